This design comes from an exercise in tuning for small area and a short achievable clock period on the open sky130 flow, not from production work.
Where RTL was checked, it was by simulation tests only, not by an equivalence proof against the original.
The runs stand in the order in which they began. Some may have run side by side, so a run need not build on the results above it, and the first need not be the original design.
The series may have gaps, and a smaller design here may also do less where the tests do not look.
The RTL of runs 1 to 6, 8, 10 to 12, 16 to 18, 20, 21 and 33 was laid out without a check of its function.
Power figures rest on the tool's default switching activity, not on a simulated workload.

## design/flow/design.v

```verilog
`timescale 1ns/1ns
module CAM #(parameter SIZE=32)(
	input 							clock, reset,
	input 							enable,
	input 							command,
	input[31:0]						data,
	input[$clog2(SIZE)-1:0]			write_idx,
	output logic[$clog2(SIZE)-1:0]	read_idx,
	output logic					hit
);
	localparam logic READ = 1'b0, WRITE = 1'b1;
	logic[SIZE-1:0][31:0]			mem;	
	logic[SIZE-1:0]					mem_valid, next_mem_valid;
	logic[$clog2(SIZE)-1:0]			next_read_idx;
	logic							next_hit;
	always@* begin
		next_mem_valid	= mem_valid;
		next_hit 		= 0;
		next_read_idx	= 0;
		if(enable && command == WRITE & write_idx <= SIZE-1)begin
			next_mem_valid[write_idx] = 1;
		end
		else if(enable && command == READ)begin
			for(int i = SIZE - 1; i >= 0; i--)begin
				if(mem[i] == data && mem_valid[i])begin
					next_hit		= 1;
					next_read_idx	= i;
				end
			end
		end
	end
	always@(posedge clock)begin
		if(reset)begin
			read_idx	<= 0;
			hit			<= 0;
			mem_valid	<= 0;
		end
		else begin
			read_idx	<= next_read_idx;
			hit			<= next_hit;
			mem_valid	<= next_mem_valid;
			if(enable && command == WRITE & write_idx <= SIZE-1)begin
				mem[write_idx] <= data;
			end
		end
	end
endmodule
```

## design/flow/run.sh

```bash
#!/bin/bash
# synth_recipe.tcl (not shown) runs the flow's synth.tcl, then flattens the netlist and writes it again
# the make line also repeats each setting of config.mk as NAME=value (left out here)
make -C /OpenROAD-flow-scripts/flow DESIGN_CONFIG=/design/flow/config.mk WORK_HOME=/design/flow/orfs CLKGATE_MAP_FILE= SYNTH_SCRIPT=/design/flow/synth_recipe.tcl finish
```

## design/flow/config.mk

```make
export PLATFORM = sky130hd
export DESIGN_NAME = CAM
export DESIGN_NICKNAME = CAM
export VERILOG_FILES = /design/flow/design.v
export SDC_FILE = /design/flow/constraint.sdc
export NUM_CORES = 4
export LEC_CHECK = 0
export CAP_MARGIN = 20
export CORE_MARGIN = 2
export CORE_UTILIZATION = 40
export SLEW_MARGIN = 20
```

## design/flow/constraint.sdc

```tcl
create_clock -name core_clock -period 4.5 [get_ports {clock}]
set_input_delay 0.9000 -clock core_clock [delete_from_list [all_inputs] [get_ports {clock}]]
set_output_delay 0.9000 -clock core_clock [all_outputs]
set_load 0.01 [all_outputs]
```

==> results of run 1 <==
==> worst paths after layout <==
check | from | to | slack [ns] | cells past startpoint
worst max-delay path | write_idx[0] | mem[291] | 0.99 | 11
worst min-delay path | mem_valid[19] | mem_valid[19] | 0.47 | 2
worst max register to register | mem[497] | read_idx[2] | 1.41 | 9
worst min register to register | mem_valid[19] | mem_valid[19] | 0.47 | 2
==> report_power, final <==
group | total, mW | internal (mW) | switching [mW]
sequential | 11.3 | 11.1 | 0.150
clock | 9.17 | 5.09 | 4.08
combinational | 2.27 | 0.965 | 1.30
total | 22.7 | 17.2 | 5.53
==> logic make-up (layout without fill, tap and decap cells) <==
logic type               Yosys count  in the layout  synth area share
AO/OA/AOI/OAI                    114            114            0.0110
XOR/XNOR                        1023           1023             0.157
adder cells (fa/ha/maj)            3              3          0.000655
buffers and inverters            346            561            0.0336
flip-flops                      1062           1062             0.550
multiplexers                     974            974             0.192
other                              0              1                 0
AND/OR/NAND/NOR                  568            568            0.0561
==> synthesized netlist by cell type (2+ instances only) <==
library cell,instances,area (um^2)
a21oi_1,37,185
a31o_1,2,17.5
a31oi_1,4,25.0
a41oi_1,2,17.5
and2_1,6,37.5
and3_1,10,62.6
buf_1,10,37.5
buf_2,104,521
buf_4,14,105
buf_6,57,642
clkbuf_1,148,556
dfxtp_1,38,761
edfxtp_1,1024,30700
ha_1,3,37.5
inv_1,12,45.0
mux2_1,5,56.3
mux2_2,969,10900
nand2_1,88,330
nand2b_1,3,18.8
nand3_1,55,275
nand4_1,199,1240
nand4_2,2,25.0
nor2_1,55,206
nor2b_1,6,37.5
nor3_1,24,120
nor3_2,3,30.0
nor4_1,84,526
nor4_2,2,25.0
o21ai_0,54,270
o21ai_1,2,10.0
o22ai_1,2,12.5
or2_2,2,12.5
or4_1,13,97.6
or4_4,9,101
xnor2_1,793,6950
xnor2_2,3,48.8
xor2_1,227,1990
==> layer usage <==
metal | vias to the layer above | routed length (um)
met5 | - | 126
met4 | 8 | 4130
met3 | 195 | 9800
met2 | 912 | 68500
met1 | 17300 | 71500
li1 | 15300 | -
==> area by class of cell <==
class	instances	share of cell area
diodes	1	0.0000387
clock buffers	169	0.0506
clock inverters	48	0.00468
inverters	12	0.000696
multi-input cells	2682	0.369
flip-flops and latches	1062	0.487
well taps	1890	0.0365
repair buffers	332	0.0511
==> registers in the layout (all words and copies together), names as in the netlist <==
name,flops
mem,1024
mem_valid,32
read_idx,5
hit,1
==> critical path, stage by stage <==
cell,delay [ns]
clkdlybuf4s50_1,0.59
inv_1,0.12
ha_1,0.29
nor3b_1,0.18
ha_1,0.30
buf_4,0.15
nand2_1,0.11
or2_2,0.35
nor3_2,0.36
buf_12,0.27
mux2_2,0.36
==> stage by stage <==
step                      worst slack, ns  power, mW  cell area [um^2]   util  hold slack, ns
after floorplan                    -12.44       13.1             57300      -           0.429
after global placement              0.287       13.7             61100  0.431           0.450
after detailed placement            0.279       13.7             61100  0.431           0.464
after CTS                            1.07       22.9             64700  0.457           0.479
after global routing                0.943       23.4             64700  0.457           0.505
final                               0.985       22.7             64700  0.457           0.475
==> placed cells by master (no fill, tap or decap), types with 3 or more instances in the layout <==
cell type	instances
dfxtp_1	38
nor2_1	54
buf_12	63
and2_1	6
a31oi_1	4
xnor2_1	793
nor2b_1	6
and3_1	10
clkbuf_8	9
clkdlybuf4s50_1	13
o21ai_0	54
or4_4	9
clkinv_2	19
nand2_1	86
clkbuf_1	40
nor3_2	7
xor2_1	227
nand3_1	55
edfxtp_1	1024
buf_4	255
mux2_2	969
a21oi_1	37
nor3_1	20
xnor2_2	3
clkinv_1	22
or4_1	13
nand4_1	199
nor4_1	84
mux2_1	5
clkbuf_16	120
inv_1	12
==> out/metrics.csv, run 1 <==
stage,metric,value,unit
status,status,timing/DRC/antenna clean,
yosys,synth_edf_count,1024,
routing,viasPerCell,5.44,
grt,grtUsageTotal,0.207,
floorplan,die_w,382,um
routing,final_antenna_net_count,0,
clock_network,clk_latency,0.74,ns
grt,grt_max_degree,126,
clock_network,cts_tree,done,
critical_path,critPathRequiredTime,4.99,ns
layout,final_cells,6196,
layout,multi_input_area,23900,um^2
critical_path,path_class,in2reg,
placement,place_inst,5978,
clock_network,cts_resized,0,
grt,grt_overflow,0,
grt,antenna_found_initial,11,
yosys,synth_nets,4134,
routing,drt-initial-drc-count,3008,
yosys,yosysSeqAreaShare,0.550,
yosys,ys_types,56,
critical_path,endpoint_kind,flop,
clock_network,post_cts_buffers,0,
layout,layout.nets,4252,
yosys,synth_top_flop_cell,edfxtp_1,
clock_network,ctsHtreeMaxLevel,3,
grt,gr-max-usage-layer,met2,
clock_network,cts.clk_slew.worst_paths,0.06,ns
routing,vias,33700,
routing,drt_pass1_iterations,5,
critical_path,worst_setup_path_start_kind,input port,
yosys,ys_ff_latch,1062,
floorplan,coreArea,142000,um^2
timing,slew_headroom,0.410,
routing,drc,0,
layout,syn2layout_area_growth,13.0,%
routing,wire_per_inst,24.9,um
critical_path,path_max_fanout,32,
placement,dp.final_hpwl,98.6,mm
yosys,syn_area,57300,um^2
grt,met3_usage,0.0370,
grt,grtUsageMet1,0.300,
pwr,power.density,351,nW/um^2
pwr,vdd_drop_max,0.319,mV
timing,rsz0062_at_grt,no,
placement,place_congestion,0.838,
yosys,syn_avg_cell_area,14.0,um^2
floorplan,initial_utilization,0.404,
job,maxCapViolCount,0,
timing,final.setup.tns,0,ns
floorplan,dieArea,146000,um^2
grt,grt_pass1_wl,223,mm
timing,max_freq,285,MHz
floorplan,rows,138,
grt,met2_usage,0.314,
layout,final.fill_count,12700,
yosys,yosys_warnings,1,
yosys,syn_inst,4090,
pwr,p_leak,21.0,nW
floorplan,ios,47,
placement,io_buffer_count,46,
floorplan,fp.dieH,382,um
timing,hold_viol,0,
clock_network,cts_hold_buf,0,
clock_network,ctsLongestPathBuffers,3,
grt,grt_pass1_vias,32300,
critical_path,arrival,4.00,ns
routing,wl,154,mm
hold_path,hp-class,reg2reg,
clock_network,numCtsBuffers,118,
yosys,async_reset_ff_frac,0,
timing,clock_skew,0.0239,ns
clock_network,clock-sinks,1062,
timing,tightest_slew,0.885,ns
timing,slew_violations,0,
layout,seqCellArea,31500,um^2
layout,drive_gt1_frac,0.344,
timing,setup_viol,0,
timing,fin_crit,3.51,ns
timing,fin_crit_sh,0.781,
clock_network,root_buffer,clkbuf_16,
==> inputs of run 2 (changes only) <==
==> design/flow/design.v (replaced) <==
`timescale 1ns/1ns
module CAM #(parameter SIZE=32)(
	input 							clock, reset,
	input 							enable,
	input 							command,
	input[31:0]						data,
	input[$clog2(SIZE)-1:0]			write_idx,
	output reg[$clog2(SIZE)-1:0]	read_idx,
	output reg						hit
);
	localparam IW = $clog2(SIZE);
	wire wr = enable & command;
	wire rd = enable & ~command;
	reg [SIZE-1:0] valid;
	wire [SIZE-1:0] match;
	genvar i;
	generate for (i = 0; i < SIZE; i = i + 1) begin : e
		reg [31:0] word;
		always @(posedge clock)
			if (!reset && wr && write_idx == i)
				word <= data;
		assign match[i] = valid[i] && (word == data);
	end endgenerate
	always @(posedge clock)
		if (reset)
			valid <= 0;
		else if (wr)
			valid[write_idx] <= 1'b1;
	reg [IW-1:0] idx;
	integer k;
	always @* begin
		idx = 0;
		for (k = SIZE - 1; k >= 0; k = k - 1)
			if (match[k]) idx = k;
	end
	always @(posedge clock)
		if (reset || !rd) begin
			hit <= 1'b0;
			read_idx <= 0;
		end else begin
			hit <= |match;
			read_idx <= idx;
		end
endmodule
==> out/metrics.csv, run 2 <==
stage,metric,value,unit,change
status,status,timing/DRC/antenna clean,,unchanged
grt,antenna_found_initial,4,,was 11
yosys,synth_top_cell_by_area,edfxtp_1,,unchanged
timing,tightest_slew,1.06,ns,was 0.885 ns
pwr,p_sw,4.67,mW,was 5.53 mW
pwr,power.density,410,nW/um^2,was 351 nW/um^2
grt,grt_overflow,0,,unchanged
yosys,ys_types,40,,was 56
yosys,yosys_warnings,1,,unchanged
timing,hold_viol,0,,unchanged
layout,drive_gt1_frac,0.139,,was 0.344
clock_network,cts.clk_slew.worst_paths,0.06,ns,about the same
clock_network,post_cts_buffers,0,,unchanged
critical_path,slowest_delay,0.70,ns,was 0.59 ns
clock_network,ctsLongestPathBuffers,3,,unchanged
timing,clock_skew,0.0372,ns,was 0.0239 ns
layout,fin_area,51800,um^2,was 64700 um^2
routing,final_antenna_net_count,0,,unchanged
yosys,synth_top_area_frac,0.685,,was 0.537
clock_network,clock-sinks,1062,,unchanged
routing,drt_pass1_iterations,5,,unchanged
yosys,syn_area,44900,um^2,was 57300 um^2
routing,topRoutingLayerUsed,met5,,unchanged
floorplan,dieArea,115000,um^2,was 146000 um^2
floorplan,initial_utilization,0.405,,was 0.404
pwr,p_clk_frac,0.424,,was 0.404
routing,viasPerCell,5.33,,was 5.44
grt,grt_max_degree,43,,was 126
yosys,syn_inst,2801,,was 4090
clock_network,cts_tree,done,,unchanged
clock_network,numCtsBuffers,108,,was 118
yosys,synth_nets,2849,,was 4134
yosys,ys_ff_latch,1062,,unchanged
critical_path,critPathRequiredTime,5.09,ns,was 4.99 ns
yosys,ys_top_cells_by_count,"edfxtp_1 (1024), xnor2_1 (765), xor2_1 (258), nand4_1 (198), nor4_1 (92)",,"was edfxtp_1 (1024), mux2_2 (969), xnor2_1 (793), xor2_1 (227), nand4_1 (199)"
critical_path,crit_family,simple AND/OR/NAND/NOR gates,,was buffers and inverters
floorplan,rows,122,,was 138
grt,grt_pass1_wl,175,mm,was 223 mm
grt,grtUsageTotal,0.208,,was 0.207
grt,grt_pass1_vias,24300,,was 32300
yosys,yosysSeqAreaShare,0.702,,was 0.550
pwr,swShare,0.220,,was 0.243
timing,slew_headroom,0.290,,was 0.410
critical_path,endpoint_kind,flop,,unchanged
yosys,synth_edf_count,1024,,unchanged
yosys,syn_avg_cell_area,16.0,um^2,was 14.0 um^2
critical_path,path_max_fanout,14,,was 32
clock_network,clk_latency,0.70,ns,was 0.74 ns
floorplan,ios,47,,unchanged
routing,dr_wl_met3,8.45,mm,was 9.80 mm
layout,layout_commonest_cell,edfxtp_1,,unchanged
pwr,p_comb_frac,0.063,,was 0.100
pwr,vdd_drop_max,0.300,mV,was 0.319 mV
routing,drt-initial-drc-count,2587,,was 3008
floorplan,fp.dieH,339,um,was 382 um
yosys,yosysMostFrequentCell,edfxtp_1,,unchanged
critical_path,crit_chain,buf_4 > buf_4 > xnor2_1 > nand4_1 > nor4_1 > nand4_1 > or4_1 > nand2_2 > nor2_1 > a21oi_1 > o21ai_1 > a21oi_1 > nor3_2,,was clkdlybuf4s50_1 > inv_1 > ha_1 > nor3b_1 > ha_1 > buf_4 > nand2_1 > or2_2 > nor3_2 > buf_12 > mux2_2
layout,layout.nets,3079,,was 4252
clock_network,root_buffer,clkbuf_16,,unchanged
layout,top_regs,"e.word (1024), valid (32), read_idx (5)",,"was mem (1024), mem_valid (32), read_idx (5)"
pwr,sequentialPowerShare,0.512,,was 0.496
layout,final_cell_mix,"edfxtp_1 (1024), xnor2_1 (765), xor2_1 (257), buf_4 (205), nand4_1 (198)",,"was edfxtp_1 (1024), mux2_2 (969), xnor2_1 (793), buf_4 (255), xor2_1 (227)"
placement,io_buffer_count,46,,unchanged
routing,drc,0,,unchanged
job,maxCapViolCount,0,,unchanged
routing,wire_per_inst,26.2,um,was 24.9 um
layout,syn2layout_area_growth,15.4,%,was 13.0%
clock_network,cts_hold_buf,0,,unchanged
routing,wl,121,mm,was 154 mm
floorplan,die_w,339,um,was 382 um
placement,dp.final_hpwl,77.4,mm,was 98.6 mm
timing,fin_crit,3.43,ns,was 3.51 ns
placement,place_congestion,0.918,,was 0.838
layout,largest_reg_flops,1024,,unchanged
timing,setup_viol,0,,unchanged
pwr,p_leak,16.1,nW,was 21.0 nW
timing,rsz0062_at_grt,no,,unchanged
routing,vias,24600,,was 33700
placement,dpl_cell_area,48200,um^2,was 61100 um^2
layout,regMostFlops,e.word,,was mem
yosys,synth_top_flop_cell,edfxtp_1,,unchanged
clock_network,cts_resized,0,,unchanged
critical_path,arrival,4.02,ns,was 4.00 ns
timing,slew_violations,0,,unchanged
routing,met1_length,54.0,mm,was 71.5 mm
layout,final.fill_count,9575,,was 12700
routing,wl_met2,55.0,mm,was 68.5 mm
critical_path,cpMaxStageDelayCell,or4_1,,was clkdlybuf4s50_1
yosys,async_reset_ff_frac,0,,unchanged
timing,final.setup.tns,0,ns,unchanged
critical_path,worst_setup_path_start_kind,input port,,unchanged
yosys,synth_top_cells_by_area,"edfxtp_1 (69%), xnor2_1 (15%), xor2_1 (5.0%)",,"was edfxtp_1 (54%), mux2_2 (19%), xnor2_1 (12%)"
critical_path,path_class,in2reg,,unchanged
timing,fin_crit_sh,0.762,,was 0.781
hold_path,hp-class,reg2reg,,unchanged
clock_network,ctsHtreeMaxLevel,3,,unchanged
timing,max_freq,292,MHz,was 285 MHz
critical_path,path_buf_inv,2,,was 4
pwr,internal_power,16.6,mW,was 17.2 mW
floorplan,coreArea,111000,um^2,was 142000 um^2
-- run 2: worst min-delay path, stage by stage (launching register included) --
cell     delay [ns]
dfxtp_1        0.34
a31oi_1        0.05
nor2_1         0.07
-- run 2: worst paths after layout --
| path | start | to | slack (ns) | depth (start not counted) |
|---|---|---|---|---|
| setup / recovery | data[14] | read_idx[2] | 1.07 | 13 |
| setup reg to reg | e[24].word[25] | read_idx[2] | 1.41 | 11 |
| hold / removal | valid[12] | valid[12] | 0.49 | 2 |
| hold reg to reg | valid[12] | valid[12] | 0.49 | 2 |
-- run 2: power by group through the flow --
| stage | registers [mW] | logic (mW) | clock network (mW) |
|---|---|---|---|
| after global routing | 10.9 | 1.43 | 9.56 |
| after detailed placement | 11.1 | 1.35 | 0 |
| after CTS | 10.9 | 1.35 | 9.18 |
| final | 10.9 | 1.35 | 9.01 |
| after global placement | 11.1 | 1.33 | 0 |
| after floorplan | 11.1 | 0.714 | 0 |
-- run 2: layer usage --
| layer | global-route usage | vias to the layer above |
|---|---|---|
| met3 | 0.0388 | 179 |
| met2 | 0.325 | 902 |
| met1 | 0.298 | 12800 |
| met4 | 0.0575 | 10 |
| li1 | - | 10700 |
| met5 | 0 | - |
-- run 2: area by class of cell --
| cell class | instances | area (um^2) | share of cell area |
|---|---|---|---|
| Timing Repair Buffer | 258 | 2450 | 0.0474 |
| Sequential cell | 1062 | 31500 | 0.608 |
| Multi-Input combinational cell | 1590 | 12400 | 0.239 |
| Clock buffer | 148 | 3020 | 0.0583 |
| Antenna cell | 1 | 2.50 | 0.0000483 |
| Tap cell | 1488 | 1860 | 0.0359 |
| Inverter | 11 | 41.3 | 0.000797 |
| Clock inverter | 50 | 551 | 0.0106 |
-- run 2: logic make-up after synthesis --
kind of cell / after synthesis / share of synthesized area
buffers and inverters: 149 / 0.0239
AND/OR/NAND/NOR: 498 / 0.0640
AO/OA/AOI/OAI: 60 / 0.00783
adder cells (fa/ha/maj): 7 / 0.00195
XOR/XNOR: 1025 / 0.200
flip-flops: 1062 / 0.702
-- run 2: stage by stage --
step | utilization | setup WS, ns | instances | total power, mW | hold WS, ns
after floorplan | - | 0.316 | 2801 | 11.8 | 0.429
after global placement | 0.435 | 0.456 | 4409 | 12.4 | 0.472
after detailed placement | 0.435 | 0.409 | 4409 | 12.4 | 0.475
after CTS | 0.467 | 1.13 | 4607 | 21.4 | 0.491
after global routing | 0.467 | 1.01 | 4607 | 21.9 | 0.518
final | 0.467 | 1.07 | 4608 | 21.2 | 0.493
==> inputs of run 3 (changes only) <==
==> design/flow/design.v (replaced) <==
`timescale 1ns/1ns
module CAM #(parameter SIZE=32)(
	input 							clock, reset,
	input 							enable,
	input 							command,
	input[31:0]						data,
	input[$clog2(SIZE)-1:0]			write_idx,
	output reg[$clog2(SIZE)-1:0]	read_idx,
	output reg						hit
);
	localparam IW = $clog2(SIZE);
	wire wr = enable & command;
	wire rd = enable & ~command;
	reg [SIZE-1:0] valid;
	reg [SIZE-1:0] found;
	genvar i;
	generate for (i = 0; i < SIZE; i = i + 1) begin : e
		reg [31:0] word;
		always @(posedge clock)
			if (!reset && wr && write_idx == i)
				word <= data;
		always @(posedge clock)
			found[i] <= !reset && rd && valid[i] && (word == data);
	end endgenerate
	always @(posedge clock)
		if (reset)
			valid <= 0;
		else if (wr)
			valid[write_idx] <= 1'b1;
	integer k;
	always @* begin
		hit = |found;
		read_idx = 0;
		for (k = SIZE - 1; k >= 0; k = k - 1)
			if (found[k]) read_idx = k;
	end
endmodule
==> out/metrics.csv, run 3 <==
stage,metric,value,unit,change
pwr,vdd_drop_max,0.349,mV,was 0.300 mV
critical_path,critPathRequiredTime,3.60,ns,was 5.09 ns
critical_path,ff2ff_setup_slack,2.40,ns,was 1.41 ns
grt,grt_pass1_vias,24500,,was 24300
timing,final.setup.tns,0,ns,unchanged
floorplan,die_w,340,um,was 339 um
critical_path,path_class,reg2out,,was in2reg
grt,grt_pass1_wl,173,mm,was 175 mm
yosys,ys_types,42,,was 40
clock_network,root_buffer,clkbuf_16,,unchanged
timing,fin_crit_sh,0.910,,was 0.762
yosys,ys_top_cells_by_count,"edfxtp_1 (1024), xor2_1 (546), xnor2_1 (468), nor4_1 (166), nand4_1 (157)",,"was edfxtp_1 (1024), xnor2_1 (765), xor2_1 (258), nand4_1 (198), nor4_1 (92)"
floorplan,rows,123,,was 122
timing,setup_viol,0,,unchanged
yosys,synth_top_flop_cell,edfxtp_1,,unchanged
layout,syn2layout_area_growth,15.2,%,was 15.4%
routing,drt_pass1_iterations,5,,unchanged
clock_network,cts_hold_buf,0,,unchanged
yosys,yosysMostFrequentCell,edfxtp_1,,unchanged
layout,final.fill_count,9529,,was 9575
layout,layout_commonest_cell,edfxtp_1,,unchanged
yosys,synth_top_cell_by_area,edfxtp_1,,unchanged
grt,grt_overflow,0,,unchanged
clock_network,clock-sinks,1088,,was 1062
yosys,yosys_warnings,1,,unchanged
clock_network,ctsLongestPathBuffers,3,,unchanged
layout,largest_reg_flops,1024,,unchanged
floorplan,coreArea,112000,um^2,was 111000 um^2
clock_network,numCtsBuffers,109,,was 108
layout,layout.nets,3083,,was 3079
pwr,internal_power,17.1,mW,was 16.6 mW
critical_path,path_max_fanout,5,,was 14
timing,fin_ws,0.403,ns,was 1.07 ns
yosys,yosysSeqAreaShare,0.710,,was 0.702
critical_path,crit_family,compound AO/OA/AOI/OAI gates,,was simple AND/OR/NAND/NOR gates
critical_path,arrival,3.20,ns,was 4.02 ns
hold_path,hp-class,reg2reg,,unchanged
pwr,p_clk_frac,0.434,,was 0.424
timing,fin_crit,4.10,ns,was 3.43 ns
pwr,p_sw,4.69,mW,was 4.67 mW
grt,antenna_found_initial,10,,was 4
routing,drc,0,,unchanged
routing,final_antenna_net_count,0,,unchanged
routing,drt-initial-drc-count,2239,,was 2587
clock_network,ctsHtreeMaxLevel,3,,unchanged
pwr,p_comb_frac,0.057,,was 0.063
critical_path,endpoint_kind,primary output,,was flop
status,status,timing/DRC/antenna clean,,unchanged
clock_network,post_cts_buffers,0,,unchanged
pwr,sequentialPowerShare,0.509,,was 0.512
routing,wire_per_inst,25.9,um,was 26.2 um
clock_network,cts_resized,0,,unchanged
floorplan,initial_utilization,0.402,,was 0.405
critical_path,path_buf_inv,1,,was 2
timing,rsz0062_at_grt,no,,unchanged
pwr,power.density,420,nW/um^2,was 410 nW/um^2
yosys,synth_edf_count,1024,,unchanged
clock_network,clk_latency,0.68,ns,was 0.70 ns
timing,clock_skew,0.0195,ns,was 0.0372 ns
critical_path,worst_setup_path_start_kind,flop,,was input port
job,maxCapViolCount,0,,unchanged
timing,slew_violations,0,,unchanged
critical_path,slowest_delay,0.68,ns,was 0.70 ns
timing,tightest_slew,1.05,ns,was 1.06 ns
layout,regMostFlops,e.word,,unchanged
yosys,syn_inst,2856,,was 2801
layout,top_regs,"e.word (1024), found (32), valid (32)",,"was e.word (1024), valid (32), read_idx (5)"
routing,vias,24700,,was 24600
layout,final_cell_mix,"edfxtp_1 (1024), xor2_1 (546), xnor2_1 (468), buf_4 (179), nor4_1 (165)",,"was edfxtp_1 (1024), xnor2_1 (765), xor2_1 (257), buf_4 (205), nand4_1 (198)"
timing,slew_headroom,0.295,,was 0.290
placement,place_congestion,0.841,,was 0.918
clock_network,cts_tree,done,,unchanged
routing,wl,120,mm,was 121 mm
pwr,p_leak,16.6,nW,was 16.1 nW
yosys,syn_avg_cell_area,15.8,um^2,was 16.0 um^2
floorplan,fp.dieH,340,um,was 339 um
pwr,swShare,0.215,,was 0.220
clock_network,cts.clk_slew.worst_paths,0.07,ns,was 0.06 ns
floorplan,dieArea,115000,um^2,about the same
timing,hold_viol,0,,unchanged
critical_path,cpMaxStageDelayCell,clkdlybuf4s50_1,,was or4_1
grt,grt_max_degree,36,,was 43
grt,grtUsageTotal,0.206,,was 0.208
yosys,syn_area,45100,um^2,was 44900 um^2
yosys,async_reset_ff_frac,0,,unchanged
layout,final_core_util,0.463,,was 0.467
yosys,ys_ff_latch,1088,,was 1062
placement,pre_cts_slack,0.637,ns,was 0.409 ns
yosys,synth_top_cells_by_area,"edfxtp_1 (68%), xor2_1 (11%), xnor2_1 (9.1%)",,"was edfxtp_1 (69%), xnor2_1 (15%), xor2_1 (5.0%)"
critical_path,crit_chain,nor3b_1 > nor3_1 > o31ai_1 > o2111ai_1 > a221oi_1 > clkdlybuf4s50_1,,was buf_4 > buf_4 > xnor2_1 > nand4_1 > nor4_1 > nand4_1 > or4_1 > nand2_2 > nor2_1 > a21oi_1 > o21ai_1 > a21oi_1 > nor3_2
floorplan,ios,47,,unchanged
timing,max_freq,244,MHz,was 292 MHz
routing,viasPerCell,5.33,,about the same
yosys,synth_top_area_frac,0.682,,was 0.685
placement,io_buffer_count,46,,unchanged
placement,dp.final_hpwl,72.0,mm,was 77.4 mm
layout,drive_gt1_frac,0.123,,was 0.139
yosys,synth_nets,2903,,was 2849
run 3: cell types whose count changed after synthesis, moves of 21 or more:
cell / delta
nor3_1: +21
buf_2: +33
nand3_1: -37
nand4_1: -41
nor4_1: +74
xor2_1: +288
buf_6: -38
xnor2_1: -297
nand2_1: +23
dfxtp_1: +26
clkbuf_1: +31
run 3: final timing paths:
check                                  start          end  cells after the start
worst min-delay path               valid[23]    valid[23]                      2
worst min register to register     valid[23]    valid[23]                      2
worst max-delay path               found[28]  read_idx[0]                      6
worst max register to register  e[4].word[1]     found[4]                      5
run 3: logic make-up after synthesis:
| logic type | synth area share |
|---|---|
| flops | 0.710 |
| xor+xnor | 0.197 |
| simple gates | 0.0648 |
| buf+inv | 0.0164 |
| compound gates | 0.00996 |
| fa+ha+maj | 0.00166 |
run 3: power by group through the flow:
stage | combinational, mW | clock [mW] | sequential [mW]
after detailed placement | 1.25 | 0 | 11.3
final | 1.25 | 9.48 | 11.1
after global routing | 1.33 | 10.0 | 11.1
after CTS | 1.26 | 9.61 | 11.1
after global placement | 1.23 | 0 | 11.3
after floorplan | 0.638 | 0 | 11.3
run 3: layout make-up:
cell class / instances / area [um^2] / area share
Timing Repair Buffer: 208 / 1780 / 0.0342
Clock buffer: 161 / 3270 / 0.0629
Multi-Input combinational cell: 1605 / 12400 / 0.238
Sequential cell: 1088 / 32000 / 0.616
Tap cell: 1500 / 1880 / 0.0361
Clock inverter: 44 / 528 / 0.0102
Antenna cell: 2 / 5.00 / 0.0000963
Inverter: 24 / 90.1 / 0.00173
run 3: layer usage:
layer,up-vias,track usage,part of all wire
li1,10800,-,-
met1,12900,0.298,0.46
met2,826,0.326,0.46
met3,164,0.0296,0.057
met4,6,0.0523,0.024
met5,-,0,0.00028
run 3: metrics by stage:
stage / cells / power [mW] / instance area, um^2 / hold slack, ns
after global placement: 4425 / 12.6 / 48200 / 0.485
after floorplan: 2856 / 12.0 / 45100 / 0.430
after CTS: 4630 / 22.0 / 52000 / 0.489
after detailed placement: 4425 / 12.6 / 48200 / 0.473
after global routing: 4631 / 22.4 / 52000 / 0.508
final: 4632 / 21.8 / 52000 / 0.484
run 3: tightest hold or removal path, stage by stage (launching register included):
cell and delay [ns]:
dfxtp_1 0.34, a31oi_1 0.04, nor2_1 0.07
==> inputs of run 4 (changes only) <==
--- a/design/flow/design.v
+++ b/design/flow/design.v
@@ -13,5 +13,5 @@
 	wire rd = enable & ~command;
 	reg [SIZE-1:0] valid;
-	reg [SIZE-1:0] found;
+	wire [SIZE-1:0] match;
 	genvar i;
 	generate for (i = 0; i < SIZE; i = i + 1) begin : e
@@ -20,6 +20,5 @@
 			if (!reset && wr && write_idx == i)
 				word <= data;
-		always @(posedge clock)
-			found[i] <= !reset && rd && valid[i] && (word == data);
+		assign match[i] = valid[i] && (word == data);
 	end endgenerate
 	always @(posedge clock)
@@ -28,10 +27,18 @@
 		else if (wr)
 			valid[write_idx] <= 1'b1;
+	reg [IW-1:0] idx;
 	integer k;
 	always @* begin
-		hit = |found;
-		read_idx = 0;
+		idx = 0;
 		for (k = SIZE - 1; k >= 0; k = k - 1)
-			if (found[k]) read_idx = k;
+			if (match[k]) idx = k;
 	end
+	always @(posedge clock)
+		if (reset || !rd) begin
+			hit <= 1'b0;
+			read_idx <= 0;
+		end else begin
+			hit <= |match;
+			read_idx <= idx;
+		end
 endmodule
--- a/design/flow/config.mk
+++ b/design/flow/config.mk
@@ -9,3 +9,4 @@
 export CORE_MARGIN = 2
 export CORE_UTILIZATION = 40
+export SETUP_SLACK_MARGIN = 1.5
 export SLEW_MARGIN = 20
==> out/metrics.csv, run 4 <==
stage,metric,value,unit,change
critical_path,worst_setup_path_start_kind,input port,,was flop
placement,dp.final_hpwl,78.7,mm,was 72.0 mm
layout,regMostFlops,e.word,,unchanged
clock_network,numCtsBuffers,108,,was 109
timing,setup_viol,0,,unchanged
floorplan,rows,122,,was 123
routing,wl,126,mm,was 120 mm
clock_network,clock-sinks,1062,,was 1088
routing,topRoutingLayerUsed,met5,,unchanged
timing,max_freq,336,MHz,was 244 MHz
grt,grtUsageTotal,0.212,,was 0.206
layout,final.fill_count,9469,,was 9529
routing,met1_length,56.6,mm,was 54.8 mm
yosys,ys_ff_latch,1062,,was 1088
layout,final_cell_mix,"edfxtp_1 (1024), xnor2_1 (759), xor2_1 (257), nand4_1 (198), buf_4 (190)",,"was edfxtp_1 (1024), xor2_1 (546), xnor2_1 (468), buf_4 (179), nor4_1 (165)"
layout,layout_commonest_cell,edfxtp_1,,unchanged
placement,place_inst,4429,,was 4425
yosys,syn_area,44900,um^2,was 45100 um^2
grt,grt_pass1_wl,178,mm,was 173 mm
yosys,async_reset_ff_frac,0,,unchanged
routing,drt_pass1_iterations,6,,was 5
clock_network,clk_latency,0.69,ns,was 0.68 ns
yosys,synth_edf_count,1024,,unchanged
layout,syn2layout_area_growth,17.7,%,was 15.2%
pwr,p_leak,16.6,nW,about the same
timing,rsz0062_at_grt,yes,,was no
critical_path,cp-startpoint,data[13],,was found[28]
floorplan,die_w,339,um,was 340 um
routing,vias,24900,,was 24700
clock_network,ctsHtreeMaxLevel,3,,unchanged
yosys,synth_top_cell_by_area,edfxtp_1,,unchanged
critical_path,crit_family,simple AND/OR/NAND/NOR gates,,was compound AO/OA/AOI/OAI gates
floorplan,initial_utilization,0.405,,was 0.402
critical_path,critPathRequiredTime,5.07,ns,was 3.60 ns
routing,drt-initial-drc-count,2760,,was 2239
timing,tightest_slew,0.765,ns,was 1.05 ns
pwr,power.density,403,nW/um^2,was 420 nW/um^2
yosys,yosysSeqAreaShare,0.702,,was 0.710
floorplan,dieArea,115000,um^2,about the same
placement,io_buffer_count,46,,unchanged
layout,final_cells,4646,,was 4632
critical_path,path_max_fanout,17,,was 5
routing,viasPerCell,5.36,,was 5.33
floorplan,ios,47,,unchanged
clock_network,root_buffer,clkbuf_16,,unchanged
yosys,synth_nets,2849,,was 2903
clock_network,ctsLongestPathBuffers,3,,unchanged
critical_path,crit_chain,buf_4 > buf_4 > xor2_1 > nor4_1 > nand4_1 > or4_4 > nand4_1 > o21ai_2 > a21oi_1 > nor3_2,,was nor3b_1 > nor3_1 > o31ai_1 > o2111ai_1 > a221oi_1 > clkdlybuf4s50_1
yosys,synth_top_area_frac,0.685,,was 0.682
pwr,vdd_drop_max,0.372,mV,was 0.349 mV
floorplan,fp.dieH,339,um,was 340 um
yosys,synth_top_flop_cell,edfxtp_1,,unchanged
layout,layout.nets,3114,,was 3083
yosys,ys_top_cells_by_count,"edfxtp_1 (1024), xnor2_1 (765), xor2_1 (258), nand4_1 (198), nor4_1 (92)",,"was edfxtp_1 (1024), xor2_1 (546), xnor2_1 (468), nor4_1 (166), nand4_1 (157)"
timing,slew_headroom,0.490,,was 0.295
yosys,yosys_warnings,1,,unchanged
timing,fin_crit,2.98,ns,was 4.10 ns
status,status,timing/DRC/antenna clean,,unchanged
grt,grt_pass1_vias,24500,,about the same
critical_path,path_class,in2reg,,was reg2out
timing,slew_violations,0,,unchanged
yosys,syn_inst,2801,,was 2856
timing,clock_skew,0.0260,ns,was 0.0195 ns
critical_path,cpMaxStageDelayCell,or4_4,,was clkdlybuf4s50_1
critical_path,worstReg2RegStart,e[21].word[11],,was e[4].word[1]
grt,grt_overflow,0,,unchanged
yosys,synth_top_cells_by_area,"edfxtp_1 (69%), xnor2_1 (15%), xor2_1 (5.0%)",,"was edfxtp_1 (68%), xor2_1 (11%), xnor2_1 (9.1%)"
yosys,yosysMostFrequentCell,edfxtp_1,,unchanged
critical_path,arrival,3.55,ns,was 3.20 ns
critical_path,slowest_delay,0.62,ns,was 0.68 ns
timing,fin_crit_sh,0.661,,was 0.910
routing,drc,0,,unchanged
routing,dr_wl_met3,8.60,mm,was 6.84 mm
clock_network,cts_tree,done,,unchanged
critical_path,endpoint_kind,flop,,was primary output
grt,antenna_found_initial,6,,was 10
floorplan,coreArea,111000,um^2,was 112000 um^2
timing,final.setup.tns,0,ns,unchanged
layout,largest_reg_flops,1024,,unchanged
yosys,ys_types,40,,was 42
critical_path,path_buf_inv,2,,was 1
hold_path,hp-class,reg2reg,,unchanged
yosys,syn_avg_cell_area,16.0,um^2,was 15.8 um^2
grt,grt_max_degree,34,,was 36
timing,hold_viol,0,,unchanged
job,maxCapViolCount,0,,unchanged
routing,wl_met2,58.1,mm,was 55.3 mm
layout,drive_gt1_frac,0.161,,was 0.123
hold_path,hold_start,valid[11],,was valid[23]
routing,final_antenna_net_count,0,,unchanged
clock_network,cts.clk_slew.worst_paths,0.06,ns,was 0.07 ns
routing,wire_per_inst,27.1,um,was 25.9 um
placement,place_congestion,0.898,,was 0.841
layout,top_regs,"e.word (1024), valid (32), read_idx (5)",,"was e.word (1024), found (32), valid (32)"
## run 4: cells by family (layout without fill, tap and decap cells)
logic type,count (synthesis),after routing,synth area share
compound gates,60,60,0.00783
xor+xnor,1025,1025,0.200
fa+ha+maj,7,7,0.00195
buf+inv,149,503,0.0239
flops,1062,1062,0.702
other cells,0,3,0
simple gates,498,498,0.0640
## run 4: where the power goes
group / internal (mW) / switching, mW
clock network: 5.21 / 3.75
logic: 0.546 / 0.911
registers: 10.9 / 0.0168
## run 4: metal layers
layer | track usage | vias to the layer above
met3 | 0.0275 | 149
met5 | 0 | -
li1 | - | 10800
met2 | 0.333 | 912
met1 | 0.311 | 13100
met4 | 0.0501 | 2
## run 4: final cells by class
class	count	area, um^2	area share
inverter	11	41.3	0.000782
multi-input combinational	1590	12800	0.242
clock buffer	152	2970	0.0562
tap	1488	1860	0.0353
antenna	3	7.51	0.000142
timing repair buffer	293	3120	0.0590
clock inverter	47	526	0.00995
sequential	1062	31500	0.597
## run 4: worst paths after layout
check | end | slack, ns | depth (start not counted)
min | valid[11] | 0.48 | 2
min reg2reg | valid[11] | 0.48 | 2
max | read_idx[2] | 1.52 | 10
max reg2reg | read_idx[0] | 1.71 | 10
## run 4: what timing repair did
item,CTS,global route
endpoints found under the setup margin,18,59
gates resized for setup,58,93
pin swaps,0,15
buffers inserted,0,9
hold buffers,0,0
gates cloned,0,6
## run 4: through the flow
stage	power (mW)	hold slack [ns]	setup slack (ns)	util	instance area, um^2
finish	21.3	0.480	1.52	0.476	52800
detailed placement	12.5	0.455	0.282	0.436	48300
global route	21.9	0.491	1.46	0.476	52800
global placement	12.4	0.443	0.236	0.436	48300
CTS	21.4	0.472	1.45	0.470	52100
floorplan	11.8	0.429	1.18	-	44900
## run 4: tightest hold or removal path, delay by kind of cell, from the launching register on
| kind | cells | cell delay, ns |
|---|---|---|
| DFF | 1 | 0.33 |
| AOI/OAI and AO/OA | 1 | 0.05 |
| and+or+nand+nor | 1 | 0.07 |
==> inputs of run 5 (changes only) <==
--- a/design/flow/config.mk
+++ b/design/flow/config.mk
@@ -9,4 +9,4 @@
 export CORE_MARGIN = 2
 export CORE_UTILIZATION = 40
-export SETUP_SLACK_MARGIN = 1.5
+export SETUP_SLACK_MARGIN = 2.2
 export SLEW_MARGIN = 20
==> out/metrics.csv, run 5 <==
stage,metric,value,unit,change
critical_path,ff2ff_setup_slack,1.70,ns,was 1.71 ns
placement,dp.final_hpwl,77.3,mm,was 78.7 mm
critical_path,worst_path_most_repeated_cell,nand4_1,,
yosys,synth_top_flop_cell,edfxtp_1,,unchanged
grt,antenna_found_initial,18,,was 6
routing,dr_wl_met3,14.0,mm,was 8.60 mm
placement,place_congestion,0.873,,was 0.898
clock_network,clock-sinks,1062,,unchanged
critical_path,cpMaxStageDelayCell,or4_4,,unchanged
critical_path,crit_chain,buf_16 > buf_12 > xnor2_2 > nand4_1 > nor4_4 > nand4_1 > or4_4 > nand4_1 > nor3b_4 > a41oi_2,,was buf_4 > buf_4 > xor2_1 > nor4_1 > nand4_1 > or4_4 > nand4_1 > o21ai_2 > a21oi_1 > nor3_2
layout,final.fill_count,9071,,was 9469
critical_path,crit_family,simple AND/OR/NAND/NOR gates,,unchanged
hold_path,hp-class,in2reg,,was reg2reg
yosys,synth_top_area_frac,0.685,,unchanged
yosys,synth_nets,2849,,unchanged
pwr,sequentialPowerShare,0.500,,was 0.511
yosys,syn_avg_cell_area,16.0,um^2,unchanged
timing,setup_viol,0,,unchanged
clock_network,numCtsBuffers,111,,was 108
critical_path,reg2reg_depth,8,,was 10
grt,grtUsageTotal,0.243,,was 0.212
clock_network,clk_latency,0.70,ns,was 0.69 ns
routing,wl,144,mm,was 126 mm
yosys,syn_area,44900,um^2,unchanged
pwr,internal_power,16.9,mW,was 16.6 mW
floorplan,initial_utilization,0.405,,unchanged
clock_network,cts.clk_slew.worst_paths,0.06,ns,about the same
timing,rsz0062_at_grt,yes,,unchanged
critical_path,slowest_delay,0.56,ns,was 0.62 ns
grt,grt_overflow,0,,unchanged
pwr,total_power,21.8,mW,was 21.3 mW
clock_network,root_buffer,clkbuf_16,,unchanged
pwr,swShare,0.225,,was 0.219
routing,drt_pass1_iterations,7,,was 6
timing,final.setup.tns,0,ns,unchanged
layout,drive_gt1_frac,0.236,,was 0.161
routing,met1_length,59.8,mm,was 56.6 mm
yosys,yosysMostFrequentCell,edfxtp_1,,unchanged
critical_path,critical_path_cell_count,10,,unchanged
yosys,yosys_warnings,1,,unchanged
grt,grt_pass1_vias,25600,,was 24500
critical_path,path_class,in2reg,,unchanged
yosys,ys_ff_latch,1062,,unchanged
layout,regMostFlops,e.word,,unchanged
floorplan,rows,122,,unchanged
floorplan,ios,47,,unchanged
timing,fin_crit,2.87,ns,was 2.98 ns
critical_path,path_max_fanout,26,,was 17
yosys,synth_top_cells_by_area,"edfxtp_1 (69%), xnor2_1 (15%), xor2_1 (5.0%)",,unchanged
yosys,yosysSeqAreaShare,0.702,,unchanged
routing,final_antenna_net_count,0,,unchanged
placement,io_buffer_count,46,,unchanged
critical_path,arrival,3.44,ns,was 3.55 ns
pwr,power.density,388,nW/um^2,was 403 nW/um^2
critical_path,worst_setup_path_start_kind,input port,,unchanged
pwr,vdd_drop_max,0.281,mV,was 0.372 mV
layout,multi_input_area,13800,um^2,was 12800 um^2
timing,hold_viol,0,,unchanged
routing,vias,26400,,was 24900
yosys,synth_edf_count,1024,,unchanged
floorplan,fp.dieH,339,um,unchanged
yosys,async_reset_ff_frac,0,,unchanged
routing,drc,0,,unchanged
critical_path,critPathRequiredTime,5.07,ns,about the same
timing,clock_skew,0.0218,ns,was 0.0260 ns
grt,grt_max_degree,35,,was 34
pwr,p_comb_frac,0.084,,was 0.068
critical_path,path_buf_inv,2,,unchanged
layout,final_cell_mix,"edfxtp_1 (1024), xnor2_1 (723), xor2_1 (257), buf_4 (218), nand4_1 (198)",,"was edfxtp_1 (1024), xnor2_1 (759), xor2_1 (257), nand4_1 (198), buf_4 (190)"
layout,top_regs,"e.word (1024), valid (32), read_idx (5)",,unchanged
hold_path,whs_path_depth,1,,was 2
clock_network,ctsHtreeMaxLevel,3,,unchanged
pwr,p_sw,4.91,mW,was 4.67 mW
layout,largest_reg_flops,1024,,unchanged
layout,syn2layout_area_growth,24.9,%,was 17.7%
yosys,syn_inst,2801,,unchanged
placement,pre_cts_slack,0.241,ns,was 0.282 ns
status,status,timing/DRC/antenna clean,,unchanged
routing,wl_met2,65.5,mm,was 58.1 mm
floorplan,coreArea,111000,um^2,unchanged
timing,max_freq,349,MHz,was 336 MHz
critical_path,endpoint_kind,flop,,unchanged
routing,topRoutingLayerUsed,met5,,unchanged
job,maxCapViolCount,0,,unchanged
grt,grt_pass1_wl,197,mm,was 178 mm
yosys,ys_types,40,,unchanged
routing,wire_per_inst,30.2,um,was 27.1 um
clock_network,ctsLongestPathBuffers,3,,unchanged
timing,fin_crit_sh,0.637,,was 0.661
routing,drt-initial-drc-count,3616,,was 2760
yosys,ys_top_cells_by_count,"edfxtp_1 (1024), xnor2_1 (765), xor2_1 (258), nand4_1 (198), nor4_1 (92)",,unchanged
timing,tightest_slew,0.872,ns,was 0.765 ns
clock_network,cts_tree,done,,unchanged
pwr,p_clk_frac,0.417,,was 0.421
layout,layout_commonest_cell,edfxtp_1,,unchanged
timing,slew_violations,0,,unchanged
layout,seqCellArea,31500,um^2,about the same
timing,slew_headroom,0.419,,was 0.490
clock_network,cts_hold_buf,0,,unchanged
floorplan,die_w,339,um,unchanged
floorplan,dieArea,115000,um^2,unchanged
pwr,p_leak,18.2,nW,was 16.6 nW
routing,viasPerCell,5.53,,was 5.36
yosys,synth_top_cell_by_area,edfxtp_1,,unchanged
timing,fin_ws,1.63,ns,was 1.52 ns
layout,layout.nets,3234,,was 3114
==> run 5: cell counts after synthesis <==
No cell type changed its count.
==> run 5: power groups by stage <==
| stage | combinational [mW] | clock, mW | sequential, mW |
|---|---|---|---|
| floorplan | 0.796 | 0 | 11.1 |
| global placement | 1.37 | 0 | 11.1 |
| detailed placement | 1.39 | 0 | 11.1 |
| CTS | 1.75 | 9.16 | 10.9 |
| global route | 1.89 | 9.52 | 10.9 |
| finish | 1.82 | 9.07 | 10.9 |
==> run 5: worst paths after layout <==
path | from | endpoint
min reg2reg | valid[29] | valid[29]
min | data[1] | e[30].word[1]
max | data[12] | hit
max reg2reg | e[17].word[8] | hit
==> run 5: kinds of logic (layout without fill, tap and decap cells) <==
family / count (synthesis) / count (layout) / share of synthesized area
buffers and inverters: 149 / 615 / 0.0239
other: 0 / 1 / 0
DFF: 1062 / 1062 / 0.702
adders and majority gates: 7 / 7 / 0.00195
AOI/OAI and AO/OA: 60 / 60 / 0.00783
xor gates and xnor gates: 1025 / 1025 / 0.200
and+or+nand+nor: 498 / 509 / 0.0640
==> run 5: repair_timing <==
item,in CTS,in global routing
gates cloned,33,6
endpoints found under the setup margin,1063,584
buffers inserted,91,34
pin swaps,61,33
hold endpoints to repair,0,0
resized for setup,292,68
==> run 5: area by class of cell <==
| type | instances | share of cell area |
|---|---|---|
| Tap cell | 1488 | 0.0332 |
| Clock inverter | 56 | 0.00915 |
| Multi-Input combinational cell | 1601 | 0.246 |
| Inverter | 11 | 0.000736 |
| Antenna cell | 1 | 0.0000446 |
| Sequential cell | 1062 | 0.562 |
| Clock buffer | 149 | 0.0543 |
| Timing Repair Buffer | 399 | 0.0949 |
==> run 5: per-stage QoR <==
step	util	instances	hold WS (ns)	cell area, um^2
final	0.505	4767	0.441	56100
after global routing	0.505	4766	0.417	56100
after CTS	0.499	4726	0.404	55400
after detailed placement	0.439	4397	0.461	48700
after global placement	0.439	4397	0.445	48700
after floorplan	-	2801	0.429	45900
==> run 5: worst reg2reg max path, cell delays in order (launching register included) <==
cell and delay, ns:
edfxtp_1 0.39, xnor2_1 0.31, nand4_1 0.26, nor4_4 0.36, nand4_1 0.13, or4_4 0.56, nand4_1 0.26, nor3b_4 0.11
a41oi_2 0.32
==> run 5: layer usage <==
layer	GRT usage	vias to the layer above
met2	0.376	1368
met5	0	-
met1	0.347	13700
met3	0.0483	235
li1	-	11100
met4	0.0706	14
==> inputs of run 6 (changes only) <==
--- a/design/flow/config.mk
+++ b/design/flow/config.mk
@@ -8,5 +8,6 @@
 export CAP_MARGIN = 20
 export CORE_MARGIN = 2
-export CORE_UTILIZATION = 40
+export CORE_UTILIZATION = 65
+export PLACE_DENSITY = 0.75
 export SETUP_SLACK_MARGIN = 2.2
 export SLEW_MARGIN = 20
==> out/metrics.csv, run 6 <==
stage,metric,value,unit,change
yosys,synth_compound_area_frac,0.00783,,unchanged
grt,grt_overflow,0,,unchanged
clock_network,numCtsBuffers,103,,was 111
yosys,synthMuxAreaShare,0,,unchanged
yosys,synth_top_cells_by_area,"edfxtp_1 (69%), xnor2_1 (15%), xor2_1 (5.0%)",,unchanged
layout,final.fill_count,3225,,was 9071
grt,grt_pass1_wl,199,mm,was 197 mm
floorplan,ios,47,,unchanged
yosys,synth_nets,2849,,unchanged
pwr,vdd_drop_max,0.352,mV,was 0.281 mV
routing,drt-initial-drc-count,3848,,was 3616
yosys,ys_ff_latch,1062,,unchanged
routing,drc,0,,unchanged
layout,final_core_util,0.819,,was 0.505
placement,place_inst,3775,,was 4397
yosys,synth_adder_area_share,0.00195,,unchanged
critical_path,reg2reg_depth,12,,was 8
critical_path,path_class,in2reg,,unchanged
routing,wl_met2,63.6,mm,was 65.5 mm
floorplan,dieArea,71200,um^2,was 115000 um^2
placement,place_congestion,0.973,,was 0.873
layout,largest_reg_flops,1024,,unchanged
yosys,syn_area,44900,um^2,unchanged
grt,grt_pass1_vias,27400,,was 25600
timing,rsz0062_at_grt,yes,,unchanged
timing,setup_viol,0,,unchanged
layout,syn2layout_area_growth,24.9,%,about the same
timing,hold_viol,0,,unchanged
yosys,synth_xor_area_frac,0.200,,unchanged
layout,drive_gt1_frac,0.250,,was 0.236
yosys,synth_edf_count,1024,,unchanged
yosys,yosysSeqAreaShare,0.702,,unchanged
yosys,synth_top_area_frac,0.685,,unchanged
yosys,async_reset_ff_frac,0,,unchanged
timing,slew_headroom,0.368,,was 0.419
layout,seqCellArea,31500,um^2,about the same
timing,max_freq,347,MHz,was 349 MHz
timing,tightest_slew,0.948,ns,was 0.872 ns
clock_network,cts_tree,done,,unchanged
hold_path,whs_path_depth,2,,was 1
yosys,yosysMostFrequentCell,edfxtp_1,,unchanged
timing,final.setup.tns,0,ns,unchanged
layout,final_cells,4195,,was 4767
routing,drt_pass1_iterations,6,,was 7
grt,grtUsageTotal,0.404,,was 0.243
yosys,yosys.area_share.simple,0.0640,,unchanged
floorplan,die_w,267,um,was 339 um
floorplan,rows,96,,was 122
yosys,ys_types,40,,unchanged
floorplan,coreArea,68500,um^2,was 111000 um^2
clock_network,ctsLongestPathBuffers,3,,unchanged
hold_path,hp-class,reg2reg,,was in2reg
yosys,syn_inst,2801,,unchanged
placement,io_buffer_count,46,,unchanged
timing,clock_skew,0.0180,ns,was 0.0218 ns
placement,pre_cts_slack,0.533,ns,was 0.241 ns
floorplan,fp.dieH,267,um,was 339 um
routing,topRoutingLayerUsed,met5,,unchanged
critical_path,worst_setup_path_start_kind,input port,,unchanged
grt,antenna_found_initial,5,,was 18
timing,fin_crit_sh,0.640,,was 0.637
routing,vias,27800,,was 26400
yosys,syn_avg_cell_area,16.0,um^2,unchanged
timing,fin_ws,1.62,ns,was 1.63 ns
clock_network,clk_latency,0.67,ns,was 0.70 ns
layout,final_cell_mix,"edfxtp_1 (1024), xnor2_1 (707), xor2_1 (254), buf_4 (252), nand4_1 (198)",,"was edfxtp_1 (1024), xnor2_1 (723), xor2_1 (257), buf_4 (218), nand4_1 (198)"
yosys,ys_top_cells_by_count,"edfxtp_1 (1024), xnor2_1 (765), xor2_1 (258), nand4_1 (198), nor4_1 (92)",,unchanged
critical_path,endpoint_kind,flop,,unchanged
timing,fin_crit,2.88,ns,was 2.87 ns
layout,layout.nets,3276,,was 3234
yosys,yosys_warnings,1,,unchanged
critical_path,path_max_fanout,14,,was 26
job,maxCapViolCount,0,,unchanged
yosys,synth_top_flop_cell,edfxtp_1,,unchanged
routing,wl,142,mm,was 144 mm
clock_network,ctsHtreeMaxLevel,3,,unchanged
pwr,power.density,383,nW/um^2,was 388 nW/um^2
routing,wire_per_inst,33.7,um,was 30.2 um
clock_network,clock-sinks,1062,,unchanged
clock_network,root_buffer,clkbuf_16,,unchanged
placement,dp.final_hpwl,70.8,mm,was 77.3 mm
routing,dr_wl_met3,19.0,mm,was 14.0 mm
layout,multi_input_area,14000,um^2,was 13800 um^2
critical_path,arrival,3.48,ns,was 3.44 ns
status,status,timing/DRC/antenna clean,,unchanged
grt,grt_max_degree,35,,unchanged
layout,layout_commonest_cell,edfxtp_1,,unchanged
routing,viasPerCell,6.62,,was 5.53
routing,met1_length,48.9,mm,was 59.8 mm
routing,final_antenna_net_count,0,,unchanged
clock_network,cts.clk_slew.worst_paths,0.06,ns,about the same
timing,slew_violations,0,,unchanged
layout,top_regs,"e.word (1024), valid (32), read_idx (5)",,unchanged
yosys,synth_top_family_by_area,XOR/XNOR gates,,unchanged
yosys,synth_top_cell_by_area,edfxtp_1,,unchanged
layout,regMostFlops,e.word,,unchanged
floorplan,initial_utilization,0.656,,was 0.405
critical_path,critPathRequiredTime,5.10,ns,was 5.07 ns
pwr,p_leak,18.6,nW,was 18.2 nW
run 6: cell counts after synthesis:
Identical to the previous run, type by type.
run 6: power breakdown:
group / internal, mW / switching (mW)
sequential: 10.9 / 0.0180
clock: 4.90 / 3.72
combinational: 0.848 / 1.09
run 6: final cells by class:
type,instances,share of cell area
Antenna cell,4,0.000179
Timing Repair Buffer,448,0.109
Clock buffer,138,0.0504
Tap cell,882,0.0197
Clock inverter,48,0.00848
Sequential cell,1062,0.562
Inverter,11,0.000781
Multi-Input combinational cell,1602,0.249
run 6: worst paths after layout:
check / start / endpoint / slack [ns]
hold / removal: valid[24] / valid[24] / 0.47
hold reg to reg: valid[24] / valid[24] / 0.47
setup / recovery: data[26] / read_idx[1] / 1.62
setup reg to reg: e[24].word[13] / read_idx[2] / 1.77
run 6: through the flow:
step           power, mW  hold WS (ns)  area, um^2
2_1_floorplan       11.9         0.429       45900
3_3_place_gp        12.4         0.448       47700
3_5_place_dp        12.4         0.456       47700
4_1_cts             21.3         0.462       55400
5_1_grt             21.8         0.463       56000
6_report            21.5         0.475       56100
run 6: timing repair:
item / 4_1_cts / 5_1_grt
endpoints found under the hold margin: 0 / 0
pin swaps: 65 / 56
gates resized for setup: 363 / 59
cloned: 49 / 0
buffers inserted: 141 / 40
endpoints found under the setup margin: 1068 / 953
hold buffers: 0 / 0
run 6: per-layer routing:
metal | track usage | vias to the layer above
li1 | - | 11100
met1 | 0.547 | 14000
met2 | 0.599 | 2166
met3 | 0.0978 | 524
met4 | 0.243 | 6
met5 | 0 | -
run 6: kinds of logic (layout without fill, tap and decap cells):
kind of cell | Yosys count | count (layout)
adders and majority gates | 7 | 7
and+or+nand+nor | 498 | 510
xor gates and xnor gates | 1025 | 1025
buffers and inverters | 149 | 645
AOI/OAI and AO/OA | 60 | 60
DFF | 1062 | 1062
other | 0 | 4
run 6: critical path: stages:
cell	delay (ns)
buf_16	0.14
buf_16	0.16
buf_12	0.13
buf_12	0.14
xor2_1	0.19
nor4_2	0.38
and3_1	0.24
nand3_1	0.18
nand2_2	0.20
a21oi_2	0.06
nor2_4	0.12
o21bai_4	0.08
a31oi_4	0.22
o21ai_2	0.09
a31oi_1	0.18
==> inputs of run 7 (changes only) <==
==> design/flow/design.v (replaced) <==
`timescale 1ns/1ns
module CAM #(parameter SIZE=32)(
	input 							clock, reset,
	input 							enable,
	input 							command,
	input[31:0]						data,
	input[$clog2(SIZE)-1:0]			write_idx,
	output reg[$clog2(SIZE)-1:0]	read_idx,
	output reg						hit
);
	localparam IW = $clog2(SIZE);
	wire wr = enable & command;
	wire rd = enable & ~command;
	reg [SIZE-1:0] valid;
	wire [SIZE-1:0] h0;
	genvar i, l;
	generate for (i = 0; i < SIZE; i = i + 1) begin : e
		reg [31:0] word;
		always @(posedge clock)
			if (!reset && wr && write_idx == i)
				word <= data;
		assign h0[i] = valid[i] && (word == data);
	end endgenerate
	generate for (l = 1; l <= IW; l = l + 1) begin : t
		localparam N = SIZE >> l;
		wire [N-1:0] h;
		wire [N*l-1:0] x;
		for (i = 0; i < N; i = i + 1) begin : n
			wire hl, hh;
			if (l == 1) begin : b
				assign hl = h0[2*i];
				assign hh = h0[2*i+1];
				assign x[i] = !hl && hh;
			end else begin : b
				assign hl = t[l-1].h[2*i];
				assign hh = t[l-1].h[2*i+1];
				assign x[i*l +: l] = hl ? {1'b0, t[l-1].x[(2*i)*(l-1) +: l-1]}
				                        : {hh,   t[l-1].x[(2*i+1)*(l-1) +: l-1]};
			end
			assign h[i] = hl || hh;
		end
	end endgenerate
	always @(posedge clock)
		if (reset || !rd) begin
			hit <= 1'b0;
			read_idx <= 0;
		end else begin
			hit <= t[IW].h[0];
			read_idx <= t[IW].x[IW-1:0];
		end
	always @(posedge clock)
		if (reset)
			valid <= 0;
		else if (wr)
			valid[write_idx] <= 1'b1;
endmodule
--- a/design/flow/config.mk
+++ b/design/flow/config.mk
@@ -8,6 +8,5 @@
 export CAP_MARGIN = 20
 export CORE_MARGIN = 2
-export CORE_UTILIZATION = 65
-export PLACE_DENSITY = 0.75
+export CORE_UTILIZATION = 40
 export SETUP_SLACK_MARGIN = 2.2
 export SLEW_MARGIN = 20
==> out/metrics.csv, run 7 <==
stage,metric,value,unit,change
layout,drive_gt1_frac,0.212,,was 0.250
grt,grtUsageTotal,0.242,,was 0.404
yosys,synth_top_flop_cell,edfxtp_1,,unchanged
layout,layout.nets,3219,,was 3276
yosys,synth_top_cell_by_area,edfxtp_1,,unchanged
critical_path,crit_family,simple AND/OR/NAND/NOR gates,,unchanged
pwr,p_leak,18.0,nW,was 18.6 nW
critical_path,worstReg2RegStart,e[14].word[27],,was e[24].word[13]
timing,setup_viol,0,,unchanged
hold_path,whs_path_depth,1,,was 2
routing,wl,140,mm,was 142 mm
timing,fin_crit_sh,0.632,,was 0.640
grt,grt_pass1_vias,25700,,was 27400
critical_path,path_class,in2reg,,unchanged
pwr,vdd_drop_max,0.354,mV,was 0.352 mV
clock_network,ctsHtreeMaxLevel,3,,unchanged
floorplan,initial_utilization,0.404,,was 0.656
critical_path,reg2reg_depth,11,,was 12
timing,clock_skew,0.0221,ns,was 0.0180 ns
grt,grt_pass1_wl,196,mm,was 199 mm
grt,antenna_found_initial,16,,was 5
layout,final_cell_mix,"edfxtp_1 (1024), xnor2_1 (599), xor2_1 (400), buf_4 (204), nand4_1 (153)",,"was edfxtp_1 (1024), xnor2_1 (707), xor2_1 (254), buf_4 (252), nand4_1 (198)"
floorplan,dieArea,115000,um^2,was 71200 um^2
timing,hold_slack,0.459,ns,was 0.475 ns
routing,vias,26000,,was 27800
yosys,async_reset_ff_frac,0,,unchanged
layout,layout_commonest_cell,edfxtp_1,,unchanged
yosys,yosys_warnings,1,,unchanged
timing,rsz0062_at_grt,yes,,unchanged
critical_path,slowest_delay,0.57,ns,was 0.38 ns
routing,final_antenna_net_count,0,,unchanged
placement,dp.final_hpwl,76.1,mm,was 70.8 mm
floorplan,fp.dieH,338,um,was 267 um
critical_path,worst_path_most_repeated_cell,nand4_1,,
placement,place_congestion,0.878,,was 0.973
yosys,yosysMostFrequentCell,edfxtp_1,,unchanged
critical_path,cpMaxStageDelayCell,or4_4,,was nor4_2
critical_path,critPathRequiredTime,5.10,ns,about the same
timing,hold_viol,0,,unchanged
yosys,ys_top_cells_by_count,"edfxtp_1 (1024), xnor2_1 (613), xor2_1 (402), nand4_1 (153), nor4_1 (116)",,"was edfxtp_1 (1024), xnor2_1 (765), xor2_1 (258), nand4_1 (198), nor4_1 (92)"
clock_network,clock-sinks,1062,,unchanged
yosys,yosysSeqAreaShare,0.704,,was 0.702
clock_network,cts_tree,done,,unchanged
clock_network,cts.clk_slew.worst_paths,0.06,ns,about the same
yosys,synth_top_cells_by_area,"edfxtp_1 (69%), xnor2_1 (12%), xor2_1 (7.9%)",,"was edfxtp_1 (69%), xnor2_1 (15%), xor2_1 (5.0%)"
yosys,syn_inst,2819,,was 2801
grt,grt_overflow,0,,unchanged
yosys,ys_ff_latch,1062,,unchanged
clock_network,cts_hold_buf,0,,unchanged
floorplan,ios,47,,unchanged
hold_path,hold_start,data[23],,was valid[24]
floorplan,rows,122,,was 96
pwr,power.density,388,nW/um^2,was 383 nW/um^2
yosys,synth_edf_count,1024,,unchanged
yosys,ys_types,49,,was 40
layout,top_regs,"e.word (1024), valid (32), read_idx (5)",,unchanged
status,status,timing/DRC/antenna clean,,unchanged
yosys,syn_area,44800,um^2,was 44900 um^2
hold_path,hp-class,in2reg,,was reg2reg
critical_path,worst_setup_path_start_kind,input port,,unchanged
clock_network,numCtsBuffers,108,,was 103
critical_path,path_buf_inv,5,,was 4
yosys,syn_avg_cell_area,15.9,um^2,was 16.0 um^2
layout,syn2layout_area_growth,23.3,%,was 24.9%
critical_path,crit_chain,buf_8 > buf_12 > buf_16 > xnor2_2 > nand4_1 > nor4_2 > nand4_1 > or4_4 > nand4_1 > nand3b_1 > buf_4 > a21oi_1 > buf_4,,was buf_16 > buf_16 > buf_12 > buf_12 > xor2_1 > nor4_2 > and3_1 > nand3_1 > nand2_2 > a21oi_2 > nor2_4 > o21bai_4 > a31oi_4 > o21ai_2 > a31oi_1
critical_path,endpoint_kind,flop,,unchanged
critical_path,ff2ff_setup_slack,1.80,ns,was 1.77 ns
yosys,synth_top_area_frac,0.687,,was 0.685
critical_path,path_max_fanout,8,,was 14
job,maxCapViolCount,0,,unchanged
routing,wire_per_inst,29.5,um,was 33.7 um
clock_network,clk_latency,0.70,ns,was 0.67 ns
clock_network,ctsLongestPathBuffers,3,,unchanged
timing,tightest_slew,0.865,ns,was 0.948 ns
timing,slew_headroom,0.423,,was 0.368
placement,io_buffer_count,46,,unchanged
routing,drc,0,,unchanged
critical_path,reg2reg_to,read_idx[0],,was read_idx[2]
timing,slew_violations,0,,unchanged
floorplan,die_w,338,um,was 267 um
routing,drt_pass1_iterations,7,,was 6
timing,final.setup.tns,0,ns,unchanged
timing,fin_crit,2.84,ns,was 2.88 ns
grt,grt_max_degree,37,,was 35
layout,regMostFlops,e.word,,unchanged
routing,viasPerCell,5.46,,was 6.62
routing,drt-initial-drc-count,2895,,was 3848
floorplan,coreArea,111000,um^2,was 68500 um^2
clock_network,root_buffer,clkbuf_16,,unchanged
timing,max_freq,352,MHz,was 347 MHz
hold_path,whs_endpoint,e[14].word[23],,was valid[24]
yosys,synth_nets,2867,,was 2849
critical_path,arrival,3.44,ns,was 3.48 ns
layout,largest_reg_flops,1024,,unchanged
layout,final.fill_count,9269,,was 3225
[run 7: power breakdown]
group | switching [mW] | total (mW) | internal [mW] | leakage [nW]
Combinational | 1.04 | 1.74 | 0.697 | 6.78
Sequential | 0.0165 | 10.9 | 10.9 | 9.52
Clock | 3.81 | 8.76 | 4.95 | 1.66
Total | 4.87 | 21.4 | 16.5 | 18.0
[run 7: cell families after synthesis]
logic type | share of synthesized area
flops | 0.704
compound gates | 0.0105
xor+xnor | 0.200
buf+inv | 0.0206
fa+ha+maj | 0.00196
simple gates | 0.0631
[run 7: cell type report]
type	count	area, um^2	area share
Inverter	18	71.3	0.00129
Clock inverter	54	474	0.00859
Multi-Input combinational cell	1605	13500	0.244
Sequential cell	1062	31500	0.571
Tap cell	1488	1860	0.0337
Timing Repair Buffer	376	4860	0.0881
Antenna cell	2	5.00	0.0000907
Clock buffer	144	2920	0.0530
[run 7: routing by layer]
layer	share of wire	track usage	vias to the layer above	wire, um
met3	0.098	0.0615	280	13700
met5	0.00037	0	-	52
met4	0.041	0.0971	10	5730
met2	0.45	0.369	1249	62900
met1	0.41	0.332	13400	57600
li1	-	-	11000	-
[run 7: through the flow]
stage | cells | utilization | cell area (um^2) | power (mW) | worst slack (ns)
final | 4749 | 0.498 | 55200 | 21.4 | 1.66
after global routing | 4747 | 0.498 | 55200 | 21.9 | 1.64
after CTS | 4736 | 0.495 | 54900 | 21.5 | 1.81
after detailed placement | 4408 | 0.439 | 48600 | 12.4 | 0.481
after global placement | 4408 | 0.439 | 48600 | 12.4 | 0.441
after floorplan | 2819 | - | 45700 | 11.9 | 1.53
[run 7: worst max-delay path by stage]
stage,from,end,slack (ns),depth (start not counted)
4_1_cts,e[14].word[27],read_idx[0],1.81,11
3_5_place_dp,data[25],read_idx[0],0.48,12
6_report,data[3],read_idx[3],1.66,13
5_1_grt,data[5],read_idx[1],1.64,12
3_3_place_gp,data[25],read_idx[0],0.44,12
2_1_floorplan,data[6],read_idx[2],1.53,12
[run 7: repair_timing]
action / 4_1_cts / 5_1_grt
setup buffers: 106 / 9
cloned: 24 / 2
pin swaps: 44 / 15
setup endpoints to repair: 1064 / 469
resized for setup: 269 / 37
==> inputs of run 8 (changes only) <==
==> design/flow/design.v (replaced) <==
`timescale 1ns/1ns
module CAM #(parameter SIZE=32)(
	input 							clock, reset,
	input 							enable,
	input 							command,
	input[31:0]						data,
	input[$clog2(SIZE)-1:0]			write_idx,
	output reg[$clog2(SIZE)-1:0]	read_idx,
	output reg						hit
);
	localparam IW = $clog2(SIZE);
	wire wr = enable & command;
	wire rd = enable & ~command;
	reg [SIZE-1:0] valid;
	wire [SIZE-1:0] match;
	genvar i;
	generate for (i = 0; i < SIZE; i = i + 1) begin : e
		reg [31:0] word;
		always @(posedge clock)
			if (!reset && wr && write_idx == i)
				word <= data;
		assign match[i] = valid[i] && (word == data);
	end endgenerate
	always @(posedge clock)
		if (reset)
			valid <= 0;
		else if (wr)
			valid[write_idx] <= 1'b1;
	reg [IW-1:0] idx;
	integer k;
	always @* begin
		idx = 0;
		for (k = SIZE - 1; k >= 0; k = k - 1)
			if (match[k]) idx = k;
	end
	always @(posedge clock)
		if (reset || !rd) begin
			hit <= 1'b0;
			read_idx <= 0;
		end else begin
			hit <= |match;
			read_idx <= idx;
		end
endmodule
--- a/design/flow/config.mk
+++ b/design/flow/config.mk
@@ -6,7 +6,8 @@
 export NUM_CORES = 4
 export LEC_CHECK = 0
+export ABC_AREA = 1
 export CAP_MARGIN = 20
 export CORE_MARGIN = 2
 export CORE_UTILIZATION = 40
-export SETUP_SLACK_MARGIN = 2.2
+export SETUP_SLACK_MARGIN = 2.3
 export SLEW_MARGIN = 20
==> out/metrics.csv, run 8 <==
stage,metric,value,unit,change
status,status,timing/DRC/antenna clean,,unchanged
critical_path,reg2reg_to,read_idx[0],,unchanged
critical_path,cpMaxStageDelayCell,or4_4,,unchanged
timing,clock_skew,0.0311,ns,was 0.0221 ns
yosys,async_reset_ff_frac,0,,unchanged
critical_path,slowest_delay,0.44,ns,was 0.57 ns
layout,final_core_util,0.490,,was 0.498
grt,grt_overflow,0,,unchanged
layout,layout.nets,4032,,was 3219
timing,slew_headroom,0.408,,was 0.423
yosys,synth_top_cell_by_area,edfxtp_1,,unchanged
critical_path,worst_setup_path_start_kind,input port,,unchanged
job,maxCapViolCount,0,,unchanged
floorplan,fp.dieH,342,um,was 338 um
yosys,synth_adder_area_share,0.00192,,was 0.00196
timing,final.setup.tns,0,ns,unchanged
layout,layout_commonest_cell,edfxtp_1,,unchanged
critical_path,arrival,4.10,ns,was 3.44 ns
critical_path,cp-endpoint,read_idx[0],,was read_idx[3]
routing,wl,170,mm,was 140 mm
clock_network,root_buffer,clkbuf_16,,unchanged
floorplan,initial_utilization,0.404,,about the same
routing,wire_per_inst,30.5,um,was 29.5 um
yosys,ys_types,46,,was 49
yosys,yosysSeqAreaShare,0.691,,was 0.704
layout,largest_reg_flops,1024,,unchanged
layout,syn2layout_area_growth,21.4,%,was 23.3%
yosys,syn_avg_cell_area,12.5,um^2,was 15.9 um^2
clock_network,cts_tree,done,,unchanged
critical_path,path_class,in2reg,,unchanged
yosys,synth_edf_count,1024,,unchanged
clock_network,cts.clk_slew.worst_paths,0.06,ns,about the same
routing,met1_length,67.1,mm,was 57.6 mm
routing,drc,0,,unchanged
floorplan,die_w,342,um,was 338 um
pwr,p_leak,18.7,nW,was 18.0 nW
grt,grt_pass1_wl,235,mm,was 196 mm
timing,max_freq,290,MHz,was 352 MHz
critical_path,path_max_fanout,11,,was 8
timing,setup_viol,0,,unchanged
critical_path,cp-startpoint,data[1],,was data[3]
placement,io_buffer_count,46,,unchanged
grt,grt_pass1_vias,31100,,was 25700
layout,top_regs,"e.word (1024), valid (32), read_idx (5)",,unchanged
pwr,vdd_drop_max,0.274,mV,was 0.354 mV
yosys,yosysMostFrequentCell,edfxtp_1,,unchanged
yosys,synth_xor_area_frac,0.0559,,was 0.200
critical_path,reg2reg_depth,31,,was 11
clock_network,ctsLongestPathBuffers,3,,unchanged
yosys,yosys.area_share.simple,0.121,,was 0.0631
layout,regMostFlops,e.word,,unchanged
floorplan,coreArea,113000,um^2,was 111000 um^2
timing,hold_viol,0,,unchanged
grt,antenna_found_initial,20,,was 16
floorplan,ios,47,,unchanged
timing,hold_slack,0.464,ns,was 0.459 ns
routing,drt-initial-drc-count,5446,,was 2895
layout,final_cell_mix,"edfxtp_1 (1024), nand2_1 (646), buf_4 (285), o21ai_0 (246), xnor2_1 (186)",,"was edfxtp_1 (1024), xnor2_1 (599), xor2_1 (400), buf_4 (204), nand4_1 (153)"
routing,final_antenna_net_count,0,,unchanged
routing,drt_pass1_iterations,6,,was 7
grt,grt_max_degree,39,,was 37
floorplan,dieArea,117000,um^2,was 115000 um^2
yosys,synth_compound_area_frac,0.0956,,was 0.0105
grt,grtUsageTotal,0.287,,was 0.242
routing,wl_met2,74.6,mm,was 62.9 mm
clock_network,clock-sinks,1062,,unchanged
clock_network,numCtsBuffers,110,,was 108
clock_network,clk_latency,0.71,ns,was 0.70 ns
timing,fin_crit,3.45,ns,was 2.84 ns
critical_path,ff2ff_setup_slack,1.16,ns,was 1.80 ns
yosys,synthMuxAreaShare,0,,unchanged
yosys,synth_top_cells_by_area,"edfxtp_1 (67%), nand2_1 (5.5%), xnor2_1 (3.6%)",,"was edfxtp_1 (69%), xnor2_1 (12%), xor2_1 (7.9%)"
placement,pre_cts_slack,-0.0312,ns,was 0.481 ns
hold_path,hp-class,in2reg,,unchanged
critical_path,critPathRequiredTime,5.15,ns,was 5.10 ns
critical_path,worstReg2RegStart,e[23].word[10],,was e[14].word[27]
floorplan,rows,123,,was 122
timing,tightest_slew,0.889,ns,was 0.865 ns
placement,place_congestion,0.970,,was 0.878
pwr,power.density,400,nW/um^2,was 388 nW/um^2
routing,viasPerCell,5.99,,was 5.46
yosys,syn_inst,3633,,was 2819
clock_network,cts_hold_buf,0,,unchanged
yosys,synth_top_flop_cell,edfxtp_1,,unchanged
yosys,syn_area,45600,um^2,was 44800 um^2
clock_network,ctsHtreeMaxLevel,3,,unchanged
yosys,ys_top_cells_by_count,"edfxtp_1 (1024), nand2_1 (663), o21ai_0 (248), nor2_1 (199), xnor2_1 (187)",,"was edfxtp_1 (1024), xnor2_1 (613), xor2_1 (402), nand4_1 (153), nor4_1 (116)"
timing,fin_ws,1.05,ns,was 1.66 ns
pwr,total_power,22.1,mW,was 21.4 mW
layout,drive_gt1_frac,0.195,,was 0.212
timing,fin_crit_sh,0.767,,was 0.632
yosys,synth_top_family_by_area,simple AND/OR/NAND/NOR gates,,was XOR/XNOR gates
placement,dp.final_hpwl,113,mm,was 76.1 mm
critical_path,endpoint_kind,flop,,unchanged
routing,topRoutingLayerUsed,met5,,unchanged
yosys,synth_nets,3681,,was 2867
timing,rsz0062_at_grt,yes,,unchanged
critical_path,worst_path_most_repeated_cell,nand2_1,,was nand4_1
yosys,ys_ff_latch,1062,,unchanged
timing,slew_violations,0,,unchanged
yosys,synth_top_area_frac,0.675,,was 0.687
yosys,yosys_warnings,1,,unchanged
routing,dr_wl_met3,21.4,mm,was 13.7 mm
routing,vias,33400,,was 26000
## run 8: cell count changes after synthesis, sizes merged, moves of 86 or more
cell   previous run  this run
inv              18       175
xor2            402       104
nand2            26       663
o22ai             2       147
nor2             67       199
nand4           153        67
o21ai            10       248
xnor2           616       187
## run 8: how the worst min path moves through the flow
stage | from | end | slack, ns | cells past startpoint
2_1_floorplan | valid[0] | valid[0] | 0.42 | 2
6_report | data[24] | e[12].word[24] | 0.46 | 1
3_5_place_dp | valid[25] | valid[25] | 0.45 | 2
3_3_place_gp | valid[17] | valid[17] | 0.45 | 2
4_1_cts | data[24] | e[23].word[24] | 0.44 | 1
5_1_grt | data[24] | e[12].word[24] | 0.45 | 1
## run 8: layer usage
metal | track usage | up-vias
met5 | 0 | -
met4 | 0.107 | 12
met3 | 0.0671 | 379
met2 | 0.431 | 2303
met1 | 0.406 | 16600
li1 | - | 14100
## run 8: final cells by class
type / instances / area (um^2)
sequential: 1062 / 31500
clock inverter: 59 / 647
timing repair inverter: 1 / 7.51
tap: 1500 / 1880
clock buffer: 148 / 3130
antenna: 5 / 12.5
fill: 9728 / 57500
timing repair buffer: 417 / 4100
inverter: 177 / 800
multi-input combinational: 2215 / 13200
## run 8: report_power, final
part           switching [mW]  total, mW  internal [mW]
clock network            3.95       9.57           5.62
registers              0.0177       10.9           10.9
logic                    1.19       1.69          0.504
total                    5.15       22.1           17.0
## run 8: stage by stage
step                      cell area (um^2)  std cells
after floorplan                      46500       3633
final                                55300       5584
after global placement               50300       5340
after CTS                            54900       5568
after global routing                 55300       5580
after detailed placement             50300       5340
## run 8: worst max-delay path: cells and delay by family
kind / cells / cell delay (ns)
buffers and inverters: 6 / 0.93
AO/OA/AOI/OAI: 2 / 0.22
AND/OR/NAND/NOR: 22 / 2.04
## run 8: timing repair
action / in CTS / in global routing
pin swaps: 25 / 31
gates cloned: 3 / 4
resized for setup: 178 / 64
endpoints found under the setup margin: 1068 / 1029
buffers inserted: 18 / 7
## run 8: logic make-up (layout without fill, tap and decap cells)
| kind of cell | Yosys count | in the layout |
|---|---|---|
| simple gates | 1236 | 1238 |
| flops | 1062 | 1062 |
| compound gates | 679 | 679 |
| buf+inv | 358 | 802 |
| xor+xnor | 291 | 291 |
| fa+ha+maj | 7 | 7 |
| other cells | 0 | 5 |
==> inputs of run 9 (changes only) <==
==> design/flow/design.v (replaced) <==
`timescale 1ns/1ns
module CAM #(parameter SIZE=32)(
	input 							clock, reset,
	input 							enable,
	input 							command,
	input[31:0]						data,
	input[$clog2(SIZE)-1:0]			write_idx,
	output reg[$clog2(SIZE)-1:0]	read_idx,
	output reg						hit
);
	localparam IW = $clog2(SIZE);
	wire wr = enable & command;
	wire rd = enable & ~command;
	reg [SIZE-1:0] valid;
	wire [SIZE-1:0] h0;
	genvar i, l;
	generate for (i = 0; i < SIZE; i = i + 1) begin : e
		reg [31:0] word;
		always @(posedge clock)
			if (!reset && wr && write_idx == i)
				word <= data;
		assign h0[i] = valid[i] && (word == data);
	end endgenerate
	generate for (l = 1; l <= IW; l = l + 1) begin : t
		localparam N = SIZE >> l;
		wire [N-1:0] h;
		wire [N*l-1:0] x;
		for (i = 0; i < N; i = i + 1) begin : n
			wire hl, hh;
			if (l == 1) begin : b
				assign hl = h0[2*i];
				assign hh = h0[2*i+1];
				assign x[i] = !hl && hh;
			end else begin : b
				assign hl = t[l-1].h[2*i];
				assign hh = t[l-1].h[2*i+1];
				assign x[i*l +: l] = hl ? {1'b0, t[l-1].x[(2*i)*(l-1) +: l-1]}
				                        : {hh,   t[l-1].x[(2*i+1)*(l-1) +: l-1]};
			end
			assign h[i] = hl || hh;
		end
	end endgenerate
	always @(posedge clock)
		if (reset || !rd) begin
			hit <= 1'b0;
			read_idx <= 0;
		end else begin
			hit <= t[IW].h[0];
			read_idx <= t[IW].x[IW-1:0];
		end
	always @(posedge clock)
		if (reset)
			valid <= 0;
		else if (wr)
			valid[write_idx] <= 1'b1;
endmodule
==> out/metrics.csv, run 9 <==
stage,metric,value,unit,change
status,status,timing/DRC/antenna clean,,unchanged
yosys,synth_top_family_by_area,simple AND/OR/NAND/NOR gates,,unchanged
yosys,synth_xor_area_frac,0.0575,,was 0.0559
critical_path,reg2reg_depth,13,,was 31
clock_network,cts.clk_slew.worst_paths,0.06,ns,about the same
floorplan,fp.dieH,355,um,was 342 um
critical_path,critPathRequiredTime,5.08,ns,was 5.15 ns
timing,slew_violations,0,,unchanged
hold_path,hp-class,reg2reg,,was in2reg
yosys,synth_top_cells_by_area,"edfxtp_1 (63%), nand2_1 (10%), xnor2_1 (4.9%)",,"was edfxtp_1 (67%), nand2_1 (5.5%), xnor2_1 (3.6%)"
routing,viasPerCell,5.62,,was 5.99
yosys,synth_edf_count,1024,,unchanged
timing,tightest_slew,0.947,ns,was 0.889 ns
yosys,syn_area,49200,um^2,was 45600 um^2
layout,seqCellArea,31500,um^2,about the same
grt,grt_pass1_vias,34400,,was 31100
grt,grt_overflow,0,,unchanged
critical_path,worst_setup_path_start_kind,input port,,unchanged
layout,final_core_util,0.491,,was 0.490
timing,hold_slack,0.454,ns,was 0.464 ns
yosys,async_reset_ff_frac,0,,unchanged
pwr,power.density,376,nW/um^2,was 400 nW/um^2
pwr,p_leak,22.4,nW,was 18.7 nW
pwr,vdd_drop_max,0.334,mV,was 0.274 mV
layout,drive_gt1_frac,0.136,,was 0.195
floorplan,coreArea,122000,um^2,was 113000 um^2
routing,wire_per_inst,28.6,um,was 30.5 um
yosys,ys_ff_latch,1062,,unchanged
layout,regMostFlops,e.word,,unchanged
yosys,synthMuxAreaShare,0,,unchanged
yosys,synth_compound_area_frac,0.0546,,was 0.0956
yosys,synth_top_area_frac,0.625,,was 0.675
yosys,syn_inst,4809,,was 3633
clock_network,ctsHtreeMaxLevel,3,,unchanged
clock_network,ctsLongestPathBuffers,3,,unchanged
timing,slew_headroom,0.364,,was 0.408
hold_path,whs_path_depth,2,,was 1
yosys,synth_top_flop_cell,edfxtp_1,,unchanged
floorplan,rows,128,,was 123
layout,final_cell_mix,"nand2_1 (1356), edfxtp_1 (1024), inv_1 (491), nor2_1 (444), o21ai_0 (301)",,"was edfxtp_1 (1024), nand2_1 (646), buf_4 (285), o21ai_0 (246), xnor2_1 (186)"
critical_path,path_class,in2reg,,unchanged
critical_path,cp-startpoint,data[16],,was data[1]
timing,final.setup.tns,0,ns,unchanged
grt,antenna_found_initial,22,,was 20
placement,place_congestion,0.930,,was 0.970
job,maxCapViolCount,0,,unchanged
grt,grt_max_degree,50,,was 39
routing,vias,38200,,was 33400
yosys,yosys_warnings,1,,unchanged
layout,layout.nets,5109,,was 4032
layout,final.fill_count,10800,,was 9728
yosys,synth_adder_area_share,0.00178,,was 0.00192
yosys,yosys.area_share.simple,0.179,,was 0.121
yosys,ys_top_cells_by_count,"nand2_1 (1372), edfxtp_1 (1024), nor2_1 (535), inv_1 (497), o21ai_0 (314)",,"was edfxtp_1 (1024), nand2_1 (663), o21ai_0 (248), nor2_1 (199), xnor2_1 (187)"
yosys,ys_types,38,,was 46
routing,final_antenna_net_count,0,,unchanged
critical_path,path_max_fanout,21,,was 11
floorplan,ios,47,,unchanged
layout,layout_commonest_cell,nand2_1,,was edfxtp_1
critical_path,reg2reg_to,read_idx[0],,unchanged
clock_network,clock-sinks,1062,,unchanged
routing,drt-initial-drc-count,5807,,was 5446
routing,drc,0,,unchanged
clock_network,clk_latency,0.70,ns,was 0.71 ns
timing,clock_skew,0.0264,ns,was 0.0311 ns
yosys,synth_nets,4857,,was 3681
layout,syn2layout_area_growth,21.7,%,was 21.4%
hold_path,whs_endpoint,valid[25],,was e[12].word[24]
hold_path,hold_start,valid[25],,was data[24]
timing,setup_viol,0,,unchanged
yosys,yosysMostFrequentCell,nand2_1,,was edfxtp_1
timing,max_freq,432,MHz,was 290 MHz
floorplan,initial_utilization,0.404,,about the same
timing,rsz0062_at_grt,yes,,unchanged
yosys,synth_top_cell_by_area,edfxtp_1,,unchanged
grt,grtUsageTotal,0.287,,about the same
layout,largest_reg_flops,1024,,unchanged
critical_path,endpoint_kind,flop,,unchanged
clock_network,cts_hold_buf,0,,unchanged
timing,hold_viol,0,,unchanged
routing,drt_pass1_iterations,6,,unchanged
critical_path,ff2ff_setup_slack,2.38,ns,was 1.16 ns
clock_network,numCtsBuffers,113,,was 110
grt,grt_pass1_wl,255,mm,was 235 mm
floorplan,dieArea,126000,um^2,was 117000 um^2
timing,fin_crit_sh,0.514,,was 0.767
clock_network,root_buffer,clkbuf_16,,unchanged
timing,fin_crit,2.31,ns,was 3.45 ns
layout,multi_input_area,15300,um^2,was 13200 um^2
floorplan,die_w,355,um,was 342 um
routing,wl,195,mm,was 170 mm
layout,top_regs,"e.word (1024), valid (32), read_idx (5)",,unchanged
yosys,syn_avg_cell_area,10.2,um^2,was 12.5 um^2
critical_path,arrival,2.89,ns,was 4.10 ns
critical_path,worstReg2RegStart,e[4].word[29],,was e[23].word[10]
clock_network,cts_tree,done,,unchanged
placement,dp.final_hpwl,102,mm,was 113 mm
placement,io_buffer_count,46,,unchanged
yosys,yosysSeqAreaShare,0.641,,was 0.691
run 9: cells by family (layout without fill, tap and decap cells):
| kind of cell | after synthesis | after routing |
|---|---|---|
| and+or+nand+nor | 2197 | 2200 |
| buffers and inverters | 713 | 1060 |
| AOI/OAI and AO/OA | 507 | 507 |
| other | 0 | 15 |
| adders and majority gates | 7 | 7 |
| xor gates and xnor gates | 323 | 323 |
| DFF | 1062 | 1062 |
run 9: stage by stage:
| step | worst slack [ns] | instances | cell area (um^2) | total power [mW] |
|---|---|---|---|---|
| after floorplan | 2.06 | 4809 | 49800 | 11.9 |
| after global placement | 0.831 | 6445 | 52100 | 12.6 |
| after detailed placement | 0.866 | 6445 | 52100 | 12.6 |
| after CTS | 2.26 | 6728 | 58300 | 22.3 |
| after global routing | 2.16 | 6792 | 59800 | 22.9 |
| final | 2.19 | 6799 | 59800 | 22.5 |
run 9: worst max-delay path by stage:
stage / slack (ns) / end / cells after the start
2_1_floorplan: 2.06 / e[10].word[0] / 5
3_3_place_gp: 0.83 / read_idx[1] / 16
3_5_place_dp: 0.87 / read_idx[0] / 16
4_1_cts: 2.26 / read_idx[1] / 17
5_1_grt: 2.16 / read_idx[0] / 18
6_report: 2.19 / read_idx[0] / 14
run 9: power by group:
part | internal (mW) | switching, mW | leakage, nW
clock network | 5.57 | 3.98 | 1.83
registers | 10.9 | 0.0162 | 9.52
logic | 0.657 | 1.44 | 11.1
run 9: worst max-delay path, stage by stage:
cell,delay [ns]
buf_12,0.20
inv_6,0.18
nand2_1,0.15
nand3_1,0.16
nor2_4,0.17
nand2_1,0.06
nor2_1,0.16
nand3_2,0.20
inv_1,0.10
o21ai_1,0.07
nand2_2,0.16
nand2_1,0.09
a21oi_1,0.13
a21oi_1,0.09
run 9: timing repair:
item / 4_1_cts / 5_1_grt
buffers inserted: 44 / 34
endpoints found under the setup margin: 1068 / 722
pin swaps: 20 / 36
cloned: 26 / 22
resized for setup: 398 / 197
run 9: per-layer routing:
layer  wire [um]  global-route usage  share of wire  vias to the layer above
met5          32                   0        0.00016                        -
met4       11900               0.136          0.061                        4
met1       72500               0.398           0.37                    18500
met2       83400               0.435           0.43                     2766
met3       26800              0.0571           0.14                      564
li1            -                   -              -                    16400
run 9: layout make-up:
cell class | count | area share
Timing Repair Buffer | 307 | 0.0803
Antenna cell | 15 | 0.000627
Sequential cell | 1062 | 0.527
Clock buffer | 150 | 0.0513
Tap cell | 1625 | 0.0340
Multi-Input combinational cell | 3037 | 0.255
Clock inverter | 63 | 0.0109
Timing Repair inverter | 7 | 0.00115
Inverter | 533 | 0.0399
==> inputs of run 10 (changes only) <==
==> design/flow/design.v (replaced) <==
`timescale 1ns/1ns
module CAM #(parameter SIZE=32)(
	input 							clock, reset,
	input 							enable,
	input 							command,
	input[31:0]						data,
	input[$clog2(SIZE)-1:0]			write_idx,
	output reg[$clog2(SIZE)-1:0]	read_idx,
	output reg						hit
);
	localparam IW = $clog2(SIZE);
	wire wr = enable & command;
	wire rd = enable & ~command;
	reg [SIZE-1:0] valid;
	wire [SIZE-1:0] match;
	genvar i;
	generate for (i = 0; i < SIZE; i = i + 1) begin : e
		reg [31:0] word;
		always @(posedge clock)
			if (!reset && wr && write_idx == i)
				word <= data;
		CAM_match u_match (.word(word), .key(data), .valid(valid[i]), .match(match[i]));
	end endgenerate
	wire			any;
	wire [IW-1:0]	first;
	CAM_first u_first (.m(match), .hit(any), .idx(first));
	always @(posedge clock)
		if (reset || !rd) begin
			hit <= 1'b0;
			read_idx <= 0;
		end else begin
			hit <= any;
			read_idx <= first;
		end
	always @(posedge clock)
		if (reset)
			valid <= 0;
		else if (wr)
			valid[write_idx] <= 1'b1;
endmodule
module CAM_match(
	input [31:0]	word,
	input [31:0]	key,
	input			valid,
	output			match
);
	assign match = valid && (word == key);
endmodule
module CAM_first(
	input [31:0]	m,
	output			hit,
	output [4:0]	idx
);
	genvar i, l;
	generate for (l = 1; l <= 5; l = l + 1) begin : t
		localparam N = 32 >> l;
		wire [N-1:0] h;
		wire [N*l-1:0] x;
		for (i = 0; i < N; i = i + 1) begin : n
			wire hl, hh;
			if (l == 1) begin : b
				assign hl = m[2*i];
				assign hh = m[2*i+1];
				assign x[i] = !hl && hh;
			end else begin : b
				assign hl = t[l-1].h[2*i];
				assign hh = t[l-1].h[2*i+1];
				assign x[i*l +: l] = hl ? {1'b0, t[l-1].x[(2*i)*(l-1) +: l-1]}
				                        : {hh,   t[l-1].x[(2*i+1)*(l-1) +: l-1]};
			end
			assign h[i] = hl || hh;
		end
	end endgenerate
	assign hit = t[5].h[0];
	assign idx = t[5].x[4:0];
endmodule
--- a/design/flow/config.mk
+++ b/design/flow/config.mk
@@ -6,5 +6,4 @@
 export NUM_CORES = 4
 export LEC_CHECK = 0
-export ABC_AREA = 1
 export CAP_MARGIN = 20
 export CORE_MARGIN = 2
@@ -12,2 +11,4 @@
 export SETUP_SLACK_MARGIN = 2.3
 export SLEW_MARGIN = 20
+export SYNTH_HIERARCHICAL = 1
+export SYNTH_MINIMUM_KEEP_SIZE = 0
==> out/metrics.csv, run 10 <==
stage,metric,value,unit,change
status,status,timing/DRC/antenna clean,,unchanged
clock_network,ctsHtreeMaxLevel,3,,unchanged
yosys,synth_nets,2743,,was 4857
layout,final.fill_count,8948,,was 10800
critical_path,reg2reg_to,read_idx[0],,unchanged
clock_network,cts_tree,done,,unchanged
layout,top_regs,"e.word (1024), valid (32), read_idx (5)",,unchanged
grt,grt_pass1_wl,175,mm,was 255 mm
yosys,ys_top_cells_by_count,"edfxtp_1 (1024), xor2_1 (993), nor4_1 (227), nand3_1 (65), nor3_1 (42)",,"was nand2_1 (1372), edfxtp_1 (1024), nor2_1 (535), inv_1 (497), o21ai_0 (314)"
clock_network,clock-sinks,1062,,unchanged
floorplan,fp.dieH,337,um,was 355 um
routing,final_antenna_net_count,0,,unchanged
pwr,sequentialPowerShare,0.504,,was 0.483
placement,place_congestion,0.821,,was 0.930
critical_path,endpoint_kind,flop,,unchanged
layout,layout_commonest_cell,edfxtp_1,,was nand2_1
layout,drive_gt1_frac,0.240,,was 0.136
pwr,p_sw,4.75,mW,was 5.44 mW
hold_path,hold_start,data[6],,was valid[25]
pwr,power.density,384,nW/um^2,was 376 nW/um^2
yosys,ys_types,49,,was 38
layout,fin_area,56300,um^2,was 59800 um^2
floorplan,rows,122,,was 128
grt,grt_overflow,0,,unchanged
hold_path,hp-class,in2reg,,was reg2reg
floorplan,dieArea,113000,um^2,was 126000 um^2
pwr,internal_power,16.9,mW,was 17.1 mW
yosys,syn_avg_cell_area,16.4,um^2,was 10.2 um^2
critical_path,path_class,in2reg,,unchanged
timing,rsz0062_at_grt,yes,,unchanged
clock_network,cts.clk_slew.worst_paths,0.06,ns,about the same
clock_network,ctsLongestPathBuffers,3,,unchanged
timing,max_freq,356,MHz,was 432 MHz
hold_path,whs_endpoint,e[11].word[6],,was valid[25]
routing,drt-initial-drc-count,3025,,was 5807
routing,vias,25500,,was 38200
grt,grtUsageTotal,0.215,,was 0.287
yosys,syn_inst,2696,,was 4809
layout,final_cell_mix,"edfxtp_1 (1024), xor2_1 (981), buf_4 (238), nor4_1 (143), clkbuf_16 (122)",,"was nand2_1 (1356), edfxtp_1 (1024), inv_1 (491), nor2_1 (444), o21ai_0 (301)"
yosys,yosysSeqAreaShare,0.712,,was 0.641
layout,layout.nets,3255,,was 5109
hold_path,whs_path_depth,1,,was 2
placement,dp.final_hpwl,71.2,mm,was 102 mm
critical_path,worstReg2RegStart,e[26].word[25],,was e[4].word[29]
pwr,total_power,21.6,mW,was 22.5 mW
timing,hold_viol,0,,unchanged
pwr,p_clk_frac,0.426,,was 0.424
timing,slew_violations,0,,unchanged
critical_path,critPathRequiredTime,5.08,ns,about the same
yosys,ys_ff_latch,1062,,unchanged
yosys,synth_top_cell_by_area,edfxtp_1,,unchanged
timing,clock_skew,0.0290,ns,was 0.0264 ns
critical_path,arrival,3.39,ns,was 2.89 ns
timing,fin_crit,2.81,ns,was 2.31 ns
timing,setup_viol,0,,unchanged
layout,largest_reg_flops,1024,,unchanged
yosys,yosysMostFrequentCell,edfxtp_1,,was nand2_1
yosys,synth_top_flop_cell,edfxtp_1,,unchanged
job,maxCapViolCount,0,,unchanged
grt,grt_max_degree,45,,was 50
clock_network,numCtsBuffers,109,,was 113
critical_path,path_max_fanout,10,,was 21
layout,seqCellArea,31500,um^2,about the same
layout,regMostFlops,e.word,,unchanged
floorplan,initial_utilization,0.402,,was 0.404
yosys,async_reset_ff_frac,0,,unchanged
routing,viasPerCell,5.32,,was 5.62
critical_path,reg2reg_depth,10,,was 13
routing,drc,0,,unchanged
pwr,p_leak,19.7,nW,was 22.4 nW
critical_path,ff2ff_setup_slack,1.82,ns,was 2.38 ns
floorplan,ios,47,,unchanged
yosys,syn_area,44300,um^2,was 49200 um^2
yosys,synth_top_cells_by_area,"edfxtp_1 (69%), xor2_1 (20%), nor4_1 (3.2%)",,"was edfxtp_1 (63%), nand2_1 (10%), xnor2_1 (4.9%)"
grt,antenna_found_initial,3,,was 22
yosys,synth_edf_count,1024,,unchanged
clock_network,cts_hold_buf,0,,unchanged
timing,fin_crit_sh,0.624,,was 0.514
layout,multi_input_area,14100,um^2,was 15300 um^2
pwr,swShare,0.220,,was 0.241
layout,final_core_util,0.511,,was 0.491
yosys,synth_top_area_frac,0.695,,was 0.625
critical_path,worst_setup_path_start_kind,input port,,unchanged
routing,wire_per_inst,26.8,um,was 28.6 um
placement,place_inst,4410,,was 6445
clock_network,root_buffer,clkbuf_16,,unchanged
routing,wl,128,mm,was 195 mm
layout,syn2layout_area_growth,27.2,%,was 21.7%
clock_network,clk_latency,0.69,ns,was 0.70 ns
floorplan,die_w,337,um,was 355 um
grt,grt_pass1_vias,24500,,was 34400
timing,final.setup.tns,0,ns,unchanged
timing,tightest_slew,0.656,ns,was 0.947 ns
floorplan,coreArea,110000,um^2,was 122000 um^2
yosys,yosys_warnings,7,,was 1
routing,drt_pass1_iterations,7,,was 6
pwr,vdd_drop_max,0.367,mV,was 0.334 mV
placement,dpl_cell_area,48500,um^2,was 52100 um^2
placement,io_buffer_count,46,,unchanged
pwr,p_comb_frac,0.070,,was 0.093
layout,final_cells,4791,,was 6799
timing,slew_headroom,0.562,,was 0.364
==> run 10: changes by cell type after synthesis, moves of 70 or more <==
cell | before | now
buf_2 | 74 | 4
nand3_1 | 140 | 65
o21ai_0 | 314 | 4
inv_1 | 497 | 38
xor2_1 | 49 | 993
nor2_1 | 535 | 28
nor4_1 | 0 | 227
xnor2_1 | 274 | 33
nand2_1 | 1372 | 12
==> run 10: what timing repair did <==
item | 4_1_cts | 5_1_grt
buffers inserted | 64 | 73
resized for setup | 298 | 111
gates cloned | 24 | 14
pin swaps | 69 | 42
setup endpoints to repair | 1060 | 278
endpoints found under the hold margin | 0 | 0
==> run 10: modules after synthesis, one instance, submodules excluded <==
module | cells | area [um^2] | flops+latches | times used
CAM_match | 44 | 355 | 0 | 32
CAM | 1227 | 32500 | 1062 | 1
CAM_first | 61 | 375 | 0 | 1
==> run 10: worst max path at each step <==
stage,from,end,slack (ns),cells past startpoint
detailed placement,data[19],read_idx[0],0.29,13
CTS,data[3],read_idx[0],1.77,13
finish,data[19],read_idx[0],1.69,13
floorplan,reset,e[3].word[0],1.73,4
global placement,data[19],read_idx[0],0.38,13
global route,data[21],read_idx[0],1.66,12
==> run 10: worst max-delay path, stage by stage <==
cell and delay, ns:
buf_16 0.14, buf_16 0.16, buf_12 0.13, xor2_1 0.16
nor4_1 0.28, nand4_1 0.43, nor3_4 0.39, inv_2 0.07
a21oi_2 0.16, o221ai_2 0.13, o211ai_1 0.10, o221ai_1 0.14
and2_1 0.16
==> run 10: per-layer routing <==
metal  vias to the layer above  routed length, um  part of all wire  GRT usage
li1                      11100                  -                 -          -
met1                     13200              57300              0.45      0.324
met2                      1049              58300              0.45      0.325
met3                       156              10200             0.080     0.0400
met4                         0               2500             0.019     0.0426
met5                         -                  0                 0          0
==> run 10: power by group through the flow <==
stage	combinational, mW	clock [mW]	sequential [mW]
after global placement	1.09	0	11.1
after CTS	1.38	9.33	10.9
final	1.52	9.21	10.9
after floorplan	0.425	0	11.1
after global routing	1.60	9.70	10.9
after detailed placement	1.11	0	11.1
==> run 10: kinds of logic after synthesis <==
family	Yosys count	share of synthesized area
compound gates	56	0.00890
fa+ha+maj	6	0.00170
simple gates	496	0.0696
buf+inv	46	0.00410
mux	4	0.000905
flops	1062	0.712
xor+xnor	1026	0.203
==> run 10: stage by stage <==
stage / hold WS (ns) / worst slack [ns]
2_1_floorplan: 0.427 / 1.73
3_3_place_gp: 0.460 / 0.376
3_5_place_dp: 0.468 / 0.293
4_1_cts: 0.449 / 1.77
5_1_grt: 0.406 / 1.66
6_report: 0.431 / 1.69
==> run 10: layout make-up <==
class,count,area share
multi-input combinational,1595,0.250
antenna,1,0.0000444
tap,1488,0.0331
inverter,38,0.00258
sequential,1062,0.560
clock buffer,148,0.0534
timing repair buffer,402,0.0897
clock inverter,57,0.0117
==> inputs of run 11 (changes only) <==
==> design/flow/design.v (replaced) <==
`timescale 1ns/1ns
module CAM #(parameter SIZE=32)(
	input 							clock, reset,
	input 							enable,
	input 							command,
	input[31:0]						data,
	input[$clog2(SIZE)-1:0]			write_idx,
	output reg[$clog2(SIZE)-1:0]	read_idx,
	output reg						hit
);
	localparam IW = $clog2(SIZE);	 
	wire wr = enable & command;
	wire rd = enable & ~command;
	reg [SIZE-1:0] vacant;			 
	wire [SIZE-1:0] z;				 
	genvar i;
	generate for (i = 0; i < SIZE; i = i + 1) begin : e
		reg [31:0] word;
		always @(posedge clock)
			if (!reset && wr && write_idx == i)
				word <= data;
		CAM_miss u_miss (.word(word), .key(data), .vacant(vacant[i]), .z(z[i]));
	end endgenerate
	wire			any;
	wire [IW-1:0]	first;
	CAM_first u_first (.z(z), .hit(any), .idx(first));
	always @(posedge clock)
		if (reset || !rd) begin
			hit <= 1'b0;
			read_idx <= 0;
		end else begin
			hit <= any;
			read_idx <= first;
		end
	always @(posedge clock)
		if (reset)
			vacant <= {SIZE{1'b1}};
		else if (wr)
			vacant[write_idx] <= 1'b0;
endmodule
module CAM_miss(
	input [31:0]	word,
	input [31:0]	key,
	input			vacant,
	output			z
);
	wire [31:0]	eq;		 
	wire [7:0]	ne4;	 
	wire [3:0]	eq8;	 
	genvar j;
	generate for (j = 0; j < 32; j = j + 1) begin : b
		CAM_xnor2 u (.a(word[j]), .b(key[j]), .y(eq[j]));
	end
	for (j = 0; j < 8; j = j + 1) begin : n
		CAM_nand4 u (.a(eq[4*j]), .b(eq[4*j+1]), .c(eq[4*j+2]), .d(eq[4*j+3]), .y(ne4[j]));
	end
	for (j = 1; j < 4; j = j + 1) begin : y
		CAM_nor2 u (.a(ne4[2*j]), .b(ne4[2*j+1]), .y(eq8[j]));
	end endgenerate
	CAM_nor3 u_y0 (.a(ne4[0]), .b(ne4[1]), .c(vacant), .y(eq8[0]));
	CAM_nand4 u_w (.a(eq8[0]), .b(eq8[1]), .c(eq8[2]), .d(eq8[3]), .y(z));
endmodule
module CAM_first(
	input [31:0]	z,
	output			hit,
	output [4:0]	idx
);
	genvar i, l, b;
	generate for (l = 1; l <= 5; l = l + 1) begin : t
		localparam N = 32 >> l;
		wire [N-1:0] h;
		wire [N*l-1:0] x;
		for (i = 0; i < N; i = i + 1) begin : n
			wire hl, hh;
			wire [l-1:0] xo;
			if (l == 1) begin : c
				assign hl = z[2*i];
				assign hh = z[2*i+1];
			end else begin : c
				assign hl = t[l-1].h[2*i];
				assign hh = t[l-1].h[2*i+1];
			end
			if (l % 2 == 1) begin : o
				CAM_nand2 u_h (.a(hl), .b(hh), .y(h[i]));
				CAM_andn  u_t (.a(hl), .b(hh), .y(xo[l-1]));
				for (b = 0; b < l - 1; b = b + 1) begin : m
					CAM_muxi u (.s(hl), .a(t[l-1].x[(2*i)*(l-1) + b]), .b(t[l-1].x[(2*i+1)*(l-1) + b]), .y(xo[b]));
				end
			end else begin : o
				CAM_nor2 u_h (.a(hl), .b(hh), .y(h[i]));
				CAM_andn  u_t (.a(hh), .b(hl), .y(xo[l-1]));
				for (b = 0; b < l - 1; b = b + 1) begin : m
					CAM_muxi u (.s(hl), .a(t[l-1].x[(2*i+1)*(l-1) + b]), .b(t[l-1].x[(2*i)*(l-1) + b]), .y(xo[b]));
				end
			end
			assign x[i*l +: l] = xo;
		end
	end endgenerate
	assign hit = t[5].h[0];
	assign idx = t[5].x[4:0] ^ 5'b01010;
endmodule
module CAM_xnor2(input a, input b, output y);
	assign y = ~(a ^ b);
endmodule
module CAM_nand4(input a, input b, input c, input d, output y);
	assign y = ~(a & b & c & d);
endmodule
module CAM_nor3(input a, input b, input c, output y);
	assign y = ~(a | b | c);
endmodule
module CAM_nor2(input a, input b, output y);
	assign y = ~(a | b);
endmodule
module CAM_nand2(input a, input b, output y);
	assign y = ~(a & b);
endmodule
module CAM_andn(input a, input b, output y);
	assign y = a & ~b;
endmodule
module CAM_muxi(input s, input a, input b, output y);
	assign y = ~(s ? b : a);
endmodule
==> out/metrics.csv, run 11 <==
stage,metric,value,unit,change
status,status,timing/DRC/antenna clean,,unchanged
timing,fin_crit_sh,0.567,,was 0.624
grt,grtUsageTotal,0.240,,was 0.215
grt,antenna_found_initial,5,,was 3
timing,rsz0062_at_grt,yes,,unchanged
grt,grt_pass1_wl,197,mm,was 175 mm
hold_path,hp-class,in2reg,,unchanged
layout,multi_input_area,14600,um^2,was 14100 um^2
clock_network,cts.clk_slew.worst_paths,0.06,ns,about the same
clock_network,ctsLongestPathBuffers,3,,unchanged
critical_path,slowest_delay,0.28,ns,was 0.43 ns
layout,regMostFlops,e.word,,unchanged
timing,setup_viol,0,,unchanged
pwr,power.density,373,nW/um^2,was 384 nW/um^2
layout,top_regs,"e.word (1024), vacant (32), read_idx (5)",,"was e.word (1024), valid (32), read_idx (5)"
critical_path,reg2reg_to,read_idx[0],,unchanged
routing,drt-initial-drc-count,2933,,was 3025
layout,largest_reg_flops,1024,,unchanged
critical_path,cp-endpoint,read_idx[0],,unchanged
critical_path,path_max_fanout,10,,unchanged
grt,grt_overflow,0,,unchanged
pwr,total_power,21.7,mW,was 21.6 mW
critical_path,ff2ff_setup_slack,2.05,ns,was 1.82 ns
yosys,synth_edf_count,1024,,unchanged
critical_path,worst_setup_path_start_kind,input port,,unchanged
critical_path,arrival,3.13,ns,was 3.39 ns
critical_path,reg2reg_depth,10,,unchanged
yosys,synth_nets,2785,,was 2743
critical_path,worstReg2RegStart,e[25].word[0],,was e[26].word[25]
yosys,synthMuxAreaShare,0.00607,,was 0.000904
job,maxCapViolCount,0,,unchanged
clock_network,clock-sinks,1062,,unchanged
yosys,synth_top_flop_cell,edfxtp_1,,unchanged
placement,dp.final_hpwl,69.1,mm,was 71.2 mm
yosys,synth_top_cell_by_area,edfxtp_1,,unchanged
critical_path,crit_chain,buf_16 > buf_16 > xnor2_2 > nand4_1 > nor3_2 > nand4_1 > nand2_2 > mux2i_1 > mux2i_1 > mux2i_1 > mux2i_1 > and2_1,,was buf_16 > buf_16 > buf_12 > xor2_1 > nor4_1 > nand4_1 > nor3_4 > inv_2 > a21oi_2 > o221ai_2 > o211ai_1 > o221ai_1 > and2_1
yosys,syn_avg_cell_area,16.3,um^2,was 16.4 um^2
yosys,ys_types,32,,was 49
critical_path,cpMaxStageDelayCell,nand4_1,,unchanged
floorplan,initial_utilization,0.404,,was 0.402
yosys,yosysMostFrequentCell,xnor2_1,,was edfxtp_1
floorplan,dieArea,114000,um^2,was 113000 um^2
yosys,yosys.area_share.simple,0.0787,,was 0.0696
layout,layout.nets,3359,,was 3255
yosys,ys_ff_latch,1062,,unchanged
yosys,syn_area,44700,um^2,was 44300 um^2
routing,vias,26400,,was 25500
critical_path,cp-startpoint,data[0],,was data[19]
clock_network,numCtsBuffers,114,,was 109
yosys,synth_top_area_frac,0.688,,was 0.695
layout,final.fill_count,8846,,was 8948
placement,io_buffer_count,46,,unchanged
clock_network,root_buffer,clkbuf_16,,unchanged
yosys,synth_compound_area_frac,0.00557,,was 0.00890
layout,final_cell_mix,"edfxtp_1 (1024), xnor2_1 (954), nand4_1 (288), buf_4 (208), clkbuf_16 (121)",,"was edfxtp_1 (1024), xor2_1 (981), buf_4 (238), nor4_1 (143), clkbuf_16 (122)"
routing,viasPerCell,5.39,,was 5.32
floorplan,ios,47,,unchanged
routing,final_antenna_net_count,0,,unchanged
yosys,yosys_warnings,7,,unchanged
critical_path,endpoint_kind,flop,,unchanged
timing,slew_headroom,0.377,,was 0.562
timing,slew_violations,0,,unchanged
critical_path,worst_path_most_repeated_cell,mux2i_1,,was buf_16
yosys,yosysSeqAreaShare,0.705,,was 0.712
critical_path,crit_family,simple AND/OR/NAND/NOR gates,,unchanged
layout,drive_gt1_frac,0.268,,was 0.240
routing,wire_per_inst,28.6,um,was 26.8 um
yosys,synth_top_family_by_area,XOR/XNOR gates,,unchanged
critical_path,critPathRequiredTime,5.08,ns,about the same
timing,fin_ws,1.95,ns,was 1.69 ns
critical_path,critical_path_cell_count,12,,was 13
routing,drc,0,,unchanged
timing,tightest_slew,0.932,ns,was 0.656 ns
routing,drt_pass1_iterations,5,,was 7
pwr,p_leak,18.7,nW,was 19.7 nW
grt,grt_max_degree,36,,was 45
grt,grt_pass1_vias,26000,,was 24500
layout,layout_commonest_cell,edfxtp_1,,unchanged
critical_path,path_class,in2reg,,unchanged
floorplan,fp.dieH,338,um,was 337 um
yosys,syn_inst,2738,,was 2696
routing,wl,140,mm,was 128 mm
yosys,ys_top_cells_by_count,"xnor2_1 (1026), edfxtp_1 (1024), nand4_1 (288), nor2_1 (123), dfxtp_1 (38)",,"was edfxtp_1 (1024), xor2_1 (993), nor4_1 (227), nand3_1 (65), nor3_1 (42)"
clock_network,cts_hold_buf,0,,unchanged
layout,seqCellArea,31500,um^2,about the same
pwr,vdd_drop_max,0.294,mV,was 0.367 mV
yosys,synth_top_cells_by_area,"edfxtp_1 (69%), xnor2_1 (20%), nand4_1 (4.0%)",,"was edfxtp_1 (69%), xor2_1 (20%), nor4_1 (3.2%)"
layout,final_core_util,0.526,,was 0.511
floorplan,coreArea,111000,um^2,was 110000 um^2
timing,max_freq,392,MHz,was 356 MHz
timing,fin_crit,2.55,ns,was 2.81 ns
clock_network,ctsHtreeMaxLevel,3,,unchanged
placement,place_congestion,0.852,,was 0.821
yosys,async_reset_ff_frac,0,,unchanged
timing,hold_viol,0,,unchanged
floorplan,die_w,338,um,was 337 um
critical_path,path_buf_inv,2,,was 4
yosys,synth_xor_area_frac,0.202,,was 0.203
timing,final.setup.tns,0,ns,unchanged
yosys,synth_adder_area_share,0.00168,,was 0.00170
timing,hold_slack,0.472,ns,was 0.431 ns
timing,clock_skew,0.0210,ns,was 0.0290 ns
clock_network,cts_tree,done,,unchanged
placement,pre_cts_slack,0.673,ns,was 0.293 ns
layout,syn2layout_area_growth,30.4,%,was 27.2%
floorplan,rows,122,,unchanged
clock_network,clk_latency,0.69,ns,about the same
-- run 11: how the worst min path moves through the flow --
stage,start,to,depth (start not counted)
floorplan,vacant[0],vacant[0],1
CTS,vacant[0],vacant[0],1
detailed placement,vacant[0],vacant[0],1
finish,data[23],e[30].word[23],1
global route,data[23],e[30].word[23],1
global placement,vacant[0],vacant[0],1
-- run 11: cell families after synthesis --
logic type | count (synthesis)
adders and majority gates | 6
AOI/OAI and AO/OA | 32
DFF | 1062
buffers and inverters | 16
xor gates and xnor gates | 1028
and+or+nand+nor | 567
muxes | 27
-- run 11: area by class of cell --
type | count | area share
Multi-Input combinational cell | 1689 | 0.250
Antenna cell | 3 | 0.000129
Clock buffer | 155 | 0.0539
Tap cell | 1488 | 0.0319
Inverter | 5 | 0.000322
Timing Repair Buffer | 440 | 0.116
Sequential cell | 1062 | 0.541
Clock inverter | 52 | 0.00727
-- run 11: stage by stage --
stage / cell area (um^2) / instances
CTS: 57700 / 4851
finish: 58300 / 4894
detailed placement: 48400 / 4373
global placement: 48400 / 4373
global route: 58300 / 4891
floorplan: 45100 / 2738
-- run 11: metal layers --
metal,up-vias,wire (um),GRT usage
met2,1043,65600,0.385
met5,-,13,0
met1,13800,61200,0.350
met3,162,10300,0.0356
met4,2,2740,0.0472
li1,11400,-,-
-- run 11: per-module statistics from Yosys, one instance, submodules excluded, excerpt --
module	cell area [um^2]	flip-flops and latches
CAM_nor2	3.75	0
CAM_first	30.0	0
CAM_nand2	3.75	0
CAM	32400	1062
CAM_andn	13.8	0
CAM_nand4	6.26	0
CAM_nor3	10.0	0
CAM_muxi	10.0	0
CAM_xnor2	8.76	0
-- run 11: where the power goes --
group / internal (mW) / leakage [nW] / switching (mW) / total (mW)
sequential: 10.9 / 9.52 / 0.0179 / 10.9
combinational: 0.906 / 7.48 / 0.933 / 1.84
clock: 5.25 / 1.74 / 3.78 / 9.02
total: 17.0 / 18.7 / 4.73 / 21.7
-- run 11: repair_timing --
item | CTS | global route
pin swaps | 136 | 50
setup endpoints to repair | 1068 | 711
setup buffers | 187 | 34
gates resized for setup | 458 | 41
gates cloned | 84 | 6
==> inputs of run 12 (changes only) <==
--- a/design/flow/config.mk
+++ b/design/flow/config.mk
@@ -9,5 +9,5 @@
 export CORE_MARGIN = 2
 export CORE_UTILIZATION = 40
-export SETUP_SLACK_MARGIN = 2.3
+export SETUP_SLACK_MARGIN = 1.9
 export SLEW_MARGIN = 20
 export SYNTH_HIERARCHICAL = 1
==> out/metrics.csv, run 12 <==
stage,metric,value,unit,change
status,status,timing/DRC/antenna clean,,unchanged
yosys,synth_top_flop_cell,edfxtp_1,,unchanged
timing,tightest_slew,0.795,ns,was 0.932 ns
placement,dpl_cell_area,48200,um^2,was 48400 um^2
pwr,swShare,0.214,,was 0.217
timing,fin_crit,2.67,ns,was 2.55 ns
critical_path,path_class,in2reg,,unchanged
layout,regMostFlops,e.word,,unchanged
routing,drt-initial-drc-count,2535,,was 2933
yosys,synthMuxAreaShare,0.00607,,unchanged
critical_path,worst_setup_path_start_kind,input port,,unchanged
clock_network,cts.clk_slew.worst_paths,0.06,ns,about the same
yosys,ys_types,32,,unchanged
layout,final_cell_mix,"edfxtp_1 (1024), xnor2_1 (991), nand4_1 (288), buf_4 (187), clkbuf_16 (140)",,"was edfxtp_1 (1024), xnor2_1 (954), nand4_1 (288), buf_4 (208), clkbuf_16 (121)"
routing,final_antenna_net_count,0,,unchanged
hold_path,hp-class,reg2reg,,was in2reg
layout,drive_gt1_frac,0.211,,was 0.268
grt,grtUsageTotal,0.198,,was 0.240
hold_path,hold_start,vacant[0],,was data[23]
yosys,yosysMostFrequentCell,xnor2_1,,unchanged
layout,syn2layout_area_growth,24.0,%,was 30.4%
critical_path,endpoint_kind,flop,,unchanged
floorplan,dieArea,114000,um^2,unchanged
critical_path,reg2reg_to,read_idx[0],,unchanged
clock_network,root_buffer,clkbuf_16,,unchanged
timing,final.setup.tns,0,ns,unchanged
job,maxCapViolCount,0,,unchanged
yosys,synth_xor_area_frac,0.202,,unchanged
placement,dp.final_hpwl,69.3,mm,was 69.1 mm
critical_path,worstReg2RegStart,e[8].word[6],,was e[25].word[0]
yosys,yosys_warnings,7,,unchanged
clock_network,cts_hold_buf,0,,unchanged
grt,antenna_found_initial,5,,unchanged
timing,clock_skew,0.0164,ns,was 0.0210 ns
grt,met3_usage,0.0353,,was 0.0356
routing,wire_per_inst,26.3,um,was 28.6 um
clock_network,clk_latency,0.68,ns,was 0.69 ns
floorplan,fp.dieH,338,um,unchanged
yosys,synth_compound_area_frac,0.00557,,unchanged
placement,place_congestion,0.886,,was 0.852
routing,vias,25100,,was 26400
grt,met2_usage,0.304,,was 0.385
yosys,yosys.area_share.simple,0.0787,,unchanged
timing,slew_headroom,0.470,,was 0.377
timing,max_freq,374,MHz,was 392 MHz
floorplan,ios,47,,unchanged
pwr,p_comb_frac,0.072,,was 0.085
placement,io_buffer_count,46,,unchanged
critical_path,reg2reg_depth,10,,unchanged
pwr,p_leak,17.3,nW,was 18.7 nW
yosys,async_reset_ff_frac,0,,unchanged
timing,rsz0062_at_grt,yes,,unchanged
floorplan,initial_utilization,0.404,,unchanged
pwr,p_sw,4.56,mW,was 4.73 mW
clock_network,ctsHtreeMaxLevel,3,,unchanged
grt,grtUsageMet1,0.294,,was 0.350
critical_path,path_max_fanout,8,,was 10
layout,top_regs,"e.word (1024), vacant (32), read_idx (5)",,unchanged
pwr,sequentialPowerShare,0.511,,was 0.500
yosys,ys_ff_latch,1062,,unchanged
grt,grt_overflow,0,,unchanged
yosys,synth_top_family_by_area,XOR/XNOR gates,,unchanged
yosys,synth_edf_count,1024,,unchanged
pwr,power.density,384,nW/um^2,was 373 nW/um^2
pwr,p_clk_frac,0.417,,was 0.415
clock_network,ctsLongestPathBuffers,3,,unchanged
routing,drt_pass1_iterations,5,,unchanged
grt,grt_max_degree,51,,was 36
clock_network,numCtsBuffers,110,,was 114
critical_path,critPathRequiredTime,5.07,ns,was 5.08 ns
clock_network,clock-sinks,1062,,unchanged
yosys,yosysSeqAreaShare,0.705,,unchanged
layout,layout_commonest_cell,edfxtp_1,,unchanged
yosys,ys_top_cells_by_count,"xnor2_1 (1026), edfxtp_1 (1024), nand4_1 (288), nor2_1 (123), dfxtp_1 (38)",,unchanged
yosys,syn_avg_cell_area,16.3,um^2,unchanged
layout,largest_reg_flops,1024,,unchanged
yosys,syn_inst,2738,,unchanged
critical_path,arrival,3.25,ns,was 3.13 ns
grt,grt_pass1_vias,23600,,was 26000
timing,hold_slack,0.478,ns,was 0.472 ns
floorplan,die_w,338,um,unchanged
routing,viasPerCell,5.28,,was 5.39
timing,hold_viol,0,,unchanged
layout,layout.nets,3223,,was 3359
clock_network,cts_tree,done,,unchanged
pwr,vdd_drop_max,0.276,mV,was 0.294 mV
pwr,internal_power,16.7,mW,was 17.0 mW
timing,fin_crit_sh,0.594,,was 0.567
hold_path,whs_endpoint,vacant[0],,was e[30].word[23]
grt,grt_pass1_wl,167,mm,was 197 mm
hold_path,whs_path_depth,1,,unchanged
yosys,synth_nets,2785,,unchanged
critical_path,ff2ff_setup_slack,2.00,ns,was 2.05 ns
routing,drc,0,,unchanged
timing,slew_violations,0,,unchanged
yosys,synth_top_area_frac,0.688,,unchanged
floorplan,coreArea,111000,um^2,unchanged
yosys,synth_top_cell_by_area,edfxtp_1,,unchanged
floorplan,rows,122,,unchanged
yosys,synth_top_cells_by_area,"edfxtp_1 (69%), xnor2_1 (20%), nand4_1 (4.0%)",,unchanged
yosys,synth_adder_area_share,0.00168,,unchanged
grt,gr-max-usage-layer,met2,,unchanged
timing,setup_viol,0,,unchanged
layout,fin_area,55400,um^2,was 58300 um^2
routing,wl,125,mm,was 140 mm
yosys,syn_area,44700,um^2,unchanged
-- run 12: cell counts after synthesis --
Identical to the previous run, type by type.
-- run 12: what timing repair did --
action / in CTS / in global routing
pin swaps: 13 / 71
setup buffers: 16 / 119
resized for setup: 168 / 172
endpoints found under the setup margin: 656 / 420
gates cloned: 15 / 29
-- run 12: Yosys stat by module (local to each module, per instance), a selection --
module | cell area [um^2] | flops+latches | times used | cells
CAM | 32400 | 1062 | 1 | 1205
CAM_andn | 13.8 | 0 | 31 | 1
CAM_nor3 | 10.0 | 0 | 32 | 1
CAM_muxi | 10.0 | 0 | 26 | 1
CAM_nand2 | 3.75 | 0 | 21 | 1
CAM_nor2 | 3.75 | 0 | 106 | 1
-- run 12: through the flow --
stage	setup WS [ns]	util	power (mW)	instances
6_report	1.83	0.500	21.3	4754
5_1_grt	1.77	0.500	21.9	4751
4_1_cts	1.77	0.478	21.2	4603
3_5_place_dp	0.594	0.435	12.2	4373
3_3_place_gp	0.492	0.435	12.2	4373
2_1_floorplan	1.72	-	11.6	2738
-- run 12: kinds of logic after synthesis --
| logic type | count (synthesis) |
|---|---|
| flops | 1062 |
| xor+xnor | 1028 |
| simple gates | 567 |
| compound gates | 32 |
| mux | 27 |
| buf+inv | 16 |
| fa+ha+maj | 6 |
-- run 12: worst max path at each step --
stage                       startpoint            to  slack, ns  depth (start not counted)
after global placement         data[7]   read_idx[1]       0.49                         13
after floorplan                  reset  e[8].word[0]       1.72                          5
after detailed placement       data[7]   read_idx[1]       0.59                         13
after global routing      write_idx[0]     vacant[0]       1.77                          8
final                     write_idx[0]     vacant[0]       1.83                          8
after CTS                 write_idx[0]     vacant[0]       1.77                          8
-- run 12: final cells by class --
| cell class | count | area [um^2] |
|---|---|---|
| clock inverter | 43 | 427 |
| timing repair buffer | 337 | 4700 |
| antenna | 3 | 7.51 |
| multi-input combinational | 1660 | 13800 |
| tap | 1488 | 1860 |
| inverter | 5 | 18.8 |
| fill | 9130 | 55400 |
| sequential | 1062 | 31500 |
| clock buffer | 156 | 3060 |
-- run 12: power groups by stage --
| stage | sequential (mW) | clock (mW) | combinational [mW] |
|---|---|---|---|
| 5_1_grt | 10.9 | 9.41 | 1.63 |
| 4_1_cts | 10.9 | 9.00 | 1.29 |
| 3_5_place_dp | 11.1 | 0 | 1.14 |
| 3_3_place_gp | 11.1 | 0 | 1.11 |
| 6_report | 10.9 | 8.88 | 1.54 |
| 2_1_floorplan | 11.1 | 0 | 0.508 |
-- run 12: critical path: stages --
cell             delay (ns)
clkdlybuf4s50_1        0.60
inv_1                  0.13
ha_4                   0.22
nor3b_2                0.17
ha_1                   0.40
nor4b_1                0.35
nand3_1                0.24
a21o_1                 0.23
-- run 12: metal layers --
metal / vias to the layer above / routed length (um)
li1: 11000 / -
met1: 13100 / 56500
met2: 870 / 56500
met3: 174 / 9080
met4: 2 / 3010
met5: - / 18
==> inputs of run 13 (changes only) <==
==> design/flow/design.v (replaced) <==
`timescale 1ns/1ns
module CAM #(parameter SIZE=32)(
	input 							clock, reset,
	input 							enable,
	input 							command,
	input[31:0]						data,
	input[$clog2(SIZE)-1:0]			write_idx,
	output reg[$clog2(SIZE)-1:0]	read_idx,
	output reg						hit
);
	localparam IW = $clog2(SIZE);
	wire wr = enable & command;
	wire rd = enable & ~command;
	reg [SIZE-1:0] valid;
	wire [SIZE-1:0] h0;
	genvar i, l;
	generate for (i = 0; i < SIZE; i = i + 1) begin : e
		reg [31:0] word;
		always @(posedge clock)
			if (!reset && wr && write_idx == i)
				word <= data;
		assign h0[i] = valid[i] && (word == data);
	end endgenerate
	generate for (l = 1; l <= IW; l = l + 1) begin : t
		localparam N = SIZE >> l;
		wire [N-1:0] h;
		wire [N*l-1:0] x;
		for (i = 0; i < N; i = i + 1) begin : n
			wire hl, hh;
			if (l == 1) begin : b
				assign hl = h0[2*i];
				assign hh = h0[2*i+1];
				assign x[i] = !hl && hh;
			end else begin : b
				assign hl = t[l-1].h[2*i];
				assign hh = t[l-1].h[2*i+1];
				assign x[i*l +: l] = hl ? {1'b0, t[l-1].x[(2*i)*(l-1) +: l-1]}
				                        : {hh,   t[l-1].x[(2*i+1)*(l-1) +: l-1]};
			end
			assign h[i] = hl || hh;
		end
	end endgenerate
	always @(posedge clock)
		if (reset || !rd) begin
			hit <= 1'b0;
			read_idx <= 0;
		end else begin
			hit <= t[IW].h[0];
			read_idx <= t[IW].x[IW-1:0];
		end
	always @(posedge clock)
		if (reset)
			valid <= 0;
		else if (wr)
			valid[write_idx] <= 1'b1;
endmodule
==> design/flow/config.mk (replaced) <==
export PLATFORM = sky130hd
export DESIGN_NAME = CAM
export DESIGN_NICKNAME = CAM
export VERILOG_FILES = /design/flow/design.v
export SDC_FILE = /design/flow/constraint.sdc
export NUM_CORES = 4
export LEC_CHECK = 0
export ABC_AREA = 1
export CAP_MARGIN = 20
export CORE_MARGIN = 2
export CORE_UTILIZATION = 40
export SETUP_SLACK_MARGIN = 2.3
export SLEW_MARGIN = 20
export TNS_END_PERCENT = 5
==> out/metrics.csv, run 13 <==
stage,metric,value,unit,change
status,status,timing/DRC/antenna clean,,unchanged
pwr,vdd_drop_max,0.311,mV,was 0.276 mV
yosys,async_reset_ff_frac,0,,unchanged
yosys,yosysMostFrequentCell,nand2_1,,was xnor2_1
floorplan,coreArea,122000,um^2,was 111000 um^2
placement,dp.final_hpwl,99.3,mm,was 69.3 mm
layout,fin_area,59300,um^2,was 55400 um^2
hold_path,hp-class,in2reg,,was reg2reg
pwr,p_leak,22.3,nW,was 17.3 nW
layout,layout_commonest_cell,nand2_1,,was edfxtp_1
yosys,yosysSeqAreaShare,0.641,,was 0.705
floorplan,fp.dieH,355,um,was 338 um
layout,drive_gt1_frac,0.131,,was 0.211
floorplan,rows,128,,was 122
yosys,synth_top_area_frac,0.625,,was 0.688
floorplan,initial_utilization,0.404,,about the same
floorplan,dieArea,126000,um^2,was 114000 um^2
layout,syn2layout_area_growth,20.7,%,was 24.0%
routing,vias,38400,,was 25100
yosys,ys_top_cells_by_count,"nand2_1 (1372), edfxtp_1 (1024), nor2_1 (535), inv_1 (497), o21ai_0 (314)",,"was xnor2_1 (1026), edfxtp_1 (1024), nand4_1 (288), nor2_1 (123), dfxtp_1 (38)"
routing,drt_pass1_iterations,6,,was 5
timing,final.setup.tns,0,ns,unchanged
timing,fin_ws,2.15,ns,was 1.83 ns
layout,top_regs,"e.word (1024), valid (32), read_idx (5)",,"was e.word (1024), vacant (32), read_idx (5)"
floorplan,die_w,355,um,was 338 um
layout,regMostFlops,e.word,,unchanged
critical_path,path_class,in2reg,,unchanged
placement,pre_cts_slack,0.820,ns,was 0.594 ns
clock_network,numCtsBuffers,113,,was 110
yosys,synth_top_cell_by_area,edfxtp_1,,unchanged
grt,grt_pass1_vias,34000,,was 23600
layout,largest_reg_flops,1024,,unchanged
layout,final_cells,6799,,was 4754
yosys,synth_nets,4857,,was 2785
clock_network,clock-sinks,1062,,unchanged
timing,fin_crit,2.35,ns,was 2.67 ns
clock_network,cts.clk_slew.worst_paths,0.06,ns,about the same
timing,slew_violations,0,,unchanged
placement,place_inst,6459,,was 4373
critical_path,path_max_fanout,5,,was 8
placement,dpl_cell_area,52200,um^2,was 48200 um^2
routing,drt-initial-drc-count,6839,,was 2535
yosys,syn_avg_cell_area,10.2,um^2,was 16.3 um^2
layout,final_cell_mix,"nand2_1 (1362), edfxtp_1 (1024), inv_1 (488), nor2_1 (463), o21ai_0 (309)",,"was edfxtp_1 (1024), xnor2_1 (991), nand4_1 (288), buf_4 (187), clkbuf_16 (140)"
yosys,ys_types,38,,was 32
clock_network,clk_latency,0.71,ns,was 0.68 ns
routing,wl,199,mm,was 125 mm
pwr,power.density,370,nW/um^2,was 384 nW/um^2
timing,tightest_slew,0.523,ns,was 0.795 ns
clock_network,cts_tree,done,,unchanged
critical_path,critPathRequiredTime,5.09,ns,was 5.07 ns
yosys,synth_top_cells_by_area,"edfxtp_1 (63%), nand2_1 (10%), xnor2_1 (4.9%)",,"was edfxtp_1 (69%), xnor2_1 (20%), nand4_1 (4.0%)"
timing,slew_headroom,0.648,,was 0.470
timing,hold_viol,0,,unchanged
yosys,syn_inst,4809,,was 2738
grt,grt_pass1_wl,263,mm,was 167 mm
timing,setup_viol,0,,unchanged
timing,clock_skew,0.0236,ns,was 0.0164 ns
routing,drc,0,,unchanged
layout,layout.nets,5116,,was 3223
yosys,syn_area,49200,um^2,was 44700 um^2
clock_network,root_buffer,clkbuf_16,,unchanged
placement,io_buffer_count,46,,unchanged
timing,rsz0062_at_grt,yes,,unchanged
critical_path,endpoint_kind,flop,,unchanged
yosys,yosys_warnings,1,,was 7
job,maxCapViolCount,0,,unchanged
critical_path,arrival,2.94,ns,was 3.25 ns
grt,antenna_found_initial,23,,was 5
grt,grt_overflow,0,,unchanged
timing,hold_slack,0.459,ns,was 0.478 ns
yosys,synth_top_flop_cell,edfxtp_1,,unchanged
placement,place_congestion,0.931,,was 0.886
clock_network,ctsHtreeMaxLevel,3,,unchanged
timing,max_freq,426,MHz,was 374 MHz
critical_path,worst_setup_path_start_kind,input port,,unchanged
routing,wire_per_inst,29.3,um,was 26.3 um
timing,fin_crit_sh,0.521,,was 0.594
clock_network,ctsLongestPathBuffers,3,,unchanged
routing,viasPerCell,5.64,,was 5.28
grt,grt_max_degree,56,,was 51
routing,final_antenna_net_count,0,,unchanged
floorplan,ios,47,,unchanged
grt,grtUsageTotal,0.301,,was 0.198
yosys,synth_edf_count,1024,,unchanged
yosys,ys_ff_latch,1062,,unchanged
==> run 13: repair_timing <==
item / 4_1_cts / 5_1_grt
hold buffers: 0 / 0
buffers inserted: 33 / 39
gates cloned: 34 / 13
endpoints found under the setup margin: 1063 / 968
pin swaps: 11 / 29
hold endpoints to repair: 0 / 0
resized for setup: 341 / 128
==> run 13: logic make-up after synthesis <==
| family | share of synthesized area |
|---|---|
| simple gates | 0.179 |
| compound gates | 0.0546 |
| flops | 0.641 |
| xor+xnor | 0.0575 |
| buf+inv | 0.0668 |
| fa+ha+maj | 0.00178 |
==> run 13: metrics by stage <==
step           total power, mW   util
2_1_floorplan             11.9      -
3_3_place_gp              12.6  0.428
3_5_place_dp              12.6  0.428
4_1_cts                   21.7  0.477
5_1_grt                   22.3  0.487
6_report                  21.9  0.487
==> run 13: critical path: stages <==
cell and delay, ns:
buf_4 0.15, clkinv_8 0.09, buf_12 0.11, nor2_1 0.05
nor2_2 0.20, nand2_1 0.11, nor2_2 0.17, nand2_1 0.12
nor2_4 0.22, nand3_4 0.16, nand2_2 0.14, nor2_2 0.07
nand3_1 0.07, nand2_1 0.06, a21oi_1 0.21, a21oi_2 0.08
==> run 13: report_power, final <==
part	internal (mW)	switching, mW	leakage, nW
combinational	0.664	1.48	11.1
sequential	10.9	0.0161	9.52
clock	4.96	3.96	1.70
==> run 13: final cells by class <==
| type | count | area (um^2) |
|---|---|---|
| repair buffers | 317 | 4750 |
| fillers | 10800 | 62500 |
| repair inverters | 6 | 60.1 |
| well taps | 1625 | 2030 |
| flip-flops and latches | 1062 | 31500 |
| clock inverters | 56 | 362 |
| inverters | 533 | 2410 |
| diodes | 12 | 30.0 |
| multi-input cells | 3035 | 15100 |
| clock buffers | 153 | 3090 |
==> run 13: path summary, 6_finish.rpt <==
kind	slack [ns]	cells after the start	endpoint	from
worst max-delay path	2.15	16	read_idx[0]	data[9]
worst min-delay path	0.46	1	e[30].word[24]	data[24]
worst max register to register	2.19	13	read_idx[0]	e[8].word[9]
worst min register to register	0.46	2	valid[2]	valid[2]
==> run 13: layer usage <==
| layer | vias to the layer above | wire [um] | GRT usage |
|---|---|---|---|
| met4 | 10 | 11500 | 0.140 |
| met1 | 18500 | 74300 | 0.420 |
| met3 | 537 | 29500 | 0.0705 |
| li1 | 16400 | - | - |
| met5 | - | 78 | 0 |
| met2 | 2985 | 83600 | 0.443 |
==> inputs of run 14 (changes only) <==
==> design/flow/design.v (replaced) <==
`timescale 1ns/1ns
module CAM #(parameter SIZE=32)(
	input 							clock, reset,
	input 							enable,
	input 							command,
	input[31:0]						data,
	input[$clog2(SIZE)-1:0]			write_idx,
	output reg[$clog2(SIZE)-1:0]	read_idx,
	output reg						hit
);
	localparam IW = $clog2(SIZE);	 
	wire wr = enable & command;
	wire rd = enable & ~command;
	reg [SIZE-1:0] vacant;			 
	wire [SIZE-1:0] z;				 
	genvar i;
	generate for (i = 0; i < SIZE; i = i + 1) begin : e
		reg [31:0] word;
		always @(posedge clock)
			if (!reset && wr && write_idx == i)
				word <= data;
		CAM_miss u_miss (.word(word), .key(data), .vacant(vacant[i]), .z(z[i]));
	end endgenerate
	wire			any;
	wire [IW-1:0]	first_n;
	CAM_first u_first (.z(z), .hit(any), .idx_n(first_n));
	always @(posedge clock)
		if (reset || !rd) begin
			hit <= 1'b0;
			read_idx <= 0;
		end else begin
			hit <= any;
			read_idx <= ~first_n;
		end
	always @(posedge clock)
		if (reset)
			vacant <= {SIZE{1'b1}};
		else if (wr)
			vacant[write_idx] <= 1'b0;
endmodule
module CAM_miss(
	input [31:0]	word,
	input [31:0]	key,
	input			vacant,
	output			z
);
	wire [31:0]	eq1;	 
	wire [15:0]	ne2;	 
	wire [7:0]	eq4;	 
	wire [3:0]	ne8;	 
	wire [1:0]	eq16;	 
	genvar j;
	generate for (j = 0; j < 32; j = j + 1) begin : b
		CAM_xnor2 u (.a(word[j]), .b(key[j]), .y(eq1[j]));
	end
	for (j = 0; j < 16; j = j + 1) begin : p
		CAM_nand2 u (.a(eq1[2*j]), .b(eq1[2*j+1]), .y(ne2[j]));
	end
	for (j = 0; j < 8; j = j + 1) begin : n
		CAM_nor2 u (.a(ne2[2*j]), .b(ne2[2*j+1]), .y(eq4[j]));
	end
	for (j = 0; j < 4; j = j + 1) begin : y
		CAM_nand2 u (.a(eq4[2*j]), .b(eq4[2*j+1]), .y(ne8[j]));
	end endgenerate
	CAM_nor3 u_h0 (.a(ne8[0]), .b(ne8[1]), .c(vacant), .y(eq16[0]));
	CAM_nor2 u_h1 (.a(ne8[2]), .b(ne8[3]), .y(eq16[1]));
	CAM_nand2 u_w (.a(eq16[0]), .b(eq16[1]), .y(z));
endmodule
module CAM_first(
	input [31:0]	z,
	output			hit,	 
	output [4:0]	idx_n	 
);
	genvar i, l, b;
	generate for (l = 1; l <= 5; l = l + 1) begin : t
		localparam N = 32 >> l;
		wire [N-1:0] h;
		wire [N*l-1:0] x;
		for (i = 0; i < N; i = i + 1) begin : n
			wire cl, ch;	 
			wire [l-1:0] xo;
			if (l == 1) begin : c
				assign cl = z[2*i];
				assign ch = z[2*i+1];
			end else begin : c
				assign cl = t[l-1].h[2*i];
				assign ch = t[l-1].h[2*i+1];
			end
			if (l % 2 == 1) begin : o
				CAM_nand2  u_h (.a(cl), .b(ch), .y(h[i]));
				CAM_nand2b u_t (.a_n(ch), .b(cl), .y(xo[l-1]));
				for (b = 0; b < l - 1; b = b + 1) begin : m
					CAM_a21oi u (.a1(cl), .a2(t[l-1].x[(2*i+1)*(l-1) + b]), .b1(t[l-1].x[(2*i)*(l-1) + b]), .y(xo[b]));
				end
			end else begin : o
				CAM_nor2  u_h (.a(cl), .b(ch), .y(h[i]));
				CAM_nor2b u_t (.a(cl), .b_n(ch), .y(xo[l-1]));
				for (b = 0; b < l - 1; b = b + 1) begin : m
					CAM_o21ai u (.a1(cl), .a2(t[l-1].x[(2*i+1)*(l-1) + b]), .b1(t[l-1].x[(2*i)*(l-1) + b]), .y(xo[b]));
				end
			end
			assign x[i*l +: l] = xo;
		end
	end endgenerate
	assign hit = t[5].h[0];
	assign idx_n = t[5].x[4:0];
endmodule
module CAM_xnor2(input a, input b, output y);
	assign y = ~(a ^ b);
endmodule
module CAM_nor3(input a, input b, input c, output y);
	assign y = ~(a | b | c);
endmodule
module CAM_nor2(input a, input b, output y);
	assign y = ~(a | b);
endmodule
module CAM_nand2(input a, input b, output y);
	assign y = ~(a & b);
endmodule
module CAM_nand2b(input a_n, input b, output y);
	assign y = ~(~a_n & b);
endmodule
module CAM_nor2b(input a, input b_n, output y);
	assign y = ~a & b_n;
endmodule
module CAM_a21oi(input a1, input a2, input b1, output y);
	assign y = ~((a1 & a2) | b1);
endmodule
module CAM_o21ai(input a1, input a2, input b1, output y);
	assign y = ~((a1 | a2) & b1);
endmodule
--- a/design/flow/config.mk
+++ b/design/flow/config.mk
@@ -6,9 +6,12 @@
 export NUM_CORES = 4
 export LEC_CHECK = 0
-export ABC_AREA = 1
 export CAP_MARGIN = 20
 export CORE_MARGIN = 2
 export CORE_UTILIZATION = 40
+export CTS_BUF_LIST = sky130_fd_sc_hd__clkbuf_8 sky130_fd_sc_hd__clkbuf_16
+export CTS_CLUSTER_DIAMETER = 80
+export CTS_CLUSTER_SIZE = 20
 export SETUP_SLACK_MARGIN = 2.3
 export SLEW_MARGIN = 20
-export TNS_END_PERCENT = 5
+export SYNTH_HIERARCHICAL = 1
+export SYNTH_MINIMUM_KEEP_SIZE = 0
==> out/metrics.csv, run 14 <==
stage,metric,value,unit,change
status,status,timing/DRC/antenna clean,,unchanged
layout,syn2layout_area_growth,20.8,%,was 20.7%
placement,place_congestion,0.777,,was 0.931
layout,drive_gt1_frac,0.171,,was 0.131
timing,fin_ws,2.18,ns,was 2.15 ns
yosys,synth_edf_count,1024,,unchanged
critical_path,path_max_fanout,21,,was 5
layout,layout.nets,3717,,was 5116
grt,grt_max_degree,45,,was 56
clock_network,cts_tree,done,,unchanged
pwr,vdd_drop_max,0.311,mV,about the same
timing,slew_headroom,0.414,,was 0.648
layout,largest_reg_flops,1024,,unchanged
yosys,syn_area,45900,um^2,was 49200 um^2
timing,fin_crit,2.32,ns,was 2.35 ns
clock_network,ctsLongestPathBuffers,3,,unchanged
placement,dp.final_hpwl,59.3,mm,was 99.3 mm
clock_network,clock-sinks,1062,,unchanged
grt,grt_pass1_vias,24100,,was 34000
grt,grtUsageTotal,0.188,,was 0.301
routing,wire_per_inst,22.6,um,was 29.3 um
layout,regMostFlops,e.word,,unchanged
timing,final.setup.tns,0,ns,unchanged
critical_path,endpoint_kind,flop,,unchanged
routing,final_antenna_net_count,0,,unchanged
routing,vias,25700,,was 38400
critical_path,path_class,in2reg,,unchanged
timing,max_freq,431,MHz,was 426 MHz
timing,fin_crit_sh,0.515,,was 0.521
routing,drc,0,,unchanged
timing,hold_slack,0.474,ns,was 0.459 ns
routing,drt_pass1_iterations,5,,was 6
layout,final_cells,5227,,was 6799
yosys,async_reset_ff_frac,0,,unchanged
yosys,ys_top_cells_by_count,"xnor2_1 (1026), edfxtp_1 (1024), nand2_1 (705), nor2_1 (321), dfxtp_1 (38)",,"was nand2_1 (1372), edfxtp_1 (1024), nor2_1 (535), inv_1 (497), o21ai_0 (314)"
timing,setup_viol,0,,unchanged
critical_path,ff2ff_setup_slack,2.45,ns,was 2.19 ns
critical_path,worstReg2RegStart,e[17].word[12],,was e[8].word[9]
yosys,synth_top_cells_by_area,"edfxtp_1 (67%), xnor2_1 (20%), nand2_1 (5.8%)",,"was edfxtp_1 (63%), nand2_1 (10%), xnor2_1 (4.9%)"
clock_network,cts_hold_buf,0,,unchanged
clock_network,cts.clk_slew.worst_paths,0.08,ns,was 0.06 ns
placement,io_buffer_count,46,,unchanged
layout,fin_area,55400,um^2,was 59300 um^2
yosys,syn_inst,3311,,was 4809
clock_network,numCtsBuffers,60,,was 113
layout,top_regs,"e.word (1024), vacant (32), read_idx (5)",,"was e.word (1024), valid (32), read_idx (5)"
floorplan,die_w,343,um,was 355 um
timing,hold_viol,0,,unchanged
routing,wl,118,mm,was 199 mm
floorplan,initial_utilization,0.402,,was 0.404
grt,antenna_found_initial,9,,was 23
hold_path,hold_start,data[12],,was data[24]
yosys,yosysSeqAreaShare,0.687,,was 0.641
floorplan,coreArea,114000,um^2,was 122000 um^2
critical_path,critPathRequiredTime,4.84,ns,was 5.09 ns
hold_path,hp-class,in2reg,,unchanged
grt,grt_pass1_wl,162,mm,was 263 mm
yosys,synth_top_area_frac,0.670,,was 0.625
yosys,ys_types,32,,was 38
critical_path,arrival,2.65,ns,was 2.94 ns
critical_path,reg2reg_depth,12,,was 13
timing,slew_violations,0,,unchanged
placement,pre_cts_slack,0.738,ns,was 0.820 ns
floorplan,rows,124,,was 128
floorplan,fp.dieH,343,um,was 355 um
yosys,synth_top_cell_by_area,edfxtp_1,,unchanged
pwr,p_leak,17.9,nW,was 22.3 nW
job,maxCapViolCount,0,,unchanged
yosys,syn_avg_cell_area,13.9,um^2,was 10.2 um^2
hold_path,whs_endpoint,e[1].word[12],,was e[30].word[24]
hold_path,whs_path_depth,1,,unchanged
yosys,yosys_warnings,7,,was 1
yosys,ys_ff_latch,1062,,unchanged
clock_network,clk_latency,0.68,ns,was 0.71 ns
yosys,synth_top_flop_cell,edfxtp_1,,unchanged
timing,clock_skew,0.0291,ns,was 0.0236 ns
critical_path,reg2reg_to,read_idx[0],,unchanged
floorplan,dieArea,117000,um^2,was 126000 um^2
placement,place_inst,4938,,was 6459
grt,grt_overflow,0,,unchanged
placement,dpl_cell_area,49000,um^2,was 52200 um^2
yosys,synth_nets,3358,,was 4857
timing,rsz0062_at_grt,yes,,unchanged
layout,layout_commonest_cell,edfxtp_1,,was nand2_1
routing,viasPerCell,4.92,,was 5.64
layout,final_cell_mix,"edfxtp_1 (1024), xnor2_1 (1001), nand2_1 (649), nor2_1 (266), clkbuf_16 (85)",,"was nand2_1 (1362), edfxtp_1 (1024), inv_1 (488), nor2_1 (463), o21ai_0 (309)"
clock_network,ctsHtreeMaxLevel,2,,was 3
clock_network,root_buffer,clkbuf_16,,unchanged
routing,drt-initial-drc-count,2144,,was 6839
floorplan,ios,47,,unchanged
yosys,yosysMostFrequentCell,xnor2_1,,was nand2_1
critical_path,worst_setup_path_start_kind,input port,,unchanged
timing,tightest_slew,0.879,ns,was 0.523 ns
pwr,power.density,328,nW/um^2,was 370 nW/um^2
run 14: per-module statistics from Yosys, one instance, submodules excluded, excerpt:
module / cells / flip-flops and latches / area [um^2]
CAM: 1207 / 1062 / 32400
CAM_nand2: 1 / 0 / 3.75
CAM_nor3: 1 / 0 / 10.0
CAM_xnor2: 1 / 0 / 8.76
CAM_nand2b: 1 / 0 / 6.26
CAM_o21ai: 1 / 0 / 5.00
CAM_nor2: 1 / 0 / 3.75
CAM_nor2b: 1 / 0 / 13.8
CAM_a21oi: 1 / 0 / 8.76
run 14: worst max-delay path by stage:
stage                 startpoint        endpoint  cells after the start
floorplan                  reset    e[8].word[0]                      5
global placement    write_idx[1]   e[0].word[24]                      6
detailed placement  write_idx[1]   e[0].word[24]                      6
CTS                 write_idx[0]   e[22].word[5]                      4
global route        write_idx[0]   e[23].word[4]                      3
finish              write_idx[0]  e[23].word[12]                      3
run 14: critical path, cell delays in order:
cell and delay, ns:
dlygate4sd2_1 0.34, ha_2 0.82, and2_2 0.58
run 14: stage by stage:
step | total power, mW | util
2_1_floorplan | 11.7 | -
3_3_place_gp | 12.3 | 0.430
3_5_place_dp | 12.3 | 0.430
4_1_cts | 18.2 | 0.470
5_1_grt | 18.8 | 0.486
6_report | 18.2 | 0.486
run 14: final cells by class:
class / instances / area (um^2)
Antenna cell: 4 / 10.0
Inverter: 4 / 15.0
Clock buffer: 64 / 1590
Fill cell: 9812 / 58600
Clock inverter: 39 / 176
Multi-Input combinational cell: 2274 / 15700
Sequential cell: 1062 / 31500
Timing Repair Buffer: 268 / 4490
Tap cell: 1512 / 1890
run 14: timing repair:
item	4_1_cts	5_1_grt
gates resized for setup	336	195
endpoints found under the setup margin	1068	612
gates cloned	53	29
buffers inserted	49	51
pin swaps	40	91
run 14: power by group:
group	switching [mW]	leakage, nW	total [mW]	internal (mW)
clock network	3.17	0.990	5.72	2.55
registers	0.0174	9.52	10.9	10.8
logic	0.867	7.42	1.61	0.747
run 14: cells by family after synthesis:
logic type / count (synthesis) / share of synthesized area
DFF: 1062 / 0.687
buffers and inverters: 13 / 0.00134
muxes: 1 / 0.000245
adders and majority gates: 6 / 0.00164
xor gates and xnor gates: 1028 / 0.196
and+or+nand+nor: 1143 / 0.104
AOI/OAI and AO/OA: 58 / 0.00924
run 14: metal layers:
layer | vias up | global-route usage | wire [um]
li1 | 12000 | - | -
met1 | 13000 | 0.276 | 54300
met2 | 628 | 0.298 | 55100
met3 | 135 | 0.0230 | 6160
met4 | 6 | 0.0424 | 2570
met5 | - | 0 | 28
==> inputs of run 15 (changes only) <==
--- a/design/flow/config.mk
+++ b/design/flow/config.mk
@@ -9,7 +9,4 @@
 export CORE_MARGIN = 2
 export CORE_UTILIZATION = 40
-export CTS_BUF_LIST = sky130_fd_sc_hd__clkbuf_8 sky130_fd_sc_hd__clkbuf_16
-export CTS_CLUSTER_DIAMETER = 80
-export CTS_CLUSTER_SIZE = 20
 export SETUP_SLACK_MARGIN = 2.3
 export SLEW_MARGIN = 20
==> out/metrics.csv, run 15 <==
stage,metric,value,unit,change
status,status,timing/DRC/antenna clean,,unchanged
timing,max_freq,448,MHz,was 431 MHz
layout,syn2layout_area_growth,23.5,%,was 20.8%
yosys,yosys_warnings,7,,unchanged
timing,slew_violations,0,,unchanged
critical_path,cp-startpoint,data[15],,was write_idx[0]
pwr,sequentialPowerShare,0.515,,was 0.597
clock_network,cts.clk_slew.worst_paths,0.06,ns,was 0.08 ns
timing,hold_viol,0,,unchanged
grt,grt_overflow,0,,unchanged
grt,met2_usage,0.306,,was 0.298
yosys,synth_top_area_frac,0.670,,unchanged
routing,drt-initial-drc-count,2084,,was 2144
pwr,p_sw,4.63,mW,was 4.05 mW
routing,drt_pass1_iterations,5,,unchanged
timing,clock_skew,0.0316,ns,was 0.0291 ns
critical_path,endpoint_kind,flop,,unchanged
critical_path,worstReg2RegStart,e[17].word[12],,unchanged
yosys,synth_top_cell_by_area,edfxtp_1,,unchanged
routing,final_antenna_net_count,0,,unchanged
layout,diodes,0,,was 4
layout,largest_reg_flops,1024,,unchanged
pwr,vdd_drop_max,0.302,mV,was 0.311 mV
routing,viasPerCell,4.87,,was 4.92
yosys,syn_inst,3311,,unchanged
layout,layout_commonest_cell,edfxtp_1,,unchanged
critical_path,path_class,in2reg,,unchanged
pwr,swShare,0.219,,was 0.223
pwr,p_clk_frac,0.410,,was 0.314
grt,grtUsageTotal,0.195,,was 0.188
critical_path,path_buf_inv,2,,was 1
routing,vias,25900,,was 25700
critical_path,crit_family,simple AND/OR/NAND/NOR gates,,was adder cells
timing,fin_crit,2.23,ns,was 2.32 ns
placement,dp.final_hpwl,59.3,mm,unchanged
floorplan,die_w,343,um,unchanged
timing,rsz0062_at_grt,yes,,unchanged
floorplan,rows,124,,unchanged
grt,grt_max_degree,45,,unchanged
critical_path,arrival,2.86,ns,was 2.65 ns
yosys,syn_area,45900,um^2,unchanged
yosys,yosysMostFrequentCell,xnor2_1,,unchanged
clock_network,cts_hold_buf,0,,unchanged
grt,grt_pass1_vias,24800,,was 24100
grt,antenna_found_initial,3,,was 9
yosys,async_reset_ff_frac,0,,unchanged
pwr,internal_power,16.5,mW,was 14.1 mW
floorplan,coreArea,114000,um^2,unchanged
critical_path,critPathRequiredTime,5.13,ns,was 4.84 ns
placement,place_congestion,0.777,,unchanged
yosys,ys_top_cells_by_count,"xnor2_1 (1026), edfxtp_1 (1024), nand2_1 (705), nor2_1 (321), dfxtp_1 (38)",,unchanged
floorplan,initial_utilization,0.402,,unchanged
critical_path,crit_chain,buf_16 > buf_12 > xnor2_1 > nand2_1 > nor2_1 > nand2_1 > nor3_2 > nand2_2 > nand2b_1 > o21ai_1 > a21oi_2 > o21ai_2 > a21oi_2 > nor2_1,,was dlygate4sd2_1 > ha_2 > and2_2
hold_path,hold_start,data[7],,was data[12]
clock_network,ctsLongestPathBuffers,3,,unchanged
grt,gr-max-usage-layer,met2,,unchanged
yosys,synth_top_cells_by_area,"edfxtp_1 (67%), xnor2_1 (20%), nand2_1 (5.8%)",,unchanged
routing,wire_per_inst,22.1,um,was 22.6 um
critical_path,worst_setup_path_start_kind,input port,,unchanged
clock_network,clk_latency,0.70,ns,was 0.68 ns
layout,regMostFlops,e.word,,unchanged
pwr,power.density,373,nW/um^2,was 328 nW/um^2
placement,dpl_cell_area,49000,um^2,unchanged
grt,met3_usage,0.0285,,was 0.0230
timing,setup_viol,0,,unchanged
clock_network,ctsHtreeMaxLevel,3,,was 2
timing,slew_headroom,0.474,,was 0.414
pwr,p_comb_frac,0.074,,was 0.089
yosys,synth_top_flop_cell,edfxtp_1,,unchanged
yosys,synth_nets,3358,,unchanged
critical_path,slowest_delay,0.29,ns,was 0.82 ns
critical_path,path_max_fanout,13,,was 21
critical_path,cpMaxStageDelayCell,nor3_2,,was ha_2
pwr,p_leak,18.4,nW,was 17.9 nW
yosys,synth_edf_count,1024,,unchanged
timing,fin_crit_sh,0.496,,was 0.515
yosys,yosysSeqAreaShare,0.687,,unchanged
timing,tightest_slew,0.790,ns,was 0.879 ns
layout,layout.nets,3761,,was 3717
routing,wl,117,mm,was 118 mm
floorplan,dieArea,117000,um^2,unchanged
layout,fin_area,56700,um^2,was 55400 um^2
clock_network,clock-sinks,1062,,unchanged
layout,top_regs,"e.word (1024), vacant (32), read_idx (5)",,unchanged
job,maxCapViolCount,0,,unchanged
placement,io_buffer_count,46,,unchanged
grt,grtUsageMet1,0.284,,was 0.276
layout,final_cell_mix,"edfxtp_1 (1024), xnor2_1 (1006), nand2_1 (655), nor2_1 (269), clkbuf_16 (124)",,"was edfxtp_1 (1024), xnor2_1 (1001), nand2_1 (649), nor2_1 (266), clkbuf_16 (85)"
grt,grt_pass1_wl,167,mm,was 162 mm
floorplan,fp.dieH,343,um,unchanged
clock_network,cts_tree,done,,unchanged
yosys,ys_ff_latch,1062,,unchanged
clock_network,root_buffer,clkbuf_16,,unchanged
floorplan,ios,47,,unchanged
layout,drive_gt1_frac,0.180,,was 0.171
clock_network,numCtsBuffers,111,,was 60
yosys,ys_types,32,,unchanged
timing,final.setup.tns,0,ns,unchanged
hold_path,hp-class,in2reg,,unchanged
yosys,syn_avg_cell_area,13.9,um^2,unchanged
routing,drc,0,,unchanged
## run 15: cell count changes in the layout (fill, tap and decap cells not counted), sizes merged, moves of 2 or more
cell	change
bufinv	+3
clkinv	+45
diode	-4
dlygate4sd2	-2
inv	-35
and2	-3
buf	+4
clkbuf	+83
## run 15: metal layers
| layer | routed length (um) | part of all wire |
|---|---|---|
| met4 | 2510 | 0.021 |
| met2 | 54000 | 0.46 |
| met1 | 54300 | 0.46 |
| met5 | 21 | 0.00018 |
| met3 | 6570 | 0.056 |
## run 15: path summary, 6_finish.rpt
path | end | slack (ns) | cells after the start
hold / removal | e[17].word[7] | 0.48 | 1
setup reg to reg | read_idx[0] | 2.41 | 12
hold reg to reg | vacant[14] | 0.52 | 1
setup / recovery | read_idx[0] | 2.27 | 14
## run 15: cells by family (layout without fill, tap and decap cells)
logic type               after synthesis  after routing  synth area share
AO/OA/AOI/OAI                         58             58           0.00924
XOR/XNOR                            1028           1028             0.196
adder cells (fa/ha/maj)                6              6           0.00164
buffers and inverters                 13            476           0.00134
flip-flops                          1062           1062             0.687
multiplexers                           1              1          0.000245
AND/OR/NAND/NOR                     1143           1178             0.104
## run 15: timing repair
action / in CTS / in global routing
resized for setup: 336 / 159
endpoints found under the setup margin: 1068 / 719
pin swaps: 38 / 64
hold endpoints to repair: 0 / 0
setup buffers: 54 / 51
cloned: 57 / 13
## run 15: final cells by class
class	instances	area (um^2)
Inverter	4	15.0
Timing Repair Buffer	264	4240
Sequential cell	1062	31500
Multi-Input combinational cell	2271	15600
Clock inverter	53	372
Tap cell	1512	1890
Clock buffer	155	3060
Fill cell	9737	57400
## run 15: per-stage QoR
step | setup slack [ns] | power, mW | std cells | hold WS, ns | utilization
CTS | 2.23 | 21.2 | 5257 | 0.466 | 0.485
global route | 2.18 | 21.8 | 5321 | 0.464 | 0.497
global placement | 0.772 | 12.3 | 4938 | 0.470 | 0.430
detailed placement | 0.738 | 12.3 | 4938 | 0.475 | 0.430
finish | 2.27 | 21.1 | 5321 | 0.479 | 0.497
floorplan | 1.80 | 11.7 | 3311 | 0.448 | -
## run 15: power groups by stage
stage          combinational (mW)  clock [mW]  sequential [mW]
2_1_floorplan               0.597           0             11.1
3_3_place_gp                 1.19           0             11.1
3_5_place_dp                 1.21           0             11.1
4_1_cts                      1.47        8.84             10.9
5_1_grt                      1.69        9.22             10.9
6_report                     1.57        8.67             10.9
## run 15: Yosys stat by module (local to each module, per instance), a selection
module | flops+latches | cells inside | area (um^2) | times used
CAM | 1062 | 1207 | 32400 | 1
CAM_nor2b | 0 | 1 | 13.8 | 10
CAM_nor3 | 0 | 1 | 10.0 | 32
CAM_a21oi | 0 | 1 | 8.76 | 12
CAM_xnor2 | 0 | 1 | 8.76 | 1024
CAM_nand2b | 0 | 1 | 6.26 | 21
CAM_o21ai | 0 | 1 | 5.00 | 14
CAM_nand2 | 0 | 1 | 3.75 | 693
CAM_nor2 | 0 | 1 | 3.75 | 298
==> inputs of run 16 (changes only) <==
--- a/design/flow/design.v
+++ b/design/flow/design.v
@@ -12,13 +12,23 @@
 	wire wr = enable & command;
 	wire rd = enable & ~command;
-	reg [SIZE-1:0] vacant;			 
+	reg [SIZE-1:0] valid;
 	wire [SIZE-1:0] z;				 
+	wire [3:0] we_lo;
+	wire [7:0] we_hi;
+	wire [SIZE-1:0] we;
 	genvar i;
-	generate for (i = 0; i < SIZE; i = i + 1) begin : e
+	generate for (i = 0; i < 4; i = i + 1) begin : pl
+		assign we_lo[i] = write_idx[1:0] == i;
+	end
+	for (i = 0; i < 8; i = i + 1) begin : ph
+		assign we_hi[i] = !reset && wr && write_idx[4:2] == i;
+	end
+	for (i = 0; i < SIZE; i = i + 1) begin : e
 		reg [31:0] word;
+		CAM_and2 u_we (.a(we_lo[i % 4]), .b(we_hi[i / 4]), .y(we[i]));
 		always @(posedge clock)
-			if (!reset && wr && write_idx == i)
+			if (we[i])
 				word <= data;
-		CAM_miss u_miss (.word(word), .key(data), .vacant(vacant[i]), .z(z[i]));
+		CAM_miss u_miss (.word(word), .key(data), .valid(valid[i]), .z(z[i]));
 	end endgenerate
 	wire			any;
@@ -35,12 +45,12 @@
 	always @(posedge clock)
 		if (reset)
-			vacant <= {SIZE{1'b1}};
+			valid <= 0;
 		else if (wr)
-			vacant[write_idx] <= 1'b0;
+			valid[write_idx] <= 1'b1;
 endmodule
 module CAM_miss(
 	input [31:0]	word,
 	input [31:0]	key,
-	input			vacant,
+	input			valid,
 	output			z
 );
@@ -63,7 +73,7 @@
 		CAM_nand2 u (.a(eq4[2*j]), .b(eq4[2*j+1]), .y(ne8[j]));
 	end endgenerate
-	CAM_nor3 u_h0 (.a(ne8[0]), .b(ne8[1]), .c(vacant), .y(eq16[0]));
+	CAM_nor2 u_h0 (.a(ne8[0]), .b(ne8[1]), .y(eq16[0]));
 	CAM_nor2 u_h1 (.a(ne8[2]), .b(ne8[3]), .y(eq16[1]));
-	CAM_nand2 u_w (.a(eq16[0]), .b(eq16[1]), .y(z));
+	CAM_nand3 u_w (.a(eq16[0]), .b(eq16[1]), .c(valid), .y(z));
 endmodule
 module CAM_first(
@@ -109,6 +119,9 @@
 	assign y = ~(a ^ b);
 endmodule
-module CAM_nor3(input a, input b, input c, output y);
-	assign y = ~(a | b | c);
+module CAM_nand3(input a, input b, input c, output y);
+	assign y = ~(a & b & c);
+endmodule
+module CAM_and2(input a, input b, output y);
+	assign y = a & b;
 endmodule
 module CAM_nor2(input a, input b, output y);
==> out/metrics.csv, run 16 <==
stage,metric,value,unit,change
critical_path,crit_chain,buf_16 > xnor2_1 > nand2_1 > nor2_1 > nand2_1 > nor2_2 > nand3_1 > nand2b_1 > o21ai_1 > a21oi_2 > o21ai_2 > a21oi_2 > nor2_1,,was buf_16 > buf_12 > xnor2_1 > nand2_1 > nor2_1 > nand2_1 > nor3_2 > nand2_2 > nand2b_1 > o21ai_1 > a21oi_2 > o21ai_2 > a21oi_2 > nor2_1
routing,final_antenna_net_count,0,,unchanged
floorplan,dieArea,117000,um^2,about the same
layout,top_regs,"e.word (1024), valid (32), read_idx (5)",,"was e.word (1024), vacant (32), read_idx (5)"
layout,final.fill_count,9586,,was 9737
hold_path,hp-class,reg2reg,,was in2reg
layout,layout.nets,3757,,was 3761
yosys,syn_avg_cell_area,13.7,um^2,was 13.9 um^2
placement,place_congestion,0.831,,was 0.777
layout,layout_commonest_cell,edfxtp_1,,unchanged
yosys,synth_top_cells_by_area,"edfxtp_1 (67%), xnor2_1 (20%), nand2_1 (5.5%)",,"was edfxtp_1 (67%), xnor2_1 (20%), nand2_1 (5.8%)"
clock_network,ctsLongestPathBuffers,3,,unchanged
layout,seqCellArea,31500,um^2,about the same
placement,dp.final_hpwl,58.9,mm,was 59.3 mm
floorplan,coreArea,114000,um^2,about the same
clock_network,numCtsBuffers,108,,was 111
yosys,synth_top_flop_cell,edfxtp_1,,unchanged
yosys,async_reset_ff_frac,0,,unchanged
critical_path,path_class,in2reg,,unchanged
timing,hold_slack,0.467,ns,was 0.479 ns
job,maxCapViolCount,0,,unchanged
clock_network,clk_latency,0.68,ns,was 0.70 ns
yosys,ys_types,30,,was 32
critical_path,critPathRequiredTime,5.12,ns,was 5.13 ns
yosys,synth_nets,3378,,was 3358
critical_path,worst_setup_path_start_kind,input port,,unchanged
critical_path,cpMaxStageDelayCell,nor2_2,,was nor3_2
layout,drive_gt1_frac,0.165,,was 0.180
timing,hold_viol,0,,unchanged
routing,drt_pass1_iterations,5,,unchanged
layout,syn2layout_area_growth,24.2,%,was 23.5%
timing,max_freq,448,MHz,about the same
layout,multi_input_area,15300,um^2,was 15600 um^2
floorplan,ios,47,,unchanged
yosys,ys_top_cells_by_count,"edfxtp_1 (1024), xnor2_1 (1024), nand2_1 (667), nor2_1 (380), dfxtp_1 (38)",,"was xnor2_1 (1026), edfxtp_1 (1024), nand2_1 (705), nor2_1 (321), dfxtp_1 (38)"
pwr,vdd_drop_max,0.282,mV,was 0.302 mV
status,status,timing/DRC/antenna clean,,unchanged
layout,final_cell_mix,"edfxtp_1 (1024), xnor2_1 (1017), nand2_1 (646), nor2_1 (308), clkbuf_16 (133)",,"was edfxtp_1 (1024), xnor2_1 (1006), nand2_1 (655), nor2_1 (269), clkbuf_16 (124)"
grt,antenna_found_initial,11,,was 3
placement,io_buffer_count,46,,unchanged
timing,rsz0062_at_grt,yes,,unchanged
yosys,syn_area,45700,um^2,was 45900 um^2
pwr,power.density,380,nW/um^2,was 373 nW/um^2
grt,grt_pass1_wl,168,mm,was 167 mm
yosys,synth_top_cell_by_area,edfxtp_1,,unchanged
timing,slew_headroom,0.665,,was 0.474
timing,final.setup.tns,0,ns,unchanged
yosys,yosysSeqAreaShare,0.689,,was 0.687
routing,vias,26500,,was 25900
timing,setup_viol,0,,unchanged
critical_path,path_max_fanout,24,,was 13
clock_network,cts_hold_buf,0,,unchanged
grt,grtUsageTotal,0.196,,was 0.195
timing,slew_violations,0,,unchanged
clock_network,cts.clk_slew.worst_paths,0.06,ns,about the same
floorplan,rows,124,,unchanged
layout,largest_reg_flops,1024,,unchanged
yosys,synth_top_area_frac,0.673,,was 0.670
critical_path,endpoint_kind,flop,,unchanged
routing,viasPerCell,4.98,,was 4.87
grt,grt_pass1_vias,24700,,was 24800
yosys,ys_ff_latch,1062,,unchanged
timing,clock_skew,0.0288,ns,was 0.0316 ns
clock_network,ctsHtreeMaxLevel,3,,unchanged
routing,drt-initial-drc-count,2808,,was 2084
yosys,yosys_warnings,7,,unchanged
critical_path,slowest_delay,0.21,ns,was 0.29 ns
pwr,p_leak,18.1,nW,was 18.4 nW
clock_network,cts_tree,done,,unchanged
routing,wl,125,mm,was 117 mm
routing,wire_per_inst,23.4,um,was 22.1 um
yosys,syn_inst,3331,,was 3311
clock_network,root_buffer,clkbuf_16,,unchanged
grt,grt_max_degree,55,,was 45
floorplan,initial_utilization,0.402,,about the same
floorplan,die_w,342,um,was 343 um
grt,grt_overflow,0,,unchanged
timing,fin_crit_sh,0.497,,was 0.496
timing,fin_crit,2.23,ns,about the same
critical_path,arrival,2.86,ns,about the same
clock_network,clock-sinks,1062,,unchanged
routing,drc,0,,unchanged
floorplan,fp.dieH,342,um,was 343 um
timing,tightest_slew,0.493,ns,was 0.790 ns
yosys,synth_edf_count,1024,,unchanged
layout,regMostFlops,e.word,,unchanged
-- run 16: timing repair --
action / 4_1_cts / 5_1_grt
gates cloned: 53 / 24
pin swaps: 27 / 20
setup buffers: 77 / 13
endpoints found under the setup margin: 1067 / 522
resized for setup: 322 / 122
-- run 16: logic make-up after synthesis --
group,after synthesis,share of synthesized area
adder cells (fa/ha/maj),6,0.00164
AND/OR/NAND/NOR,1165,0.104
multiplexers,2,0.000438
AO/OA/AOI/OAI,62,0.00802
buffers and inverters,9,0.000739
flip-flops,1062,0.689
XOR/XNOR,1025,0.197
-- run 16: area by class of cell --
class | instances | area share
multi-input cells | 2296 | 0.269
well taps | 1512 | 0.0333
clock inverters | 60 | 0.0116
inverters | 3 | 0.000198
repair buffers | 239 | 0.0791
clock buffers | 143 | 0.0515
flip-flops and latches | 1062 | 0.555
diodes | 5 | 0.000220
-- run 16: power by group --
part           total (mW)  switching (mW)  internal, mW
clock                9.14            3.77          5.36
sequential           10.9          0.0151          10.9
combinational        1.56           0.868         0.694
total                21.6            4.66          16.9
-- run 16: Yosys stat by module (local to each module, per instance), excerpt --
module      cells  copies in the design  area, um^2
CAM_nand2       1                   661        3.75
CAM_nor2        1                   330        3.75
CAM          1195                     1       32200
CAM_xnor2       1                  1024        8.76
CAM_nor2b       1                    10        13.8
CAM_nand2b      1                    21        6.26
CAM_nand3       1                    32        5.00
CAM_a21oi       1                    12        8.76
CAM_and2        1                    32        6.26
-- run 16: final timing paths --
kind	startpoint	endpoint	slack, ns	depth (start not counted)
setup / recovery	data[15]	read_idx[0]	2.27	13
hold / removal	valid[16]	valid[16]	0.47	2
setup reg to reg	e[31].word[14]	read_idx[0]	2.34	12
hold reg to reg	valid[16]	valid[16]	0.47	2
-- run 16: metal layers --
metal | routed length (um) | part of all wire | track usage
met1 | 56000 | 0.45 | 0.294
met2 | 55600 | 0.45 | 0.291
met3 | 10700 | 0.086 | 0.0400
met4 | 2250 | 0.018 | 0.0480
met5 | 94 | 0.00075 | 0
-- run 16: critical path: cells and delay by family --
kind	cells	cell delay (ns)
simple gates	7	1.00
compound gates	4	0.55
xor+xnor	1	0.19
buf+inv	1	0.15
-- run 16: per-stage QoR --
step           instances  cell area [um^2]  setup WS, ns  power [mW]  utilization
2_1_floorplan       3331             45900          2.14        11.7            -
3_3_place_gp        4945             48800         0.997        12.3        0.429
3_5_place_dp        4945             48800         0.945        12.3        0.429
4_1_cts             5278             55600          2.25        21.6        0.488
5_1_grt             5315             56800          2.20        22.2        0.499
6_report            5320             56800          2.27        21.6        0.499
==> inputs of run 17 (changes only) <==
--- a/design/flow/config.mk
+++ b/design/flow/config.mk
@@ -9,4 +9,7 @@
 export CORE_MARGIN = 2
 export CORE_UTILIZATION = 40
+export CTS_BUF_LIST = sky130_fd_sc_hd__clkbuf_8 sky130_fd_sc_hd__clkbuf_16
+export CTS_CLUSTER_DIAMETER = 80
+export CTS_CLUSTER_SIZE = 20
 export SETUP_SLACK_MARGIN = 2.3
 export SLEW_MARGIN = 20
==> out/metrics.csv, run 17 <==
stage,metric,value,unit,change
yosys,async_reset_ff_frac,0,,unchanged
pwr,total_power,18.1,mW,was 21.6 mW
placement,dp.final_hpwl,58.9,mm,unchanged
yosys,ys_top_cells_by_count,"edfxtp_1 (1024), xnor2_1 (1024), nand2_1 (667), nor2_1 (380), dfxtp_1 (38)",,unchanged
floorplan,initial_utilization,0.402,,unchanged
floorplan,rows,124,,unchanged
routing,dr_wl_met3,10.2,mm,was 10.7 mm
yosys,yosysSeqAreaShare,0.689,,unchanged
timing,slew_headroom,0.611,,was 0.665
yosys,syn_area,45700,um^2,unchanged
timing,slew_violations,0,,unchanged
layout,final_cells,5230,,was 5320
timing,rsz0062_at_grt,yes,,unchanged
timing,tightest_slew,0.583,ns,was 0.493 ns
layout,drive_gt1_frac,0.146,,was 0.165
yosys,ys_ff_latch,1062,,unchanged
grt,antenna_found_initial,10,,was 11
critical_path,path_max_fanout,24,,unchanged
critical_path,path_class,in2reg,,unchanged
grt,grt_max_degree,55,,unchanged
routing,vias,26000,,was 26500
floorplan,fp.dieH,342,um,unchanged
timing,fin_crit_sh,0.508,,was 0.497
layout,top_regs,"e.word (1024), valid (32), read_idx (5)",,unchanged
grt,grt_overflow,0,,unchanged
routing,wl_met2,54.6,mm,was 55.6 mm
yosys,yosys_warnings,7,,unchanged
timing,setup_viol,0,,unchanged
grt,grt_pass1_wl,168,mm,about the same
critical_path,endpoint_kind,flop,,unchanged
routing,final_antenna_net_count,0,,unchanged
layout,final_cell_mix,"edfxtp_1 (1024), xnor2_1 (1016), nand2_1 (646), nor2_1 (305), clkbuf_16 (78)",,"was edfxtp_1 (1024), xnor2_1 (1017), nand2_1 (646), nor2_1 (308), clkbuf_16 (133)"
placement,place_inst,4945,,unchanged
status,status,timing/DRC/antenna clean,,unchanged
critical_path,path_buf_inv,2,,was 1
routing,topRoutingLayerUsed,met5,,unchanged
floorplan,die_w,342,um,unchanged
clock_network,numCtsBuffers,60,,was 108
critical_path,crit_chain,buf_16 > buf_12 > xnor2_1 > nand2_1 > nor2_2 > nand2_1 > nor2_1 > nand3_1 > nand2b_1 > o21ai_1 > a21oi_2 > o21ai_2 > a21oi_2 > nor2_1,,was buf_16 > xnor2_1 > nand2_1 > nor2_1 > nand2_1 > nor2_2 > nand3_1 > nand2b_1 > o21ai_1 > a21oi_2 > o21ai_2 > a21oi_2 > nor2_1
yosys,syn_avg_cell_area,13.7,um^2,unchanged
routing,drt-initial-drc-count,2676,,was 2808
pwr,power.density,328,nW/um^2,was 380 nW/um^2
clock_network,cts.clk_slew.worst_paths,0.08,ns,was 0.06 ns
critical_path,arrival,2.89,ns,was 2.86 ns
routing,drt_pass1_iterations,5,,unchanged
yosys,synth_top_area_frac,0.673,,unchanged
floorplan,coreArea,114000,um^2,unchanged
clock_network,cts_hold_buf,0,,unchanged
grt,grt_pass1_vias,24200,,was 24700
critical_path,slowest_delay,0.24,ns,was 0.21 ns
placement,dpl_cell_area,48800,um^2,unchanged
yosys,syn_inst,3331,,unchanged
floorplan,dieArea,117000,um^2,unchanged
yosys,synth_top_cell_by_area,edfxtp_1,,unchanged
critical_path,critPathRequiredTime,5.10,ns,was 5.12 ns
pwr,p_leak,17.4,nW,was 18.1 nW
clock_network,root_buffer,clkbuf_16,,unchanged
floorplan,ios,47,,unchanged
timing,fin_crit,2.28,ns,was 2.23 ns
yosys,synth_edf_count,1024,,unchanged
layout,fin_area,55200,um^2,was 56800 um^2
routing,met1_length,55.6,mm,was 56.0 mm
layout,layout.nets,3712,,was 3757
layout,regMostFlops,e.word,,unchanged
clock_network,ctsLongestPathBuffers,3,,unchanged
placement,place_congestion,0.831,,unchanged
routing,drc,0,,unchanged
yosys,synth_top_cells_by_area,"edfxtp_1 (67%), xnor2_1 (20%), nand2_1 (5.5%)",,unchanged
yosys,synth_nets,3378,,unchanged
yosys,ys_types,30,,unchanged
critical_path,worst_setup_path_start_kind,input port,,unchanged
layout,largest_reg_flops,1024,,unchanged
timing,hold_viol,0,,unchanged
clock_network,ctsHtreeMaxLevel,2,,was 3
clock_network,clk_latency,0.68,ns,about the same
layout,layout_commonest_cell,edfxtp_1,,unchanged
clock_network,clock-sinks,1062,,unchanged
grt,grtUsageTotal,0.198,,was 0.196
hold_path,hp-class,reg2reg,,unchanged
routing,viasPerCell,4.98,,about the same
timing,clock_skew,0.0175,ns,was 0.0288 ns
clock_network,cts_tree,done,,unchanged
critical_path,crit_family,simple AND/OR/NAND/NOR gates,,unchanged
timing,final.setup.tns,0,ns,unchanged
layout,syn2layout_area_growth,20.6,%,was 24.2%
placement,io_buffer_count,46,,unchanged
yosys,synth_top_flop_cell,edfxtp_1,,unchanged
critical_path,cpMaxStageDelayCell,nor2_2,,unchanged
routing,wl,122,mm,was 125 mm
timing,max_freq,438,MHz,was 448 MHz
pwr,vdd_drop_max,0.318,mV,was 0.282 mV
routing,wire_per_inst,23.4,um,about the same
job,maxCapViolCount,0,,unchanged
-- run 17: cell counts after synthesis --
No cell type changed its count.
-- run 17: layer usage --
layer  GRT usage  vias up
met5           0        -
met2       0.298      829
met1       0.295    13100
li1            -    12000
met4      0.0393        4
met3      0.0404      102
-- run 17: logic make-up (layout without fill, tap and decap cells) --
kind of cell             Yosys count  after routing  share of synthesized area
AND/OR/NAND/NOR                 1165           1199                      0.104
flip-flops                      1062           1062                      0.689
XOR/XNOR                        1025           1025                      0.197
AO/OA/AOI/OAI                     62             62                    0.00802
buffers and inverters              9            359                   0.000739
adder cells (fa/ha/maj)            6              6                    0.00164
multiplexers                       2              2                   0.000438
other                              0              3                          0
-- run 17: what timing repair did --
| item | in CTS | in global routing |
|---|---|---|
| pin swaps | 25 | 26 |
| gates cloned | 56 | 18 |
| setup buffers | 79 | 17 |
| gates resized for setup | 331 | 126 |
| endpoints found under the setup margin | 1068 | 767 |
-- run 17: path summary, 6_finish.rpt --
kind                  startpoint          end  slack (ns)  depth (start not counted)
hold / removal         valid[19]    valid[19]        0.47                          2
setup / recovery        data[15]  read_idx[0]        2.22                         14
hold reg to reg        valid[19]    valid[19]        0.47                          2
setup reg to reg  e[31].word[14]  read_idx[0]        2.39                         12
-- run 17: area by class of cell --
cell class / instances / area, um^2
fill: 9799 / 58700
sequential: 1062 / 31500
inverter: 3 / 11.3
multi-input combinational: 2294 / 15300
timing repair buffer: 244 / 4660
clock inverter: 51 / 221
clock buffer: 61 / 1530
antenna: 3 / 7.51
tap: 1512 / 1890
-- run 17: through the flow --
step	util	worst slack (ns)	hold WS (ns)
6_report	0.484	2.22	0.474
2_1_floorplan	-	2.14	0.437
5_1_grt	0.484	2.17	0.456
4_1_cts	0.474	2.22	0.470
3_5_place_dp	0.429	0.945	0.459
3_3_place_gp	0.429	0.997	0.448
-- run 17: per-module statistics from Yosys (local to each module, per instance), a selection --
| module | area (um^2) | cells inside | copies in the design | flip-flops and latches |
|---|---|---|---|---|
| CAM | 32200 | 1195 | 1 | 1062 |
| CAM_nor2b | 13.8 | 1 | 10 | 0 |
| CAM_xnor2 | 8.76 | 1 | 1024 | 0 |
| CAM_a21oi | 8.76 | 1 | 12 | 0 |
| CAM_nand3 | 5.00 | 1 | 32 | 0 |
| CAM_o21ai | 5.00 | 1 | 14 | 0 |
| CAM_nor2 | 3.75 | 1 | 330 | 0 |
| CAM_nand2 | 3.75 | 1 | 661 | 0 |
-- run 17: report_power, final --
| group | total [mW] | switching [mW] | leakage (nW) | internal, mW |
|---|---|---|---|---|
| sequential | 10.9 | 0.0151 | 9.51 | 10.8 |
| clock | 5.67 | 3.20 | 1.02 | 2.47 |
| combinational | 1.57 | 0.866 | 6.87 | 0.705 |
| total | 18.1 | 4.08 | 17.4 | 14.0 |
-- run 17: worst register-to-register path, delay by kind of cell (launching register included) --
family	cells	cell delay, ns
AO/OA/AOI/OAI	4	0.54
flip-flops	1	0.39
AND/OR/NAND/NOR	7	0.96
XOR/XNOR	1	0.15
==> inputs of run 18 (changes only) <==
--- a/design/flow/config.mk
+++ b/design/flow/config.mk
@@ -12,5 +12,5 @@
 export CTS_CLUSTER_DIAMETER = 80
 export CTS_CLUSTER_SIZE = 20
-export SETUP_SLACK_MARGIN = 2.3
+export SETUP_SLACK_MARGIN = 2.5
 export SLEW_MARGIN = 20
 export SYNTH_HIERARCHICAL = 1
==> out/metrics.csv, run 18 <==
stage,metric,value,unit,change
yosys,syn_area,45700,um^2,unchanged
critical_path,endpoint_kind,flop,,unchanged
critical_path,critPathRequiredTime,5.13,ns,was 5.10 ns
clock_network,clock-sinks,1062,,unchanged
placement,place_congestion,0.797,,was 0.831
hold_path,hold_start,data[2],,was valid[19]
floorplan,die_w,342,um,unchanged
layout,final_cells,5384,,was 5230
grt,met3_usage,0.0302,,was 0.0404
critical_path,worstReg2RegStart,e[31].word[2],,was e[31].word[14]
critical_path,ff2ff_setup_slack,2.48,ns,was 2.39 ns
yosys,yosys_warnings,7,,unchanged
critical_path,slowest_delay,0.20,ns,was 0.24 ns
critical_path,worst_setup_path_start_kind,input port,,unchanged
routing,drt_pass1_iterations,5,,unchanged
pwr,swShare,0.230,,was 0.225
clock_network,ctsHtreeMaxLevel,2,,unchanged
floorplan,dieArea,117000,um^2,unchanged
critical_path,path_max_fanout,8,,was 24
yosys,synth_nets,3378,,unchanged
clock_network,clk_latency,0.71,ns,was 0.68 ns
layout,layout_commonest_cell,edfxtp_1,,unchanged
grt,grt_pass1_wl,188,mm,was 168 mm
placement,pre_cts_slack,0.990,ns,was 0.945 ns
yosys,syn_avg_cell_area,13.7,um^2,unchanged
critical_path,reg2reg_depth,12,,unchanged
floorplan,rows,124,,unchanged
pwr,p_clk_frac,0.313,,about the same
hold_path,whs_path_depth,1,,was 2
yosys,async_reset_ff_frac,0,,unchanged
layout,layout.nets,3866,,was 3712
grt,grt_max_degree,40,,was 55
layout,top_regs,"e.word (1024), valid (32), read_idx (5)",,unchanged
clock_network,ctsLongestPathBuffers,3,,unchanged
yosys,yosysSeqAreaShare,0.689,,unchanged
routing,drt-initial-drc-count,2489,,was 2676
clock_network,cts_hold_buf,0,,unchanged
yosys,ys_types,30,,unchanged
timing,setup_viol,0,,unchanged
layout,final_cell_mix,"edfxtp_1 (1024), xnor2_1 (965), nand2_1 (631), nor2_1 (261), buf_4 (141)",,"was edfxtp_1 (1024), xnor2_1 (1016), nand2_1 (646), nor2_1 (305), clkbuf_16 (78)"
grt,gr-max-usage-layer,met2,,unchanged
grt,grt_pass1_vias,26000,,was 24200
placement,io_buffer_count,46,,unchanged
critical_path,path_class,in2reg,,unchanged
layout,drive_gt1_frac,0.220,,was 0.146
clock_network,cts_tree,done,,unchanged
hold_path,whs_endpoint,e[31].word[2],,was valid[19]
pwr,total_power,18.7,mW,was 18.1 mW
layout,diodes,0,,was 3
yosys,synth_edf_count,1024,,unchanged
hold_path,hp-class,in2reg,,was reg2reg
timing,fin_crit_sh,0.488,,was 0.508
critical_path,cpMaxStageDelayCell,nor2_4,,was nor2_2
timing,tightest_slew,0.388,ns,was 0.583 ns
pwr,vdd_drop_max,0.306,mV,was 0.318 mV
timing,hold_slack,0.451,ns,was 0.474 ns
grt,antenna_found_initial,5,,was 10
layout,fin_area,58500,um^2,was 55200 um^2
yosys,synth_top_area_frac,0.673,,unchanged
pwr,p_comb_frac,0.104,,was 0.087
timing,fin_crit,2.20,ns,was 2.28 ns
layout,regMostFlops,e.word,,unchanged
grt,grtUsageMet1,0.312,,was 0.295
status,status,timing/DRC/antenna clean,,unchanged
grt,met2_usage,0.365,,was 0.298
job,maxCapViolCount,0,,unchanged
timing,rsz0062_at_grt,yes,,unchanged
timing,clock_skew,0.0246,ns,was 0.0175 ns
yosys,synth_top_cells_by_area,"edfxtp_1 (67%), xnor2_1 (20%), nand2_1 (5.5%)",,unchanged
clock_network,numCtsBuffers,61,,was 60
layout,final_core_util,0.514,,was 0.484
pwr,p_leak,19.1,nW,was 17.4 nW
critical_path,arrival,2.83,ns,was 2.89 ns
placement,place_inst,4953,,was 4945
pwr,power.density,319,nW/um^2,was 328 nW/um^2
layout,final.fill_count,9424,,was 9799
grt,grt_overflow,0,,unchanged
routing,drc,0,,unchanged
floorplan,coreArea,114000,um^2,unchanged
yosys,ys_ff_latch,1062,,unchanged
timing,slew_headroom,0.736,,was 0.611
pwr,sequentialPowerShare,0.582,,was 0.600
timing,max_freq,455,MHz,was 438 MHz
floorplan,initial_utilization,0.402,,unchanged
grt,grtUsageTotal,0.224,,was 0.198
placement,dpl_cell_area,49300,um^2,was 48800 um^2
floorplan,fp.dieH,342,um,unchanged
yosys,synth_top_flop_cell,edfxtp_1,,unchanged
clock_network,root_buffer,clkbuf_16,,unchanged
layout,multi_input_area,16200,um^2,was 15300 um^2
routing,vias,27200,,was 26000
critical_path,crit_chain,buf_16 > buf_16 > buf_4 > xnor2_1 > nand2_1 > nor2_1 > nand2_1 > nor2_4 > nand3_2 > nand2b_1 > o21ai_2 > a21oi_2 > o21ai_2 > a21oi_2 > nor2_1,,was buf_16 > buf_12 > xnor2_1 > nand2_1 > nor2_2 > nand2_1 > nor2_1 > nand3_1 > nand2b_1 > o21ai_1 > a21oi_2 > o21ai_2 > a21oi_2 > nor2_1
routing,viasPerCell,5.05,,was 4.98
routing,wl,135,mm,was 122 mm
critical_path,reg2reg_to,read_idx[0],,unchanged
clock_network,cts.clk_slew.worst_paths,0.09,ns,was 0.08 ns
yosys,synth_top_cell_by_area,edfxtp_1,,unchanged
layout,largest_reg_flops,1024,,unchanged
timing,hold_viol,0,,unchanged
yosys,syn_inst,3331,,unchanged
placement,dp.final_hpwl,59.1,mm,was 58.9 mm
pwr,p_sw,4.30,mW,was 4.08 mW
pwr,internal_power,14.4,mW,was 14.0 mW
layout,syn2layout_area_growth,28.0,%,was 20.6%
timing,slew_violations,0,,unchanged
floorplan,ios,47,,unchanged
timing,fin_ws,2.30,ns,was 2.22 ns
timing,final.setup.tns,0,ns,unchanged
layout,seqCellArea,31500,um^2,about the same
routing,final_antenna_net_count,0,,unchanged
routing,wire_per_inst,25.0,um,was 23.4 um
yosys,ys_top_cells_by_count,"edfxtp_1 (1024), xnor2_1 (1024), nand2_1 (667), nor2_1 (380), dfxtp_1 (38)",,unchanged
[run 18: power by group through the flow]
stage / logic, mW / registers, mW / clock network (mW)
floorplan: 0.606 / 11.1 / 0
global placement: 1.24 / 11.1 / 0
detailed placement: 1.25 / 11.1 / 0
CTS: 1.82 / 10.9 / 5.97
global route: 2.06 / 10.9 / 6.29
finish: 1.94 / 10.9 / 5.85
[run 18: worst max-delay path by stage]
stage	startpoint	end	depth (start not counted)
2_1_floorplan	reset	e[0].word[0]	4
3_3_place_gp	data[11]	read_idx[0]	14
3_5_place_dp	data[11]	read_idx[0]	14
4_1_cts	read_idx[3]	read_idx[3]	1
5_1_grt	data[30]	read_idx[0]	14
6_report	data[9]	read_idx[0]	15
[run 18: kinds of logic after synthesis]
family,count (synthesis),share of synthesized area
mux,2,0.000438
compound gates,62,0.00802
buf+inv,9,0.000739
simple gates,1165,0.104
fa+ha+maj,6,0.00164
flops,1062,0.689
xor+xnor,1025,0.197
[run 18: worst max-delay path: cells and delay by family]
| kind | cells | cell delay (ns) |
|---|---|---|
| buf+inv | 3 | 0.43 |
| simple gates | 7 | 0.88 |
| xor+xnor | 1 | 0.14 |
| compound gates | 4 | 0.44 |
[run 18: timing repair]
| item | CTS | global route |
|---|---|---|
| setup endpoints to repair | 1068 | 921 |
| setup buffers | 144 | 62 |
| pin swaps | 110 | 89 |
| gates resized for setup | 525 | 131 |
| cloned | 95 | 14 |
[run 18: cell type report]
cell class / instances / share of cell area
clock buffer: 63 / 0.0269
clock inverter: 53 / 0.00425
inverter: 3 / 0.000256
multi-input combinational: 2293 / 0.278
sequential: 1062 / 0.539
tap: 1512 / 0.0323
timing repair buffer: 398 / 0.120
[run 18: modules after synthesis, one instance, submodules excluded, a selection]
module / copies in the design / flip-flops and latches / cells inside
CAM_nand2b: 21 / 0 / 1
CAM_xnor2: 1024 / 0 / 1
CAM_nand3: 32 / 0 / 1
CAM: 1 / 1062 / 1195
CAM_nand2: 661 / 0 / 1
CAM_and2: 32 / 0 / 1
CAM_o21ai: 14 / 0 / 1
CAM_a21oi: 12 / 0 / 1
CAM_nor2b: 10 / 0 / 1
CAM_nor2: 330 / 0 / 1
[run 18: metal layers]
metal,up-vias,wire length [um],share of wire
met1,13800,57300,0.42
li1,12300,-,-
met4,10,3780,0.028
met5,-,60,0.00045
met3,182,9130,0.068
met2,854,64600,0.48
==> inputs of run 19 (changes only) <==
--- a/design/flow/design.v
+++ b/design/flow/design.v
@@ -13,4 +13,5 @@
 	wire rd = enable & ~command;
 	reg [SIZE-1:0] valid;
+	wire search = rd && !reset;		 
 	wire [SIZE-1:0] z;				 
 	wire [3:0] we_lo;
@@ -30,17 +31,15 @@
 			if (we[i])
 				word <= data;
-		CAM_miss u_miss (.word(word), .key(data), .valid(valid[i]), .z(z[i]));
+		wire live;
+		CAM_and2 u_live (.a(valid[i]), .b(search), .y(live));
+		CAM_miss u_miss (.word(word), .key(data), .valid(live), .z(z[i]));
 	end endgenerate
 	wire			any;
-	wire [IW-1:0]	first_n;
-	CAM_first u_first (.z(z), .hit(any), .idx_n(first_n));
-	always @(posedge clock)
-		if (reset || !rd) begin
-			hit <= 1'b0;
-			read_idx <= 0;
-		end else begin
-			hit <= any;
-			read_idx <= ~first_n;
-		end
+	wire [IW-1:0]	first;
+	CAM_first u_first (.z(z), .hit(any), .idx(first));
+	always @(posedge clock) begin
+		hit <= any;
+		read_idx <= first;
+	end
 	always @(posedge clock)
 		if (reset)
@@ -80,5 +79,5 @@
 	input [31:0]	z,
 	output			hit,	 
-	output [4:0]	idx_n	 
+	output [4:0]	idx		 
 );
 	genvar i, l, b;
@@ -97,5 +96,11 @@
 				assign ch = t[l-1].h[2*i+1];
 			end
-			if (l % 2 == 1) begin : o
+			if (l == 5) begin : o
+				CAM_nand2 u_h (.a(cl), .b(ch), .y(h[i]));
+				CAM_nor2b u_t (.a(ch), .b_n(cl), .y(xo[l-1]));
+				for (b = 0; b < l - 1; b = b + 1) begin : m
+					CAM_a21o u (.a1(cl), .a2(t[l-1].x[(2*i+1)*(l-1) + b]), .b1(t[l-1].x[(2*i)*(l-1) + b]), .y(xo[b]));
+				end
+			end else if (l % 2 == 1) begin : o
 				CAM_nand2  u_h (.a(cl), .b(ch), .y(h[i]));
 				CAM_nand2b u_t (.a_n(ch), .b(cl), .y(xo[l-1]));
@@ -114,5 +119,5 @@
 	end endgenerate
 	assign hit = t[5].h[0];
-	assign idx_n = t[5].x[4:0];
+	assign idx = t[5].x[4:0];
 endmodule
 module CAM_xnor2(input a, input b, output y);
@@ -143,2 +148,5 @@
 	assign y = ~((a1 | a2) & b1);
 endmodule
+module CAM_a21o(input a1, input a2, input b1, output y);
+	assign y = (a1 & a2) | b1;
+endmodule
--- a/design/flow/config.mk
+++ b/design/flow/config.mk
@@ -12,5 +12,5 @@
 export CTS_CLUSTER_DIAMETER = 80
 export CTS_CLUSTER_SIZE = 20
-export SETUP_SLACK_MARGIN = 2.5
+export SETUP_SLACK_MARGIN = 2.3
 export SLEW_MARGIN = 20
 export SYNTH_HIERARCHICAL = 1
==> out/metrics.csv, run 19 <==
stage,metric,value,unit,change
grt,grt_pass1_wl,157,mm,was 188 mm
layout,final_cell_mix,"edfxtp_1 (1024), xnor2_1 (1023), nand2_1 (652), nor2_1 (275), clkbuf_16 (79)",,"was edfxtp_1 (1024), xnor2_1 (965), nand2_1 (631), nor2_1 (261), buf_4 (141)"
critical_path,path_max_fanout,21,,was 8
yosys,synth_top_cells_by_area,"edfxtp_1 (67%), xnor2_1 (20%), nand2_1 (5.5%)",,unchanged
floorplan,rows,124,,unchanged
timing,fin_crit,2.18,ns,was 2.20 ns
layout,layout.nets,3677,,was 3866
hold_path,hold_start,valid[17],,was data[2]
layout,largest_reg_flops,1024,,unchanged
routing,wire_per_inst,21.8,um,was 25.0 um
clock_network,ctsHtreeMaxLevel,2,,unchanged
routing,final_antenna_net_count,0,,unchanged
critical_path,cp-startpoint,data[26],,was data[9]
yosys,synth_top_flop_cell,edfxtp_1,,unchanged
yosys,syn_area,45900,um^2,was 45700 um^2
floorplan,dieArea,118000,um^2,was 117000 um^2
routing,vias,25300,,was 27200
timing,max_freq,458,MHz,was 455 MHz
layout,layout_commonest_cell,edfxtp_1,,unchanged
clock_network,ctsLongestPathBuffers,3,,unchanged
critical_path,endpoint_kind,flop,,unchanged
clock_network,cts.clk_slew.worst_paths,0.09,ns,about the same
status,status,timing/DRC/antenna clean,,unchanged
yosys,synth_top_cell_by_area,edfxtp_1,,unchanged
yosys,ys_ff_latch,1062,,unchanged
routing,viasPerCell,4.86,,was 5.05
timing,setup_viol,0,,unchanged
clock_network,root_buffer,clkbuf_16,,unchanged
layout,drive_gt1_frac,0.126,,was 0.220
placement,place_congestion,0.824,,was 0.797
timing,clock_skew,0.0301,ns,was 0.0246 ns
pwr,power.density,335,nW/um^2,was 319 nW/um^2
routing,drt-initial-drc-count,2182,,was 2489
critical_path,path_class,in2reg,,unchanged
yosys,ys_top_cells_by_count,"xnor2_1 (1025), edfxtp_1 (1024), nand2_1 (669), nor2_1 (338), and2_1 (65)",,"was edfxtp_1 (1024), xnor2_1 (1024), nand2_1 (667), nor2_1 (380), dfxtp_1 (38)"
floorplan,coreArea,114000,um^2,about the same
grt,grt_max_degree,49,,was 40
critical_path,ff2ff_setup_slack,2.42,ns,was 2.48 ns
timing,slew_headroom,0.660,,was 0.736
timing,hold_viol,0,,unchanged
pwr,p_leak,16.7,nW,was 19.1 nW
timing,fin_crit_sh,0.485,,was 0.488
yosys,yosys_warnings,7,,unchanged
floorplan,ios,47,,unchanged
yosys,synth_edf_count,1024,,unchanged
pwr,vdd_drop_max,0.271,mV,was 0.306 mV
layout,final_core_util,0.471,,was 0.514
yosys,syn_avg_cell_area,13.7,um^2,about the same
routing,wl,114,mm,was 135 mm
yosys,ys_types,36,,was 30
critical_path,critPathRequiredTime,5.10,ns,was 5.13 ns
clock_network,numCtsBuffers,60,,was 61
clock_network,cts_hold_buf,0,,unchanged
clock_network,clk_latency,0.70,ns,was 0.71 ns
critical_path,arrival,2.78,ns,was 2.83 ns
yosys,async_reset_ff_frac,0,,unchanged
timing,rsz0062_at_grt,yes,,unchanged
grt,grt_pass1_vias,23800,,was 26000
grt,grt_overflow,0,,unchanged
hold_path,hp-class,reg2reg,,was in2reg
placement,dp.final_hpwl,58.5,mm,was 59.1 mm
layout,regMostFlops,e.word,,unchanged
timing,fin_ws,2.32,ns,was 2.30 ns
critical_path,worst_setup_path_start_kind,input port,,unchanged
critical_path,worstReg2RegStart,e[15].word[9],,was e[31].word[2]
timing,tightest_slew,0.510,ns,was 0.388 ns
placement,io_buffer_count,46,,unchanged
clock_network,cts_tree,done,,unchanged
floorplan,fp.dieH,343,um,was 342 um
layout,syn2layout_area_growth,17.2,%,was 28.0%
job,maxCapViolCount,0,,unchanged
yosys,synth_top_area_frac,0.669,,was 0.673
routing,drt_pass1_iterations,5,,unchanged
yosys,yosysSeqAreaShare,0.686,,was 0.689
layout,top_regs,"e.word (1024), valid (32), read_idx (5)",,unchanged
floorplan,initial_utilization,0.402,,about the same
clock_network,clock-sinks,1062,,unchanged
placement,pre_cts_slack,0.984,ns,was 0.990 ns
grt,antenna_found_initial,8,,was 5
timing,final.setup.tns,0,ns,unchanged
yosys,yosysMostFrequentCell,xnor2_1,,
routing,drc,0,,unchanged
yosys,syn_inst,3358,,was 3331
timing,slew_violations,0,,unchanged
grt,grtUsageTotal,0.180,,was 0.224
floorplan,die_w,343,um,was 342 um
yosys,synth_nets,3405,,was 3378
run 19: power by group:
group,total [mW],switching [mW],leakage (nW),internal (mW)
Clock,5.75,3.19,1.04,2.56
Sequential,10.9,0.0142,9.52,10.8
Combinational,1.44,0.812,6.16,0.626
Total,18.0,4.01,16.7,14.0
run 19: path summary, 6_finish.rpt:
check | depth (start not counted) | end
setup / recovery | 13 | read_idx[1]
hold reg to reg | 2 | valid[17]
hold / removal | 2 | valid[17]
setup reg to reg | 11 | read_idx[0]
run 19: cells by family after synthesis:
family | after synthesis | synth area share
adder cells (fa/ha/maj) | 6 | 0.00163
XOR/XNOR | 1025 | 0.195
flip-flops | 1062 | 0.686
buffers and inverters | 42 | 0.00392
AND/OR/NAND/NOR | 1158 | 0.104
AO/OA/AOI/OAI | 65 | 0.00901
run 19: critical path, cell delays in order:
cell     delay [ns]
buf_8          0.20
buf_8          0.21
xnor2_1        0.14
nand2_1        0.10
nor2_1         0.11
nand2_1        0.09
nor2_2         0.21
nand3_2        0.13
nand2_4        0.11
nor2_4         0.06
a21oi_2        0.18
o21ai_1        0.13
a21o_1         0.17
run 19: layout make-up:
cell class	instances	area [um^2]
Antenna cell	5	12.5
Clock inverter	49	233
Inverter	35	131
Fill cell	10100	60400
Clock buffer	63	1550
Sequential cell	1062	31500
Timing Repair Buffer	170	3080
Tap cell	1512	1890
Multi-Input combinational cell	2301	15400
run 19: routing by layer:
metal  GRT usage  share of wire  vias up
met4      0.0330          0.018        6
met5     0.00881        0.00038        -
met3      0.0383          0.068      117
met2       0.276           0.45      580
li1            -              -    11900
met1       0.266           0.47    12600
run 19: through the flow:
stage               hold slack [ns]  total power [mW]  area (um^2)  cells
finish                        0.469              18.0        53800   5197
global route                  0.479              18.7        53800   5196
global placement              0.453              12.3        49200   4980
CTS                           0.471              18.1        52800   5170
detailed placement            0.458              12.3        49200   4980
floorplan                     0.421              11.7        46300   3358
run 19: what timing repair did:
action | CTS | global route
endpoints found under the setup margin | 1068 | 489
buffers inserted | 26 | 4
resized for setup | 277 | 134
cloned | 52 | 18
pin swaps | 21 | 3
run 19: modules after synthesis, one instance, submodules excluded, a selection:
module / cells inside / copies in the design / flops+latches
CAM_nor2: 1 / 330 / 0
CAM_nand2b: 1 / 20 / 0
CAM_a21o: 1 / 4 / 0
CAM_xnor2: 1 / 1024 / 0
CAM_o21ai: 1 / 14 / 0
CAM_nand2: 1 / 661 / 0
CAM_nand3: 1 / 32 / 0
CAM_nor2b: 1 / 11 / 0
==> inputs of run 20 (changes only) <==
--- a/design/flow/design.v
+++ b/design/flow/design.v
@@ -55,24 +55,23 @@
 );
 	wire [31:0]	eq1;	 
-	wire [15:0]	ne2;	 
-	wire [7:0]	eq4;	 
-	wire [3:0]	ne8;	 
-	wire [1:0]	eq16;	 
+	wire [7:0]	ne4;	 
+	wire [3:0]	eq8;	 
+	wire [1:0]	ne16;	 
+	wire		eq32;	 
 	genvar j;
 	generate for (j = 0; j < 32; j = j + 1) begin : b
 		CAM_xnor2 u (.a(word[j]), .b(key[j]), .y(eq1[j]));
 	end
-	for (j = 0; j < 16; j = j + 1) begin : p
-		CAM_nand2 u (.a(eq1[2*j]), .b(eq1[2*j+1]), .y(ne2[j]));
-	end
 	for (j = 0; j < 8; j = j + 1) begin : n
-		CAM_nor2 u (.a(ne2[2*j]), .b(ne2[2*j+1]), .y(eq4[j]));
+		CAM_nand4 u (.a(eq1[4*j]), .b(eq1[4*j+1]), .c(eq1[4*j+2]), .d(eq1[4*j+3]), .y(ne4[j]));
 	end
 	for (j = 0; j < 4; j = j + 1) begin : y
-		CAM_nand2 u (.a(eq4[2*j]), .b(eq4[2*j+1]), .y(ne8[j]));
+		CAM_nor2 u (.a(ne4[2*j]), .b(ne4[2*j+1]), .y(eq8[j]));
+	end
+	for (j = 0; j < 2; j = j + 1) begin : h
+		CAM_nand2 u (.a(eq8[2*j]), .b(eq8[2*j+1]), .y(ne16[j]));
 	end endgenerate
-	CAM_nor2 u_h0 (.a(ne8[0]), .b(ne8[1]), .y(eq16[0]));
-	CAM_nor2 u_h1 (.a(ne8[2]), .b(ne8[3]), .y(eq16[1]));
-	CAM_nand3 u_w (.a(eq16[0]), .b(eq16[1]), .c(valid), .y(z));
+	CAM_nor2 u_w (.a(ne16[0]), .b(ne16[1]), .y(eq32));
+	CAM_nand2 u_z (.a(eq32), .b(valid), .y(z));
 endmodule
 module CAM_first(
@@ -151,2 +150,5 @@
 	assign y = (a1 & a2) | b1;
 endmodule
+module CAM_nand4(input a, input b, input c, input d, output y);
+	assign y = ~(a & b & c & d);
+endmodule
==> out/metrics.csv, run 20 <==
stage,metric,value,unit,change
yosys,ys_top_cells_by_count,"xnor2_1 (1025), edfxtp_1 (1024), nand4_1 (256), nor2_1 (178), nand2_1 (125)",,"was xnor2_1 (1025), edfxtp_1 (1024), nand2_1 (669), nor2_1 (338), and2_1 (65)"
grt,grt_overflow,0,,unchanged
clock_network,clock-sinks,1062,,unchanged
yosys,syn_avg_cell_area,15.5,um^2,was 13.7 um^2
placement,place_congestion,0.844,,was 0.824
layout,top_regs,"e.word (1024), valid (32), read_idx (5)",,unchanged
clock_network,clk_latency,0.70,ns,about the same
clock_network,root_buffer,clkbuf_16,,unchanged
pwr,vdd_drop_max,0.332,mV,was 0.271 mV
layout,drive_gt1_frac,0.211,,was 0.126
grt,antenna_found_initial,12,,was 8
routing,wl,144,mm,was 114 mm
timing,slew_violations,0,,unchanged
critical_path,path_class,in2reg,,unchanged
job,maxCapViolCount,0,,unchanged
clock_network,cts.clk_slew.worst_paths,0.08,ns,was 0.09 ns
timing,final.setup.tns,0,ns,unchanged
routing,drt_pass1_iterations,5,,unchanged
grt,grt_pass1_vias,25200,,was 23800
routing,viasPerCell,5.49,,was 4.86
placement,io_buffer_count,46,,unchanged
pwr,power.density,335,nW/um^2,about the same
timing,slew_headroom,0.628,,was 0.660
critical_path,worst_setup_path_start_kind,input port,,unchanged
routing,final_antenna_net_count,0,,unchanged
clock_network,ctsLongestPathBuffers,3,,unchanged
routing,vias,26800,,was 25300
critical_path,critPathRequiredTime,4.90,ns,was 5.10 ns
yosys,ys_types,37,,was 36
timing,fin_crit_sh,0.505,,was 0.485
layout,layout_commonest_cell,edfxtp_1,,unchanged
yosys,synth_top_cells_by_area,"edfxtp_1 (69%), xnor2_1 (20%), nand4_1 (3.6%)",,"was edfxtp_1 (67%), xnor2_1 (20%), nand2_1 (5.5%)"
clock_network,cts_hold_buf,0,,unchanged
clock_network,numCtsBuffers,61,,was 60
yosys,synth_top_flop_cell,edfxtp_1,,unchanged
routing,drc,0,,unchanged
routing,wire_per_inst,29.5,um,was 21.8 um
timing,setup_viol,0,,unchanged
clock_network,cts_tree,done,,unchanged
yosys,syn_inst,2878,,was 3358
timing,fin_crit,2.27,ns,was 2.18 ns
routing,drt-initial-drc-count,3139,,was 2182
floorplan,fp.dieH,338,um,was 343 um
grt,grt_max_degree,38,,was 49
grt,grt_pass1_wl,185,mm,was 157 mm
floorplan,ios,47,,unchanged
yosys,synth_top_cell_by_area,edfxtp_1,,unchanged
layout,final_core_util,0.502,,was 0.471
hold_path,hp-class,in2reg,,was reg2reg
critical_path,endpoint_kind,flop,,unchanged
layout,syn2layout_area_growth,24.2,%,was 17.2%
timing,clock_skew,0.0322,ns,was 0.0301 ns
layout,final_cells,4889,,was 5197
layout,layout.nets,3400,,was 3677
floorplan,dieArea,115000,um^2,was 118000 um^2
layout,regMostFlops,e.word,,unchanged
layout,largest_reg_flops,1024,,unchanged
floorplan,rows,122,,was 124
timing,rsz0062_at_grt,yes,,unchanged
floorplan,die_w,338,um,was 343 um
yosys,synth_nets,2925,,was 3405
yosys,syn_area,44700,um^2,was 45900 um^2
yosys,yosysSeqAreaShare,0.704,,was 0.686
yosys,yosys_warnings,7,,unchanged
clock_network,ctsHtreeMaxLevel,2,,unchanged
grt,grtUsageTotal,0.224,,was 0.180
placement,dp.final_hpwl,63.5,mm,was 58.5 mm
layout,final_cell_mix,"edfxtp_1 (1024), xnor2_1 (988), nand4_1 (256), buf_4 (164), nor2_1 (116)",,"was edfxtp_1 (1024), xnor2_1 (1023), nand2_1 (652), nor2_1 (275), clkbuf_16 (79)"
critical_path,arrival,2.67,ns,was 2.78 ns
yosys,async_reset_ff_frac,0,,unchanged
pwr,p_leak,17.1,nW,was 16.7 nW
critical_path,path_max_fanout,15,,was 21
floorplan,initial_utilization,0.404,,was 0.402
placement,place_inst,4516,,was 4980
yosys,synth_top_area_frac,0.687,,was 0.669
timing,hold_viol,0,,unchanged
yosys,yosysMostFrequentCell,xnor2_1,,unchanged
timing,tightest_slew,0.558,ns,was 0.510 ns
yosys,ys_ff_latch,1062,,unchanged
status,status,timing/DRC/antenna clean,,unchanged
timing,max_freq,440,MHz,was 458 MHz
floorplan,coreArea,111000,um^2,was 114000 um^2
yosys,synth_edf_count,1024,,unchanged
run 20: layout make-up:
type / count / area, um^2
tap: 1488 / 1860
multi-input combinational: 1827 / 14500
clock inverter: 43 / 259
clock buffer: 64 / 1580
fill: 9174 / 55200
sequential: 1062 / 31500
inverter: 35 / 131
timing repair buffer: 366 / 5670
antenna: 4 / 10.0
run 20: cells by family (layout without fill, tap and decap cells):
| kind of cell | Yosys count | count (layout) | share of synthesized area |
|---|---|---|---|
| adder cells (fa/ha/maj) | 6 | 6 | 0.00168 |
| XOR/XNOR | 1025 | 1025 | 0.201 |
| flip-flops | 1062 | 1062 | 0.704 |
| other | 0 | 4 | 0 |
| buffers and inverters | 42 | 508 | 0.00403 |
| AO/OA/AOI/OAI | 65 | 65 | 0.00926 |
| AND/OR/NAND/NOR | 678 | 731 | 0.0802 |
run 20: per-layer routing:
| metal | vias to the layer above | routed length [um] | track usage |
|---|---|---|---|
| met5 | - | 60 | 0 |
| met4 | 10 | 3640 | 0.0569 |
| met3 | 195 | 12800 | 0.0339 |
| met2 | 1266 | 68000 | 0.362 |
| met1 | 13900 | 59900 | 0.317 |
| li1 | 11400 | - | - |
run 20: final timing paths:
| kind | startpoint | endpoint | slack [ns] | cells after the start |
|---|---|---|---|---|
| max reg2reg | e[20].word[28] | read_idx[2] | 2.43 | 11 |
| min | data[7] | e[9].word[7] | 0.46 | 1 |
| max | command | e[4].word[14] | 2.23 | 8 |
| min reg2reg | valid[18] | valid[18] | 0.47 | 2 |
run 20: through the flow:
stage / total power [mW] / hold slack [ns] / setup WS (ns) / cell area (um^2)
floorplan: 11.6 / 0.421 / 2.12 / 45000
global placement: 12.3 / 0.449 / 0.897 / 48500
detailed placement: 12.4 / 0.459 / 0.867 / 48500
CTS: 18.5 / 0.456 / 2.28 / 53300
global route: 19.1 / 0.429 / 2.19 / 55600
finish: 18.6 / 0.463 / 2.23 / 55600
run 20: critical path: stages:
cell and delay [ns]:
dlygate4sd2_1 0.30, nand2_2 0.15, buf_4 0.17, nor2_2 0.20, nand2_4 0.17, nor3_4 0.26
buf_12 0.20, and2_2 0.31
run 20: timing repair:
action	4_1_cts	5_1_grt
setup buffers	58	91
pin swaps	17	106
hold endpoints to repair	0	0
cloned	72	41
gates resized for setup	310	181
setup endpoints to repair	1068	606
run 20: modules after synthesis, one instance, submodules excluded, excerpt:
module	copies in the design	area [um^2]	flops+latches	cells
CAM_nor2b	11	13.8	0	1
CAM_nand2	117	3.75	0	1
CAM_nand2b	20	6.26	0	1
CAM_nor2	170	3.75	0	1
CAM_nand4	256	6.26	0	1
CAM_o21ai	14	5.00	0	1
CAM	1	32300	1062	1190
CAM_xnor2	1024	8.76	0	1
CAM_and2	64	6.26	0	1
CAM_a21oi	8	8.76	0	1
CAM_a21o	4	7.51	0	1
run 20: report_power, final:
group	total (mW)	internal [mW]	switching (mW)
clock	5.87	2.61	3.26
sequential	10.9	10.8	0.0156
combinational	1.89	0.833	1.06
total	18.6	14.3	4.33
==> inputs of run 21 (changes only) <==
--- a/design/flow/design.v
+++ b/design/flow/design.v
@@ -56,7 +56,5 @@
 	wire [31:0]	eq1;	 
 	wire [7:0]	ne4;	 
-	wire [3:0]	eq8;	 
-	wire [1:0]	ne16;	 
-	wire		eq32;	 
+	wire [1:0]	eq16;	 
 	genvar j;
 	generate for (j = 0; j < 32; j = j + 1) begin : b
@@ -66,12 +64,8 @@
 		CAM_nand4 u (.a(eq1[4*j]), .b(eq1[4*j+1]), .c(eq1[4*j+2]), .d(eq1[4*j+3]), .y(ne4[j]));
 	end
-	for (j = 0; j < 4; j = j + 1) begin : y
-		CAM_nor2 u (.a(ne4[2*j]), .b(ne4[2*j+1]), .y(eq8[j]));
-	end
 	for (j = 0; j < 2; j = j + 1) begin : h
-		CAM_nand2 u (.a(eq8[2*j]), .b(eq8[2*j+1]), .y(ne16[j]));
+		CAM_nor4 u (.a(ne4[4*j]), .b(ne4[4*j+1]), .c(ne4[4*j+2]), .d(ne4[4*j+3]), .y(eq16[j]));
 	end endgenerate
-	CAM_nor2 u_w (.a(ne16[0]), .b(ne16[1]), .y(eq32));
-	CAM_nand2 u_z (.a(eq32), .b(valid), .y(z));
+	CAM_nand3 u_z (.a(eq16[0]), .b(eq16[1]), .c(valid), .y(z));
 endmodule
 module CAM_first(
@@ -153,2 +147,5 @@
 	assign y = ~(a & b & c & d);
 endmodule
+module CAM_nor4(input a, input b, input c, input d, output y);
+	assign y = ~(a | b | c | d);
+endmodule
==> out/metrics.csv, run 21 <==
stage,metric,value,unit,change
yosys,synth_adder_area_share,0.00168,,unchanged
routing,viasPerCell,5.66,,was 5.49
grt,grtUsageTotal,0.247,,was 0.224
yosys,synth_nets,2765,,was 2925
layout,fin_area,56000,um^2,was 55600 um^2
yosys,synthMuxAreaShare,0,,unchanged
critical_path,reg2reg_depth,9,,was 11
yosys,synth_top_flop_cell,edfxtp_1,,unchanged
pwr,vdd_drop_max,0.280,mV,was 0.332 mV
pwr,internal_power,14.6,mW,was 14.3 mW
clock_network,ctsLongestPathBuffers,3,,unchanged
clock_network,cts_hold_buf,0,,unchanged
layout,final_core_util,0.505,,was 0.502
yosys,synth_top_cells_by_area,"edfxtp_1 (69%), xnor2_1 (20%), nand4_1 (3.6%)",,unchanged
floorplan,initial_utilization,0.404,,unchanged
pwr,power.density,338,nW/um^2,was 335 nW/um^2
critical_path,critPathRequiredTime,5.04,ns,was 4.90 ns
floorplan,fp.dieH,338,um,unchanged
routing,wl,148,mm,was 144 mm
clock_network,root_buffer,clkbuf_16,,unchanged
pwr,swShare,0.230,,was 0.232
yosys,ys_types,38,,was 37
layout,syn2layout_area_growth,25.1,%,was 24.2%
hold_path,hp-class,reg2reg,,was in2reg
job,maxCapViolCount,0,,unchanged
grt,antenna_found_initial,16,,was 12
grt,grt_pass1_vias,25200,,about the same
floorplan,ios,47,,unchanged
placement,place_congestion,0.865,,was 0.844
layout,top_regs,"e.word (1024), valid (32), read_idx (5)",,unchanged
yosys,async_reset_ff_frac,0,,unchanged
placement,pre_cts_slack,0.771,ns,was 0.867 ns
pwr,total_power,18.9,mW,was 18.6 mW
layout,regMostFlops,e.word,,unchanged
critical_path,arrival,2.99,ns,was 2.67 ns
yosys,yosysMostFrequentCell,xnor2_1,,unchanged
timing,rsz0062_at_grt,yes,,unchanged
pwr,p_leak,17.7,nW,was 17.1 nW
pwr,p_comb_frac,0.099,,was 0.101
critical_path,cp-endpoint,read_idx[1],,was e[4].word[14]
routing,vias,26400,,was 26800
pwr,p_sw,4.35,mW,was 4.33 mW
layout,final_cells,4660,,was 4889
placement,dp.final_hpwl,66.3,mm,was 63.5 mm
timing,setup_viol,0,,unchanged
clock_network,clock-sinks,1062,,unchanged
pwr,sequentialPowerShare,0.574,,was 0.583
layout,drive_gt1_frac,0.218,,was 0.211
routing,wire_per_inst,31.8,um,was 29.5 um
yosys,synth_compound_area_frac,0.00926,,unchanged
placement,place_inst,4340,,was 4516
timing,slew_violations,0,,unchanged
placement,io_buffer_count,46,,unchanged
yosys,ys_top_cells_by_count,"xnor2_1 (1025), edfxtp_1 (1024), nand4_1 (256), and2_1 (65), nor4_2 (64)",,"was xnor2_1 (1025), edfxtp_1 (1024), nand4_1 (256), nor2_1 (178), nand2_1 (125)"
layout,layout.nets,3186,,was 3400
clock_network,ctsHtreeMaxLevel,3,,was 2
clock_network,numCtsBuffers,66,,was 61
clock_network,clk_latency,0.65,ns,was 0.70 ns
timing,fin_crit,2.45,ns,was 2.27 ns
critical_path,endpoint_kind,flop,,unchanged
routing,final_antenna_net_count,0,,unchanged
timing,clock_skew,0.0394,ns,was 0.0322 ns
floorplan,dieArea,115000,um^2,unchanged
yosys,yosysSeqAreaShare,0.704,,unchanged
timing,hold_slack,0.469,ns,was 0.463 ns
critical_path,worstReg2RegStart,e[4].word[19],,was e[20].word[28]
yosys,synth_xor_area_frac,0.201,,unchanged
critical_path,reg2reg_to,read_idx[0],,was read_idx[2]
layout,layout_commonest_cell,edfxtp_1,,unchanged
layout,final_cell_mix,"edfxtp_1 (1024), xnor2_1 (983), nand4_1 (256), buf_4 (109), clkbuf_16 (84)",,"was edfxtp_1 (1024), xnor2_1 (988), nand4_1 (256), buf_4 (164), nor2_1 (116)"
routing,drt-initial-drc-count,3505,,was 3139
timing,slew_headroom,0.538,,was 0.628
critical_path,path_max_fanout,13,,was 15
grt,grt_max_degree,41,,was 38
grt,grt_overflow,0,,unchanged
routing,drc,0,,unchanged
placement,dpl_cell_area,48200,um^2,was 48500 um^2
timing,hold_viol,0,,unchanged
yosys,yosys_warnings,7,,unchanged
clock_network,cts.clk_slew.worst_paths,0.09,ns,was 0.08 ns
routing,drt_pass1_iterations,6,,was 5
layout,largest_reg_flops,1024,,unchanged
yosys,syn_avg_cell_area,16.5,um^2,was 15.5 um^2
yosys,synth_top_area_frac,0.687,,unchanged
pwr,p_clk_frac,0.327,,was 0.315
timing,max_freq,408,MHz,was 440 MHz
floorplan,rows,122,,unchanged
yosys,synth_top_cell_by_area,edfxtp_1,,unchanged
critical_path,worst_setup_path_start_kind,input port,,unchanged
yosys,synth_top_family_by_area,XOR/XNOR gates,,unchanged
critical_path,path_class,in2reg,,unchanged
floorplan,die_w,338,um,unchanged
timing,fin_ws,2.05,ns,was 2.23 ns
grt,grt_pass1_wl,199,mm,was 185 mm
critical_path,ff2ff_setup_slack,2.24,ns,was 2.43 ns
clock_network,cts_tree,done,,unchanged
yosys,syn_area,44700,um^2,unchanged
status,status,timing/DRC/antenna clean,,unchanged
yosys,synth_edf_count,1024,,unchanged
yosys,ys_ff_latch,1062,,unchanged
timing,tightest_slew,0.692,ns,was 0.558 ns
timing,final.setup.tns,0,ns,unchanged
floorplan,coreArea,111000,um^2,unchanged
yosys,syn_inst,2718,,was 2878
critical_path,cp-startpoint,data[24],,was command
timing,fin_crit_sh,0.545,,was 0.505
yosys,yosys.area_share.simple,0.0802,,unchanged
run 21: area by class of cell:
class | instances | area [um^2]
antenna | 2 | 5.00
clock buffer | 70 | 1750
clock inverter | 29 | 205
fill | 9054 | 54900
inverter | 35 | 131
multi-input combinational | 1655 | 14800
sequential | 1062 | 31500
tap | 1488 | 1860
timing repair buffer | 319 | 5630
run 21: worst min path at each step:
stage	startpoint	to	slack (ns)	depth (start not counted)
2_1_floorplan	valid[0]	valid[0]	0.42	2
3_3_place_gp	valid[0]	valid[0]	0.44	2
3_5_place_dp	valid[0]	valid[0]	0.45	2
4_1_cts	valid[0]	valid[0]	0.47	2
5_1_grt	valid[0]	valid[0]	0.49	2
6_report	valid[0]	valid[0]	0.47	2
run 21: routing by layer:
metal  wire (um)  vias up  track usage
met5          40        -            0
met4        4630        6       0.0723
met3       14900      230       0.0476
met2       66600     1303        0.383
met1       61700    13800        0.353
li1            -    11000            -
run 21: repair_timing:
action | in CTS | in global routing
resized for setup | 420 | 87
buffers inserted | 63 | 48
setup endpoints to repair | 1068 | 651
gates cloned | 88 | 20
pin swaps | 119 | 73
run 21: Yosys stat by module, one instance, submodules excluded, excerpt:
module      copies in the design  flops+latches  area [um^2]
CAM                            1           1062        32300
CAM_nor2b                     11              0         13.8
CAM_a21oi                      8              0         8.76
CAM_xnor2                   1024              0         8.76
CAM_a21o                       4              0         7.51
CAM_nand2b                    20              0         6.26
CAM_o21ai                     14              0         5.00
CAM_nand3                     32              0         5.00
CAM_nor2                      10              0         3.75
run 21: worst max-delay path, stage by stage:
cell and delay [ns]:
buf_16 0.13, buf_16 0.13, buf_12 0.15, xnor2_1 0.18
nand4_1 0.22, nor4_4 0.43, nand3_2 0.15, nand2_2 0.12
nor2_4 0.06, a21oi_2 0.19, o21ai_1 0.11, a21o_1 0.17
run 21: kinds of logic after synthesis:
family                     Yosys count
DFF                               1062
xor gates and xnor gates          1025
and+or+nand+nor                    518
AOI/OAI and AO/OA                   65
buffers and inverters               42
adders and majority gates            6
run 21: power groups by stage:
stage | Sequential, mW | Clock, mW | Combinational [mW]
6_report | 10.9 | 6.20 | 1.88
5_1_grt | 10.9 | 6.59 | 1.94
4_1_cts | 10.9 | 6.29 | 1.74
3_5_place_dp | 11.1 | 0 | 1.21
3_3_place_gp | 11.1 | 0 | 1.17
2_1_floorplan | 11.1 | 0 | 0.519
==> inputs of run 22 (changes only) <==
--- a/design/flow/design.v
+++ b/design/flow/design.v
@@ -55,5 +55,7 @@
 );
 	wire [31:0]	eq1;	 
-	wire [7:0]	ne4;	 
+	wire [15:0]	ne2;	 
+	wire [7:0]	eq4;	 
+	wire [3:0]	ne8;	 
 	wire [1:0]	eq16;	 
 	genvar j;
@@ -61,11 +63,16 @@
 		CAM_xnor2 u (.a(word[j]), .b(key[j]), .y(eq1[j]));
 	end
+	for (j = 0; j < 16; j = j + 1) begin : p
+		CAM_nand2 u (.a(eq1[2*j]), .b(eq1[2*j+1]), .y(ne2[j]));
+	end
 	for (j = 0; j < 8; j = j + 1) begin : n
-		CAM_nand4 u (.a(eq1[4*j]), .b(eq1[4*j+1]), .c(eq1[4*j+2]), .d(eq1[4*j+3]), .y(ne4[j]));
+		CAM_nor2 u (.a(ne2[2*j]), .b(ne2[2*j+1]), .y(eq4[j]));
 	end
-	for (j = 0; j < 2; j = j + 1) begin : h
-		CAM_nor4 u (.a(ne4[4*j]), .b(ne4[4*j+1]), .c(ne4[4*j+2]), .d(ne4[4*j+3]), .y(eq16[j]));
+	for (j = 0; j < 4; j = j + 1) begin : y
+		CAM_nand2 u (.a(eq4[2*j]), .b(eq4[2*j+1]), .y(ne8[j]));
 	end endgenerate
-	CAM_nand3 u_z (.a(eq16[0]), .b(eq16[1]), .c(valid), .y(z));
+	CAM_nor2 u_h0 (.a(ne8[0]), .b(ne8[1]), .y(eq16[0]));
+	CAM_nor2 u_h1 (.a(ne8[2]), .b(ne8[3]), .y(eq16[1]));
+	CAM_nand3 u_w (.a(eq16[0]), .b(eq16[1]), .c(valid), .y(z));
 endmodule
 module CAM_first(
@@ -144,8 +151,2 @@
 	assign y = (a1 & a2) | b1;
 endmodule
-module CAM_nand4(input a, input b, input c, input d, output y);
-	assign y = ~(a & b & c & d);
-endmodule
-module CAM_nor4(input a, input b, input c, input d, output y);
-	assign y = ~(a | b | c | d);
-endmodule
--- a/design/flow/config.mk
+++ b/design/flow/config.mk
@@ -11,5 +11,5 @@
 export CTS_BUF_LIST = sky130_fd_sc_hd__clkbuf_8 sky130_fd_sc_hd__clkbuf_16
 export CTS_CLUSTER_DIAMETER = 80
-export CTS_CLUSTER_SIZE = 20
+export CTS_CLUSTER_SIZE = 25
 export SETUP_SLACK_MARGIN = 2.3
 export SLEW_MARGIN = 20
==> out/metrics.csv, run 22 <==
stage,metric,value,unit,change
yosys,yosys.area_share.simple,0.104,,was 0.0802
routing,viasPerCell,4.89,,was 5.66
yosys,synthMuxAreaShare,0,,unchanged
job,maxCapViolCount,0,,unchanged
clock_network,clk_latency,0.68,ns,was 0.65 ns
grt,grt_pass1_wl,160,mm,was 199 mm
pwr,internal_power,14.0,mW,was 14.6 mW
yosys,synth_top_cells_by_area,"edfxtp_1 (67%), xnor2_1 (20%), nand2_1 (5.5%)",,"was edfxtp_1 (69%), xnor2_1 (20%), nand4_1 (3.6%)"
timing,max_freq,456,MHz,was 408 MHz
layout,regMostFlops,e.word,,unchanged
critical_path,critPathRequiredTime,5.12,ns,was 5.04 ns
grt,grt_overflow,0,,unchanged
yosys,synth_top_area_frac,0.669,,was 0.687
routing,drc,0,,unchanged
yosys,synth_xor_area_frac,0.195,,was 0.201
floorplan,ios,47,,unchanged
critical_path,path_class,in2reg,,unchanged
placement,io_buffer_count,46,,unchanged
floorplan,dieArea,118000,um^2,was 115000 um^2
grt,antenna_found_initial,12,,was 16
layout,syn2layout_area_growth,17.2,%,was 25.1%
timing,rsz0062_at_grt,yes,,unchanged
pwr,p_clk_frac,0.314,,was 0.327
timing,slew_violations,0,,unchanged
floorplan,die_w,343,um,was 338 um
timing,slew_headroom,0.651,,was 0.538
clock_network,cts_hold_buf,0,,unchanged
yosys,async_reset_ff_frac,0,,unchanged
placement,dp.final_hpwl,58.5,mm,was 66.3 mm
routing,final_antenna_net_count,0,,unchanged
yosys,syn_inst,3358,,was 2718
critical_path,reg2reg_depth,11,,was 9
layout,largest_reg_flops,1024,,unchanged
critical_path,path_max_fanout,26,,was 13
timing,fin_crit,2.19,ns,was 2.45 ns
layout,final_cell_mix,"edfxtp_1 (1024), xnor2_1 (1023), nand2_1 (652), nor2_1 (274), and2_4 (68)",,"was edfxtp_1 (1024), xnor2_1 (983), nand4_1 (256), buf_4 (109), clkbuf_16 (84)"
yosys,syn_avg_cell_area,13.7,um^2,was 16.5 um^2
floorplan,rows,124,,was 122
yosys,ys_ff_latch,1062,,unchanged
grt,grtUsageTotal,0.185,,was 0.247
pwr,vdd_drop_max,0.242,mV,was 0.280 mV
pwr,total_power,17.9,mW,was 18.9 mW
pwr,swShare,0.221,,was 0.230
yosys,ys_top_cells_by_count,"xnor2_1 (1025), edfxtp_1 (1024), nand2_1 (669), nor2_1 (338), and2_1 (65)",,"was xnor2_1 (1025), edfxtp_1 (1024), nand4_1 (256), and2_1 (65), nor4_2 (64)"
yosys,yosysMostFrequentCell,xnor2_1,,unchanged
routing,drt-initial-drc-count,2302,,was 3505
yosys,ys_types,36,,was 38
routing,drt_pass1_iterations,5,,was 6
hold_path,whs_path_depth,2,,unchanged
timing,fin_crit_sh,0.487,,was 0.545
yosys,synth_top_family_by_area,XOR/XNOR gates,,unchanged
yosys,yosys_warnings,7,,unchanged
clock_network,numCtsBuffers,52,,was 66
yosys,synth_top_flop_cell,edfxtp_1,,unchanged
placement,place_inst,4980,,was 4340
timing,final.setup.tns,0,ns,unchanged
floorplan,fp.dieH,343,um,was 338 um
routing,wl,114,mm,was 148 mm
clock_network,cts_tree,done,,unchanged
grt,grt_max_degree,49,,was 41
clock_network,root_buffer,clkbuf_16,,unchanged
grt,grt_pass1_vias,24000,,was 25200
yosys,syn_area,45900,um^2,was 44700 um^2
timing,clock_skew,0.0326,ns,was 0.0394 ns
layout,layout_commonest_cell,edfxtp_1,,unchanged
layout,layout.nets,3677,,was 3186
yosys,synth_nets,3405,,was 2765
clock_network,cts.clk_slew.worst_paths,0.10,ns,was 0.09 ns
clock_network,clock-sinks,1062,,unchanged
status,status,timing/DRC/antenna clean,,unchanged
placement,place_congestion,0.824,,was 0.865
layout,top_regs,"e.word (1024), valid (32), read_idx (5)",,unchanged
pwr,sequentialPowerShare,0.606,,was 0.574
routing,wire_per_inst,22.0,um,was 31.8 um
layout,drive_gt1_frac,0.129,,was 0.218
clock_network,ctsLongestPathBuffers,3,,unchanged
layout,final_cells,5172,,was 4660
yosys,yosysSeqAreaShare,0.686,,was 0.704
critical_path,worst_setup_path_start_kind,input port,,unchanged
timing,tightest_slew,0.523,ns,was 0.692 ns
floorplan,initial_utilization,0.402,,was 0.404
yosys,synth_edf_count,1024,,unchanged
hold_path,hp-class,reg2reg,,unchanged
floorplan,coreArea,114000,um^2,was 111000 um^2
clock_network,ctsHtreeMaxLevel,2,,was 3
timing,hold_viol,0,,unchanged
pwr,p_comb_frac,0.080,,was 0.099
yosys,synth_compound_area_frac,0.00901,,was 0.00926
critical_path,endpoint_kind,flop,,unchanged
yosys,synth_top_cell_by_area,edfxtp_1,,unchanged
pwr,p_leak,16.6,nW,was 17.7 nW
pwr,p_sw,3.97,mW,was 4.35 mW
timing,setup_viol,0,,unchanged
critical_path,arrival,2.81,ns,was 2.99 ns
yosys,synth_adder_area_share,0.00163,,was 0.00168
pwr,power.density,333,nW/um^2,was 338 nW/um^2
routing,vias,25300,,was 26400
[run 22: cell count changes after synthesis, sizes merged]
cell / previous run / this run
nand4: 256 / 0
nand2: 29 / 669
nor2: 18 / 338
nor4: 68 / 4
[run 22: final timing paths]
path	from	endpoint	slack, ns
max reg2reg	e[15].word[9]	read_idx[0]	2.43
min reg2reg	valid[17]	valid[17]	0.47
min	valid[17]	valid[17]	0.47
max	data[23]	read_idx[0]	2.31
[run 22: through the flow]
stage               utilization  hold WS [ns]  worst slack (ns)  instance area [um^2]
floorplan                     -         0.421              2.10                 46300
global placement          0.431         0.453             0.991                 49200
detailed placement        0.431         0.458             0.984                 49200
CTS                       0.464         0.473              2.19                 53000
global route              0.472         0.487              2.21                 53800
finish                    0.472         0.474              2.31                 53800
[run 22: final cells by class]
cell class	count	area (um^2)
Timing Repair Buffer	182	3300
Clock buffer	54	1340
Multi-Input combinational cell	2297	15400
Sequential cell	1062	31500
Inverter	35	131
Tap cell	1512	1890
Clock inverter	27	297
Antenna cell	3	7.51
Fill cell	10100	60300
[run 22: per-layer routing]
layer	vias up	global-route usage	wire length [um]	part of all wire
met1	12700	0.280	53000	0.47
met3	101	0.0270	7250	0.064
met5	-	0	27	0.00024
li1	11900	-	-	-
met2	554	0.283	51600	0.45
met4	4	0.0349	1720	0.015
[run 22: power by group through the flow]
stage	Combinational, mW	Clock [mW]	Sequential, mW
after floorplan	0.599	0	11.1
after global routing	1.56	6.10	10.9
after detailed placement	1.20	0	11.1
final	1.43	5.63	10.9
after CTS	1.36	5.79	10.9
after global placement	1.19	0	11.1
[run 22: per-module statistics from Yosys, one instance, submodules excluded, a selection]
module | area [um^2] | cells
CAM_nor2 | 3.75 | 1
CAM_o21ai | 5.00 | 1
CAM_xnor2 | 8.76 | 1
CAM | 32300 | 1190
CAM_nor2b | 13.8 | 1
CAM_a21o | 7.51 | 1
CAM_a21oi | 8.76 | 1
CAM_nand3 | 5.00 | 1
CAM_and2 | 6.26 | 1
CAM_nand2b | 6.26 | 1
CAM_nand2 | 3.75 | 1
[run 22: timing repair]
item / CTS / global route
resized for setup: 290 / 110
endpoints found under the setup margin: 1068 / 554
cloned: 51 / 14
setup buffers: 43 / 0
pin swaps: 22 / 2
[run 22: kinds of logic after synthesis]
kind of cell / count (synthesis)
AND/OR/NAND/NOR: 1158
flip-flops: 1062
XOR/XNOR: 1025
AO/OA/AOI/OAI: 65
buffers and inverters: 42
adder cells (fa/ha/maj): 6
[run 22: critical path, stage by stage]
cell and delay, ns:
buf_12 0.20, buf_16 0.20, xnor2_1 0.14, nand2_1 0.08, nor2_1 0.10, nand2_1 0.13
nor2_4 0.21, nand3_1 0.15, nand2b_1 0.18, o21ai_2 0.15, a21oi_2 0.06, o21ai_1 0.14
a21o_1 0.16
==> inputs of run 23 (changes only) <==
--- a/design/flow/config.mk
+++ b/design/flow/config.mk
@@ -11,6 +11,6 @@
 export CTS_BUF_LIST = sky130_fd_sc_hd__clkbuf_8 sky130_fd_sc_hd__clkbuf_16
 export CTS_CLUSTER_DIAMETER = 80
-export CTS_CLUSTER_SIZE = 25
-export SETUP_SLACK_MARGIN = 2.3
+export CTS_CLUSTER_SIZE = 20
+export SETUP_SLACK_MARGIN = 2.2
 export SLEW_MARGIN = 20
 export SYNTH_HIERARCHICAL = 1
==> out/metrics.csv, run 23 <==
stage,metric,value,unit,change
status,status,timing/DRC/antenna clean,,unchanged
grt,antenna_found_initial,5,,was 12
yosys,ys_ff_latch,1062,,unchanged
yosys,synth_top_cell_by_area,edfxtp_1,,unchanged
yosys,ys_top_cells_by_count,"xnor2_1 (1025), edfxtp_1 (1024), nand2_1 (669), nor2_1 (338), and2_1 (65)",,unchanged
timing,max_freq,426,MHz,was 456 MHz
yosys,synth_edf_count,1024,,unchanged
clock_network,ctsHtreeMaxLevel,2,,unchanged
routing,viasPerCell,4.80,,was 4.89
layout,diodes,0,,was 3
critical_path,slowest_delay,0.47,ns,was 0.21 ns
layout,final_cell_mix,"xnor2_1 (1025), edfxtp_1 (1024), nand2_1 (650), nor2_1 (292), clkbuf_16 (69)",,"was edfxtp_1 (1024), xnor2_1 (1023), nand2_1 (652), nor2_1 (274), and2_4 (68)"
critical_path,worst_setup_path_start_kind,input port,,unchanged
floorplan,initial_utilization,0.402,,unchanged
critical_path,crit_chain,clkdlybuf4s15_2 > buf_8 > or3_4 > nor3_4 > buf_12 > and2_4 > buf_12,,was buf_12 > buf_16 > xnor2_1 > nand2_1 > nor2_1 > nand2_1 > nor2_4 > nand3_1 > nand2b_1 > o21ai_2 > a21oi_2 > o21ai_1 > a21o_1
layout,top_regs,"e.word (1024), valid (32), read_idx (5)",,unchanged
routing,wl,105,mm,was 114 mm
timing,fin_crit_sh,0.521,,was 0.487
layout,multi_input_area,15100,um^2,was 15400 um^2
placement,dp.final_hpwl,56.8,mm,was 58.5 mm
grt,grt_pass1_wl,154,mm,was 160 mm
yosys,synth_top_family_by_area,XOR/XNOR gates,,unchanged
critical_path,path_max_fanout,37,,was 26
floorplan,die_w,343,um,unchanged
critical_path,cp-startpoint,reset,,was data[23]
routing,wire_per_inst,20.5,um,was 22.0 um
timing,setup_viol,0,,unchanged
critical_path,arrival,2.74,ns,was 2.81 ns
timing,rsz0062_at_grt,yes,,unchanged
pwr,vdd_drop_max,0.323,mV,was 0.242 mV
yosys,synth_xor_area_frac,0.195,,unchanged
routing,drt-initial-drc-count,1707,,was 2302
clock_network,cts_hold_buf,0,,unchanged
grt,grtUsageTotal,0.175,,was 0.185
timing,tightest_slew,0.699,ns,was 0.523 ns
yosys,yosys_warnings,7,,unchanged
timing,slew_violations,0,,unchanged
placement,place_inst,4979,,was 4980
floorplan,ios,47,,unchanged
clock_network,cts_tree,done,,unchanged
hold_path,hold_start,valid[13],,was valid[17]
yosys,synth_top_flop_cell,edfxtp_1,,unchanged
placement,io_buffer_count,46,,unchanged
yosys,yosysSeqAreaShare,0.686,,unchanged
grt,grt_pass1_vias,24000,,about the same
yosys,async_reset_ff_frac,0,,unchanged
clock_network,root_buffer,clkbuf_16,,unchanged
timing,clock_skew,0.0472,ns,was 0.0326 ns
yosys,synth_top_cells_by_area,"edfxtp_1 (67%), xnor2_1 (20%), nand2_1 (5.5%)",,unchanged
floorplan,fp.dieH,343,um,unchanged
floorplan,rows,124,,unchanged
yosys,syn_area,45900,um^2,unchanged
timing,slew_headroom,0.534,,was 0.651
critical_path,worstReg2RegStart,e[25].word[26],,was e[15].word[9]
yosys,synth_nets,3405,,unchanged
floorplan,coreArea,114000,um^2,unchanged
job,maxCapViolCount,0,,unchanged
critical_path,endpoint_kind,flop,,unchanged
routing,vias,24700,,was 25300
critical_path,critPathRequiredTime,4.89,ns,was 5.12 ns
floorplan,dieArea,118000,um^2,unchanged
routing,drc,0,,unchanged
grt,grt_overflow,0,,unchanged
layout,drive_gt1_frac,0.112,,was 0.129
timing,final.setup.tns,0,ns,unchanged
clock_network,ctsLongestPathBuffers,3,,unchanged
yosys,yosysMostFrequentCell,xnor2_1,,unchanged
layout,seqCellArea,31500,um^2,about the same
layout,final_cells,5144,,was 5172
clock_network,cts.clk_slew.worst_paths,0.08,ns,was 0.10 ns
layout,layout_commonest_cell,xnor2_1,,was edfxtp_1
hold_path,hp-class,reg2reg,,unchanged
yosys,yosys.area_share.simple,0.104,,unchanged
critical_path,cpMaxStageDelayCell,or3_4,,was nor2_4
yosys,ys_types,36,,unchanged
layout,largest_reg_flops,1024,,unchanged
yosys,synthMuxAreaShare,0,,unchanged
clock_network,numCtsBuffers,61,,was 52
timing,fin_crit,2.35,ns,was 2.19 ns
placement,place_congestion,0.768,,was 0.824
yosys,syn_avg_cell_area,13.7,um^2,unchanged
routing,drt_pass1_iterations,5,,unchanged
pwr,p_leak,16.2,nW,was 16.6 nW
layout,final.fill_count,10200,,was 10100
pwr,power.density,339,nW/um^2,was 333 nW/um^2
critical_path,path_class,in2reg,,unchanged
yosys,synth_compound_area_frac,0.00901,,unchanged
yosys,synth_top_area_frac,0.669,,unchanged
critical_path,worst_path_most_repeated_cell,buf_12,,was nand2_1
layout,syn2layout_area_growth,14.9,%,was 17.2%
yosys,syn_inst,3358,,unchanged
clock_network,clock-sinks,1062,,unchanged
yosys,synth_adder_area_share,0.00163,,unchanged
routing,final_antenna_net_count,0,,unchanged
layout,layout.nets,3645,,was 3677
clock_network,clk_latency,0.71,ns,was 0.68 ns
timing,hold_viol,0,,unchanged
layout,regMostFlops,e.word,,unchanged
grt,grt_max_degree,46,,was 49
## run 23: cell counts after synthesis
No cell type changed its count.
## run 23: area by class of cell
| type | count | area share |
|---|---|---|
| tap | 1512 | 0.0358 |
| inverter | 35 | 0.00249 |
| clock buffer | 63 | 0.0296 |
| clock inverter | 34 | 0.00372 |
| timing repair buffer | 150 | 0.0450 |
| sequential | 1062 | 0.597 |
| multi-input combinational | 2288 | 0.286 |
## run 23: where the power goes
| part | internal (mW) | switching, mW | leakage, nW |
|---|---|---|---|
| registers | 10.8 | 0.0144 | 9.52 |
| clock network | 2.53 | 3.17 | 0.954 |
| logic | 0.560 | 0.776 | 5.74 |
## run 23: timing repair
| action | in CTS | in global routing |
|---|---|---|
| endpoints found under the setup margin | 1068 | 277 |
| pin swaps | 16 | 1 |
| cloned | 31 | 11 |
| resized for setup | 205 | 78 |
| buffers inserted | 24 | 2 |
## run 23: final timing paths
check,end,slack (ns),depth (start not counted)
worst max-delay path,e[3].word[14],2.15,7
worst min-delay path,valid[13],0.47,2
worst max register to register,read_idx[0],2.48,11
worst min register to register,valid[13],0.47,2
## run 23: per-layer routing
| metal | vias to the layer above | part of all wire | wire [um] | global-route usage |
|---|---|---|---|---|
| li1 | 11800 | - | - | - |
| met1 | 12300 | 0.49 | 51300 | 0.263 |
| met2 | 453 | 0.45 | 47400 | 0.273 |
| met3 | 114 | 0.049 | 5120 | 0.0262 |
| met4 | 4 | 0.016 | 1680 | 0.0341 |
| met5 | - | 0.00026 | 27 | 0 |
## run 23: cells by family (layout without fill, tap and decap cells)
kind of cell / after synthesis / in the layout
buffers and inverters: 42 / 282
AO/OA/AOI/OAI: 65 / 65
flip-flops: 1062 / 1062
adder cells (fa/ha/maj): 6 / 6
AND/OR/NAND/NOR: 1158 / 1191
XOR/XNOR: 1025 / 1026
## run 23: modules after synthesis, one instance, submodules excluded, a selection
module / area (um^2) / flip-flops and latches
CAM_nand3: 5.00 / 0
CAM_o21ai: 5.00 / 0
CAM_a21o: 7.51 / 0
CAM_nor2b: 13.8 / 0
CAM_a21oi: 8.76 / 0
CAM_xnor2: 8.76 / 0
CAM: 32300 / 1062
CAM_and2: 6.26 / 0
CAM_nand2: 3.75 / 0
CAM_nor2: 3.75 / 0
CAM_nand2b: 6.26 / 0
## run 23: through the flow
stage | setup WS (ns) | power, mW | instance area (um^2) | util | hold slack, ns
3_3_place_gp | 0.744 | 12.3 | 49200 | 0.431 | 0.454
6_report | 2.15 | 17.9 | 52800 | 0.462 | 0.473
3_5_place_dp | 0.750 | 12.3 | 49200 | 0.431 | 0.459
2_1_floorplan | 2.10 | 11.7 | 46300 | - | 0.421
4_1_cts | 2.20 | 18.1 | 52300 | 0.458 | 0.471
5_1_grt | 2.18 | 18.6 | 52800 | 0.462 | 0.490
## run 23: critical path, delay by kind of cell
family / cells / cell delay [ns]
buf+inv: 4 / 0.92
simple gates: 3 / 0.87
==> inputs of run 24 (changes only) <==
--- a/design/flow/config.mk
+++ b/design/flow/config.mk
@@ -6,5 +6,5 @@
 export NUM_CORES = 4
 export LEC_CHECK = 0
-export CAP_MARGIN = 20
+export CAP_MARGIN = 10
 export CORE_MARGIN = 2
 export CORE_UTILIZATION = 40
@@ -12,6 +12,6 @@
 export CTS_CLUSTER_DIAMETER = 80
 export CTS_CLUSTER_SIZE = 20
-export SETUP_SLACK_MARGIN = 2.2
-export SLEW_MARGIN = 20
+export SETUP_SLACK_MARGIN = 2.3
+export SLEW_MARGIN = 10
 export SYNTH_HIERARCHICAL = 1
 export SYNTH_MINIMUM_KEEP_SIZE = 0
==> out/metrics.csv, run 24 <==
stage,metric,value,unit,change
yosys,synth_top_area_frac,0.669,,unchanged
timing,fin_crit_sh,0.485,,was 0.521
routing,final_antenna_net_count,0,,unchanged
yosys,synth_top_flop_cell,edfxtp_1,,unchanged
critical_path,endpoint_kind,flop,,unchanged
clock_network,clk_latency,0.70,ns,was 0.71 ns
clock_network,clock-sinks,1062,,unchanged
critical_path,arrival,2.78,ns,was 2.74 ns
placement,io_buffer_count,46,,unchanged
critical_path,path_class,in2reg,,unchanged
grt,grt_pass1_vias,23800,,was 24000
yosys,syn_area,45900,um^2,unchanged
clock_network,numCtsBuffers,60,,was 61
grt,met3_usage,0.0383,,was 0.0262
yosys,yosysMostFrequentCell,xnor2_1,,unchanged
critical_path,reg2reg_depth,11,,unchanged
floorplan,dieArea,118000,um^2,unchanged
hold_path,whs_path_depth,2,,unchanged
placement,place_congestion,0.824,,was 0.768
floorplan,initial_utilization,0.402,,unchanged
clock_network,cts_hold_buf,0,,unchanged
routing,wire_per_inst,21.8,um,was 20.5 um
hold_path,hp-class,reg2reg,,unchanged
clock_network,root_buffer,clkbuf_16,,unchanged
layout,largest_reg_flops,1024,,unchanged
timing,slew_headroom,0.660,,was 0.534
critical_path,cpMaxStageDelayCell,buf_8,,was or3_4
timing,fin_ws,2.32,ns,was 2.15 ns
layout,syn2layout_area_growth,17.2,%,was 14.9%
layout,top_regs,"e.word (1024), valid (32), read_idx (5)",,unchanged
yosys,synth_top_cells_by_area,"edfxtp_1 (67%), xnor2_1 (20%), nand2_1 (5.5%)",,unchanged
floorplan,ios,47,,unchanged
layout,final_core_util,0.471,,was 0.462
floorplan,coreArea,114000,um^2,unchanged
layout,layout.nets,3677,,was 3645
routing,drt-initial-drc-count,2182,,was 1707
routing,viasPerCell,4.86,,was 4.80
yosys,ys_top_cells_by_count,"xnor2_1 (1025), edfxtp_1 (1024), nand2_1 (669), nor2_1 (338), and2_1 (65)",,unchanged
grt,grt_max_degree,49,,was 46
grt,grt_pass1_wl,157,mm,was 154 mm
timing,tightest_slew,0.510,ns,was 0.699 ns
placement,pre_cts_slack,0.984,ns,was 0.750 ns
yosys,syn_avg_cell_area,13.7,um^2,unchanged
yosys,synth_edf_count,1024,,unchanged
yosys,ys_types,36,,unchanged
grt,grtUsageMet1,0.266,,was 0.263
grt,antenna_found_initial,8,,was 5
timing,clock_skew,0.0301,ns,was 0.0472 ns
layout,regMostFlops,e.word,,unchanged
critical_path,critPathRequiredTime,5.10,ns,was 4.89 ns
critical_path,crit_chain,buf_8 > buf_8 > xnor2_1 > nand2_1 > nor2_1 > nand2_1 > nor2_2 > nand3_2 > nand2_4 > nor2_4 > a21oi_2 > o21ai_1 > a21o_1,,was clkdlybuf4s15_2 > buf_8 > or3_4 > nor3_4 > buf_12 > and2_4 > buf_12
yosys,async_reset_ff_frac,0,,unchanged
timing,hold_viol,0,,unchanged
placement,dp.final_hpwl,58.5,mm,was 56.8 mm
clock_network,cts_tree,done,,unchanged
critical_path,ff2ff_setup_slack,2.42,ns,was 2.48 ns
timing,final.setup.tns,0,ns,unchanged
pwr,p_leak,16.7,nW,was 16.2 nW
timing,fin_crit,2.18,ns,was 2.35 ns
pwr,vdd_drop_max,0.271,mV,was 0.323 mV
grt,grt_overflow,0,,unchanged
yosys,yosys_warnings,7,,unchanged
yosys,synth_nets,3405,,unchanged
timing,slew_violations,0,,unchanged
critical_path,worst_setup_path_start_kind,input port,,unchanged
routing,vias,25300,,was 24700
layout,final_cells,5197,,was 5144
yosys,syn_inst,3358,,unchanged
timing,max_freq,458,MHz,was 426 MHz
grt,grtUsageTotal,0.180,,was 0.175
pwr,power.density,335,nW/um^2,was 339 nW/um^2
clock_network,ctsHtreeMaxLevel,2,,unchanged
yosys,ys_ff_latch,1062,,unchanged
clock_network,cts.clk_slew.worst_paths,0.09,ns,was 0.08 ns
routing,drc,0,,unchanged
placement,place_inst,4980,,was 4979
floorplan,rows,124,,unchanged
status,status,timing/DRC/antenna clean,,unchanged
critical_path,slowest_delay,0.21,ns,was 0.47 ns
yosys,synth_top_cell_by_area,edfxtp_1,,unchanged
layout,drive_gt1_frac,0.126,,was 0.112
floorplan,die_w,343,um,unchanged
job,maxCapViolCount,0,,unchanged
routing,wl,114,mm,was 105 mm
timing,setup_viol,0,,unchanged
floorplan,fp.dieH,343,um,unchanged
critical_path,path_max_fanout,21,,was 37
grt,gr-max-usage-layer,met2,,unchanged
layout,final_cell_mix,"edfxtp_1 (1024), xnor2_1 (1023), nand2_1 (652), nor2_1 (275), clkbuf_16 (79)",,"was xnor2_1 (1025), edfxtp_1 (1024), nand2_1 (650), nor2_1 (292), clkbuf_16 (69)"
timing,rsz0062_at_grt,yes,,unchanged
routing,drt_pass1_iterations,5,,unchanged
grt,met2_usage,0.276,,was 0.273
yosys,yosysSeqAreaShare,0.686,,unchanged
clock_network,ctsLongestPathBuffers,3,,unchanged
layout,layout_commonest_cell,edfxtp_1,,was xnor2_1
==> run 24: cells by family after synthesis <==
| kind of cell | synth area share |
|---|---|
| flip-flops | 0.686 |
| buffers and inverters | 0.00392 |
| XOR/XNOR | 0.195 |
| adder cells (fa/ha/maj) | 0.00163 |
| AO/OA/AOI/OAI | 0.00901 |
| AND/OR/NAND/NOR | 0.104 |
==> run 24: through the flow <==
stage	cell area, um^2	total power [mW]	hold WS [ns]
3_5_place_dp	49200	12.3	0.458
5_1_grt	53800	18.7	0.479
4_1_cts	52800	18.1	0.471
2_1_floorplan	46300	11.7	0.421
3_3_place_gp	49200	12.3	0.453
6_report	53800	18.0	0.469
==> run 24: final cells by class <==
type / instances / area (um^2)
antenna: 5 / 12.5
multi-input combinational: 2301 / 15400
sequential: 1062 / 31500
tap: 1512 / 1890
clock inverter: 49 / 233
timing repair buffer: 170 / 3080
inverter: 35 / 131
fill: 10100 / 60400
clock buffer: 63 / 1550
==> run 24: final timing paths <==
path / start / end
setup / recovery: data[26] / read_idx[1]
hold reg to reg: valid[17] / valid[17]
setup reg to reg: e[15].word[9] / read_idx[0]
hold / removal: valid[17] / valid[17]
==> run 24: report_power, final <==
part,switching [mW],internal [mW],total (mW)
Clock,3.19,2.56,5.75
Sequential,0.0142,10.8,10.9
Combinational,0.812,0.626,1.44
Total,4.01,14.0,18.0
==> run 24: modules after synthesis, one instance, submodules excluded, excerpt <==
module / flip-flops and latches / copies in the design / area, um^2 / cells
CAM_nor2: 0 / 330 / 3.75 / 1
CAM_a21o: 0 / 4 / 7.51 / 1
CAM_and2: 0 / 64 / 6.26 / 1
CAM_nand2b: 0 / 20 / 6.26 / 1
CAM_nand2: 0 / 661 / 3.75 / 1
CAM: 1062 / 1 / 32300 / 1190
CAM_xnor2: 0 / 1024 / 8.76 / 1
CAM_a21oi: 0 / 8 / 8.76 / 1
CAM_nand3: 0 / 32 / 5.00 / 1
CAM_nor2b: 0 / 11 / 13.8 / 1
CAM_o21ai: 0 / 14 / 5.00 / 1
==> run 24: worst max-delay path: cells and delay by family <==
kind                   cells  cell delay, ns
XOR/XNOR                   1            0.14
AND/OR/NAND/NOR            7            0.81
AO/OA/AOI/OAI              3            0.48
buffers and inverters      2            0.41
==> run 24: repair_timing <==
action	CTS	global route
setup endpoints to repair	1068	489
pin swaps	21	3
cloned	52	18
gates resized for setup	277	134
setup buffers	26	4
==> run 24: metal layers <==
| layer | up-vias | share of wire |
|---|---|---|
| met1 | 12600 | 0.47 |
| li1 | 11900 | - |
| met2 | 580 | 0.45 |
| met4 | 6 | 0.018 |
| met3 | 117 | 0.068 |
| met5 | - | 0.00038 |
==> inputs of run 25 (changes only) <==
--- a/design/flow/config.mk
+++ b/design/flow/config.mk
@@ -6,5 +6,5 @@
 export NUM_CORES = 4
 export LEC_CHECK = 0
-export CAP_MARGIN = 10
+export CAP_MARGIN = 20
 export CORE_MARGIN = 2
 export CORE_UTILIZATION = 40
@@ -12,6 +12,6 @@
 export CTS_CLUSTER_DIAMETER = 80
 export CTS_CLUSTER_SIZE = 20
-export SETUP_SLACK_MARGIN = 2.3
-export SLEW_MARGIN = 10
+export SETUP_SLACK_MARGIN = 2.4
+export SLEW_MARGIN = 20
 export SYNTH_HIERARCHICAL = 1
 export SYNTH_MINIMUM_KEEP_SIZE = 0
==> out/metrics.csv, run 25 <==
stage,metric,value,unit,change
critical_path,reg2reg_to,read_idx[0],,unchanged
yosys,synth_top_flop_cell,edfxtp_1,,unchanged
yosys,yosysSeqAreaShare,0.686,,unchanged
yosys,syn_area,45900,um^2,unchanged
grt,grt_overflow,0,,unchanged
timing,final.setup.tns,0,ns,unchanged
layout,final_core_util,0.497,,was 0.471
critical_path,path_max_fanout,10,,was 21
critical_path,critPathRequiredTime,5.12,ns,was 5.10 ns
yosys,synth_nets,3405,,unchanged
yosys,async_reset_ff_frac,0,,unchanged
timing,tightest_slew,0.495,ns,was 0.510 ns
placement,io_buffer_count,46,,unchanged
yosys,yosys_warnings,7,,unchanged
timing,max_freq,473,MHz,was 458 MHz
critical_path,arrival,2.74,ns,was 2.78 ns
clock_network,ctsLongestPathBuffers,3,,unchanged
yosys,ys_types,36,,unchanged
floorplan,dieArea,118000,um^2,unchanged
routing,vias,26800,,was 25300
clock_network,clk_latency,0.72,ns,was 0.70 ns
timing,slew_violations,0,,unchanged
placement,dp.final_hpwl,60.0,mm,was 58.5 mm
clock_network,numCtsBuffers,60,,unchanged
pwr,power.density,323,nW/um^2,was 335 nW/um^2
critical_path,worst_path_most_repeated_cell,nand2_1,,
yosys,syn_inst,3358,,unchanged
status,status,timing/DRC/antenna clean,,unchanged
timing,fin_crit,2.11,ns,was 2.18 ns
routing,final_antenna_net_count,0,,unchanged
grt,antenna_found_initial,8,,unchanged
timing,rsz0062_at_grt,yes,,unchanged
grt,grt_pass1_wl,171,mm,was 157 mm
timing,hold_viol,0,,unchanged
floorplan,die_w,343,um,unchanged
critical_path,reg2reg_depth,11,,unchanged
critical_path,worstReg2RegStart,e[11].word[30],,was e[15].word[9]
routing,wl,132,mm,was 114 mm
layout,regMostFlops,e.word,,unchanged
hold_path,hold_start,valid[18],,was valid[17]
timing,slew_headroom,0.666,,was 0.660
grt,grt_max_degree,40,,was 49
routing,drt-initial-drc-count,2801,,was 2182
grt,grtUsageTotal,0.199,,was 0.180
clock_network,cts.clk_slew.worst_paths,0.09,ns,about the same
layout,layout.nets,3795,,was 3677
yosys,yosysMostFrequentCell,xnor2_1,,unchanged
clock_network,ctsHtreeMaxLevel,2,,unchanged
layout,top_regs,"e.word (1024), valid (32), read_idx (5)",,unchanged
timing,fin_crit_sh,0.470,,was 0.485
clock_network,root_buffer,clkbuf_16,,unchanged
layout,final_cell_mix,"edfxtp_1 (1024), xnor2_1 (989), nand2_1 (631), nor2_1 (236), clkbuf_16 (104)",,"was edfxtp_1 (1024), xnor2_1 (1023), nand2_1 (652), nor2_1 (275), clkbuf_16 (79)"
floorplan,fp.dieH,343,um,unchanged
layout,final.fill_count,9681,,was 10100
timing,setup_viol,0,,unchanged
routing,viasPerCell,5.06,,was 4.86
yosys,synth_top_cell_by_area,edfxtp_1,,unchanged
layout,largest_reg_flops,1024,,unchanged
clock_network,cts_tree,done,,unchanged
hold_path,whs_path_depth,2,,unchanged
critical_path,cpMaxStageDelayCell,nor2_4,,was buf_8
pwr,vdd_drop_max,0.317,mV,was 0.271 mV
routing,drc,0,,unchanged
yosys,synth_top_cells_by_area,"edfxtp_1 (67%), xnor2_1 (20%), nand2_1 (5.5%)",,unchanged
critical_path,endpoint_kind,flop,,unchanged
yosys,ys_ff_latch,1062,,unchanged
yosys,syn_avg_cell_area,13.7,um^2,unchanged
timing,clock_skew,0.0308,ns,was 0.0301 ns
placement,place_congestion,0.816,,was 0.824
routing,wire_per_inst,24.9,um,was 21.8 um
critical_path,crit_chain,buf_16 > buf_4 > xnor2_1 > nand2_1 > nor2_1 > nand2_1 > nor2_4 > nand3_1 > nand2b_1 > o21ai_1 > a21oi_2 > o21ai_2 > a21o_1,,was buf_8 > buf_8 > xnor2_1 > nand2_1 > nor2_1 > nand2_1 > nor2_2 > nand3_2 > nand2_4 > nor2_4 > a21oi_2 > o21ai_1 > a21o_1
yosys,synth_top_area_frac,0.669,,unchanged
routing,drt_pass1_iterations,6,,was 5
critical_path,slowest_delay,0.21,ns,about the same
hold_path,whs_endpoint,valid[18],,was valid[17]
yosys,synth_edf_count,1024,,unchanged
floorplan,ios,47,,unchanged
job,maxCapViolCount,0,,unchanged
critical_path,worst_setup_path_start_kind,input port,,unchanged
hold_path,hp-class,reg2reg,,unchanged
critical_path,ff2ff_setup_slack,2.48,ns,was 2.42 ns
clock_network,clock-sinks,1062,,unchanged
layout,drive_gt1_frac,0.181,,was 0.126
critical_path,path_class,in2reg,,unchanged
layout,syn2layout_area_growth,23.6,%,was 17.2%
grt,grt_pass1_vias,24500,,was 23800
pwr,p_leak,18.1,nW,was 16.7 nW
yosys,ys_top_cells_by_count,"xnor2_1 (1025), edfxtp_1 (1024), nand2_1 (669), nor2_1 (338), and2_1 (65)",,unchanged
layout,layout_commonest_cell,edfxtp_1,,unchanged
floorplan,rows,124,,unchanged
floorplan,initial_utilization,0.402,,unchanged
floorplan,coreArea,114000,um^2,unchanged
[run 25: report_power, final]
group,total [mW],switching [mW],internal (mW)
combinational,1.74,0.930,0.812
sequential,10.9,0.0149,10.8
clock,5.71,3.24,2.47
total,18.3,4.19,14.1
[run 25: layout make-up]
| type | count | area, um^2 | area share |
|---|---|---|---|
| Timing Repair Buffer | 298 | 5600 | 0.0986 |
| Tap cell | 1512 | 1890 | 0.0333 |
| Clock buffer | 61 | 1530 | 0.0269 |
| Inverter | 35 | 131 | 0.00231 |
| Sequential cell | 1062 | 31500 | 0.555 |
| Clock inverter | 42 | 198 | 0.00348 |
| Antenna cell | 2 | 5.00 | 0.0000881 |
| Multi-Input combinational cell | 2291 | 15900 | 0.280 |
[run 25: how the worst max path moves through the flow]
stage,from,end,slack (ns),depth (start not counted)
after floorplan,reset,read_idx[0],2.10,9
after global placement,data[22],read_idx[2],0.91,14
after detailed placement,data[22],read_idx[2],0.95,14
after CTS,read_idx[1],read_idx[1],2.35,1
after global routing,read_idx[3],read_idx[3],2.33,1
final,data[22],read_idx[0],2.39,13
[run 25: layer usage]
| metal | wire [um] | part of all wire | track usage |
|---|---|---|---|
| met3 | 8510 | 0.065 | 0.0281 |
| met1 | 59900 | 0.45 | 0.304 |
| met2 | 61000 | 0.46 | 0.305 |
| met4 | 2540 | 0.019 | 0.0347 |
| met5 | 51 | 0.00039 | 0 |
[run 25: cell families (layout without fill, tap and decap cells)]
| logic type | count (synthesis) | in the layout | share of synthesized area |
|---|---|---|---|
| simple gates | 1158 | 1195 | 0.104 |
| flops | 1062 | 1062 | 0.686 |
| xor+xnor | 1025 | 1025 | 0.195 |
| compound gates | 65 | 65 | 0.00901 |
| buf+inv | 42 | 436 | 0.00392 |
| fa+ha+maj | 6 | 6 | 0.00163 |
| other cells | 0 | 2 | 0 |
[run 25: timing repair]
action | 4_1_cts | 5_1_grt
cloned | 60 | 43
pin swaps | 27 | 74
setup buffers | 56 | 58
gates resized for setup | 380 | 228
hold buffers | 0 | 0
setup endpoints to repair | 1068 | 676
[run 25: through the flow]
stage                     cells  total power [mW]  setup slack [ns]  hold WS [ns]  cell area, um^2
after detailed placement   4981              12.3             0.954         0.458            49200
after global placement     4981              12.3             0.906         0.455            49200
after global routing       5303              18.9              2.33         0.445            56800
final                      5303              18.3              2.39         0.471            56800
after CTS                  5200              18.2              2.35         0.472            54100
after floorplan            3358              11.7              2.10         0.421            46300
[run 25: modules after synthesis, one instance, submodules excluded, a selection]
module / copies in the design / area [um^2] / cells
CAM_nor2: 330 / 3.75 / 1
CAM: 1 / 32300 / 1190
CAM_nor2b: 11 / 13.8 / 1
CAM_o21ai: 14 / 5.00 / 1
CAM_nand2: 661 / 3.75 / 1
CAM_a21o: 4 / 7.51 / 1
CAM_a21oi: 8 / 8.76 / 1
CAM_nand3: 32 / 5.00 / 1
CAM_xnor2: 1024 / 8.76 / 1
CAM_nand2b: 20 / 6.26 / 1
CAM_and2: 64 / 6.26 / 1
[run 25: critical path, delay by kind of cell]
family | cells | cell delay, ns
AND/OR/NAND/NOR | 6 | 0.83
AO/OA/AOI/OAI | 4 | 0.49
buffers and inverters | 2 | 0.33
XOR/XNOR | 1 | 0.17
==> inputs of run 26 (changes only) <==
--- a/design/flow/config.mk
+++ b/design/flow/config.mk
@@ -12,5 +12,6 @@
 export CTS_CLUSTER_DIAMETER = 80
 export CTS_CLUSTER_SIZE = 20
-export SETUP_SLACK_MARGIN = 2.4
+export PLACE_DENSITY = 0.7
+export SETUP_SLACK_MARGIN = 2.3
 export SLEW_MARGIN = 20
 export SYNTH_HIERARCHICAL = 1
==> out/metrics.csv, run 26 <==
stage,metric,value,unit,change
clock_network,numCtsBuffers,59,,was 60
timing,clock_skew,0.0258,ns,was 0.0308 ns
timing,tightest_slew,0.535,ns,was 0.495 ns
routing,drt_pass1_iterations,8,,was 6
floorplan,ios,47,,unchanged
floorplan,rows,124,,unchanged
pwr,p_comb_frac,0.083,,was 0.095
placement,pre_cts_slack,0.948,ns,was 0.954 ns
yosys,yosys_warnings,7,,unchanged
yosys,ys_types,36,,unchanged
yosys,yosysMostFrequentCell,xnor2_1,,unchanged
layout,multi_input_area,15300,um^2,was 15900 um^2
placement,dp.final_hpwl,56.2,mm,was 60.0 mm
critical_path,ff2ff_setup_slack,2.50,ns,was 2.48 ns
layout,largest_reg_flops,1024,,unchanged
yosys,synth_top_cell_by_area,edfxtp_1,,unchanged
layout,layout.nets,3673,,was 3795
yosys,synth_nets,3405,,unchanged
clock_network,cts_tree,done,,unchanged
routing,wl,117,mm,was 132 mm
floorplan,initial_utilization,0.402,,unchanged
clock_network,root_buffer,clkbuf_16,,unchanged
timing,hold_viol,0,,unchanged
layout,final_cell_mix,"xnor2_1 (1024), edfxtp_1 (1024), nand2_1 (652), nor2_1 (262), clkbuf_16 (87)",,"was edfxtp_1 (1024), xnor2_1 (989), nand2_1 (631), nor2_1 (236), clkbuf_16 (104)"
layout,regMostFlops,e.word,,unchanged
yosys,ys_top_cells_by_count,"xnor2_1 (1025), edfxtp_1 (1024), nand2_1 (669), nor2_1 (338), and2_1 (65)",,unchanged
clock_network,clk_latency,0.69,ns,was 0.72 ns
grt,grtUsageMet1,0.252,,was 0.304
yosys,syn_avg_cell_area,13.7,um^2,unchanged
critical_path,worstReg2RegStart,e[7].word[10],,was e[11].word[30]
yosys,synth_top_area_frac,0.669,,unchanged
clock_network,cts.clk_slew.worst_paths,0.09,ns,about the same
timing,rsz0062_at_grt,yes,,unchanged
routing,wire_per_inst,22.5,um,was 24.9 um
floorplan,die_w,343,um,unchanged
layout,top_regs,"e.word (1024), valid (32), read_idx (5)",,unchanged
hold_path,hp-class,reg2reg,,unchanged
clock_network,ctsLongestPathBuffers,3,,unchanged
pwr,swShare,0.223,,was 0.229
grt,grtUsageTotal,0.171,,was 0.199
grt,grt_pass1_wl,152,mm,was 171 mm
yosys,syn_area,45900,um^2,unchanged
grt,gr-max-usage-layer,met2,,unchanged
timing,slew_violations,0,,unchanged
timing,fin_crit,2.22,ns,was 2.11 ns
timing,final.setup.tns,0,ns,unchanged
floorplan,coreArea,114000,um^2,unchanged
pwr,sequentialPowerShare,0.608,,was 0.593
routing,vias,26300,,was 26800
floorplan,fp.dieH,343,um,unchanged
layout,syn2layout_area_growth,17.1,%,was 23.6%
yosys,yosysSeqAreaShare,0.686,,unchanged
placement,io_buffer_count,46,,unchanged
pwr,power.density,332,nW/um^2,was 323 nW/um^2
floorplan,dieArea,118000,um^2,unchanged
critical_path,cp-startpoint,write_idx[2],,was data[22]
critical_path,endpoint_kind,flop,,unchanged
grt,antenna_found_initial,9,,was 8
timing,slew_headroom,0.643,,was 0.666
grt,grt_overflow,0,,unchanged
clock_network,cts_hold_buf,0,,unchanged
critical_path,arrival,2.63,ns,was 2.74 ns
routing,viasPerCell,5.07,,was 5.06
layout,final.fill_count,9904,,was 9681
placement,place_congestion,0.865,,was 0.816
routing,drt-initial-drc-count,3011,,was 2801
timing,fin_crit_sh,0.493,,was 0.470
critical_path,critPathRequiredTime,4.91,ns,was 5.12 ns
critical_path,reg2reg_depth,11,,unchanged
yosys,synth_top_flop_cell,edfxtp_1,,unchanged
critical_path,path_max_fanout,8,,was 10
layout,seqCellArea,31500,um^2,about the same
clock_network,ctsHtreeMaxLevel,2,,unchanged
critical_path,slowest_delay,0.50,ns,was 0.21 ns
routing,final_antenna_net_count,0,,unchanged
grt,met2_usage,0.269,,was 0.305
pwr,p_clk_frac,0.309,,was 0.312
yosys,async_reset_ff_frac,0,,unchanged
critical_path,path_class,in2reg,,unchanged
yosys,syn_inst,3358,,unchanged
yosys,synth_edf_count,1024,,unchanged
critical_path,reg2reg_to,read_idx[0],,unchanged
critical_path,crit_chain,dlygate4sd2_1 > or3_4 > nor3_4 > buf_4 > and2_4 > buf_12,,was buf_16 > buf_4 > xnor2_1 > nand2_1 > nor2_1 > nand2_1 > nor2_4 > nand3_1 > nand2b_1 > o21ai_1 > a21oi_2 > o21ai_2 > a21o_1
timing,setup_viol,0,,unchanged
yosys,synth_top_cells_by_area,"edfxtp_1 (67%), xnor2_1 (20%), nand2_1 (5.5%)",,unchanged
critical_path,cp-endpoint,e[2].word[12],,was read_idx[0]
timing,max_freq,451,MHz,was 473 MHz
grt,grt_max_degree,59,,was 40
job,maxCapViolCount,0,,unchanged
routing,drc,0,,unchanged
timing,fin_ws,2.28,ns,was 2.39 ns
critical_path,cpMaxStageDelayCell,or3_4,,was nor2_4
pwr,vdd_drop_max,0.319,mV,was 0.317 mV
pwr,internal_power,13.9,mW,was 14.1 mW
status,status,timing/DRC/antenna clean,,unchanged
grt,grt_pass1_vias,24400,,was 24500
pwr,p_leak,16.7,nW,was 18.1 nW
layout,drive_gt1_frac,0.127,,was 0.181
pwr,p_sw,3.99,mW,was 4.19 mW
grt,met3_usage,0.0263,,was 0.0281
clock_network,clock-sinks,1062,,unchanged
yosys,ys_ff_latch,1062,,unchanged
critical_path,worst_setup_path_start_kind,input port,,unchanged
## run 26: cells by family (layout without fill, tap and decap cells)
family / Yosys count / count (layout) / share of synthesized area
DFF: 1062 / 1062 / 0.686
xor gates and xnor gates: 1025 / 1025 / 0.195
adders and majority gates: 6 / 6 / 0.00163
and+or+nand+nor: 1158 / 1191 / 0.104
AOI/OAI and AO/OA: 65 / 65 / 0.00901
buffers and inverters: 42 / 327 / 0.00392
other: 0 / 2 / 0
## run 26: modules after synthesis, one instance, submodules excluded, excerpt
module      flops+latches  cells inside  cell area, um^2  times used
CAM                  1062          1190            32300           1
CAM_nor2b               0             1             13.8          11
CAM_a21oi               0             1             8.76           8
CAM_xnor2               0             1             8.76        1024
CAM_a21o                0             1             7.51           4
CAM_and2                0             1             6.26          64
CAM_nand2b              0             1             6.26          20
CAM_nand3               0             1             5.00          32
CAM_o21ai               0             1             5.00          14
CAM_nand2               0             1             3.75         661
CAM_nor2                0             1             3.75         330
## run 26: worst min-delay path by stage
stage                          from        end  slack, ns  cells past startpoint
final                      valid[0]   valid[0]       0.47                      2
after global routing      valid[21]  valid[21]       0.49                      2
after CTS                  valid[0]   valid[0]       0.47                      2
after detailed placement   valid[0]   valid[0]       0.45                      2
after global placement     valid[0]   valid[0]       0.45                      2
after floorplan            valid[0]   valid[0]       0.42                      2
## run 26: routing by layer
layer  up-vias  part of all wire
li1      11900                 -
met1     13200              0.43
met2      1034              0.46
met3       111             0.091
met4         6             0.017
met5         -           0.00029
## run 26: final cells by class
class	count	share of cell area
Tap cell	1512	0.0352
Antenna cell	2	0.0000930
Inverter	35	0.00244
Timing Repair Buffer	181	0.0596
Clock inverter	52	0.00409
Multi-Input combinational cell	2287	0.285
Sequential cell	1062	0.586
Clock buffer	59	0.0274
## run 26: metrics by stage
step                instances  power (mW)  area [um^2]  utilization  hold slack (ns)
detailed placement       4971        12.3        49200        0.431            0.453
global placement         4971        12.3        49200        0.431            0.450
CTS                      5145        17.8        52500        0.459            0.467
floorplan                3358        11.7        46300            -            0.421
finish                   5190        17.9        53800        0.471            0.466
global route             5189        18.4        53800        0.471            0.486
## run 26: what timing repair did
action | in CTS | in global routing
setup buffers | 29 | 11
pin swaps | 21 | 5
endpoints found under the setup margin | 1068 | 810
gates cloned | 34 | 32
gates resized for setup | 267 | 109
## run 26: power groups by stage
stage	clock, mW	sequential [mW]	combinational, mW
floorplan	0	11.1	0.599
global placement	0	11.1	1.16
detailed placement	0	11.1	1.19
CTS	5.63	10.9	1.31
global route	5.94	10.9	1.59
finish	5.51	10.9	1.49
## run 26: critical path, delay by kind of cell
family | cells | cell delay (ns)
AND/OR/NAND/NOR | 3 | 0.99
buffers and inverters | 3 | 0.73
==> inputs of run 27 (changes only) <==
--- a/design/flow/config.mk
+++ b/design/flow/config.mk
@@ -12,5 +12,5 @@
 export CTS_CLUSTER_DIAMETER = 80
 export CTS_CLUSTER_SIZE = 20
-export PLACE_DENSITY = 0.7
+export GPL_ROUTABILITY_DRIVEN = 0
 export SETUP_SLACK_MARGIN = 2.3
 export SLEW_MARGIN = 20
==> out/metrics.csv, run 27 <==
stage,metric,value,unit,change
status,status,timing/DRC/antenna clean,,unchanged
critical_path,critPathRequiredTime,5.10,ns,was 4.91 ns
layout,layout_commonest_cell,edfxtp_1,,
floorplan,ios,47,,unchanged
routing,vias,25300,,was 26300
timing,final.setup.tns,0,ns,unchanged
yosys,yosysSeqAreaShare,0.686,,unchanged
yosys,syn_area,45900,um^2,unchanged
timing,hold_slack,0.469,ns,was 0.466 ns
hold_path,hp-class,reg2reg,,unchanged
critical_path,reg2reg_depth,11,,unchanged
yosys,async_reset_ff_frac,0,,unchanged
routing,wire_per_inst,21.8,um,was 22.5 um
pwr,power.density,335,nW/um^2,was 332 nW/um^2
yosys,yosys_warnings,7,,unchanged
routing,drt-initial-drc-count,2182,,was 3011
critical_path,ff2ff_setup_slack,2.42,ns,was 2.50 ns
routing,drt_pass1_iterations,5,,was 8
timing,fin_crit,2.18,ns,was 2.22 ns
placement,io_buffer_count,46,,unchanged
grt,grt_overflow,0,,unchanged
layout,largest_reg_flops,1024,,unchanged
yosys,synth_top_cells_by_area,"edfxtp_1 (67%), xnor2_1 (20%), nand2_1 (5.5%)",,unchanged
layout,drive_gt1_frac,0.126,,was 0.127
layout,final_cell_mix,"edfxtp_1 (1024), xnor2_1 (1023), nand2_1 (652), nor2_1 (275), clkbuf_16 (79)",,"was xnor2_1 (1024), edfxtp_1 (1024), nand2_1 (652), nor2_1 (262), clkbuf_16 (87)"
timing,setup_viol,0,,unchanged
floorplan,dieArea,118000,um^2,unchanged
critical_path,endpoint_kind,flop,,unchanged
clock_network,numCtsBuffers,60,,was 59
yosys,synth_nets,3405,,unchanged
routing,final_antenna_net_count,0,,unchanged
yosys,synth_top_cell_by_area,edfxtp_1,,unchanged
clock_network,cts.clk_slew.worst_paths,0.09,ns,about the same
grt,grtUsageTotal,0.180,,was 0.171
timing,hold_viol,0,,unchanged
critical_path,path_max_fanout,21,,was 8
floorplan,rows,124,,unchanged
yosys,synth_top_flop_cell,edfxtp_1,,unchanged
critical_path,arrival,2.78,ns,was 2.63 ns
placement,place_inst,4980,,was 4971
floorplan,die_w,343,um,unchanged
pwr,p_leak,16.7,nW,about the same
timing,rsz0062_at_grt,yes,,unchanged
critical_path,cpMaxStageDelayCell,buf_8,,was or3_4
yosys,ys_ff_latch,1062,,unchanged
routing,wl,114,mm,was 117 mm
critical_path,path_class,in2reg,,unchanged
yosys,synth_edf_count,1024,,unchanged
timing,fin_crit_sh,0.485,,was 0.493
timing,tightest_slew,0.510,ns,was 0.535 ns
clock_network,ctsHtreeMaxLevel,2,,unchanged
layout,regMostFlops,e.word,,unchanged
layout,final_core_util,0.471,,about the same
critical_path,worst_setup_path_start_kind,input port,,unchanged
yosys,ys_types,36,,unchanged
yosys,ys_top_cells_by_count,"xnor2_1 (1025), edfxtp_1 (1024), nand2_1 (669), nor2_1 (338), and2_1 (65)",,unchanged
timing,fin_ws,2.32,ns,was 2.28 ns
clock_network,cts_tree,done,,unchanged
floorplan,coreArea,114000,um^2,unchanged
yosys,syn_inst,3358,,unchanged
layout,final.fill_count,10100,,was 9904
critical_path,slowest_delay,0.21,ns,was 0.50 ns
floorplan,fp.dieH,343,um,unchanged
routing,viasPerCell,4.86,,was 5.07
pwr,vdd_drop_max,0.271,mV,was 0.319 mV
hold_path,whs_path_depth,2,,unchanged
grt,grt_max_degree,49,,was 59
yosys,synth_top_area_frac,0.669,,unchanged
placement,dp.final_hpwl,58.5,mm,was 56.2 mm
floorplan,initial_utilization,0.402,,unchanged
grt,antenna_found_initial,8,,was 9
grt,grt_pass1_vias,23800,,was 24400
clock_network,clk_latency,0.70,ns,was 0.69 ns
placement,dpl_cell_area,49200,um^2,about the same
pwr,total_power,18.0,mW,was 17.9 mW
clock_network,ctsLongestPathBuffers,3,,unchanged
layout,layout.nets,3677,,was 3673
yosys,yosysMostFrequentCell,xnor2_1,,unchanged
clock_network,clock-sinks,1062,,unchanged
timing,clock_skew,0.0301,ns,was 0.0258 ns
grt,grt_pass1_wl,157,mm,was 152 mm
timing,slew_headroom,0.660,,was 0.643
timing,slew_violations,0,,unchanged
clock_network,cts_hold_buf,0,,unchanged
layout,fin_area,53800,um^2,about the same
timing,max_freq,458,MHz,was 451 MHz
layout,top_regs,"e.word (1024), valid (32), read_idx (5)",,unchanged
routing,drc,0,,unchanged
placement,pre_cts_slack,0.984,ns,was 0.948 ns
job,maxCapViolCount,0,,unchanged
layout,final_cells,5197,,was 5190
yosys,syn_avg_cell_area,13.7,um^2,unchanged
critical_path,crit_chain,buf_8 > buf_8 > xnor2_1 > nand2_1 > nor2_1 > nand2_1 > nor2_2 > nand3_2 > nand2_4 > nor2_4 > a21oi_2 > o21ai_1 > a21o_1,,was dlygate4sd2_1 > or3_4 > nor3_4 > buf_4 > and2_4 > buf_12
layout,syn2layout_area_growth,17.2,%,was 17.1%
clock_network,root_buffer,clkbuf_16,,unchanged
run 27: cell types whose count changed in the layout (fill, tap and decap cells not counted), moves of 6 or more:
cell and change:
clkbuf_16 -8, nor2_1 +13, nor2_2 -7, buf_8 +14, nor2_4 -6, buf_4 -15, buf_6 -6, buf_12 +10
and2_4 +15
run 27: final timing paths:
| path | endpoint | startpoint |
|---|---|---|
| max reg2reg | read_idx[0] | e[15].word[9] |
| min | valid[17] | valid[17] |
| min reg2reg | valid[17] | valid[17] |
| max | read_idx[1] | data[26] |
run 27: layer usage:
| metal | track usage | vias to the layer above | wire, um |
|---|---|---|---|
| met5 | 0.00881 | - | 43 |
| met4 | 0.0330 | 6 | 2000 |
| met3 | 0.0383 | 117 | 7750 |
| met2 | 0.276 | 580 | 50900 |
| met1 | 0.266 | 12600 | 52800 |
| li1 | - | 11900 | - |
run 27: timing repair:
action / 4_1_cts / 5_1_grt
setup buffers: 26 / 4
gates cloned: 52 / 18
pin swaps: 21 / 3
endpoints found under the setup margin: 1068 / 489
gates resized for setup: 277 / 134
run 27: final cells by class:
type | count | area, um^2 | area share
Sequential cell | 1062 | 31500 | 0.586
Multi-Input combinational cell | 2301 | 15400 | 0.286
Timing Repair Buffer | 170 | 3080 | 0.0571
Tap cell | 1512 | 1890 | 0.0351
Clock buffer | 63 | 1550 | 0.0289
Clock inverter | 49 | 233 | 0.00432
Inverter | 35 | 131 | 0.00244
Antenna cell | 5 | 12.5 | 0.000232
run 27: cells by family after synthesis:
group           after synthesis  synth area share
fa+ha+maj                     6           0.00163
xor+xnor                   1025             0.195
compound gates               65           0.00901
buf+inv                      42           0.00392
flops                      1062             0.686
simple gates               1158             0.104
run 27: power by group:
group          internal, mW  switching, mW  leakage (nW)
Sequential             10.8         0.0142          9.52
Combinational         0.626          0.812          6.16
Clock                  2.56           3.19          1.04
run 27: Yosys stat by module (local to each module, per instance), excerpt:
module	times used	cells
CAM_nor2b	11	1
CAM_a21o	4	1
CAM_nor2	330	1
CAM_o21ai	14	1
CAM	1	1190
CAM_a21oi	8	1
CAM_nand2b	20	1
CAM_xnor2	1024	1
CAM_nand3	32	1
run 27: critical path, delay by kind of cell:
kind / cells / cell delay [ns]
buf+inv: 2 / 0.41
xor+xnor: 1 / 0.14
compound gates: 3 / 0.48
simple gates: 7 / 0.81
==> inputs of run 28 (changes only) <==
--- a/design/flow/config.mk
+++ b/design/flow/config.mk
@@ -9,8 +9,7 @@
 export CORE_MARGIN = 2
 export CORE_UTILIZATION = 40
-export CTS_BUF_LIST = sky130_fd_sc_hd__clkbuf_8 sky130_fd_sc_hd__clkbuf_16
+export CTS_BUF_LIST = sky130_fd_sc_hd__clkbuf_4 sky130_fd_sc_hd__clkbuf_8
 export CTS_CLUSTER_DIAMETER = 80
-export CTS_CLUSTER_SIZE = 20
-export GPL_ROUTABILITY_DRIVEN = 0
+export CTS_CLUSTER_SIZE = 16
 export SETUP_SLACK_MARGIN = 2.3
 export SLEW_MARGIN = 20
==> out/metrics.csv, run 28 <==
stage,metric,value,unit,change
timing,slew_headroom,0.504,,was 0.660
job,maxCapViolCount,0,,unchanged
grt,grt_max_degree,49,,unchanged
timing,rsz0062_at_grt,yes,,unchanged
layout,syn2layout_area_growth,16.3,%,was 17.2%
routing,viasPerCell,4.80,,was 4.86
yosys,synth_top_cells_by_area,"edfxtp_1 (67%), xnor2_1 (20%), nand2_1 (5.5%)",,unchanged
clock_network,cts.clk_slew.worst_paths,0.11,ns,was 0.09 ns
floorplan,fp.dieH,343,um,unchanged
placement,place_inst,4980,,unchanged
routing,wire_per_inst,20.8,um,was 21.8 um
floorplan,coreArea,114000,um^2,unchanged
placement,io_buffer_count,46,,unchanged
critical_path,arrival,2.65,ns,was 2.78 ns
critical_path,cpMaxStageDelayCell,dlygate4sd2_1,,was buf_8
floorplan,die_w,343,um,unchanged
timing,clock_skew,0.0511,ns,was 0.0301 ns
hold_path,hp-class,in2reg,,was reg2reg
critical_path,crit_chain,dlygate4sd2_1 > nand2_1 > nor2_4 > and2_4,,was buf_8 > buf_8 > xnor2_1 > nand2_1 > nor2_1 > nand2_1 > nor2_2 > nand3_2 > nand2_4 > nor2_4 > a21oi_2 > o21ai_1 > a21o_1
routing,drt-initial-drc-count,1860,,was 2182
critical_path,endpoint_kind,flop,,unchanged
clock_network,ctsLongestPathBuffers,3,,unchanged
status,status,timing/DRC/antenna clean,,unchanged
grt,grt_pass1_vias,24100,,was 23800
timing,max_freq,449,MHz,was 458 MHz
timing,fin_crit_sh,0.495,,was 0.485
yosys,ys_top_cells_by_count,"xnor2_1 (1025), edfxtp_1 (1024), nand2_1 (669), nor2_1 (338), and2_1 (65)",,unchanged
layout,layout.nets,3716,,was 3677
yosys,yosysSeqAreaShare,0.686,,unchanged
critical_path,slowest_delay,0.68,ns,was 0.21 ns
layout,drive_gt1_frac,0.141,,was 0.126
yosys,ys_types,36,,unchanged
timing,final.setup.tns,0,ns,unchanged
placement,place_congestion,0.824,,
timing,tightest_slew,0.744,ns,was 0.510 ns
layout,final_cells,5233,,was 5197
routing,wl,109,mm,was 114 mm
yosys,synth_top_cell_by_area,edfxtp_1,,unchanged
layout,layout_commonest_cell,xnor2_1,,was edfxtp_1
floorplan,rows,124,,unchanged
layout,final.fill_count,10100,,about the same
routing,drc,0,,unchanged
pwr,p_leak,16.4,nW,was 16.7 nW
yosys,synth_top_flop_cell,edfxtp_1,,unchanged
layout,top_regs,"e.word (1024), valid (32), read_idx (5)",,unchanged
critical_path,worst_setup_path_start_kind,input port,,unchanged
timing,setup_viol,0,,unchanged
floorplan,ios,47,,unchanged
clock_network,clk_latency,0.76,ns,was 0.70 ns
critical_path,critPathRequiredTime,4.93,ns,was 5.10 ns
yosys,yosys_warnings,7,,unchanged
pwr,power.density,324,nW/um^2,was 335 nW/um^2
routing,drt_pass1_iterations,5,,unchanged
yosys,yosysMostFrequentCell,xnor2_1,,unchanged
layout,regMostFlops,e.word,,unchanged
timing,slew_violations,0,,unchanged
yosys,ys_ff_latch,1062,,unchanged
grt,antenna_found_initial,8,,unchanged
critical_path,path_class,in2reg,,unchanged
floorplan,dieArea,118000,um^2,unchanged
layout,largest_reg_flops,1024,,unchanged
clock_network,ctsHtreeMaxLevel,3,,was 2
yosys,synth_top_area_frac,0.669,,unchanged
clock_network,root_buffer,clkbuf_8,,was clkbuf_16
timing,fin_crit,2.23,ns,was 2.18 ns
grt,grt_pass1_wl,160,mm,was 157 mm
layout,final_cell_mix,"xnor2_1 (1025), edfxtp_1 (1024), nand2_1 (652), nor2_1 (285), buf_12 (84)",,"was edfxtp_1 (1024), xnor2_1 (1023), nand2_1 (652), nor2_1 (275), clkbuf_16 (79)"
clock_network,cts_hold_buf,0,,unchanged
routing,vias,25100,,was 25300
timing,hold_viol,0,,unchanged
yosys,async_reset_ff_frac,0,,unchanged
clock_network,clock-sinks,1062,,unchanged
routing,final_antenna_net_count,0,,unchanged
placement,dp.final_hpwl,58.5,mm,unchanged
grt,grt_overflow,0,,unchanged
yosys,syn_avg_cell_area,13.7,um^2,unchanged
yosys,syn_area,45900,um^2,unchanged
pwr,vdd_drop_max,0.193,mV,was 0.271 mV
yosys,synth_nets,3405,,unchanged
grt,grtUsageTotal,0.183,,was 0.180
critical_path,path_max_fanout,16,,was 21
yosys,synth_edf_count,1024,,unchanged
clock_network,numCtsBuffers,78,,was 60
floorplan,initial_utilization,0.402,,unchanged
clock_network,cts_tree,done,,unchanged
yosys,syn_inst,3358,,unchanged
-- run 28: changes by cell type in the layout (fill, tap and decap cells not counted), moves of 5 or more --
cell        change
buf_6          +16
clkbuf_4       +36
clkinvlp_4      +5
buf_4          +14
clkbuf_8       +80
buf_12         +37
nor2_1         +10
clkbuf_16      -74
buf_8           -5
nor2_4         -13
buf_16         -18
inv_1          -42
-- run 28: metrics by stage --
step	worst slack, ns	area (um^2)	power [mW]	hold slack (ns)	utilization
floorplan	2.10	46300	11.7	0.421	-
global placement	0.991	49200	12.3	0.453	0.431
detailed placement	0.984	49200	12.3	0.458	0.431
CTS	2.18	52900	17.5	0.434	0.463
global route	2.24	53500	18.0	0.406	0.468
finish	2.27	53500	17.3	0.465	0.468
-- run 28: path summary, 6_finish.rpt --
check / end / from / slack (ns) / depth (start not counted)
hold / removal: e[17].word[30] / data[30] / 0.47 / 1
hold reg to reg: valid[21] / valid[21] / 0.47 / 2
setup / recovery: e[25].word[23] / write_idx[3] / 2.27 / 4
setup reg to reg: read_idx[0] / e[15].word[9] / 2.46 / 11
-- run 28: Yosys stat by module, one instance, submodules excluded, excerpt --
module      area (um^2)  cells  copies in the design  flops+latches
CAM               32300   1190                     1           1062
CAM_nor2b          13.8      1                    11              0
CAM_nand3          5.00      1                    32              0
CAM_nand2          3.75      1                   661              0
CAM_xnor2          8.76      1                  1024              0
CAM_a21oi          8.76      1                     8              0
CAM_o21ai          5.00      1                    14              0
CAM_nand2b         6.26      1                    20              0
CAM_nor2           3.75      1                   330              0
CAM_and2           6.26      1                    64              0
CAM_a21o           7.51      1                     4              0
-- run 28: critical path, delay by kind of cell --
family / cells / cell delay, ns
AND/OR/NAND/NOR: 3 / 1.05
buffers and inverters: 1 / 0.68
-- run 28: final cells by class --
| cell class | count | area, um^2 | share of cell area |
|---|---|---|---|
| clock inverter | 9 | 82.6 | 0.00154 |
| inverter | 35 | 131 | 0.00246 |
| antenna | 5 | 12.5 | 0.000234 |
| clock buffer | 118 | 1400 | 0.0262 |
| timing repair buffer | 195 | 3150 | 0.0590 |
| sequential | 1062 | 31500 | 0.590 |
| multi-input combinational | 2297 | 15300 | 0.285 |
| tap | 1512 | 1890 | 0.0354 |
-- run 28: what timing repair did --
item / CTS / global route
pin swaps: 25 / 0
cloned: 47 / 5
endpoints found under the setup margin: 1068 / 100
gates resized for setup: 219 / 110
setup buffers: 66 / 3
-- run 28: logic make-up after synthesis --
| family | share of synthesized area |
|---|---|
| adders and majority gates | 0.00163 |
| xor gates and xnor gates | 0.195 |
| and+or+nand+nor | 0.104 |
| buffers and inverters | 0.00392 |
| AOI/OAI and AO/OA | 0.00901 |
| DFF | 0.686 |
-- run 28: routing by layer --
layer,share of wire,GRT usage,vias up
met5,0.00050,0,-
met3,0.051,0.0288,106
li1,-,-,12000
met4,0.014,0.0330,8
met1,0.49,0.275,12500
met2,0.45,0.282,479
-- run 28: power breakdown --
part | total (mW) | internal [mW] | switching, mW | leakage (nW)
clock network | 5.13 | 2.01 | 3.12 | 0.776
registers | 10.9 | 10.8 | 0.0142 | 9.52
logic | 1.34 | 0.568 | 0.774 | 6.14
total | 17.3 | 13.4 | 3.91 | 16.4
==> inputs of run 29 (changes only) <==
--- a/design/flow/config.mk
+++ b/design/flow/config.mk
@@ -9,7 +9,7 @@
 export CORE_MARGIN = 2
 export CORE_UTILIZATION = 40
-export CTS_BUF_LIST = sky130_fd_sc_hd__clkbuf_4 sky130_fd_sc_hd__clkbuf_8
+export CTS_BUF_LIST = sky130_fd_sc_hd__clkbuf_8
 export CTS_CLUSTER_DIAMETER = 80
-export CTS_CLUSTER_SIZE = 16
+export CTS_CLUSTER_SIZE = 15
 export SETUP_SLACK_MARGIN = 2.3
 export SLEW_MARGIN = 20
==> out/metrics.csv, run 29 <==
stage,metric,value,unit,change
pwr,power.density,321,nW/um^2,was 324 nW/um^2
grt,antenna_found_initial,9,,was 8
pwr,sequentialPowerShare,0.633,,was 0.627
timing,rsz0062_at_grt,yes,,unchanged
routing,vias,25400,,was 25100
grt,grt_pass1_wl,161,mm,was 160 mm
grt,grt_overflow,0,,unchanged
yosys,synth_nets,3405,,unchanged
floorplan,die_w,343,um,unchanged
routing,wire_per_inst,21.2,um,was 20.8 um
routing,wl,111,mm,was 109 mm
timing,max_freq,455,MHz,was 449 MHz
routing,viasPerCell,4.86,,was 4.80
yosys,yosysMostFrequentCell,xnor2_1,,unchanged
layout,regMostFlops,e.word,,unchanged
layout,drive_gt1_frac,0.132,,was 0.141
clock_network,ctsLongestPathBuffers,3,,unchanged
yosys,async_reset_ff_frac,0,,unchanged
grt,grt_pass1_vias,24300,,was 24100
clock_network,root_buffer,clkbuf_8,,unchanged
placement,dp.final_hpwl,58.5,mm,unchanged
yosys,ys_top_cells_by_count,"xnor2_1 (1025), edfxtp_1 (1024), nand2_1 (669), nor2_1 (338), and2_1 (65)",,unchanged
placement,io_buffer_count,46,,unchanged
job,maxCapViolCount,0,,unchanged
clock_network,clk_latency,0.76,ns,about the same
status,status,timing/DRC/antenna clean,,unchanged
timing,slew_headroom,0.631,,was 0.504
grt,grt_max_degree,49,,unchanged
placement,place_congestion,0.824,,unchanged
layout,largest_reg_flops,1024,,unchanged
placement,dpl_cell_area,49200,um^2,unchanged
timing,final.setup.tns,0,ns,unchanged
critical_path,crit_family,flip-flops,,was simple AND/OR/NAND/NOR gates
critical_path,worst_setup_path_start_kind,flop,,was input port
layout,layout_commonest_cell,xnor2_1,,unchanged
yosys,syn_area,45900,um^2,unchanged
yosys,yosysSeqAreaShare,0.686,,unchanged
critical_path,path_class,reg2out,,was in2reg
yosys,synth_top_cells_by_area,"edfxtp_1 (67%), xnor2_1 (20%), nand2_1 (5.5%)",,unchanged
routing,drt-initial-drc-count,2284,,was 1860
floorplan,dieArea,118000,um^2,unchanged
pwr,total_power,17.1,mW,was 17.3 mW
yosys,ys_types,36,,unchanged
floorplan,coreArea,114000,um^2,unchanged
timing,fin_crit_sh,0.488,,was 0.495
floorplan,rows,124,,unchanged
timing,hold_slack,0.462,ns,was 0.465 ns
layout,syn2layout_area_growth,16.4,%,was 16.3%
clock_network,cts_tree,done,,unchanged
timing,fin_crit,2.20,ns,was 2.23 ns
yosys,yosys_warnings,7,,unchanged
critical_path,endpoint_kind,primary output,,was flop
floorplan,initial_utilization,0.402,,unchanged
critical_path,path_buf_inv,1,,unchanged
layout,top_regs,"e.word (1024), valid (32), read_idx (5)",,unchanged
yosys,synth_top_cell_by_area,edfxtp_1,,unchanged
timing,hold_viol,0,,unchanged
clock_network,cts.clk_slew.worst_paths,0.11,ns,about the same
clock_network,clock-sinks,1062,,unchanged
routing,drc,0,,unchanged
timing,slew_violations,0,,unchanged
pwr,p_clk_frac,0.287,,was 0.296
critical_path,cpMaxStageDelayCell,dfxtp_4,,was dlygate4sd2_1
critical_path,crit_chain,buf_6,,was dlygate4sd2_1 > nand2_1 > nor2_4 > and2_4
layout,final_core_util,0.468,,about the same
layout,final_cell_mix,"xnor2_1 (1025), edfxtp_1 (1024), nand2_1 (652), nor2_1 (282), clkbuf_8 (84)",,"was xnor2_1 (1025), edfxtp_1 (1024), nand2_1 (652), nor2_1 (285), buf_12 (84)"
clock_network,numCtsBuffers,82,,was 78
yosys,syn_avg_cell_area,13.7,um^2,unchanged
timing,tightest_slew,0.553,ns,was 0.744 ns
hold_path,hp-class,in2reg,,unchanged
floorplan,fp.dieH,343,um,unchanged
pwr,p_leak,16.5,nW,was 16.4 nW
layout,fin_area,53500,um^2,about the same
pwr,p_comb_frac,0.080,,was 0.077
grt,grtUsageTotal,0.185,,was 0.183
critical_path,arrival,1.30,ns,was 2.65 ns
timing,clock_skew,0.0621,ns,was 0.0511 ns
routing,final_antenna_net_count,0,,unchanged
clock_network,ctsHtreeMaxLevel,3,,unchanged
yosys,synth_top_area_frac,0.669,,unchanged
layout,layout.nets,3716,,unchanged
critical_path,slowest_delay,0.42,ns,was 0.68 ns
yosys,syn_inst,3358,,unchanged
floorplan,ios,47,,unchanged
critical_path,path_max_fanout,1,,was 16
pwr,swShare,0.229,,was 0.225
yosys,ys_ff_latch,1062,,unchanged
pwr,internal_power,13.2,mW,was 13.4 mW
timing,setup_viol,0,,unchanged
routing,drt_pass1_iterations,5,,unchanged
yosys,synth_top_flop_cell,edfxtp_1,,unchanged
pwr,vdd_drop_max,0.202,mV,was 0.193 mV
pwr,p_sw,3.92,mW,was 3.91 mW
critical_path,critPathRequiredTime,3.60,ns,was 4.93 ns
yosys,synth_edf_count,1024,,unchanged
## run 29: cell counts after synthesis
No cell type changed its count.
## run 29: area by class of cell
cell class | instances | area (um^2)
Multi-Input combinational cell | 2299 | 15300
Tap cell | 1512 | 1890
Fill cell | 10200 | 60700
Antenna cell | 3 | 7.51
Sequential cell | 1062 | 31500
Timing Repair Buffer | 189 | 3230
Clock buffer | 84 | 1160
Clock inverter | 42 | 214
Inverter | 35 | 131
## run 29: layer usage
metal  wire length (um)  vias to the layer above  GRT usage
li1                   -                    12000          -
met1              52300                    12700      0.279
met2              49400                      595      0.282
met3               7430                      112     0.0312
met4               1430                        6     0.0349
met5                 40                        -          0
## run 29: what timing repair did
item                                     CTS  global route
endpoints found under the setup margin  1068           151
pin swaps                                 24             1
gates cloned                              49             7
gates resized for setup                  247           114
setup buffers                             61             0
hold buffers                               0             0
hold endpoints to repair                   0             0
## run 29: kinds of logic (layout without fill, tap and decap cells)
| logic type | after synthesis | after routing | share of synthesized area |
|---|---|---|---|
| adders and majority gates | 6 | 6 | 0.00163 |
| other | 0 | 3 | 0 |
| AOI/OAI and AO/OA | 65 | 65 | 0.00901 |
| DFF | 1062 | 1062 | 0.686 |
| buffers and inverters | 42 | 350 | 0.00392 |
| xor gates and xnor gates | 1025 | 1026 | 0.195 |
| and+or+nand+nor | 1158 | 1202 | 0.104 |
## run 29: through the flow
step                      std cells  worst slack, ns
after floorplan                3358             2.10
after global routing           5224             2.26
after global placement         4980            0.991
after detailed placement       4980            0.984
after CTS                      5216             2.23
final                          5226             2.30
## run 29: power groups by stage
stage | clock, mW | sequential (mW) | combinational (mW)
floorplan | 0 | 11.1 | 0.599
global placement | 0 | 11.1 | 1.19
detailed placement | 0 | 11.1 | 1.20
CTS | 5.11 | 10.9 | 1.33
global route | 5.45 | 10.9 | 1.50
finish | 4.93 | 10.9 | 1.36
## run 29: final timing paths
kind | startpoint | cells past startpoint | endpoint | slack [ns]
hold reg to reg | valid[20] | 2 | valid[20] | 0.47
hold / removal | data[21] | 1 | e[26].word[21] | 0.46
setup reg to reg | e[15].word[9] | 11 | read_idx[0] | 2.45
setup / recovery | read_idx[3] | 1 | read_idx[3] | 2.30
## run 29: modules after synthesis (local to each module, per instance), a selection
module / flip-flops and latches / cell area, um^2
CAM_and2: 0 / 6.26
CAM_nand2b: 0 / 6.26
CAM_xnor2: 0 / 8.76
CAM_a21o: 0 / 7.51
CAM_a21oi: 0 / 8.76
CAM_nor2: 0 / 3.75
CAM_nor2b: 0 / 13.8
CAM_nand2: 0 / 3.75
CAM: 1062 / 32300
CAM_o21ai: 0 / 5.00
CAM_nand3: 0 / 5.00
==> inputs of run 30 (changes only) <==
--- a/design/flow/config.mk
+++ b/design/flow/config.mk
@@ -11,5 +11,5 @@
 export CTS_BUF_LIST = sky130_fd_sc_hd__clkbuf_8
 export CTS_CLUSTER_DIAMETER = 80
-export CTS_CLUSTER_SIZE = 15
+export CTS_CLUSTER_SIZE = 12
 export SETUP_SLACK_MARGIN = 2.3
 export SLEW_MARGIN = 20
==> out/metrics.csv, run 30 <==
stage,metric,value,unit,change
placement,dpl_cell_area,49200,um^2,unchanged
timing,fin_crit,2.20,ns,about the same
yosys,yosysSeqAreaShare,0.686,,unchanged
critical_path,critPathRequiredTime,4.96,ns,was 3.60 ns
timing,hold_viol,0,,unchanged
yosys,yosysMostFrequentCell,xnor2_1,,unchanged
pwr,vdd_drop_max,0.245,mV,was 0.202 mV
layout,final_cells,5262,,was 5226
timing,fin_crit_sh,0.488,,about the same
timing,rsz0062_at_grt,yes,,unchanged
routing,viasPerCell,4.80,,was 4.86
grt,grt_overflow,0,,unchanged
floorplan,fp.dieH,343,um,unchanged
floorplan,rows,124,,unchanged
critical_path,path_class,in2reg,,was reg2out
routing,drt-initial-drc-count,1990,,was 2284
placement,place_inst,4980,,unchanged
layout,drive_gt1_frac,0.135,,was 0.132
yosys,syn_inst,3358,,unchanged
yosys,synth_edf_count,1024,,unchanged
critical_path,path_max_fanout,14,,was 1
placement,dp.final_hpwl,58.5,mm,unchanged
floorplan,dieArea,118000,um^2,unchanged
hold_path,hp-class,reg2reg,,was in2reg
clock_network,clk_latency,0.76,ns,about the same
timing,final.setup.tns,0,ns,unchanged
grt,grtUsageTotal,0.184,,was 0.185
grt,grtUsageMet1,0.271,,was 0.279
clock_network,root_buffer,clkbuf_8,,unchanged
routing,drt_pass1_iterations,5,,unchanged
clock_network,numCtsBuffers,100,,was 82
critical_path,arrival,2.65,ns,was 1.30 ns
critical_path,worst_setup_path_start_kind,input port,,was flop
floorplan,coreArea,114000,um^2,unchanged
layout,regMostFlops,e.word,,unchanged
clock_network,ctsLongestPathBuffers,3,,unchanged
layout,syn2layout_area_growth,16.7,%,was 16.4%
yosys,ys_types,36,,unchanged
critical_path,ff2ff_setup_slack,2.48,ns,was 2.45 ns
timing,slew_headroom,0.652,,was 0.631
floorplan,initial_utilization,0.402,,unchanged
layout,layout.nets,3739,,was 3716
grt,gr-max-usage-layer,met2,,unchanged
placement,io_buffer_count,46,,unchanged
timing,max_freq,455,MHz,about the same
yosys,ys_top_cells_by_count,"xnor2_1 (1025), edfxtp_1 (1024), nand2_1 (669), nor2_1 (338), and2_1 (65)",,unchanged
yosys,synth_top_flop_cell,edfxtp_1,,unchanged
yosys,synth_top_cell_by_area,edfxtp_1,,unchanged
pwr,p_leak,16.7,nW,was 16.5 nW
yosys,synth_top_cells_by_area,"edfxtp_1 (67%), xnor2_1 (20%), nand2_1 (5.5%)",,unchanged
grt,met3_usage,0.0408,,was 0.0312
grt,grt_pass1_wl,160,mm,was 161 mm
clock_network,cts.clk_slew.worst_paths,0.08,ns,was 0.11 ns
grt,met2_usage,0.279,,was 0.282
yosys,async_reset_ff_frac,0,,unchanged
critical_path,endpoint_kind,flop,,was primary output
layout,top_regs,"e.word (1024), valid (32), read_idx (5)",,unchanged
job,maxCapViolCount,0,,unchanged
placement,place_congestion,0.824,,unchanged
clock_network,cts_tree,done,,unchanged
hold_path,whs_path_depth,2,,was 1
clock_network,clock-sinks,1062,,unchanged
timing,setup_viol,0,,unchanged
grt,antenna_found_initial,13,,was 9
routing,final_antenna_net_count,0,,unchanged
critical_path,reg2reg_depth,11,,unchanged
routing,wire_per_inst,20.8,um,was 21.2 um
pwr,power.density,327,nW/um^2,was 321 nW/um^2
floorplan,ios,47,,unchanged
timing,clock_skew,0.0377,ns,was 0.0621 ns
routing,drc,0,,unchanged
layout,final_cell_mix,"xnor2_1 (1024), edfxtp_1 (1024), nand2_1 (652), nor2_1 (286), clkbuf_8 (103)",,"was xnor2_1 (1025), edfxtp_1 (1024), nand2_1 (652), nor2_1 (282), clkbuf_8 (84)"
status,status,timing/DRC/antenna clean,,unchanged
yosys,syn_area,45900,um^2,unchanged
timing,tightest_slew,0.521,ns,was 0.553 ns
yosys,ys_ff_latch,1062,,unchanged
yosys,synth_nets,3405,,unchanged
timing,slew_violations,0,,unchanged
pwr,total_power,17.5,mW,was 17.1 mW
layout,largest_reg_flops,1024,,unchanged
yosys,syn_avg_cell_area,13.7,um^2,unchanged
yosys,yosys_warnings,7,,unchanged
grt,grt_pass1_vias,24400,,was 24300
routing,wl,110,mm,was 111 mm
grt,grt_max_degree,49,,unchanged
clock_network,ctsHtreeMaxLevel,3,,unchanged
routing,vias,25300,,was 25400
layout,fin_area,53600,um^2,was 53500 um^2
floorplan,die_w,343,um,unchanged
yosys,synth_top_area_frac,0.669,,unchanged
[run 30: cell types whose count changed in the layout (fill, tap and decap cells not counted), moves of 2 or more]
| cell | previous run | this run |
|---|---|---|
| and2_4 | 70 | 66 |
| buf_12 | 78 | 83 |
| buf_16 | 19 | 12 |
| buf_4 | 24 | 39 |
| buf_6 | 27 | 30 |
| buf_8 | 22 | 19 |
| clkbuf_16 | 7 | 5 |
| clkbuf_8 | 84 | 103 |
| inv_1 | 70 | 84 |
| nor2_1 | 282 | 286 |
| nor2_4 | 24 | 20 |
[run 30: metrics by stage]
stage	worst slack, ns	hold WS [ns]	utilization
finish	2.30	0.471	0.470
global route	2.24	0.425	0.470
global placement	0.991	0.453	0.431
detailed placement	0.984	0.458	0.431
floorplan	2.10	0.421	-
CTS	2.21	0.437	0.465
[run 30: path summary, 6_finish.rpt]
| path | endpoint | from |
|---|---|---|
| max | e[2].word[9] | command |
| min | valid[20] | valid[20] |
| max reg2reg | read_idx[0] | e[13].word[14] |
| min reg2reg | valid[20] | valid[20] |
[run 30: worst max-delay path, stage by stage]
cell and delay, ns:
clkdlybuf4s15_1 0.35, nand2_2 0.17, or3_4 0.44, nor3_4 0.25, buf_12 0.18, and2_4 0.18
buf_12 0.15
[run 30: cell families (layout without fill, tap and decap cells)]
group,Yosys count,after routing,share of synthesized area
other,0,3,0
XOR/XNOR,1025,1025,0.195
AO/OA/AOI/OAI,65,65,0.00901
adder cells (fa/ha/maj),6,6,0.00163
flip-flops,1062,1062,0.686
AND/OR/NAND/NOR,1158,1197,0.104
buffers and inverters,42,392,0.00392
[run 30: area by class of cell]
class	count	area (um^2)
multi-input cells	2293	15200
clock inverters	54	228
well taps	1512	1890
clock buffers	103	1420
diodes	3	7.51
repair buffers	200	3200
inverters	35	131
flip-flops and latches	1062	31500
fillers	10100	60600
[run 30: modules after synthesis (local to each module, per instance), a selection]
module      copies in the design  flip-flops and latches  area, um^2  cells
CAM_nand2                    661                       0        3.75      1
CAM_nand2b                    20                       0        6.26      1
CAM_nor2                     330                       0        3.75      1
CAM_a21o                       4                       0        7.51      1
CAM_and2                      64                       0        6.26      1
CAM                            1                    1062       32300   1190
CAM_nand3                     32                       0        5.00      1
CAM_xnor2                   1024                       0        8.76      1
CAM_a21oi                      8                       0        8.76      1
CAM_o21ai                     14                       0        5.00      1
CAM_nor2b                     11                       0        13.8      1
[run 30: power by group]
| part | switching [mW] | internal, mW | total [mW] |
|---|---|---|---|
| Combinational | 0.770 | 0.566 | 1.34 |
| Sequential | 0.0142 | 10.8 | 10.9 |
| Clock | 3.22 | 2.11 | 5.33 |
| Total | 4.00 | 13.5 | 17.5 |
[run 30: layer usage]
metal / vias to the layer above / share of wire
li1: 12000 / -
met1: 12500 / 0.47
met2: 596 / 0.44
met3: 135 / 0.068
met4: 10 / 0.019
met5: - / 0.00058
[run 30: what timing repair did]
| item | in CTS | in global routing |
|---|---|---|
| hold buffers | 0 | 0 |
| setup endpoints to repair | 1068 | 537 |
| cloned | 43 | 5 |
| gates resized for setup | 224 | 97 |
| pin swaps | 20 | 0 |
| setup buffers | 74 | 0 |
==> inputs of run 31 (changes only) <==
--- a/design/flow/config.mk
+++ b/design/flow/config.mk
@@ -10,6 +10,6 @@
 export CORE_UTILIZATION = 40
 export CTS_BUF_LIST = sky130_fd_sc_hd__clkbuf_8
-export CTS_CLUSTER_DIAMETER = 80
-export CTS_CLUSTER_SIZE = 12
+export CTS_CLUSTER_DIAMETER = 50
+export CTS_CLUSTER_SIZE = 20
 export SETUP_SLACK_MARGIN = 2.3
 export SLEW_MARGIN = 20
==> out/metrics.csv, run 31 <==
stage,metric,value,unit,change
timing,rsz0062_at_grt,yes,,unchanged
layout,layout.nets,3739,,unchanged
yosys,ys_top_cells_by_count,"xnor2_1 (1025), edfxtp_1 (1024), nand2_1 (669), nor2_1 (338), and2_1 (65)",,unchanged
layout,drive_gt1_frac,0.156,,was 0.135
grt,grt_pass1_vias,24500,,was 24400
critical_path,arrival,2.71,ns,was 2.65 ns
grt,gr-max-usage-layer,met1,,was met2
critical_path,crit_chain,dlygate4sd2_1 > nand2b_1 > nor2_4 > and2_4,,was clkdlybuf4s15_1 > nand2_2 > or3_4 > nor3_4 > buf_12 > and2_4 > buf_12
critical_path,worstReg2RegStart,e[4].word[10],,was e[13].word[14]
timing,slew_headroom,0.506,,was 0.652
timing,clock_skew,0.0464,ns,was 0.0377 ns
layout,top_regs,"e.word (1024), valid (32), read_idx (5)",,unchanged
yosys,yosysSeqAreaShare,0.686,,unchanged
floorplan,initial_utilization,0.402,,unchanged
layout,regMostFlops,e.word,,unchanged
hold_path,hp-class,in2reg,,was reg2reg
yosys,synth_nets,3405,,unchanged
clock_network,cts.clk_slew.worst_paths,0.10,ns,was 0.08 ns
clock_network,cts_hold_buf,0,,unchanged
critical_path,slowest_delay,0.68,ns,was 0.44 ns
critical_path,cp-startpoint,write_idx[3],,was command
yosys,async_reset_ff_frac,0,,unchanged
hold_path,hold_start,data[14],,was valid[20]
critical_path,crit_family,simple AND/OR/NAND/NOR gates,,unchanged
routing,drc,0,,unchanged
clock_network,cts_tree,done,,unchanged
grt,antenna_found_initial,7,,was 13
yosys,syn_inst,3358,,unchanged
pwr,p_leak,16.9,nW,was 16.7 nW
routing,wire_per_inst,20.6,um,was 20.8 um
critical_path,endpoint_kind,flop,,unchanged
clock_network,numCtsBuffers,113,,was 100
yosys,synth_edf_count,1024,,unchanged
timing,setup_viol,0,,unchanged
grt,grt_overflow,0,,unchanged
yosys,synth_top_flop_cell,edfxtp_1,,unchanged
layout,final_cell_mix,"xnor2_1 (1024), edfxtp_1 (1024), nand2_1 (651), nor2_1 (284), clkbuf_8 (122)",,"was xnor2_1 (1024), edfxtp_1 (1024), nand2_1 (652), nor2_1 (286), clkbuf_8 (103)"
timing,hold_viol,0,,unchanged
routing,wl,109,mm,was 110 mm
timing,fin_ws,2.24,ns,was 2.30 ns
critical_path,path_class,in2reg,,unchanged
timing,fin_crit_sh,0.501,,was 0.488
yosys,ys_ff_latch,1062,,unchanged
placement,place_congestion,0.824,,unchanged
grt,met3_usage,0.0294,,was 0.0408
pwr,power.density,356,nW/um^2,was 327 nW/um^2
critical_path,path_buf_inv,1,,was 3
routing,drt_pass1_iterations,5,,unchanged
floorplan,dieArea,118000,um^2,unchanged
placement,pre_cts_slack,0.984,ns,unchanged
floorplan,die_w,343,um,unchanged
placement,dp.final_hpwl,58.5,mm,unchanged
grt,met2_usage,0.282,,was 0.279
yosys,synth_top_cells_by_area,"edfxtp_1 (67%), xnor2_1 (20%), nand2_1 (5.5%)",,unchanged
placement,io_buffer_count,46,,unchanged
yosys,synth_top_area_frac,0.669,,unchanged
floorplan,coreArea,114000,um^2,unchanged
grt,grtUsageMet1,0.283,,was 0.271
timing,final.setup.tns,0,ns,unchanged
yosys,yosys_warnings,7,,unchanged
yosys,syn_area,45900,um^2,unchanged
clock_network,ctsHtreeMaxLevel,3,,unchanged
yosys,syn_avg_cell_area,13.7,um^2,unchanged
yosys,synth_top_cell_by_area,edfxtp_1,,unchanged
status,status,timing/DRC/antenna clean,,unchanged
timing,tightest_slew,0.742,ns,was 0.521 ns
yosys,ys_types,36,,unchanged
grt,grtUsageTotal,0.186,,was 0.184
layout,largest_reg_flops,1024,,unchanged
pwr,vdd_drop_max,0.225,mV,was 0.245 mV
timing,max_freq,443,MHz,was 455 MHz
critical_path,critPathRequiredTime,4.95,ns,was 4.96 ns
yosys,yosysMostFrequentCell,xnor2_1,,unchanged
clock_network,clk_latency,0.81,ns,was 0.76 ns
critical_path,worst_setup_path_start_kind,input port,,unchanged
routing,final_antenna_net_count,0,,unchanged
clock_network,ctsLongestPathBuffers,3,,unchanged
grt,grt_max_degree,49,,unchanged
routing,drt-initial-drc-count,1989,,was 1990
grt,grt_pass1_wl,162,mm,was 160 mm
floorplan,fp.dieH,343,um,unchanged
clock_network,root_buffer,clkbuf_8,,unchanged
floorplan,rows,124,,unchanged
timing,slew_violations,0,,unchanged
job,maxCapViolCount,0,,unchanged
timing,fin_crit,2.26,ns,was 2.20 ns
critical_path,path_max_fanout,16,,was 14
layout,syn2layout_area_growth,18.2,%,was 16.7%
critical_path,cpMaxStageDelayCell,dlygate4sd2_1,,was or3_4
routing,viasPerCell,4.78,,was 4.80
clock_network,clock-sinks,1062,,unchanged
routing,vias,25400,,was 25300
floorplan,ios,47,,unchanged
==> run 31: cell counts after synthesis <==
Identical to the previous run, type by type.
==> run 31: Yosys stat by module, one instance, submodules excluded, a selection <==
module | times used | cells inside | area [um^2]
CAM_nor2b | 11 | 1 | 13.8
CAM_o21ai | 14 | 1 | 5.00
CAM_nand2b | 20 | 1 | 6.26
CAM_nor2 | 330 | 1 | 3.75
CAM_nand3 | 32 | 1 | 5.00
CAM_a21oi | 8 | 1 | 8.76
CAM_a21o | 4 | 1 | 7.51
CAM_nand2 | 661 | 1 | 3.75
==> run 31: path summary, 6_finish.rpt <==
| path | cells past startpoint | to | slack (ns) |
|---|---|---|---|
| min | 1 | e[11].word[14] | 0.45 |
| max reg2reg | 11 | read_idx[4] | 2.43 |
| max | 4 | e[14].word[2] | 2.24 |
| min reg2reg | 2 | valid[20] | 0.47 |
==> run 31: what timing repair did <==
action | in CTS | in global routing
gates resized for setup | 201 | 103
setup endpoints to repair | 1068 | 376
cloned | 40 | 2
setup buffers | 63 | 4
pin swaps | 15 | 2
==> run 31: cell type report <==
class | count | area, um^2
antenna | 3 | 7.51
sequential | 1062 | 31500
inverter | 35 | 131
multi-input combinational | 2291 | 15200
tap | 1512 | 1890
fill | 10100 | 59900
timing repair buffer | 189 | 2890
clock inverter | 92 | 983
clock buffer | 122 | 1680
==> run 31: metal layers <==
layer	routed length [um]	share of wire
met1	53100	0.49
met2	48200	0.44
met3	5980	0.055
met4	1880	0.017
met5	51	0.00047
==> run 31: stage by stage <==
| step | cell area (um^2) | cells | util | power, mW | hold WS [ns] |
|---|---|---|---|---|---|
| 2_1_floorplan | 46300 | 3358 | - | 11.7 | 0.421 |
| 3_3_place_gp | 49200 | 4980 | 0.431 | 12.3 | 0.453 |
| 3_5_place_dp | 49200 | 4980 | 0.431 | 12.3 | 0.458 |
| 4_1_cts | 53800 | 5297 | 0.471 | 19.5 | 0.391 |
| 5_1_grt | 54300 | 5306 | 0.476 | 20.0 | 0.391 |
| 6_report | 54300 | 5306 | 0.476 | 19.3 | 0.451 |
==> run 31: cells by family (layout without fill, tap and decap cells) <==
family | count (synthesis) | in the layout | share of synthesized area
other | 0 | 3 | 0
adders and majority gates | 6 | 6 | 0.00163
AOI/OAI and AO/OA | 65 | 65 | 0.00901
buffers and inverters | 42 | 438 | 0.00392
and+or+nand+nor | 1158 | 1195 | 0.104
xor gates and xnor gates | 1025 | 1025 | 0.195
DFF | 1062 | 1062 | 0.686
==> run 31: power by group <==
group	internal [mW]	switching (mW)
Sequential	10.8	0.0142
Combinational	0.551	0.763
Clock	3.29	3.86
==> inputs of run 32 (changes only) <==
--- a/design/flow/config.mk
+++ b/design/flow/config.mk
@@ -10,6 +10,6 @@
 export CORE_UTILIZATION = 40
 export CTS_BUF_LIST = sky130_fd_sc_hd__clkbuf_8
-export CTS_CLUSTER_DIAMETER = 50
-export CTS_CLUSTER_SIZE = 20
+export CTS_CLUSTER_DIAMETER = 80
+export CTS_CLUSTER_SIZE = 17
 export SETUP_SLACK_MARGIN = 2.3
 export SLEW_MARGIN = 20
==> out/metrics.csv, run 32 <==
stage,metric,value,unit,change
critical_path,worst_setup_path_start_kind,input port,,unchanged
floorplan,rows,124,,unchanged
layout,regMostFlops,e.word,,unchanged
yosys,yosys_warnings,7,,unchanged
yosys,ys_ff_latch,1062,,unchanged
pwr,power.density,320,nW/um^2,was 356 nW/um^2
floorplan,dieArea,118000,um^2,unchanged
timing,fin_crit,2.21,ns,was 2.26 ns
yosys,syn_inst,3358,,unchanged
hold_path,hp-class,in2reg,,unchanged
job,maxCapViolCount,0,,unchanged
layout,syn2layout_area_growth,16.1,%,was 18.2%
timing,hold_slack,0.472,ns,was 0.451 ns
yosys,yosys.area_share.simple,0.104,,unchanged
clock_network,ctsLongestPathBuffers,3,,unchanged
critical_path,critPathRequiredTime,4.91,ns,was 4.95 ns
grt,grt_pass1_wl,161,mm,was 162 mm
layout,fin_area,53300,um^2,was 54300 um^2
placement,dpl_cell_area,49200,um^2,unchanged
status,status,timing/DRC/antenna clean,,unchanged
grt,grt_pass1_vias,24200,,was 24500
yosys,synth_compound_area_frac,0.00901,,unchanged
critical_path,ff2ff_setup_slack,2.46,ns,was 2.43 ns
clock_network,root_buffer,clkbuf_8,,unchanged
clock_network,cts_tree,done,,unchanged
timing,tightest_slew,0.541,ns,was 0.742 ns
critical_path,arrival,2.62,ns,was 2.71 ns
yosys,synth_edf_count,1024,,unchanged
yosys,synth_top_family_by_area,XOR/XNOR gates,,unchanged
grt,antenna_found_initial,8,,was 7
layout,top_regs,"e.word (1024), valid (32), read_idx (5)",,unchanged
routing,viasPerCell,4.82,,was 4.78
timing,slew_headroom,0.639,,was 0.506
critical_path,endpoint_kind,flop,,unchanged
placement,io_buffer_count,46,,unchanged
yosys,synth_adder_area_share,0.00163,,unchanged
clock_network,clk_latency,0.75,ns,was 0.81 ns
clock_network,clock-sinks,1062,,unchanged
layout,final_cell_mix,"xnor2_1 (1024), edfxtp_1 (1024), nand2_1 (652), nor2_1 (285), buf_12 (80)",,"was xnor2_1 (1024), edfxtp_1 (1024), nand2_1 (651), nor2_1 (284), clkbuf_8 (122)"
grt,grt_overflow,0,,unchanged
yosys,synth_top_flop_cell,edfxtp_1,,unchanged
placement,pre_cts_slack,0.984,ns,unchanged
clock_network,cts.clk_slew.worst_paths,0.12,ns,was 0.10 ns
placement,dp.final_hpwl,58.5,mm,unchanged
layout,drive_gt1_frac,0.131,,was 0.156
layout,final_core_util,0.467,,was 0.476
yosys,async_reset_ff_frac,0,,unchanged
yosys,synth_top_cell_by_area,edfxtp_1,,unchanged
timing,hold_viol,0,,unchanged
grt,grtUsageTotal,0.185,,was 0.186
timing,final.setup.tns,0,ns,unchanged
yosys,ys_top_cells_by_count,"xnor2_1 (1025), edfxtp_1 (1024), nand2_1 (669), nor2_1 (338), and2_1 (65)",,unchanged
layout,largest_reg_flops,1024,,unchanged
timing,max_freq,453,MHz,was 443 MHz
floorplan,fp.dieH,343,um,unchanged
timing,fin_crit_sh,0.491,,was 0.501
timing,fin_ws,2.29,ns,was 2.24 ns
pwr,vdd_drop_max,0.207,mV,was 0.225 mV
yosys,synthMuxAreaShare,0,,unchanged
floorplan,ios,47,,unchanged
routing,drt-initial-drc-count,2060,,was 1989
yosys,ys_types,36,,unchanged
placement,place_congestion,0.824,,unchanged
yosys,synth_top_area_frac,0.669,,unchanged
pwr,p_leak,16.5,nW,was 16.9 nW
timing,clock_skew,0.0353,ns,was 0.0464 ns
yosys,yosysMostFrequentCell,xnor2_1,,unchanged
yosys,synth_xor_area_frac,0.195,,unchanged
pwr,p_sw,3.88,mW,was 4.64 mW
layout,layout.nets,3713,,was 3739
routing,drt_pass1_iterations,6,,was 5
timing,setup_viol,0,,unchanged
yosys,syn_area,45900,um^2,unchanged
yosys,syn_avg_cell_area,13.7,um^2,unchanged
pwr,p_comb_frac,0.079,,was 0.068
timing,slew_violations,0,,unchanged
yosys,synth_top_cells_by_area,"edfxtp_1 (67%), xnor2_1 (20%), nand2_1 (5.5%)",,unchanged
timing,rsz0062_at_grt,yes,,unchanged
floorplan,initial_utilization,0.402,,unchanged
clock_network,numCtsBuffers,74,,was 113
routing,drc,0,,unchanged
clock_network,ctsHtreeMaxLevel,3,,unchanged
critical_path,path_class,in2reg,,unchanged
yosys,synth_nets,3405,,unchanged
floorplan,die_w,343,um,unchanged
routing,wire_per_inst,21.0,um,was 20.6 um
pwr,p_clk_frac,0.284,,was 0.370
yosys,yosysSeqAreaShare,0.686,,unchanged
floorplan,coreArea,114000,um^2,unchanged
critical_path,path_max_fanout,16,,unchanged
routing,vias,25200,,was 25400
pwr,swShare,0.228,,was 0.240
pwr,sequentialPowerShare,0.637,,was 0.562
routing,final_antenna_net_count,0,,unchanged
pwr,internal_power,13.2,mW,was 14.7 mW
grt,grt_max_degree,49,,unchanged
routing,wl,110,mm,was 109 mm
==> run 32: cell counts after synthesis <==
Identical to the previous run, type by type.
==> run 32: per-module statistics from Yosys (local to each module, per instance), a selection <==
module | flip-flops and latches | cells inside | copies in the design | cell area [um^2]
CAM_nand2b | 0 | 1 | 20 | 6.26
CAM_nand2 | 0 | 1 | 661 | 3.75
CAM_and2 | 0 | 1 | 64 | 6.26
CAM | 1062 | 1190 | 1 | 32300
CAM_a21oi | 0 | 1 | 8 | 8.76
CAM_nand3 | 0 | 1 | 32 | 5.00
CAM_xnor2 | 0 | 1 | 1024 | 8.76
CAM_nor2 | 0 | 1 | 330 | 3.75
CAM_a21o | 0 | 1 | 4 | 7.51
CAM_nor2b | 0 | 1 | 11 | 13.8
CAM_o21ai | 0 | 1 | 14 | 5.00
==> run 32: critical path, cell delays in order <==
cell	delay (ns)
dlygate4sd2_1	0.38
nand2_2	0.17
or3_4	0.44
nor2_4	0.27
and2_4	0.44
==> run 32: worst paths after layout <==
kind / start / cells after the start / endpoint
hold reg to reg: valid[20] / 2 / valid[20]
setup reg to reg: e[15].word[9] / 11 / read_idx[0]
setup / recovery: command / 5 / e[27].word[27]
hold / removal: data[31] / 1 / e[17].word[31]
==> run 32: cell families after synthesis <==
kind of cell,after synthesis
simple gates,1158
flops,1062
compound gates,65
fa+ha+maj,6
xor+xnor,1025
buf+inv,42
==> run 32: power by group through the flow <==
stage	logic, mW	registers (mW)	clock network, mW
after CTS	1.32	10.9	5.02
after floorplan	0.599	11.1	0
after global routing	1.48	10.9	5.35
final	1.35	10.9	4.85
after detailed placement	1.20	11.1	0
after global placement	1.19	11.1	0
==> run 32: what timing repair did <==
item                       in CTS  in global routing
gates cloned                   46                  5
resized for setup             229                110
setup buffers                  71                  0
hold buffers                    0                  0
pin swaps                      26                  0
setup endpoints to repair    1068                341
==> run 32: final cells by class <==
class                      instances  area [um^2]
antenna                            5         12.5
sequential                      1062        31500
clock buffer                      79         1090
multi-input combinational       2296        15300
fill                           10200        60900
tap                             1512         1890
inverter                          35          131
timing repair buffer             197         3190
clock inverter                    40          229
==> run 32: metrics by stage <==
step	std cells	power (mW)
floorplan	3358	11.7
global route	5225	17.7
finish	5226	17.1
global placement	4980	12.3
CTS	5216	17.2
detailed placement	4980	12.3
==> run 32: per-layer routing <==
metal / GRT usage / share of wire / wire, um / up-vias
met5: 0 / 0.00057 / 63 / -
met4: 0.0356 / 0.015 / 1620 / 10
met1: 0.278 / 0.48 / 52400 / 12500
met2: 0.284 / 0.45 / 49300 / 548
li1: - / - / - / 12000
met3: 0.0300 / 0.059 / 6490 / 114
==> inputs of run 33 (changes only) <==
--- a/design/flow/design.v
+++ b/design/flow/design.v
@@ -31,7 +31,5 @@
 			if (we[i])
 				word <= data;
-		wire live;
-		CAM_and2 u_live (.a(valid[i]), .b(search), .y(live));
-		CAM_miss u_miss (.word(word), .key(data), .valid(live), .z(z[i]));
+		CAM_miss u_miss (.word(word), .key(data), .valid(valid[i]), .search(search), .z(z[i]));
 	end endgenerate
 	wire			any;
@@ -52,4 +50,5 @@
 	input [31:0]	key,
 	input			valid,
+	input			search,
 	output			z
 );
@@ -74,5 +73,5 @@
 	CAM_nor2 u_h0 (.a(ne8[0]), .b(ne8[1]), .y(eq16[0]));
 	CAM_nor2 u_h1 (.a(ne8[2]), .b(ne8[3]), .y(eq16[1]));
-	CAM_nand3 u_w (.a(eq16[0]), .b(eq16[1]), .c(valid), .y(z));
+	CAM_nand4 u_w (.a(eq16[0]), .b(eq16[1]), .c(valid), .d(search), .y(z));
 endmodule
 module CAM_first(
@@ -124,6 +123,6 @@
 	assign y = ~(a ^ b);
 endmodule
-module CAM_nand3(input a, input b, input c, output y);
-	assign y = ~(a & b & c);
+module CAM_nand4(input a, input b, input c, input d, output y);
+	assign y = ~(a & b & c & d);
 endmodule
 module CAM_and2(input a, input b, output y);
--- a/design/flow/config.mk
+++ b/design/flow/config.mk
@@ -11,5 +11,5 @@
 export CTS_BUF_LIST = sky130_fd_sc_hd__clkbuf_8
 export CTS_CLUSTER_DIAMETER = 80
-export CTS_CLUSTER_SIZE = 17
+export CTS_CLUSTER_SIZE = 12
 export SETUP_SLACK_MARGIN = 2.3
 export SLEW_MARGIN = 20
==> out/metrics.csv, run 33 <==
stage,metric,value,unit,change
yosys,synth_top_family_by_area,XOR/XNOR gates,,unchanged
layout,largest_reg_flops,1024,,unchanged
yosys,yosys.area_share.simple,0.101,,was 0.104
layout,drive_gt1_frac,0.135,,was 0.131
critical_path,reg2reg_depth,11,,unchanged
yosys,syn_avg_cell_area,13.8,um^2,was 13.7 um^2
clock_network,cts_tree,done,,unchanged
floorplan,die_w,342,um,was 343 um
critical_path,ff2ff_setup_slack,2.52,ns,was 2.46 ns
clock_network,cts_hold_buf,0,,unchanged
yosys,synth_compound_area_frac,0.00905,,was 0.00901
placement,dp.final_hpwl,58.6,mm,was 58.5 mm
critical_path,worst_setup_path_start_kind,input port,,unchanged
clock_network,numCtsBuffers,99,,was 74
yosys,ys_types,37,,was 36
critical_path,path_max_fanout,16,,unchanged
job,maxCapViolCount,0,,unchanged
routing,drt_pass1_iterations,5,,was 6
timing,setup_viol,0,,unchanged
timing,hold_slack,0.446,ns,was 0.472 ns
floorplan,ios,47,,unchanged
timing,fin_crit,2.22,ns,was 2.21 ns
yosys,synth_adder_area_share,0.00164,,was 0.00163
critical_path,worstReg2RegStart,e[11].word[14],,was e[15].word[9]
yosys,async_reset_ff_frac,0,,unchanged
timing,fin_crit_sh,0.493,,was 0.491
clock_network,root_buffer,clkbuf_8,,unchanged
floorplan,rows,124,,unchanged
clock_network,ctsHtreeMaxLevel,3,,unchanged
critical_path,reg2reg_to,read_idx[0],,unchanged
status,status,timing/DRC/antenna clean,,unchanged
grt,grt_pass1_vias,24100,,was 24200
clock_network,clk_latency,0.76,ns,was 0.75 ns
yosys,synth_top_cell_by_area,edfxtp_1,,unchanged
routing,final_antenna_net_count,0,,unchanged
hold_path,hp-class,in2reg,,unchanged
critical_path,endpoint_kind,flop,,unchanged
layout,top_regs,"e.word (1024), valid (32), read_idx (5)",,unchanged
layout,final_cell_mix,"xnor2_1 (1024), edfxtp_1 (1024), nand2_1 (657), nor2_1 (275), clkbuf_8 (101)",,"was xnor2_1 (1024), edfxtp_1 (1024), nand2_1 (652), nor2_1 (285), buf_12 (80)"
routing,wl,120,mm,was 110 mm
placement,place_congestion,0.781,,was 0.824
grt,grt_pass1_wl,156,mm,was 161 mm
routing,wire_per_inst,23.0,um,was 21.0 um
pwr,power.density,327,nW/um^2,was 320 nW/um^2
layout,regMostFlops,e.word,,unchanged
clock_network,ctsLongestPathBuffers,3,,unchanged
yosys,yosysSeqAreaShare,0.688,,was 0.686
hold_path,whs_path_depth,1,,unchanged
critical_path,arrival,2.66,ns,was 2.62 ns
yosys,synth_top_cells_by_area,"edfxtp_1 (67%), xnor2_1 (20%), nand2_1 (5.5%)",,unchanged
pwr,vdd_drop_max,0.184,mV,was 0.207 mV
critical_path,path_class,in2reg,,unchanged
floorplan,dieArea,117000,um^2,was 118000 um^2
pwr,p_leak,16.9,nW,was 16.5 nW
yosys,syn_inst,3326,,was 3358
yosys,ys_top_cells_by_count,"xnor2_1 (1025), edfxtp_1 (1024), nand2_1 (669), nor2_1 (338), dfxtp_1 (38)",,"was xnor2_1 (1025), edfxtp_1 (1024), nand2_1 (669), nor2_1 (338), and2_1 (65)"
timing,slew_headroom,0.541,,was 0.639
layout,final.fill_count,9887,,was 10200
placement,io_buffer_count,46,,unchanged
floorplan,fp.dieH,342,um,was 343 um
grt,grt_max_degree,53,,was 49
yosys,syn_area,45800,um^2,was 45900 um^2
timing,slew_violations,0,,unchanged
clock_network,cts.clk_slew.worst_paths,0.08,ns,was 0.12 ns
routing,drc,0,,unchanged
floorplan,initial_utilization,0.402,,about the same
timing,tightest_slew,0.688,ns,was 0.541 ns
timing,clock_skew,0.0464,ns,was 0.0353 ns
timing,final.setup.tns,0,ns,unchanged
yosys,synth_nets,3373,,was 3405
critical_path,critPathRequiredTime,4.94,ns,was 4.91 ns
grt,grtUsageTotal,0.180,,was 0.185
timing,hold_viol,0,,unchanged
yosys,synth_top_flop_cell,edfxtp_1,,unchanged
clock_network,clock-sinks,1062,,unchanged
routing,viasPerCell,4.92,,was 4.82
routing,drt-initial-drc-count,2371,,was 2060
routing,vias,25700,,was 25200
hold_path,whs_endpoint,e[8].word[9],,was e[17].word[31]
grt,antenna_found_initial,7,,was 8
timing,max_freq,450,MHz,was 453 MHz
layout,layout.nets,3716,,was 3713
grt,grt_overflow,0,,unchanged
yosys,synth_top_area_frac,0.672,,was 0.669
timing,rsz0062_at_grt,yes,,unchanged
yosys,yosys_warnings,7,,unchanged
layout,syn2layout_area_growth,18.1,%,was 16.1%
yosys,synth_edf_count,1024,,unchanged
yosys,ys_ff_latch,1062,,unchanged
yosys,yosysMostFrequentCell,xnor2_1,,unchanged
floorplan,coreArea,114000,um^2,about the same
hold_path,hold_start,data[9],,was data[31]
yosys,synthMuxAreaShare,0,,unchanged
yosys,synth_xor_area_frac,0.196,,was 0.195
## run 33: changes by cell type in the layout (fill, tap and decap cells not counted), sizes merged
cell	change
nand4	+32
clkdlybuf4s15	-1
clkinv	+2
inv	+7
diode	-3
clkinvlp	+1
clkbuf	+48
bufinv	-1
nand3	-32
buf	-6
dlymetal6s2s	+1
dlygate4sd2	-2
and2	-40
## run 33: timing repair
action,in CTS,in global routing
resized for setup,214,145
pin swaps,15,10
endpoints found under the setup margin,1068,957
buffers inserted,55,17
cloned,26,40
## run 33: modules after synthesis (local to each module, per instance), excerpt
module      copies in the design  flops+latches  area [um^2]  cells inside
CAM                            1           1062        32300          1190
CAM_nor2b                     11              0         13.8             1
CAM_a21oi                      8              0         8.76             1
CAM_xnor2                   1024              0         8.76             1
CAM_a21o                       4              0         7.51             1
CAM_and2                      32              0         6.26             1
CAM_nand2b                    20              0         6.26             1
CAM_nand4                     32              0         6.26             1
CAM_o21ai                     14              0         5.00             1
CAM_nand2                    661              0         3.75             1
CAM_nor2                     330              0         3.75             1
## run 33: worst max-delay path, cell delays in order
cell and delay (ns):
dlygate4sd2_1 0.64, nand2_1 0.32, nor2_4 0.37, and2_4 0.23, buf_12 0.17
## run 33: kinds of logic after synthesis
group,count (synthesis)
AOI/OAI and AO/OA,65
xor gates and xnor gates,1025
adders and majority gates,6
buffers and inverters,42
DFF,1062
and+or+nand+nor,1126
## run 33: report_power, final
| part | internal [mW] | leakage (nW) | switching (mW) |
|---|---|---|---|
| Sequential | 10.8 | 9.52 | 0.0146 |
| Clock | 2.11 | 0.980 | 3.20 |
| Combinational | 0.640 | 6.39 | 0.842 |
## run 33: metal layers
layer,global-route usage,up-vias,share of wire
met5,0,-,0.00037
met4,0.0430,8,0.015
met3,0.0337,115,0.074
met2,0.276,756,0.46
met1,0.265,12900,0.46
li1,-,12000,-
## run 33: worst max path at each step
stage	endpoint	start	slack, ns
after floorplan	read_idx[0]	reset	1.88
after global placement	e[8].word[18]	command	0.96
after detailed placement	e[1].word[4]	command	0.97
after CTS	e[30].word[5]	command	2.09
after global routing	read_idx[3]	read_idx[3]	2.25
final	e[18].word[6]	write_idx[4]	2.28
## run 33: area by class of cell
| class | count | area, um^2 | share of cell area |
|---|---|---|---|
| multi-input cells | 2256 | 15000 | 0.277 |
| clock inverters | 49 | 224 | 0.00414 |
| clock buffers | 101 | 1390 | 0.0257 |
| diodes | 2 | 5.00 | 0.0000926 |
| repair buffers | 215 | 3940 | 0.0728 |
| well taps | 1512 | 1890 | 0.0350 |
| inverters | 35 | 131 | 0.00243 |
| flip-flops and latches | 1062 | 31500 | 0.583 |
## run 33: per-stage QoR
stage          instances  area, um^2   util  total power [mW]  worst slack [ns]
3_5_place_dp        4942       49000  0.430              12.3             0.970
4_1_cts             5173       52400  0.460              17.7              2.09
3_3_place_gp        4942       49000  0.430              12.3             0.960
5_1_grt             5231       54100  0.475              18.3              2.25
2_1_floorplan       3326       46000      -              11.7              1.88
6_report            5232       54100  0.475              17.7              2.28
==> inputs of run 34 (changes only) <==
--- a/design/flow/design.v
+++ b/design/flow/design.v
@@ -31,5 +31,7 @@
 			if (we[i])
 				word <= data;
-		CAM_miss u_miss (.word(word), .key(data), .valid(valid[i]), .search(search), .z(z[i]));
+		wire live;
+		CAM_and2 u_live (.a(valid[i]), .b(search), .y(live));
+		CAM_miss u_miss (.word(word), .key(data), .valid(live), .z(z[i]));
 	end endgenerate
 	wire			any;
@@ -50,5 +52,4 @@
 	input [31:0]	key,
 	input			valid,
-	input			search,
 	output			z
 );
@@ -73,5 +74,5 @@
 	CAM_nor2 u_h0 (.a(ne8[0]), .b(ne8[1]), .y(eq16[0]));
 	CAM_nor2 u_h1 (.a(ne8[2]), .b(ne8[3]), .y(eq16[1]));
-	CAM_nand4 u_w (.a(eq16[0]), .b(eq16[1]), .c(valid), .d(search), .y(z));
+	CAM_nand3 u_w (.a(eq16[0]), .b(eq16[1]), .c(valid), .y(z));
 endmodule
 module CAM_first(
@@ -123,6 +124,6 @@
 	assign y = ~(a ^ b);
 endmodule
-module CAM_nand4(input a, input b, input c, input d, output y);
-	assign y = ~(a & b & c & d);
+module CAM_nand3(input a, input b, input c, output y);
+	assign y = ~(a & b & c);
 endmodule
 module CAM_and2(input a, input b, output y);
--- a/design/flow/config.mk
+++ b/design/flow/config.mk
@@ -8,5 +8,5 @@
 export CAP_MARGIN = 20
 export CORE_MARGIN = 2
-export CORE_UTILIZATION = 40
+export CORE_UTILIZATION = 55
 export CTS_BUF_LIST = sky130_fd_sc_hd__clkbuf_8
 export CTS_CLUSTER_DIAMETER = 80
==> out/metrics.csv, run 34 <==
stage,metric,value,unit,change
timing,hold_slack,0.398,ns,was 0.446 ns
yosys,ys_top_cells_by_count,"xnor2_1 (1025), edfxtp_1 (1024), nand2_1 (669), nor2_1 (338), and2_1 (65)",,"was xnor2_1 (1025), edfxtp_1 (1024), nand2_1 (669), nor2_1 (338), dfxtp_1 (38)"
yosys,synth_top_cells_by_area,"edfxtp_1 (67%), xnor2_1 (20%), nand2_1 (5.5%)",,unchanged
yosys,async_reset_ff_frac,0,,unchanged
routing,drt_pass1_iterations,5,,unchanged
yosys,yosys_warnings,7,,unchanged
layout,fin_area,53400,um^2,was 54100 um^2
critical_path,reg2reg_to,read_idx[2],,was read_idx[0]
layout,layout_commonest_cell,edfxtp_1,,
status,status,timing/DRC/antenna clean,,unchanged
yosys,synth_edf_count,1024,,unchanged
timing,fin_crit_sh,0.497,,was 0.493
critical_path,critical_path_cell_count,6,,was 5
layout,multi_input_area,15200,um^2,was 15000 um^2
routing,vias,26800,,was 25700
layout,layout.nets,3761,,was 3716
critical_path,slowest_delay,0.44,ns,was 0.64 ns
routing,drt-initial-drc-count,2445,,was 2371
hold_path,hp-class,in2reg,,unchanged
routing,viasPerCell,5.52,,was 4.92
yosys,ys_ff_latch,1062,,unchanged
floorplan,initial_utilization,0.558,,was 0.402
clock_network,cts.clk_slew.worst_paths,0.08,ns,about the same
routing,wire_per_inst,26.2,um,was 23.0 um
yosys,yosysMostFrequentCell,xnor2_1,,unchanged
timing,hold_viol,0,,unchanged
yosys,yosysSeqAreaShare,0.686,,was 0.688
pwr,p_leak,17.0,nW,was 16.9 nW
yosys,syn_avg_cell_area,13.7,um^2,was 13.8 um^2
layout,final_cell_mix,"edfxtp_1 (1024), xnor2_1 (1023), nand2_1 (651), nor2_1 (279), clkbuf_8 (100)",,"was xnor2_1 (1024), edfxtp_1 (1024), nand2_1 (657), nor2_1 (275), clkbuf_8 (101)"
pwr,swShare,0.237,,was 0.230
yosys,synth_top_flop_cell,edfxtp_1,,unchanged
grt,grt_pass1_vias,25700,,was 24100
routing,final_antenna_net_count,0,,unchanged
critical_path,crit_chain,dlygate4sd2_1 > nand2_1 > or3_4 > nor3_4 > buf_4 > and2_4,,was dlygate4sd2_1 > nand2_1 > nor2_4 > and2_4 > buf_12
clock_network,cts_tree,done,,unchanged
clock_network,cts_hold_buf,0,,unchanged
timing,fin_crit,2.24,ns,was 2.22 ns
yosys,synth_top_cell_by_area,edfxtp_1,,unchanged
pwr,p_sw,4.21,mW,was 4.05 mW
yosys,synth_nets,3405,,was 3373
pwr,p_comb_frac,0.090,,was 0.084
critical_path,worst_setup_path_start_kind,input port,,unchanged
critical_path,path_class,in2reg,,unchanged
floorplan,ios,47,,unchanged
critical_path,arrival,2.65,ns,was 2.66 ns
critical_path,cp-endpoint,e[1].word[4],,was e[18].word[6]
pwr,p_clk_frac,0.299,,was 0.301
critical_path,endpoint_kind,flop,,unchanged
clock_network,numCtsBuffers,98,,was 99
floorplan,die_w,293,um,was 342 um
pwr,power.density,333,nW/um^2,was 327 nW/um^2
clock_network,clk_latency,0.75,ns,was 0.76 ns
critical_path,critPathRequiredTime,4.92,ns,was 4.94 ns
critical_path,worstReg2RegStart,e[0].word[14],,was e[11].word[14]
timing,final.setup.tns,0,ns,unchanged
grt,grtUsageTotal,0.272,,was 0.180
layout,final.fill_count,6119,,was 9887
grt,antenna_found_initial,11,,was 7
placement,io_buffer_count,46,,unchanged
yosys,synth_top_area_frac,0.669,,was 0.672
floorplan,coreArea,82400,um^2,was 114000 um^2
yosys,ys_types,36,,was 37
timing,tightest_slew,0.637,ns,was 0.688 ns
floorplan,dieArea,85900,um^2,was 117000 um^2
clock_network,clock-sinks,1062,,unchanged
timing,slew_violations,0,,unchanged
layout,drive_gt1_frac,0.143,,was 0.135
clock_network,ctsHtreeMaxLevel,3,,unchanged
placement,dpl_cell_area,48800,um^2,was 49000 um^2
routing,wl,127,mm,was 120 mm
job,maxCapViolCount,0,,unchanged
clock_network,ctsLongestPathBuffers,3,,unchanged
clock_network,root_buffer,clkbuf_8,,unchanged
critical_path,cpMaxStageDelayCell,or3_4,,was dlygate4sd2_1
timing,slew_headroom,0.576,,was 0.541
timing,setup_viol,0,,unchanged
critical_path,crit_family,simple AND/OR/NAND/NOR gates,,unchanged
placement,place_inst,4547,,was 4942
timing,rsz0062_at_grt,yes,,unchanged
placement,dp.final_hpwl,62.6,mm,was 58.6 mm
critical_path,cp-startpoint,command,,was write_idx[4]
pwr,sequentialPowerShare,0.611,,was 0.615
layout,seqCellArea,31500,um^2,about the same
yosys,syn_area,45900,um^2,was 45800 um^2
yosys,syn_inst,3358,,was 3326
grt,grt_pass1_wl,169,mm,was 156 mm
layout,regMostFlops,e.word,,unchanged
timing,clock_skew,0.0412,ns,was 0.0464 ns
floorplan,rows,105,,was 124
critical_path,ff2ff_setup_slack,2.36,ns,was 2.52 ns
pwr,internal_power,13.6,mW,about the same
floorplan,fp.dieH,293,um,was 342 um
layout,syn2layout_area_growth,16.3,%,was 18.1%
grt,grt_max_degree,49,,was 53
critical_path,reg2reg_depth,11,,unchanged
placement,place_congestion,0.820,,was 0.781
layout,largest_reg_flops,1024,,unchanged
pwr,vdd_drop_max,0.251,mV,was 0.184 mV
layout,top_regs,"e.word (1024), valid (32), read_idx (5)",,unchanged
timing,max_freq,447,MHz,was 450 MHz
critical_path,path_buf_inv,2,,unchanged
grt,grt_overflow,0,,unchanged
layout,final_cells,4849,,was 5232
routing,drc,0,,unchanged
critical_path,path_max_fanout,16,,unchanged
-- run 34: per-module statistics from Yosys, one instance, submodules excluded, a selection --
module	times used	cells inside	flip-flops and latches	cell area [um^2]
CAM_xnor2	1024	1	0	8.76
CAM_a21oi	8	1	0	8.76
CAM_o21ai	14	1	0	5.00
CAM	1	1190	1062	32300
CAM_a21o	4	1	0	7.51
CAM_nor2	330	1	0	3.75
CAM_nand2	661	1	0	3.75
CAM_nand2b	20	1	0	6.26
CAM_nor2b	11	1	0	13.8
CAM_nand3	32	1	0	5.00
CAM_and2	64	1	0	6.26
-- run 34: per-stage QoR --
step                utilization  setup WS [ns]  total power, mW
finish                    0.648           2.26             17.8
global route              0.648           2.26             18.3
CTS                       0.632           2.30             17.7
detailed placement        0.593          0.932             12.4
global placement          0.593          0.926             12.3
floorplan                     -           2.10             11.7
-- run 34: what timing repair did --
| action | CTS | global route |
|---|---|---|
| pin swaps | 23 | 4 |
| setup buffers | 33 | 40 |
| resized for setup | 228 | 99 |
| gates cloned | 43 | 21 |
| setup endpoints to repair | 1068 | 333 |
| endpoints found under the hold margin | 0 | 0 |
-- run 34: cell type report --
| type | instances | area share |
|---|---|---|
| diodes | 2 | 0.0000937 |
| clock buffers | 100 | 0.0258 |
| clock inverters | 63 | 0.00497 |
| inverters | 35 | 0.00246 |
| multi-input cells | 2291 | 0.285 |
| flip-flops and latches | 1062 | 0.590 |
| well taps | 1070 | 0.0251 |
| repair buffers | 226 | 0.0661 |
-- run 34: power groups by stage --
stage,Combinational (mW),Sequential (mW),Clock [mW]
after floorplan,0.599,11.1,0
after global placement,1.26,11.1,0
after detailed placement,1.29,11.1,0
after CTS,1.43,10.9,5.41
after global routing,1.70,10.9,5.77
final,1.60,10.9,5.32
-- run 34: logic make-up after synthesis --
kind of cell / Yosys count / share of synthesized area
adder cells (fa/ha/maj): 6 / 0.00163
XOR/XNOR: 1025 / 0.195
buffers and inverters: 42 / 0.00392
AO/OA/AOI/OAI: 65 / 0.00901
flip-flops: 1062 / 0.686
AND/OR/NAND/NOR: 1158 / 0.104
-- run 34: per-layer routing --
| layer | vias up | global-route usage | routed length (um) |
|---|---|---|---|
| li1 | 12100 | - | - |
| met1 | 13500 | 0.383 | 53300 |
| met2 | 972 | 0.439 | 60000 |
| met3 | 188 | 0.0458 | 10200 |
| met4 | 6 | 0.0779 | 3570 |
| met5 | - | 0 | 39 |
-- run 34: worst min path at each step --
stage	start	endpoint	slack [ns]	depth (start not counted)
after floorplan	valid[0]	valid[0]	0.42	2
after global placement	valid[0]	valid[0]	0.44	2
after detailed placement	valid[0]	valid[0]	0.44	2
after CTS	data[19]	e[23].word[19]	0.34	1
after global routing	data[19]	e[23].word[19]	0.37	1
final	data[19]	e[23].word[19]	0.40	1
==> inputs of run 35 (changes only) <==
--- a/design/flow/config.mk
+++ b/design/flow/config.mk
@@ -8,5 +8,5 @@
 export CAP_MARGIN = 20
 export CORE_MARGIN = 2
-export CORE_UTILIZATION = 55
+export CORE_UTILIZATION = 70
 export CTS_BUF_LIST = sky130_fd_sc_hd__clkbuf_8
 export CTS_CLUSTER_DIAMETER = 80
==> out/metrics.csv, run 35 <==
stage,metric,value,unit,change
yosys,syn_avg_cell_area,13.7,um^2,unchanged
critical_path,ff2ff_setup_slack,2.38,ns,was 2.36 ns
yosys,synth_top_cells_by_area,"edfxtp_1 (67%), xnor2_1 (20%), nand2_1 (5.5%)",,unchanged
floorplan,rows,93,,was 105
yosys,synth_top_area_frac,0.669,,unchanged
critical_path,crit_chain,buf_16 > buf_16 > xnor2_1 > nand2_1 > nor2_1 > nand2_1 > nor2_1 > nand3_1 > nand2_1 > nor2_1 > nand2b_1 > o21ai_1 > a21o_1,,was dlygate4sd2_1 > nand2_1 > or3_4 > nor3_4 > buf_4 > and2_4
clock_network,root_buffer,clkbuf_8,,unchanged
floorplan,fp.dieH,260,um,was 293 um
timing,fin_crit,2.24,ns,about the same
yosys,synth_top_flop_cell,edfxtp_1,,unchanged
yosys,yosysSeqAreaShare,0.686,,unchanged
floorplan,initial_utilization,0.710,,was 0.558
layout,layout_commonest_cell,edfxtp_1,,unchanged
timing,rsz0062_at_grt,no,,was yes
timing,slew_violations,0,,unchanged
hold_path,hp-class,in2reg,,unchanged
critical_path,endpoint_kind,flop,,unchanged
routing,wire_per_inst,27.1,um,was 26.2 um
critical_path,cpMaxStageDelayCell,buf_16,,was or3_4
layout,largest_reg_flops,1024,,unchanged
clock_network,numCtsBuffers,98,,unchanged
routing,drt_pass1_iterations,6,,was 5
grt,grt_pass1_vias,26600,,was 25700
timing,fin_crit_sh,0.497,,about the same
routing,drt-initial-drc-count,3705,,was 2445
layout,layout.nets,3748,,was 3761
clock_network,clk_latency,0.75,ns,about the same
yosys,ys_ff_latch,1062,,unchanged
critical_path,path_max_fanout,39,,was 16
yosys,syn_inst,3358,,unchanged
grt,grtUsageTotal,0.333,,was 0.272
yosys,async_reset_ff_frac,0,,unchanged
yosys,syn_area,45900,um^2,unchanged
yosys,ys_top_cells_by_count,"xnor2_1 (1025), edfxtp_1 (1024), nand2_1 (669), nor2_1 (338), and2_1 (65)",,unchanged
yosys,synth_top_cell_by_area,edfxtp_1,,unchanged
yosys,synthMuxAreaShare,0,,unchanged
timing,clock_skew,0.0282,ns,was 0.0412 ns
pwr,power.density,332,nW/um^2,was 333 nW/um^2
timing,setup_viol,0,,unchanged
yosys,yosysMostFrequentCell,xnor2_1,,unchanged
critical_path,path_buf_inv,2,,unchanged
yosys,synth_compound_area_frac,0.00901,,unchanged
layout,top_regs,"e.word (1024), valid (32), read_idx (5)",,unchanged
yosys,synth_edf_count,1024,,unchanged
placement,place_inst,4324,,was 4547
yosys,synth_xor_area_frac,0.195,,unchanged
critical_path,crit_family,simple AND/OR/NAND/NOR gates,,unchanged
placement,io_buffer_count,46,,unchanged
yosys,synth_adder_area_share,0.00163,,unchanged
critical_path,path_class,in2reg,,unchanged
yosys,yosys_warnings,7,,unchanged
floorplan,dieArea,67700,um^2,was 85900 um^2
floorplan,coreArea,64700,um^2,was 82400 um^2
placement,place_congestion,0.897,,was 0.820
timing,slew_headroom,0.560,,was 0.576
floorplan,ios,47,,unchanged
layout,final_cells,4602,,was 4849
layout,drive_gt1_frac,0.141,,was 0.143
routing,viasPerCell,6.06,,was 5.52
grt,grt_max_degree,57,,was 49
routing,final_antenna_net_count,0,,unchanged
placement,dp.final_hpwl,60.9,mm,was 62.6 mm
timing,final.setup.tns,0,ns,unchanged
grt,grt_overflow,0,,unchanged
timing,hold_slack,0.444,ns,was 0.398 ns
timing,max_freq,447,MHz,about the same
routing,wl,125,mm,was 127 mm
routing,vias,27900,,was 26800
grt,grt_pass1_wl,164,mm,was 169 mm
grt,antenna_found_initial,8,,was 11
pwr,vdd_drop_max,0.372,mV,was 0.251 mV
clock_network,clock-sinks,1062,,unchanged
timing,hold_viol,0,,unchanged
timing,tightest_slew,0.660,ns,was 0.637 ns
pwr,p_leak,16.8,nW,was 17.0 nW
status,status,timing/DRC/antenna clean,,unchanged
clock_network,ctsHtreeMaxLevel,3,,unchanged
job,maxCapViolCount,0,,unchanged
critical_path,arrival,2.92,ns,was 2.65 ns
critical_path,worst_setup_path_start_kind,input port,,unchanged
layout,regMostFlops,e.word,,unchanged
yosys,ys_types,36,,unchanged
yosys,yosys.area_share.simple,0.104,,unchanged
yosys,synth_nets,3405,,unchanged
critical_path,slowest_delay,0.24,ns,was 0.44 ns
routing,drc,0,,unchanged
critical_path,critPathRequiredTime,5.18,ns,was 4.92 ns
clock_network,cts.clk_slew.worst_paths,0.08,ns,about the same
layout,final_cell_mix,"edfxtp_1 (1024), xnor2_1 (1023), nand2_1 (652), nor2_1 (279), clkbuf_8 (100)",,"was edfxtp_1 (1024), xnor2_1 (1023), nand2_1 (651), nor2_1 (279), clkbuf_8 (100)"
layout,syn2layout_area_growth,15.5,%,was 16.3%
clock_network,cts_tree,done,,unchanged
yosys,synth_top_family_by_area,XOR/XNOR gates,,unchanged
clock_network,ctsLongestPathBuffers,3,,unchanged
floorplan,die_w,260,um,was 293 um
layout,final_core_util,0.820,,was 0.648
==> run 35: changes by cell type in the layout (fill, tap and decap cells not counted), sizes merged <==
| cell | change |
|---|---|
| nor3b | +1 |
| dlymetal6s2s | -1 |
| bufbuf | -1 |
| buf | -19 |
| clkbuf | +6 |
| clkinvlp | +2 |
| and2 | +1 |
| inv | -22 |
| diode | +1 |
| xnor2 | +1 |
| dlygate4sd2 | -1 |
==> run 35: area by class of cell <==
| class | instances | area, um^2 |
|---|---|---|
| inverters | 35 | 131 |
| fillers | 3459 | 11600 |
| diodes | 3 | 7.51 |
| clock buffers | 100 | 1380 |
| clock inverters | 43 | 190 |
| multi-input cells | 2294 | 15300 |
| well taps | 855 | 1070 |
| flip-flops and latches | 1062 | 31500 |
| repair buffers | 210 | 3450 |
==> run 35: per-module statistics from Yosys (local to each module, per instance), excerpt <==
module	cell area (um^2)	times used	cells inside
CAM_nand2b	6.26	20	1
CAM_o21ai	5.00	14	1
CAM_nor2b	13.8	11	1
CAM_a21o	7.51	4	1
CAM	32300	1	1190
CAM_nor2	3.75	330	1
CAM_and2	6.26	64	1
CAM_xnor2	8.76	1024	1
CAM_nand3	5.00	32	1
==> run 35: worst paths after layout <==
check / from / to / cells past startpoint
min: data[16] / e[4].word[16] / 1
min reg2reg: valid[0] / valid[0] / 2
max: data[13] / read_idx[2] / 13
max reg2reg: e[5].word[9] / read_idx[1] / 11
==> run 35: worst reg2reg max path, cell delays in order (launching register included) <==
cell and delay [ns]:
edfxtp_1 0.41, xnor2_1 0.22, nand2_1 0.08, nor2_1 0.22, nand2_1 0.11, nor2_2 0.26, nand3_2 0.17, nand2_4 0.13
nor2_2 0.06, nand2_4 0.11, nor2_4 0.07, a21o_1 0.18
==> run 35: routing by layer <==
layer	vias to the layer above	part of all wire	GRT usage
met3	298	0.11	0.0413
met1	13800	0.37	0.476
met5	-	0.00022	0
met2	1659	0.47	0.537
met4	4	0.041	0.119
li1	12100	-	-
==> run 35: cells by family (layout without fill, tap and decap cells) <==
| logic type | count (synthesis) | count (layout) |
|---|---|---|
| flip-flops | 1062 | 1062 |
| buffers and inverters | 42 | 388 |
| AO/OA/AOI/OAI | 65 | 65 |
| adder cells (fa/ha/maj) | 6 | 6 |
| XOR/XNOR | 1025 | 1026 |
| AND/OR/NAND/NOR | 1158 | 1197 |
| other | 0 | 3 |
==> run 35: repair_timing <==
action / in CTS / in global routing
hold buffers: 0 / 0
setup buffers: 26 / 35
pin swaps: 16 / 6
gates cloned: 44 / 27
setup endpoints to repair: 1068 / 832
resized for setup: 225 / 122
==> run 35: power by group <==
part | leakage [nW] | total [mW] | internal (mW) | switching [mW]
Sequential | 9.52 | 10.9 | 10.8 | 0.0158
Combinational | 6.39 | 1.63 | 0.672 | 0.956
Clock | 0.931 | 5.14 | 2.03 | 3.11
==> run 35: stage by stage <==
stage | area [um^2] | worst slack [ns] | power, mW
3_5_place_dp | 48500 | 0.859 | 12.4
4_1_cts | 51600 | 2.24 | 17.5
3_3_place_gp | 48500 | 0.916 | 12.3
6_report | 53100 | 2.26 | 17.6
5_1_grt | 53000 | 2.21 | 18.1
2_1_floorplan | 46300 | 2.10 | 11.7
==> inputs of run 36 (changes only) <==
--- a/design/flow/config.mk
+++ b/design/flow/config.mk
@@ -8,5 +8,5 @@
 export CAP_MARGIN = 20
 export CORE_MARGIN = 2
-export CORE_UTILIZATION = 70
+export CORE_UTILIZATION = 40
 export CTS_BUF_LIST = sky130_fd_sc_hd__clkbuf_8
 export CTS_CLUSTER_DIAMETER = 80
@@ -16,2 +16,3 @@
 export SYNTH_HIERARCHICAL = 1
 export SYNTH_MINIMUM_KEEP_SIZE = 0
+export TNS_END_PERCENT = 10
==> out/metrics.csv, run 36 <==
stage,metric,value,unit,change
status,status,timing/DRC/antenna clean,,unchanged
timing,fin_crit_sh,0.510,,was 0.497
critical_path,endpoint_kind,flop,,unchanged
hold_path,whs_path_depth,2,,was 1
timing,setup_viol,0,,unchanged
pwr,power.density,333,nW/um^2,was 332 nW/um^2
hold_path,hp-class,reg2reg,,was in2reg
floorplan,rows,124,,was 93
critical_path,critPathRequiredTime,4.89,ns,was 5.18 ns
yosys,synth_top_cells_by_area,"edfxtp_1 (67%), xnor2_1 (20%), nand2_1 (5.5%)",,unchanged
pwr,internal_power,13.5,mW,was 13.6 mW
critical_path,path_max_fanout,16,,was 39
pwr,p_clk_frac,0.302,,was 0.292
floorplan,ios,47,,unchanged
yosys,yosys.area_share.simple,0.104,,unchanged
pwr,vdd_drop_max,0.242,mV,was 0.372 mV
floorplan,die_w,343,um,was 260 um
yosys,yosysSeqAreaShare,0.686,,unchanged
clock_network,cts_tree,done,,unchanged
yosys,synth_top_cell_by_area,edfxtp_1,,unchanged
floorplan,initial_utilization,0.402,,was 0.710
yosys,synth_adder_area_share,0.00163,,unchanged
grt,grt_pass1_vias,24100,,was 26600
timing,hold_viol,0,,unchanged
yosys,yosys_warnings,7,,unchanged
routing,drt-initial-drc-count,2066,,was 3705
routing,drc,0,,unchanged
pwr,p_leak,16.2,nW,was 16.8 nW
yosys,ys_types,36,,unchanged
floorplan,dieArea,118000,um^2,was 67700 um^2
grt,grt_pass1_wl,159,mm,was 164 mm
timing,final.setup.tns,0,ns,unchanged
layout,final_cell_mix,"xnor2_1 (1024), edfxtp_1 (1024), nand2_1 (653), nor2_1 (283), clkbuf_8 (102)",,"was edfxtp_1 (1024), xnor2_1 (1023), nand2_1 (652), nor2_1 (279), clkbuf_8 (100)"
critical_path,worst_setup_path_start_kind,input port,,unchanged
timing,rsz0062_at_grt,yes,,was no
routing,wire_per_inst,20.6,um,was 27.1 um
critical_path,arrival,2.68,ns,was 2.92 ns
yosys,synth_edf_count,1024,,unchanged
yosys,synth_top_flop_cell,edfxtp_1,,unchanged
critical_path,reg2reg_to,read_idx[0],,was read_idx[1]
grt,grt_max_degree,65,,was 57
timing,tightest_slew,0.626,ns,was 0.660 ns
routing,final_antenna_net_count,0,,unchanged
routing,drt_pass1_iterations,5,,was 6
yosys,synth_top_area_frac,0.669,,unchanged
layout,regMostFlops,e.word,,unchanged
placement,place_congestion,0.814,,was 0.897
grt,grt_overflow,0,,unchanged
critical_path,reg2reg_depth,11,,unchanged
timing,slew_headroom,0.583,,was 0.560
clock_network,cts.clk_slew.worst_paths,0.08,ns,about the same
routing,wl,107,mm,was 125 mm
critical_path,worstReg2RegStart,e[2].word[6],,was e[5].word[9]
layout,final.fill_count,10300,,was 3459
yosys,syn_inst,3358,,unchanged
placement,io_buffer_count,46,,unchanged
clock_network,clock-sinks,1062,,unchanged
job,maxCapViolCount,0,,unchanged
hold_path,whs_endpoint,valid[26],,was e[4].word[16]
timing,clock_skew,0.0449,ns,was 0.0282 ns
clock_network,ctsHtreeMaxLevel,3,,unchanged
pwr,total_power,17.4,mW,was 17.6 mW
pwr,p_comb_frac,0.075,,was 0.092
layout,syn2layout_area_growth,14.1,%,was 15.5%
timing,fin_crit,2.29,ns,was 2.24 ns
placement,dp.final_hpwl,59.9,mm,was 60.9 mm
grt,antenna_found_initial,16,,was 8
clock_network,numCtsBuffers,99,,was 98
yosys,synthMuxAreaShare,0,,unchanged
yosys,yosysMostFrequentCell,xnor2_1,,unchanged
layout,drive_gt1_frac,0.123,,was 0.141
timing,max_freq,436,MHz,was 447 MHz
pwr,sequentialPowerShare,0.622,,was 0.616
clock_network,clk_latency,0.76,ns,was 0.75 ns
grt,grtUsageTotal,0.183,,was 0.333
pwr,p_sw,3.97,mW,was 4.08 mW
yosys,async_reset_ff_frac,0,,unchanged
yosys,ys_top_cells_by_count,"xnor2_1 (1025), edfxtp_1 (1024), nand2_1 (669), nor2_1 (338), and2_1 (65)",,unchanged
routing,vias,25100,,was 27900
layout,largest_reg_flops,1024,,unchanged
floorplan,coreArea,114000,um^2,was 64700 um^2
routing,viasPerCell,4.82,,was 6.06
yosys,synth_top_family_by_area,XOR/XNOR gates,,unchanged
yosys,syn_avg_cell_area,13.7,um^2,unchanged
clock_network,root_buffer,clkbuf_8,,unchanged
hold_path,hold_start,valid[26],,was data[16]
yosys,ys_ff_latch,1062,,unchanged
layout,layout.nets,3683,,was 3748
yosys,synth_compound_area_frac,0.00901,,unchanged
timing,slew_violations,0,,unchanged
critical_path,path_class,in2reg,,unchanged
layout,top_regs,"e.word (1024), valid (32), read_idx (5)",,unchanged
critical_path,ff2ff_setup_slack,2.47,ns,was 2.38 ns
yosys,synth_xor_area_frac,0.195,,unchanged
floorplan,fp.dieH,343,um,was 260 um
yosys,synth_nets,3405,,unchanged
timing,hold_slack,0.475,ns,was 0.444 ns
clock_network,ctsLongestPathBuffers,3,,unchanged
yosys,syn_area,45900,um^2,unchanged
pwr,swShare,0.228,,was 0.231
[run 36: cell count changes in the layout (fill, tap and decap cells not counted), sizes merged, moves of 2 or more]
cell / previous run / this run
and2: 103 / 99
buf: 173 / 136
clkbuf: 128 / 106
clkinvlp: 3 / 1
diode: 3 / 5
inv: 74 / 82
[run 36: cell type report]
type | instances | area [um^2] | area share
antenna | 5 | 12.5 | 0.000239
clock buffer | 102 | 1400 | 0.0268
clock inverter | 50 | 218 | 0.00415
inverter | 35 | 131 | 0.00251
multi-input combinational | 2289 | 15200 | 0.290
sequential | 1062 | 31500 | 0.602
tap | 1512 | 1890 | 0.0361
timing repair buffer | 149 | 2050 | 0.0391
[run 36: cell families after synthesis]
group / Yosys count
and+or+nand+nor: 1158
adders and majority gates: 6
buffers and inverters: 42
DFF: 1062
xor gates and xnor gates: 1025
AOI/OAI and AO/OA: 65
[run 36: worst max-delay path by stage]
stage,from,to,slack (ns),cells past startpoint
finish,write_idx[4],e[8].word[17],2.21,4
global route,data[26],read_idx[0],2.18,13
CTS,write_idx[2],e[25].word[29],2.17,4
detailed placement,write_idx[0],valid[13],0.99,7
global placement,enable,e[6].word[16],0.98,6
floorplan,reset,read_idx[0],2.10,9
[run 36: per-stage QoR]
stage	setup slack [ns]	cell area (um^2)	utilization	std cells
floorplan	2.10	46300	-	3358
global placement	0.975	49400	0.432	4984
detailed placement	0.988	49400	0.432	4984
CTS	2.17	52300	0.458	5197
global route	2.18	52400	0.459	5202
finish	2.21	52400	0.459	5204
[run 36: routing by layer]
metal	part of all wire	vias to the layer above	track usage
li1	-	11900	-
met5	0.00094	-	0
met4	0.019	16	0.0402
met2	0.44	545	0.278
met1	0.47	12400	0.269
met3	0.065	153	0.0392
[run 36: timing repair]
| action | in CTS | in global routing |
|---|---|---|
| buffers inserted | 22 | 1 |
| pin swaps | 29 | 2 |
| hold buffers | 0 | 0 |
| resized for setup | 232 | 18 |
| gates cloned | 39 | 1 |
| setup endpoints to repair | 1068 | 921 |
[run 36: modules after synthesis (local to each module, per instance), a selection]
module	cells inside	copies in the design
CAM_nand2b	1	20
CAM_nand3	1	32
CAM_nor2	1	330
CAM_o21ai	1	14
CAM_a21o	1	4
CAM_nand2	1	661
CAM_xnor2	1	1024
CAM	1190	1
CAM_a21oi	1	8
CAM_and2	1	64
CAM_nor2b	1	11
[run 36: power groups by stage]
| stage | logic, mW | clock network, mW | registers (mW) |
|---|---|---|---|
| 2_1_floorplan | 0.596 | 0 | 11.1 |
| 3_3_place_gp | 1.20 | 0 | 11.1 |
| 3_5_place_dp | 1.22 | 0 | 11.1 |
| 4_1_cts | 1.33 | 5.47 | 10.9 |
| 5_1_grt | 1.45 | 5.82 | 10.9 |
| 6_report | 1.31 | 5.28 | 10.9 |
[run 36: critical path, stage by stage]
cell,delay [ns]
clkdlybuf4s50_1,0.63
nand2b_1,0.34
nor2_4,0.34
and2_4,0.42
==> inputs of run 37 (changes only) <==
--- a/design/flow/config.mk
+++ b/design/flow/config.mk
@@ -16,3 +16,3 @@
 export SYNTH_HIERARCHICAL = 1
 export SYNTH_MINIMUM_KEEP_SIZE = 0
-export TNS_END_PERCENT = 10
+export TNS_END_PERCENT = 30
==> out/metrics.csv, run 37 <==
stage,metric,value,unit,change
layout,regMostFlops,e.word,,unchanged
yosys,yosysSeqAreaShare,0.686,,unchanged
layout,layout.nets,3702,,was 3683
placement,dp.final_hpwl,58.2,mm,was 59.9 mm
floorplan,die_w,343,um,unchanged
critical_path,endpoint_kind,primary output,,was flop
yosys,synth_top_cells_by_area,"edfxtp_1 (67%), xnor2_1 (20%), nand2_1 (5.5%)",,unchanged
routing,wire_per_inst,21.9,um,was 20.6 um
critical_path,worst_setup_path_start_kind,flop,,was input port
critical_path,crit_chain,clkdlybuf4s15_2,,was clkdlybuf4s50_1 > nand2b_1 > nor2_4 > and2_4
pwr,p_leak,16.6,nW,was 16.2 nW
clock_network,cts.clk_slew.worst_paths,0.08,ns,about the same
timing,clock_skew,0.0337,ns,was 0.0449 ns
layout,syn2layout_area_growth,15.7,%,was 14.1%
grt,grtUsageTotal,0.172,,was 0.183
timing,hold_slack,0.464,ns,was 0.475 ns
yosys,yosys.area_share.simple,0.104,,unchanged
critical_path,critPathRequiredTime,3.60,ns,was 4.89 ns
yosys,synth_top_cell_by_area,edfxtp_1,,unchanged
critical_path,path_class,reg2out,,was in2reg
pwr,power.density,332,nW/um^2,was 333 nW/um^2
timing,max_freq,444,MHz,was 436 MHz
layout,largest_reg_flops,1024,,unchanged
clock_network,ctsHtreeMaxLevel,3,,unchanged
yosys,yosysMostFrequentCell,xnor2_1,,unchanged
grt,grt_overflow,0,,unchanged
timing,fin_crit_sh,0.501,,was 0.510
clock_network,numCtsBuffers,99,,unchanged
floorplan,dieArea,118000,um^2,unchanged
floorplan,fp.dieH,343,um,unchanged
status,status,timing/DRC/antenna clean,,unchanged
clock_network,cts_tree,done,,unchanged
routing,drc,0,,unchanged
yosys,synth_compound_area_frac,0.00901,,unchanged
placement,place_inst,4988,,was 4984
routing,viasPerCell,4.87,,was 4.82
job,maxCapViolCount,0,,unchanged
timing,final.setup.tns,0,ns,unchanged
critical_path,slowest_delay,0.38,ns,was 0.63 ns
pwr,vdd_drop_max,0.223,mV,was 0.242 mV
placement,pre_cts_slack,0.798,ns,was 0.988 ns
yosys,syn_avg_cell_area,13.7,um^2,unchanged
yosys,ys_ff_latch,1062,,unchanged
critical_path,path_max_fanout,1,,was 16
timing,fin_ws,2.25,ns,was 2.21 ns
layout,top_regs,"e.word (1024), valid (32), read_idx (5)",,unchanged
hold_path,hp-class,in2reg,,was reg2reg
timing,tightest_slew,0.601,ns,was 0.626 ns
critical_path,ff2ff_setup_slack,2.50,ns,was 2.47 ns
yosys,yosys_warnings,7,,unchanged
placement,place_congestion,0.768,,was 0.814
floorplan,initial_utilization,0.402,,unchanged
placement,io_buffer_count,46,,unchanged
routing,final_antenna_net_count,0,,unchanged
clock_network,clock-sinks,1062,,unchanged
critical_path,arrival,1.35,ns,was 2.68 ns
routing,drt-initial-drc-count,2116,,was 2066
clock_network,root_buffer,clkbuf_8,,unchanged
grt,grt_pass1_vias,23500,,was 24100
layout,fin_area,53200,um^2,was 52400 um^2
clock_network,cts_hold_buf,0,,unchanged
grt,grt_pass1_wl,151,mm,was 159 mm
yosys,synthMuxAreaShare,0,,unchanged
timing,setup_viol,0,,unchanged
floorplan,rows,124,,unchanged
layout,final_cell_mix,"xnor2_1 (1024), edfxtp_1 (1024), nand2_1 (652), nor2_1 (281), clkbuf_8 (104)",,"was xnor2_1 (1024), edfxtp_1 (1024), nand2_1 (653), nor2_1 (283), clkbuf_8 (102)"
yosys,syn_inst,3358,,unchanged
critical_path,cpMaxStageDelayCell,dfxtp_4,,was clkdlybuf4s50_1
grt,antenna_found_initial,7,,was 16
layout,drive_gt1_frac,0.127,,was 0.123
yosys,synth_top_family_by_area,XOR/XNOR gates,,unchanged
placement,dpl_cell_area,49400,um^2,about the same
yosys,syn_area,45900,um^2,unchanged
layout,multi_input_area,15100,um^2,was 15200 um^2
yosys,synth_adder_area_share,0.00163,,unchanged
layout,final.fill_count,10200,,was 10300
layout,final_cells,5235,,was 5204
yosys,synth_nets,3405,,unchanged
yosys,ys_types,36,,unchanged
yosys,synth_edf_count,1024,,unchanged
routing,wl,115,mm,was 107 mm
routing,vias,25500,,was 25100
timing,rsz0062_at_grt,yes,,unchanged
layout,seqCellArea,31500,um^2,about the same
yosys,synth_top_area_frac,0.669,,unchanged
clock_network,ctsLongestPathBuffers,3,,unchanged
critical_path,path_buf_inv,1,,unchanged
floorplan,coreArea,114000,um^2,unchanged
pwr,total_power,17.7,mW,was 17.4 mW
yosys,async_reset_ff_frac,0,,unchanged
yosys,ys_top_cells_by_count,"xnor2_1 (1025), edfxtp_1 (1024), nand2_1 (669), nor2_1 (338), and2_1 (65)",,unchanged
yosys,synth_xor_area_frac,0.195,,unchanged
grt,grt_max_degree,65,,unchanged
layout,final_core_util,0.466,,was 0.459
yosys,synth_top_flop_cell,edfxtp_1,,unchanged
timing,hold_viol,0,,unchanged
floorplan,ios,47,,unchanged
clock_network,clk_latency,0.77,ns,was 0.76 ns
timing,slew_headroom,0.600,,was 0.583
timing,fin_crit,2.25,ns,was 2.29 ns
critical_path,crit_family,flip-flops,,was simple AND/OR/NAND/NOR gates
routing,drt_pass1_iterations,8,,was 5
timing,slew_violations,0,,unchanged
-- run 37: cell type report --
class	instances	area share
flip-flops and latches	1062	0.593
multi-input cells	2281	0.284
repair buffers	176	0.0530
well taps	1512	0.0356
clock buffers	104	0.0269
clock inverters	63	0.00473
inverters	35	0.00247
diodes	2	0.0000941
-- run 37: final timing paths --
kind	from	end	cells after the start
worst max-delay path	read_idx[3]	read_idx[3]	1
worst min-delay path	data[18]	e[1].word[18]	1
worst max register to register	e[16].word[10]	read_idx[0]	11
worst min register to register	valid[31]	valid[31]	2
-- run 37: timing repair --
action                                  4_1_cts  5_1_grt
pin swaps                                    10       11
gates cloned                                 17       33
resized for setup                           125      185
endpoints found under the setup margin     1068     1020
setup buffers                                 7       21
-- run 37: worst register-to-register path: stages, from the launching register on --
cell and delay [ns]:
edfxtp_1 0.38, xnor2_1 0.14, nand2_1 0.07, nor2_1 0.21, nand2_1 0.14, nor2_2 0.21, nand3_2 0.15, nand2_4 0.12
nor2_4 0.07, a21oi_2 0.12, o21ai_1 0.12, a21o_1 0.17
-- run 37: cell families after synthesis --
family,count (synthesis)
xor gates and xnor gates,1025
AOI/OAI and AO/OA,65
DFF,1062
adders and majority gates,6
and+or+nand+nor,1158
buffers and inverters,42
-- run 37: power by group --
part / total [mW] / switching, mW / internal (mW)
Sequential: 10.9 / 0.0144 / 10.8
Clock: 5.36 / 3.24 / 2.12
Combinational: 1.44 / 0.835 / 0.603
Total: 17.7 / 4.09 / 13.6
-- run 37: modules after synthesis (local to each module, per instance), excerpt --
| module | copies in the design | cells | area [um^2] | flops+latches |
|---|---|---|---|---|
| CAM_a21oi | 8 | 1 | 8.76 | 0 |
| CAM_nand3 | 32 | 1 | 5.00 | 0 |
| CAM_and2 | 64 | 1 | 6.26 | 0 |
| CAM_nand2b | 20 | 1 | 6.26 | 0 |
| CAM | 1 | 1190 | 32300 | 1062 |
| CAM_xnor2 | 1024 | 1 | 8.76 | 0 |
| CAM_o21ai | 14 | 1 | 5.00 | 0 |
| CAM_a21o | 4 | 1 | 7.51 | 0 |
| CAM_nor2b | 11 | 1 | 13.8 | 0 |
| CAM_nor2 | 330 | 1 | 3.75 | 0 |
| CAM_nand2 | 661 | 1 | 3.75 | 0 |
-- run 37: routing by layer --
layer  vias to the layer above  global-route usage  wire, um
li1                      11900                   -         -
met2                       649               0.267     52200
met5                         -                   0        41
met1                     12700               0.255     53500
met3                       130              0.0282      7110
met4                         6              0.0361      1790

==> static timing again, ports no longer ideal <==
Ports are ideal in the flow. The routed layouts listed here were re-timed in OpenROAD.
Step 1 assumes that a clkbuf_16 drives the clock port and a buf_2 every other input.
Step 2 adds t to the input delays and takes it off the output delays; t is the mean of the earliest and latest rising clock arrival at the registers after step 1. Input paths then give back, and output paths get back, about the clock's delay inside the block.
a / b / c = ideal ports / drivers / drivers and shift; a / b = the first two.
run | t, ns | setup WS [ns] | latest minus earliest clock arrival (ns) | worst data-port slew with drivers (ns) | cell pins on the clock port's net
run 1 | 0.800 | 0.985 / 1.019 / 0.218 | 0.031 / 0.031 | 0.11 | 1
run 2 | 0.748 | 1.073 / 1.113 / 0.365 | 0.045 / 0.045 | 0.06 | 1
run 3 | 0.740 | 0.403 / 0.336 / 0.565 | 0.028 / 0.029 | 0.08 | 1
run 4 | 0.746 | 1.525 / 1.491 / 0.745 | 0.027 / 0.027 | 0.11 | 1
run 5 | 0.760 | 1.633 / 1.631 / 0.871 | 0.023 / 0.023 | 0.15 | 1
run 6 | 0.732 | 1.622 / 1.581 / 0.848 | 0.027 / 0.027 | 0.34 | 1
run 7 | 0.760 | 1.657 / 1.677 / 0.917 | 0.027 / 0.027 | 0.17 | 1
run 8 | 0.773 | 1.051 / 0.958 / 0.185 | 0.038 / 0.038 | 0.17 | 1
run 9 | 0.768 | 2.188 / 2.086 / 1.318 | 0.036 / 0.036 | 0.26 | 1
run 10 | 0.746 | 1.693 / 1.628 / 0.883 | 0.039 / 0.039 | 0.23 | 1
run 11 | 0.740 | 1.950 / 1.789 / 1.048 | 0.023 / 0.023 | 0.30 | 1
run 12 | 0.744 | 1.827 / 1.789 / 1.045 | 0.019 / 0.019 | 0.36 | 1
run 13 | 0.776 | 2.154 / 2.170 / 1.402 | 0.036 / 0.036 | 0.13 | 1
run 14 | 0.746 | 2.181 / 2.182 / 1.436 | 0.030 / 0.030 | 0.23 | 1
run 15 | 0.762 | 2.268 / 2.134 / 1.372 | 0.031 / 0.032 | 0.24 | 1
run 16 | 0.747 | 2.265 / 2.139 / 1.392 | 0.034 / 0.034 | 0.24 | 1
run 17 | 0.735 | 2.215 / 2.095 / 1.360 | 0.028 / 0.028 | 0.23 | 1
run 18 | 0.768 | 2.302 / 2.201 / 1.434 | 0.035 / 0.035 | 0.28 | 1
run 19 | 0.755 | 2.315 / 2.232 / 1.477 | 0.032 / 0.032 | 0.25 | 1
run 20 | 0.774 | 2.227 / 2.151 / 1.378 | 0.051 / 0.051 | 0.29 | 1
run 21 | 0.702 | 2.047 / 1.895 / 1.193 | 0.046 / 0.046 | 0.32 | 1
run 22 | 0.734 | 2.309 / 2.125 / 1.390 | 0.039 / 0.039 | 0.30 | 1
run 23 | 0.764 | 2.154 / 2.155 / 1.391 | 0.055 / 0.055 | 0.24 | 1
run 24 | 0.755 | 2.315 / 2.232 / 1.477 | 0.032 / 0.032 | 0.25 | 1
run 25 | 0.764 | 2.386 / 2.235 / 1.471 | 0.039 / 0.039 | 0.29 | 1
run 26 | 0.746 | 2.281 / 2.145 / 1.398 | 0.035 / 0.035 | 0.30 | 1
run 27 | 0.755 | 2.315 / 2.232 / 1.477 | 0.032 / 0.032 | 0.25 | 1
run 28 | 0.803 | 2.274 / 2.173 / 1.370 | 0.054 / 0.054 | 0.21 | 1
run 29 | 0.793 | 2.303 / 2.237 / 1.445 | 0.064 / 0.063 | 0.21 | 1
run 30 | 0.812 | 2.305 / 2.242 / 1.431 | 0.040 / 0.040 | 0.20 | 1
run 31 | 0.851 | 2.244 / 2.173 / 1.323 | 0.056 / 0.057 | 0.15 | 1
run 32 | 0.802 | 2.290 / 2.232 / 1.430 | 0.035 / 0.035 | 0.22 | 1
run 33 | 0.804 | 2.280 / 2.211 / 1.406 | 0.051 / 0.051 | 0.29 | 1
run 34 | 0.806 | 2.264 / 2.175 / 1.369 | 0.050 / 0.050 | 0.32 | 1
run 35 | 0.804 | 2.262 / 2.122 / 1.317 | 0.035 / 0.035 | 0.29 | 1
run 36 | 0.799 | 2.207 / 2.192 / 1.393 | 0.048 / 0.048 | 0.23 | 1
run 37 | 0.818 | 2.246 / 2.174 / 1.356 | 0.034 / 0.034 | 0.27 | 1
After both steps every run listed still meets setup and hold. For run 35, which loses most, drivers alone change the setup slack by -0.140 ns; drivers and shift together by -0.945 ns.
